This design comes from an exercise in tuning for small area, a short achievable clock period and few clock cycles on the open sky130 flow, not from production work. RTL that was checked went through simulation tests only; none was proved equivalent to the original. The runs stand in the order in which they began. Some may have run side by side, so a run need not build on the results above it, and the first need not be the original design. Some runs may be left out. An edit can pass the tests and still lose a function that they never use. Only the layout flow was run in runs 2 to 4, 7, 9, 11 to 14, 18 to 22, 27, 30 and 31; the RTL was not checked for function there. Power and IR drop assume default switching activity.

==> design/flow/design.v <==
`timescale 1ns / 1ps
module ALU(
	input [2:0]ALUCtl,
	input [31:0]A,
	input [31:0]B,
	output reg [31:0]ALUOut,
	output Zero
    );
	assign Zero=(ALUOut==0);
	always@(*)
		case(ALUCtl)
		0:ALUOut<=A&B;
		1:ALUOut<=A|B;
		2:ALUOut<=A+B;
		6:ALUOut<=A-B;
		7:ALUOut<=A<B?1:0;
		12:ALUOut<=~(A|B);
		default:ALUOut<=0;
		endcase
endmodule
`timescale 1ns / 1ps
module Control_Unit(
	input [5:0]Op,
	input [5:0]Funct,
	output reg RegWrite,
	output reg RegDst,
	output reg ALUSrc,
	output reg [2:0]ALUControl,
	output reg Branch,
	output reg MemWrite,
	output reg MemtoReg,
	output reg Jump,
	output reg bgtz
    );
	always@(*)
	begin
		RegDst=0;
		ALUSrc=0;
		MemtoReg=0;
		RegWrite=0;
		MemWrite=0;
		Branch=0;
		ALUControl=0;
		Jump=0;
		bgtz=0;
	casex({Op,Funct})
		12'b000000_100000: begin 
		RegDst=1;
		RegWrite=1;
		ALUControl=3'b010;
		end
		12'b000000_100010: begin 
		RegDst=1;
		RegWrite=1;
		ALUControl=3'b110;
		end
		12'b000000_100100: begin 
		RegDst=1;
		RegWrite=1;
		ALUControl=3'b000;
		end
		12'b000000_100101: begin 
		RegDst=1;
		RegWrite=1;
		ALUControl=3'b001;
		end
		12'b000000_101010: begin 
		RegDst=1;
		RegWrite=1;
		ALUControl=3'b111;
		end
		12'b100011_xxxxxx: begin 
		ALUSrc=1;
		MemtoReg=1;
		RegWrite=1;
		ALUControl=3'b010;
		end
		12'b101011_xxxxxx: begin 
		ALUSrc=1;
		MemWrite=1;
		ALUControl=3'b010;
		end
		12'b000100_xxxxxx: begin 
		Branch=1;
		ALUControl=3'b110;
		end
		12'b001000_xxxxxx: begin 
		ALUSrc=1;
		RegWrite=1;
		ALUControl=3'b010;
		end
		12'b000111_xxxxxx: begin 
		bgtz=1;
		ALUControl=3'b110;
		end
		12'b000010_xxxxxx: begin 
		Jump=1;
		end
		default:;
	endcase
	end
endmodule
`timescale 1ns / 1ps
module Register_File(
	input clk,
	input [4:0]A1,
	input [4:0]A2,
	input [4:0]A3,
	input [31:0]WD3,
	input RegWrite,
	output [31:0]RD1,
	output [31:0]RD2
    );
	reg [31:0]reg_file[0:31];
	assign RD1=(A1==0) ? 0 : reg_file[A1];
	assign RD2=(A2==0) ? 0 : reg_file[A2];
	always@(posedge clk)
	if(RegWrite)
		reg_file[A3]<=WD3;
endmodule
`timescale 1ns / 1ps
module PC(
	input clk,
	input rst,
	input [31:0]pc_i,
	output [31:0]pc_o
    );
	reg [31:0]PC;
	assign pc_o=PC;
	always@(posedge clk)
		if(rst)
			PC<=0;
		else
			PC<=pc_i;
endmodule
`timescale 1ns / 1ps
module CPU(
	input clk,
	input rst,
	output [31:0]imem_addr,
	input [31:0]imem_rdata,
	output [31:0]dmem_addr,
	output [31:0]dmem_wdata,
	output dmem_we,
	input [31:0]dmem_rdata
    );
	wire [31:0]Instr;
	wire RegWrite,RegDst,ALUSrc,Branch,MemWrite,MemtoReg,Jump,bgtz;
	wire [2:0]ALUControl;
	Control_Unit CONTROL(Instr[31:26],Instr[5:0],RegWrite,RegDst,ALUSrc,ALUControl,Branch,MemWrite,MemtoReg,Jump,bgtz);
	wire PCSrc;
	wire [31:0]PCBranch,PCPlus4,PC_,PC,PCJump,PCSrcA;
	assign PCSrcA=PCSrc ? PCBranch : PCPlus4;
	assign PC_=Jump ? PCJump : PCSrcA;
	PC PC_unit(clk,rst,PC_,PC);
	assign PCPlus4=PC+4;
	assign imem_addr=PC;
	assign Instr=imem_rdata;
	wire [4:0]WriteReg;
	wire [31:0]Result,RD1,RD2;
	wire [4:0]A1,A2;
	assign A1=Instr[25:21];
	assign A2=Instr[20:16];
	Register_File reg_file(clk,A1,A2,WriteReg,Result,RegWrite,RD1,RD2);
	assign WriteReg=RegDst ? Instr[15:11] : Instr[20:16];
	wire [31:0]SignImm;
	assign SignImm[15:0] = Instr[15:0];  
   assign SignImm[31:16] = Instr[15]? 16'hffff : 16'h0000;
	assign PCJump=(Instr[25:0]<<2);
	wire [31:0]SrcA,SrcB,ALUResult;
	wire Zero;
	assign SrcA=RD1;
	assign SrcB=ALUSrc ? SignImm : RD2;
	ALU ALU_unit(ALUControl,SrcA,SrcB,ALUResult,Zero);
	assign PCSrc=(Zero & Branch) | ((~SrcA[31]) & (| SrcA[30:0]) & bgtz);
	assign PCBranch=(SignImm<<2)+PCPlus4;
	wire [31:0]WriteData,ReadData;
	assign WriteData=RD2;
	assign dmem_addr=ALUResult;
	assign dmem_wdata=WriteData;
	assign dmem_we=MemWrite;
	assign ReadData=dmem_rdata;
	assign Result=MemtoReg ? ReadData : ALUResult;
endmodule
==> design/flow/run.sh <==
#!/bin/bash
# synth_recipe.tcl (not shown) runs the flow's synth.tcl, then flattens the netlist and writes it again
# the make line also repeats each setting of config.mk as NAME=value (left out here)
make -C /OpenROAD-flow-scripts/flow DESIGN_CONFIG=/design/flow/config.mk WORK_HOME=/design/flow/orfs CLKGATE_MAP_FILE= SYNTH_SCRIPT=/design/flow/synth_recipe.tcl finish
==> design/flow/config.mk <==
export PLATFORM = sky130hd
export DESIGN_NAME = CPU
export DESIGN_NICKNAME = CPU
export VERILOG_FILES = /design/flow/design.v
export SDC_FILE = /design/flow/constraint.sdc
export NUM_CORES = 8
export LEC_CHECK = 0
export CAP_MARGIN = 20
export CORE_MARGIN = 2
export CORE_UTILIZATION = 40
export SLEW_MARGIN = 20
==> design/flow/constraint.sdc <==
create_clock -name core_clock -period 10.5 [get_ports {clk}]
set_input_delay 2.1000 -clock core_clock [delete_from_list [all_inputs] [get_ports {clk}]]
set_output_delay 2.1000 -clock core_clock [all_outputs]
set_load 0.01 [all_outputs]
==> results of run 1 <==
-- metal layers --
| layer | part of all wire [%] | up-vias | GRT usage [%] |
|---|---|---|---|
| li1 | - | 14800 | - |
| met2 | 47 | 1895 | 40.8 |
| met3 | 9.0 | 300 | 4.91 |
| met5 | 0 | - | 0 |
| met4 | 3.6 | 0 | 9.33 |
| met1 | 40 | 19500 | 35.5 |
-- path summary, 6_finish.rpt --
check	from	endpoint	slack, ps	cells past startpoint
setup / recovery	imem_rdata[21]	dmem_addr[31]	260	19
hold / removal	PC_unit.PC[30]	PC_unit.PC[30]	650	3
setup reg to reg	reg_file.reg_file[21][10]	PC_unit.PC[23]	3470	21
hold reg to reg	PC_unit.PC[30]	PC_unit.PC[30]	650	3
-- logic make-up (layout without fill, tap and decap cells) --
logic type / count (synthesis) / count (layout) / synth area share [%]
and+or+nand+nor: 556 / 556 / 4.77
DFF: 1054 / 1054 / 55.3
other: 1 / 4 / 0.00661
muxes: 712 / 712 / 26.8
adders and majority gates: 129 / 129 / 2.88
buffers and inverters: 364 / 702 / 2.59
xor gates and xnor gates: 65 / 65 / 1.00
AOI/OAI and AO/OA: 538 / 538 / 6.73
-- Yosys cell counts, types with 10 or more instances --
library cell and instances:
and3_1 15, o221ai_1 16, a21o_1 40, inv_1 116, nand2b_1 13, mux2i_1 39
nand3_1 45, nor2b_1 19, mux4_2 640, clkbuf_1 152, buf_2 47, o211ai_1 21
or2_2 14, a21oi_1 140, mux2_2 32, o21a_1 19, edfxtp_1 1024, nor2_1 203
buf_1 43, nand2_1 108, ha_1 126, nand4_1 28, a211oi_1 30, a221o_1 13
xnor2_1 48, dfxtp_1 30, o21ai_0 58, o31ai_1 18, nor4_1 13, nor3_1 40
a22oi_1 32, o21bai_1 20, xor2_1 17, or3_1 10
-- power breakdown --
| part | leakage [nW] | switching (mW) | internal (mW) |
|---|---|---|---|
| Combinational | 10.3 | 1.35 | 0.812 |
| Sequential | 9.54 | 0.00586 | 4.91 |
| Clock | 1.76 | 1.69 | 2.27 |
-- flip-flops by register name (all words and copies together), names as in the netlist --
register           flops
reg_file.reg_file   1024
PC_unit.PC            30
-- final cells by class --
class / instances / area (um^2)
fillers: 12100 / 75700
clock inverters: 73 / 871
inverters: 116 / 435
repair buffers: 388 / 3580
clock buffers: 125 / 2770
diodes: 2 / 5.00
well taps: 1890 / 2360
multi-input cells: 2002 / 24200
flip-flops and latches: 1054 / 31400
-- metrics by stage --
stage	std cells	cell area [um^2]	hold slack [ps]	setup slack, ps
final	5650	65600	650	257
after global routing	5648	65600	725	6.78
after CTS	5648	65500	660	14.3
after detailed placement	5450	61900	642	37.1
after global placement	5449	61900	625	3.26
after floorplan	3420	56700	610	1220
-- critical path, delay by kind of cell --
kind,cells,cell delay [ps]
buffers and inverters,8,2160
AO/OA/AOI/OAI,5,2040
adder cells (fa/ha/maj),1,370
multiplexers,2,990
AND/OR/NAND/NOR,3,380
==> out/qor.txt, run 1 <==
outcome - no timing/DRC/antenna violations
Post-synth EDFFs - 1024
routed wire length - 188000 um
largest net degree at the start of global routing - 69
DPL Wire Length - 116000 um
maximum root-to-sink buffer count - 3
vias in the first global route - 36200
# resized after CTS - 0
share of Yosys cell area claimed by the top area cell type - 54.2%
Port Buf Inserts - 160
actual transition at the worst max-transition pin - 1180 ps
number of buffers created by CTS - 107
clk root buf - clkbuf_16
P_leak - 21.6 nW
GRT Util Overall - 25.7%
most frequent CP cell - buf_4
achievable frequency - 97.6 MHz
hold buffer count at cts - 0
worst relative slew slack - 20.9%
data required time of the worst path - 8400 ps
detailed-route wire length per cell - 33.3 um
part of the cycle the worst path needs - 97.6%
final hold violations - 0
total negative setup slack - 0 ps
number of remaining DRC errors - 0
Tmin final - 10240 ps
endpoint kind of the worst setup timing path - primary output
most area-hungry cell type in the Yosys netlist - edfxtp_1
antenna violations before repair - 2
most common cell after layout, fill and taps aside - edfxtp_1
weighted congestion reported at the end of routability-driven placement - 0.934
count of routing violations after the opening detailed-route iteration - 4961
drt pass-1 iters - 5
area of the placeable core - 141000 um^2
first-pass GRT wire length - 267000 um
type of the worst setup path - in -> out
number of max-slew violations in the final report - 0
worst vdd ir - 0.137 mV
total vias in the final route - 36600
synthesized netlist cell count - 3419
Routed Antenna Nets - 0
die width - 381 um
Final Util - 46.4%
via count normalized by instance count - 6.47
final-report setup violation count - 0
CTS tree - built
category of the worst setup path launch point - input pin
class of the tightest hold or removal check - reg -> reg
overflow left after global routing - 0
chip height - 381 um
Async S/R FF share, synth - 0%
count of pins on the block boundary - 163
cell row count - 138
top library cells by usage in the layout, fill and taps aside - edfxtp_1 (1024), mux4_2 (640), buf_4 (210), nor2_1 (170), clkdlybuf4s50_1 (150)
per-instance average area after synthesis - 16.6 um^2
flip-flop and latch count after synthesis - 1054
Clock Skews - 74.0 ps
post-CTS repair timing setup buffer count - 0
clock slew seen by the registers of the worst setup and hold paths - 60 ps
CTS H-tree depth - 3
data arrival at the endpoint of the critical path - 8140 ps
clock latency of the later-clocked register in the worst-skew pair - 750 ps
post-synth design cell area - 56700 um^2
yosys warns - 4
count of cell types in the netlist - 93
top area cells in the synthesized netlist - edfxtp_1 (54%), mux4_2 (25%), ha_1 (2.8%), nor2_1 (1.3%), a21oi_1 (1.2%)
Final nets - 3864
crit path max-delay cell type - a22oi_1
relative area change from synthesis to final layout - 15.6%
die area - 145000 um^2
# Max-Cap Violations - 0
post-layout total power - 11.0 mW
clock tree sinks - 1054
share of cells above drive strength 1 - 30.7%
worst stage delay on the critical path - 590 ps
RSZ-0062 raised after global routing - false
Crit Path Max Fanout - 41
Cell Chain, Critical Path - buf_8, buf_12, buf_12, buf_4, mux4_2, mux4_2, a22oi_1, inv_1, ha_1, nor3_1, buf_4, nand2_1, a2111oi_1, buf_4, nor2_1, o31a_1, a2111o_1, a32o_1, clkdlybuf4s50_1
PwrDens - 168 nW/um^2
Starting Density - 40.2%
top_reg_cell synth - edfxtp_1
fraction of the yosys area taken by sequential cells - 55.3%
Testbench counts, summed over its fixed seeds: cycles 29,473.
==> run 2: changes to the inputs <==
==> design/flow/design.v (replaced) <==
module CPU(
	input clk,
	input rst,
	output [31:0]imem_addr,
	input [31:0]imem_rdata,
	output [31:0]dmem_addr,
	output [31:0]dmem_wdata,
	output dmem_we,
	input [31:0]dmem_rdata
    );
	reg [9:0] pc;                  
	reg        id_valid;           
	reg [31:1] id_rsa, id_rsb;     
	reg        id_fwa, id_fwb;     
	reg [15:0] id_imm;             
	reg        id_useimm;
	reg        id_sub, id_and, id_or, id_slt;
	reg        id_lw, id_sw, id_beq, id_bgtz, id_pt;
	reg        id_wr;              
	reg [4:0]  id_dest;
	reg [9:0]  id_alt;             
	reg [31:0] mem_res;            
	reg [31:0] mem_sd;             
	reg        mem_we, mem_wb, mem_ld;
	reg [4:0]  mem_dest;
	reg [31:0] rf [1:31];
	wire [31:0] ins = imem_rdata;
	wire [5:0] op = ins[31:26];
	wire [5:0] fn = ins[5:0];
	wire [4:0] f_rs = ins[25:21];
	wire [4:0] f_rt = ins[20:16];
	wire [4:0] f_rd = ins[15:11];
	wire f_rtype = (op == 6'h00) & ((fn == 6'h20) | (fn == 6'h22) | (fn == 6'h24) |
	                                 (fn == 6'h25) | (fn == 6'h2a));
	wire f_addi = (op == 6'h08);
	wire f_lw   = (op == 6'h23);
	wire f_sw   = (op == 6'h2b);
	wire f_beq  = (op == 6'h04);
	wire f_bgtz = (op == 6'h07);
	wire f_j    = (op == 6'h02);
	wire f_pt   = (f_beq | f_bgtz) & ins[15];
	wire f_rdrs = f_rtype | f_addi | f_lw | f_sw | f_beq | f_bgtz;
	wire f_rdrt = f_rtype | f_sw | f_beq;
	wire [4:0] f_dest = f_rtype ? f_rd : f_rt;
	wire f_wr = (f_rtype | f_addi | f_lw) & (f_dest != 5'd0);
	wire [9:0] pc1  = pc + 10'd1;
	wire [9:0] btgt = pc1 + ins[9:0];
	wire [9:0] pred = f_j ? ins[9:0] : (f_pt ? btgt : pc1);
	wire [9:0] alt  = f_pt ? pc1 : btgt;
	wire ex_fire = id_valid;
	reg [31:0] ra, rt;
	integer i;
	always @(*) begin
		ra = {32{id_fwa}} & mem_res;
		rt = {32{id_fwb}} & mem_res;
		for (i = 1; i < 32; i = i + 1) begin
			ra = ra | ({32{id_rsa[i]}} & rf[i]);
			rt = rt | ({32{id_rsb[i]}} & rf[i]);
		end
	end
	wire [31:0] bop = id_useimm ? {{16{id_imm[15]}}, id_imm} : rt;
	wire sub = id_sub | id_slt;
	wire [32:0] sum = {1'b0, ra} + {1'b0, bop ^ {32{sub}}} + {32'd0, sub};
	wire [31:0] res = id_and ? (ra & bop) :
	                  id_or  ? (ra | bop) :
	                  id_slt ? {31'd0, ~sum[32]} : sum[31:0];
	wire eq  = (ra == rt);
	wire gtz = ~ra[31] & (|ra[30:0]);
	wire taken = (id_beq & eq) | (id_bgtz & gtz);
	wire redirect = ex_fire & (id_beq | id_bgtz) & (taken ^ id_pt);
	wire ex_wr_alu = ex_fire & id_wr & ~id_lw;
	wire ex_wr_ld  = ex_fire & id_wr & id_lw;
	wire n_fwa = ex_wr_alu & (f_rs == id_dest);
	wire n_fwb = ex_wr_alu & (f_rt == id_dest);
	wire n_stall = ex_wr_ld & ((f_rdrs & (f_rs == id_dest)) | (f_rdrt & (f_rt == id_dest)));
	always @(posedge clk) begin
		if (rst) begin
			pc <= 10'd0;
			id_valid <= 1'b0;
		end else if (redirect) begin
			pc <= id_alt;
			id_valid <= 1'b0;
		end else if (n_stall) begin
			id_valid <= 1'b0;
		end else begin
			pc <= pred;
			id_valid <= 1'b1;
		end
	end
	integer k;
	always @(posedge clk) begin
		for (k = 1; k < 32; k = k + 1) begin
			id_rsa[k] <= (f_rs == k) & ~n_fwa;
			id_rsb[k] <= (f_rt == k) & ~n_fwb;
		end
		id_fwa <= n_fwa;
		id_fwb <= n_fwb;
		id_imm <= (f_rtype | f_beq) ? 16'd0 : ins[15:0];
		id_useimm <= ~(f_rtype | f_beq);
		id_sub <= f_rtype & (fn == 6'h22);
		id_and <= f_rtype & (fn == 6'h24);
		id_or  <= f_rtype & (fn == 6'h25);
		id_slt <= f_rtype & (fn == 6'h2a);
		id_lw <= f_lw;
		id_sw <= f_sw;
		id_beq <= f_beq;
		id_bgtz <= f_bgtz;
		id_pt <= f_pt;
		id_wr <= f_wr;
		id_dest <= f_dest;
		id_alt <= alt;
	end
	always @(posedge clk) begin
		if (rst) begin
			mem_we <= 1'b0;
			mem_wb <= 1'b0;
		end else begin
			mem_we <= ex_fire & id_sw;
			mem_wb <= ex_fire & id_wr;
		end
		mem_ld <= id_lw;
		mem_dest <= id_dest;
		mem_res <= res;
		mem_sd <= rt;
	end
	assign imem_addr  = {20'd0, pc, 2'b00};
	assign dmem_addr  = mem_res;
	assign dmem_wdata = mem_sd;
	assign dmem_we    = mem_we;
	wire [31:0] wd = mem_ld ? dmem_rdata : mem_res;
	always @(posedge clk)
		if (mem_wb) rf[mem_dest] <= wd;
endmodule
==> design/flow/flow/run.sh (new file) <==
#!/bin/bash
# Standard layout, run through standard.sh.
bash standard.sh > standard.log 2>&1
==> design/flow/standard.sh (new file) <==
#!/bin/bash
# synth_recipe.tcl (not shown) runs the flow's synth.tcl, then flattens the netlist and writes it again
# the make line also repeats each setting of config.mk as NAME=value (left out here)
make -C /OpenROAD-flow-scripts/flow DESIGN_CONFIG=/design/flow/config.mk WORK_HOME=/design/flow/orfs CLKGATE_MAP_FILE= SYNTH_SCRIPT=/design/flow/synth_recipe.tcl "${@:-finish}"
removed: design/flow/run.sh
==> run 2 against run 1 <==
Still clean on timing, DRC and antenna. Synthesized cell count up 9.1%. Core utilization down 0.14 points. Clock skew fell by 41 ps. Critical endpoint is now mem_res[30]. Largest cell class unchanged.
==> out/qor.txt, run 2 <==
drt pass-1 iters - 10
clock latency of the later-clocked register in the worst-skew pair - 760 ps
fraction of the yosys area taken by sequential cells - 66.2%
clock slew seen by the registers of the worst setup and hold paths - 70 ps
top cell types by occurrence after synthesis - edfxtp_1 (992), a22oi_1 (775), dfxtp_1 (189)
number of buffer and inverter instances along the worst setup path - 2
flip-flop count of the largest register after layout - 992
area of the placeable core - 126000 um^2
die width - 360 um
setup slack on the worst flop-to-flop path - 4310 ps
number of max-slew violations in the final report - 0
CTS H-tree depth - 3
maximum root-to-sink buffer count - 3
Routed Antenna Nets - 0
cell row count - 130
achievable frequency - 162 MHz
Starting Density - 40.3%
DPL Wire Length - 128000 um
hold_sp - id_lw
actual transition at the worst max-transition pin - 1340 ps
data arrival at the endpoint of the critical path - 6790 ps
class of the tightest hold or removal check - reg -> reg
routed wire length - 249000 um
die area - 130000 um^2
Crit Path Max Fanout - 23
outcome - no timing/DRC/antenna violations
worst stage delay on the critical path - 720 ps
most frequent cell after synthesis - edfxtp_1
Post-synth EDFFs - 992
# Max-Cap Violations - 0
worst relative slew slack - 10.4%
detailed-route wire length per cell - 44.6 um
relative area change from synthesis to final layout - 14.8%
met1 routed wirelength after detailed routing - 82000 um
number of remaining DRC errors - 0
endpoint kind of the worst setup timing path - flop
category of the worst setup path launch point - flop
CTS tree - built
Async S/R FF share, synth - 0%
synthesized netlist cell count - 3730
top_reg_cell synth - edfxtp_1
worst flop-to-flop path endpoint - mem_res[30]
RSZ-0062 raised after global routing - false
largest net degree at the start of global routing - 34
R2R cell count - 21
yosys warns - 1
first-pass GRT wire length - 332000 um
worst setup path startpoint - id_rsb[16]
Routed met2 length - 96700 um
crit path max-delay cell type - or4_1
Regs by FF count - rf x992, mem_res x32, mem_sd x32
total vias in the final route - 42500
share of Yosys cell area claimed by the top area cell type - 58.8%
most area-hungry cell type in the Yosys netlist - edfxtp_1
cell class contributing the biggest share of worst-path delay - simple AND/OR/NAND/NOR gates
PwrDens - 205 nW/um^2
number of buffers created by CTS - 116
Filler Cells Inserted - 11000
Tmin final - 6190 ps
Top Layer Used - met5
part of the cycle the worst path needs - 58.9%
chip height - 360 um
P_leak - 18.8 nW
top area cells in the synthesized netlist - edfxtp_1 (59%), a22oi_1 (11%), dfxtp_1 (7.5%), a22o_1 (2.2%), a221oi_1 (2.0%)
Storage cell area - 33700 um^2
combined area of the multi-input logic cells - 16000 um^2
share of cells above drive strength 1 - 11.9%
Port Buf Inserts - 140
post-CTS repair timing setup buffer count - 0
GRT Util Overall - 37.2%
reg-to-reg critical path startpoint - id_rsb[16]
Hold EP - mem_ld
hold buffer count at cts - 0
final hold violations - 0
# resized after CTS - 0
final-report setup violation count - 0
Clock Skews - 32.6 ps
data required time of the worst path - 11110 ps
most frequent CP cell - o21ai_0
weighted congestion reported at the end of routability-driven placement - 0.961
count of routing violations after the opening detailed-route iteration - 10600
flip-flop and latch count after synthesis - 1181
Final Util - 46.3%
clock tree sinks - 1181
count of cell types in the netlist - 67
vias in the first global route - 39200
top library cells by usage in the layout, fill and taps aside - edfxtp_1 (992), a22oi_1 (775), nand3_1 (147), nand4_1 (143), clkdlybuf4s50_1 (140)
antenna violations before repair - 9
Final nets - 3936
largest register by flop count - rf
Cell Chain, Critical Path - buf_4, a22o_1, a221oi_1, nand3_1, or4_1, mux2_2, xnor2_1, inv_1, fa_1, nor2b_1, o21ai_0, a21boi_0, o21ai_0, a21oi_1, o21a_1, o2111ai_1, nand4_1, a31oi_1, nand2b_1, and4_1, or3b_2
post-synth design cell area - 50700 um^2
per-instance average area after synthesis - 13.6 um^2
amount of wire on met3 after detailed routing - 45100 um
clk root buf - clkbuf_16
via count normalized by instance count - 7.61
worst vdd ir - 0.139 mV
type of the worst setup path - reg -> reg
most common cell after layout, fill and taps aside - edfxtp_1
final-layout worst hold slack - 385 ps
cell depth of the worst hold path - 0
total negative setup slack - 0 ps
overflow left after global routing - 0
count of pins on the block boundary - 163
run 2: cell types whose count changed after synthesis, sizes merged, moves of 85 or more:
cell    before  now
ha         126   41
nand4       28  143
a221oi       9  128
a21oi      140   52
a22oi       32  775
dfxtp       30  189
a22o         3  126
mux4       640    0
nand3       45  147
run 2: per-layer routing:
| layer | vias to the layer above | global-route usage (%) |
|---|---|---|
| li1 | 15500 | - |
| met1 | 20500 | 46.3 |
| met2 | 5075 | 51.0 |
| met3 | 1446 | 16.5 |
| met4 | 6 | 27.1 |
| met5 | - | 0.222 |
run 2: worst reg2reg max path, cell delays in order (launching register included):
cell	delay, ps
dfxtp_2	490
buf_4	410
a22o_1	290
a221oi_1	290
nand3_1	120
or4_1	720
mux2_2	390
xnor2_1	250
inv_1	100
fa_1	430
nor2b_1	150
o21ai_0	130
a21boi_0	310
o21ai_0	160
a21oi_1	210
o21a_1	200
o2111ai_1	210
nand4_1	170
a31oi_1	170
nand2b_1	240
and4_1	190
or3b_2	430
run 2: power breakdown:
group / leakage [nW] / total (mW) / internal (mW) / switching, mW
Sequential: 10.5 / 5.87 / 5.65 / 0.217
Clock: 1.95 / 4.44 / 2.54 / 1.90
Combinational: 6.38 / 1.60 / 0.450 / 1.15
Total: 18.8 / 11.9 / 8.64 / 3.26
run 2: through the flow:
stage	setup WS [ps]	area [um^2]	std cells	power [mW]
after floorplan	5750	50800	3751	6.62
after global placement	4750	54100	5358	7.45
after detailed placement	4660	54100	5358	7.45
after CTS	4620	58100	5578	11.8
after global routing	3970	58200	5580	12.1
final	4310	58200	5587	11.9
run 2: worst max path at each step:
stage             endpoint  slack (ps)  cells past startpoint
4_1_cts        mem_res[30]        4620                     21
6_report       mem_res[30]        4310                     21
3_5_place_dp   mem_res[30]        4660                     21
5_1_grt        mem_res[30]        3970                     21
2_1_floorplan  mem_res[30]        5750                     19
3_3_place_gp   mem_res[30]        4750                     18
run 2: cell families after synthesis:
| family | synth area share (%) |
|---|---|
| other | 0.00740 |
| and+or+nand+nor | 7.74 |
| buffers and inverters | 2.84 |
| DFF | 66.2 |
| xor gates and xnor gates | 1.93 |
| AOI/OAI and AO/OA | 18.9 |
| adders and majority gates | 1.09 |
| muxes | 1.29 |
run 2: layout make-up:
cell class / count / share of cell area [%]
multi-input cells: 2238 / 27.5
clock inverters: 65 / 1.38
clock buffers: 155 / 5.56
diodes: 8 / 0.0344
inverters: 39 / 0.252
repair buffers: 251 / 3.86
well taps: 1650 / 3.55
flip-flops and latches: 1181 / 57.8
==> run 3: changes to the inputs <==
==> design/flow/flow/run.sh (replaced) <==
#!/bin/bash
# Standard layout with a larger setup-slack margin for timing repair.
bash standard.sh SETUP_SLACK_MARGIN=5 TNS_END_PERCENT=100 finish > standard.log 2>&1
==> run 3 against run 2 <==
Final cell count barely moved. Combinational power barely moved. Largest power group unchanged. Core utilization up 0.29 points. Die area unchanged. Non-clock buffer count grew 3. Area after synthesis unchanged. Still clean on timing, DRC and antenna.
==> out/qor.txt, run 3 <==
top_reg_cell synth - edfxtp_1
# Max-Cap Violations - 0
reg-to-reg critical path startpoint - id_rsa[28]
Clock Skews - 34.7 ps
most area-hungry cell type in the Yosys netlist - edfxtp_1
CTS tree - built
Crit Path Max Fanout - 25
part of the cycle the worst path needs - 52.1%
total vias in the final route - 42300
Tmin final - 5470 ps
routed wire length - 248000 um
clk root buf - clkbuf_16
die width - 360 um
count of pins on the block boundary - 163
largest net degree at the start of global routing - 34
clock tree sinks - 1181
top cell types by occurrence after synthesis - edfxtp_1 (992), a22oi_1 (775), dfxtp_1 (189)
overflow left after global routing - 0
post-synth design cell area - 50700 um^2
most frequent cell after synthesis - edfxtp_1
count of cell types in the netlist - 67
count of routing violations after the opening detailed-route iteration - 10200
data required time of the worst path - 11100 ps
P_leak - 18.9 nW
number of max-slew violations in the final report - 0
Port Buf Inserts - 140
vias in the first global route - 39300
Filler Cells Inserted - 10900
die area - 130000 um^2
R2R cell count - 15
share of cells above drive strength 1 - 12.8%
flip-flop and latch count after synthesis - 1181
category of the worst setup path launch point - flop
type of the worst setup path - reg -> reg
fraction of the yosys area taken by sequential cells - 66.2%
cell row count - 130
maximum root-to-sink buffer count - 3
via count normalized by instance count - 7.58
most common cell after layout, fill and taps aside - edfxtp_1
flip-flop count of the largest register after layout - 992
non-filler cells in the finished layout - 5588
achievable frequency - 183 MHz
final-report setup violation count - 0
Starting Density - 40.3%
PwrDens - 204 nW/um^2
top area cells in the synthesized netlist - edfxtp_1 (59%), a22oi_1 (11%), dfxtp_1 (7.5%), a22o_1 (2.2%), a221oi_1 (2.0%)
hold buffer count at cts - 0
worst setup path startpoint - id_rsa[28]
DPL Wire Length - 128000 um
endpoint kind of the worst setup timing path - flop
relative area change from synthesis to final layout - 15.5%
actual transition at the worst max-transition pin - 1180 ps
antenna violations before repair - 9
clock latency of the later-clocked register in the worst-skew pair - 750 ps
top library cells by usage in the layout, fill and taps aside - edfxtp_1 (992), a22oi_1 (774), nand3_1 (147), nand4_1 (143), clkdlybuf4s50_1 (140)
Async S/R FF share, synth - 0%
RSZ-0062 raised after global routing - true
first-pass GRT wire length - 332000 um
endpoint of the most critical setup path - mem_res[30]
data arrival at the endpoint of the critical path - 6070 ps
largest register by flop count - rf
clock slew seen by the registers of the worst setup and hold paths - 60 ps
post-layout total power - 11.9 mW
class of the tightest hold or removal check - reg -> reg
worst flop-to-flop path endpoint - mem_res[30]
worst vdd ir - 0.138 mV
area of the placeable core - 126000 um^2
weighted congestion reported at the end of routability-driven placement - 0.961
outcome - no timing/DRC/antenna violations
synthesized netlist cell count - 3730
GRT Util Overall - 37.2%
CTS H-tree depth - 3
yosys warns - 1
setup slack on the worst flop-to-flop path - 5030 ps
total negative setup slack - 0 ps
Final Util - 46.6%
per-instance average area after synthesis - 13.6 um^2
final hold violations - 0
detailed-route wire length per cell - 44.5 um
number of remaining DRC errors - 0
number of buffers created by CTS - 116
chip height - 360 um
drt pass-1 iters - 13
Regs by FF count - rf x992, mem_res x32, mem_sd x32
Routed Antenna Nets - 0
share of Yosys cell area claimed by the top area cell type - 58.8%
Final nets - 3939
total placed cells including tap cells - 5358
worst relative slew slack - 21.4%
Post-synth EDFFs - 992
==> run 3: cells by family (layout without fill, tap and decap cells) <==
group                      Yosys count  after routing  synth area share [%]
other                                1             28               0.00740
muxes                               59             59                  1.29
and+or+nand+nor                    746            746                  7.74
buffers and inverters              332            513                  2.84
xor gates and xnor gates           112            112                  1.93
AOI/OAI and AO/OA                 1256           1256                  18.9
adders and majority gates           43             43                  1.09
DFF                               1181           1181                  66.2
==> run 3: metrics by stage <==
| stage | worst slack, ps | hold slack [ps] | cell area (um^2) |
|---|---|---|---|
| after detailed placement | 4660 | 379 | 54100 |
| after global routing | 4970 | 401 | 58500 |
| after CTS | 5010 | 388 | 58300 |
| after global placement | 4750 | 377 | 54100 |
| final | 5030 | 385 | 58500 |
| after floorplan | 5750 | 362 | 50800 |
==> run 3: cell type report <==
| class | instances | area (um^2) | share of cell area [%] |
|---|---|---|---|
| inverter | 39 | 146 | 0.250 |
| timing repair buffer | 254 | 2420 | 4.14 |
| sequential | 1181 | 33700 | 57.5 |
| multi-input combinational | 2238 | 16200 | 27.6 |
| antenna | 6 | 15.0 | 0.0256 |
| clock inverter | 65 | 803 | 1.37 |
| clock buffer | 155 | 3230 | 5.52 |
| tap | 1650 | 2060 | 3.53 |
==> run 3: timing repair <==
item | CTS | global route
pin swaps | 0 | 3
cloned | 0 | 0
gates resized for setup | 40 | 48
setup endpoints to repair | 6 | 10
buffers inserted | 0 | 3
==> run 3: worst min path at each step <==
stage           from  endpoint  slack (ps)  cells past startpoint
2_1_floorplan  id_lw    mem_ld         360                      0
3_3_place_gp   id_lw    mem_ld         380                      0
3_5_place_dp   id_lw    mem_ld         380                      0
4_1_cts        id_lw    mem_ld         390                      0
5_1_grt        id_lw    mem_ld         400                      0
6_report       id_lw    mem_ld         380                      0
==> run 3: report_power, final <==
part / leakage, nW / internal (mW) / switching [mW]
logic: 6.46 / 0.468 / 1.15
clock network: 1.95 / 2.54 / 1.89
registers: 10.5 / 5.65 / 0.217
==> run 3: layer usage <==
layer	vias to the layer above	GRT usage [%]	routed length (um)
met5	-	0.111	83
met4	6	27.2	25300
met3	1482	16.9	45300
met2	5113	50.7	96500
met1	20200	46.1	81200
li1	15500	-	-
==> run 3: worst max-delay path, stage by stage (launching register included) <==
cell	delay, ps
dfxtp_2	790
buf_4	760
a22oi_1	160
nand4_1	170
or4_1	620
ha_1	430
a21oi_1	150
o21ai_0	90
a311o_1	360
or3_1	360
o2111ai_2	230
nand4_1	200
a31oi_4	220
nand2b_2	190
a31oi_1	80
or3b_2	450
==> run 4: changes to the inputs <==
==> design/flow/flow/run.sh (replaced) <==
#!/bin/bash
# Standard layout with a larger setup-slack margin for timing repair.
bash standard.sh SETUP_SLACK_MARGIN=7 TNS_END_PERCENT=100 finish > standard.log 2>&1
==> run 4 against run 3 <==
Clock skew increased by 6.4 ps. Combinational power up 17%. Sequential cell count did not move. Still clean on timing, DRC and antenna. Die area did not move. Hold slack gained 20 ps. Area after synthesis is the same. Design area rose by 6.3%. Largest cell class unchanged. Critical path type unchanged. Sequential share of layout area shrank 3.1 points.
==> out/qor.txt, run 4 <==
number of remaining DRC errors - 0
category of the worst setup path launch point - flop
largest net degree at the start of global routing - 34
setup slack on the worst flop-to-flop path - 5550 ps
Async S/R FF share, synth - 0%
Final Util - 49.5%
fraction of the yosys area taken by sequential cells - 66.2%
clock slew seen by the registers of the worst setup and hold paths - 60 ps
top library cells by usage in the layout, fill and taps aside - edfxtp_1 (992), a22oi_1 (764), buf_4 (192), nand3_1 (145), nand4_1 (143)
post-synth design cell area - 50700 um^2
achievable frequency - 202 MHz
class of the tightest hold or removal check - reg -> reg
most area-hungry cell type in the Yosys netlist - edfxtp_1
RSZ-0062 raised after global routing - true
clock latency of the later-clocked register in the worst-skew pair - 740 ps
Post-synth EDFFs - 992
worst relative slew slack - 19.7%
count of cell types in the netlist - 67
Regs by FF count - rf x992, mem_res x32, mem_sd x32
final hold violations - 0
part of the cycle the worst path needs - 47.1%
die area - 130000 um^2
combined area of the multi-input logic cells - 17400 um^2
area of the placeable core - 126000 um^2
critical path depth in cells - 20
GRT Util Overall - 39.7%
outcome - no timing/DRC/antenna violations
maximum root-to-sink buffer count - 3
overflow left after global routing - 0
number of max-slew violations in the final report - 0
Port Buf Inserts - 140
post-layout total power - 12.1 mW
final-report setup violation count - 0
die width - 360 um
Tmin final - 4950 ps
detailed-route wire length per cell - 46.3 um
top cell types by occurrence after synthesis - edfxtp_1 (992), a22oi_1 (775), dfxtp_1 (189)
vias in the first global route - 40900
clk root buf - clkbuf_16
count of pins on the block boundary - 163
CTS H-tree depth - 3
Crit Path Max Fanout - 32
actual transition at the worst max-transition pin - 1200 ps
most frequent CP cell - nand4_1
Storage cell area - 33800 um^2
type of the worst setup path - reg -> reg
Starting Density - 40.3%
yosys warns - 1
antenna violations before repair - 17
Routed Antenna Nets - 0
routed wire length - 268000 um
CTS tree - built
drt pass-1 iters - 14
cell row count - 130
Filler Cells Inserted - 10700
share of cells above drive strength 1 - 22.8%
P_leak - 20.6 nW
per-instance average area after synthesis - 13.6 um^2
flip-flop and latch count after synthesis - 1181
number of buffer and inverter instances along the worst setup path - 2
R2R cell count - 20
largest register by flop count - rf
total negative setup slack - 0 ps
chip height - 360 um
# Max-Cap Violations - 0
clock tree sinks - 1181
most frequent cell after synthesis - edfxtp_1
count of routing violations after the opening detailed-route iteration - 13000
cell depth of the worst hold path - 0
DPL Wire Length - 131000 um
share of Yosys cell area claimed by the top area cell type - 58.8%
number of buffers created by CTS - 117
weighted congestion reported at the end of routability-driven placement - 0.999
data required time of the worst path - 11090 ps
top area cells in the synthesized netlist - edfxtp_1 (59%), a22oi_1 (11%), dfxtp_1 (7.5%), a22o_1 (2.2%), a221oi_1 (2.0%)
Final nets - 4132
via count normalized by instance count - 7.72
most common cell after layout, fill and taps aside - edfxtp_1
top_reg_cell synth - edfxtp_1
synthesized netlist cell count - 3730
relative area change from synthesis to final layout - 22.8%
Clock Skews - 41.1 ps
worst stage delay on the critical path - 670 ps
first-pass GRT wire length - 351000 um
worst vdd ir - 0.154 mV
cell class contributing the biggest share of worst-path delay - simple AND/OR/NAND/NOR gates
endpoint kind of the worst setup timing path - flop
Cell Chain, Critical Path - buf_8, a22oi_1, nand4_1, or4_4, mux2_4, xnor2_4, inv_2, fa_2, nor2b_4, o21ai_4, a21boi_2, o21ai_2, a21oi_2, o21a_1, o2111ai_4, nand4_1, a31oi_2, nand2b_4, and4_1, or3b_4
flip-flop count of the largest register after layout - 992
crit path max-delay cell type - or4_4
total vias in the final route - 44700
data arrival at the endpoint of the critical path - 5540 ps
PwrDens - 194 nW/um^2
## run 4: cell types whose count changed in the layout (fill, tap and decap cells not counted), sizes merged, moves of 5 or more
cell / previous run / this run
buf: 114 / 301
bufbuf: 0 / 14
bufinv: 15 / 10
clkbuf: 155 / 169
clkdlybuf4s15: 0 / 18
clkdlybuf4s50: 140 / 56
diode: 6 / 11
dlygate4sd2: 0 / 38
dlymetal6s2s: 0 / 8
## run 4: worst paths after layout
kind,from,to
min reg2reg,id_dest[1],mem_dest[1]
min,id_dest[1],mem_dest[1]
max,id_rsb[19],mem_res[30]
max reg2reg,id_rsb[19],mem_res[30]
## run 4: logic make-up (layout without fill, tap and decap cells)
| kind of cell | count (synthesis) | after routing | synth area share (%) |
|---|---|---|---|
| AO/OA/AOI/OAI | 1256 | 1259 | 18.9 |
| other | 1 | 33 | 0.00740 |
| adder cells (fa/ha/maj) | 43 | 43 | 1.09 |
| AND/OR/NAND/NOR | 746 | 746 | 7.74 |
| XOR/XNOR | 112 | 112 | 1.93 |
| multiplexers | 59 | 59 | 1.29 |
| buffers and inverters | 332 | 701 | 2.84 |
| flip-flops | 1181 | 1181 | 66.2 |
## run 4: final cells by class
type | instances | share of cell area, %
Sequential cell | 1181 | 54.4
Multi-Input combinational cell | 2241 | 28.0
Timing Repair Buffer | 443 | 7.77
Clock buffer | 161 | 5.25
Tap cell | 1650 | 3.32
Clock inverter | 58 | 0.959
Inverter | 39 | 0.253
Antenna cell | 11 | 0.0442
## run 4: routing by layer
metal / vias to the layer above / share of wire (%) / global-route usage [%]
li1: 15900 / - / -
met1: 21500 / 32 / 48.5
met2: 5609 / 38 / 53.1
met3: 1606 / 19 / 20.2
met4: 21 / 10 / 29.4
met5: - / 0.11 / 0.407
## run 4: power breakdown
group,total (mW),internal (mW),switching [mW]
Sequential,5.89,5.68,0.210
Clock,4.28,2.42,1.86
Combinational,1.89,0.608,1.28
## run 4: stage by stage
stage	worst slack (ps)	cells	cell area [um^2]	hold WS (ps)
after floorplan	6170	3751	51500	373
after CTS	5750	5735	61300	405
after detailed placement	5040	5358	54400	390
after global placement	5030	5358	54400	404
after global routing	5470	5777	62200	424
final	5550	5784	62200	404
## run 4: timing repair
item | in CTS | in global routing
hold buffers | 0 | 0
endpoints found under the setup margin | 160 | 97
pin swaps | 63 | 77
gates cloned | 19 | 1
gates resized for setup | 492 | 150
buffers inserted | 139 | 36
## run 4: worst register-to-register path, stage by stage, from the launching register on
cell and delay [ps]:
dfxtp_2 330, buf_8 240, a22oi_1 400, nand4_1 110, or4_4 670, mux2_4 360, xnor2_4 190, inv_2 60
fa_2 390, nor2b_4 150, o21ai_4 90, a21boi_2 190, o21ai_2 100, a21oi_2 200, o21a_1 220, o2111ai_4 150
nand4_1 140, a31oi_2 120, nand2b_4 170, and4_1 170, or3b_4 380
==> run 5: changes to the inputs <==
--- a/design/flow/design.v
+++ b/design/flow/design.v
@@ -1 +1,147 @@
+module c_a22oi(input a1, input a2, input b1, input b2, output y); assign y = ~((a1 & a2) | (b1 & b2)); endmodule
+module c_a221oi(input a1, input a2, input b1, input b2, input c1, output y); assign y = ~((a1 & a2) | (b1 & b2) | c1); endmodule
+module c_a21oi(input a1, input a2, input b1, output y); assign y = ~((a1 & a2) | b1); endmodule
+module c_o21ai(input a1, input a2, input b1, output y); assign y = ~((a1 | a2) & b1); endmodule
+module c_a21o(input a1, input a2, input b1, output y); assign y = (a1 & a2) | b1; endmodule
+module c_nand4(input a, input b, input c, input d, output y); assign y = ~(a & b & c & d); endmodule
+module c_nand2(input a, input b, output y); assign y = ~(a & b); endmodule
+module c_nor2(input a, input b, output y); assign y = ~(a | b); endmodule
+module c_and2(input a, input b, output y); assign y = a & b; endmodule
+module c_andn(input a, input bn, output y); assign y = a & ~bn; endmodule
+module c_xnor2(input a, input b, output y); assign y = ~(a ^ b); endmodule
+module ks_add(input [31:0] a, input [31:0] bn, input ci, output [31:0] p, output [32:0] cn);
+	wire [31:0] g;
+	wire [31:0] G0, G1n, P1n, G2, P2, G3n, P3n, G4, P4, G5n;
+	genvar i;
+	generate for (i = 0; i < 32; i = i + 1) begin : l
+		c_xnor2 up0(.a(a[i]), .b(bn[i]), .y(p[i]));           
+		c_andn ug0(.a(a[i]), .bn(bn[i]), .y(g[i]));          
+		if (i == 0) begin : c0
+			assign G0[i] = g[i] | (p[i] & ci);
+		end else begin : c1
+			assign G0[i] = g[i];
+		end
+		if (i >= 1) begin : a1
+			c_a21oi ug(.a1(p[i]), .a2(G0[i-1]), .b1(G0[i]), .y(G1n[i]));
+			c_nand2 up(.a(p[i]), .b(p[i-1]), .y(P1n[i]));
+		end else begin : b1
+			assign G1n[i] = ~G0[i]; assign P1n[i] = ~p[i];
+		end
+		if (i >= 2) begin : a2
+			c_o21ai ug(.a1(P1n[i]), .a2(G1n[i-2]), .b1(G1n[i]), .y(G2[i]));
+			c_nor2 up(.a(P1n[i]), .b(P1n[i-2]), .y(P2[i]));
+		end else begin : b2
+			assign G2[i] = ~G1n[i]; assign P2[i] = ~P1n[i];
+		end
+		if (i >= 4) begin : a3
+			c_a21oi ug(.a1(P2[i]), .a2(G2[i-4]), .b1(G2[i]), .y(G3n[i]));
+			c_nand2 up(.a(P2[i]), .b(P2[i-4]), .y(P3n[i]));
+		end else begin : b3
+			assign G3n[i] = ~G2[i]; assign P3n[i] = ~P2[i];
+		end
+		if (i >= 8) begin : a4
+			c_o21ai ug(.a1(P3n[i]), .a2(G3n[i-8]), .b1(G3n[i]), .y(G4[i]));
+			c_nor2 up(.a(P3n[i]), .b(P3n[i-8]), .y(P4[i]));
+		end else begin : b4
+			assign G4[i] = ~G3n[i]; assign P4[i] = ~P3n[i];
+		end
+		if (i >= 16) begin : a5
+			c_a21oi ug(.a1(P4[i]), .a2(G4[i-16]), .b1(G4[i]), .y(G5n[i]));
+		end else begin : b5
+			assign G5n[i] = ~G4[i];
+		end
+	end endgenerate
+	assign cn = {G5n, ~ci};
+endmodule
+module ex_alu(
+	input [31:0] a,
+	input [31:0] rt, input [31:0] rtn,
+	input [31:0] imm,         
+	input pos, input neg,     
+	input ci,
+	input sel_sum,
+	input [31:0] lres,
+	output [31:0] res,
+	output co
+    );
+	wire [31:0] bn, p, sum;
+	wire [32:0] cn;
+	genvar i;
+	generate for (i = 0; i < 32; i = i + 1) begin : b
+		c_a221oi ub(.a1(rt[i]), .a2(pos), .b1(rtn[i]), .b2(neg), .c1(imm[i]), .y(bn[i]));
+	end endgenerate
+	ks_add add(.a(a), .bn(bn), .ci(ci), .p(p), .cn(cn));
+	generate for (i = 0; i < 32; i = i + 1) begin : s
+		wire sbit;
+		c_xnor2 ux(.a(p[i]), .b(cn[i]), .y(sbit));
+		c_a21o ur(.a1(sbit), .a2(sel_sum), .b1(lres[i]), .y(res[i]));
+	end endgenerate
+	assign co = ~cn[32];
+endmodule
+module c_xor2(input a, input b, output y); assign y = a ^ b; endmodule
+module c_nor4(input a, input b, input c, input d, output y); assign y = ~(a | b | c | d); endmodule
+module eq32(input [31:0] a, input [31:0] b, output eq, output ne);
+	wire [31:0] d;
+	wire [7:0] z;
+	wire [1:0] n;
+	genvar i;
+	generate for (i = 0; i < 32; i = i + 1) begin : x
+		c_xor2 u(.a(a[i]), .b(b[i]), .y(d[i]));
+	end
+	for (i = 0; i < 8; i = i + 1) begin : z4
+		c_nor4 u(.a(d[4*i]), .b(d[4*i+1]), .c(d[4*i+2]), .d(d[4*i+3]), .y(z[i]));
+	end endgenerate
+	c_nand4 u0(.a(z[0]), .b(z[1]), .c(z[2]), .d(z[3]), .y(n[0]));
+	c_nand4 u1(.a(z[4]), .b(z[5]), .c(z[6]), .d(z[7]), .y(n[1]));
+	c_nor2 ue(.a(n[0]), .b(n[1]), .y(eq));
+	assign ne = ~eq;
+endmodule
+module gtz32(input [31:0] a, output gt, output le);
+	wire [7:0] z;
+	wire [1:0] n;
+	genvar i;
+	generate for (i = 0; i < 8; i = i + 1) begin : z4
+		if (i == 7) begin : top
+			c_nor4 u(.a(a[28]), .b(a[29]), .c(a[30]), .d(1'b0), .y(z[i]));
+		end else begin : lo
+			c_nor4 u(.a(a[4*i]), .b(a[4*i+1]), .c(a[4*i+2]), .d(a[4*i+3]), .y(z[i]));
+		end
+	end endgenerate
+	c_nand4 u0(.a(z[0]), .b(z[1]), .c(z[2]), .d(z[3]), .y(n[0]));
+	c_nand4 u1(.a(z[4]), .b(z[5]), .c(z[6]), .d(z[7]), .y(n[1]));
+	assign gt = (n[0] | n[1]) & ~a[31];
+	assign le = ~gt;
+endmodule
+module rd_port(
+	input [31:1] sel,
+	input fsel,
+	input [31:0] fwd,
+	input [32*31-1:0] regs,    
+	output [31:0] q,
+	output [31:0] qn
+    );
+	genvar b, k;
+	generate for (b = 0; b < 32; b = b + 1) begin : bt
+		wire [31:0] d, s;
+		wire [15:0] l1;
+		wire [3:0] l2;
+		wire [1:0] l3;
+		assign d[0] = fwd[b];
+		assign s[0] = fsel;
+		for (k = 1; k < 32; k = k + 1) begin : t
+			assign d[k] = regs[32*(k-1) + b];
+			assign s[k] = sel[k];
+		end
+		for (k = 0; k < 16; k = k + 1) begin : a
+			c_a22oi u(.a1(d[2*k]), .a2(s[2*k]), .b1(d[2*k+1]), .b2(s[2*k+1]), .y(l1[k]));
+		end
+		for (k = 0; k < 4; k = k + 1) begin : n
+			c_nand4 u(.a(l1[4*k]), .b(l1[4*k+1]), .c(l1[4*k+2]), .d(l1[4*k+3]), .y(l2[k]));
+		end
+		c_nor2 o0(.a(l2[0]), .b(l2[1]), .y(l3[0]));
+		c_nor2 o1(.a(l2[2]), .b(l2[3]), .y(l3[1]));
+		c_nand2 oq(.a(l3[0]), .b(l3[1]), .y(q[b]));
+		c_and2 oqn(.a(l3[0]), .b(l3[1]), .y(qn[b]));
+	end endgenerate
+endmodule
 module CPU(
@@ -15,5 +161,8 @@
 	reg [15:0] id_imm;             
-	reg        id_useimm;
-	reg        id_sub, id_and, id_or, id_slt;
-	reg        id_lw, id_sw, id_beq, id_bgtz, id_pt;
+	reg        id_pos, id_neg;     
+	reg        id_ci;              
+	reg        id_sum;             
+	reg        id_and, id_or, id_slt;
+	reg        id_lw, id_sw;
+	reg        id_rq, id_rn, id_rg, id_rl;    
 	reg        id_wr;              
@@ -32,4 +181,9 @@
 	wire [4:0] f_rd = ins[15:11];
-	wire f_rtype = (op == 6'h00) & ((fn == 6'h20) | (fn == 6'h22) | (fn == 6'h24) |
-	                                 (fn == 6'h25) | (fn == 6'h2a));
+	wire f_r0   = (op == 6'h00);
+	wire f_add  = f_r0 & (fn == 6'h20);
+	wire f_sub  = f_r0 & (fn == 6'h22);
+	wire f_and  = f_r0 & (fn == 6'h24);
+	wire f_or   = f_r0 & (fn == 6'h25);
+	wire f_slt  = f_r0 & (fn == 6'h2a);
+	wire f_rtype = f_add | f_sub | f_and | f_or | f_slt;
 	wire f_addi = (op == 6'h08);
@@ -40,4 +194,5 @@
 	wire f_j    = (op == 6'h02);
+	wire f_imm  = f_addi | f_lw | f_sw;
 	wire f_pt   = (f_beq | f_bgtz) & ins[15];
-	wire f_rdrs = f_rtype | f_addi | f_lw | f_sw | f_beq | f_bgtz;
+	wire f_rdrs = f_rtype | f_imm | f_beq | f_bgtz;
 	wire f_rdrt = f_rtype | f_sw | f_beq;
@@ -50,22 +205,22 @@
 	wire ex_fire = id_valid;
-	reg [31:0] ra, rt;
-	integer i;
-	always @(*) begin
-		ra = {32{id_fwa}} & mem_res;
-		rt = {32{id_fwb}} & mem_res;
-		for (i = 1; i < 32; i = i + 1) begin
-			ra = ra | ({32{id_rsa[i]}} & rf[i]);
-			rt = rt | ({32{id_rsb[i]}} & rf[i]);
-		end
-	end
-	wire [31:0] bop = id_useimm ? {{16{id_imm[15]}}, id_imm} : rt;
-	wire sub = id_sub | id_slt;
-	wire [32:0] sum = {1'b0, ra} + {1'b0, bop ^ {32{sub}}} + {32'd0, sub};
-	wire [31:0] res = id_and ? (ra & bop) :
-	                  id_or  ? (ra | bop) :
-	                  id_slt ? {31'd0, ~sum[32]} : sum[31:0];
-	wire eq  = (ra == rt);
-	wire gtz = ~ra[31] & (|ra[30:0]);
-	wire taken = (id_beq & eq) | (id_bgtz & gtz);
-	wire redirect = ex_fire & (id_beq | id_bgtz) & (taken ^ id_pt);
+	wire [32*31-1:0] regs;
+	genvar gi;
+	generate for (gi = 1; gi < 32; gi = gi + 1) begin : rfw
+		assign regs[32*(gi-1) +: 32] = rf[gi];
+	end endgenerate
+	wire [31:0] ra, ran, rt, rtn;
+	rd_port porta(.sel(id_rsa), .fsel(id_fwa), .fwd(mem_res), .regs(regs), .q(ra), .qn(ran));
+	rd_port portb(.sel(id_rsb), .fsel(id_fwb), .fwd(mem_res), .regs(regs), .q(rt), .qn(rtn));
+	wire co;
+	wire [31:0] lres = ({32{id_and}} & (ra & rt)) |
+	                   ({32{id_or}}  & (ra | rt)) |
+	                   {31'd0, id_slt & ~co};
+	wire [31:0] res;
+	ex_alu alu(.a(ra), .rt(rt), .rtn(rtn), .imm({{16{id_imm[15]}}, id_imm}),
+	           .pos(id_pos), .neg(id_neg), .ci(id_ci), .sel_sum(id_sum),
+	           .lres(lres), .res(res), .co(co));
+	wire eq, ne, gtz, lez;
+	eq32 ueq(.a(ra), .b(rt), .eq(eq), .ne(ne));
+	gtz32 ugt(.a(ra), .gt(gtz), .le(lez));
+	wire redirect = (id_rq & eq) | (id_rn & ne) | (id_rg & gtz) | (id_rl & lez);
 	wire ex_wr_alu = ex_fire & id_wr & ~id_lw;
@@ -75,2 +230,3 @@
 	wire n_stall = ex_wr_ld & ((f_rdrs & (f_rs == id_dest)) | (f_rdrt & (f_rt == id_dest)));
+	wire n_valid = ~rst & ~redirect & ~n_stall;
 	always @(posedge clk) begin
@@ -97,13 +253,16 @@
 		id_fwb <= n_fwb;
-		id_imm <= (f_rtype | f_beq) ? 16'd0 : ins[15:0];
-		id_useimm <= ~(f_rtype | f_beq);
-		id_sub <= f_rtype & (fn == 6'h22);
-		id_and <= f_rtype & (fn == 6'h24);
-		id_or  <= f_rtype & (fn == 6'h25);
-		id_slt <= f_rtype & (fn == 6'h2a);
+		id_imm <= f_imm ? ins[15:0] : 16'd0;
+		id_pos <= f_add;
+		id_neg <= f_sub | f_slt;
+		id_ci  <= f_sub | f_slt;
+		id_sum <= f_add | f_sub | f_imm;
+		id_and <= f_and;
+		id_or  <= f_or;
+		id_slt <= f_slt;
 		id_lw <= f_lw;
 		id_sw <= f_sw;
-		id_beq <= f_beq;
-		id_bgtz <= f_bgtz;
-		id_pt <= f_pt;
+		id_rq <= n_valid & f_beq & ~f_pt;
+		id_rn <= n_valid & f_beq & f_pt;
+		id_rg <= n_valid & f_bgtz & ~f_pt;
+		id_rl <= n_valid & f_bgtz & f_pt;
 		id_wr <= f_wr;
==> design/flow/flow/run.sh (replaced) <==
#!/bin/bash
# Layout flow: the standard synthesis, then the ORFS flow with
#  - combinational cells reset to drive strength 1 before floorplanning,
#  - timing repair aimed at a tighter setup target (SETUP_SLACK_MARGIN),
#  - port buffers of a plain buffer cell.
# Each tool's log goes to the ORFS logs folder; make's output to *.log here.
set -e
F=$(pwd)/flow
bash standard.sh synth > synth.log 2>&1
bash standard.sh \
  SETUP_SLACK_MARGIN=7 TNS_END_PERCENT=100 \
  "BUFFER_PORTS_ARGS=-buffer_cell sky130_fd_sc_hd__buf_4" \
  finish > layout.log 2>&1
==> design/flow/flow/downsize.tcl (new file) <==
# Before floorplanning: put every combinational logic cell at its smallest
# drive strength; timing repair later sizes up the cells that need it.
set db [ord::get_db]
set n 0
foreach inst [[ord::get_db_block] getInsts] {
  set m [[$inst getMaster] getName]
  if {![regexp {^sky130_fd_sc_hd__([a-z0-9]+)_([0-9]+)$} $m -> base sz]} { continue }
  if {$sz <= 1} { continue }
  if {[regexp {^(df|edf|sdf|dl|buf|inv|clk|conb|tap|fill|decap|diode|bufbuf|bufinv|probe|lpflow|macro)} $base]} { continue }
  set new [$db findMaster sky130_fd_sc_hd__${base}_1]
  if {$new eq "NULL" || $new eq ""} { continue }
  $inst swapMaster $new
  incr n
}
puts "downsize: $n cells set to drive strength 1"
--- a/design/flow/config.mk
+++ b/design/flow/config.mk
@@ -11 +11,2 @@
 export SLEW_MARGIN = 20
+export SYNTH_HIERARCHICAL = 1
==> run 5 against run 4 <==
Still clean on timing, DRC and antenna. Die area is 11% higher. Synthesized cell count is 0.32% higher. Sequential share of layout area is 4.9 points lower. Area after synthesis rose by 11%. Wire length decreased by 22%. Clock-buffer cell count is 17 higher. Maximum frequency rose by 27%. Register-to-register slack improved by 1100 ps. Final cell count up 7.1%. Clock skew is 7.3 ps lower. Via count is 12% lower. First-iteration DRC count decreased by 65%. Critical endpoint is now id_rl. Largest cell class unchanged. Largest power group unchanged.
==> out/qor.txt, run 5 <==
outcome - no timing/DRC/antenna violations
GRT Util Overall - 28.4%
total negative setup slack - 0 ps
Hold EP - mem_dest[2]
clock latency of the later-clocked register in the worst-skew pair - 780 ps
vias in the first global route - 38300
post-synth design cell area - 56200 um^2
type of the worst setup path - reg -> reg
Clock Skews - 33.8 ps
worst setup path startpoint - id_rsa[24]
Routed Antenna Nets - 0
CTS H-tree depth - 4
actual transition at the worst max-transition pin - 1150 ps
Filler Cells Inserted - 11900
Cell Chain, Critical Path - buf_12, clkbuf_16, a22oi_2, nand4_1, nor2_4, nand2_4, xor2_2, nor4_2, nand4_1, nor2_2, inv_2, a221oi_4, buf_6, nor2b_4, nand3_4, nor3_2
Tmin final - 3890 ps
part of the cycle the worst path needs - 37.0%
total vias in the final route - 39400
category of the worst setup path launch point - flop
Setup WS post-layout - 6610 ps
relative area change from synthesis to final layout - 21.8%
Starting Density - 40.3%
number of remaining DRC errors - 0
overflow left after global routing - 0
worst slack at placement - 5870 ps
clk root buf - clkbuf_16
Final nets - 4289
detailed-route wire length per cell - 33.7 um
die area - 143000 um^2
flip-flop count of the largest register after layout - 992
largest register by flop count - rf
Regs by FF count - rf x992, mem_res x32, mem_sd x32
first-pass GRT wire length - 288000 um
total placed cells including tap cells - 5815
antenna diode count - 0
Port Buf Inserts - 140
synthesized netlist cell count - 3742
achievable frequency - 257 MHz
reg-to-reg critical path startpoint - id_rsa[24]
number of buffer and inverter instances along the worst setup path - 4
largest net degree at the start of global routing - 36
maximum root-to-sink buffer count - 3
worst vdd ir - 0.157 mV
DPL Wire Length - 126000 um
cell row count - 137
final-report setup violation count - 0
data arrival at the endpoint of the critical path - 4580 ps
via count normalized by instance count - 6.37
chip height - 379 um
die width - 379 um
clock slew seen by the registers of the worst setup and hold paths - 60 ps
worst relative slew slack - 23.4%
most common cell after layout, fill and taps aside - a22oi_2
share of cells above drive strength 1 - 50.7%
count of routing violations after the opening detailed-route iteration - 4574
R2R cell count - 16
data required time of the worst path - 11200 ps
area of the placeable core - 139000 um^2
RSZ-0062 raised after global routing - true
top library cells by usage in the layout, fill and taps aside - a22oi_2 (1024), edfxtp_1 (992), buf_4 (283), nand4_1 (263), nor2_1 (173)
drt pass-1 iters - 6
cell depth of the worst hold path - 0
P_leak - 21.5 nW
worst stage delay on the critical path - 370 ps
worst flop-to-flop path endpoint - id_rl
number of buffers created by CTS - 133
post-layout total power - 10.7 mW
antenna violations before repair - 0
per-instance average area after synthesis - 15.0 um^2
weighted congestion reported at the end of routability-driven placement - 0.958
hold_sp - id_dest[2]
endpoint kind of the worst setup timing path - flop
crit path max-delay cell type - nand4_1
number of max-slew violations in the final report - 0
final hold violations - 0
# Max-Cap Violations - 0
most frequent CP cell - nand4_1
count of pins on the block boundary - 163
PwrDens - 156 nW/um^2
clock tree sinks - 1183
yosys warns - 7
Crit Path Max Fanout - 9
class of the tightest hold or removal check - reg -> reg
CTS tree - built
non-filler cells in the finished layout - 6195
cell class contributing the biggest share of worst-path delay - simple AND/OR/NAND/NOR gates
routed wire length - 209000 um
setup slack on the worst flop-to-flop path - 6610 ps
run 5: worst reg2reg max path, stage by stage (launching register included):
cell,delay [ps]
dfxtp_4,350
buf_12,150
clkbuf_16,190
a22oi_2,230
nand4_1,360
nor2_4,310
nand2_4,110
xor2_2,160
nor4_2,230
nand4_1,370
nor2_2,320
inv_2,70
a221oi_4,290
buf_6,160
nor2b_4,170
nand3_4,130
nor3_2,210
run 5: routing by layer:
metal	vias to the layer above	GRT usage (%)	wire [um]
met5	-	0	0
met4	0	14.7	11200
met3	425	4.84	16500
met2	2152	44.4	96900
met1	20400	37.8	84300
li1	16500	-	-
run 5: worst max path at each step:
stage	end	slack, ps	depth (start not counted)
finish	id_rl	6610	16
global placement	id_rn	5980	15
detailed placement	id_rn	5870	15
global route	id_rn	6620	16
CTS	id_rn	6780	15
floorplan	pc[8]	6580	9
run 5: metrics by stage:
stage	hold slack, ps	area, um^2	utilization (%)
CTS	407	67200	48.2
detailed placement	398	60400	43.3
global route	412	68400	49.1
global placement	409	60400	43.3
finish	408	68400	49.1
floorplan	371	56400	-
run 5: where the power goes:
part	internal, mW	leakage [nW]	switching (mW)
logic	0.313	8.37	0.587
registers	5.08	11.0	0.0573
clock network	2.68	2.09	1.95
run 5: area by class of cell:
| type | instances | area (um^2) | share of cell area [%] |
|---|---|---|---|
| Sequential cell | 1183 | 33900 | 49.5 |
| Multi-Input combinational cell | 2488 | 23900 | 35.0 |
| Timing Repair Buffer | 380 | 3910 | 5.71 |
| Clock buffer | 178 | 3670 | 5.37 |
| Tap cell | 1876 | 2350 | 3.43 |
| Clock inverter | 64 | 607 | 0.887 |
| Inverter | 26 | 97.6 | 0.143 |
run 5: what timing repair did:
action,CTS,global route
gates resized for setup,438,145
pin swaps,60,44
hold buffers,0,0
gates cloned,9,5
endpoints found under the setup margin,92,67
buffers inserted,62,62
Testbench counts for the RTL of run 5, summed over its fixed seeds: cycles 33,368.
==> run 6: changes to the inputs <==
--- a/design/flow/flow/run.sh
+++ b/design/flow/flow/run.sh
@@ -9,3 +9,3 @@
 bash standard.sh synth > synth.log 2>&1
-bash standard.sh \
+bash standard.sh PRE_FLOORPLAN_TCL=$F/downsize.tcl \
   SETUP_SLACK_MARGIN=7 TNS_END_PERCENT=100 \
==> run 6 against run 5 <==
Final cell count decreased by 5.2%. Highest routed layer is now met5. Wire length decreased by 5.0%. Still clean. Sequential share of layout area increased by 5.0 points. Critical endpoint is now id_rq. Largest power group unchanged. Sequential cell count unchanged. Die area decreased by 11%. Register-to-register slack improved by 240 ps. Global-route usage increased by 1.2 points. Total power decreased by 3.2%.
==> out/qor.txt, run 6 <==
chip height - 358 um
CTS H-tree depth - 3
antenna violations before repair - 4
part of the cycle the worst path needs - 34.8%
DPL Wire Length - 116000 um
RSZ-0062 raised after global routing - true
yosys warns - 7
final-layout worst hold slack - 478 ps
number of remaining DRC errors - 0
overflow left after global routing - 0
Tmin final - 3650 ps
CTS tree - built
die area - 128000 um^2
count of routing violations after the opening detailed-route iteration - 6212
share of cells above drive strength 1 - 23.8%
cell row count - 129
hold buffer count at cts - 0
Port Buf Inserts - 140
PwrDens - 167 nW/um^2
weighted congestion reported at the end of routability-driven placement - 0.979
final-report setup violation count - 0
relative area change from synthesis to final layout - 23.4%
final hold violations - 0
die width - 358 um
vias in the first global route - 37700
total vias in the final route - 39900
number of buffers created by CTS - 119
Final nets - 4204
outcome - no timing/DRC/antenna violations
area of the placeable core - 124000 um^2
clock tree sinks - 1183
P_leak - 20.3 nW
flip-flop count of the largest register after layout - 992
total negative setup slack - 0 ps
category of the worst setup path launch point - flop
count of pins on the block boundary - 163
worst relative slew slack - 14.1%
actual transition at the worst max-transition pin - 1290 ps
Clock Skews - 31.6 ps
Routed Antenna Nets - 0
via count normalized by instance count - 6.79
clk root buf - clkbuf_16
post-synth design cell area - 50100 um^2
drt pass-1 iters - 9
achievable frequency - 274 MHz
largest register by flop count - rf
# Max-Cap Violations - 0
clock slew seen by the registers of the worst setup and hold paths - 60 ps
Starting Density - 40.4%
type of the worst setup path - reg -> reg
placed cell areas - 54100 um^2
worst setup path startpoint - id_rsa[16]
clock latency of the later-clocked register in the worst-skew pair - 740 ps
maximum root-to-sink buffer count - 3
hold_sp - id_sw
data arrival at the endpoint of the critical path - 4300 ps
Filler Cells Inserted - 10600
Regs by FF count - rf x992, mem_res x32, mem_sd x32
worst vdd ir - 0.138 mV
synthesized netlist cell count - 3742
top library cells by usage in the layout, fill and taps aside - edfxtp_1 (992), a22oi_1 (980), nand4_1 (263), buf_4 (219), nor2_1 (152)
data required time of the worst path - 11150 ps
detailed-route wire length per cell - 33.8 um
largest net degree at the start of global routing - 36
endpoint kind of the worst setup timing path - flop
combined area of the multi-input logic cells - 18900 um^2
routed wire length - 198000 um
Crit Path Max Fanout - 32
most common cell after layout, fill and taps aside - edfxtp_1
Storage cell area - 33700 um^2
cell area after layout - 61800 um^2
class of the tightest hold or removal check - reg -> reg
number of max-slew violations in the final report - 0
first-pass GRT wire length - 271000 um
reg-to-reg critical path startpoint - id_rsa[16]
per-instance average area after synthesis - 13.4 um^2
GRT Util Overall - 29.6%
[run 6: worst max-delay path, cell delays in order (launching register included)]
cell	delay (ps)
dfxtp_1	320
buf_8	210
a22oi_1	260
nand4_1	290
nor2_4	310
nand2_4	130
xor2_1	170
nor4_2	320
nand4_1	270
nor2_2	260
inv_2	70
a221oi_4	250
buf_6	150
nor2b_4	170
nand3_4	120
nor4_4	230
[run 6: final timing paths]
kind / endpoint / slack [ps] / cells past startpoint
max reg2reg: id_rq / 6850 / 15
min reg2reg: mem_we / 480 / 1
min: mem_we / 480 / 1
max: id_rq / 6850 / 15
[run 6: final cells by class]
class / instances / share of cell area (%)
diodes: 3 / 0.0121
clock buffers: 153 / 5.24
clock inverters: 72 / 1.20
inverters: 26 / 0.158
multi-input cells: 2488 / 30.5
flip-flops and latches: 1183 / 54.5
well taps: 1637 / 3.31
repair buffers: 309 / 5.06
[run 6: repair_timing]
action | CTS | global route
setup buffers | 32 | 21
setup endpoints to repair | 68 | 46
pin swaps | 78 | 119
cloned | 1 | 7
resized for setup | 448 | 299
[run 6: metrics by stage]
step	util, %	total power, mW	std cells	worst slack, ps
2_1_floorplan	-	5.58	3763	6580
3_3_place_gp	43.6	5.89	5579	5970
3_5_place_dp	43.6	5.89	5581	5900
4_1_cts	48.5	10.2	5839	6960
5_1_grt	49.9	10.6	5869	6810
6_report	49.9	10.3	5871	6850
[run 6: where the power goes]
| group | internal (mW) | total [mW] | switching [mW] |
|---|---|---|---|
| clock network | 2.48 | 4.34 | 1.86 |
| registers | 5.09 | 5.14 | 0.0524 |
| logic | 0.282 | 0.852 | 0.570 |
[run 6: metal layers]
layer / part of all wire, % / wire length (um) / GRT usage, % / vias to the layer above
met2: 44 / 87300 / 44.7 / 3108
met1: 38 / 74700 / 38.7 / 20000
li1: - / - / - / 16300
met3: 13 / 25100 / 8.47 / 499
met5: 0.088 / 174 / 0.926 / -
met4: 5.6 / 11200 / 15.1 / 3
==> run 7: changes to the inputs <==
--- a/design/flow/design.v
+++ b/design/flow/design.v
@@ -6,2 +6,4 @@
 module c_nand4(input a, input b, input c, input d, output y); assign y = ~(a & b & c & d); endmodule
+module c_nand3(input a, input b, input c, output y); assign y = ~(a & b & c); endmodule
+module c_and3(input a, input b, input c, output y); assign y = a & b & c; endmodule
 module c_nand2(input a, input b, output y); assign y = ~(a & b); endmodule
@@ -118,2 +120,4 @@
 	input [31:0] fwd,
+	input lsel,
+	input [31:0] ld,
 	input [32*31-1:0] regs,    
@@ -128,2 +132,3 @@
 		wire [1:0] l3;
+		wire lt;
 		assign d[0] = fwd[b];
@@ -142,4 +147,5 @@
 		c_nor2 o1(.a(l2[2]), .b(l2[3]), .y(l3[1]));
-		c_nand2 oq(.a(l3[0]), .b(l3[1]), .y(q[b]));
-		c_and2 oqn(.a(l3[0]), .b(l3[1]), .y(qn[b]));
+		c_nand2 ol(.a(lsel), .b(ld[b]), .y(lt));
+		c_nand3 oq(.a(l3[0]), .b(l3[1]), .c(lt), .y(q[b]));
+		c_and3 oqn(.a(l3[0]), .b(l3[1]), .c(lt), .y(qn[b]));
 	end endgenerate
@@ -160,2 +166,3 @@
 	reg        id_fwa, id_fwb;     
+	reg        id_fla, id_flb;     
 	reg [15:0] id_imm;             
@@ -196,4 +203,2 @@
 	wire f_pt   = (f_beq | f_bgtz) & ins[15];
-	wire f_rdrs = f_rtype | f_imm | f_beq | f_bgtz;
-	wire f_rdrt = f_rtype | f_sw | f_beq;
 	wire [4:0] f_dest = f_rtype ? f_rd : f_rt;
@@ -211,4 +216,4 @@
 	wire [31:0] ra, ran, rt, rtn;
-	rd_port porta(.sel(id_rsa), .fsel(id_fwa), .fwd(mem_res), .regs(regs), .q(ra), .qn(ran));
-	rd_port portb(.sel(id_rsb), .fsel(id_fwb), .fwd(mem_res), .regs(regs), .q(rt), .qn(rtn));
+	rd_port porta(.sel(id_rsa), .fsel(id_fwa), .fwd(mem_res), .lsel(id_fla), .ld(dmem_rdata), .regs(regs), .q(ra), .qn(ran));
+	rd_port portb(.sel(id_rsb), .fsel(id_fwb), .fwd(mem_res), .lsel(id_flb), .ld(dmem_rdata), .regs(regs), .q(rt), .qn(rtn));
 	wire co;
@@ -224,9 +229,7 @@
 	gtz32 ugt(.a(ra), .gt(gtz), .le(lez));
-	wire redirect = (id_rq & eq) | (id_rn & ne) | (id_rg & gtz) | (id_rl & lez);
-	wire ex_wr_alu = ex_fire & id_wr & ~id_lw;
-	wire ex_wr_ld  = ex_fire & id_wr & id_lw;
-	wire n_fwa = ex_wr_alu & (f_rs == id_dest);
-	wire n_fwb = ex_wr_alu & (f_rt == id_dest);
-	wire n_stall = ex_wr_ld & ((f_rdrs & (f_rs == id_dest)) | (f_rdrt & (f_rt == id_dest)));
-	wire n_valid = ~rst & ~redirect & ~n_stall;
+	wire redirect = id_valid & ((id_rq & eq) | (id_rn & ne) | (id_rg & gtz) | (id_rl & lez));
+	wire ex_wr = ex_fire & id_wr;
+	wire n_fxa = ex_wr & (f_rs == id_dest);
+	wire n_fxb = ex_wr & (f_rt == id_dest);
+	wire n_valid = ~rst & ~redirect;
 	always @(posedge clk) begin
@@ -234,12 +237,8 @@
 			pc <= 10'd0;
-			id_valid <= 1'b0;
 		end else if (redirect) begin
 			pc <= id_alt;
-			id_valid <= 1'b0;
-		end else if (n_stall) begin
-			id_valid <= 1'b0;
 		end else begin
 			pc <= pred;
-			id_valid <= 1'b1;
-		end
+		end
+		id_valid <= n_valid;
 	end
@@ -248,7 +247,9 @@
 		for (k = 1; k < 32; k = k + 1) begin
-			id_rsa[k] <= (f_rs == k) & ~n_fwa;
-			id_rsb[k] <= (f_rt == k) & ~n_fwb;
-		end
-		id_fwa <= n_fwa;
-		id_fwb <= n_fwb;
+			id_rsa[k] <= (f_rs == k) & ~n_fxa;
+			id_rsb[k] <= (f_rt == k) & ~n_fxb;
+		end
+		id_fwa <= n_fxa & ~id_lw;
+		id_fwb <= n_fxb & ~id_lw;
+		id_fla <= n_fxa & id_lw;
+		id_flb <= n_fxb & id_lw;
 		id_imm <= f_imm ? ins[15:0] : 16'd0;
@@ -263,6 +264,6 @@
 		id_sw <= f_sw;
-		id_rq <= n_valid & f_beq & ~f_pt;
-		id_rn <= n_valid & f_beq & f_pt;
-		id_rg <= n_valid & f_bgtz & ~f_pt;
-		id_rl <= n_valid & f_bgtz & f_pt;
+		id_rq <= f_beq & ~f_pt;
+		id_rn <= f_beq & f_pt;
+		id_rg <= f_bgtz & ~f_pt;
+		id_rl <= f_bgtz & f_pt;
 		id_wr <= f_wr;
==> run 7 against run 6 <==
Still clean on timing, DRC and antenna. Design area is 0.20% lower. Clock skew grew 3.5 ps. Global-route usage increased by 0.13 points. Register-to-register slack lost 430 ps. Worst setup slack got worse by 430 ps. Area after synthesis rose by 0.26%. Total power is 0.48% higher. Wire length about the same. Sequential share of layout area rose by 0.056 points. Largest cell class unchanged.
==> out/qor.txt, run 7 <==
outcome - no timing/DRC/antenna violations
cell row count - 130
type of the worst setup path - reg -> reg
number of remaining DRC errors - 0
share of cells above drive strength 1 - 23.1%
clock tree sinks - 1185
# Max-Cap Violations - 0
Final nets - 4268
largest register by flop count - rf
Clock Skews - 35.1 ps
die width - 358 um
drt pass-1 iters - 9
R2R cell count - 16
count of pins on the block boundary - 163
Starting Density - 40.2%
post-layout total power - 10.4 mW
clk root buf - clkbuf_16
weighted congestion reported at the end of routability-driven placement - 1.04
yosys warns - 7
endpoint kind of the worst setup timing path - flop
Routed Antenna Nets - 0
final-report setup violation count - 0
Port Buf Inserts - 140
worst flop-to-flop path endpoint - pc[8]
relative area change from synthesis to final layout - 22.8%
overflow left after global routing - 0
cell depth of the worst hold path - 0
chip height - 358 um
first-pass GRT wire length - 273000 um
PwrDens - 168 nW/um^2
part of the cycle the worst path needs - 38.9%
synthesized netlist cell count - 3776
CTS tree - built
worst vdd ir - 0.145 mV
DPL Wire Length - 116000 um
number of buffers created by CTS - 116
CTS H-tree depth - 3
die area - 128000 um^2
actual transition at the worst max-transition pin - 1160 ps
Regs by FF count - rf x992, mem_res x32, mem_sd x32
via count normalized by instance count - 6.76
clock latency of the later-clocked register in the worst-skew pair - 740 ps
top library cells by usage in the layout, fill and taps aside - a22oi_1 (1023), edfxtp_1 (992), buf_4 (300), nand4_1 (263), nor2_1 (187)
category of the worst setup path launch point - flop
P_leak - 20.6 nW
largest net degree at the start of global routing - 36
data required time of the worst path - 11110 ps
worst relative slew slack - 23.0%
antenna violations before repair - 5
hold buffer count at cts - 0
routed wire length - 198000 um
count of routing violations after the opening detailed-route iteration - 6333
detailed-route wire length per cell - 33.4 um
maximum root-to-sink buffer count - 3
total negative setup slack - 0 ps
Tmin final - 4080 ps
total vias in the final route - 40200
Hold EP - mem_ld
most common cell after layout, fill and taps aside - a22oi_1
setup slack on the worst flop-to-flop path - 6420 ps
clock slew seen by the registers of the worst setup and hold paths - 60 ps
achievable frequency - 245 MHz
post-synth design cell area - 50300 um^2
vias in the first global route - 37800
hold_sp - id_lw
Crit Path Max Fanout - 32
flip-flop count of the largest register after layout - 992
GRT Util Overall - 29.7%
class of the tightest hold or removal check - reg -> reg
RSZ-0062 raised after global routing - true
number of max-slew violations in the final report - 0
data arrival at the endpoint of the critical path - 4690 ps
area of the placeable core - 125000 um^2
reg-to-reg critical path startpoint - id_rsa[22]
final hold violations - 0
per-instance average area after synthesis - 13.3 um^2
-- run 7: changes by cell type in the layout (fill, tap and decap cells not counted), moves of 35 or more --
cell     change
nand3_4     +39
nor2_4      -44
a22oi_1     +43
buf_4       +81
nor2_1      +35
a22oi_2     -41
-- run 7: how the worst max path moves through the flow --
| stage | start | end |
|---|---|---|
| after floorplan | dmem_rdata[10] | pc[5] |
| after global placement | dmem_rdata[16] | pc[5] |
| after detailed placement | dmem_rdata[16] | pc[8] |
| after CTS | dmem_rdata[17] | pc[8] |
| after global routing | id_rsa[22] | pc[5] |
| final | id_rsa[22] | pc[8] |
-- run 7: layout make-up --
class / instances / area, um^2
clock inverter: 73 / 801
clock buffer: 144 / 3100
tap: 1650 / 2060
sequential: 1185 / 33700
timing repair buffer: 333 / 2680
antenna: 2 / 5.00
fill: 10700 / 63400
multi-input combinational: 2525 / 19300
inverter: 30 / 120
-- run 7: report_power, final --
group	switching [mW]	total (mW)	internal (mW)	leakage (nW)
clock	1.84	4.33	2.48	1.90
combinational	0.595	0.914	0.318	7.73
sequential	0.0452	5.14	5.10	11.0
total	2.48	10.4	7.90	20.6
-- run 7: worst max-delay path: stages (launching register included) --
cell and delay (ps):
dfxtp_1 300, buf_4 280, a22oi_1 280, nand4_1 260, nor2_1 400, nand3_2 280, xor2_1 270, nor4_2 370
nand4_1 170, nor2_2 230, inv_1 100, a22oi_2 180, nand2_2 140, and2_4 190, or3_1 370, o21ai_1 80
a211oi_1 50
-- run 7: per-stage QoR --
step / instances / utilization [%] / cell area [um^2] / setup slack [ps] / hold WS [ps]
floorplan: 3797 / - / 51000 / 6420 / 365
global placement: 5636 / 43.8 / 54800 / 4990 / 383
detailed placement: 5636 / 43.8 / 54800 / 4950 / 385
CTS: 5897 / 48.3 / 60400 / 6550 / 400
global route: 5941 / 49.3 / 61700 / 6450 / 418
finish: 5942 / 49.3 / 61700 / 6420 / 394
-- run 7: timing repair --
action	in CTS	in global routing
resized for setup	313	200
buffers inserted	44	43
endpoints found under the setup margin	63	40
pin swaps	50	44
-- run 7: layer usage --
layer  vias up  GRT usage, %  share of wire (%)
met4         4          13.5                4.8
met3       536          6.37                 12
met5         -         0.148              0.012
met2      2999          46.4                 45
met1     20200          39.8                 38
li1      16500             -                  -
==> run 8: changes to the inputs <==
--- a/design/flow/design.v
+++ b/design/flow/design.v
@@ -86,4 +86,5 @@
 	wire [31:0] d;
-	wire [7:0] z;
-	wire [1:0] n;
+	wire [15:0] z;
+	wire [3:0] n;
+	wire [1:0] m;
 	genvar i;
@@ -92,26 +93,73 @@
 	end
-	for (i = 0; i < 8; i = i + 1) begin : z4
-		c_nor4 u(.a(d[4*i]), .b(d[4*i+1]), .c(d[4*i+2]), .d(d[4*i+3]), .y(z[i]));
+	for (i = 0; i < 16; i = i + 1) begin : z2
+		c_nor2 u(.a(d[2*i]), .b(d[2*i+1]), .y(z[i]));
+	end
+	for (i = 0; i < 4; i = i + 1) begin : n4
+		c_nand4 u(.a(z[4*i]), .b(z[4*i+1]), .c(z[4*i+2]), .d(z[4*i+3]), .y(n[i]));
 	end endgenerate
-	c_nand4 u0(.a(z[0]), .b(z[1]), .c(z[2]), .d(z[3]), .y(n[0]));
-	c_nand4 u1(.a(z[4]), .b(z[5]), .c(z[6]), .d(z[7]), .y(n[1]));
-	c_nor2 ue(.a(n[0]), .b(n[1]), .y(eq));
-	assign ne = ~eq;
+	c_nor2 um0(.a(n[0]), .b(n[1]), .y(m[0]));
+	c_nor2 um1(.a(n[2]), .b(n[3]), .y(m[1]));
+	c_and2 ue(.a(m[0]), .b(m[1]), .y(eq));
+	c_nand2 un(.a(m[0]), .b(m[1]), .y(ne));
 endmodule
 module gtz32(input [31:0] a, output gt, output le);
-	wire [7:0] z;
-	wire [1:0] n;
+	wire [15:0] z;
+	wire [3:0] n;
+	wire [1:0] m;
 	genvar i;
-	generate for (i = 0; i < 8; i = i + 1) begin : z4
-		if (i == 7) begin : top
-			c_nor4 u(.a(a[28]), .b(a[29]), .c(a[30]), .d(1'b0), .y(z[i]));
+	generate for (i = 0; i < 16; i = i + 1) begin : z2
+		if (i == 15) begin : top
+			c_inv u(.a(a[30]), .y(z[i]));
 		end else begin : lo
-			c_nor4 u(.a(a[4*i]), .b(a[4*i+1]), .c(a[4*i+2]), .d(a[4*i+3]), .y(z[i]));
+			c_nor2 u(.a(a[2*i]), .b(a[2*i+1]), .y(z[i]));
 		end
+	end
+	for (i = 0; i < 4; i = i + 1) begin : n4
+		c_nand4 u(.a(z[4*i]), .b(z[4*i+1]), .c(z[4*i+2]), .d(z[4*i+3]), .y(n[i]));
 	end endgenerate
-	c_nand4 u0(.a(z[0]), .b(z[1]), .c(z[2]), .d(z[3]), .y(n[0]));
-	c_nand4 u1(.a(z[4]), .b(z[5]), .c(z[6]), .d(z[7]), .y(n[1]));
-	assign gt = (n[0] | n[1]) & ~a[31];
+	c_nor2 um0(.a(n[0]), .b(n[1]), .y(m[0]));
+	c_nor2 um1(.a(n[2]), .b(n[3]), .y(m[1]));
+	c_a21oi ug(.a1(m[0]), .a2(m[1]), .b1(a[31]), .y(gt));
 	assign le = ~gt;
 endmodule
+module c_inv(input a, output y); assign y = ~a; endmodule
+module c_mux2i(input a0, input a1, input s, output y); assign y = ~(s ? a1 : a0); endmodule
+module c_a222oi(input a1, input a2, input b1, input b2, input c1, input c2, output y); assign y = ~((a1 & a2) | (b1 & b2) | (c1 & c2)); endmodule
+module ks10(input [9:0] a, input [9:0] b, output [9:0] s);
+	wire [9:0] p, g, G0, G1n, P1n, G2, P2, G3n, P3n, G4;
+	genvar i;
+	generate for (i = 0; i < 10; i = i + 1) begin : l
+		c_xor2 up0(.a(a[i]), .b(b[i]), .y(p[i]));
+		if (i == 0) begin : c0
+			assign G0[i] = a[i] | b[i];       
+		end else begin : c1
+			c_and2 ug0(.a(a[i]), .b(b[i]), .y(g[i]));
+			assign G0[i] = g[i];
+		end
+		if (i >= 1) begin : a1
+			c_a21oi ug(.a1(p[i]), .a2(G0[i-1]), .b1(G0[i]), .y(G1n[i]));
+			c_nand2 up(.a(p[i]), .b(p[i-1]), .y(P1n[i]));
+		end else begin : b1
+			assign G1n[i] = ~G0[i]; assign P1n[i] = ~p[i];
+		end
+		if (i >= 2) begin : a2
+			c_o21ai ug(.a1(P1n[i]), .a2(G1n[i-2]), .b1(G1n[i]), .y(G2[i]));
+			c_nor2 up(.a(P1n[i]), .b(P1n[i-2]), .y(P2[i]));
+		end else begin : b2
+			assign G2[i] = ~G1n[i]; assign P2[i] = ~P1n[i];
+		end
+		if (i >= 4) begin : a3
+			c_a21oi ug(.a1(P2[i]), .a2(G2[i-4]), .b1(G2[i]), .y(G3n[i]));
+			c_nand2 up(.a(P2[i]), .b(P2[i-4]), .y(P3n[i]));
+		end else begin : b3
+			assign G3n[i] = ~G2[i]; assign P3n[i] = ~P2[i];
+		end
+		if (i >= 8) begin : a4
+			c_o21ai ug(.a1(P3n[i]), .a2(G3n[i-8]), .b1(G3n[i]), .y(G4[i]));
+		end else begin : b4
+			assign G4[i] = ~G3n[i];
+		end
+	end endgenerate
+	assign s = p ^ {G4[8:0], 1'b1};
+endmodule
 module rd_port(
@@ -164,2 +212,5 @@
 	reg        id_valid;           
+	reg        id_vn;              
+	reg [1:0]  id_bix;             
+	reg [1:0]  bht [0:3];          
 	reg [31:1] id_rsa, id_rsb;     
@@ -182,2 +233,3 @@
 	reg [31:0] rf [1:31];
+	wire bht_p = bht[pc[1:0]][1];
 	wire [31:0] ins = imem_rdata;
@@ -202,3 +254,3 @@
 	wire f_imm  = f_addi | f_lw | f_sw;
-	wire f_pt   = (f_beq | f_bgtz) & ins[15];
+	wire f_pt   = (f_beq | f_bgtz) & bht_p;    
 	wire [4:0] f_dest = f_rtype ? f_rd : f_rt;
@@ -206,5 +258,16 @@
 	wire [9:0] pc1  = pc + 10'd1;
-	wire [9:0] btgt = pc1 + ins[9:0];
-	wire [9:0] pred = f_j ? ins[9:0] : (f_pt ? btgt : pc1);
+	wire [9:0] btgt;
+	ks10 uadd(.a(pc), .b(ins[9:0]), .s(btgt));
 	wire [9:0] alt  = f_pt ? pc1 : btgt;
+	wire s_j = f_j & ~rst;
+	wire s_t = f_pt & ~rst;
+	wire s_s = ~f_j & ~f_pt & ~rst;
+	wire [9:0] predn;
+	wire [9:0] altn = ~(id_alt & {10{~rst}});
+	wire [9:0] pc_d;
+	genvar gp;
+	generate for (gp = 0; gp < 10; gp = gp + 1) begin : npc
+		c_a222oi up(.a1(ins[gp]), .a2(s_j), .b1(btgt[gp]), .b2(s_t), .c1(pc1[gp]), .c2(s_s), .y(predn[gp]));
+		c_mux2i um(.a0(predn[gp]), .a1(altn[gp]), .s(redirect), .y(pc_d[gp]));
+	end endgenerate
 	wire ex_fire = id_valid;
@@ -229,3 +292,8 @@
 	gtz32 ugt(.a(ra), .gt(gtz), .le(lez));
-	wire redirect = id_valid & ((id_rq & eq) | (id_rn & ne) | (id_rg & gtz) | (id_rl & lez));
+	wire x1, x2, redirect;
+	c_a22oi ur1(.a1(id_rq), .a2(eq), .b1(id_rn), .b2(ne), .y(x1));
+	c_a22oi ur2(.a1(id_rg), .a2(gtz), .b1(id_rl), .b2(lez), .y(x2));
+	c_a21oi ur3(.a1(x1), .a2(x2), .b1(id_vn), .y(redirect));
+	wire taken = ((id_rq | id_rn) & eq) | ((id_rg | id_rl) & gtz);
+	wire ex_br = id_valid & (id_rq | id_rn | id_rg | id_rl);
 	wire ex_wr = ex_fire & id_wr;
@@ -234,13 +302,15 @@
 	wire n_valid = ~rst & ~redirect;
+	integer k;
 	always @(posedge clk) begin
-		if (rst) begin
-			pc <= 10'd0;
-		end else if (redirect) begin
-			pc <= id_alt;
-		end else begin
-			pc <= pred;
-		end
+		pc <= pc_d;
 		id_valid <= n_valid;
+		id_vn <= ~n_valid;
+		id_bix <= pc[1:0];
+		for (k = 0; k < 4; k = k + 1)
+			if (rst) bht[k] <= 2'b01;
+			else if (ex_br && id_bix == k) begin
+				if (taken && bht[k] != 2'b11) bht[k] <= bht[k] + 2'd1;
+				else if (!taken && bht[k] != 2'b00) bht[k] <= bht[k] - 2'd1;
+			end
 	end
-	integer k;
 	always @(posedge clk) begin
--- a/design/flow/flow/run.sh
+++ b/design/flow/flow/run.sh
@@ -10,3 +10,3 @@
 bash standard.sh PRE_FLOORPLAN_TCL=$F/downsize.tcl \
-  SETUP_SLACK_MARGIN=7 TNS_END_PERCENT=100 \
+  SETUP_SLACK_MARGIN=7.4 TNS_END_PERCENT=100 \
   "BUFFER_PORTS_ARGS=-buffer_cell sky130_fd_sc_hd__buf_4" \
==> run 8 against run 7 <==
Still clean. Clock skew down 11 ps. Sequential share of layout area down 1.1 points. Worst setup slack better by 390 ps. Via count up 3.1%. Final cell count up 2.1%. Maximum frequency up 10%. First-iteration DRC count up 8.4%. Critical path type is now in -> reg. Wire length up 3.4%. Clock power up 3%. Clock-buffer cell count up 18. Total power up 2.5%.
==> out/qor.txt, run 8 <==
Port Buf Inserts - 140
worst relative slew slack - 20.4%
hold_sp - id_lw
synthesized netlist cell count - 3854
weighted congestion reported at the end of routability-driven placement - 1.01
worst flop-to-flop path endpoint - bht[3][0]
die area - 130000 um^2
Final Util - 50.6%
vias in the first global route - 39400
Crit Path Max Fanout - 5
total negative setup slack - 0 ps
antenna violations before repair - 7
clock tree sinks - 1196
Tmin final - 3690 ps
cell row count - 130
antenna diode count - 0
part of the cycle the worst path needs - 35.2%
endpoint kind of the worst setup timing path - flop
achievable frequency - 271 MHz
final hold violations - 0
setup slack on the worst flop-to-flop path - 6810 ps
outcome - no timing/DRC/antenna violations
actual transition at the worst max-transition pin - 1190 ps
Regs by FF count - rf x992, mem_res x32, mem_sd x32
post-synth design cell area - 50900 um^2
cell depth of the worst hold path - 0
RSZ-0062 raised after global routing - true
clock slew seen by the registers of the worst setup and hold paths - 60 ps
number of remaining DRC errors - 0
type of the worst setup path - in -> reg
total placed cells including tap cells - 5712
via count normalized by instance count - 6.83
Routed Antenna Nets - 0
flip-flop count of the largest register after layout - 992
die width - 361 um
# Max-Cap Violations - 0
most common cell after layout, fill and taps aside - a22oi_1
category of the worst setup path launch point - input pin
class of the tightest hold or removal check - reg -> reg
data arrival at the endpoint of the critical path - 4340 ps
Hold EP - mem_ld
CTS tree - built
maximum root-to-sink buffer count - 3
share of cells above drive strength 1 - 25.7%
R2R cell count - 14
P_leak - 21.3 nW
final-report setup violation count - 0
clock latency of the later-clocked register in the worst-skew pair - 740 ps
count of pins on the block boundary - 163
overflow left after global routing - 0
per-instance average area after synthesis - 13.2 um^2
relative area change from synthesis to final layout - 25.2%
GRT Util Overall - 30.3%
first-pass GRT wire length - 284000 um
chip height - 361 um
yosys warns - 8
number of max-slew violations in the final report - 0
CTS H-tree depth - 3
routed wire length - 205000 um
Clock Skews - 24.2 ps
number of buffers created by CTS - 121
drt pass-1 iters - 9
hold buffer count at cts - 0
PwrDens - 167 nW/um^2
data required time of the worst path - 11150 ps
largest register by flop count - rf
Final nets - 4378
total vias in the final route - 41400
count of routing violations after the opening detailed-route iteration - 6865
Starting Density - 40.4%
detailed-route wire length per cell - 33.8 um
top library cells by usage in the layout, fill and taps aside - a22oi_1 (1023), edfxtp_1 (992), buf_4 (269), nand4_1 (267), nor2_1 (185)
clk root buf - clkbuf_16
reg-to-reg critical path startpoint - id_rsa[22]
worst vdd ir - 0.152 mV
area of the placeable core - 126000 um^2
largest net degree at the start of global routing - 36
Filler Cells Inserted - 10600
DPL Wire Length - 119000 um
non-filler cells in the finished layout - 6067
-- run 8: cell types whose count changed in the layout (fill, tap and decap cells not counted), sizes merged, moves of 12 or more --
| cell | before | now |
|---|---|---|
| nor2 | 303 | 316 |
| xor2 | 40 | 52 |
| clkbuf | 144 | 162 |
| buf | 333 | 367 |
-- run 8: power by group --
part | leakage (nW) | switching, mW | internal (mW) | total (mW)
logic | 8.23 | 0.631 | 0.354 | 0.985
clock network | 2.00 | 1.92 | 2.56 | 4.48
registers | 11.1 | 0.0431 | 5.14 | 5.18
total | 21.3 | 2.59 | 8.05 | 10.6
-- run 8: repair_timing --
action / 4_1_cts / 5_1_grt
setup buffers: 76 / 46
hold endpoints to repair: 0 / 0
pin swaps: 87 / 99
resized for setup: 565 / 177
gates cloned: 0 / 1
endpoints found under the setup margin: 127 / 128
-- run 8: worst max path at each step --
| stage | cells past startpoint | to | start |
|---|---|---|---|
| floorplan | 12 | mem_res[30] | dmem_rdata[0] |
| global placement | 12 | mem_res[29] | dmem_rdata[4] |
| detailed placement | 12 | mem_res[29] | dmem_rdata[4] |
| CTS | 12 | mem_res[31] | dmem_rdata[10] |
| global route | 12 | bht[1][0] | dmem_rdata[8] |
| finish | 12 | bht[3][0] | dmem_rdata[17] |
-- run 8: final cells by class --
type / count / area, um^2 / area share (%)
inverter: 36 / 138 / 0.216
timing repair buffer: 367 / 3160 / 4.96
clock inverter: 70 / 786 / 1.23
tap: 1650 / 2060 / 3.24
clock buffer: 162 / 3330 / 5.23
sequential: 1196 / 34100 / 53.5
multi-input combinational: 2586 / 20200 / 31.7
-- run 8: stage by stage --
stage	power, mW	setup slack (ps)	hold WS [ps]	instance area (um^2)
after floorplan	5.67	6510	365	51700
after global placement	5.99	5340	386	55400
after detailed placement	5.99	5340	390	55400
after CTS	10.5	6920	399	62500
after global routing	10.9	6760	403	63800
final	10.6	6810	391	63800
-- run 8: metal layers --
layer | wire length (um) | GRT usage [%]
met2 | 87300 | 43.6
met4 | 9130 | 13.4
met3 | 30300 | 10.9
met1 | 78400 | 41.0
met5 | 70 | 0
-- run 8: critical path: stages --
cell and delay, ps:
buf_4 140, nand2_1 120, nand3_4 150, xor2_1 210
nor2_1 120, nand4_1 290, nor2_4 270, and2_4 250
o21ai_4 110, and2_4 210, and3_1 170, o31ai_1 180
Testbench counts for the RTL of run 8, summed over its fixed seeds: cycles 30,406.
==> run 9: changes to the inputs <==
--- a/design/flow/design.v
+++ b/design/flow/design.v
@@ -164,3 +164,3 @@
 endmodule
-module rd_port(
+module rd_tree(
 	input [31:1] sel,
@@ -168,7 +168,5 @@
 	input [31:0] fwd,
-	input lsel,
-	input [31:0] ld,
 	input [32*31-1:0] regs,    
-	output [31:0] q,
-	output [31:0] qn
+	output [31:0] h0,          
+	output [31:0] h1
     );
@@ -179,4 +177,2 @@
 		wire [3:0] l2;
-		wire [1:0] l3;
-		wire lt;
 		assign d[0] = fwd[b];
@@ -193,7 +189,35 @@
 		end
-		c_nor2 o0(.a(l2[0]), .b(l2[1]), .y(l3[0]));
-		c_nor2 o1(.a(l2[2]), .b(l2[3]), .y(l3[1]));
+		c_nor2 o0(.a(l2[0]), .b(l2[1]), .y(h0[b]));
+		c_nor2 o1(.a(l2[2]), .b(l2[3]), .y(h1[b]));
+	end endgenerate
+endmodule
+module rd_port_a(
+	input [31:1] sel, input fsel, input [31:0] fwd,
+	input lsel, input [31:0] ld,
+	input [32*31-1:0] regs,
+	output [31:0] q,           
+	output [31:0] q0           
+    );
+	wire [31:0] h0, h1;
+	rd_tree t(.sel(sel), .fsel(fsel), .fwd(fwd), .regs(regs), .h0(h0), .h1(h1));
+	genvar b;
+	generate for (b = 0; b < 32; b = b + 1) begin : bt
+		wire lt;
 		c_nand2 ol(.a(lsel), .b(ld[b]), .y(lt));
-		c_nand3 oq(.a(l3[0]), .b(l3[1]), .c(lt), .y(q[b]));
-		c_and3 oqn(.a(l3[0]), .b(l3[1]), .c(lt), .y(qn[b]));
+		c_nand3 oq(.a(h0[b]), .b(h1[b]), .c(lt), .y(q[b]));
+		c_nand2 o0(.a(h0[b]), .b(h1[b]), .y(q0[b]));
+	end endgenerate
+endmodule
+module rd_port_b(
+	input [31:1] sel, input fsel, input [31:0] fwd,
+	input [32*31-1:0] regs,
+	output [31:0] q,
+	output [31:0] qn
+    );
+	wire [31:0] h0, h1;
+	rd_tree t(.sel(sel), .fsel(fsel), .fwd(fwd), .regs(regs), .h0(h0), .h1(h1));
+	genvar b;
+	generate for (b = 0; b < 32; b = b + 1) begin : bt
+		c_nand2 oq(.a(h0[b]), .b(h1[b]), .y(q[b]));
+		c_and2 on(.a(h0[b]), .b(h1[b]), .y(qn[b]));
 	end endgenerate
@@ -217,3 +241,4 @@
 	reg        id_fwa, id_fwb;     
-	reg        id_fla, id_flb;     
+	reg        id_fla;             
+	reg        id_sdl;             
 	reg [15:0] id_imm;             
@@ -222,3 +247,3 @@
 	reg        id_sum;             
-	reg        id_and, id_or, id_slt;
+	reg        id_and, id_or, id_slt, id_sltw;
 	reg        id_lw, id_sw;
@@ -262,4 +287,5 @@
 	wire s_j = f_j & ~rst;
-	wire s_t = f_pt & ~rst;
-	wire s_s = ~f_j & ~f_pt & ~rst;
+	wire s_t = f_pt & ~n_stall & ~rst;
+	wire s_s = ((~f_j & ~f_pt) | n_stall) & ~rst;
+	wire [9:0] pcs = n_stall ? pc : pc1;
 	wire [9:0] predn;
@@ -269,3 +295,3 @@
 	generate for (gp = 0; gp < 10; gp = gp + 1) begin : npc
-		c_a222oi up(.a1(ins[gp]), .a2(s_j), .b1(btgt[gp]), .b2(s_t), .c1(pc1[gp]), .c2(s_s), .y(predn[gp]));
+		c_a222oi up(.a1(ins[gp]), .a2(s_j), .b1(btgt[gp]), .b2(s_t), .c1(pcs[gp]), .c2(s_s), .y(predn[gp]));
 		c_mux2i um(.a0(predn[gp]), .a1(altn[gp]), .s(redirect), .y(pc_d[gp]));
@@ -278,5 +304,5 @@
 	end endgenerate
-	wire [31:0] ra, ran, rt, rtn;
-	rd_port porta(.sel(id_rsa), .fsel(id_fwa), .fwd(mem_res), .lsel(id_fla), .ld(dmem_rdata), .regs(regs), .q(ra), .qn(ran));
-	rd_port portb(.sel(id_rsb), .fsel(id_fwb), .fwd(mem_res), .lsel(id_flb), .ld(dmem_rdata), .regs(regs), .q(rt), .qn(rtn));
+	wire [31:0] ra, ra0, rt, rtn;
+	rd_port_a porta(.sel(id_rsa), .fsel(id_fwa), .fwd(mem_res), .lsel(id_fla), .ld(dmem_rdata), .regs(regs), .q(ra), .q0(ra0));
+	rd_port_b portb(.sel(id_rsb), .fsel(id_fwb), .fwd(mem_res), .regs(regs), .q(rt), .qn(rtn));
 	wire co;
@@ -284,3 +310,3 @@
 	                   ({32{id_or}}  & (ra | rt)) |
-	                   {31'd0, id_slt & ~co};
+	                   {31'd0, (id_slt & ~co) | (id_sltw & co)};
 	wire [31:0] res;
@@ -290,4 +316,4 @@
 	wire eq, ne, gtz, lez;
-	eq32 ueq(.a(ra), .b(rt), .eq(eq), .ne(ne));
-	gtz32 ugt(.a(ra), .gt(gtz), .le(lez));
+	eq32 ueq(.a(ra0), .b(rt), .eq(eq), .ne(ne));
+	gtz32 ugt(.a(ra0), .gt(gtz), .le(lez));
 	wire x1, x2, redirect;
@@ -299,5 +325,15 @@
 	wire ex_wr = ex_fire & id_wr;
-	wire n_fxa = ex_wr & (f_rs == id_dest);
-	wire n_fxb = ex_wr & (f_rt == id_dest);
-	wire n_valid = ~rst & ~redirect;
+	wire m_rs = ex_wr & (f_rs == id_dest);
+	wire m_rt = ex_wr & (f_rt == id_dest);
+	wire l_rs = m_rs & id_lw;
+	wire l_rt = m_rt & id_lw;
+	wire f_comm = f_add | f_and | f_or | f_slt;    
+	wire n_stall = ((f_beq | f_bgtz) & l_rs) | (f_beq & l_rt) |
+	               (f_rtype & l_rt & (~f_comm | l_rs));
+	wire swap = f_comm & l_rt & ~l_rs;
+	wire [4:0] ea = swap ? f_rt : f_rs;
+	wire [4:0] eb = swap ? f_rs : f_rt;
+	wire ma = swap ? m_rt : m_rs;
+	wire mb = swap ? m_rs : m_rt;
+	wire n_valid = ~rst & ~redirect & ~n_stall;
 	integer k;
@@ -317,9 +353,9 @@
 		for (k = 1; k < 32; k = k + 1) begin
-			id_rsa[k] <= (f_rs == k) & ~n_fxa;
-			id_rsb[k] <= (f_rt == k) & ~n_fxb;
+			id_rsa[k] <= (ea == k) & ~ma;
+			id_rsb[k] <= (eb == k) & ~mb;
 		end
-		id_fwa <= n_fxa & ~id_lw;
-		id_fwb <= n_fxb & ~id_lw;
-		id_fla <= n_fxa & id_lw;
-		id_flb <= n_fxb & id_lw;
+		id_fwa <= ma & ~id_lw;
+		id_fwb <= mb & ~id_lw;
+		id_fla <= ma & id_lw;
+		id_sdl <= mb & id_lw;
 		id_imm <= f_imm ? ins[15:0] : 16'd0;
@@ -327,3 +363,3 @@
 		id_neg <= f_sub | f_slt;
-		id_ci  <= f_sub | f_slt;
+		id_ci  <= f_sub | (f_slt & ~swap);
 		id_sum <= f_add | f_sub | f_imm;
@@ -331,3 +367,4 @@
 		id_or  <= f_or;
-		id_slt <= f_slt;
+		id_slt <= f_slt & ~swap;
+		id_sltw <= f_slt & swap;
 		id_lw <= f_lw;
@@ -353,3 +390,3 @@
 		mem_res <= res;
-		mem_sd <= rt;
+		mem_sd <= id_sdl ? dmem_rdata : rt;
 	end
--- a/design/flow/flow/run.sh
+++ b/design/flow/flow/run.sh
@@ -10,3 +10,3 @@
 bash standard.sh PRE_FLOORPLAN_TCL=$F/downsize.tcl \
-  SETUP_SLACK_MARGIN=7.4 TNS_END_PERCENT=100 \
+  SETUP_SLACK_MARGIN=7 TNS_END_PERCENT=100 \
   "BUFFER_PORTS_ARGS=-buffer_cell sky130_fd_sc_hd__buf_4" \
==> run 9 against run 8 <==
Combinational power down 4.0%. Design area down 0.25%. Sequential share of layout area about the same. Final cell count up 2.2%. Sequential power about the same. Clock skew up 23 ps. Maximum frequency up 1.4%. Critical endpoint is now pc[7]. Largest power group unchanged.
==> out/qor.txt, run 9 <==
outcome - no timing/DRC/antenna violations
actual transition at the worst max-transition pin - 1200 ps
worst stage delay on the critical path - 390 ps
final-report setup violation count - 0
crit path max-delay cell type - nor4_4
first-pass GRT wire length - 286000 um
# Max-Cap Violations - 0
largest register by flop count - rf
class of the tightest hold or removal check - reg -> reg
DPL Wire Length - 123000 um
category of the worst setup path launch point - input pin
area of the placeable core - 129000 um^2
die width - 364 um
final-layout worst hold slack - 420 ps
endpoint kind of the worst setup timing path - flop
total vias in the final route - 41800
Cell Chain, Critical Path - buf_12, xor2_4, nor4_4, a311oi_4, buf_4, o311a_4, nor3b_4, buf_6, a222oi_1, mux2i_1
Tmin final - 3640 ps
Port Buf Inserts - 140
Crit Path Max Fanout - 7
final hold violations - 0
CTS H-tree depth - 3
Clock Skews - 47.6 ps
combined area of the multi-input logic cells - 20400 um^2
clock tree sinks - 1198
count of pins on the block boundary - 163
achievable frequency - 275 MHz
yosys warns - 8
CTS tree - built
type of the worst setup path - in -> reg
cell class contributing the biggest share of worst-path delay - compound AO/OA/AOI/OAI gates
weighted congestion reported at the end of routability-driven placement - 1.00
drt pass-1 iters - 9
Final nets - 4425
cell row count - 132
routed wire length - 209000 um
top library cells by usage in the layout, fill and taps aside - a22oi_1 (1013), edfxtp_1 (992), nand4_1 (266), buf_4 (237), nor2_1 (208)
Storage cell area - 34000 um^2
Regs by FF count - rf x992, mem_res x32, mem_sd x32
vias in the first global route - 39300
clock latency of the later-clocked register in the worst-skew pair - 780 ps
chip height - 364 um
detailed-route wire length per cell - 33.7 um
antenna violations before repair - 6
data required time of the worst path - 11110 ps
count of routing violations after the opening detailed-route iteration - 6691
number of max-slew violations in the final report - 0
Final Util - 49.3%
post-layout total power - 10.4 mW
overflow left after global routing - 0
share of cells above drive strength 1 - 21.9%
Routed Antenna Nets - 0
P_leak - 21.3 nW
die area - 132000 um^2
clock slew seen by the registers of the worst setup and hold paths - 60 ps
flip-flop count of the largest register after layout - 992
GRT Util Overall - 30.3%
worst relative slew slack - 20.1%
clk root buf - clkbuf_16
largest net degree at the start of global routing - 59
RSZ-0062 raised after global routing - true
via count normalized by instance count - 6.75
part of the cycle the worst path needs - 34.7%
Starting Density - 40.1%
number of buffer and inverter instances along the worst setup path - 3
number of remaining DRC errors - 0
worst vdd ir - 0.143 mV
data arrival at the endpoint of the critical path - 4250 ps
PwrDens - 163 nW/um^2
hold buffer count at cts - 0
Filler Cells Inserted - 11100
total negative setup slack - 0 ps
most common cell after layout, fill and taps aside - a22oi_1
maximum root-to-sink buffer count - 3
synthesized netlist cell count - 3956
number of buffers created by CTS - 119
## run 9: what timing repair did
| action | 4_1_cts | 5_1_grt |
|---|---|---|
| pin swaps | 36 | 82 |
| setup endpoints to repair | 148 | 114 |
| gates cloned | 1 | 3 |
| gates resized for setup | 310 | 231 |
| hold endpoints to repair | 0 | 0 |
| setup buffers | 27 | 38 |
## run 9: final timing paths
kind                            depth (start not counted)  slack (ps)     endpoint      startpoint
worst min register to register                          2         420       mem_we           id_sw
worst min-delay path                                    2         420       mem_we           id_sw
worst max register to register                         17        6910  mem_res[30]      id_rsb[22]
worst max-delay path                                   10        6860        pc[7]  imem_rdata[25]
## run 9: per-stage QoR
stage               instances  setup slack [ps]  area [um^2]
floorplan                3977              6320        52800
global placement         5906              5030        56700
detailed placement       5906              4980        56700
CTS                      6153              6860        62100
global route             6196              6760        63600
finish                   6200              6860        63600
## run 9: area by class of cell
class / instances / share of cell area, %
Multi-Input combinational cell: 2682 / 32.1
Sequential cell: 1198 / 53.4
Antenna cell: 5 / 0.0197
Inverter: 33 / 0.195
Tap cell: 1742 / 3.43
Clock inverter: 47 / 0.718
Timing Repair Buffer: 321 / 4.76
Clock buffer: 172 / 5.31
## run 9: per-layer routing
| metal | up-vias | track usage (%) | part of all wire, % |
|---|---|---|---|
| met2 | 3164 | 45.1 | 43 |
| li1 | 17100 | - | - |
| met5 | - | 0.690 | 0.063 |
| met3 | 621 | 8.87 | 13 |
| met1 | 20900 | 41.2 | 39 |
| met4 | 4 | 13.0 | 4.7 |
## run 9: where the power goes
| group | leakage [nW] | switching [mW] | internal [mW] | total [mW] |
|---|---|---|---|---|
| sequential | 11.1 | 0.0351 | 5.15 | 5.19 |
| combinational | 8.30 | 0.632 | 0.314 | 0.946 |
| clock | 1.88 | 1.87 | 2.38 | 4.25 |
| total | 21.3 | 2.54 | 7.84 | 10.4 |
## run 9: worst register-to-register path, cell delays in order (launching register included)
cell and delay, ps:
dfxtp_4 400, buf_12 170, a22oi_2 210, nand4_1 260, nor2_4 180, buf_12 150
nand2_8 80, a221oi_4 350, nor2b_1 140, a21o_1 230, a21oi_4 240, buf_6 130
inv_1 70, a21oi_4 190, o21ai_1 140, a21oi_1 220, xnor2_1 120, a21o_1 180
==> run 10: changes to the inputs <==
==> design/flow/design.v: back to that of run 8 <==
==> run 10 against run 9 <==
Highest routed layer unchanged. Register-to-register slack worse by 80 ps. Sequential cell count decreased by 2. Core utilization up 0.71 points. Clock power increased by 3%. Critical endpoint is now bht[3][0]. Clock skew fell by 7.2 ps. Hold slack got worse by 28 ps. Global-route usage shrank 0.84 points. Total power grew 1.2%. Sequential share of layout area up 0.33 points.
==> out/qor.txt, run 10 <==
flip-flop count of the largest register after layout - 992
clock tree sinks - 1196
vias in the first global route - 38500
total negative setup slack - 0 ps
final-report setup violation count - 0
final hold violations - 0
number of max-slew violations in the final report - 0
die width - 361 um
number of buffers created by CTS - 119
category of the worst setup path launch point - input pin
overflow left after global routing - 0
endpoint kind of the worst setup timing path - flop
total vias in the final route - 40500
synthesized netlist cell count - 3854
Clock Skews - 40.4 ps
combined area of the multi-input logic cells - 20300 um^2
RSZ-0062 raised after global routing - true
maximum root-to-sink buffer count - 3
PwrDens - 167 nW/um^2
Crit Path Max Fanout - 10
top library cells by usage in the layout, fill and taps aside - a22oi_1 (1025), edfxtp_1 (992), buf_4 (305), nand4_1 (267), nor2_1 (193)
relative area change from synthesis to final layout - 23.8%
P_leak - 21.1 nW
Final nets - 4338
area of the placeable core - 126000 um^2
Filler Cells Inserted - 10700
achievable frequency - 269 MHz
data arrival at the endpoint of the critical path - 4340 ps
DPL Wire Length - 118000 um
Tmin final - 3710 ps
GRT Util Overall - 29.5%
total placed cells including tap cells - 5714
largest net degree at the start of global routing - 36
# Max-Cap Violations - 0
via count normalized by instance count - 6.72
routed wire length - 202000 um
part of the cycle the worst path needs - 35.4%
detailed-route wire length per cell - 33.4 um
worst relative slew slack - 20.3%
count of pins on the block boundary - 163
CTS H-tree depth - 3
outcome - no timing/DRC/antenna violations
class of the tightest hold or removal check - reg -> reg
setup slack on the worst flop-to-flop path - 6830 ps
first-pass GRT wire length - 276000 um
non-filler cells in the finished layout - 6028
Routed Antenna Nets - 0
Port Buf Inserts - 140
chip height - 361 um
data required time of the worst path - 11130 ps
post-layout total power - 10.5 mW
worst vdd ir - 0.143 mV
clock slew seen by the registers of the worst setup and hold paths - 60 ps
weighted congestion reported at the end of routability-driven placement - 0.981
CTS tree - built
cell row count - 130
number of remaining DRC errors - 0
antenna violations before repair - 6
hold buffer count at cts - 0
clock latency of the later-clocked register in the worst-skew pair - 740 ps
Storage cell area - 33900 um^2
Starting Density - 40.4%
yosys warns - 8
clk root buf - clkbuf_16
Final Util - 50.0%
post-synth design cell area - 50900 um^2
Regs by FF count - rf x992, mem_res x32, mem_sd x32
most common cell after layout, fill and taps aside - a22oi_1
count of routing violations after the opening detailed-route iteration - 6385
actual transition at the worst max-transition pin - 1200 ps
type of the worst setup path - in -> reg
largest register by flop count - rf
Setup WS post-layout - 6790 ps
per-instance average area after synthesis - 13.2 um^2
share of cells above drive strength 1 - 23.7%
worst slack at placement - 5520 ps
die area - 130000 um^2
drt pass-1 iters - 7
run 10: report_power, final:
group | leakage [nW] | switching, mW | internal, mW
clock | 1.96 | 1.88 | 2.50
combinational | 8.04 | 0.615 | 0.329
sequential | 11.1 | 0.0429 | 5.14
run 10: final timing paths:
| path | startpoint | to | cells after the start |
|---|---|---|---|
| min | id_lw | mem_ld | 0 |
| max reg2reg | id_rsa[20] | id_vn | 15 |
| min reg2reg | id_lw | mem_ld | 0 |
| max | dmem_rdata[13] | bht[3][0] | 12 |
run 10: worst max-delay path, cell delays in order:
cell and delay, ps:
buf_4 140, nand2_1 100, nand3_4 130, xor2_1 190, nor2_1 170, nand4_1 310, nor2_2 300, and2_4 210
o21ai_4 120, and2_4 220, and3_1 170, o31ai_1 170
run 10: timing repair:
| item | in CTS | in global routing |
|---|---|---|
| endpoints found under the setup margin | 70 | 54 |
| gates resized for setup | 306 | 338 |
| pin swaps | 68 | 177 |
| cloned | 0 | 1 |
| setup buffers | 28 | 53 |
| endpoints found under the hold margin | 0 | 0 |
run 10: metrics by stage:
step	cell area, um^2	hold WS (ps)
after CTS	60800	397
final	63100	393
after global placement	55200	389
after floorplan	51400	365
after detailed placement	55200	388
after global routing	63100	410
run 10: routing by layer:
| metal | wire [um] | global-route usage [%] |
|---|---|---|
| met2 | 90500 | 45.2 |
| met4 | 9230 | 13.7 |
| met5 | 34 | 0 |
| met3 | 25100 | 8.03 |
| met1 | 76700 | 39.0 |
run 10: cell type report:
type | instances | area share, %
Sequential cell | 1196 | 53.8
Clock inverter | 68 | 1.09
Multi-Input combinational cell | 2585 | 32.2
Inverter | 36 | 0.218
Clock buffer | 159 | 5.28
Timing Repair Buffer | 330 | 4.15
Tap cell | 1650 | 3.27
Antenna cell | 4 | 0.0159
Testbench counts for the RTL of run 10, summed over its fixed seeds: cycles 30,406.
==> run 11: changes to the inputs <==
==> design/flow/design.v: back to that of run 9 <==
--- a/design/flow/config.mk
+++ b/design/flow/config.mk
@@ -10,2 +10,4 @@
 export CORE_UTILIZATION = 40
+export CTS_BUF_LIST = sky130_fd_sc_hd__clkbuf_8
+export CTS_CLUSTER_SIZE = 30
 export SLEW_MARGIN = 20
==> run 11 against run 10 <==
Critical endpoint is now id_vn. Sequential power about the same. Design area is 1.7% higher. Highest routed layer is now met4. Register-to-register slack better by 120 ps. Core utilization shrank 0.31 points. Clock-buffer cell count is 50 higher. Largest power group unchanged. Synthesized cell count up 2.6%. Via count increased by 4.9%. Non-clock buffer count grew 23. Clock skew grew 9.4 ps. Critical path depth grew 2. Still clean.
==> out/qor.txt, run 11 <==
outcome - no timing/DRC/antenna violations
top library cells by usage in the layout, fill and taps aside - a22oi_1 (1017), edfxtp_1 (992), nand4_1 (266), nor2_1 (210), clkbuf_8 (209)
worst relative slew slack - 19.4%
most common cell after layout, fill and taps aside - a22oi_1
count of routing violations after the opening detailed-route iteration - 7115
Clock Skews - 49.7 ps
synthesized netlist cell count - 3956
endpoint kind of the worst setup timing path - flop
chip height - 364 um
Storage cell area - 34100 um^2
yosys warns - 8
detailed-route wire length per cell - 33.1 um
first-pass GRT wire length - 287000 um
combined area of the multi-input logic cells - 20500 um^2
actual transition at the worst max-transition pin - 1210 ps
CTS tree - built
Regs by FF count - rf x992, mem_res x32, mem_sd x32
final-report setup violation count - 0
overflow left after global routing - 0
Crit Path Max Fanout - 32
class of the tightest hold or removal check - reg -> reg
CTS H-tree depth - 4
GRT Util Overall - 30.6%
clock slew seen by the registers of the worst setup and hold paths - 60 ps
Port Buf Inserts - 140
via count normalized by instance count - 6.67
largest register by flop count - rf
# Max-Cap Violations - 0
area of the placeable core - 129000 um^2
Routed Antenna Nets - 0
vias in the first global route - 40000
Setup WS post-layout - 6950 ps
part of the cycle the worst path needs - 33.8%
cell class contributing the biggest share of worst-path delay - simple AND/OR/NAND/NOR gates
type of the worst setup path - reg -> reg
number of remaining DRC errors - 0
total vias in the final route - 42500
data arrival at the endpoint of the critical path - 4340 ps
drt pass-1 iters - 9
Final nets - 4526
PwrDens - 157 nW/um^2
achievable frequency - 282 MHz
share of cells above drive strength 1 - 24.3%
clock tree sinks - 1198
worst slack at placement - 4980 ps
data required time of the worst path - 11280 ps
worst vdd ir - 0.142 mV
total negative setup slack - 0 ps
clock latency of the later-clocked register in the worst-skew pair - 950 ps
RSZ-0062 raised after global routing - true
crit path max-delay cell type - or3b_1
number of max-slew violations in the final report - 0
Filler Cells Inserted - 11200
weighted congestion reported at the end of routability-driven placement - 1.00
category of the worst setup path launch point - flop
P_leak - 21.8 nW
DPL Wire Length - 123000 um
Final Util - 49.7%
largest net degree at the start of global routing - 59
Cell Chain, Critical Path - buf_4, a22oi_1, nand4_1, nor2_1, nand2_1, xor2_1, nor2_1, nand4_1, nor2_4, buf_4, nand2_1, a22oi_1, a21oi_2, or3b_1
Starting Density - 40.1%
hold buffer count at cts - 0
cell row count - 132
routed wire length - 211000 um
worst stage delay on the critical path - 390 ps
number of buffer and inverter instances along the worst setup path - 2
maximum root-to-sink buffer count - 3
die width - 364 um
final hold violations - 0
flip-flop count of the largest register after layout - 992
die area - 132000 um^2
count of pins on the block boundary - 163
post-layout total power - 10.1 mW
antenna violations before repair - 10
clk root buf - clkbuf_8
Tmin final - 3550 ps
number of buffers created by CTS - 188
run 11: cell types whose count changed in the layout (fill, tap and decap cells not counted), moves of 26 or more:
cell       delta
clkbuf_8    +204
clkbuf_16   -123
buf_4       -101
buf_6        +95
inv_1        +74
dfxtp_1      -52
dfxtp_4      +45
nand3_4      -35
and2_1       +34
clkbuf_1     -28
a21o_1       +26
mux2_1       +26
run 11: final cells by class:
type                       count  share of cell area, %
antenna                       10                 0.0390
multi-input combinational   2682                   31.9
sequential                  1198                   53.2
clock inverter               141                   1.30
tap                         1742                   3.40
inverter                      33                  0.193
clock buffer                 209                   4.49
timing repair buffer         353                   5.44
run 11: worst register-to-register path: stages (launching register included):
cell	delay, ps
dfxtp_1	300
buf_4	260
a22oi_1	450
nand4_1	130
nor2_1	250
nand2_1	130
xor2_1	150
nor2_1	180
nand4_1	350
nor2_4	320
buf_4	150
nand2_1	50
a22oi_1	190
a21oi_2	140
or3b_1	390
run 11: what timing repair did:
action / in CTS / in global routing
cloned: 0 / 6
endpoints found under the setup margin: 190 / 147
setup buffers: 54 / 42
pin swaps: 37 / 110
gates resized for setup: 420 / 268
run 11: metrics by stage:
stage                     instance area (um^2)  hold slack (ps)  instances
after floorplan                          52800              350       3977
after global placement                   56700              411       5906
after detailed placement                 56700              414       5906
after CTS                                62400              416       6310
after global routing                     64100              435       6362
final                                    64100              413       6368
run 11: path summary, 6_finish.rpt:
check	cells after the start	from	slack, ps	end
max reg2reg	14	id_fwa	6950	id_vn
max	14	id_fwa	6950	id_vn
min	2	id_sw	410	mem_we
min reg2reg	2	id_sw	410	mem_we
run 11: power by group:
group / switching (mW) / leakage (nW) / internal (mW)
combinational: 0.641 / 8.55 / 0.333
sequential: 0.0342 / 11.1 / 5.15
clock: 1.94 / 2.16 / 1.99
run 11: per-layer routing:
metal | track usage (%) | routed length, um | up-vias
li1 | - | - | 17400
met4 | 14.2 | 9110 | 0
met1 | 41.1 | 80700 | 21300
met3 | 9.06 | 28600 | 612
met5 | 0.726 | 0 | -
met2 | 45.4 | 92300 | 3245
==> run 12: changes to the inputs <==
--- a/design/flow/design.v
+++ b/design/flow/design.v
@@ -237,2 +237,4 @@
 	reg        id_vn;              
+	reg        rp;                 
+	reg [9:0]  rpc;
 	reg [1:0]  id_bix;             
@@ -286,6 +288,6 @@
 	wire [9:0] alt  = f_pt ? pc1 : btgt;
-	wire s_j = f_j & ~rst;
-	wire s_t = f_pt & ~n_stall & ~rst;
-	wire s_s = ((~f_j & ~f_pt) | n_stall) & ~rst;
-	wire [9:0] pcs = n_stall ? pc : pc1;
+	wire s_j = f_j & ~rp & ~rst;
+	wire s_t = f_pt & ~rp & ~rst;
+	wire s_s = ((~f_j & ~f_pt) | rp) & ~rst;
+	wire [9:0] pcs = rp ? rpc : pc1;
 	wire [9:0] predn;
@@ -337,3 +339,3 @@
 	wire mb = swap ? m_rs : m_rt;
-	wire n_valid = ~rst & ~redirect & ~n_stall;
+	wire n_valid = ~rst & ~redirect & ~n_stall & ~rp;
 	integer k;
@@ -343,2 +345,4 @@
 		id_vn <= ~n_valid;
+		rp <= ~rst & n_stall & ~redirect;
+		rpc <= pc;
 		id_bix <= pc[1:0];
--- a/design/flow/flow/run.sh
+++ b/design/flow/flow/run.sh
@@ -11,3 +11,3 @@
   SETUP_SLACK_MARGIN=7 TNS_END_PERCENT=100 \
-  "BUFFER_PORTS_ARGS=-buffer_cell sky130_fd_sc_hd__buf_4" \
+  "BUFFER_PORTS_ARGS=-buffer_cell sky130_fd_sc_hd__buf_2" \
   finish > layout.log 2>&1
==> run 12 against run 11 <==
Sequential power rose by 0.8%. Global-route usage rose by 0.20 points. Die area rose by 0.91%. Clock-buffer cell count rose by 3. Critical endpoint is now pc[4]. Largest power group unchanged.
==> out/qor.txt, run 12 <==
clock latency of the later-clocked register in the worst-skew pair - 960 ps
type of the worst setup path - reg -> reg
DPL Wire Length - 125000 um
CTS tree - built
Starting Density - 40.3%
number of max-slew violations in the final report - 0
antenna violations before repair - 16
Tmin final - 3700 ps
Setup WS post-layout - 6800 ps
share of cells above drive strength 1 - 22.5%
flip-flop count of the largest register after layout - 992
achievable frequency - 270 MHz
yosys warns - 8
clock tree sinks - 1207
maximum root-to-sink buffer count - 3
PwrDens - 159 nW/um^2
overflow left after global routing - 0
part of the cycle the worst path needs - 35.3%
largest net degree at the start of global routing - 58
P_leak - 21.5 nW
first-pass GRT wire length - 291000 um
detailed-route wire length per cell - 33.3 um
top library cells by usage in the layout, fill and taps aside - a22oi_1 (995), edfxtp_1 (992), nand4_1 (273), clkbuf_8 (212), nor2_1 (176)
combined area of the multi-input logic cells - 20200 um^2
number of remaining DRC errors - 0
total negative setup slack - 0 ps
vias in the first global route - 40400
actual transition at the worst max-transition pin - 1200 ps
CTS H-tree depth - 4
endpoint kind of the worst setup timing path - flop
final-report setup violation count - 0
most common cell after layout, fill and taps aside - a22oi_1
outcome - no timing/DRC/antenna violations
Clock Skews - 49.1 ps
hold buffer count at cts - 0
class of the tightest hold or removal check - reg -> reg
count of pins on the block boundary - 163
R2R cell count - 15
# Max-Cap Violations - 0
Final nets - 4546
data arrival at the endpoint of the critical path - 4570 ps
clk root buf - clkbuf_8
cell area after layout - 63600 um^2
Routed Antenna Nets - 0
worst slack at placement - 5790 ps
routed wire length - 213000 um
drt pass-1 iters - 7
largest register by flop count - rf
chip height - 365 um
RSZ-0062 raised after global routing - true
worst vdd ir - 0.133 mV
via count normalized by instance count - 6.74
placed cell areas - 56400 um^2
total vias in the final route - 43100
clock slew seen by the registers of the worst setup and hold paths - 60 ps
category of the worst setup path launch point - flop
Storage cell area - 34300 um^2
cell depth of the worst hold path - 0
cell row count - 132
worst relative slew slack - 19.7%
number of buffers created by CTS - 192
die area - 134000 um^2
synthesized netlist cell count - 4001
GRT Util Overall - 30.8%
data required time of the worst path - 11360 ps
area of the placeable core - 130000 um^2
weighted congestion reported at the end of routability-driven placement - 1.01
Crit Path Max Fanout - 8
die width - 365 um
final-layout worst hold slack - 396 ps
Regs by FF count - rf x992, mem_res x32, mem_sd x32
final hold violations - 0
count of routing violations after the opening detailed-route iteration - 7662
Port Buf Inserts - 140
Filler Cells Inserted - 11300
## run 12: path summary, 6_finish.rpt
kind                                 start          end  slack (ps)
worst min-delay path            id_dest[3]  mem_dest[3]         400
worst max register to register  id_rsb[22]        pc[4]        6800
worst min register to register  id_dest[3]  mem_dest[3]         400
worst max-delay path            id_rsb[22]        pc[4]        6800
## run 12: cell type report
| class | instances | area share (%) |
|---|---|---|
| multi-input combinational | 2712 | 31.8 |
| clock inverter | 146 | 1.32 |
| sequential | 1207 | 53.9 |
| tap | 1742 | 3.43 |
| inverter | 33 | 0.195 |
| clock buffer | 212 | 4.59 |
| timing repair buffer | 330 | 4.73 |
| antenna | 10 | 0.0393 |
## run 12: routing by layer
layer / part of all wire (%) / up-vias / GRT usage, %
met4: 4.3 / 6 / 13.2
met5: 0.077 / - / 0.726
li1: - / 17500 / -
met3: 15 / 616 / 9.67
met1: 38 / 21400 / 42.4
met2: 42 / 3601 / 44.6
## run 12: repair_timing
item	in CTS	in global routing
pin swaps	44	116
endpoints found under the setup margin	161	158
cloned	0	6
setup buffers	51	21
gates resized for setup	412	262
hold endpoints to repair	0	0
## run 12: critical path, cell delays in order, from the launching register on
cell,delay (ps)
dfxtp_4,410
buf_12,170
a22oi_1,210
nand4_1,350
nor2_4,310
nand2_4,140
xor2_1,190
nor2_1,180
nand4_1,370
nor2_4,310
and2_4,180
a22oi_1,80
a21oi_1,160
buf_6,170
buf_12,140
mux2i_1,200
## run 12: power by group
group / switching [mW] / internal, mW / total [mW]
Clock: 1.97 / 2.02 / 3.98
Sequential: 0.0366 / 5.18 / 5.22
Combinational: 0.629 / 0.300 / 0.928
Total: 2.63 / 7.50 / 10.1
## run 12: per-stage QoR
step | utilization (%) | std cells | power (mW)
floorplan | - | 4022 | 5.74
global placement | 43.5 | 5946 | 6.05
detailed placement | 43.5 | 5946 | 6.06
CTS | 47.9 | 6355 | 10.0
global route | 49.0 | 6386 | 10.4
finish | 49.1 | 6392 | 10.1
==> run 13: changes to the inputs <==
--- a/design/flow/config.mk
+++ b/design/flow/config.mk
@@ -10,3 +10,4 @@
 export CORE_UTILIZATION = 40
-export CTS_BUF_LIST = sky130_fd_sc_hd__clkbuf_8
+export CTS_BUF_LIST = sky130_fd_sc_hd__clkbuf_16
+export CTS_CLUSTER_DIAMETER = 60
 export CTS_CLUSTER_SIZE = 30
==> run 13 against run 12 <==
Largest power group unchanged. Critical path depth rose by 1. Die area did not move. Still clean. Sequential cell count stayed put. Total power rose by 0.51%. Via count fell by 2.3%. Largest cell class unchanged. Register-to-register slack about the same. Clock skew is 12 ps lower. Maximum frequency up 0.16%.
==> out/qor.txt, run 13 <==
worst vdd ir - 0.126 mV
category of the worst setup path launch point - flop
die area - 134000 um^2
worst relative slew slack - 19.5%
Routed Antenna Nets - 0
first-pass GRT wire length - 287000 um
number of remaining DRC errors - 0
Starting Density - 40.3%
type of the worst setup path - reg -> reg
PwrDens - 163 nW/um^2
DPL Wire Length - 125000 um
most common cell after layout, fill and taps aside - a22oi_1
chip height - 365 um
total vias in the final route - 42100
detailed-route wire length per cell - 34.0 um
yosys warns - 8
endpoint kind of the worst setup timing path - flop
final-layout worst hold slack - 400 ps
largest register by flop count - rf
via count normalized by instance count - 6.84
worst stage delay on the critical path - 380 ps
most frequent CP cell - o21ai_1
Crit Path Max Fanout - 32
data arrival at the endpoint of the critical path - 4320 ps
die width - 365 um
achievable frequency - 270 MHz
CTS H-tree depth - 3
final hold violations - 0
cell class contributing the biggest share of worst-path delay - compound AO/OA/AOI/OAI gates
antenna violations before repair - 12
count of routing violations after the opening detailed-route iteration - 7131
synthesized netlist cell count - 4001
Final nets - 4403
GRT Util Overall - 30.3%
Regs by FF count - rf x992, mem_res x32, mem_sd x32
Cell Chain, Critical Path - buf_12, a22oi_1, nand4_1, nor2_4, nand2_4, a221oi_4, nor2b_1, a21oi_2, o21ai_1, a21oi_1, o21ai_1, a21oi_2, inv_2, a221oi_2, o21ai_1, a21o_1
flip-flop count of the largest register after layout - 992
drt pass-1 iters - 8
number of buffers created by CTS - 97
data required time of the worst path - 11120 ps
number of buffer and inverter instances along the worst setup path - 2
Tmin final - 3700 ps
part of the cycle the worst path needs - 35.2%
weighted congestion reported at the end of routability-driven placement - 1.01
Port Buf Inserts - 140
cell row count - 132
overflow left after global routing - 0
clock latency of the later-clocked register in the worst-skew pair - 740 ps
P_leak - 20.7 nW
class of the tightest hold or removal check - reg -> reg
vias in the first global route - 39500
share of cells above drive strength 1 - 20.3%
area of the placeable core - 130000 um^2
CTS tree - built
hold buffer count at cts - 0
crit path max-delay cell type - nor2_4
total negative setup slack - 0 ps
clock tree sinks - 1207
final-report setup violation count - 0
top library cells by usage in the layout, fill and taps aside - a22oi_1 (1005), edfxtp_1 (992), nand4_1 (273), dfxtp_1 (177), nor2_1 (168)
clock slew seen by the registers of the worst setup and hold paths - 90 ps
maximum root-to-sink buffer count - 3
outcome - no timing/DRC/antenna violations
clk root buf - clkbuf_16
actual transition at the worst max-transition pin - 1210 ps
largest net degree at the start of global routing - 58
number of max-slew violations in the final report - 0
Clock Skews - 37.4 ps
# Max-Cap Violations - 0
RSZ-0062 raised after global routing - true
count of pins on the block boundary - 163
routed wire length - 209000 um
==> run 13: cell count changes in the layout (fill, tap and decap cells not counted), sizes merged <==
cell,before,now
clkbuf,216,103
inv,109,73
diode,10,2
clkinvlp,6,2
buf,326,281
o211a,1,2
clkinv,58,33
bufinv,6,4
==> run 13: per-layer routing <==
metal  track usage, %  up-vias  share of wire (%)
met1             42.2    21000                 39
met4             12.4        6                4.6
li1                 -    17200                  -
met2             44.1     3306                 42
met3             9.14      625                 14
met5                0        -              0.016
==> run 13: path summary, 6_finish.rpt <==
kind,start,to,slack [ps],depth (start not counted)
worst max register to register,id_rsb[22],mem_res[0],6800,16
worst min-delay path,id_dest[3],mem_dest[3],400,0
worst max-delay path,id_rsb[22],mem_res[0],6800,16
worst min register to register,id_dest[3],mem_dest[3],400,0
==> run 13: area by class of cell <==
class	instances	area (um^2)
Antenna cell	2	5.00
Clock buffer	103	2580
Clock inverter	79	1030
Fill cell	11400	67200
Inverter	33	124
Multi-Input combinational cell	2713	20300
Sequential cell	1207	34200
Tap cell	1742	2180
Timing Repair Buffer	281	2120
==> run 13: worst reg2reg max path, stage by stage, from the launching register on <==
cell and delay, ps:
dfxtp_1 330, buf_12 200, a22oi_1 260, nand4_1 370
nor2_4 380, nand2_4 170, a221oi_4 360, nor2b_1 170
a21oi_2 180, o21ai_1 120, a21oi_1 180, o21ai_1 100
a21oi_2 220, inv_2 90, a221oi_2 210, o21ai_1 100
a21o_1 160
==> run 13: timing repair <==
item	CTS	global route
gates resized for setup	279	247
gates cloned	0	2
pin swaps	46	101
setup endpoints to repair	142	69
setup buffers	9	19
==> run 13: where the power goes <==
| part | total, mW | internal, mW | switching, mW |
|---|---|---|---|
| clock network | 4.07 | 2.03 | 2.05 |
| logic | 0.892 | 0.271 | 0.621 |
| registers | 5.21 | 5.18 | 0.0365 |
| total | 10.2 | 7.48 | 2.70 |
==> run 13: metrics by stage <==
stage	utilization, %	setup slack [ps]	total power [mW]	area, um^2	std cells
CTS	47.2	6860	10.1	61200	6137
global route	48.2	6800	10.4	62500	6160
floorplan	-	6630	5.74	52800	4022
global placement	43.5	5800	6.05	56400	5946
detailed placement	43.5	5790	6.06	56400	5946
finish	48.2	6800	10.2	62500	6160
==> run 14: changes to the inputs <==
--- a/design/flow/config.mk
+++ b/design/flow/config.mk
@@ -10,5 +10,5 @@
 export CORE_UTILIZATION = 40
-export CTS_BUF_LIST = sky130_fd_sc_hd__clkbuf_16
-export CTS_CLUSTER_DIAMETER = 60
-export CTS_CLUSTER_SIZE = 30
+export CTS_BUF_LIST = sky130_fd_sc_hd__clkbuf_8
+export CTS_CLUSTER_DIAMETER = 50
+export CTS_CLUSTER_SIZE = 20
 export SLEW_MARGIN = 20
==> run 14 against run 13 <==
Still clean on timing, DRC and antenna. Maximum frequency rose by 2.2%. Wire length rose by 0.41%. Clock-buffer cell count rose by 17. Clock skew rose by 6.3 ps. Hold slack got worse by 0.55 ps. Global-route usage barely moved. Worst setup slack improved by 78 ps. Non-clock buffer count rose by 52. Core utilization barely moved. Sequential power barely moved.
==> out/qor.txt, run 14 <==
number of remaining DRC errors - 0
crit path max-delay cell type - dfxtp_4
cell depth of the worst hold path - 0
proportion of total power due to net switching - 27.0%
P_leak - 20.7 nW
most common cell after layout, fill and taps aside - a22oi_1
Regs by FF count - rf x992, mem_res x32, mem_sd x32
overflow left after global routing - 0
number of max-slew violations in the final report - 0
CTS H-tree depth - 3
Starting Density - 40.3%
Setup WS post-layout - 6880 ps
area of the placeable core - 130000 um^2
outcome - no timing/DRC/antenna violations
clk root buf - clkbuf_8
total negative setup slack - 0 ps
number of buffers created by CTS - 115
Global Route met2 Usage - 43.9%
Port Buf Inserts - 140
proportion of power drawn by combinational gates - 9.7%
clock tree sinks - 1207
count of pins on the block boundary - 163
maximum root-to-sink buffer count - 3
die area - 134000 um^2
endpoint kind of the worst setup timing path - flop
achievable frequency - 276 MHz
GR peak layer - met2
data arrival at the endpoint of the critical path - 4410 ps
most frequent CP cell - nand2_1
reg-to-reg critical path startpoint - id_rsb[16]
RSZ-0062 raised after global routing - true
chip height - 365 um
antenna violations before repair - 14
internal power of the cells - 6.89 mW
Cell Chain, Critical Path - buf_12, a22oi_1, nand4_1, nor2_4, nand2_4, a221oi_4, xnor2_2, nand2_1, nor2_1, nand2_1, o21ai_1, inv_1, xnor2_1, a21o_1
vias in the first global route - 39600
routed wire length - 210000 um
CTS tree - built
flip-flop count of the largest register after layout - 992
worst stage delay on the critical path - 410 ps
synthesized netlist cell count - 4001
die width - 365 um
drt pass-1 iters - 7
relative contribution of sequential cells to total power - 55.2%
# Max-Cap Violations - 0
count of routing violations after the opening detailed-route iteration - 7404
met3 layer usage reported by global route - 9.43%
Clock Skews - 43.7 ps
critical path depth in cells - 14
detailed-route wire length per cell - 33.6 um
final hold violations - 0
total vias in the final route - 42600
clock latency of the later-clocked register in the worst-skew pair - 890 ps
Tmin final - 3620 ps
yosys warns - 8
clock network fraction of design power - 35.1%
via count normalized by instance count - 6.80
worst vdd ir - 0.107 mV
top library cells by usage in the layout, fill and taps aside - a22oi_1 (993), edfxtp_1 (992), nand4_1 (273), nor2_1 (171), nand2_1 (152)
weighted congestion reported at the end of routability-driven placement - 1.01
cell row count - 132
Crit Path Max Fanout - 8
final-report setup violation count - 0
worst relative slew slack - 18.2%
clock slew seen by the registers of the worst setup and hold paths - 90 ps
category of the worst setup path launch point - flop
PwrDens - 151 nW/um^2
type of the worst setup path - reg -> reg
GRT Util Overall - 30.4%
Final Util - 48.2%
worst setup path startpoint - id_rsb[16]
Final nets - 4472
class of the tightest hold or removal check - reg -> reg
number of buffer and inverter instances along the worst setup path - 2
part of the cycle the worst path needs - 34.5%
data required time of the worst path - 11290 ps
actual transition at the worst max-transition pin - 1230 ps
met1 global-route usage - 42.3%
R2R cell count - 14
DPL Wire Length - 125000 um
share of cells above drive strength 1 - 22.6%
largest register by flop count - rf
Routed Antenna Nets - 0
cell class contributing the biggest share of worst-path delay - simple AND/OR/NAND/NOR gates
worst slack at placement - 5790 ps
first-pass GRT wire length - 288000 um
hold buffer count at cts - 0
NetSw - 2.54 mW
hold_sp - id_dest[3]
largest net degree at the start of global routing - 58
-- run 14: power by group through the flow --
stage | Combinational (mW) | Sequential (mW) | Clock [mW]
after global placement | 0.730 | 5.32 | 0
final | 0.917 | 5.21 | 3.31
after global routing | 0.952 | 5.21 | 3.50
after detailed placement | 0.734 | 5.32 | 0
after floorplan | 0.394 | 5.34 | 0
after CTS | 0.807 | 5.20 | 3.32
-- run 14: area by class of cell --
| class | instances | area [um^2] |
|---|---|---|
| Multi-Input combinational cell | 2712 | 20300 |
| Sequential cell | 1207 | 34300 |
| Clock inverter | 98 | 1040 |
| Tap cell | 1742 | 2180 |
| Clock buffer | 120 | 1650 |
| Antenna cell | 10 | 25.0 |
| Inverter | 33 | 124 |
| Fill cell | 11400 | 67200 |
| Timing Repair Buffer | 333 | 2910 |
-- run 14: timing repair --
action / in CTS / in global routing
gates cloned: 0 / 3
gates resized for setup: 392 / 277
setup endpoints to repair: 165 / 123
pin swaps: 47 / 103
setup buffers: 55 / 23
-- run 14: per-layer routing --
layer  up-vias  routed length [um]
li1      17300                   -
met1     21300               82200
met2      3358               88600
met3       606               30200
met4         6                9000
met5         -                  33
-- run 14: path summary, 6_finish.rpt --
path                       to  slack, ps
setup / recovery  mem_res[10]       6880
hold / removal    mem_dest[3]        400
setup reg to reg  mem_res[10]       6880
hold reg to reg   mem_dest[3]        400
-- run 14: metrics by stage --
step                cell area [um^2]  power, mW  cells  hold slack, ps
detailed placement             56400       6.06   5946             388
CTS                            61000       9.33   6219             402
floorplan                      52800       5.74   4022             375
global placement               56400       6.05   5946             391
finish                         62500       9.44   6255             400
global route                   62500       9.67   6250             410
==> run 15: changes to the inputs <==
--- a/design/flow/design.v
+++ b/design/flow/design.v
@@ -11,2 +11,3 @@
 module c_and2(input a, input b, output y); assign y = a & b; endmodule
+module c_majn(input a, input bn, input c, output y); assign y = (a & ~bn) | (c & (a | ~bn)); endmodule
 module c_andn(input a, input bn, output y); assign y = a & ~bn; endmodule
@@ -21,3 +22,3 @@
 		if (i == 0) begin : c0
-			assign G0[i] = g[i] | (p[i] & ci);
+			c_majn um(.a(a[i]), .bn(bn[i]), .c(ci), .y(G0[i]));    
 		end else begin : c1
--- a/design/flow/config.mk
+++ b/design/flow/config.mk
@@ -9,3 +9,3 @@
 export CORE_MARGIN = 2
-export CORE_UTILIZATION = 40
+export CORE_UTILIZATION = 65
 export CTS_BUF_LIST = sky130_fd_sc_hd__clkbuf_8
==> run 15 against run 14 <==
Clock-buffer cell count decreased by 7. Worst setup slack got worse by 73 ps. First-iteration DRC count increased by 20%. Sequential share of layout area increased by 1.8 points. Design area decreased by 3.4%. Clock power decreased by 5%. Final cell count decreased by 12%. Global-route usage increased by 17 points. Critical path depth increased by 2. Hold slack got worse by 4.8 ps.
==> out/qor.txt, run 15 <==
largest register by flop count - rf
achievable frequency - 271 MHz
die width - 288 um
CTS H-tree depth - 3
cell depth of the worst hold path - 0
hold buffer count at cts - 0
P_leak - 20.3 nW
Port Buf Inserts - 140
Storage cell area - 34200 um^2
number of remaining DRC errors - 0
setup slack on the worst flop-to-flop path - 6810 ps
total negative setup slack - 0 ps
category of the worst setup path launch point - flop
clock slew seen by the registers of the worst setup and hold paths - 100 ps
total vias in the final route - 43400
final-report setup violation count - 0
top library cells by usage in the layout, fill and taps aside - a22oi_1 (1013), edfxtp_1 (992), nand4_1 (273), nor2_1 (185), dfxtp_1 (161)
most common cell after layout, fill and taps aside - a22oi_1
Clock Skews - 45.8 ps
Crit Path Max Fanout - 32
final hold violations - 0
weighted congestion reported at the end of routability-driven placement - 1.01
RSZ-0062 raised after global routing - true
clk root buf - clkbuf_8
non-filler cells in the finished layout - 5496
count of pins on the block boundary - 163
CTS tree - built
placed cell areas - 55500 um^2
Regs by FF count - rf x992, mem_res x32, mem_sd x32
Setup WS post-layout - 6810 ps
combined area of the multi-input logic cells - 19900 um^2
outcome - no timing/DRC/antenna violations
chip height - 288 um
crit path max-delay cell type - a221oi_4
Final nets - 4419
type of the worst setup path - reg -> reg
class of the tightest hold or removal check - reg -> reg
number of buffers created by CTS - 109
hold_sp - id_dest[4]
yosys warns - 8
largest net degree at the start of global routing - 58
actual transition at the worst max-transition pin - 1240 ps
synthesized netlist cell count - 4001
reg-to-reg critical path startpoint - id_rsb[6]
detailed-route wire length per cell - 36.6 um
cell area after layout - 60400 um^2
share of cells above drive strength 1 - 19.7%
endpoint kind of the worst setup timing path - flop
first-pass GRT wire length - 278000 um
maximum root-to-sink buffer count - 3
data arrival at the endpoint of the critical path - 4380 ps
data required time of the worst path - 11180 ps
Tmin final - 3690 ps
final-layout worst hold slack - 395 ps
GRT Util Overall - 47.4%
via count normalized by instance count - 7.90
# Max-Cap Violations - 0
number of buffer and inverter instances along the worst setup path - 2
number of max-slew violations in the final report - 0
clock tree sinks - 1207
worst vdd ir - 0.152 mV
worst relative slew slack - 17.4%
cell row count - 103
area of the placeable core - 79300 um^2
Starting Density - 65.9%
Routed Antenna Nets - 0
count of routing violations after the opening detailed-route iteration - 8892
flip-flop count of the largest register after layout - 992
drt pass-1 iters - 8
clock latency of the later-clocked register in the worst-skew pair - 810 ps
overflow left after global routing - 0
Cell Chain, Critical Path - clkbuf_8, a22oi_1, nand4_1, nor2_1, nand2_4, a221oi_4, xnor2_2, a21oi_1, o21ai_1, a21oi_1, o21ai_1, a21oi_1, inv_1, a221oi_2, o21ai_1, a21o_1
worst flop-to-flop path endpoint - mem_res[0]
die area - 82700 um^2
Filler Cells Inserted - 5058
R2R cell count - 16
worst slack at placement - 5780 ps
DPL Wire Length - 117000 um
Hold EP - mem_dest[4]
routed wire length - 201000 um
part of the cycle the worst path needs - 35.2%
worst stage delay on the critical path - 380 ps
total placed cells including tap cells - 5252
vias in the first global route - 40800
PwrDens - 153 nW/um^2
cell class contributing the biggest share of worst-path delay - compound AO/OA/AOI/OAI gates
antenna violations before repair - 6
-- run 15: layout make-up --
| cell class | count | area share [%] |
|---|---|---|
| timing repair buffer | 287 | 3.76 |
| sequential | 1207 | 56.6 |
| clock buffer | 113 | 2.58 |
| tap | 1050 | 2.18 |
| multi-input combinational | 2709 | 33.0 |
| clock inverter | 92 | 1.64 |
| inverter | 35 | 0.222 |
| antenna | 3 | 0.0124 |
-- run 15: worst max path at each step --
stage / to / start / cells after the start / slack, ps
finish: mem_res[0] / id_rsb[6] / 16 / 6810
global route: mem_res[0] / id_rsb[20] / 17 / 6730
CTS: mem_res[0] / id_rsb[25] / 17 / 6790
detailed placement: id_rsb[20] / imem_rdata[5] / 6 / 5780
global placement: id_rsb[20] / imem_rdata[5] / 6 / 5810
floorplan: mem_res[0] / dmem_rdata[0] / 12 / 6670
-- run 15: stage by stage --
stage          utilization, %  power, mW
3_5_place_dp             70.1       6.04
4_1_cts                  74.6       9.09
5_1_grt                  76.2       9.39
6_report                 76.2       9.21
2_1_floorplan               -       5.74
3_3_place_gp             70.1       6.03
-- run 15: worst register-to-register path: stages (launching register included) --
cell and delay [ps]:
dfxtp_2 330, clkbuf_8 290, a22oi_1 360, nand4_1 130
nor2_1 320, nand2_4 180, a221oi_4 380, xnor2_2 180
a21oi_1 260, o21ai_1 160, a21oi_1 180, o21ai_1 100
a21oi_1 170, inv_1 90, a221oi_2 210, o21ai_1 90
a21o_1 160
-- run 15: repair_timing --
item / in CTS / in global routing
setup endpoints to repair: 148 / 91
gates resized for setup: 247 / 204
cloned: 0 / 2
buffers inserted: 12 / 21
pin swaps: 30 / 60
-- run 15: where the power goes --
part / switching (mW) / internal (mW) / total (mW)
clock network: 1.89 / 1.24 / 3.13
logic: 0.603 / 0.266 / 0.869
registers: 0.0317 / 5.18 / 5.21
-- run 15: metal layers --
layer	track usage (%)	share of wire, %	up-vias	wire [um]
met2	65.6	41	4681	82800
met1	61.5	33	20600	66100
met3	18.9	18	904	36200
met4	32.3	7.9	12	15900
li1	-	-	17200	-
met5	0.465	0.084	-	169
Testbench counts for the RTL of run 15, summed over its fixed seeds: cycles 30,486.
==> run 16: changes to the inputs <==
--- a/design/flow/config.mk
+++ b/design/flow/config.mk
@@ -9,3 +9,3 @@
 export CORE_MARGIN = 2
-export CORE_UTILIZATION = 65
+export CORE_UTILIZATION = 40
 export CTS_BUF_LIST = sky130_fd_sc_hd__clkbuf_8
==> run 16 against run 15 <==
Register-to-register slack improved by 20 ps. Sequential share of layout area decreased by 2.5 points. Clock-buffer cell count increased by 10. Final cell count increased by 15%. Critical endpoint unchanged. Largest power group unchanged. Highest routed layer unchanged.
==> out/qor.txt, run 16 <==
category of the worst setup path launch point - flop
clock slew seen by the registers of the worst setup and hold paths - 100 ps
cell row count - 132
non-filler cells in the finished layout - 6312
worst relative slew slack - 21.6%
part of the cycle the worst path needs - 35.0%
Final nets - 4523
NetSw - 2.67 mW
data arrival at the endpoint of the critical path - 4440 ps
worst vdd ir - 0.104 mV
actual transition at the worst max-transition pin - 1180 ps
total negative setup slack - 0 ps
clk root buf - clkbuf_8
detailed-route wire length per cell - 33.6 um
via count normalized by instance count - 6.77
drt pass-1 iters - 10
total vias in the final route - 42700
relative contribution of sequential cells to total power - 53.9%
reg-to-reg critical path startpoint - id_rsb[22]
DPL Wire Length - 125000 um
die width - 365 um
vias in the first global route - 39300
top library cells by usage in the layout, fill and taps aside - a22oi_1 (1000), edfxtp_1 (992), nand4_1 (273), buf_4 (167), nor2_1 (166)
area of the placeable core - 130000 um^2
internal power of the cells - 6.97 mW
worst setup path startpoint - id_rsb[22]
die area - 134000 um^2
largest net degree at the start of global routing - 58
flip-flop count of the largest register after layout - 992
Setup WS post-layout - 6830 ps
PwrDens - 152 nW/um^2
count of pins on the block boundary - 163
CTS tree - built
Filler Cells Inserted - 11300
weighted congestion reported at the end of routability-driven placement - 0.991
Tmin final - 3670 ps
cell area after layout - 63300 um^2
routed wire length - 212000 um
outcome - no timing/DRC/antenna violations
Port Buf Inserts - 140
chip height - 365 um
Starting Density - 40.3%
synthesized netlist cell count - 4001
yosys warns - 8
Regs by FF count - rf x992, mem_res x32, mem_sd x32
proportion of power drawn by combinational gates - 10.0%
combined area of the multi-input logic cells - 20300 um^2
number of max-slew violations in the final report - 0
maximum root-to-sink buffer count - 3
proportion of total power due to net switching - 27.7%
# Max-Cap Violations - 0
post-layout total power - 9.64 mW
number of buffers created by CTS - 118
achievable frequency - 272 MHz
Clock Skews - 52.7 ps
P_leak - 21.1 nW
share of cells above drive strength 1 - 23.5%
clock network fraction of design power - 36.1%
most common cell after layout, fill and taps aside - a22oi_1
overflow left after global routing - 0
Routed Antenna Nets - 0
clock latency of the later-clocked register in the worst-skew pair - 880 ps
class of the tightest hold or removal check - reg -> reg
hold buffer count at cts - 0
clock tree sinks - 1207
antenna violations before repair - 16
first-pass GRT wire length - 292000 um
worst slack at placement - 5760 ps
Storage cell area - 34300 um^2
number of remaining DRC errors - 0
RSZ-0062 raised after global routing - true
total placed cells including tap cells - 5952
GRT Util Overall - 30.7%
Crit Path Max Fanout - 13
count of routing violations after the opening detailed-route iteration - 7441
placed cell areas - 56500 um^2
final-report setup violation count - 0
type of the worst setup path - reg -> reg
data required time of the worst path - 11260 ps
largest register by flop count - rf
endpoint kind of the worst setup timing path - flop
hold_sp - id_dest[0]
final hold violations - 0
CTS H-tree depth - 3
run 16: worst paths after layout:
check                 to  slack (ps)  cells past startpoint
max reg2reg   mem_res[0]        6830                     16
min reg2reg  mem_dest[0]         400                      0
max           mem_res[0]        6830                     16
min          mem_dest[0]         400                      0
run 16: power groups by stage:
stage / Combinational, mW / Clock (mW) / Sequential [mW]
finish: 0.964 / 3.48 / 5.20
global route: 1.00 / 3.67 / 5.21
CTS: 0.845 / 3.49 / 5.20
detailed placement: 0.740 / 0 / 5.32
global placement: 0.736 / 0 / 5.32
floorplan: 0.396 / 0 / 5.34
run 16: worst max-delay path, cell delays in order (launching register included):
cell	delay (ps)
dfxtp_4	380
buf_12	160
a22oi_1	210
nand4_1	410
nor2_4	380
nand2_4	120
a221oi_4	370
xnor2_2	170
a21oi_2	260
o21ai_4	80
a21oi_1	140
o21ai_1	90
a21oi_2	180
inv_2	90
a221oi_2	230
o21ai_1	110
a21o_1	180
run 16: repair_timing:
action,4_1_cts,5_1_grt
pin swaps,86,130
endpoints found under the setup margin,118,68
resized for setup,488,179
cloned,4,3
buffers inserted,63,53
hold endpoints to repair,0,0
run 16: cell type report:
type	instances	share of cell area, %
Antenna cell	13	0.0514
Clock buffer	123	2.68
Clock inverter	101	1.92
Inverter	35	0.220
Multi-Input combinational cell	2710	32.1
Sequential cell	1207	54.2
Tap cell	1742	3.45
Timing Repair Buffer	381	5.41
run 16: metal layers:
metal / vias to the layer above / share of wire (%) / wire length (um) / GRT usage (%)
li1: 17500 / - / - / -
met1: 21300 / 39 / 83000 / 42.5
met2: 3412 / 42 / 89600 / 44.2
met3: 576 / 15 / 30700 / 10.6
met4: 6 / 4.0 / 8380 / 11.2
met5: - / 0.10 / 218 / 0
run 16: per-stage QoR:
step / hold slack, ps / util [%]
4_1_cts: 385 / 47.8
5_1_grt: 403 / 48.8
6_report: 397 / 48.8
3_3_place_gp: 383 / 43.5
3_5_place_dp: 385 / 43.6
2_1_floorplan: 375 / -
==> run 17: changes to the inputs <==
--- a/design/flow/config.mk
+++ b/design/flow/config.mk
@@ -9,3 +9,3 @@
 export CORE_MARGIN = 2
-export CORE_UTILIZATION = 40
+export CORE_UTILIZATION = 55
 export CTS_BUF_LIST = sky130_fd_sc_hd__clkbuf_8
==> run 17 against run 16 <==
Still clean. Hold slack better by 11 ps. Global-route usage increased by 11 points. Final cell count down 8.1%. Core utilization rose by 16 points. First-iteration DRC count grew 3.2%. Non-clock buffer count shrank 33. Worst setup slack better by 49 ps. Total power decreased by 0.64%. Clock skew rose by 13 ps. Clock power about the same. Critical path type unchanged. Largest cell class unchanged. Highest routed layer unchanged.
==> out/qor.txt, run 17 <==
number of remaining DRC errors - 0
chip height - 312 um
Routed Antenna Nets - 0
actual transition at the worst max-transition pin - 1250 ps
die area - 97500 um^2
part of the cycle the worst path needs - 34.5%
achievable frequency - 276 MHz
DPL Wire Length - 123000 um
crit path max-delay cell type - buf_6
worst stage delay on the critical path - 410 ps
relative contribution of sequential cells to total power - 54.3%
yosys warns - 8
Hold EP - mem_dest[1]
cell row count - 113
P_leak - 20.8 nW
first-pass GRT wire length - 289000 um
Crit Path Max Fanout - 32
vias in the first global route - 40400
setup slack on the worst flop-to-flop path - 6870 ps
final hold violations - 0
clock latency of the later-clocked register in the worst-skew pair - 890 ps
Clock Skews - 65.9 ps
Starting Density - 55.3%
top library cells by usage in the layout, fill and taps aside - a22oi_1 (1017), edfxtp_1 (992), nand4_1 (273), nor2_1 (172), nand2_1 (161)
endpoint kind of the worst setup timing path - flop
drt pass-1 iters - 9
GRT Util Overall - 41.7%
proportion of power drawn by combinational gates - 9.3%
routed wire length - 209000 um
post-layout total power - 9.58 mW
overflow left after global routing - 0
R2R cell count - 16
cell depth of the worst hold path - 0
Regs by FF count - rf x992, mem_res x32, mem_sd x32
proportion of total power due to net switching - 26.7%
number of max-slew violations in the final report - 0
category of the worst setup path launch point - flop
share of cells above drive strength 1 - 21.7%
Port Buf Inserts - 140
PwrDens - 155 nW/um^2
hold buffer count at cts - 0
type of the worst setup path - reg -> reg
number of buffer and inverter instances along the worst setup path - 4
worst relative slew slack - 16.6%
outcome - no timing/DRC/antenna violations
internal power of the cells - 7.03 mW
largest net degree at the start of global routing - 58
antenna violations before repair - 7
clock slew seen by the registers of the worst setup and hold paths - 110 ps
clk root buf - clkbuf_8
area of the placeable core - 94600 um^2
reg-to-reg critical path startpoint - id_rsb[8]
worst flop-to-flop path endpoint - mem_res[30]
synthesized netlist cell count - 4001
RSZ-0062 raised after global routing - true
die width - 312 um
total vias in the final route - 42700
Cell Chain, Critical Path - buf_6, a22oi_1, nand4_1, nor2_4, and2_1, a221oi_4, inv_1, maj3_2, a21oi_4, buf_4, inv_1, a21oi_4, o21ai_2, a21oi_2, xnor2_1, a21o_1
# Max-Cap Violations - 0
weighted congestion reported at the end of routability-driven placement - 1.02
flip-flop count of the largest register after layout - 992
via count normalized by instance count - 7.36
count of pins on the block boundary - 163
clock tree sinks - 1207
most common cell after layout, fill and taps aside - a22oi_1
largest register by flop count - rf
total negative setup slack - 0 ps
class of the tightest hold or removal check - reg -> reg
cell class contributing the biggest share of worst-path delay - compound AO/OA/AOI/OAI gates
final-report setup violation count - 0
worst vdd ir - 0.169 mV
NetSw - 2.55 mW
data required time of the worst path - 11220 ps
count of routing violations after the opening detailed-route iteration - 7677
Filler Cells Inserted - 7064
Final Util - 65.2%
CTS H-tree depth - 3
hold_sp - id_dest[1]
maximum root-to-sink buffer count - 3
clock network fraction of design power - 36.4%
data arrival at the endpoint of the critical path - 4350 ps
CTS tree - built
Final nets - 4492
detailed-route wire length per cell - 36.1 um
number of buffers created by CTS - 121
Tmin final - 3630 ps
run 17: power by group through the flow:
stage / Clock, mW / Combinational [mW] / Sequential [mW]
after floorplan: 0 / 0.396 / 5.34
after global placement: 0 / 0.731 / 5.32
after detailed placement: 0 / 0.733 / 5.32
after CTS: 3.50 / 0.808 / 5.20
after global routing: 3.69 / 0.926 / 5.20
final: 3.49 / 0.892 / 5.20
run 17: what timing repair did:
| item | in CTS | in global routing |
|---|---|---|
| pin swaps | 49 | 74 |
| setup endpoints to repair | 141 | 61 |
| cloned | 0 | 3 |
| resized for setup | 346 | 177 |
| setup buffers | 57 | 29 |
run 17: per-stage QoR:
step | setup slack (ps) | hold slack (ps) | area [um^2] | instances
after floorplan | 6670 | 375 | 52800 | 4022
after global placement | 5750 | 404 | 55800 | 5473
after detailed placement | 5710 | 408 | 55900 | 5474
after CTS | 6970 | 391 | 60600 | 5761
after global routing | 6770 | 402 | 61700 | 5796
final | 6870 | 408 | 61700 | 5798
run 17: area by class of cell:
class,count,area (um^2),area share (%)
Clock inverter,107,1250,2.03
Timing Repair Buffer,348,2840,4.61
Multi-Input combinational cell,2709,19900,32.3
Antenna cell,4,10.0,0.0162
Inverter,35,134,0.217
Sequential cell,1207,34300,55.6
Clock buffer,123,1690,2.74
Tap cell,1265,1580,2.57
run 17: metal layers:
metal / wire, um / vias to the layer above / track usage (%)
li1: - / 17400 / -
met1: 75700 / 20900 / 55.8
met2: 89200 / 3764 / 59.5
met3: 31000 / 618 / 13.5
met4: 13500 / 4 / 24.9
met5: 31 / - / 0
run 17: worst max-delay path by stage:
stage / start / end / depth (start not counted)
floorplan: dmem_rdata[0] / mem_res[0] / 12
global placement: imem_rdata[27] / id_rsb[17] / 6
detailed placement: imem_rdata[27] / id_rsb[17] / 6
CTS: mem_res[20] / dmem_addr[20] / 1
global route: id_rsb[24] / mem_res[0] / 17
finish: id_rsb[8] / mem_res[30] / 16
==> run 18: changes to the inputs <==
--- a/design/flow/design.v
+++ b/design/flow/design.v
@@ -242,2 +242,4 @@
 	reg [1:0]  bht [0:3];          
+	reg        up_v, up_t;         
+	reg [1:0]  up_ix;
 	reg [31:1] id_rsa, id_rsb;     
@@ -349,7 +351,10 @@
 		id_bix <= pc[1:0];
+		up_v <= ex_br & ~rst;
+		up_t <= taken;
+		up_ix <= id_bix;
 		for (k = 0; k < 4; k = k + 1)
 			if (rst) bht[k] <= 2'b01;
-			else if (ex_br && id_bix == k) begin
-				if (taken && bht[k] != 2'b11) bht[k] <= bht[k] + 2'd1;
-				else if (!taken && bht[k] != 2'b00) bht[k] <= bht[k] - 2'd1;
+			else if (up_v && up_ix == k) begin
+				if (up_t && bht[k] != 2'b11) bht[k] <= bht[k] + 2'd1;
+				else if (!up_t && bht[k] != 2'b00) bht[k] <= bht[k] - 2'd1;
 			end
--- a/design/flow/config.mk
+++ b/design/flow/config.mk
@@ -9,3 +9,3 @@
 export CORE_MARGIN = 2
-export CORE_UTILIZATION = 55
+export CORE_UTILIZATION = 50
 export CTS_BUF_LIST = sky130_fd_sc_hd__clkbuf_8
==> run 18 against run 17 <==
Global-route usage down 4.7 points. Die area is 10% higher. Sequential cell count increased by 4. Critical path type unchanged. Largest cell class unchanged.
==> out/qor.txt, run 18 <==
outcome - no timing/DRC/antenna violations
count of routing violations after the opening detailed-route iteration - 6605
chip height - 328 um
Regs by FF count - rf x992, mem_res x32, mem_sd x32
# Max-Cap Violations - 0
flip-flop count of the largest register after layout - 992
antenna violations before repair - 5
R2R cell count - 15
largest net degree at the start of global routing - 57
die area - 107000 um^2
endpoint kind of the worst setup timing path - flop
Crit Path Max Fanout - 32
Clock Skews - 47.1 ps
part of the cycle the worst path needs - 34.2%
number of buffers created by CTS - 130
P_leak - 20.7 nW
PwrDens - 154 nW/um^2
Starting Density - 50.5%
total vias in the final route - 42200
die width - 328 um
setup slack on the worst flop-to-flop path - 6910 ps
worst setup path startpoint - id_rsb[30]
overflow left after global routing - 0
clock latency of the later-clocked register in the worst-skew pair - 870 ps
largest register by flop count - rf
top library cells by usage in the layout, fill and taps aside - a22oi_1 (1020), edfxtp_1 (992), nand4_1 (270), nor2_1 (173), dfxtp_1 (168)
Tmin final - 3590 ps
cell depth of the worst hold path - 0
final hold violations - 0
area of the placeable core - 104000 um^2
cell area after layout - 61800 um^2
Filler Cells Inserted - 8412
final-report setup violation count - 0
data arrival at the endpoint of the critical path - 4320 ps
clk root buf - clkbuf_8
maximum root-to-sink buffer count - 3
first-pass GRT wire length - 282000 um
hold buffer count at cts - 0
Setup WS post-layout - 6910 ps
Hold EP - up_ix[0]
CTS tree - built
data required time of the worst path - 11230 ps
RSZ-0062 raised after global routing - true
cell row count - 118
worst vdd ir - 0.117 mV
Routed Antenna Nets - 0
detailed-route wire length per cell - 34.7 um
final-layout worst hold slack - 358 ps
reg-to-reg critical path startpoint - id_rsb[30]
worst relative slew slack - 23.6%
number of remaining DRC errors - 0
number of max-slew violations in the final report - 0
yosys warns - 8
clock slew seen by the registers of the worst setup and hold paths - 90 ps
class of the tightest hold or removal check - reg -> reg
vias in the first global route - 39700
via count normalized by instance count - 7.17
Final Util - 59.6%
achievable frequency - 279 MHz
synthesized netlist cell count - 4008
clock tree sinks - 1211
actual transition at the worst max-transition pin - 1150 ps
most common cell after layout, fill and taps aside - a22oi_1
CTS H-tree depth - 4
worst flop-to-flop path endpoint - mem_res[26]
weighted congestion reported at the end of routability-driven placement - 1.01
Final nets - 4467
share of cells above drive strength 1 - 21.2%
DPL Wire Length - 116000 um
Port Buf Inserts - 140
worst slack at placement - 5810 ps
GRT Util Overall - 37.0%
drt pass-1 iters - 9
routed wire length - 204000 um
total negative setup slack - 0 ps
hold_sp - id_bix[0]
category of the worst setup path launch point - flop
count of pins on the block boundary - 163
placed cell areas - 56300 um^2
type of the worst setup path - reg -> reg
## run 18: power breakdown
part | switching [mW] | internal (mW)
combinational | 0.606 | 0.273
clock | 1.89 | 1.55
sequential | 0.0261 | 5.19
total | 2.52 | 7.01
## run 18: worst max-delay path: stages, from the launching register on
cell,delay [ps]
dfxtp_1,320
buf_6,230
a22oi_1,270
nand4_1,190
nor2_4,280
nand2_1,210
a221oi_4,300
buf_4,190
xnor2_4,140
nand2_1,140
nor2_1,280
nand2_1,180
o21ai_2,250
a21oi_2,130
xnor2_1,150
a21o_1,190
## run 18: area by class of cell
type                            instances  area (um^2)  share of cell area [%]
Sequential cell                      1211        34300                    55.6
Multi-Input combinational cell       2709        20200                    32.7
Timing Repair Buffer                  309         2470                    4.00
Clock buffer                          143         1970                    3.19
Tap cell                             1380         1730                    2.80
Clock inverter                         92          946                    1.53
Inverter                               36          135                   0.219
Antenna cell                            3         7.51                  0.0122
## run 18: worst max-delay path by stage
stage / to / slack, ps
finish: mem_res[26] / 6910
CTS: dmem_addr[13] / 6960
global placement: id_rsb[27] / 5860
global route: mem_res[0] / 6860
floorplan: id_rsa[24] / 6750
detailed placement: id_rsb[26] / 5810
## run 18: per-stage QoR
step	power, mW	std cells
after floorplan	5.77	4029
after CTS	9.50	5861
after global routing	9.78	5881
final	9.53	5883
after global placement	6.08	5586
after detailed placement	6.08	5586
## run 18: layer usage
| layer | part of all wire (%) | up-vias | GRT usage, % |
|---|---|---|---|
| met1 | 38 | 20800 | 49.7 |
| met3 | 13 | 644 | 9.28 |
| met4 | 7.2 | 4 | 24.0 |
| met2 | 42 | 3359 | 53.6 |
| met5 | 0.013 | - | 0 |
| li1 | - | 17300 | - |
## run 18: repair_timing
item                       in CTS  in global routing
pin swaps                      41                 60
setup endpoints to repair     107                 59
buffers inserted               40                 17
gates cloned                    0                  2
resized for setup             332                169
==> run 19: changes to the inputs <==
--- a/design/flow/config.mk
+++ b/design/flow/config.mk
@@ -9,3 +9,3 @@
 export CORE_MARGIN = 2
-export CORE_UTILIZATION = 50
+export CORE_UTILIZATION = 60
 export CTS_BUF_LIST = sky130_fd_sc_hd__clkbuf_8
==> run 19 against run 18 <==
Still clean on timing, DRC and antenna. Hold slack gained 3.9 ps. Sequential share of layout area up 0.098 points. Final cell count is 3.8% lower. Via count up 1.8%. Highest routed layer unchanged.
==> out/qor.txt, run 19 <==
actual transition at the worst max-transition pin - 1230 ps
# Max-Cap Violations - 0
P_leak - 20.8 nW
CTS H-tree depth - 3
Setup WS post-layout - 6960 ps
number of max-slew violations in the final report - 0
GRT Util Overall - 43.6%
Filler Cells Inserted - 6085
detailed-route wire length per cell - 35.4 um
relative contribution of sequential cells to total power - 55.2%
R2R cell count - 17
yosys warns - 8
cell row count - 108
Tmin final - 3540 ps
clk root buf - clkbuf_8
Regs by FF count - rf x992, mem_res x32, mem_sd x32
worst vdd ir - 0.130 mV
maximum root-to-sink buffer count - 3
clock slew seen by the registers of the worst setup and hold paths - 100 ps
RSZ-0062 raised after global routing - true
worst relative slew slack - 18.1%
area of the placeable core - 86600 um^2
vias in the first global route - 40200
type of the worst setup path - reg -> reg
proportion of total power due to net switching - 27.3%
DPL Wire Length - 120000 um
overflow left after global routing - 0
CTS tree - built
part of the cycle the worst path needs - 33.8%
outcome - no timing/DRC/antenna violations
via count normalized by instance count - 7.58
clock tree sinks - 1211
top library cells by usage in the layout, fill and taps aside - a22oi_1 (1009), edfxtp_1 (992), nand4_1 (270), dfxtp_1 (171), nor2_1 (146)
internal power of the cells - 6.86 mW
data required time of the worst path - 11230 ps
NetSw - 2.58 mW
largest net degree at the start of global routing - 57
share of cells above drive strength 1 - 22.4%
flip-flop count of the largest register after layout - 992
worst setup path startpoint - id_rsb[27]
die width - 299 um
count of pins on the block boundary - 163
final hold violations - 0
crit path max-delay cell type - maj3_2
Storage cell area - 34300 um^2
total negative setup slack - 0 ps
combined area of the multi-input logic cells - 20500 um^2
most common cell after layout, fill and taps aside - a22oi_1
first-pass GRT wire length - 279000 um
routed wire length - 201000 um
PwrDens - 153 nW/um^2
Final nets - 4466
Starting Density - 60.4%
endpoint kind of the worst setup timing path - flop
Cell Chain, Critical Path - buf_6, a22oi_1, nand4_1, nor2_4, nand2_4, a221oi_4, inv_1, maj3_2, a21oi_4, o21ai_4, a21oi_4, o21ai_1, a21oi_1, inv_1, mux2i_1, nand3_1, a21o_1
drt pass-1 iters - 7
post-layout total power - 9.44 mW
hold_sp - rpc[1]
Clock Skews - 74.6 ps
class of the tightest hold or removal check - reg -> reg
clock latency of the later-clocked register in the worst-skew pair - 860 ps
total vias in the final route - 42900
final-report setup violation count - 0
placed cell areas - 56100 um^2
number of remaining DRC errors - 0
Crit Path Max Fanout - 32
category of the worst setup path launch point - flop
clock network fraction of design power - 35.1%
achievable frequency - 282 MHz
weighted congestion reported at the end of routability-driven placement - 1.01
proportion of power drawn by combinational gates - 9.7%
worst slack at placement - 5920 ps
Routed Antenna Nets - 0
Port Buf Inserts - 140
worst stage delay on the critical path - 360 ps
number of buffers created by CTS - 120
antenna violations before repair - 5
cell depth of the worst hold path - 0
synthesized netlist cell count - 4008
count of routing violations after the opening detailed-route iteration - 7715
largest register by flop count - rf
final-layout worst hold slack - 362 ps
data arrival at the endpoint of the critical path - 4270 ps
cell area after layout - 61600 um^2
reg-to-reg critical path startpoint - id_rsb[27]
die area - 89600 um^2
chip height - 299 um
[run 19: cell types whose count changed in the layout (fill, tap and decap cells not counted), moves of 9 or more]
cell / previous run / this run
a22oi_1: 1020 / 1009
a22oi_2: 7 / 18
buf_2: 119 / 131
clkbuf_8: 143 / 122
nand2_1: 149 / 140
nand2_4: 5 / 14
nor2_1: 173 / 146
nor2_2: 33 / 53
[run 19: critical path: cells and delay by family (launching register included)]
kind                       cells  cell delay [ps]
buffers and inverters          3              370
DFF                            1              320
AOI/OAI and AO/OA              8             1430
adders and majority gates      1              360
muxes                          1              140
and+or+nand+nor                4              790
[run 19: metal layers]
| metal | track usage (%) | routed length [um] | vias to the layer above |
|---|---|---|---|
| met5 | 0.635 | 59 | - |
| li1 | - | - | 17300 |
| met3 | 14.4 | 31100 | 710 |
| met4 | 28.4 | 15000 | 2 |
| met2 | 61.8 | 84600 | 4031 |
| met1 | 57.6 | 69900 | 20800 |
[run 19: metrics by stage]
step,utilization (%),cells
global route,71.2,5660
global placement,64.7,5369
floorplan,-,4029
CTS,69.4,5633
detailed placement,64.7,5369
finish,71.2,5660
[run 19: area by class of cell]
cell class | count | share of cell area (%)
sequential | 1211 | 55.7
tap | 1155 | 2.34
clock inverter | 107 | 1.78
timing repair buffer | 318 | 3.99
multi-input combinational | 2709 | 33.3
antenna | 2 | 0.00812
clock buffer | 122 | 2.72
inverter | 36 | 0.219
[run 19: repair_timing]
action | CTS | global route
buffers inserted | 35 | 24
resized for setup | 257 | 286
pin swaps | 11 | 77
hold buffers | 0 | 0
endpoints found under the setup margin | 103 | 94
[run 19: power by group through the flow]
stage | clock network (mW) | logic [mW] | registers, mW
after detailed placement | 0 | 0.748 | 5.33
after CTS | 3.32 | 0.798 | 5.21
after global placement | 0 | 0.745 | 5.33
final | 3.31 | 0.915 | 5.22
after global routing | 3.50 | 0.940 | 5.22
after floorplan | 0 | 0.412 | 5.36
[run 19: final timing paths]
path	to	slack (ps)
setup reg to reg	mem_res[0]	6960
hold / removal	up_ix[1]	360
setup / recovery	mem_res[0]	6960
hold reg to reg	up_ix[1]	360
==> run 20: changes to the inputs <==
--- a/design/flow/design.v
+++ b/design/flow/design.v
@@ -67,5 +67,6 @@
 	output [31:0] res,
+	output [31:0] sum,
 	output co
     );
-	wire [31:0] bn, p, sum;
+	wire [31:0] bn, p;
 	wire [32:0] cn;
@@ -77,5 +78,4 @@
 	generate for (i = 0; i < 32; i = i + 1) begin : s
-		wire sbit;
-		c_xnor2 ux(.a(p[i]), .b(cn[i]), .y(sbit));
-		c_a21o ur(.a1(sbit), .a2(sel_sum), .b1(lres[i]), .y(res[i]));
+		c_xnor2 ux(.a(p[i]), .b(cn[i]), .y(sum[i]));
+		c_a21o ur(.a1(sum[i]), .a2(sel_sum), .b1(lres[i]), .y(res[i]));
 	end endgenerate
@@ -247,3 +247,2 @@
 	reg        id_fla;             
-	reg        id_sdl;             
 	reg [15:0] id_imm;             
@@ -259,2 +258,3 @@
 	reg [31:0] mem_res;            
+	reg [31:0] mem_ao;             
 	reg [31:0] mem_sd;             
@@ -316,6 +316,6 @@
 	                   {31'd0, (id_slt & ~co) | (id_sltw & co)};
-	wire [31:0] res;
+	wire [31:0] res, sum;
 	ex_alu alu(.a(ra), .rt(rt), .rtn(rtn), .imm({{16{id_imm[15]}}, id_imm}),
 	           .pos(id_pos), .neg(id_neg), .ci(id_ci), .sel_sum(id_sum),
-	           .lres(lres), .res(res), .co(co));
+	           .lres(lres), .res(res), .sum(sum), .co(co));
 	wire eq, ne, gtz, lez;
@@ -335,3 +335,3 @@
 	wire f_comm = f_add | f_and | f_or | f_slt;    
-	wire n_stall = ((f_beq | f_bgtz) & l_rs) | (f_beq & l_rt) |
+	wire n_stall = ((f_beq | f_bgtz) & l_rs) | ((f_beq | f_sw) & l_rt) |
 	               (f_rtype & l_rt & (~f_comm | l_rs));
@@ -369,3 +369,2 @@
 		id_fla <= ma & id_lw;
-		id_sdl <= mb & id_lw;
 		id_imm <= f_imm ? ins[15:0] : 16'd0;
@@ -400,6 +399,7 @@
 		mem_res <= res;
-		mem_sd <= id_sdl ? dmem_rdata : rt;
+		mem_ao <= sum;
+		mem_sd <= rt;
 	end
 	assign imem_addr  = {20'd0, pc, 2'b00};
-	assign dmem_addr  = mem_res;
+	assign dmem_addr  = mem_ao;
 	assign dmem_wdata = mem_sd;
--- a/design/flow/config.mk
+++ b/design/flow/config.mk
@@ -9,6 +9,6 @@
 export CORE_MARGIN = 2
-export CORE_UTILIZATION = 60
-export CTS_BUF_LIST = sky130_fd_sc_hd__clkbuf_8
-export CTS_CLUSTER_DIAMETER = 50
-export CTS_CLUSTER_SIZE = 20
+export CORE_UTILIZATION = 55
+export CTS_BUF_LIST = sky130_fd_sc_hd__clkbuf_16
+export CTS_CLUSTER_DIAMETER = 60
+export CTS_CLUSTER_SIZE = 30
 export SLEW_MARGIN = 20
==> run 20 against run 19 <==
Still clean. Wire length rose by 1.1%. Clock power rose by 24%. Register-to-register slack got worse by 120 ps. Total power rose by 11%. Via count fell by 3.0%. Synthesized cell count fell by 0.60%. Highest routed layer is now met4.
==> out/qor.txt, run 20 <==
part of the cycle the worst path needs - 34.9%
count of routing violations after the opening detailed-route iteration - 7418
RSZ-0062 raised after global routing - true
DPL Wire Length - 119000 um
antenna violations before repair - 4
Hold EP - up_ix[1]
reg-to-reg critical path startpoint - id_rsb[6]
Crit Path Max Fanout - 32
clock slew seen by the registers of the worst setup and hold paths - 80 ps
data arrival at the endpoint of the critical path - 4260 ps
hold_sp - rpc[1]
via count normalized by instance count - 7.30
flip-flop count of the largest register after layout - 992
Top Layer Used - met4
worst vdd ir - 0.174 mV
endpoint kind of the worst setup timing path - flop
post-layout total power - 10.5 mW
vias in the first global route - 39200
worst relative slew slack - 19.8%
detailed-route wire length per cell - 35.6 um
Clock Skews - 28.4 ps
amount of wire on met3 after detailed routing - 27900 um
clk root buf - clkbuf_16
largest register by flop count - rf
drt pass-1 iters - 9
area of the placeable core - 94600 um^2
category of the worst setup path launch point - flop
count of pins on the block boundary - 163
die area - 97600 um^2
worst flop-to-flop path endpoint - mem_res[22]
Routed Antenna Nets - 0
number of buffers created by CTS - 99
proportion of power drawn by combinational gates - 9.3%
maximum root-to-sink buffer count - 3
Setup WS post-layout - 6840 ps
first-pass GRT wire length - 280000 um
chip height - 312 um
clock network fraction of design power - 39.3%
number of remaining DRC errors - 0
# Max-Cap Violations - 0
clock latency of the later-clocked register in the worst-skew pair - 720 ps
hold buffer count at cts - 0
CTS H-tree depth - 3
proportion of total power due to net switching - 27.0%
setup slack on the worst flop-to-flop path - 6840 ps
most common cell after layout, fill and taps aside - a22oi_1
total vias in the final route - 41600
class of the tightest hold or removal check - reg -> reg
number of max-slew violations in the final report - 0
R2R cell count - 17
internal power of the cells - 7.64 mW
PwrDens - 167 nW/um^2
weighted congestion reported at the end of routability-driven placement - 0.995
relative contribution of sequential cells to total power - 51.4%
Routed met2 length - 86700 um
worst slack at placement - 5790 ps
Starting Density - 55.3%
synthesized netlist cell count - 3984
data required time of the worst path - 11100 ps
largest net degree at the start of global routing - 34
outcome - no timing/DRC/antenna violations
Port Buf Inserts - 140
total negative setup slack - 0 ps
CTS tree - built
routed wire length - 203000 um
Final nets - 4420
met1 routed wirelength after detailed routing - 75000 um
die width - 312 um
P_leak - 21.3 nW
final-report setup violation count - 0
achievable frequency - 273 MHz
NetSw - 2.83 mW
overflow left after global routing - 0
cell depth of the worst hold path - 0
top library cells by usage in the layout, fill and taps aside - a22oi_1 (1020), edfxtp_1 (992), nand4_1 (268), dfxtp_1 (232), nor2_1 (211)
type of the worst setup path - reg -> reg
final hold violations - 0
cell row count - 113
GRT Util Overall - 40.6%
share of cells above drive strength 1 - 21.7%
yosys warns - 8
clock tree sinks - 1242
Tmin final - 3660 ps
actual transition at the worst max-transition pin - 1200 ps
==> run 20: critical path: stages (launching register included) <==
cell and delay (ps):
dfxtp_1 340, buf_6 470, a22oi_1 190, nand4_1 150, nor2_2 80, and2_1 200, a221oi_4 270, inv_1 80
maj3_2 380, a21oi_4 210, buf_4 130, buf_4 130, inv_2 60, a21oi_4 200, inv_2 80, a21oi_4 230
xnor2_2 140, a21o_1 190
==> run 20: how the worst max path moves through the flow <==
stage,startpoint,to,cells past startpoint
floorplan,imem_rdata[18],id_rsb[27],8
global placement,imem_rdata[28],id_rsb[24],8
detailed placement,id_rsb[22],mem_res[0],16
CTS,id_rsb[26],mem_res[0],16
global route,id_rsb[6],mem_res[0],16
finish,id_rsb[6],mem_res[22],17
==> run 20: area by class of cell <==
class | instances | area, um^2
Fill cell | 6927 | 31700
Antenna cell | 4 | 10.0
Multi-Input combinational cell | 2672 | 20300
Clock buffer | 104 | 2600
Sequential cell | 1242 | 34800
Tap cell | 1265 | 1580
Timing Repair Buffer | 306 | 2370
Clock inverter | 83 | 1030
Inverter | 29 | 109
==> run 20: metal layers <==
metal,track usage [%],vias to the layer above
met5,0,-
met4,24.2,0
met3,10.9,591
met2,58.5,3495
met1,55.4,20500
li1,-,17100
==> run 20: through the flow <==
step                      cell area [um^2]  cells  hold WS, ps  util, %
after floorplan                      53300   4005          327        -
after global placement               56200   5457          356     59.5
after detailed placement             56300   5459          353     59.5
after CTS                            61300   5663          374     64.8
after global routing                 62800   5701          384     66.4
final                                62900   5705          374     66.5
==> run 20: what timing repair did <==
item                                    4_1_cts  5_1_grt
buffers inserted                             17       35
gates cloned                                  0        2
pin swaps                                    34       87
endpoints found under the setup margin      141      103
gates resized for setup                     287      240
==> run 20: power by group through the flow <==
| stage | clock network [mW] | registers (mW) | logic, mW |
|---|---|---|---|
| 6_report | 4.11 | 5.38 | 0.975 |
| 5_1_grt | 4.33 | 5.39 | 1.00 |
| 4_1_cts | 4.12 | 5.38 | 0.857 |
| 3_5_place_dp | 0 | 5.49 | 0.794 |
| 3_3_place_gp | 0 | 5.49 | 0.790 |
| 2_1_floorplan | 0 | 5.52 | 0.412 |
==> run 21: changes to the inputs <==
--- a/design/flow/config.mk
+++ b/design/flow/config.mk
@@ -9,3 +9,3 @@
 export CORE_MARGIN = 2
-export CORE_UTILIZATION = 55
+export CORE_UTILIZATION = 60
 export CTS_BUF_LIST = sky130_fd_sc_hd__clkbuf_16
==> run 21 against run 20 <==
Sequential power barely moved. Die area fell by 8.2%. Sequential cell count stayed put. Combinational power is 1% lower. Synthesized cell count unchanged. Wire length is 6.4% lower. Maximum frequency rose by 1.6%. Total power is 3.6% lower. Register-to-register slack gained 60 ps. Hold slack lost 6.2 ps. Sequential share of layout area grew 0.49 points. Critical path type unchanged. Critical endpoint is now mem_res[19]. Largest cell class unchanged.
==> out/qor.txt, run 21 <==
Filler Cells Inserted - 5843
Final Util - 71.9%
number of buffers created by CTS - 88
PwrDens - 162 nW/um^2
category of the worst setup path launch point - flop
largest register by flop count - rf
Port Buf Inserts - 140
synthesized netlist cell count - 3984
proportion of power drawn by combinational gates - 9.5%
Final nets - 4406
GRT Util Overall - 41.1%
worst slack at placement - 5500 ps
routed wire length - 190000 um
DPL Wire Length - 111000 um
endpoint kind of the worst setup timing path - flop
antenna diode count - 0
worst relative slew slack - 19.1%
weighted congestion reported at the end of routability-driven placement - 0.980
chip height - 299 um
relative contribution of sequential cells to total power - 53.2%
data required time of the worst path - 11150 ps
cell row count - 108
clock latency of the later-clocked register in the worst-skew pair - 710 ps
first-pass GRT wire length - 264000 um
number of max-slew violations in the final report - 0
overflow left after global routing - 0
final-report setup violation count - 0
proportion of total power due to net switching - 26.7%
most common cell after layout, fill and taps aside - a22oi_1
flip-flop count of the largest register after layout - 992
P_leak - 21.0 nW
clock network fraction of design power - 37.3%
Routed Antenna Nets - 0
number of remaining DRC errors - 0
clock tree sinks - 1242
share of cells above drive strength 1 - 20.4%
drt pass-1 iters - 9
clk root buf - clkbuf_16
worst vdd ir - 0.192 mV
type of the worst setup path - reg -> reg
antenna violations before repair - 0
outcome - no timing/DRC/antenna violations
count of pins on the block boundary - 163
final hold violations - 0
Starting Density - 60.4%
data arrival at the endpoint of the critical path - 4260 ps
largest net degree at the start of global routing - 34
clock slew seen by the registers of the worst setup and hold paths - 90 ps
top library cells by usage in the layout, fill and taps aside - a22oi_1 (1006), edfxtp_1 (992), nand4_1 (268), dfxtp_1 (241), nor2_1 (213)
total negative setup slack - 0 ps
RSZ-0062 raised after global routing - true
CTS tree - built
Clock Skews - 33.9 ps
Crit Path Max Fanout - 16
actual transition at the worst max-transition pin - 1210 ps
via count normalized by instance count - 7.35
total vias in the final route - 40900
maximum root-to-sink buffer count - 3
NetSw - 2.69 mW
Setup WS post-layout - 6890 ps
Tmin final - 3610 ps
area of the placeable core - 86600 um^2
# Max-Cap Violations - 0
CTS H-tree depth - 3
detailed-route wire length per cell - 34.1 um
part of the cycle the worst path needs - 34.4%
class of the tightest hold or removal check - reg -> reg
die area - 89600 um^2
internal power of the cells - 7.40 mW
yosys warns - 8
die width - 299 um
count of routing violations after the opening detailed-route iteration - 6948
achievable frequency - 277 MHz
vias in the first global route - 39100
[run 21: cell types whose count changed in the layout (fill, tap and decap cells not counted), sizes merged]
cell / change
buf: -4
bufinv: +1
clkbuf: -14
clkinv: +6
clkinvlp: -1
diode: -4
inv: -12
[run 21: path summary, 6_finish.rpt]
check,slack [ps],depth (start not counted),endpoint,startpoint
max,6890,14,mem_res[19],id_rsb[21]
min,370,0,up_ix[1],rpc[1]
max reg2reg,6890,14,mem_res[19],id_rsb[21]
min reg2reg,370,0,up_ix[1],rpc[1]
[run 21: repair_timing]
item                                    4_1_cts  5_1_grt
endpoints found under the setup margin      140      110
setup buffers                                19       35
pin swaps                                    30      125
cloned                                        0        2
hold buffers                                  0        0
resized for setup                           233      288
[run 21: worst max-delay path, cell delays in order, from the launching register on]
cell	delay, ps
dfxtp_4	410
clkbuf_16	230
a22oi_1	180
nand4_1	210
nor2_4	270
nand2_2	200
a221oi_4	410
xnor2_2	230
nand2_1	210
nor2_1	260
nand2_1	140
o21ai_1	140
a21oi_1	80
xnor2_1	400
a21o_1	180
[run 21: routing by layer]
metal | global-route usage (%) | up-vias | wire length [um]
li1 | - | 17000 | -
met4 | 30.2 | 0 | 15300
met1 | 52.5 | 20000 | 64900
met5 | 0 | - | 0
met2 | 61.3 | 3288 | 84400
met3 | 10.3 | 616 | 25200
[run 21: layout make-up]
class                           instances  area, um^2  share of cell area (%)
Sequential cell                      1242       34800                    55.9
Multi-Input combinational cell       2672       20300                    32.6
Timing Repair Buffer                  303        2400                    3.85
Clock buffer                           89        2230                    3.58
Tap cell                             1155        1450                    2.32
Clock inverter                         77         975                    1.57
Inverter                               29         109                   0.175
[run 21: through the flow]
stage | total power [mW] | std cells | instance area [um^2] | hold WS [ps]
after CTS | 9.97 | 5530 | 60500 | 365
final | 10.1 | 5567 | 62300 | 368
after global placement | 6.25 | 5343 | 56100 | 335
after detailed placement | 6.26 | 5345 | 56100 | 354
after global routing | 10.3 | 5567 | 62300 | 379
after floorplan | 5.93 | 4005 | 53300 | 327
[run 21: power by group through the flow]
stage | sequential [mW] | combinational, mW | clock [mW]
floorplan | 5.52 | 0.412 | 0
global placement | 5.48 | 0.772 | 0
detailed placement | 5.48 | 0.776 | 0
CTS | 5.37 | 0.833 | 3.77
global route | 5.38 | 0.989 | 3.96
finish | 5.37 | 0.961 | 3.76
==> run 22: changes to the inputs <==
--- a/design/flow/config.mk
+++ b/design/flow/config.mk
@@ -9,3 +9,3 @@
 export CORE_MARGIN = 2
-export CORE_UTILIZATION = 60
+export CORE_UTILIZATION = 65
 export CTS_BUF_LIST = sky130_fd_sc_hd__clkbuf_16
==> run 22 against run 21 <==
Still clean. Hold slack hardly changed. Clock power is 3% lower. Synthesized cell count is the same. Sequential share of layout area rose by 0.31 points. Wire length increased by 6.2%. Sequential power about the same.
==> out/qor.txt, run 22 <==
post-layout total power - 10.0 mW
achievable frequency - 256 MHz
synthesized netlist cell count - 3984
overflow left after global routing - 0
total placed cells including tap cells - 5254
total negative setup slack - 0 ps
reg-to-reg critical path startpoint - id_rsb[16]
Port Buf Inserts - 140
most common cell after layout, fill and taps aside - a22oi_1
cell class contributing the biggest share of worst-path delay - simple AND/OR/NAND/NOR gates
Crit Path Max Fanout - 32
GRT Util Overall - 47.6%
NetSw - 2.67 mW
routed wire length - 202000 um
CTS tree - built
most frequent CP cell - nand2_1
# Max-Cap Violations - 0
number of buffer and inverter instances along the worst setup path - 2
Storage cell area - 34800 um^2
first-pass GRT wire length - 278000 um
chip height - 288 um
CTS H-tree depth - 3
area of the placeable core - 80200 um^2
worst setup path startpoint - id_rsb[16]
internal power of the cells - 7.35 mW
category of the worst setup path launch point - flop
flip-flop count of the largest register after layout - 992
antenna violations before repair - 4
via count normalized by instance count - 7.87
worst slack at placement - 5700 ps
Clock Skews - 44.8 ps
crit path max-delay cell type - a221oi_2
relative contribution of sequential cells to total power - 53.7%
share of cells above drive strength 1 - 20.9%
final-report setup violation count - 0
DPL Wire Length - 117000 um
yosys warns - 8
part of the cycle the worst path needs - 37.2%
clk root buf - clkbuf_16
Starting Density - 65.3%
Setup WS post-layout - 6590 ps
placed cell areas - 56000 um^2
cell row count - 104
count of pins on the block boundary - 163
worst stage delay on the critical path - 440 ps
Cell Chain, Critical Path - buf_12, a22oi_1, nand4_1, nor2_4, nand2_1, a221oi_2, xnor2_2, nand2_1, nor2_1, nand2_1, o21ai_2, a21oi_4, inv_1, mux2i_1, nand3_1, a21o_1
class of the tightest hold or removal check - reg -> reg
number of max-slew violations in the final report - 0
die width - 288 um
cell area after layout - 62000 um^2
Filler Cells Inserted - 4903
Tmin final - 3910 ps
clock network fraction of design power - 36.6%
outcome - no timing/DRC/antenna violations
clock tree sinks - 1242
combined area of the multi-input logic cells - 20300 um^2
type of the worst setup path - reg -> reg
largest net degree at the start of global routing - 34
endpoint kind of the worst setup timing path - flop
die area - 82800 um^2
P_leak - 21.0 nW
top library cells by usage in the layout, fill and taps aside - a22oi_1 (1009), edfxtp_1 (992), nand4_1 (268), dfxtp_1 (234), nor2_1 (206)
final hold violations - 0
clock slew seen by the registers of the worst setup and hold paths - 90 ps
vias in the first global route - 40700
maximum root-to-sink buffer count - 3
worst vdd ir - 0.181 mV
data required time of the worst path - 11080 ps
number of remaining DRC errors - 0
count of routing violations after the opening detailed-route iteration - 8546
final-layout worst hold slack - 368 ps
Final Util - 77.3%
worst relative slew slack - 16.8%
total vias in the final route - 43100
non-filler cells in the finished layout - 5470
PwrDens - 162 nW/um^2
clock latency of the later-clocked register in the worst-skew pair - 700 ps
drt pass-1 iters - 11
RSZ-0062 raised after global routing - true
number of buffers created by CTS - 82
hold_sp - rpc[1]
weighted congestion reported at the end of routability-driven placement - 0.966
detailed-route wire length per cell - 36.9 um
proportion of total power due to net switching - 26.6%
data arrival at the endpoint of the critical path - 4480 ps
actual transition at the worst max-transition pin - 1250 ps
largest register by flop count - rf
Routed Antenna Nets - 0
Final nets - 4405
proportion of power drawn by combinational gates - 9.7%
## run 22: path summary, 6_finish.rpt
kind	to	slack (ps)	cells past startpoint
hold / removal	up_ix[1]	370	0
hold reg to reg	up_ix[1]	370	0
setup / recovery	mem_res[0]	6590	16
setup reg to reg	mem_res[0]	6590	16
## run 22: per-layer routing
metal,GRT usage [%],wire length (um)
met5,0,69
met3,18.8,35000
met1,61.0,66600
met2,67.0,83000
met4,31.9,16900
## run 22: area by class of cell
cell class,count,area share (%)
Inverter,29,0.188
Antenna cell,5,0.0202
Multi-Input combinational cell,2672,32.7
Tap cell,1060,2.14
Sequential cell,1242,56.2
Timing Repair Buffer,308,3.86
Clock buffer,85,3.43
Clock inverter,69,1.46
## run 22: worst reg2reg max path, cell delays in order, from the launching register on
cell,delay (ps)
dfxtp_1,330
buf_12,170
a22oi_1,330
nand4_1,290
nor2_4,280
nand2_1,230
a221oi_2,440
xnor2_2,240
nand2_1,190
nor2_1,240
nand2_1,140
o21ai_2,200
a21oi_4,70
inv_1,130
mux2i_1,250
nand3_1,110
a21o_1,150
## run 22: power by group through the flow
stage	logic (mW)	registers, mW	clock network [mW]
6_report	0.975	5.38	3.66
5_1_grt	0.994	5.38	3.83
4_1_cts	0.846	5.38	3.65
3_5_place_dp	0.783	5.49	0
3_3_place_gp	0.776	5.49	0
2_1_floorplan	0.412	5.52	0
## run 22: timing repair
item,CTS,global route
pin swaps,34,76
endpoints found under the setup margin,143,101
gates cloned,0,3
setup buffers,20,34
hold buffers,0,0
resized for setup,263,270
==> run 23: changes to the inputs <==
--- a/design/flow/design.v
+++ b/design/flow/design.v
@@ -67,6 +67,5 @@
 	output [31:0] res,
-	output [31:0] sum,
 	output co
     );
-	wire [31:0] bn, p;
+	wire [31:0] bn, p, sum;
 	wire [32:0] cn;
@@ -78,4 +77,5 @@
 	generate for (i = 0; i < 32; i = i + 1) begin : s
-		c_xnor2 ux(.a(p[i]), .b(cn[i]), .y(sum[i]));
-		c_a21o ur(.a1(sum[i]), .a2(sel_sum), .b1(lres[i]), .y(res[i]));
+		wire sbit;
+		c_xnor2 ux(.a(p[i]), .b(cn[i]), .y(sbit));
+		c_a21o ur(.a1(sbit), .a2(sel_sum), .b1(lres[i]), .y(res[i]));
 	end endgenerate
@@ -258,3 +258,2 @@
 	reg [31:0] mem_res;            
-	reg [31:0] mem_ao;             
 	reg [31:0] mem_sd;             
@@ -316,6 +315,6 @@
 	                   {31'd0, (id_slt & ~co) | (id_sltw & co)};
-	wire [31:0] res, sum;
+	wire [31:0] res;
 	ex_alu alu(.a(ra), .rt(rt), .rtn(rtn), .imm({{16{id_imm[15]}}, id_imm}),
 	           .pos(id_pos), .neg(id_neg), .ci(id_ci), .sel_sum(id_sum),
-	           .lres(lres), .res(res), .sum(sum), .co(co));
+	           .lres(lres), .res(res), .co(co));
 	wire eq, ne, gtz, lez;
@@ -399,3 +398,2 @@
 		mem_res <= res;
-		mem_ao <= sum;
 		mem_sd <= rt;
@@ -403,3 +401,3 @@
 	assign imem_addr  = {20'd0, pc, 2'b00};
-	assign dmem_addr  = mem_ao;
+	assign dmem_addr  = mem_res;
 	assign dmem_wdata = mem_sd;
--- a/design/flow/config.mk
+++ b/design/flow/config.mk
@@ -9,3 +9,3 @@
 export CORE_MARGIN = 2
-export CORE_UTILIZATION = 65
+export CORE_UTILIZATION = 60
 export CTS_BUF_LIST = sky130_fd_sc_hd__clkbuf_16
@@ -13,2 +13,3 @@
 export CTS_CLUSTER_SIZE = 30
+export PLACE_DENSITY = 0.75
 export SLEW_MARGIN = 20
==> run 23 against run 22 <==
Total power decreased by 3.8%. Register-to-register slack improved by 290 ps. Largest cell class unchanged. Combinational power decreased by 16%. Still clean on timing, DRC and antenna. Sequential power decreased by 3%. Largest power group unchanged. Sequential cell count decreased by 32. Wire length decreased by 6.8%.
==> out/qor.txt, run 23 <==
clock slew seen by the registers of the worst setup and hold paths - 110 ps
R2R cell count - 16
die width - 298 um
antenna diode count - 0
Filler Cells Inserted - 5793
worst flop-to-flop path endpoint - mem_res[0]
category of the worst setup path launch point - flop
clock tree sinks - 1210
Tmin final - 3620 ps
routed wire length - 188000 um
number of buffer and inverter instances along the worst setup path - 2
most frequent CP cell - nand2_1
synthesized netlist cell count - 4012
crit path max-delay cell type - a221oi_4
clock latency of the later-clocked register in the worst-skew pair - 710 ps
flip-flop count of the largest register after layout - 992
# Max-Cap Violations - 0
Crit Path Max Fanout - 32
Regs by FF count - rf x992, mem_res x32, mem_sd x32
proportion of power drawn by combinational gates - 8.5%
proportion of total power due to net switching - 26.5%
vias in the first global route - 40100
weighted congestion reported at the end of routability-driven placement - 1.05
worst stage delay on the critical path - 410 ps
overflow left after global routing - 0
endpoint kind of the worst setup timing path - flop
type of the worst setup path - reg -> reg
DPL Wire Length - 108000 um
Starting Density - 60.7%
Routed Antenna Nets - 0
combined area of the multi-input logic cells - 19600 um^2
die area - 89000 um^2
worst slack at placement - 6000 ps
clock network fraction of design power - 37.3%
data required time of the worst path - 11090 ps
total vias in the final route - 42300
Clock Skews - 57.1 ps
part of the cycle the worst path needs - 34.4%
number of max-slew violations in the final report - 0
setup slack on the worst flop-to-flop path - 6880 ps
Setup WS post-layout - 6880 ps
area of the placeable core - 85500 um^2
class of the tightest hold or removal check - reg -> reg
RSZ-0062 raised after global routing - true
cell row count - 107
worst setup path startpoint - id_rsb[10]
worst vdd ir - 0.195 mV
final-layout worst hold slack - 357 ps
Storage cell area - 34200 um^2
clk root buf - clkbuf_16
final hold violations - 0
largest register by flop count - rf
critical path depth in cells - 16
data arrival at the endpoint of the critical path - 4200 ps
top library cells by usage in the layout, fill and taps aside - a22oi_1 (1019), edfxtp_1 (992), nand4_1 (290), dfxtp_1 (200), nand2_1 (191)
number of buffers created by CTS - 81
maximum root-to-sink buffer count - 3
antenna violations before repair - 3
actual transition at the worst max-transition pin - 1220 ps
worst relative slew slack - 18.6%
chip height - 298 um
Cell Chain, Critical Path - buf_6, a22oi_1, nand4_1, nor2_1, nand2_4, a221oi_4, xnor2_4, nand2_1, nor2_4, nand2_1, o21ai_2, a21oi_2, inv_1, mux2i_1, nand3_1, a21o_1
Final nets - 4393
largest net degree at the start of global routing - 34
Port Buf Inserts - 140
CTS H-tree depth - 3
endpoint of the most critical setup path - mem_res[0]
internal power of the cells - 7.08 mW
cell class contributing the biggest share of worst-path delay - simple AND/OR/NAND/NOR gates
yosys warns - 8
hold_sp - id_bix[0]
most common cell after layout, fill and taps aside - a22oi_1
share of cells above drive strength 1 - 17.9%
count of routing violations after the opening detailed-route iteration - 8044
final-report setup violation count - 0
total negative setup slack - 0 ps
number of remaining DRC errors - 0
P_leak - 20.1 nW
GRT Util Overall - 40.8%
relative contribution of sequential cells to total power - 54.2%
achievable frequency - 276 MHz
CTS tree - built
outcome - no timing/DRC/antenna violations
NetSw - 2.55 mW
count of pins on the block boundary - 163
cell depth of the worst hold path - 0
drt pass-1 iters - 11
first-pass GRT wire length - 264000 um
hold buffer count at cts - 0
detailed-route wire length per cell - 34.0 um
via count normalized by instance count - 7.65
reg-to-reg critical path startpoint - id_rsb[10]
PwrDens - 159 nW/um^2
## run 23: worst min-delay path by stage
stage	end	slack, ps
after floorplan	up_ix[1]	330
after global placement	up_ix[0]	330
after detailed placement	up_ix[0]	340
after CTS	up_ix[0]	360
after global routing	up_ix[0]	360
final	up_ix[0]	360
## run 23: layout make-up
cell class | instances | share of cell area [%]
clock buffers | 82 | 3.40
flip-flops and latches | 1210 | 56.6
clock inverters | 70 | 1.60
well taps | 1144 | 2.37
repair buffers | 279 | 3.37
multi-input cells | 2717 | 32.5
inverters | 34 | 0.211
## run 23: power by group through the flow
stage	logic [mW]	clock network [mW]	registers, mW
final	0.819	3.59	5.23
after global routing	0.851	3.76	5.23
after CTS	0.736	3.59	5.22
after detailed placement	0.677	0	5.33
after global placement	0.668	0	5.33
after floorplan	0.390	0	5.35
## run 23: layer usage
metal  track usage, %  vias to the layer above  routed length [um]
met5                0                        -                  34
met4             26.6                        6               13700
met3             14.7                      762               30800
met2             57.8                     4157               79300
met1             53.0                    20300               64200
li1                 -                    17100                   -
## run 23: worst reg2reg max path, cell delays in order (launching register included)
cell and delay [ps]:
dfxtp_1 330, buf_6 240, a22oi_1 330, nand4_1 150, nor2_1 290, nand2_4 180, a221oi_4 410, xnor2_4 190
nand2_1 190, nor2_4 210, nand2_1 120, o21ai_2 190, a21oi_2 110, inv_1 80, mux2i_1 200, nand3_1 100
a21o_1 160
## run 23: stage by stage
| stage | utilization, % | instance area, um^2 | cells | total power [mW] |
|---|---|---|---|---|
| after floorplan | - | 52600 | 4033 | 5.74 |
| after global placement | 64.6 | 55300 | 5351 | 6.00 |
| after detailed placement | 64.6 | 55300 | 5351 | 6.01 |
| after CTS | 69.5 | 59400 | 5520 | 9.55 |
| after global routing | 70.6 | 60400 | 5536 | 9.84 |
| final | 70.6 | 60400 | 5536 | 9.64 |
## run 23: repair_timing
action | in CTS | in global routing
gates cloned | 0 | 2
setup endpoints to repair | 64 | 78
gates resized for setup | 231 | 173
pin swaps | 34 | 38
buffers inserted | 17 | 13
Testbench counts for the RTL of run 23, summed over its fixed seeds: cycles 30,486.
==> run 24: changes to the inputs <==
--- a/design/flow/config.mk
+++ b/design/flow/config.mk
@@ -13,3 +13,3 @@
 export CTS_CLUSTER_SIZE = 30
-export PLACE_DENSITY = 0.75
+export PLACE_DENSITY = 0.5
 export SLEW_MARGIN = 20
==> run 24 against run 23 <==
Register-to-register slack better by 30 ps. Maximum frequency is 0.71% higher. Still clean. Final cell count barely moved. Global-route usage is 0.69 points higher. Via count is 1.1% lower. Hold slack got worse by 3.4 ps. First-iteration DRC count decreased by 6.8%. Largest cell class unchanged. Total power rose by 0.16%. Non-clock buffer count down 1. Sequential power about the same.
==> out/qor.txt, run 24 <==
number of remaining DRC errors - 0
data required time of the worst path - 11070 ps
antenna violations before repair - 2
weighted congestion reported at the end of routability-driven placement - 1.00
area of the placeable core - 85500 um^2
DPL Wire Length - 110000 um
# Max-Cap Violations - 0
number of buffers created by CTS - 84
drt pass-1 iters - 9
overflow left after global routing - 0
outcome - no timing/DRC/antenna violations
GRT Util Overall - 41.5%
maximum root-to-sink buffer count - 3
class of the tightest hold or removal check - reg -> reg
largest net degree at the start of global routing - 34
clock tree sinks - 1210
chip height - 298 um
non-filler cells in the finished layout - 5539
Routed Antenna Nets - 0
first-pass GRT wire length - 267000 um
hold buffer count at cts - 0
CTS H-tree depth - 3
largest register by flop count - rf
worst vdd ir - 0.195 mV
endpoint kind of the worst setup timing path - flop
Tmin final - 3590 ps
detailed-route wire length per cell - 34.5 um
top library cells by usage in the layout, fill and taps aside - a22oi_1 (1018), edfxtp_1 (992), nand4_1 (290), dfxtp_1 (188), nand2_1 (185)
clk root buf - clkbuf_16
synthesized netlist cell count - 4012
antenna diode count - 0
vias in the first global route - 39900
total negative setup slack - 0 ps
count of pins on the block boundary - 163
via count normalized by instance count - 7.56
data arrival at the endpoint of the critical path - 4160 ps
Final nets - 4395
final-report setup violation count - 0
Clock Skews - 45.9 ps
yosys warns - 8
cell row count - 107
CTS tree - built
RSZ-0062 raised after global routing - true
Regs by FF count - rf x992, mem_res x32, mem_sd x32
total vias in the final route - 41900
clock slew seen by the registers of the worst setup and hold paths - 90 ps
Crit Path Max Fanout - 32
post-layout total power - 9.65 mW
die width - 298 um
final hold violations - 0
share of cells above drive strength 1 - 18.8%
clock latency of the later-clocked register in the worst-skew pair - 700 ps
achievable frequency - 278 MHz
total placed cells including tap cells - 5349
P_leak - 20.2 nW
Starting Density - 60.7%
PwrDens - 159 nW/um^2
actual transition at the worst max-transition pin - 1170 ps
category of the worst setup path launch point - flop
routed wire length - 191000 um
number of max-slew violations in the final report - 0
type of the worst setup path - reg -> reg
die area - 89000 um^2
flip-flop count of the largest register after layout - 992
worst relative slew slack - 21.7%
count of routing violations after the opening detailed-route iteration - 7498
most common cell after layout, fill and taps aside - a22oi_1
Port Buf Inserts - 140
part of the cycle the worst path needs - 34.2%
==> run 24: routing by layer <==
layer	up-vias	track usage [%]	part of all wire, %
li1	17100	-	-
met1	20200	55.8	36
met2	3807	59.8	42
met3	705	11.8	15
met4	2	25.7	7.5
met5	-	0	0.019
==> run 24: metrics by stage <==
step                      hold WS [ps]  setup slack, ps  cell area [um^2]  utilization (%)
final                              353             6910             60600             70.9
after global routing               364             6850             60600             70.9
after CTS                          353             6940             59300             69.3
after detailed placement           336             5880             55300             64.7
after global placement             337             5820             55300             64.7
after floorplan                    327             6750             52600                -
==> run 24: report_power, final <==
group	switching (mW)	leakage, nW	internal [mW]
combinational	0.571	7.56	0.257
clock	1.92	1.48	1.68
sequential	0.0381	11.2	5.19
==> run 24: timing repair <==
action,CTS,global route
pin swaps,19,58
gates cloned,0,1
buffers inserted,6,26
setup endpoints to repair,60,82
endpoints found under the hold margin,0,0
resized for setup,227,226
==> run 24: worst max-delay path, stage by stage, from the launching register on <==
cell      delay, ps
dfxtp_1         330
buf_8           200
a22oi_1         210
nand4_1         290
nor2_4          280
nand2_2         190
a221oi_4        390
xnor2_2         170
a21oi_1         240
o21ai_1         160
a21oi_1         150
o21ai_1         100
a21oi_2         200
inv_1            90
mux2i_1         160
nand3_1          90
a21o_1          160
==> run 24: final timing paths <==
kind,slack [ps],to,depth (start not counted),startpoint
worst max-delay path,6910,mem_res[0],16,id_rsb[16]
worst min-delay path,350,up_ix[0],0,id_bix[0]
worst max register to register,6910,mem_res[0],16,id_rsb[16]
worst min register to register,350,up_ix[0],0,id_bix[0]
==> run 24: layout make-up <==
type / instances / area, um^2
Timing Repair Buffer: 278 / 2080
Inverter: 34 / 128
Tap cell: 1144 / 1430
Sequential cell: 1210 / 34200
Clock inverter: 69 / 817
Multi-Input combinational cell: 2717 / 19800
Clock buffer: 87 / 2180
Fill cell: 5796 / 24900
==> run 25: changes to the inputs <==
--- a/design/flow/flow/run.sh
+++ b/design/flow/flow/run.sh
@@ -10,3 +10,3 @@
 bash standard.sh PRE_FLOORPLAN_TCL=$F/downsize.tcl \
-  SETUP_SLACK_MARGIN=7 TNS_END_PERCENT=100 \
+  SETUP_SLACK_MARGIN=6.8 TNS_END_PERCENT=100 \
   "BUFFER_PORTS_ARGS=-buffer_cell sky130_fd_sc_hd__buf_2" \
--- a/design/flow/config.mk
+++ b/design/flow/config.mk
@@ -13,3 +13,2 @@
 export CTS_CLUSTER_SIZE = 30
-export PLACE_DENSITY = 0.5
 export SLEW_MARGIN = 20
==> run 25 against run 24 <==
Wire length is 0.50% higher. Critical path depth unchanged. Largest cell class unchanged. Clock power barely moved. Largest power group unchanged. First-iteration DRC count fell by 6.8%. Sequential power about the same. Sequential share of layout area rose by 1.1 points. Clock-buffer cell count is 1 lower. Die area unchanged. Sequential cell count unchanged. Highest routed layer unchanged.
==> out/qor.txt, run 25 <==
Routed Antenna Nets - 0
largest register by flop count - rf
NetSw - 2.47 mW
Final nets - 4374
cell area after layout - 59500 um^2
relative contribution of sequential cells to total power - 54.6%
final-report setup violation count - 0
part of the cycle the worst path needs - 36.3%
cell class contributing the biggest share of worst-path delay - compound AO/OA/AOI/OAI gates
proportion of total power due to net switching - 25.7%
proportion of power drawn by combinational gates - 8.1%
clock tree sinks - 1210
total negative setup slack - 0 ps
Regs by FF count - rf x992, mem_res x32, mem_sd x32
vias in the first global route - 39200
hold buffer count at cts - 0
clock network fraction of design power - 37.3%
crit path max-delay cell type - a221oi_2
Tmin final - 3810 ps
Setup WS post-layout - 6690 ps
weighted congestion reported at the end of routability-driven placement - 1.00
number of buffer and inverter instances along the worst setup path - 2
first-pass GRT wire length - 267000 um
via count normalized by instance count - 7.52
antenna violations before repair - 6
count of routing violations after the opening detailed-route iteration - 6986
worst slack at placement - 5870 ps
flip-flop count of the largest register after layout - 992
share of cells above drive strength 1 - 15.9%
overflow left after global routing - 0
placed cell areas - 54900 um^2
data required time of the worst path - 11070 ps
largest net degree at the start of global routing - 34
actual transition at the worst max-transition pin - 1410 ps
maximum root-to-sink buffer count - 3
clock latency of the later-clocked register in the worst-skew pair - 680 ps
category of the worst setup path launch point - flop
area of the placeable core - 85500 um^2
DPL Wire Length - 113000 um
post-layout total power - 9.59 mW
drt pass-1 iters - 8
final hold violations - 0
total vias in the final route - 41500
number of buffers created by CTS - 81
endpoint kind of the worst setup timing path - flop
P_leak - 19.7 nW
worst stage delay on the critical path - 430 ps
synthesized netlist cell count - 4012
cell row count - 107
CTS H-tree depth - 3
yosys warns - 8
routed wire length - 192000 um
Starting Density - 60.7%
internal power of the cells - 7.12 mW
most common cell after layout, fill and taps aside - a22oi_1
top library cells by usage in the layout, fill and taps aside - a22oi_1 (1021), edfxtp_1 (992), nand4_1 (290), dfxtp_1 (210), nand2_1 (196)
clock slew seen by the registers of the worst setup and hold paths - 100 ps
number of max-slew violations in the final report - 0
worst relative slew slack - 6.02%
PwrDens - 161 nW/um^2
Cell Chain, Critical Path - buf_6, a22oi_1, nand4_1, nor2_1, nand2_1, a221oi_2, nor2b_1, a21oi_1, o21ai_1, a21oi_2, o21ai_1, a21oi_2, inv_1, mux2i_1, nand3_1, a21o_1
data arrival at the endpoint of the critical path - 4380 ps
clk root buf - clkbuf_16
number of remaining DRC errors - 0
GRT Util Overall - 42.0%
# Max-Cap Violations - 0
RSZ-0062 raised after global routing - true
die area - 89000 um^2
detailed-route wire length per cell - 34.8 um
CTS tree - built
class of the tightest hold or removal check - reg -> reg
achievable frequency - 262 MHz
chip height - 298 um
Crit Path Max Fanout - 32
Clock Skews - 39.1 ps
worst vdd ir - 0.189 mV
die width - 298 um
Port Buf Inserts - 140
count of pins on the block boundary - 163
outcome - no timing/DRC/antenna violations
final-layout worst hold slack - 358 ps
type of the worst setup path - reg -> reg
[run 25: power by group through the flow]
stage          clock [mW]  combinational [mW]  sequential, mW
2_1_floorplan           0               0.369            5.35
3_3_place_gp            0               0.663            5.34
3_5_place_dp            0               0.669            5.34
4_1_cts              3.58               0.699            5.23
5_1_grt              3.74               0.807            5.24
6_report             3.58               0.778            5.23
[run 25: layout make-up]
| cell class | instances | area (um^2) |
|---|---|---|
| diodes | 2 | 5.00 |
| clock buffers | 86 | 2150 |
| clock inverters | 63 | 848 |
| fillers | 5958 | 26100 |
| inverters | 34 | 128 |
| multi-input cells | 2717 | 19000 |
| flip-flops and latches | 1210 | 34200 |
| well taps | 1144 | 1430 |
| repair buffers | 260 | 1770 |
[run 25: worst register-to-register path: cells and delay by family (launching register included)]
family          cells  cell delay, ps
compound gates      8            1770
simple gates        5            1050
buf+inv             2             330
flops               1             320
mux                 1             220
[run 25: what timing repair did]
| item | in CTS | in global routing |
|---|---|---|
| pin swaps | 6 | 35 |
| gates cloned | 0 | 0 |
| resized for setup | 149 | 165 |
| buffers inserted | 2 | 10 |
| endpoints found under the setup margin | 42 | 80 |
[run 25: layer usage]
layer	up-vias	routed length [um]	global-route usage, %
met5	-	35	0.271
met4	4	12900	24.9
met3	663	28000	12.1
met2	3756	82900	61.6
met1	20000	68200	55.8
li1	17000	-	-
[run 25: path summary, 6_finish.rpt]
path | slack [ps] | startpoint | cells after the start | end
setup / recovery | 6690 | id_fwb | 16 | mem_res[0]
hold reg to reg | 360 | rpc[1] | 0 | up_ix[1]
hold / removal | 360 | rpc[1] | 0 | up_ix[1]
setup reg to reg | 6690 | id_fwb | 16 | mem_res[0]
[run 25: through the flow]
step / instances / util (%)
finish: 5516 / 69.5
global route: 5514 / 69.5
CTS: 5503 / 68.5
detailed placement: 5352 / 64.2
global placement: 5352 / 64.2
floorplan: 4033 / -
==> run 26: changes to the inputs <==
--- a/design/flow/flow/run.sh
+++ b/design/flow/flow/run.sh
@@ -10,3 +10,3 @@
 bash standard.sh PRE_FLOORPLAN_TCL=$F/downsize.tcl \
-  SETUP_SLACK_MARGIN=6.8 TNS_END_PERCENT=100 \
+  SETUP_SLACK_MARGIN=7 TNS_END_PERCENT=100 \
   "BUFFER_PORTS_ARGS=-buffer_cell sky130_fd_sc_hd__buf_2" \
==> run 26 against run 25 <==
Still clean on timing, DRC and antenna. Synthesized cell count did not move. Total power rose by 0.67%. Worst setup slack improved by 220 ps. Register-to-register slack improved by 220 ps. Wire length fell by 0.49%. Combinational power rose by 6.4%. Sequential power barely moved. Clock skew rose by 6.8 ps.
==> out/qor.txt, run 26 <==
outcome - no timing/DRC/antenna violations
actual transition at the worst max-transition pin - 1170 ps
worst relative slew slack - 21.7%
count of routing violations after the opening detailed-route iteration - 7498
number of remaining DRC errors - 0
largest net degree at the start of global routing - 34
yosys warns - 8
Regs by FF count - rf x992, mem_res x32, mem_sd x32
Port Buf Inserts - 140
RSZ-0062 raised after global routing - true
cell row count - 107
Hold EP - up_ix[0]
overflow left after global routing - 0
vias in the first global route - 39900
die area - 89000 um^2
Filler Cells Inserted - 5796
largest register by flop count - rf
GRT Util Overall - 41.5%
total vias in the final route - 41900
Starting Density - 60.7%
PwrDens - 159 nW/um^2
synthesized netlist cell count - 4012
Routed Antenna Nets - 0
antenna diode count - 0
clock latency of the later-clocked register in the worst-skew pair - 700 ps
number of max-slew violations in the final report - 0
data required time of the worst path - 11070 ps
proportion of power drawn by combinational gates - 8.6%
proportion of total power due to net switching - 26.2%
maximum root-to-sink buffer count - 3
setup slack on the worst flop-to-flop path - 6910 ps
NetSw - 2.53 mW
P_leak - 20.2 nW
final-layout worst hold slack - 353 ps
data arrival at the endpoint of the critical path - 4160 ps
placed cell areas - 55300 um^2
antenna violations before repair - 2
final hold violations - 0
DPL Wire Length - 110000 um
first-pass GRT wire length - 267000 um
weighted congestion reported at the end of routability-driven placement - 1.00
category of the worst setup path launch point - flop
total negative setup slack - 0 ps
share of cells above drive strength 1 - 18.8%
drt pass-1 iters - 9
type of the worst setup path - reg -> reg
area of the placeable core - 85500 um^2
count of pins on the block boundary - 163
R2R cell count - 16
# Max-Cap Violations - 0
worst vdd ir - 0.195 mV
CTS tree - built
chip height - 298 um
clk root buf - clkbuf_16
number of buffers created by CTS - 84
reg-to-reg critical path startpoint - id_rsb[16]
Clock Skews - 45.9 ps
Tmin final - 3590 ps
worst flop-to-flop path endpoint - mem_res[0]
Final nets - 4395
hold buffer count at cts - 0
non-filler cells in the finished layout - 5539
post-layout total power - 9.65 mW
via count normalized by instance count - 7.56
top library cells by usage in the layout, fill and taps aside - a22oi_1 (1018), edfxtp_1 (992), nand4_1 (290), dfxtp_1 (188), nand2_1 (185)
most common cell after layout, fill and taps aside - a22oi_1
class of the tightest hold or removal check - reg -> reg
detailed-route wire length per cell - 34.5 um
Crit Path Max Fanout - 32
CTS H-tree depth - 3
die width - 298 um
flip-flop count of the largest register after layout - 992
routed wire length - 191000 um
internal power of the cells - 7.12 mW
endpoint kind of the worst setup timing path - flop
part of the cycle the worst path needs - 34.2%
worst setup path startpoint - id_rsb[16]
cell depth of the worst hold path - 0
total placed cells including tap cells - 5349
achievable frequency - 278 MHz
clock slew seen by the registers of the worst setup and hold paths - 90 ps
hold_sp - id_bix[0]
clock tree sinks - 1210
final-report setup violation count - 0
cell area after layout - 60600 um^2
clock network fraction of design power - 37.3%
relative contribution of sequential cells to total power - 54.2%
run 26: cell types whose count changed in the layout (fill, tap and decap cells not counted), sizes merged:
cell | previous run | this run
buf | 260 | 278
inv | 66 | 74
bufinv | 3 | 1
clkinv | 25 | 27
clkinvlp | 3 | 1
diode | 2 | 0
clkbuf | 86 | 87
run 26: area by class of cell:
cell class,instances,area [um^2],area share (%)
timing repair buffer,278,2080,3.44
clock inverter,69,817,1.35
tap,1144,1430,2.36
clock buffer,87,2180,3.59
sequential,1210,34200,56.4
multi-input combinational,2717,19800,32.7
inverter,34,128,0.210
run 26: power groups by stage:
| stage | Combinational [mW] | Sequential (mW) | Clock, mW |
|---|---|---|---|
| after floorplan | 0.390 | 5.35 | 0 |
| after global placement | 0.678 | 5.34 | 0 |
| after detailed placement | 0.684 | 5.34 | 0 |
| after CTS | 0.731 | 5.23 | 3.59 |
| after global routing | 0.862 | 5.23 | 3.77 |
| final | 0.828 | 5.23 | 3.60 |
run 26: how the worst max path moves through the flow:
| stage | endpoint | cells past startpoint |
|---|---|---|
| 2_1_floorplan | mem_res[0] | 12 |
| 3_3_place_gp | mem_res[19] | 11 |
| 3_5_place_dp | mem_res[19] | 11 |
| 4_1_cts | mem_res[19] | 14 |
| 5_1_grt | mem_res[0] | 17 |
| 6_report | mem_res[0] | 16 |
run 26: repair_timing:
item,4_1_cts,5_1_grt
gates resized for setup,227,226
pin swaps,19,58
buffers inserted,6,26
cloned,0,1
endpoints found under the hold margin,0,0
setup endpoints to repair,60,82
run 26: per-stage QoR:
stage / utilization [%] / worst slack [ps]
2_1_floorplan: - / 6750
3_3_place_gp: 64.7 / 5820
3_5_place_dp: 64.7 / 5880
4_1_cts: 69.3 / 6940
5_1_grt: 70.9 / 6850
6_report: 70.9 / 6910
run 26: layer usage:
| layer | global-route usage [%] | wire length (um) |
|---|---|---|
| met1 | 55.8 | 68400 |
| met5 | 0 | 36 |
| met4 | 25.7 | 14300 |
| met3 | 11.8 | 28200 |
| met2 | 59.8 | 80300 |
run 26: worst max-delay path, stage by stage (launching register included):
cell,delay (ps)
dfxtp_1,330
buf_8,200
a22oi_1,210
nand4_1,290
nor2_4,280
nand2_2,190
a221oi_4,390
xnor2_2,170
a21oi_1,240
o21ai_1,160
a21oi_1,150
o21ai_1,100
a21oi_2,200
inv_1,90
mux2i_1,160
nand3_1,90
a21o_1,160
==> run 27: changes to the inputs <==
--- a/design/flow/design.v
+++ b/design/flow/design.v
@@ -84,2 +84,3 @@
 module c_xor2(input a, input b, output y); assign y = a ^ b; endmodule
+module c_nor3(input a, input b, input c, output y); assign y = ~(a | b | c); endmodule
 module c_nor4(input a, input b, input c, input d, output y); assign y = ~(a | b | c | d); endmodule
@@ -170,4 +171,3 @@
 	input [32*31-1:0] regs,    
-	output [31:0] h0,          
-	output [31:0] h1
+	output [31:0] h            
     );
@@ -176,4 +176,4 @@
 		wire [31:0] d, s;
-		wire [15:0] l1;
-		wire [3:0] l2;
+		wire [10:0] l1;
+		wire [2:0] l2;
 		assign d[0] = fwd[b];
@@ -184,10 +184,11 @@
 		end
-		for (k = 0; k < 16; k = k + 1) begin : a
-			c_a22oi u(.a1(d[2*k]), .a2(s[2*k]), .b1(d[2*k+1]), .b2(s[2*k+1]), .y(l1[k]));
-		end
-		for (k = 0; k < 4; k = k + 1) begin : n
-			c_nand4 u(.a(l1[4*k]), .b(l1[4*k+1]), .c(l1[4*k+2]), .d(l1[4*k+3]), .y(l2[k]));
-		end
-		c_nor2 o0(.a(l2[0]), .b(l2[1]), .y(h0[b]));
-		c_nor2 o1(.a(l2[2]), .b(l2[3]), .y(h1[b]));
+		for (k = 0; k < 10; k = k + 1) begin : a
+			c_a222oi u(.a1(d[3*k]), .a2(s[3*k]), .b1(d[3*k+1]), .b2(s[3*k+1]),
+			           .c1(d[3*k+2]), .c2(s[3*k+2]), .y(l1[k]));
+		end
+		c_a22oi u10(.a1(d[30]), .a2(s[30]), .b1(d[31]), .b2(s[31]), .y(l1[10]));
+		c_nand4 n0(.a(l1[0]), .b(l1[1]), .c(l1[2]), .d(l1[3]), .y(l2[0]));
+		c_nand4 n1(.a(l1[4]), .b(l1[5]), .c(l1[6]), .d(l1[7]), .y(l2[1]));
+		c_nand3 n2(.a(l1[8]), .b(l1[9]), .c(l1[10]), .y(l2[2]));
+		c_nor3 o(.a(l2[0]), .b(l2[1]), .c(l2[2]), .y(h[b]));
 	end endgenerate
@@ -201,4 +202,4 @@
     );
-	wire [31:0] h0, h1;
-	rd_tree t(.sel(sel), .fsel(fsel), .fwd(fwd), .regs(regs), .h0(h0), .h1(h1));
+	wire [31:0] h;
+	rd_tree t(.sel(sel), .fsel(fsel), .fwd(fwd), .regs(regs), .h(h));
 	genvar b;
@@ -207,4 +208,4 @@
 		c_nand2 ol(.a(lsel), .b(ld[b]), .y(lt));
-		c_nand3 oq(.a(h0[b]), .b(h1[b]), .c(lt), .y(q[b]));
-		c_nand2 o0(.a(h0[b]), .b(h1[b]), .y(q0[b]));
+		c_nand2 oq(.a(h[b]), .b(lt), .y(q[b]));
+		c_inv o0(.a(h[b]), .y(q0[b]));
 	end endgenerate
@@ -217,9 +218,9 @@
     );
-	wire [31:0] h0, h1;
-	rd_tree t(.sel(sel), .fsel(fsel), .fwd(fwd), .regs(regs), .h0(h0), .h1(h1));
+	wire [31:0] h;
+	rd_tree t(.sel(sel), .fsel(fsel), .fwd(fwd), .regs(regs), .h(h));
 	genvar b;
 	generate for (b = 0; b < 32; b = b + 1) begin : bt
-		c_nand2 oq(.a(h0[b]), .b(h1[b]), .y(q[b]));
-		c_and2 on(.a(h0[b]), .b(h1[b]), .y(qn[b]));
+		c_inv oq(.a(h[b]), .y(q[b]));
 	end endgenerate
+	assign qn = h;
 endmodule
==> run 27 against run 26 <==
Still clean. Register-to-register slack worse by 570 ps. Clock-buffer cell count decreased by 4. Via count down 2.8%. Core utilization is 0.67 points higher. Sequential power barely moved. Die area shrank 3.2%. Total power rose by 2.0%. Maximum frequency shrank 14%. Hold slack lost 18 ps. Final cell count down 8.8%. Sequential share of layout area rose by 0.98 points. First-iteration DRC count is 53% higher. Critical endpoint unchanged. Largest cell class unchanged. Largest power group unchanged.
==> out/qor.txt, run 27 <==
hold_sp - id_bix[0]
Routed Antenna Nets - 0
yosys warns - 8
number of max-slew violations in the final report - 0
total negative setup slack - 0 ps
maximum root-to-sink buffer count - 3
vias in the first global route - 38700
clock latency of the later-clocked register in the worst-skew pair - 690 ps
RSZ-0062 raised after global routing - true
drt pass-1 iters - 22
Starting Density - 60.4%
cell row count - 106
clk root buf - clkbuf_16
# Max-Cap Violations - 0
worst slack at placement - 5310 ps
proportion of total power due to net switching - 26.5%
detailed-route wire length per cell - 37.3 um
number of remaining DRC errors - 0
CTS H-tree depth - 3
final hold violations - 0
relative contribution of sequential cells to total power - 53.1%
data arrival at the endpoint of the critical path - 4730 ps
clock network fraction of design power - 37.9%
total vias in the final route - 40700
routed wire length - 188000 um
hold buffer count at cts - 0
proportion of power drawn by combinational gates - 9.0%
area of the placeable core - 83300 um^2
die width - 293 um
Setup WS post-layout - 6340 ps
largest register by flop count - rf
outcome - no timing/DRC/antenna violations
Regs by FF count - rf x992, mem_res x32, mem_sd x32
NetSw - 2.61 mW
worst setup path startpoint - id_rsa[15]
reg-to-reg critical path startpoint - id_rsa[15]
Crit Path Max Fanout - 10
P_leak - 20.5 nW
class of the tightest hold or removal check - reg -> reg
share of cells above drive strength 1 - 21.4%
Storage cell area - 34200 um^2
category of the worst setup path launch point - flop
combined area of the multi-input logic cells - 17800 um^2
CTS tree - built
Port Buf Inserts - 140
count of pins on the block boundary - 163
flip-flop count of the largest register after layout - 992
endpoint kind of the worst setup timing path - flop
largest net degree at the start of global routing - 34
most common cell after layout, fill and taps aside - edfxtp_1
via count normalized by instance count - 8.05
first-pass GRT wire length - 263000 um
PwrDens - 165 nW/um^2
final-report setup violation count - 0
antenna violations before repair - 1
internal power of the cells - 7.23 mW
number of buffers created by CTS - 81
worst relative slew slack - 21.9%
achievable frequency - 240 MHz
die area - 86100 um^2
GRT Util Overall - 42.4%
Clock Skews - 40.0 ps
chip height - 293 um
Tmin final - 4160 ps
Final nets - 3976
actual transition at the worst max-transition pin - 1170 ps
clock tree sinks - 1210
overflow left after global routing - 0
part of the cycle the worst path needs - 39.6%
weighted congestion reported at the end of routability-driven placement - 0.966
top library cells by usage in the layout, fill and taps aside - edfxtp_1 (992), a222oi_1 (651), dfxtp_1 (197), nand2_1 (171), nand4_1 (162)
clock slew seen by the registers of the worst setup and hold paths - 100 ps
data required time of the worst path - 11080 ps
Filler Cells Inserted - 5390
DPL Wire Length - 113000 um
synthesized netlist cell count - 3532
count of routing violations after the opening detailed-route iteration - 11500
type of the worst setup path - reg -> reg
worst vdd ir - 0.189 mV
[run 27: critical path, cell delays in order (launching register included)]
cell and delay [ps]:
dfxtp_4 380, buf_12 160, buf_6 170, a222oi_1 440
nand4_1 500, nor3_4 470, nand2_1 280, xnor2_4 330
nand2_4 120, o21ai_4 210, a21oi_4 90, o21ai_2 170
a21oi_2 90, inv_2 150, mux2i_1 230, nand3_1 90
a21o_1 150
[run 27: power groups by stage]
stage                     Combinational (mW)  Sequential [mW]  Clock, mW
final                                  0.887             5.23       3.73
after detailed placement               0.682             5.34          0
after global placement                 0.674             5.34          0
after CTS                              0.812             5.23       3.72
after floorplan                        0.371             5.35          0
after global routing                   0.913             5.23       3.90
[run 27: routing by layer]
metal  vias up  global-route usage (%)  wire length [um]
li1      16200                       -                 -
met1     19600                    55.5             62000
met2      4184                    63.7             83200
met3       717                    9.95             27900
met4         2                    27.6             15300
met5         -                   0.737                11
[run 27: worst paths after layout]
path                end  cells after the start  slack [ps]
max          mem_res[0]                     16        6340
min            up_ix[0]                      0         340
max reg2reg  mem_res[0]                     16        6340
min reg2reg    up_ix[0]                      0         340
[run 27: metrics by stage]
step                      util [%]  instances  power, mW  instance area, um^2  hold WS [ps]
final                         71.6       5053       9.84                59600           336
after global routing          71.6       5051       10.0                59600           347
after CTS                     70.5       5016       9.76                58700           342
after detailed placement      64.1       4806       6.02                53400           339
after global placement        64.1       4804       6.01                53400           337
after floorplan                  -       3553       5.72                50700           327
[run 27: cell type report]
| class | count | area share [%] |
|---|---|---|
| sequential | 1210 | 57.4 |
| multi-input combinational | 2173 | 29.9 |
| timing repair buffer | 342 | 4.49 |
| clock buffer | 83 | 3.48 |
| tap | 1080 | 2.27 |
| clock inverter | 65 | 1.82 |
| inverter | 98 | 0.623 |
| antenna | 2 | 0.00840 |
[run 27: what timing repair did]
action                                  4_1_cts  5_1_grt
hold endpoints to repair                      0        0
buffers inserted                             59       31
gates resized for setup                     332      112
gates cloned                                  3        3
endpoints found under the setup margin      107       62
pin swaps                                   134      100
==> run 28: changes to the inputs <==
--- a/design/flow/design.v
+++ b/design/flow/design.v
@@ -84,3 +84,2 @@
 module c_xor2(input a, input b, output y); assign y = a ^ b; endmodule
-module c_nor3(input a, input b, input c, output y); assign y = ~(a | b | c); endmodule
 module c_nor4(input a, input b, input c, input d, output y); assign y = ~(a | b | c | d); endmodule
@@ -171,3 +170,4 @@
 	input [32*31-1:0] regs,    
-	output [31:0] h            
+	output [31:0] h0,          
+	output [31:0] h1
     );
@@ -176,4 +176,4 @@
 		wire [31:0] d, s;
-		wire [10:0] l1;
-		wire [2:0] l2;
+		wire [15:0] l1;
+		wire [3:0] l2;
 		assign d[0] = fwd[b];
@@ -184,11 +184,10 @@
 		end
-		for (k = 0; k < 10; k = k + 1) begin : a
-			c_a222oi u(.a1(d[3*k]), .a2(s[3*k]), .b1(d[3*k+1]), .b2(s[3*k+1]),
-			           .c1(d[3*k+2]), .c2(s[3*k+2]), .y(l1[k]));
-		end
-		c_a22oi u10(.a1(d[30]), .a2(s[30]), .b1(d[31]), .b2(s[31]), .y(l1[10]));
-		c_nand4 n0(.a(l1[0]), .b(l1[1]), .c(l1[2]), .d(l1[3]), .y(l2[0]));
-		c_nand4 n1(.a(l1[4]), .b(l1[5]), .c(l1[6]), .d(l1[7]), .y(l2[1]));
-		c_nand3 n2(.a(l1[8]), .b(l1[9]), .c(l1[10]), .y(l2[2]));
-		c_nor3 o(.a(l2[0]), .b(l2[1]), .c(l2[2]), .y(h[b]));
+		for (k = 0; k < 16; k = k + 1) begin : a
+			c_a22oi u(.a1(d[2*k]), .a2(s[2*k]), .b1(d[2*k+1]), .b2(s[2*k+1]), .y(l1[k]));
+		end
+		for (k = 0; k < 4; k = k + 1) begin : n
+			c_nand4 u(.a(l1[4*k]), .b(l1[4*k+1]), .c(l1[4*k+2]), .d(l1[4*k+3]), .y(l2[k]));
+		end
+		c_nor2 o0(.a(l2[0]), .b(l2[1]), .y(h0[b]));
+		c_nor2 o1(.a(l2[2]), .b(l2[3]), .y(h1[b]));
 	end endgenerate
@@ -202,4 +201,4 @@
     );
-	wire [31:0] h;
-	rd_tree t(.sel(sel), .fsel(fsel), .fwd(fwd), .regs(regs), .h(h));
+	wire [31:0] h0, h1;
+	rd_tree t(.sel(sel), .fsel(fsel), .fwd(fwd), .regs(regs), .h0(h0), .h1(h1));
 	genvar b;
@@ -208,4 +207,4 @@
 		c_nand2 ol(.a(lsel), .b(ld[b]), .y(lt));
-		c_nand2 oq(.a(h[b]), .b(lt), .y(q[b]));
-		c_inv o0(.a(h[b]), .y(q0[b]));
+		c_nand3 oq(.a(h0[b]), .b(h1[b]), .c(lt), .y(q[b]));
+		c_nand2 o0(.a(h0[b]), .b(h1[b]), .y(q0[b]));
 	end endgenerate
@@ -218,9 +217,9 @@
     );
-	wire [31:0] h;
-	rd_tree t(.sel(sel), .fsel(fsel), .fwd(fwd), .regs(regs), .h(h));
+	wire [31:0] h0, h1;
+	rd_tree t(.sel(sel), .fsel(fsel), .fwd(fwd), .regs(regs), .h0(h0), .h1(h1));
 	genvar b;
 	generate for (b = 0; b < 32; b = b + 1) begin : bt
-		c_inv oq(.a(h[b]), .y(q[b]));
+		c_nand2 oq(.a(h0[b]), .b(h1[b]), .y(q[b]));
+		c_and2 on(.a(h0[b]), .b(h1[b]), .y(qn[b]));
 	end endgenerate
-	assign qn = h;
 endmodule
--- a/design/flow/config.mk
+++ b/design/flow/config.mk
@@ -9,3 +9,3 @@
 export CORE_MARGIN = 2
-export CORE_UTILIZATION = 60
+export CORE_UTILIZATION = 70
 export CTS_BUF_LIST = sky130_fd_sc_hd__clkbuf_16
==> run 28 against run 27 <==
Non-clock buffer count decreased by 71. Clock skew increased by 16 ps. Maximum frequency grew 12%. Sequential cell count unchanged. Global-route usage rose by 5.2 points. Die area shrank 11%. Via count increased by 6.3%. Sequential share of layout area about the same. Synthesized cell count rose by 14%. Wire length shrank 0.22%. Design area hardly changed.
==> out/qor.txt, run 28 <==
largest net degree at the start of global routing - 34
part of the cycle the worst path needs - 35.3%
clock slew seen by the registers of the worst setup and hold paths - 100 ps
Clock Skews - 55.8 ps
synthesized netlist cell count - 4012
worst vdd ir - 0.207 mV
hold_sp - id_bix[0]
Tmin final - 3700 ps
drt pass-1 iters - 11
GRT Util Overall - 47.5%
Hold EP - up_ix[0]
area of the placeable core - 73200 um^2
weighted congestion reported at the end of routability-driven placement - 1.05
outcome - no timing/DRC/antenna violations
overflow left after global routing - 0
setup slack on the worst flop-to-flop path - 6800 ps
Crit Path Max Fanout - 26
final hold violations - 0
clock tree sinks - 1210
Starting Density - 71.0%
largest register by flop count - rf
antenna violations before repair - 0
maximum root-to-sink buffer count - 3
RSZ-0062 raised after global routing - true
most common cell after layout, fill and taps aside - a22oi_1
count of pins on the block boundary - 163
first-pass GRT wire length - 264000 um
Final Util - 81.4%
actual transition at the worst max-transition pin - 1210 ps
final-report setup violation count - 0
cell row count - 99
CTS H-tree depth - 3
data arrival at the endpoint of the critical path - 4250 ps
class of the tightest hold or removal check - reg -> reg
type of the worst setup path - reg -> reg
count of routing violations after the opening detailed-route iteration - 9380
flip-flop count of the largest register after layout - 992
reg-to-reg critical path startpoint - id_rsb[20]
Filler Cells Inserted - 4048
routed wire length - 188000 um
achievable frequency - 270 MHz
total negative setup slack - 0 ps
cell depth of the worst hold path - 0
endpoint kind of the worst setup timing path - flop
chip height - 276 um
P_leak - 19.8 nW
hold buffer count at cts - 0
category of the worst setup path launch point - flop
Final nets - 4372
R2R cell count - 16
Port Buf Inserts - 140
vias in the first global route - 41300
worst flop-to-flop path endpoint - mem_res[0]
CTS tree - built
via count normalized by instance count - 8.13
Regs by FF count - rf x992, mem_res x32, mem_sd x32
number of remaining DRC errors - 0
detailed-route wire length per cell - 35.3 um
# Max-Cap Violations - 0
DPL Wire Length - 109000 um
die area - 76400 um^2
number of buffers created by CTS - 68
yosys warns - 8
post-layout total power - 9.24 mW
die width - 276 um
Routed Antenna Nets - 0
number of max-slew violations in the final report - 0
top library cells by usage in the layout, fill and taps aside - a22oi_1 (1018), edfxtp_1 (992), nand4_1 (290), dfxtp_1 (202), nand2_1 (190)
data required time of the worst path - 11050 ps
total vias in the final route - 43300
worst relative slew slack - 19.6%
PwrDens - 155 nW/um^2
clock latency of the later-clocked register in the worst-skew pair - 670 ps
clk root buf - clkbuf_16
share of cells above drive strength 1 - 17.5%
==> run 28: cell type report <==
cell class	count	area (um^2)	share of cell area, %
sequential	1210	34200	57.3
multi-input combinational	2717	19700	33.1
timing repair buffer	271	1880	3.15
clock buffer	71	1780	2.98
tap	959	1200	2.01
clock inverter	54	753	1.26
inverter	34	128	0.214
antenna	2	5.00	0.00839
==> run 28: how the worst max path moves through the flow <==
stage	startpoint	to	slack (ps)	cells after the start
after floorplan	dmem_rdata[0]	mem_res[0]	6750	12
after global placement	dmem_rdata[0]	mem_res[0]	6000	13
after detailed placement	dmem_rdata[0]	mem_res[0]	5940	13
after CTS	id_rsb[22]	mem_res[0]	6900	16
after global routing	dmem_rdata[10]	mem_res[0]	6770	13
final	id_rsb[20]	mem_res[0]	6800	16
==> run 28: layer usage <==
metal / share of wire [%] / global-route usage, % / vias to the layer above
li1: - / - / 17100
met1: 32 / 61.8 / 20300
met2: 42 / 68.2 / 4903
met3: 17 / 15.9 / 1043
met4: 8.4 / 32.1 / 0
met5: 0 / 0.438 / -
==> run 28: timing repair <==
item / CTS / global route
endpoints found under the hold margin: 0 / 0
pin swaps: 17 / 56
gates cloned: 0 / 1
resized for setup: 189 / 222
setup endpoints to repair: 96 / 45
buffers inserted: 6 / 17
==> run 28: critical path: stages (launching register included) <==
cell and delay, ps:
dfxtp_2 390, buf_8 210, a22oi_1 230, nand4_1 270, nor2_4 290, nand2_2 170, a221oi_4 380, xnor2_2 170
a21oi_2 200, o21ai_1 140, a21oi_1 190, o21ai_1 140, a21oi_2 240, inv_1 100, mux2i_1 160, nand3_1 100
a21o_1 170
==> run 28: report_power, final <==
group          total [mW]  switching (mW)  internal [mW]
Sequential           5.23          0.0386           5.19
Combinational       0.820           0.569          0.251
Clock                3.19            1.74           1.45
Total                9.24            2.35           6.89
==> run 28: stage by stage <==
step | worst slack, ps | hold slack (ps) | instances | area, um^2
finish | 6800 | 355 | 5318 | 59600
global route | 6770 | 360 | 5316 | 59600
CTS | 6900 | 357 | 5298 | 58500
detailed placement | 5940 | 339 | 5167 | 55100
global placement | 6000 | 333 | 5167 | 55100
floorplan | 6750 | 327 | 4033 | 52600
Testbench counts for the RTL of run 28, summed over its fixed seeds: cycles 30,486.
==> run 29: changes to the inputs <==
--- a/design/flow/config.mk
+++ b/design/flow/config.mk
@@ -9,6 +9,6 @@
 export CORE_MARGIN = 2
-export CORE_UTILIZATION = 70
+export CORE_UTILIZATION = 60
 export CTS_BUF_LIST = sky130_fd_sc_hd__clkbuf_16
-export CTS_CLUSTER_DIAMETER = 60
-export CTS_CLUSTER_SIZE = 30
+export CTS_CLUSTER_DIAMETER = 45
+export CTS_CLUSTER_SIZE = 25
 export SLEW_MARGIN = 20
==> run 29 against run 28 <==
Clock power up 52%. Sequential power about the same. Combinational power down 1%. Sequential cell count unchanged. Core utilization down 8.8 points. Worst setup slack better by 88 ps. Register-to-register slack better by 90 ps. Wire length up 2.6%. Synthesized cell count unchanged. Clock-buffer cell count up 64. Maximum frequency up 2.4%. Critical endpoint is now mem_res[17].
==> out/qor.txt, run 29 <==
Port Buf Inserts - 140
number of max-slew violations in the final report - 0
non-filler cells in the finished layout - 5621
met1 global-route usage - 56.1%
number of remaining DRC errors - 0
data arrival at the endpoint of the critical path - 4250 ps
count of pins on the block boundary - 163
die area - 89000 um^2
internal power of the cells - 8.18 mW
PwrDens - 175 nW/um^2
P_leak - 20.9 nW
chip height - 298 um
category of the worst setup path launch point - flop
number of buffers created by CTS - 134
clock latency of the later-clocked register in the worst-skew pair - 770 ps
overflow left after global routing - 0
Final nets - 4438
clock slew seen by the registers of the worst setup and hold paths - 80 ps
proportion of power drawn by combinational gates - 7.5%
Crit Path Max Fanout - 32
clock network fraction of design power - 44.5%
Final Util - 72.6%
die width - 298 um
type of the worst setup path - reg -> reg
Clock Skews - 28.3 ps
cell row count - 107
NetSw - 2.71 mW
first-pass GRT wire length - 270000 um
drt pass-1 iters - 9
endpoint kind of the worst setup timing path - flop
GR peak layer - met2
vias in the first global route - 40600
worst vdd ir - 0.169 mV
routed wire length - 193000 um
final-report setup violation count - 0
placed cell areas - 55300 um^2
via count normalized by instance count - 7.52
final hold violations - 0
post-layout total power - 10.9 mW
# Max-Cap Violations - 0
largest net degree at the start of global routing - 34
final-layout worst hold slack - 352 ps
clock tree sinks - 1210
antenna violations before repair - 2
DPL Wire Length - 110000 um
GRT Util Overall - 42.1%
weighted congestion reported at the end of routability-driven placement - 1.00
part of the cycle the worst path needs - 34.4%
CTS H-tree depth - 4
met3 layer usage reported by global route - 13.0%
maximum root-to-sink buffer count - 3
share of cells above drive strength 1 - 20.1%
largest register by flop count - rf
class of the tightest hold or removal check - reg -> reg
total placed cells including tap cells - 5349
worst slack at placement - 5880 ps
Setup WS post-layout - 6890 ps
top library cells by usage in the layout, fill and taps aside - a22oi_1 (1013), edfxtp_1 (992), nand4_1 (290), nand2_1 (188), nor2_1 (176)
Global Route met2 Usage - 60.7%
synthesized netlist cell count - 4012
Tmin final - 3610 ps
count of routing violations after the opening detailed-route iteration - 7638
outcome - no timing/DRC/antenna violations
achievable frequency - 277 MHz
most common cell after layout, fill and taps aside - a22oi_1
Regs by FF count - rf x992, mem_res x32, mem_sd x32
cell area after layout - 62100 um^2
worst relative slew slack - 21.8%
area of the placeable core - 85500 um^2
Starting Density - 60.7%
RSZ-0062 raised after global routing - true
total vias in the final route - 42200
CTS tree - built
data required time of the worst path - 11130 ps
actual transition at the worst max-transition pin - 1170 ps
proportion of total power due to net switching - 24.9%
relative contribution of sequential cells to total power - 48.1%
detailed-route wire length per cell - 34.3 um
flip-flop count of the largest register after layout - 992
clk root buf - clkbuf_16
antenna diode count - 0
total negative setup slack - 0 ps
yosys warns - 8
Routed Antenna Nets - 0
run 29: path summary, 6_finish.rpt:
kind	start	end	slack, ps	cells after the start
min	id_bix[0]	up_ix[0]	350	0
min reg2reg	id_bix[0]	up_ix[0]	350	0
max	id_rsb[8]	mem_res[17]	6890	14
max reg2reg	id_rsb[8]	mem_res[17]	6890	14
run 29: metal layers:
metal,vias to the layer above,share of wire (%)
li1,17300,-
met1,20400,35
met2,3846,43
met3,698,15
met4,2,6.9
met5,-,0.0067
run 29: cell type report:
type	count	area, um^2
Tap cell	1144	1430
Timing Repair Buffer	271	2080
Inverter	34	128
Sequential cell	1210	34200
Clock buffer	135	3380
Multi-Input combinational cell	2717	19600
Fill cell	5649	23400
Clock inverter	110	1240
run 29: timing repair:
item                                    CTS  global route
buffers inserted                          6            18
endpoints found under the hold margin     0             0
cloned                                    0             1
pin swaps                                22            58
resized for setup                       242           219
endpoints found under the setup margin   65           100
hold buffers                              0             0
run 29: worst max-delay path: stages (launching register included):
cell      delay (ps)
dfxtp_1          310
buf_6            230
a22oi_1          250
nand4_1          220
nor2_1           300
nand2_4          160
a221oi_4         410
xnor2_2          170
a21oi_2          250
o21ai_1          160
a21oi_1          240
o21ai_1          120
a21oi_2          290
xnor2_1          150
a21o_1           190
run 29: power by group through the flow:
| stage | sequential, mW | combinational (mW) | clock (mW) |
|---|---|---|---|
| 5_1_grt | 5.24 | 0.843 | 5.05 |
| 6_report | 5.24 | 0.812 | 4.85 |
| 2_1_floorplan | 5.35 | 0.390 | 0 |
| 3_3_place_gp | 5.34 | 0.678 | 0 |
| 3_5_place_dp | 5.34 | 0.684 | 0 |
| 4_1_cts | 5.23 | 0.733 | 4.86 |
==> run 30: changes to the inputs <==
--- a/design/flow/design.v
+++ b/design/flow/design.v
@@ -11,3 +11,3 @@
 module c_and2(input a, input b, output y); assign y = a & b; endmodule
-module c_majn(input a, input bn, input c, output y); assign y = (a & ~bn) | (c & (a | ~bn)); endmodule
+module c_orn(input a, input bn, output y); assign y = a | ~bn; endmodule
 module c_andn(input a, input bn, output y); assign y = a & ~bn; endmodule
@@ -22,3 +22,5 @@
 		if (i == 0) begin : c0
-			c_majn um(.a(a[i]), .bn(bn[i]), .c(ci), .y(G0[i]));    
+			wire t0;
+			c_orn ut(.a(a[i]), .bn(bn[i]), .y(t0));                    
+			c_a21o um(.a1(t0), .a2(ci), .b1(g[i]), .y(G0[i]));        
 		end else begin : c1
--- a/design/flow/config.mk
+++ b/design/flow/config.mk
@@ -11,4 +11,5 @@
 export CTS_BUF_LIST = sky130_fd_sc_hd__clkbuf_16
-export CTS_CLUSTER_DIAMETER = 45
-export CTS_CLUSTER_SIZE = 25
+export CTS_CLUSTER_DIAMETER = 60
+export CTS_CLUSTER_SIZE = 30
+export GPL_ROUTABILITY_DRIVEN = 0
 export SLEW_MARGIN = 20
==> run 30 against run 29 <==
Critical path depth fell by 1. Hold slack improved by 6.3 ps. Sequential power barely moved. Via count fell by 1.5%. Sequential share of layout area rose by 2.1 points. Clock power fell by 28%. Wire length fell by 2.1%.
==> out/qor.txt, run 30 <==
Routed Antenna Nets - 0
Cell Chain, Critical Path - buf_2, nand2_1, nand3_2, xnor2_2, nand2_1, nor2_2, nand2_1, nor2_1, a21oi_2, inv_1, mux2i_1, nand3_1, a21o_1
placed cell areas - 55300 um^2
data required time of the worst path - 11060 ps
Clock Skews - 30.3 ps
actual transition at the worst max-transition pin - 1190 ps
cell depth of the worst hold path - 0
clock slew seen by the registers of the worst setup and hold paths - 90 ps
die area - 89000 um^2
CTS tree - built
data arrival at the endpoint of the critical path - 4170 ps
top library cells by usage in the layout, fill and taps aside - a22oi_1 (1021), edfxtp_1 (992), nand4_1 (290), nand2_1 (191), nor2_1 (181)
number of buffer and inverter instances along the worst setup path - 2
area of the placeable core - 85500 um^2
critical path depth in cells - 13
clock tree sinks - 1210
final hold violations - 0
CTS H-tree depth - 3
part of the cycle the worst path needs - 34.3%
die width - 298 um
number of max-slew violations in the final report - 0
class of the tightest hold or removal check - reg -> reg
relative contribution of sequential cells to total power - 55.1%
endpoint kind of the worst setup timing path - flop
total negative setup slack - 0 ps
final-report setup violation count - 0
type of the worst setup path - in -> reg
synthesized netlist cell count - 4013
internal power of the cells - 7.03 mW
largest register by flop count - rf
share of cells above drive strength 1 - 17.8%
Tmin final - 3600 ps
GRT Util Overall - 41.1%
clock network fraction of design power - 36.5%
antenna violations before repair - 1
post-layout total power - 9.50 mW
Crit Path Max Fanout - 4
number of remaining DRC errors - 0
overflow left after global routing - 0
clock latency of the later-clocked register in the worst-skew pair - 680 ps
detailed-route wire length per cell - 34.2 um
RSZ-0062 raised after global routing - true
worst relative slew slack - 20.6%
# Max-Cap Violations - 0
most frequent CP cell - nand2_1
drt pass-1 iters - 10
Port Buf Inserts - 140
P_leak - 19.9 nW
total vias in the final route - 41600
vias in the first global route - 39000
Starting Density - 60.8%
PwrDens - 159 nW/um^2
largest net degree at the start of global routing - 34
clk root buf - clkbuf_16
Setup WS post-layout - 6900 ps
number of buffers created by CTS - 78
NetSw - 2.48 mW
via count normalized by instance count - 7.54
outcome - no timing/DRC/antenna violations
cell row count - 107
crit path max-delay cell type - xnor2_2
proportion of total power due to net switching - 26.0%
category of the worst setup path launch point - input pin
cell class contributing the biggest share of worst-path delay - simple AND/OR/NAND/NOR gates
routed wire length - 189000 um
chip height - 298 um
count of routing violations after the opening detailed-route iteration - 7683
hold buffer count at cts - 0
proportion of power drawn by combinational gates - 8.5%
antenna diode count - 0
flip-flop count of the largest register after layout - 992
worst vdd ir - 0.187 mV
DPL Wire Length - 109000 um
count of pins on the block boundary - 163
R2R cell count - 16
cell area after layout - 59900 um^2
Regs by FF count - rf x992, mem_res x32, mem_sd x32
maximum root-to-sink buffer count - 3
first-pass GRT wire length - 265000 um
Final nets - 4376
achievable frequency - 277 MHz
worst stage delay on the critical path - 330 ps
worst slack at placement - 6060 ps
most common cell after layout, fill and taps aside - a22oi_1
yosys warns - 8
-- run 30: power by group through the flow --
stage                     clock network [mW]  logic [mW]  registers [mW]
final                                   3.47       0.804            5.23
after CTS                               3.47       0.712            5.23
after floorplan                            0       0.389            5.35
after detailed placement                   0       0.682            5.34
after global placement                     0       0.677            5.34
after global routing                    3.65       0.833            5.24
-- run 30: through the flow --
stage	utilization, %	hold WS (ps)	std cells
final	70.0	359	5516
after global routing	70.0	375	5516
after CTS	68.6	364	5497
after detailed placement	64.6	339	5349
after global placement	64.6	340	5349
after floorplan	-	327	4034
-- run 30: worst paths after layout --
| kind | start | to | slack, ps |
|---|---|---|---|
| max | dmem_rdata[16] | mem_res[0] | 6900 |
| max reg2reg | id_rsb[24] | mem_res[0] | 6940 |
| min | id_bix[0] | up_ix[0] | 360 |
| min reg2reg | id_bix[0] | up_ix[0] | 360 |
-- run 30: final cells by class --
class                   instances  area (um^2)
clock inverters                64          772
flip-flops and latches       1210        34200
fillers                      6054        25700
inverters                      33          124
repair buffers                264         1850
clock buffers                  82         2050
well taps                    1144         1430
multi-input cells            2719        19400
-- run 30: routing by layer --
metal | part of all wire (%) | global-route usage [%] | up-vias
li1 | - | - | 17100
met1 | 36 | 56.3 | 20000
met2 | 42 | 59.1 | 3806
met3 | 16 | 12.1 | 672
met4 | 6.9 | 23.1 | 4
met5 | 0.021 | 0 | -
-- run 30: worst reg2reg max path, delay by kind of cell (launching register included) --
family / cells / cell delay, ps
buf+inv: 2 / 310
compound gates: 8 / 1710
xor+xnor: 1 / 160
mux: 1 / 150
flops: 1 / 320
simple gates: 4 / 800
-- run 30: timing repair --
| action | in CTS | in global routing |
|---|---|---|
| pin swaps | 5 | 59 |
| endpoints found under the setup margin | 89 | 70 |
| gates resized for setup | 141 | 215 |
| buffers inserted | 2 | 18 |
==> run 31: changes to the inputs <==
--- a/design/flow/design.v
+++ b/design/flow/design.v
@@ -66,8 +66,6 @@
 	input ci,
-	input sel_sum,
-	input [31:0] lres,
-	output [31:0] res,
+	output [31:0] sum,
 	output co
     );
-	wire [31:0] bn, p, sum;
+	wire [31:0] bn, p;
 	wire [32:0] cn;
@@ -79,5 +77,3 @@
 	generate for (i = 0; i < 32; i = i + 1) begin : s
-		wire sbit;
-		c_xnor2 ux(.a(p[i]), .b(cn[i]), .y(sbit));
-		c_a21o ur(.a1(sbit), .a2(sel_sum), .b1(lres[i]), .y(res[i]));
+		c_xnor2 ux(.a(p[i]), .b(cn[i]), .y(sum[i]));
 	end endgenerate
@@ -199,2 +195,3 @@
 	input lsel, input [31:0] ld,
+	input gsel, input [31:0] lg,
 	input [32*31-1:0] regs,
@@ -207,6 +204,7 @@
 	generate for (b = 0; b < 32; b = b + 1) begin : bt
-		wire lt;
+		wire lt, gt;
 		c_nand2 ol(.a(lsel), .b(ld[b]), .y(lt));
-		c_nand3 oq(.a(h0[b]), .b(h1[b]), .c(lt), .y(q[b]));
-		c_nand2 o0(.a(h0[b]), .b(h1[b]), .y(q0[b]));
+		c_nand2 og(.a(gsel), .b(lg[b]), .y(gt));
+		c_nand4 oq(.a(h0[b]), .b(h1[b]), .c(lt), .d(gt), .y(q[b]));
+		c_nand3 o0(.a(h0[b]), .b(h1[b]), .c(gt), .y(q0[b]));
 	end endgenerate
@@ -215,2 +213,3 @@
 	input [31:1] sel, input fsel, input [31:0] fwd,
+	input gsel, input [31:0] lg,
 	input [32*31-1:0] regs,
@@ -223,4 +222,6 @@
 	generate for (b = 0; b < 32; b = b + 1) begin : bt
-		c_nand2 oq(.a(h0[b]), .b(h1[b]), .y(q[b]));
-		c_and2 on(.a(h0[b]), .b(h1[b]), .y(qn[b]));
+		wire gt;
+		c_nand2 og(.a(gsel), .b(lg[b]), .y(gt));
+		c_nand3 oq(.a(h0[b]), .b(h1[b]), .c(gt), .y(q[b]));
+		c_and3 on(.a(h0[b]), .b(h1[b]), .c(gt), .y(qn[b]));
 	end endgenerate
@@ -248,2 +249,3 @@
 	reg        id_fwa, id_fwb;     
+	reg        id_fga, id_fgb;     
 	reg        id_fla;             
@@ -260,2 +262,4 @@
 	reg [31:0] mem_res;            
+	reg [31:0] mem_lg;             
+	reg        mem_sel;            
 	reg [31:0] mem_sd;             
@@ -311,4 +315,4 @@
 	wire [31:0] ra, ra0, rt, rtn;
-	rd_port_a porta(.sel(id_rsa), .fsel(id_fwa), .fwd(mem_res), .lsel(id_fla), .ld(dmem_rdata), .regs(regs), .q(ra), .q0(ra0));
-	rd_port_b portb(.sel(id_rsb), .fsel(id_fwb), .fwd(mem_res), .regs(regs), .q(rt), .qn(rtn));
+	rd_port_a porta(.sel(id_rsa), .fsel(id_fwa), .fwd(mem_res), .lsel(id_fla), .ld(dmem_rdata), .gsel(id_fga), .lg(mem_lg), .regs(regs), .q(ra), .q0(ra0));
+	rd_port_b portb(.sel(id_rsb), .fsel(id_fwb), .fwd(mem_res), .gsel(id_fgb), .lg(mem_lg), .regs(regs), .q(rt), .qn(rtn));
 	wire co;
@@ -317,6 +321,5 @@
 	                   {31'd0, (id_slt & ~co) | (id_sltw & co)};
-	wire [31:0] res;
+	wire [31:0] sum;
 	ex_alu alu(.a(ra), .rt(rt), .rtn(rtn), .imm({{16{id_imm[15]}}, id_imm}),
-	           .pos(id_pos), .neg(id_neg), .ci(id_ci), .sel_sum(id_sum),
-	           .lres(lres), .res(res), .co(co));
+	           .pos(id_pos), .neg(id_neg), .ci(id_ci), .sum(sum), .co(co));
 	wire eq, ne, gtz, lez;
@@ -367,4 +370,6 @@
 		end
-		id_fwa <= ma & ~id_lw;
-		id_fwb <= mb & ~id_lw;
+		id_fwa <= ma & ~id_lw & id_sum;
+		id_fwb <= mb & ~id_lw & id_sum;
+		id_fga <= ma & ~id_lw & ~id_sum;
+		id_fgb <= mb & ~id_lw & ~id_sum;
 		id_fla <= ma & id_lw;
@@ -399,3 +404,5 @@
 		mem_dest <= id_dest;
-		mem_res <= res;
+		mem_res <= sum;
+		mem_lg <= lres;
+		mem_sel <= id_sum;
 		mem_sd <= rt;
@@ -406,3 +413,3 @@
 	assign dmem_we    = mem_we;
-	wire [31:0] wd = mem_ld ? dmem_rdata : mem_res;
+	wire [31:0] wd = mem_ld ? dmem_rdata : (mem_sel ? mem_res : mem_lg);
 	always @(posedge clk)
==> run 31 against run 30 <==
Non-clock buffer count is 41 higher. Combinational power increased by 14%. Register-to-register slack lost 60 ps. Maximum frequency shrank 0.37%. Hold slack got worse by 18 ps. Via count increased by 3.8%. Design area is 3.3% higher. Worst setup slack got worse by 13 ps. Sequential share of layout area decreased by 0.67 points. Synthesized cell count rose by 2.6%. Wire length increased by 4.7%. Critical endpoint is now id_valid.
==> out/qor.txt, run 31 <==
outcome - no timing/DRC/antenna violations
cell depth of the worst hold path - 0
endpoint kind of the worst setup timing path - flop
area of the placeable core - 88000 um^2
worst vdd ir - 0.183 mV
die area - 90800 um^2
count of pins on the block boundary - 163
Final nets - 4526
GRT Util Overall - 42.3%
clock slew seen by the registers of the worst setup and hold paths - 100 ps
count of routing violations after the opening detailed-route iteration - 7308
Crit Path Max Fanout - 32
placed cell areas - 56500 um^2
cell row count - 109
hold_sp - rpc[1]
number of buffers created by CTS - 83
routed wire length - 198000 um
overflow left after global routing - 0
crit path max-delay cell type - nor2_2
flip-flop count of the largest register after layout - 992
Setup WS post-layout - 6880 ps
worst stage delay on the critical path - 360 ps
final hold violations - 0
P_leak - 19.9 nW
antenna diode count - 0
data required time of the worst path - 11140 ps
drt pass-1 iters - 11
number of remaining DRC errors - 0
RSZ-0062 raised after global routing - true
actual transition at the worst max-transition pin - 1170 ps
Filler Cells Inserted - 6136
clock latency of the later-clocked register in the worst-skew pair - 700 ps
top library cells by usage in the layout, fill and taps aside - a22oi_1 (1039), edfxtp_1 (992), nand4_1 (305), nand2_1 (254), dfxtp_1 (178)
largest register by flop count - rf
vias in the first global route - 40400
largest net degree at the start of global routing - 65
CTS H-tree depth - 3
PwrDens - 163 nW/um^2
cell class contributing the biggest share of worst-path delay - simple AND/OR/NAND/NOR gates
# Max-Cap Violations - 0
total negative setup slack - 0 ps
clock tree sinks - 1245
Port Buf Inserts - 140
total vias in the final route - 43200
number of buffer and inverter instances along the worst setup path - 1
number of max-slew violations in the final report - 0
Routed Antenna Nets - 0
detailed-route wire length per cell - 34.7 um
data arrival at the endpoint of the critical path - 4260 ps
DPL Wire Length - 116000 um
Clock Skews - 38.0 ps
antenna violations before repair - 7
type of the worst setup path - reg -> reg
yosys warns - 8
part of the cycle the worst path needs - 34.5%
reg-to-reg critical path startpoint - id_rsa[27]
final-report setup violation count - 0
clk root buf - clkbuf_16
worst slack at placement - 6110 ps
Cell Chain, Critical Path - buf_4, a22oi_1, nand4_1, nor2_2, nand3_1, nor2_1, nand4_1, nor2_1, a21oi_2, a22oi_1, a21oi_2, or3_1, a31oi_1, and2_1
R2R cell count - 14
Hold EP - up_ix[1]
worst relative slew slack - 21.7%
worst flop-to-flop path endpoint - id_valid
share of cells above drive strength 1 - 19.4%
first-pass GRT wire length - 274000 um
die width - 301 um
most common cell after layout, fill and taps aside - a22oi_1
class of the tightest hold or removal check - reg -> reg
hold buffer count at cts - 0
Final Util - 70.3%
CTS tree - built
category of the worst setup path launch point - flop
achievable frequency - 276 MHz
chip height - 301 um
synthesized netlist cell count - 4119
setup slack on the worst flop-to-flop path - 6880 ps
maximum root-to-sink buffer count - 3
cell area after layout - 61900 um^2
via count normalized by instance count - 7.59
Tmin final - 3620 ps
Starting Density - 60.3%
[run 31: metal layers]
| metal | vias up | GRT usage (%) | part of all wire (%) |
|---|---|---|---|
| met5 | - | 0 | 0.039 |
| li1 | 17700 | - | - |
| met4 | 8 | 25.5 | 6.7 |
| met3 | 677 | 11.3 | 15 |
| met2 | 3920 | 62.6 | 43 |
| met1 | 20900 | 56.3 | 35 |
[run 31: timing repair]
item	CTS	global route
resized for setup	206	259
pin swaps	7	66
endpoints found under the setup margin	119	85
cloned	0	1
buffers inserted	0	27
[run 31: report_power, final]
part	internal (mW)	leakage, nW	total (mW)	switching [mW]
clock	1.77	1.49	3.72	1.95
sequential	5.34	11.1	5.45	0.106
combinational	0.293	7.38	0.918	0.624
[run 31: stage by stage]
step / hold slack [ps] / power, mW / instances
5_1_grt: 351 / 10.3 / 5690
4_1_cts: 347 / 9.94 / 5662
6_report: 341 / 10.1 / 5690
3_5_place_dp: 340 / 6.29 / 5508
3_3_place_gp: 330 / 6.28 / 5508
2_1_floorplan: 327 / 5.93 / 4140
[run 31: worst max path at each step]
| stage | startpoint | endpoint | slack (ps) | cells past startpoint |
|---|---|---|---|---|
| after floorplan | imem_rdata[19] | id_rsb[10] | 6600 | 7 |
| final | id_rsa[27] | id_valid | 6880 | 14 |
| after global routing | dmem_rdata[9] | mem_lg[0] | 6790 | 12 |
| after CTS | id_rsb[16] | mem_lg[0] | 6830 | 16 |
| after global placement | imem_rdata[25] | id_rsb[15] | 6180 | 6 |
| after detailed placement | imem_rdata[25] | id_rsa[5] | 6110 | 6 |
[run 31: cell type report]
cell class	count	area, um^2	area share [%]
repair buffers	305	2200	3.56
multi-input cells	2789	20100	32.4
inverters	32	120	0.194
flip-flops and latches	1245	34900	56.5
clock inverters	69	950	1.53
well taps	1165	1460	2.36
clock buffers	85	2130	3.44
==> run 32: changes to the inputs <==
==> design/flow/design.v: back to that of run 23 <==
==> run 32 against run 31 <==
Largest cell class unchanged. Maximum frequency rose by 0.92%. Core utilization hardly changed. Critical endpoint is now mem_res[21]. Sequential power is 4.0% lower. Worst setup slack better by 33 ps. Sequential cell count decreased by 35. Design area shrank 2.7%. Sequential share of layout area grew 0.34 points.
==> out/qor.txt, run 32 <==
data arrival at the endpoint of the critical path - 4160 ps
synthesized netlist cell count - 4012
actual transition at the worst max-transition pin - 1270 ps
hold buffer count at cts - 0
Clock Skews - 38.3 ps
crit path max-delay cell type - dfxtp_4
Starting Density - 60.7%
clk root buf - clkbuf_16
worst stage delay on the critical path - 400 ps
cell depth of the worst hold path - 0
most common cell after layout, fill and taps aside - a22oi_1
PwrDens - 159 nW/um^2
share of cells above drive strength 1 - 18.1%
maximum root-to-sink buffer count - 3
setup slack on the worst flop-to-flop path - 6920 ps
RSZ-0062 raised after global routing - true
Routed Antenna Nets - 0
yosys warns - 8
outcome - no timing/DRC/antenna violations
largest register by flop count - rf
top library cells by usage in the layout, fill and taps aside - a22oi_1 (1014), edfxtp_1 (992), nand4_1 (290), nand2_1 (189), dfxtp_1 (183)
achievable frequency - 279 MHz
category of the worst setup path launch point - flop
worst flop-to-flop path endpoint - mem_res[21]
Cell Chain, Critical Path - buf_12, a22oi_1, nand4_1, nor2_4, nand2_2, a221oi_4, nor2b_1, a21oi_1, o21ai_1, a21oi_1, o21ai_1, a21oi_2, xnor2_1, a21o_1
total vias in the final route - 41900
vias in the first global route - 39400
overflow left after global routing - 0
count of routing violations after the opening detailed-route iteration - 7221
CTS H-tree depth - 3
class of the tightest hold or removal check - reg -> reg
Port Buf Inserts - 140
Crit Path Max Fanout - 16
worst relative slew slack - 15.0%
die area - 89000 um^2
Final Util - 70.4%
via count normalized by instance count - 7.57
total negative setup slack - 0 ps
detailed-route wire length per cell - 34.5 um
chip height - 298 um
relative contribution of sequential cells to total power - 54.8%
Tmin final - 3580 ps
DPL Wire Length - 109000 um
# Max-Cap Violations - 0
Filler Cells Inserted - 5879
flip-flop count of the largest register after layout - 992
CTS tree - built
number of max-slew violations in the final report - 0
combined area of the multi-input logic cells - 19500 um^2
proportion of total power due to net switching - 26.1%
final-layout worst hold slack - 345 ps
Hold EP - up_ix[1]
type of the worst setup path - reg -> reg
clock latency of the later-clocked register in the worst-skew pair - 710 ps
total placed cells including tap cells - 5353
R2R cell count - 14
final-report setup violation count - 0
drt pass-1 iters - 9
final hold violations - 0
largest net degree at the start of global routing - 34
GRT Util Overall - 41.6%
P_leak - 20.1 nW
Regs by FF count - rf x992, mem_res x32, mem_sd x32
clock slew seen by the registers of the worst setup and hold paths - 90 ps
antenna diode count - 0
endpoint kind of the worst setup timing path - flop
cell row count - 107
internal power of the cells - 7.06 mW
Storage cell area - 34200 um^2
count of pins on the block boundary - 163
non-filler cells in the finished layout - 5536
worst vdd ir - 0.160 mV
number of remaining DRC errors - 0
first-pass GRT wire length - 266000 um
reg-to-reg critical path startpoint - id_rsb[18]
die width - 298 um
antenna violations before repair - 4
number of buffers created by CTS - 80
proportion of power drawn by combinational gates - 8.5%
area of the placeable core - 85500 um^2
data required time of the worst path - 11070 ps
hold_sp - rpc[1]
Final nets - 4394
NetSw - 2.49 mW
clock network fraction of design power - 36.7%
part of the cycle the worst path needs - 34.1%
routed wire length - 191000 um
clock tree sinks - 1210
## run 32: worst max-delay path by stage
stage | from | endpoint | slack [ps] | depth (start not counted)
floorplan | dmem_rdata[0] | mem_res[0] | 6750 | 12
global placement | dmem_rdata[12] | mem_res[17] | 6180 | 11
detailed placement | dmem_rdata[12] | mem_res[17] | 6210 | 11
CTS | id_rsb[17] | mem_res[17] | 6920 | 14
global route | dmem_rdata[9] | mem_res[0] | 6840 | 13
finish | id_rsb[18] | mem_res[21] | 6920 | 14
## run 32: cell type report
| cell class | instances | area share, % |
|---|---|---|
| clock inverter | 69 | 1.39 |
| clock buffer | 81 | 3.37 |
| timing repair buffer | 281 | 3.45 |
| tap | 1144 | 2.38 |
| multi-input combinational | 2717 | 32.4 |
| sequential | 1210 | 56.8 |
| inverter | 34 | 0.212 |
## run 32: per-layer routing
metal  GRT usage (%)  routed length [um]
met1            55.3               68000
met2            59.7               80900
met3            12.6               28000
met4            26.7               14000
met5           0.162                  95
## run 32: stage by stage
stage          power, mW  cell area [um^2]  worst slack [ps]
3_3_place_gp        6.02             55300              6180
2_1_floorplan       5.74             52600              6750
4_1_cts             9.46             59100              6920
6_report            9.55             60200              6920
5_1_grt             9.75             60200              6840
3_5_place_dp        6.02             55300              6210
## run 32: what timing repair did
| item | 4_1_cts | 5_1_grt |
|---|---|---|
| pin swaps | 12 | 62 |
| cloned | 0 | 2 |
| setup buffers | 12 | 18 |
| resized for setup | 185 | 213 |
| setup endpoints to repair | 60 | 56 |
## run 32: critical path, delay by kind of cell (launching register included)
family | cells | cell delay [ps]
buf+inv | 1 | 190
flops | 1 | 400
compound gates | 8 | 1820
simple gates | 4 | 880
xor+xnor | 1 | 150
## run 32: power groups by stage
stage / Sequential [mW] / Clock, mW / Combinational [mW]
floorplan: 5.35 / 0 / 0.390
global placement: 5.34 / 0 / 0.677
detailed placement: 5.34 / 0 / 0.682
CTS: 5.23 / 3.50 / 0.725
global route: 5.24 / 3.67 / 0.845
finish: 5.23 / 3.51 / 0.813
Testbench counts for the RTL of run 32, summed over its fixed seeds: cycles 30,486.
==> run 33: changes to the inputs <==
--- a/design/flow/config.mk
+++ b/design/flow/config.mk
@@ -9,3 +9,3 @@
 export CORE_MARGIN = 2
-export CORE_UTILIZATION = 60
+export CORE_UTILIZATION = 55
 export CTS_BUF_LIST = sky130_fd_sc_hd__clkbuf_16
==> run 33 against run 32 <==
Global-route usage is 3.0 points lower. Wire length is 1.8% higher. Die area is 9.0% higher. Combinational power is 1% higher. Still clean. Sequential power hardly changed. Total power is 3.2% higher. Worst setup slack worse by 26 ps. Critical path depth is 1 higher.
==> out/qor.txt, run 33 <==
P_leak - 20.3 nW
CTS H-tree depth - 3
yosys warns - 8
DPL Wire Length - 111000 um
largest net degree at the start of global routing - 34
internal power of the cells - 7.28 mW
worst relative slew slack - 19.9%
routed wire length - 194000 um
part of the cycle the worst path needs - 34.4%
area of the placeable core - 93500 um^2
count of routing violations after the opening detailed-route iteration - 7464
Routed Antenna Nets - 0
type of the worst setup path - reg -> reg
Clock Skews - 39.5 ps
cell row count - 112
clock network fraction of design power - 38.6%
first-pass GRT wire length - 270000 um
chip height - 311 um
total negative setup slack - 0 ps
share of cells above drive strength 1 - 19.1%
CTS tree - built
count of pins on the block boundary - 163
final hold violations - 0
largest register by flop count - rf
Cell Chain, Critical Path - buf_4, a22oi_1, nand4_1, nor2_1, nand2_1, xor2_1, nor2_1, nand4_1, nor2_4, nand2_1, a22oi_1, a21oi_2, buf_4, nor3_2, o211ai_1
NetSw - 2.58 mW
via count normalized by instance count - 7.30
Tmin final - 3610 ps
detailed-route wire length per cell - 34.3 um
number of buffers created by CTS - 90
cell class contributing the biggest share of worst-path delay - simple AND/OR/NAND/NOR gates
worst stage delay on the critical path - 430 ps
data required time of the worst path - 11040 ps
vias in the first global route - 38900
worst slack at placement - 6110 ps
actual transition at the worst max-transition pin - 1200 ps
Final nets - 4402
clock latency of the later-clocked register in the worst-skew pair - 710 ps
proportion of power drawn by combinational gates - 8.4%
antenna diode count - 0
drt pass-1 iters - 8
Crit Path Max Fanout - 32
top library cells by usage in the layout, fill and taps aside - a22oi_1 (1015), edfxtp_1 (992), nand4_1 (290), nand2_1 (189), nor2_1 (180)
Starting Density - 55.6%
Regs by FF count - rf x992, mem_res x32, mem_sd x32
crit path max-delay cell type - nor2_1
overflow left after global routing - 0
final-report setup violation count - 0
relative contribution of sequential cells to total power - 53.0%
number of remaining DRC errors - 0
PwrDens - 162 nW/um^2
die area - 97000 um^2
RSZ-0062 raised after global routing - true
Port Buf Inserts - 140
Filler Cells Inserted - 7056
flip-flop count of the largest register after layout - 992
clk root buf - clkbuf_16
achievable frequency - 277 MHz
endpoint kind of the worst setup timing path - flop
die width - 311 um
total vias in the final route - 41400
synthesized netlist cell count - 4012
clock slew seen by the registers of the worst setup and hold paths - 80 ps
GRT Util Overall - 38.6%
number of buffer and inverter instances along the worst setup path - 2
class of the tightest hold or removal check - reg -> reg
data arrival at the endpoint of the critical path - 4150 ps
maximum root-to-sink buffer count - 3
Setup WS post-layout - 6890 ps
post-layout total power - 9.86 mW
most common cell after layout, fill and taps aside - a22oi_1
outcome - no timing/DRC/antenna violations
# Max-Cap Violations - 0
category of the worst setup path launch point - flop
proportion of total power due to net switching - 26.1%
clock tree sinks - 1210
worst vdd ir - 0.156 mV
antenna violations before repair - 3
number of max-slew violations in the final report - 0
[run 33: cell type report]
type                       count  area (um^2)  area share, %
tap                         1254         1570           2.58
timing repair buffer         279         2030           3.33
multi-input combinational   2717        19700           32.3
inverter                      34          128          0.210
clock inverter                78          967           1.59
clock buffer                  92         2300           3.78
sequential                  1210        34200           56.2
[run 33: power groups by stage]
stage | Clock, mW | Sequential, mW | Combinational [mW]
2_1_floorplan | 0 | 5.35 | 0.390
3_3_place_gp | 0 | 5.34 | 0.688
3_5_place_dp | 0 | 5.34 | 0.692
4_1_cts | 3.82 | 5.23 | 0.739
5_1_grt | 4.00 | 5.23 | 0.860
6_report | 3.81 | 5.23 | 0.825
[run 33: per-stage QoR]
| stage | util (%) | instances | hold slack [ps] | instance area [um^2] |
|---|---|---|---|---|
| floorplan | - | 4033 | 327 | 52600 |
| global placement | 59.3 | 5459 | 337 | 55500 |
| detailed placement | 59.3 | 5459 | 342 | 55500 |
| CTS | 63.9 | 5635 | 357 | 59700 |
| global route | 65.1 | 5664 | 366 | 60900 |
| finish | 65.1 | 5664 | 354 | 60900 |
[run 33: path summary, 6_finish.rpt]
check             start  endpoint  slack, ps  depth (start not counted)
max          id_rsa[30]     id_vn       6890                         15
max reg2reg  id_rsa[30]     id_vn       6890                         15
min reg2reg      rpc[1]  up_ix[1]        350                          0
min              rpc[1]  up_ix[1]        350                          0
[run 33: what timing repair did]
action                                 in CTS  in global routing
setup endpoints to repair                  84                101
endpoints found under the hold margin       0                  0
setup buffers                               6                 27
pin swaps                                  21                 55
hold buffers                                0                  0
resized for setup                         212                198
[run 33: worst register-to-register path: stages, from the launching register on]
cell and delay, ps:
dfxtp_2 310, buf_4 320, a22oi_1 300, nand4_1 200
nor2_1 430, nand2_1 170, xor2_1 170, nor2_1 160
nand4_1 200, nor2_4 280, nand2_1 110, a22oi_1 230
a21oi_2 120, buf_4 160, nor3_2 150, o211ai_1 150
[run 33: per-layer routing]
metal,share of wire (%),track usage (%),up-vias
li1,-,-,17100
met1,37,52.7,20300
met2,43,55.7,3376
met3,14,10.4,579
met4,6.7,22.7,2
met5,0.0051,0,-
==> run 34: changes to the inputs <==
--- a/design/flow/config.mk
+++ b/design/flow/config.mk
@@ -9,3 +9,3 @@
 export CORE_MARGIN = 2
-export CORE_UTILIZATION = 55
+export CORE_UTILIZATION = 65
 export CTS_BUF_LIST = sky130_fd_sc_hd__clkbuf_16
==> run 34 against run 33 <==
The layout now fails its checks (capacitance limit, slew limit). Final cell count down 4.4%. Combinational power down 3.3%. Clock-buffer cell count down 16. Design area down 2.1%. Largest cell class unchanged. Largest power group unchanged. Highest routed layer unchanged.
==> out/qor.txt, run 34 <==
outcome - finished with violations
failing layout criteria - capacitance limit, slew limit
die area - 82200 um^2
count of pins on the block boundary - 163
yosys warns - 8
DPL Wire Length - 105000 um
type of the worst setup path - in -> reg
final hold violations - 0
actual transition at the worst max-transition pin - 1510 ps
Filler Cells Inserted - 5124
proportion of power drawn by combinational gates - 8.5%
reg-to-reg critical path startpoint - id_rsb[24]
Port Buf Inserts - 140
achievable frequency - 278 MHz
total negative setup slack - 0 ps
worst setup path startpoint - dmem_rdata[23]
category of the worst setup path launch point - input pin
routed wire length - 187000 um
GRT Util Overall - 44.3%
vias in the first global route - 39800
Tmin final - 3600 ps
clock tree sinks - 1210
relative contribution of sequential cells to total power - 55.9%
setup slack on the worst flop-to-flop path - 6910 ps
clock network fraction of design power - 35.6%
top library cells by usage in the layout, fill and taps aside - a22oi_1 (1021), edfxtp_1 (992), nand4_1 (290), dfxtp_1 (201), nand2_1 (196)
most common cell after layout, fill and taps aside - a22oi_1
maximum root-to-sink buffer count - 3
clock latency of the later-clocked register in the worst-skew pair - 670 ps
class of the tightest hold or removal check - reg -> reg
crit path max-delay cell type - xnor2_2
final-report setup violation count - 0
Crit Path Max Fanout - 4
first-pass GRT wire length - 261000 um
worst slack at placement - 6140 ps
total vias in the final route - 42200
Regs by FF count - rf x992, mem_res x32, mem_sd x32
NetSw - 2.39 mW
cell class contributing the biggest share of worst-path delay - compound AO/OA/AOI/OAI gates
detailed-route wire length per cell - 34.5 um
worst vdd ir - 0.176 mV
internal power of the cells - 6.98 mW
P_leak - 19.9 nW
share of cells above drive strength 1 - 16.6%
drt pass-1 iters - 7
number of max-slew violations in the final report - 18
Setup WS post-layout - 6900 ps
Cell Chain, Critical Path - buf_2, nand2_1, nand3_1, xnor2_2, nand2_1, o21ai_2, a21oi_1, o21ai_1, a21oi_2, inv_1, mux2i_1, nand3_1, a21o_1
data arrival at the endpoint of the critical path - 4170 ps
antenna violations before repair - 2
number of remaining DRC errors - 0
part of the cycle the worst path needs - 34.3%
overflow left after global routing - 0
endpoint of the most critical setup path - mem_res[0]
Clock Skews - 47.1 ps
count of routing violations after the opening detailed-route iteration - 8505
worst flop-to-flop path endpoint - mem_res[18]
clock slew seen by the registers of the worst setup and hold paths - 90 ps
largest register by flop count - rf
critical path depth in cells - 13
R2R cell count - 14
area of the placeable core - 79100 um^2
RSZ-0062 raised after global routing - true
via count normalized by instance count - 7.80
Starting Density - 65.7%
CTS tree - built
cell row count - 103
clk root buf - clkbuf_16
PwrDens - 157 nW/um^2
largest net degree at the start of global routing - 34
chip height - 287 um
number of buffers created by CTS - 73
data required time of the worst path - 11060 ps
number of buffer and inverter instances along the worst setup path - 2
synthesized netlist cell count - 4012
proportion of total power due to net switching - 25.5%
worst relative slew slack - -0.688%
flip-flop count of the largest register after layout - 992
worst stage delay on the critical path - 340 ps
hold buffer count at cts - 0
CTS H-tree depth - 3
Final nets - 4373
endpoint kind of the worst setup timing path - flop
die width - 287 um
antenna diode count - 0
Routed Antenna Nets - 0
# Max-Cap Violations - 1
==> run 34: timing repair <==
item / 4_1_cts / 5_1_grt
setup endpoints to repair: 66 / 96
pin swaps: 8 / 53
buffers inserted: 0 / 19
cloned: 0 / 1
resized for setup: 168 / 199
==> run 34: power by group through the flow <==
stage,clock network [mW],registers (mW),logic [mW]
after global placement,0,5.34,0.668
after detailed placement,0,5.34,0.674
after global routing,3.49,5.24,0.824
final,3.33,5.23,0.798
after CTS,3.33,5.23,0.709
after floorplan,0,5.35,0.390
==> run 34: worst min-delay path by stage <==
stage / from / cells past startpoint / end
after floorplan: rpc[1] / 0 / up_ix[1]
after global placement: rpc[1] / 0 / up_ix[1]
after detailed placement: id_bix[0] / 0 / up_ix[0]
after CTS: rpc[1] / 0 / up_ix[1]
after global routing: rpc[1] / 0 / up_ix[1]
final: rpc[1] / 0 / up_ix[1]
==> run 34: through the flow <==
step	utilization (%)	power, mW	cells	area (um^2)	hold slack [ps]
floorplan	-	5.74	4033	52600	327
global placement	69.8	6.01	5258	55200	334
detailed placement	69.8	6.01	5258	55200	337
CTS	74.0	9.27	5392	58600	353
global route	75.3	9.55	5412	59600	356
finish	75.3	9.37	5412	59600	351
==> run 34: worst register-to-register path, stage by stage, from the launching register on <==
cell      delay (ps)
dfxtp_4          430
buf_8            210
a22oi_1          220
nand4_1          230
nor2_4           270
nand2_2          150
a221oi_2         410
xnor2_2          220
nand2_1          180
nor2_1           270
nand2_1          190
nor2_1           180
a21oi_2          120
xnor2_1          170
a21o_1           210
==> run 34: final cells by class <==
type / instances / area [um^2] / area share [%]
Timing Repair Buffer: 267 / 1880 / 3.15
Multi-Input combinational cell: 2717 / 19400 / 32.6
Inverter: 34 / 128 / 0.214
Sequential cell: 1210 / 34200 / 57.3
Clock inverter: 58 / 763 / 1.28
Tap cell: 1050 / 1310 / 2.20
Clock buffer: 76 / 1900 / 3.19
==> run 34: layer usage <==
| metal | global-route usage [%] | part of all wire, % |
|---|---|---|
| met4 | 26.3 | 7.4 |
| met5 | 0 | 0.011 |
| met2 | 63.9 | 42 |
| met1 | 58.6 | 33 |
| met3 | 15.1 | 17 |
==> run 35: changes to the inputs <==
--- a/design/flow/config.mk
+++ b/design/flow/config.mk
@@ -9,6 +9,6 @@
 export CORE_MARGIN = 2
-export CORE_UTILIZATION = 65
+export CORE_UTILIZATION = 60
 export CTS_BUF_LIST = sky130_fd_sc_hd__clkbuf_16
 export CTS_CLUSTER_DIAMETER = 60
-export CTS_CLUSTER_SIZE = 30
+export CTS_CLUSTER_SIZE = 34
 export GPL_ROUTABILITY_DRIVEN = 0
==> run 35 against run 34 <==
The run now finishes clean. Via count down 0.79%. Critical path depth increased by 1. Worst setup slack gained 18 ps. Die area grew 8.2%. First-iteration DRC count down 15%. Clock power is 5% higher. Synthesized cell count unchanged. Largest power group unchanged. Highest routed layer unchanged.
==> out/qor.txt, run 35 <==
outcome - no timing/DRC/antenna violations
worst relative slew slack - 15.0%
final-report setup violation count - 0
Tmin final - 3580 ps
Clock Skews - 38.3 ps
cell area after layout - 60200 um^2
Cell Chain, Critical Path - buf_12, a22oi_1, nand4_1, nor2_4, nand2_2, a221oi_4, nor2b_1, a21oi_1, o21ai_1, a21oi_1, o21ai_1, a21oi_2, xnor2_1, a21o_1
data arrival at the endpoint of the critical path - 4160 ps
Port Buf Inserts - 140
overflow left after global routing - 0
antenna diode count - 0
worst stage delay on the critical path - 400 ps
internal power of the cells - 7.06 mW
via count normalized by instance count - 7.57
placed cell areas - 55300 um^2
largest net degree at the start of global routing - 34
count of routing violations after the opening detailed-route iteration - 7221
type of the worst setup path - reg -> reg
clk root buf - clkbuf_16
Crit Path Max Fanout - 16
post-layout total power - 9.55 mW
vias in the first global route - 39400
cell row count - 107
CTS H-tree depth - 3
maximum root-to-sink buffer count - 3
routed wire length - 191000 um
number of remaining DRC errors - 0
total vias in the final route - 41900
clock network fraction of design power - 36.7%
number of buffer and inverter instances along the worst setup path - 1
final hold violations - 0
Routed Antenna Nets - 0
worst slack at placement - 6210 ps
share of cells above drive strength 1 - 18.1%
data required time of the worst path - 11070 ps
clock tree sinks - 1210
clock latency of the later-clocked register in the worst-skew pair - 710 ps
non-filler cells in the finished layout - 5536
crit path max-delay cell type - dfxtp_4
yosys warns - 8
NetSw - 2.49 mW
most common cell after layout, fill and taps aside - a22oi_1
final-layout worst hold slack - 345 ps
hold buffer count at cts - 0
detailed-route wire length per cell - 34.5 um
PwrDens - 159 nW/um^2
Final Util - 70.4%
# Max-Cap Violations - 0
achievable frequency - 279 MHz
category of the worst setup path launch point - flop
number of max-slew violations in the final report - 0
number of buffers created by CTS - 80
antenna violations before repair - 4
chip height - 298 um
GRT Util Overall - 41.6%
Starting Density - 60.7%
largest register by flop count - rf
Final nets - 4394
total placed cells including tap cells - 5353
first-pass GRT wire length - 266000 um
RSZ-0062 raised after global routing - true
Regs by FF count - rf x992, mem_res x32, mem_sd x32
class of the tightest hold or removal check - reg -> reg
endpoint kind of the worst setup timing path - flop
clock slew seen by the registers of the worst setup and hold paths - 90 ps
area of the placeable core - 85500 um^2
top library cells by usage in the layout, fill and taps aside - a22oi_1 (1014), edfxtp_1 (992), nand4_1 (290), nand2_1 (189), dfxtp_1 (183)
CTS tree - built
proportion of power drawn by combinational gates - 8.5%
flip-flop count of the largest register after layout - 992
die width - 298 um
DPL Wire Length - 109000 um
synthesized netlist cell count - 4012
part of the cycle the worst path needs - 34.1%
relative contribution of sequential cells to total power - 54.8%
proportion of total power due to net switching - 26.1%
drt pass-1 iters - 9
P_leak - 20.1 nW
worst vdd ir - 0.160 mV
cell class contributing the biggest share of worst-path delay - compound AO/OA/AOI/OAI gates
total negative setup slack - 0 ps
actual transition at the worst max-transition pin - 1270 ps
Setup WS post-layout - 6920 ps
die area - 89000 um^2
count of pins on the block boundary - 163
==> run 35: worst paths after layout <==
kind | endpoint | cells past startpoint | from | slack [ps]
worst max-delay path | mem_res[21] | 14 | id_rsb[18] | 6920
worst min-delay path | up_ix[1] | 0 | rpc[1] | 340
worst max register to register | mem_res[21] | 14 | id_rsb[18] | 6920
worst min register to register | up_ix[1] | 0 | rpc[1] | 340
==> run 35: per-layer routing <==
metal  up-vias  GRT usage [%]  share of wire (%)
met5         -          0.162              0.050
li1      17100              -                  -
met3       721           12.6                 15
met4         4           26.7                7.3
met1     20300           55.3                 36
met2      3797           59.7                 42
==> run 35: power by group through the flow <==
stage	registers [mW]	clock network (mW)	logic [mW]
2_1_floorplan	5.35	0	0.390
3_3_place_gp	5.34	0	0.677
3_5_place_dp	5.34	0	0.682
4_1_cts	5.23	3.50	0.725
5_1_grt	5.24	3.67	0.845
6_report	5.23	3.51	0.813
==> run 35: cell type report <==
type / count / area, um^2
clock buffer: 81 / 2030
clock inverter: 69 / 835
fill: 5879 / 25400
inverter: 34 / 128
multi-input combinational: 2717 / 19500
sequential: 1210 / 34200
tap: 1144 / 1430
timing repair buffer: 281 / 2080
==> run 35: repair_timing <==
item | CTS | global route
buffers inserted | 12 | 18
pin swaps | 12 | 62
gates cloned | 0 | 2
resized for setup | 185 | 213
endpoints found under the setup margin | 60 | 56
==> run 36: changes to the inputs <==
--- a/design/flow/config.mk
+++ b/design/flow/config.mk
@@ -10,5 +10,5 @@
 export CORE_UTILIZATION = 60
-export CTS_BUF_LIST = sky130_fd_sc_hd__clkbuf_16
+export CTS_BUF_LIST = sky130_fd_sc_hd__clkbuf_8 sky130_fd_sc_hd__clkbuf_16
 export CTS_CLUSTER_DIAMETER = 60
-export CTS_CLUSTER_SIZE = 34
+export CTS_CLUSTER_SIZE = 30
 export GPL_ROUTABILITY_DRIVEN = 0
==> run 36 against run 35 <==
Combinational power is essentially flat. Worst setup slack is the same. Still clean. First-iteration DRC count is the same. Sequential power is essentially flat. Sequential share of layout area is the same.
==> out/qor.txt, run 36 <==
outcome - no timing/DRC/antenna violations
Final nets - 4394
achievable frequency - 279 MHz
DPL Wire Length - 109000 um
final hold violations - 0
vias in the first global route - 39400
routed wire length - 191000 um
top library cells by usage in the layout, fill and taps aside - a22oi_1 (1014), edfxtp_1 (992), nand4_1 (290), nand2_1 (189), dfxtp_1 (183)
endpoint kind of the worst setup timing path - flop
Clock Skews - 38.3 ps
crit path max-delay cell type - dfxtp_4
total negative setup slack - 0 ps
category of the worst setup path launch point - flop
yosys warns - 8
class of the tightest hold or removal check - reg -> reg
antenna diode count - 0
clk root buf - clkbuf_16
actual transition at the worst max-transition pin - 1270 ps
overflow left after global routing - 0
Tmin final - 3580 ps
worst relative slew slack - 15.0%
GRT Util Overall - 41.6%
share of cells above drive strength 1 - 18.1%
largest register by flop count - rf
clock tree sinks - 1210
clock slew seen by the registers of the worst setup and hold paths - 90 ps
Regs by FF count - rf x992, mem_res x32, mem_sd x32
via count normalized by instance count - 7.57
drt pass-1 iters - 9
maximum root-to-sink buffer count - 3
count of routing violations after the opening detailed-route iteration - 7221
worst vdd ir - 0.160 mV
synthesized netlist cell count - 4012
data arrival at the endpoint of the critical path - 4160 ps
PwrDens - 159 nW/um^2
clock latency of the later-clocked register in the worst-skew pair - 710 ps
cell row count - 107
number of max-slew violations in the final report - 0
flip-flop count of the largest register after layout - 992
type of the worst setup path - reg -> reg
worst setup path startpoint - id_rsb[18]
# Max-Cap Violations - 0
die width - 298 um
P_leak - 20.1 nW
total vias in the final route - 41900
reg-to-reg critical path startpoint - id_rsb[18]
cell depth of the worst hold path - 0
first-pass GRT wire length - 266000 um
most common cell after layout, fill and taps aside - a22oi_1
post-layout total power - 9.55 mW
die area - 89000 um^2
RSZ-0062 raised after global routing - true
Cell Chain, Critical Path - buf_12, a22oi_1, nand4_1, nor2_4, nand2_2, a221oi_4, nor2b_1, a21oi_1, o21ai_1, a21oi_1, o21ai_1, a21oi_2, xnor2_1, a21o_1
hold_sp - rpc[1]
Port Buf Inserts - 140
Routed Antenna Nets - 0
part of the cycle the worst path needs - 34.1%
number of remaining DRC errors - 0
CTS H-tree depth - 3
antenna violations before repair - 4
area of the placeable core - 85500 um^2
Filler Cells Inserted - 5879
Starting Density - 60.7%
CTS tree - built
final-report setup violation count - 0
data required time of the worst path - 11070 ps
worst stage delay on the critical path - 400 ps
count of pins on the block boundary - 163
Crit Path Max Fanout - 16
R2R cell count - 14
largest net degree at the start of global routing - 34
detailed-route wire length per cell - 34.5 um
number of buffers created by CTS - 80
chip height - 298 um
[run 36: per-stage QoR]
step	worst slack [ps]	cell area (um^2)	util (%)	cells	hold slack [ps]
2_1_floorplan	6750	52600	-	4033	327
3_3_place_gp	6180	55300	64.7	5353	336
3_5_place_dp	6210	55300	64.7	5353	336
4_1_cts	6920	59100	69.1	5515	348
5_1_grt	6840	60200	70.4	5536	348
6_report	6920	60200	70.4	5536	345
[run 36: critical path, delay by kind of cell, from the launching register on]
| family | cells | cell delay, ps |
|---|---|---|
| buffers and inverters | 1 | 190 |
| flip-flops | 1 | 400 |
| AND/OR/NAND/NOR | 4 | 880 |
| XOR/XNOR | 1 | 150 |
| AO/OA/AOI/OAI | 8 | 1820 |
[run 36: worst paths after layout]
path                               endpoint  slack (ps)
worst min register to register     up_ix[1]         340
worst min-delay path               up_ix[1]         340
worst max-delay path            mem_res[21]        6920
worst max register to register  mem_res[21]        6920
[run 36: layer usage]
layer / vias to the layer above / routed length [um] / GRT usage [%]
met5: - / 95 / 0.162
met2: 3797 / 80900 / 59.7
met4: 4 / 14000 / 26.7
li1: 17100 / - / -
met1: 20300 / 68000 / 55.3
met3: 721 / 28000 / 12.6
[run 36: power by group]
part           internal, mW  switching (mW)  leakage [nW]
logic                 0.251           0.561          7.49
registers              5.19          0.0417          11.2
clock network          1.62            1.89          1.41
[run 36: final cells by class]
class / instances / area, um^2 / area share, %
timing repair buffer: 281 / 2080 / 3.45
tap: 1144 / 1430 / 2.38
inverter: 34 / 128 / 0.212
clock inverter: 69 / 835 / 1.39
clock buffer: 81 / 2030 / 3.37
sequential: 1210 / 34200 / 56.8
multi-input combinational: 2717 / 19500 / 32.4
[run 36: timing repair]
| action | in CTS | in global routing |
|---|---|---|
| cloned | 0 | 2 |
| buffers inserted | 12 | 18 |
| endpoints found under the setup margin | 60 | 56 |
| gates resized for setup | 185 | 213 |
| pin swaps | 12 | 62 |
| hold buffers | 0 | 0 |

==> re-timing with driven ports <==
How much do the figures lean on ideal ports? The routed layouts below were timed once more, with nothing changed but the port constraints. Step 1 sets driving cells, clkbuf_16 on the clock port and buf_2 on the other inputs (assumed; they add their load-dependent delay and slew). Step 2 moves the port delays by t, midway between the first and last clock arrival at a register: inputs arrive t later, outputs are due t later. That takes back most of the time a late clock gives input paths. Slacks: no drivers / after step 1 / after step 2; pairs: no drivers / after step 1.
run	shift t [ns]	slack for setup (ns)	worst setup path at the end	pins driven straight from the clock port
run 1	0.782	0.257 / 0.181 / 0.181	input to output	1
run 2	0.819	4.314 / 4.314 / 4.314	register to register	1
run 3	0.819	5.031 / 5.031 / 4.719	input to register	1
run 4	0.812	5.552 / 5.552 / 5.552	register to register	1
run 5	0.853	6.612 / 6.612 / 6.087	input to register	1
run 6	0.807	6.848 / 6.848 / 6.265	input to register	1
run 7	0.803	6.419 / 6.419 / 5.681	input to register	1
run 8	0.805	6.807 / 6.774 / 5.968	input to register	1
run 9	0.827	6.859 / 6.849 / 6.022	input to register	1
run 10	0.797	6.787 / 6.797 / 6.000	input to register	1
run 11	1.000	6.948 / 6.890 / 6.009	input to register	1
run 12	1.012	6.796 / 6.796 / 6.140	input to register	1
run 13	0.798	6.801 / 6.801 / 6.092	input to register	1
run 14	0.949	6.880 / 6.819 / 6.147	input to register	1
run 15	0.853	6.807 / 6.807 / 6.065	input to register	1
run 16	0.929	6.826 / 6.826 / 6.107	input to register	1
run 17	0.930	6.874 / 6.874 / 6.157	input to register	1
run 18	0.916	6.911 / 6.911 / 6.126	input to register	1
run 19	0.901	6.955 / 6.880 / 6.193	input to register	1
run 20	0.784	6.835 / 6.835 / 6.168	input to register	1
run 21	0.773	6.892 / 6.892 / 6.193	input to register	1
run 22	0.756	6.593 / 6.593 / 5.967	input to register	1
run 23	0.757	6.883 / 6.883 / 6.195	input to register	1
run 24	0.753	6.909 / 6.909 / 6.233	input to register	1
run 25	0.730	6.689 / 6.689 / 6.092	input to register	1
run 26	0.753	6.909 / 6.909 / 6.233	input to register	1
run 27	0.748	6.342 / 6.342 / 6.171	input to register	1
run 28	0.722	6.797 / 6.797 / 6.162	input to register	1
run 29	0.825	6.885 / 6.885 / 6.157	input to register	1
run 30	0.734	6.896 / 6.931 / 6.206	input to register	1
run 31	0.762	6.883 / 6.883 / 6.185	input to register	1
run 32	0.766	6.916 / 6.902 / 6.214	input to register	1
run 33	0.764	6.890 / 6.890 / 6.259	input to register	1
run 34	0.720	6.897 / 6.910 / 6.225	input to register	1
run 35	0.766	6.916 / 6.902 / 6.214	input to register	1
run 36	0.766	6.916 / 6.902 / 6.214	input to register	1
The setup slack of run 11, which loses most, moves by -0.058 ns with the drivers and by -0.939 ns with both steps.
